Context: an optimization exercise on an open-source flow, tuned for a short achievable clock period and few clock cycles. The choices shown serve that exercise and are no tape-out recipe. Where RTL was checked, it was by simulation tests only, not by an equivalence proof against the original. Runs are listed by start time; runs that overlapped did not see each other's results, and the first one shown may already differ from the original design. Some runs may be left out. An edit can pass the tests and still lose a function that they never use. The RTL of runs 2 to 7, 10 to 13, 20 to 24, 27 to 43, 46, 47, 52, 53, 55, 56 and 62 was laid out without a check of its function. In runs 10, 11, 13, 14 and 17 to 62 the design's own scripts or RTL, not TritonCTS, make the clock network. The flow treats the clock pin as an ideal source. Dropping or thinning the clock tree relies on that and would not hold on a real chip. Power figures rest on the tool's default switching activity, not on a simulated workload.

[design/flow/config.mk]
export PLATFORM = sky130hd
export DESIGN_NAME = top
export DESIGN_NICKNAME = top
export VERILOG_FILES = /design/flow/design.v
export SDC_FILE = /design/flow/constraint.sdc
export NUM_CORES = 8
export LEC_CHECK = 0
export CAP_MARGIN = 20
export CORE_MARGIN = 2
export CORE_UTILIZATION = 40
export SETUP_SLACK_MARGIN = 2.0
export SLEW_MARGIN = 20
[design/flow/constraint.sdc]
create_clock -name core_clock -period 4.2 [get_ports {clk}]
set_input_delay 0.8400 -clock core_clock [delete_from_list [all_inputs] [get_ports {clk}]]
set_output_delay 0.8400 -clock core_clock [all_outputs]
set_load 0.01 [all_outputs]
[design/flow/design.v]
`timescale 1ns / 1ps
module PC (
    input logic clk,
    input logic enable,
    input logic reset,
    input logic [4:0] next_inst_addr,
    input logic pc_src,
    input logic halt,
    output logic [4:0] curr_inst_addr
);
  always_ff @(posedge clk)
    if (reset) begin
      curr_inst_addr <= 5'b0;
    end else if ((enable || pc_src) && !halt) begin
      curr_inst_addr <= next_inst_addr;
    end
endmodule
`timescale 1ns / 1ps
module adder #(
    parameter int WIDTH = 8
) (
    input  logic [WIDTH - 1:0] a,
    input  logic [WIDTH - 1:0] b,
    output logic [WIDTH - 1:0] c
);
  assign c = a + b;
endmodule
`timescale 1ns / 1ps
module subtractor (
    input  logic [7:0] a,
    input  logic [7:0] b,
    output logic [7:0] c
);
  assign c = a - b;
endmodule
`timescale 1ns / 1ps
module mux2 #(
    parameter int WIDTH = 8
) (
    input logic [WIDTH - 1:0] d0,
    input logic [WIDTH - 1:0] d1,
    input logic s,
    output logic [WIDTH - 1:0] y
);
  assign y = s ? d1 : d0;
endmodule
`timescale 1ns / 1ps
module ALU (
    input logic [7:0] a,
    input logic [7:0] b,
    input logic f,
    output logic [7:0] y,
    output logic zero
);
  logic [7:0] p, q;
  adder add (
      .a(a),
      .b(b),
      .c(p)
  );
  subtractor sub (
      .a(a),
      .b(b),
      .c(q)
  );
  always_comb
    case (f)
      0: y = p;   
      1: y = q;   
      default: y = {8{1'bx}};
    endcase
  assign zero = (q == 0);
endmodule
`timescale 1ns / 1ps
module controller (
    input logic [2:0] op,
    output logic memW,
    output logic regW,
    output logic aluF,
    output logic mem_to_reg,
    output logic addition,
    output logic branch,
    output logic halt
);
  logic [6:0] controls;
  assign {regW, memW, mem_to_reg, addition, aluF, branch, halt} = controls;
  always_comb
    case (op)
      3'b000:  controls = 7'b0100000;   
      3'b001:  controls = 7'b1010000;   
      3'b010:  controls = 7'b1001000;   
      3'b101:  controls = 7'b0000110;   
      3'b111:  controls = 7'b0000001;   
      default: controls = 7'b0000000;   
    endcase
endmodule
`timescale 1ns / 1ps
module regfile (
    input logic clk,
    input logic write_enable,
    input logic reset,
    input logic [3:0] write_addr,
    input logic [7:0] write_data,
    input logic [3:0] read_addr_1,
    input logic [3:0] read_addr_2,
    output logic [7:0] read_data_1,
    output logic [7:0] read_data_2
);
  logic [7:0] registers[16];
  always_ff @(posedge clk)
    if (reset) begin
      for (int i = 0; i < 16; i = i + 1) begin
        registers[i] <= 8'b0;
      end
    end else if (write_enable) registers[write_addr] <= write_data;
  assign read_data_1 = registers[read_addr_1];
  assign read_data_2 = registers[read_addr_2];
endmodule
`timescale 1ns / 1ps
module dmem (
    input logic clk,
    input logic write_enable,
    input logic reset,
    input logic [3:0] write_addr,
    input logic [7:0] write_data,
    input logic [3:0] read_addr_1,
    input logic [3:0] read_addr_2,
    output logic [7:0] read_data_1,
    output logic [7:0] read_data_2
);
  logic [7:0] memory[16];
  always_ff @(posedge clk)
    if (reset) begin
      for (int i = 0; i < 16; i = i + 1) begin
        memory[i] <= 8'b0;
      end
    end else if (write_enable) memory[write_addr] <= write_data;
  assign read_data_1 = memory[read_addr_1];
  assign read_data_2 = memory[read_addr_2];
endmodule
`timescale 1ns / 1ps
module datapath (
    input logic clk,
    input logic reset,
    input logic [15:0] curr_inst,
    input logic regW,
    input logic [7:0] read_data_dmem,
    input logic mem_to_reg,
    input logic aluF,
    input logic addition,
    input logic branch,
    input logic [4:0] curr_inst_addr,
    output logic [3:0] read_addr_dmem,
    output logic [3:0] write_addr_dmem,
    output logic [4:0] next_inst_addr,
    output logic pc_branch,
    output logic [7:0] write_data_dmem
);
  logic immbit;
  assign immbit = curr_inst[12];
  logic [7:0] aluA, aluB, aluR;
  mux2 #(4) wa_dmem_mux (
      .d0(curr_inst[7:4]),
      .d1(curr_inst[11:8]),
      .s (immbit),
      .y (write_addr_dmem)
  );
  mux2 #(8) wd_dmem_mux (
      .d0(aluB),
      .d1(curr_inst[7:0]),
      .s (immbit),
      .y (write_data_dmem)
  );
  logic zero;
  assign pc_branch = zero & branch;
  logic immbit_addition;
  always_comb
    if (immbit || addition) immbit_addition = 1;
    else immbit_addition = 0;
  logic immbit_not_addition;
  assign immbit_not_addition = immbit && !addition;
  logic [7:0] res_mux_out;
  logic [7:0] write_data_rf;
  logic [3:0] write_addr_rf;
  logic [4:0] cur_addr_plus_1;
  adder #(5) a1 (
      .a(curr_inst_addr),
      .b(5'b00001),
      .c(cur_addr_plus_1)
  );
  mux2 #(5) pc_mux (
      .d0(cur_addr_plus_1),
      .d1(curr_inst[12:8]),
      .s (pc_branch),
      .y (next_inst_addr)
  );
  regfile rf (
      .clk(clk),
      .write_enable(regW),
      .reset(reset),
      .write_addr(write_addr_rf),
      .write_data(write_data_rf),
      .read_addr_1(curr_inst[7:4]),
      .read_addr_2(curr_inst[3:0]),
      .read_data_1(aluA),
      .read_data_2(aluB)
  );
  mux2 #(4) wa_rf_mux (
      .d0(curr_inst[7:4]),
      .d1(curr_inst[11:8]),
      .s (immbit_addition),
      .y (write_addr_rf)
  );
  mux2 #(8) wd_rf_mux (
      .d0(res_mux_out),
      .d1(curr_inst[7:0]),
      .s (immbit_not_addition),
      .y (write_data_rf)
  );
  mux2 #(8) res_mux (
      .d0(aluR),
      .d1(read_data_dmem),
      .s (mem_to_reg),
      .y (res_mux_out)
  );
  ALU alu (
      .a(aluA),
      .b(aluB),
      .f(aluF),
      .y(aluR),
      .zero(zero)
  );
  assign read_addr_dmem = curr_inst[3:0];
endmodule
`timescale 1ns / 1ps
module mips (
    input logic clk,
    input logic reset,
    input logic [15:0] curr_inst,
    input logic [7:0] read_data_dmem,
    input logic [4:0] curr_inst_addr,
    output logic [4:0] next_inst_addr,
    output logic memW,
    output logic [3:0] read_addr_dmem,
    output logic [3:0] write_addr_dmem,
    output logic pc_branch,
    output logic halt,
    output logic [7:0] write_data_dmem
);
  logic regW, aluF, mem_to_reg, addition, branch;
  controller cc (
      .op(curr_inst[15:13]),
      .memW(memW),
      .regW(regW),
      .aluF(aluF),
      .mem_to_reg(mem_to_reg),
      .addition(addition),
      .branch(branch),
      .halt(halt)
  );
  datapath dp (
      .clk(clk),
      .reset(reset),
      .curr_inst(curr_inst),
      .regW(regW),
      .read_data_dmem(read_data_dmem),
      .mem_to_reg(mem_to_reg),
      .aluF(aluF),
      .addition(addition),
      .branch(branch),
      .curr_inst_addr(curr_inst_addr),
      .read_addr_dmem(read_addr_dmem),
      .write_addr_dmem(write_addr_dmem),
      .next_inst_addr(next_inst_addr),
      .pc_branch(pc_branch),
      .write_data_dmem(write_data_dmem)
  );
endmodule
`timescale 1ns / 1ps
module top (
    input logic clk,
    input logic reset,
    output logic [4:0] curr_inst_addr,
    input logic [15:0] curr_inst,
    output logic write_enable_dmem,
    output logic [3:0] write_addr_dmem,
    output logic [7:0] write_data_dmem,
    output logic halted
);
  logic memW;
  logic halt;
  logic [4:0] next_inst_addr;
  logic pc_branch;
  logic [3:0] read_addr_dmem;
  logic [7:0] read_data_dmem;
  logic [3:0] read_addr_dummy;
  logic [7:0] read_data_dummy;
  assign read_addr_dummy = 4'b0;
  assign write_enable_dmem = memW;
  assign halted = halt;
  PC pc (
      .clk(clk),
      .enable(1'b1),
      .reset(reset),
      .next_inst_addr(next_inst_addr),
      .pc_src(pc_branch),
      .halt(halt),
      .curr_inst_addr(curr_inst_addr)
  );
  mips processor (
      .clk(clk),
      .reset(reset),
      .curr_inst(curr_inst),
      .read_data_dmem(read_data_dmem),
      .curr_inst_addr(curr_inst_addr),
      .next_inst_addr(next_inst_addr),
      .memW(memW),
      .read_addr_dmem(read_addr_dmem),
      .write_addr_dmem(write_addr_dmem),
      .pc_branch(pc_branch),
      .halt(halt),
      .write_data_dmem(write_data_dmem)
  );
  dmem dmem (
      .clk(clk),
      .write_enable(memW),
      .reset(reset),
      .write_addr(write_addr_dmem),
      .write_data(write_data_dmem),
      .read_addr_1(read_addr_dmem),
      .read_addr_2(read_addr_dummy),
      .read_data_1(read_data_dmem),
      .read_data_2(read_data_dummy)
  );
endmodule
[design/flow/run.sh]
#!/bin/bash
# synth_recipe.tcl (not shown) runs the flow's synth.tcl, then flattens the netlist and writes it again
# the make line also repeats each setting of config.mk as NAME=value (left out here)
make -C /OpenROAD-flow-scripts/flow DESIGN_CONFIG=/design/flow/config.mk WORK_HOME=/design/flow/orfs CLKGATE_MAP_FILE= SYNTH_SCRIPT=/design/flow/synth_recipe.tcl finish
==> flow_summary.json, run 1 <==
{
  "outcome": "no timing/DRC/antenna violations",
  "timing.critical_path.to_type": "flop",
  "pre_cts_slack_ns": -0.454,
  "antenna_found_initial": 0,
  "holdWs_ns": 0.517,
  "min_path_type": "flop to flop",
  "grt_usage": 0.233,
  "detail-route-antenna-nets": 0,
  "netlist_top_cells_area": "edfxtp_1, mux4_2, nor2_1, nand2b_1, ha_1",
  "top_layer_used": "met4",
  "io_buffers": 36,
  "cap_violations": 0,
  "p_leak_nw": 6.74,
  "nNetsFinal": 1188,
  "period_share": 0.961,
  "routed_wl_mm": 40.8,
  "dieArea_um2": 35100,
  "totalPowerFinal_mw": 7.36,
  "crit_path_max_incr_delay_ns": 0.55,
  "crit_arrival_ns": 4.48,
  "tightest_slew_ns": 0.638,
  "clk_latency_ns": 0.57,
  "syn_inst": 975,
  "grt_first_pass_wirelength_mm": 60.3,
  "clk_path_buf_depth": 3,
  "setup.worst_path.class": "input pin to flop",
  "synth.avg_cell_area_um2": 13.8,
  "wl_met3_mm": 3.28,
  "area_growth_pct": 33.5,
  "path_max_fanout": 6,
  "synth_edf_count": 256,
  "diodes": 0,
  "r2r_cells": 13,
  "dp_hpwl_mm": 28.3,
  "ys_top_cells_by_count": "nor2_1, edfxtp_1, mux4_2, nand2_1, nand2b_1",
  "ys_async_sr_fraction": 0,
  "fin_worst_skew_ns": 0.0247,
  "peakVddDrop_v": 0.000372,
  "ctsRootBufferMaster": "clkbuf_16",
  "fp-row-count": 67,
  "yosys_register_bits": 261,
  "period_needed_ns": 4.04,
  "synth_top_cell_by_area": "edfxtp_1",
  "fp.dieW_um": 187,
  "r2r-start": "processor.dp.rf.registers[2][2]",
  "fin_area_um2": 17900,
  "drc": 0,
  "worst_slack_ns": 0.164,
  "cpMaxStageDelayCell": "mux4_2",
  "synth_cell_type_count": 51,
  "cts_max_level": 1,
  "fin_util": 0.539,
  "critPathLaunchType": "input pin",
  "ys_seq_area_frac": 0.579,
  "setup_viol": 0,
  "die_y_um": 187,
  "layout-drive-gt1-share": 0.448,
  "crit_chain": "buf_12 -> buf_12 -> buf_4 -> mux4_2 -> mux4_2 -> inv_2 -> ha_4 -> nor2b_4 -> o22ai_2 -> nand2_1 -> a211oi_2 -> or4b_4 -> a2111oi_4 -> buf_4 -> mux2i_2 -> a211oi_2",
  "grt_pass1_vias": 9151,
  "power-per-cell-area_nw_per_um2": 410,
  "grt-ovfl-total": 0,
  "wl_met2_mm": 18.9,
  "cts_tree": "done",
  "rsz0062_at_grt": "true",
  "vias": 9393,
  "wl_met1_mm": 17.5,
  "critPathLaunch": "curr_inst[0]",
  "cts.clk_slew.worst_paths_ns": 0.07,
  "final_max_slew_viol_count": 0,
  "core_area_um2": 33300,
  "critPathRequiredTime_ns": 4.64,
  "synth_most_common_cell": "nor2_1",
  "crit_end": "pc.curr_inst_addr[1]",
  "start_util": 0.404,
  "cts_made_buffers": 28,
  "place_area_um2": 15800,
  "dr.pass1.iters": 5,
  "grt_start_max_net_pins": 35,
  "fmax_ghz": 0.248,
  "wire_per_inst_um": 25.1,
  "synth.cell_area_um2": 13400,
  "hold_viol": 0,
  "ios": 37,
  "worstReg2RegEnd": "processor.dp.rf.registers[4][7]",
  "relSlewSlack": 0.570,
  "via_per_inst": 5.79,
  "dr.first_iter.drc_count": 893,
  "syn_nets": 1011,
  "regToRegSetupSlack_ns": 0.30,
  "cts_sinks": 261,
  "gp_congestion": 0.860,
  "fillers": 2698,
  "ys_warn_count": 6,
  "whs_path_depth": 2,
  "synth_top_area_frac": 0.572,
  "synth_ff_type": "edfxtp_1"
}
[timing repair]
item / 4_1_cts / 5_1_grt
hold buffers: 0 / 0
gates cloned: 5 / 1
pin swaps: 23 / 12
setup endpoints to repair: 536 / 535
resized for setup: 134 / 50
setup buffers: 37 / 24
[area by class of cell]
class | instances | area, um2 | area share
well taps | 448 | 561 | 0.0312
clock inverters | 15 | 204 | 0.0114
flip-flops and latches | 261 | 7790 | 0.434
clock buffers | 37 | 786 | 0.0438
inverters | 27 | 114 | 0.00635
multi-input cells | 631 | 6370 | 0.355
repair buffers | 203 | 2120 | 0.118
[per-layer routing]
layer | global-route usage | vias to the layer above
li1 | - | 4034
met1 | 0.343 | 4858
met2 | 0.356 | 430
met3 | 0.0409 | 71
met4 | 0.0675 | 0
met5 | 0 | -
[worst max-delay path, delay by kind of cell]
kind                     cells  cell delay (ns)
AO/OA/AOI/OAI                4             0.76
adder cells (fa/ha/maj)      1             0.20
buffers and inverters        5             0.66
multiplexers                 3             1.28
AND/OR/NAND/NOR              3             0.73
[kinds of logic (layout without fill, tap and decap cells)]
logic type / count (synthesis) / count (layout) / synth area share
AND/OR/NAND/NOR: 411 / 411 / 0.128
AO/OA/AOI/OAI: 58 / 58 / 0.0302
adder cells (fa/ha/maj): 18 / 18 / 0.0179
buffers and inverters: 83 / 282 / 0.0256
XOR/XNOR: 7 / 7 / 0.00456
multiplexers: 137 / 137 / 0.214
flip-flops: 261 / 261 / 0.579
[power by group]
part	internal, mW	leakage, nW	total [mW]	switching [mW]
Clock	1.62	0.485	2.67	1.05
Sequential	2.95	2.68	3.00	0.0474
Combinational	0.816	3.57	1.69	0.875
[worst min-delay path by stage]
stage / startpoint / end
CTS: pc.curr_inst_addr[4] / pc.curr_inst_addr[4]
global route: pc.curr_inst_addr[3] / pc.curr_inst_addr[3]
finish: pc.curr_inst_addr[4] / pc.curr_inst_addr[4]
detailed placement: pc.curr_inst_addr[4] / pc.curr_inst_addr[4]
floorplan: pc.curr_inst_addr[4] / pc.curr_inst_addr[4]
global placement: pc.curr_inst_addr[4] / pc.curr_inst_addr[4]
[per-stage QoR]
stage | instances | TNS [ns]
2_1_floorplan | 975 | -9.37
3_5_place_dp | 1503 | -14.70
4_1_cts | 1597 | 0
6_report | 1622 | 0
3_3_place_gp | 1503 | -13.28
5_1_grt | 1622 | 0
[layout by cell type (no fill, tap or decap), drive strengths merged, types with 2 or more instances in the layout]
cell,synthesis,routed
nand2,51,51
dlymetal6s2s,0,3
buf,18,181
clkinv,0,8
nor3,6,6
a21o,3,3
xor2,2,2
edfxtp,256,256
and2,2,2
fa,2,2
nand3,10,10
a22oi,3,3
a21oi,14,14
nand2b,42,42
mux2i,16,16
clkinvlp,0,2
o22ai,4,4
bufinv,0,5
o21ai,10,10
nor4,2,2
nor2b,3,3
a2111oi,2,2
mux2,2,2
a311o,2,2
inv,27,27
o21bai,3,3
mux4,119,119
clkbuf,38,40
or3,3,3
xnor2,5,5
dfxtp,5,5
a211oi,6,6
clkdlybuf4s50,0,15
nor2,284,284
a31oi,4,4
ha,16,16
nand3b,4,4
[state kept, by name, indices dropped and copies added (netlist names)]
name                       count
pc.curr_inst_addr              5
processor.dp.rf.registers    128
dmem.memory                  128
Testbench counts, summed over its fixed seeds: cycles 23,147.
==> run 2, diff against run 1 <==
==> design/flow/design.v (replaced) <==
`timescale 1ns / 1ps
module top (
    input logic clk,
    input logic reset,
    output logic [4:0] curr_inst_addr,
    input logic [15:0] curr_inst,
    output logic write_enable_dmem,
    output logic [3:0] write_addr_dmem,
    output logic [7:0] write_data_dmem,
    output logic halted
);
  logic [7:0] rf[16];
  logic [7:0] dm[16];
  logic [4:0] pc;
  logic halted_r;
  logic [31:0] bp_v, bp_t;
  logic ex_wr, ex_add, ex_br, ex_pred;
  logic [3:0] ex_rd;
  logic [7:0] ex_a, ex_b, ex_l;
  logic [4:0] ex_alt, ex_bpc;
  logic st_v;
  logic [3:0] st_a;
  logic [7:0] st_d;
  assign curr_inst_addr = pc;
  assign write_enable_dmem = st_v;
  assign write_addr_dmem = st_a;
  assign write_data_dmem = st_d;
  assign halted = halted_r;
  logic [7:0] res;
  logic taken, mispredict;
  assign res = ex_add ? ex_a + ex_b : ex_l;
  assign taken = (ex_a == ex_b);
  assign mispredict = ex_br & (taken != ex_pred);
  logic [2:0] op;
  logic imm;
  logic [3:0] rd, ra, rb;
  logic [7:0] k8;
  logic [4:0] tgt;
  assign op = curr_inst[15:13];
  assign imm = curr_inst[12];
  assign rd = curr_inst[11:8];
  assign ra = curr_inst[7:4];
  assign rb = curr_inst[3:0];
  assign k8 = curr_inst[7:0];
  assign tgt = curr_inst[12:8];
  logic f_ok;
  assign f_ok = !halted_r && !mispredict;
  logic is_st, is_ld, is_add, is_br, is_halt;
  assign is_st = (op == 3'b000);
  assign is_ld = (op == 3'b001);
  assign is_add = (op == 3'b010);
  assign is_br = (op == 3'b101);
  assign is_halt = (op == 3'b111);
  logic [7:0] a_n, b_n, m_n;
  assign a_n = (ex_wr && ex_rd == ra) ? res : rf[ra];
  assign b_n = (ex_wr && ex_rd == rb) ? res : rf[rb];
  assign m_n = (st_v && st_a == rb) ? st_d : dm[rb];
  logic [4:0] pc1;
  assign pc1 = pc + 5'd1;
  logic pred;
  assign pred = (ra == rb) || (bp_v[pc] ? bp_t[pc] : (tgt <= pc));
  logic [4:0] pc_n;
  always_comb
    if (mispredict) pc_n = ex_alt;
    else if (halted_r || is_halt) pc_n = pc;
    else if (is_br && pred) pc_n = tgt;
    else pc_n = pc1;
  always_ff @(posedge clk)
    if (reset) begin
      pc <= 5'd0;
      halted_r <= 1'b0;
      ex_wr <= 1'b0;
      ex_br <= 1'b0;
      st_v <= 1'b0;
      bp_v <= 32'd0;
    end else begin
      pc <= pc_n;
      if (f_ok && is_halt) halted_r <= 1'b1;
      ex_wr <= f_ok && ((is_ld) || is_add);
      ex_br <= f_ok && is_br;
      st_v <= f_ok && is_st;
      if (ex_br) begin
        bp_v[ex_bpc] <= 1'b1;
      end
    end
  always_ff @(posedge clk) begin
    ex_add <= is_add;
    ex_rd <= (is_ld && !imm) ? ra : rd;
    ex_a <= a_n;
    ex_b <= b_n;
    ex_l <= imm ? k8 : m_n;
    ex_pred <= pred;
    ex_alt <= pred ? pc1 : tgt;
    ex_bpc <= pc;
    st_a <= imm ? rd : ra;
    st_d <= imm ? k8 : b_n;
    if (ex_br) bp_t[ex_bpc] <= taken;
  end
  always_ff @(posedge clk)
    if (reset) begin
      for (int i = 0; i < 16; i++) rf[i] <= 8'd0;
    end else if (ex_wr) rf[ex_rd] <= res;
  always_ff @(posedge clk)
    if (reset) begin
      for (int i = 0; i < 16; i++) dm[i] <= 8'd0;
    end else if (st_v) dm[st_a] <= st_d;
endmodule
==> run 2 against run 1 <==
  * Critical path depth decreased by 8
  * Synthesized area grew 39%
  * Sequential power up 48%
  * Combinational power rose by 28%
  * Final cell count up 33%
  * Largest power group unchanged
  * Via count rose by 35%
  * Worst setup slack gained 1.5 ns
  * Non-clock buffer count shrank 37
  * Hold slack worse by 0.055 ns
  * Power is 41% higher
  * Wire length grew 38%
==> flow_summary.json, run 2 <==
{
  "p_leak_nw": 8.40,
  "outcome": "no timing/DRC/antenna violations",
  "seqCellArea_um2": 10600,
  "dr.pass1.iters": 5,
  "critPathLaunchType": "flop",
  "critPathRequiredTime_ns": 4.66,
  "netlist_top_cells_area": "edfxtp_1, mux4_2, dfxtp_1, and2_1, nor2_1",
  "final_common_cell": "edfxtp_1",
  "r2r-start": "pc[1]",
  "dieArea_um2": 48400,
  "dp_hpwl_mm": 35.3,
  "period_share": 0.609,
  "die_y_um": 220,
  "fin_area_um2": 23500,
  "reg_top3": "dm: 128 flops, rf: 128 flops",
  "core_area_um2": 46300,
  "synth_most_common_cell": "edfxtp_1",
  "synth_ff_type": "edfxtp_1",
  "grt-ovfl-total": 0,
  "placed_cells": 1981,
  "cap_violations": 0,
  "power-per-cell-area_nw_per_um2": 440,
  "synth.cell_area_um2": 18600,
  "start_util": 0.403,
  "wl_met3_mm": 4.00,
  "hold_viol": 0,
  "regToRegSetupSlack_ns": 1.64,
  "diodes": 0,
  "ctsRootBufferMaster": "clkbuf_16",
  "min_to": "bp_v[12]",
  "io_buffers": 36,
  "use_met1": 0.323,
  "synth_top_area_frac": 0.464,
  "fp-row-count": 79,
  "path_max_fanout": 5,
  "ys_warn_count": 1,
  "grt_usage": 0.234,
  "place_area_um2": 19900,
  "fin_util": 0.508,
  "yosys_register_bits": 381,
  "vias": 12676,
  "rsz0062_at_grt": "true",
  "relSlewSlack": 0.523,
  "final_cell_mix": "edfxtp_1, nor2_1, and2_1",
  "routed_wl_mm": 56.3,
  "grt_start_max_net_pins": 46,
  "synth.avg_cell_area_um2": 13.4,
  "top_layer_used": "met5",
  "multiInputGateArea_um2": 8670,
  "layout-drive-gt1-share": 0.366,
  "synth_edf_count": 288,
  "wire_per_inst_um": 26.2,
  "synth_top_cell_by_area": "edfxtp_1",
  "via_per_inst": 5.88,
  "gp_congestion": 0.919,
  "cpMaxStageDelayCell": "mux4_2",
  "fp.dieW_um": 220,
  "fin_worst_skew_ns": 0.0189,
  "whs_path_depth": 2,
  "cts.clk_slew.worst_paths_ns": 0.06,
  "min_path_type": "flop to flop",
  "fillers": 3921,
  "cts_sinks": 381,
  "nNetsFinal": 1549,
  "wl_met1_mm": 23.5,
  "hp-start": "bp_v[12]",
  "grt_first_pass_wirelength_mm": 82.7,
  "area_growth_pct": 26.1,
  "grtUsageMet3": 0.0357,
  "detail-route-antenna-nets": 0,
  "setup_viol": 0,
  "clk_latency_ns": 0.58,
  "met2_usage": 0.369,
  "pre_cts_slack_ns": 0.803,
  "worst_slack_ns": 1.64,
  "tightest_slew_ns": 0.710,
  "setup.worst_path.class": "flop to flop",
  "worstReg2RegEnd": "ex_alt[2]",
  "holdWs_ns": 0.462,
  "crit_arrival_ns": 3.02,
  "timing.critical_path.to_type": "flop",
  "ys_top_cells_by_count": "edfxtp_1, nor2_1, and2_1, mux4_2, dfxtp_1",
  "totalPowerFinal_mw": 10.3,
  "busiest_layer": "met2",
  "fmax_ghz": 0.391,
  "peakVddDrop_v": 0.000354,
  "ys_seq_area_frac": 0.564,
  "cts_made_buffers": 43,
  "ys_async_sr_fraction": 0,
  "final_max_slew_viol_count": 0,
  "dr.first_iter.drc_count": 1282,
  "setup_tns_ns": 0,
  "crit_path_max_incr_delay_ns": 0.48,
  "period_needed_ns": 2.56,
  "ios": 37,
  "final_cell_count_no_fill": 2154,
  "grt_pass1_vias": 12454,
  "cts_tree": "done",
  "r2r_cells": 8,
  "antenna_found_initial": 6,
  "cts_max_level": 2,
  "clk_path_buf_depth": 3
}
-- run 2: cell types whose count changed after synthesis, moves of 25 or more --
cell / delta
and2_1: +133
clkbuf_1: +28
dfxtp_1: +88
edfxtp_1: +32
mux2_1: +25
nand2b_1: -39
nor2_1: -79
o21ai_1: +36
-- run 2: cell families after synthesis --
group / share of synthesized area
flip-flops: 0.564
AO/OA/AOI/OAI: 0.0435
XOR/XNOR: 0.0122
AND/OR/NAND/NOR: 0.132
adder cells (fa/ha/maj): 0.0118
buffers and inverters: 0.0281
multiplexers: 0.209
-- run 2: layout make-up --
type                    instances  share of cell area
clock buffers                  65              0.0549
inverters                      34             0.00564
well taps                     607              0.0323
clock inverters                13             0.00405
flip-flops and latches        381               0.450
repair buffers                166              0.0845
multi-input cells             888               0.369
-- run 2: power by group --
part	leakage [nW]	internal, mW	switching (mW)
registers	3.71	4.24	0.188
logic	4.00	0.981	1.19
clock network	0.684	2.18	1.56
-- run 2: critical path: cells and delay by family, from the launching register on --
family | cells | cell delay, ns
muxes | 4 | 1.35
and+or+nand+nor | 3 | 0.56
DFF | 1 | 0.39
buffers and inverters | 1 | 0.16
-- run 2: worst max path at each step --
stage	depth (start not counted)	slack, ns	startpoint	to
6_report	8	1.64	pc[1]	ex_alt[2]
5_1_grt	7	1.61	pc[1]	ex_alt[1]
4_1_cts	8	1.70	pc[1]	ex_alt[4]
3_5_place_dp	6	0.80	curr_inst[0]	ex_l[5]
3_3_place_gp	7	0.81	curr_inst[0]	st_d[1]
2_1_floorplan	6	1.50	curr_inst[0]	ex_l[0]
-- run 2: timing repair --
action | 4_1_cts | 5_1_grt
pin swaps | 24 | 54
gates cloned | 8 | 4
gates resized for setup | 184 | 158
hold buffers | 0 | 0
setup endpoints to repair | 313 | 259
setup buffers | 57 | 26
==> run 3, diff against run 2 <==
--- a/design/flow/design.v
+++ b/design/flow/design.v
@@ -13,11 +13,11 @@
   logic [7:0] dm[16];
   logic [4:0] pc;
   logic halted_r;
-  logic [31:0] bp_v, bp_t;
+  logic [31:0] bp_t;
   logic ex_wr, ex_add, ex_br, ex_pred;
   logic [3:0] ex_rd;
   logic [7:0] ex_a, ex_b, ex_l;
-  logic [4:0] ex_alt, ex_bpc;
+  logic [4:0] ex_pc1, ex_tgt, ex_bpc;
   logic st_v;
   logic [3:0] st_a;
   logic [7:0] st_d;
@@ -58,10 +58,10 @@
   logic [4:0] pc1;
   assign pc1 = pc + 5'd1;
   logic pred;
-  assign pred = (ra == rb) || (bp_v[pc] ? bp_t[pc] : (tgt <= pc));
+  assign pred = (ra == rb) || bp_t[pc];
   logic [4:0] pc_n;
   always_comb
-    if (mispredict) pc_n = ex_alt;
+    if (mispredict) pc_n = ex_pred ? ex_pc1 : ex_tgt;
     else if (halted_r || is_halt) pc_n = pc;
     else if (is_br && pred) pc_n = tgt;
     else pc_n = pc1;
@@ -72,16 +72,14 @@
       ex_wr <= 1'b0;
       ex_br <= 1'b0;
       st_v <= 1'b0;
-      bp_v <= 32'd0;
+      bp_t <= 32'd0;
     end else begin
       pc <= pc_n;
       if (f_ok && is_halt) halted_r <= 1'b1;
       ex_wr <= f_ok && ((is_ld) || is_add);
       ex_br <= f_ok && is_br;
       st_v <= f_ok && is_st;
-      if (ex_br) begin
-        bp_v[ex_bpc] <= 1'b1;
-      end
+      if (ex_br) bp_t[ex_bpc] <= taken;
     end
   always_ff @(posedge clk) begin
     ex_add <= is_add;
@@ -90,11 +88,11 @@
     ex_b <= b_n;
     ex_l <= imm ? k8 : m_n;
     ex_pred <= pred;
-    ex_alt <= pred ? pc1 : tgt;
+    ex_pc1 <= pc1;
+    ex_tgt <= tgt;
     ex_bpc <= pc;
     st_a <= imm ? rd : ra;
     st_d <= imm ? k8 : b_n;
-    if (ex_br) bp_t[ex_bpc] <= taken;
   end
   always_ff @(posedge clk)
     if (reset) begin
--- a/design/flow/config.mk
+++ b/design/flow/config.mk
@@ -5,8 +5,9 @@
 export SDC_FILE = /design/flow/constraint.sdc
 export NUM_CORES = 8
 export LEC_CHECK = 0
+export ABC_CLOCK_PERIOD_IN_PS = 1500
 export CAP_MARGIN = 20
 export CORE_MARGIN = 2
 export CORE_UTILIZATION = 40
-export SETUP_SLACK_MARGIN = 2.0
+export SETUP_SLACK_MARGIN = 3.0
 export SLEW_MARGIN = 20
==> run 3 against run 2 <==
  * Still clean
  * Synthesized cell count is 8.5% lower
  * Sequential share of layout area is 5.3 points lower
  * Via count shrank 4.0%
  * Sequential power fell by 8.6%
  * Combinational power is 3% lower
  * Register-to-register slack better by 0.31 ns
  * Clock-buffer cell count decreased by 6
  * Final cell count fell by 3.4%
  * Wire length shrank 1.1%
  * Critical path depth rose by 3
  * Synthesized area decreased by 8.0%
  * Worst setup slack gained 0.31 ns
  * Largest cell class unchanged
==> flow_summary.json, run 3 <==
{
  "grt_start_max_net_pins": 50,
  "fin_area_um2": 24600,
  "placed_cells": 1785,
  "ctsRootBufferMaster": "clkbuf_16",
  "final_cell_count_no_fill": 2081,
  "clockPowerShare": 0.367,
  "setup_tns_ns": 0,
  "sequentialPowerShare": 0.416,
  "ys_async_sr_fraction": 0,
  "p_leak_nw": 8.82,
  "layout-drive-gt1-share": 0.526,
  "fin_util": 0.583,
  "outcome": "no timing/DRC/antenna violations",
  "critPathRequiredTime_ns": 4.53,
  "gp_congestion": 0.895,
  "dp_hpwl_mm": 31.7,
  "synth_cell_type_count": 60,
  "area_growth_pct": 43.2,
  "wl_met1_mm": 23.1,
  "p_sw_frac": 0.282,
  "clk_latency_ns": 0.57,
  "timing.critical_path.to_type": "flop",
  "cts.clk_slew.worst_paths_ns": 0.06,
  "holdWs_ns": 0.474,
  "wl_met2_mm": 26.5,
  "setup.worst_path.class": "flop to flop",
  "path_max_fanout": 8,
  "synth_compound_area_frac": 0.0371,
  "comb_power_share": 0.217,
  "peakVddDrop_v": 0.000287,
  "totalPowerFinal_mw": 9.74,
  "synth_most_common_cell": "edfxtp_1",
  "final_cell_mix": "edfxtp_1, mux4_2, and2_1",
  "synth_xor_area_frac": 0.0153,
  "diodes": 0,
  "period_needed_ns": 2.25,
  "drc": 0,
  "start_util": 0.407,
  "power-per-cell-area_nw_per_um2": 397,
  "ys_top_cells_by_count": "edfxtp_1, nor2_1, and2_1, mux4_2, dfxtp_1",
  "synth_edf_count": 256,
  "via_per_inst": 5.85,
  "worst_slack_ns": 1.95,
  "fin_worst_skew_ns": 0.0144,
  "wl_met3_mm": 4.49,
  "rsz0062_at_grt": "true",
  "fp-row-count": 75,
  "synth_ff_type": "edfxtp_1",
  "cap_violations": 0,
  "crit_arrival_ns": 2.58,
  "reg_top3": "dm: 128 flops, rf: 128 flops, bp_t: 32 flops",
  "p_int_mw": 6.99,
  "grt_usage": 0.248,
  "synth_top_area_frac": 0.448,
  "top_layer_used": "met4",
  "cts_tree": "done",
  "syn_inst": 1276,
  "critPathLaunchType": "flop",
  "relSlewSlack": 0.402,
  "synth.avg_cell_area_um2": 13.4,
  "wire_per_inst_um": 26.8,
  "detail-route-antenna-nets": 0,
  "routed_wl_mm": 55.7,
  "grt-ovfl-total": 0,
  "fmax_ghz": 0.445,
  "netlist_top_cells_area": "edfxtp_1, mux4_2, dfxtp_1, and2_1, nor2_1",
  "hold_viol": 0,
  "cts_hold_buf": 0,
  "clk_path_buf_depth": 3,
  "synth_adder_area_share": 0.00919,
  "dr.pass1.iters": 5
}
==> run 3: changes by cell type after synthesis, sizes merged, moves of 6 or more <==
cell,before,now
nand4,5,11
nand2,64,44
mux2i,28,43
inv,30,24
xor2,13,19
a22oi,2,8
and3,3,11
nand2b,3,21
mux2,55,14
o21ai,58,17
or2,6,16
and2,135,128
edfxtp,288,256
==> run 3: area by class of cell <==
type	instances	area, um2	area share
multi-input cells	813	9100	0.370
clock buffers	59	1170	0.0478
flip-flops and latches	354	9750	0.397
inverters	25	100	0.00407
well taps	539	674	0.0275
repair buffers	274	3610	0.147
clock inverters	17	158	0.00642
==> run 3: worst paths after layout <==
| check | startpoint | to | slack [ns] | cells past startpoint |
|---|---|---|---|---|
| max | ex_a[0] | rf[5][6] | 1.95 | 11 |
| min | bp_t[5] | bp_t[5] | 0.47 | 2 |
| max reg2reg | ex_a[0] | rf[5][6] | 1.95 | 11 |
| min reg2reg | bp_t[5] | bp_t[5] | 0.47 | 2 |
==> run 3: power by group through the flow <==
stage | combinational, mW | clock (mW) | sequential (mW)
final | 2.11 | 3.58 | 4.05
after CTS | 1.83 | 3.61 | 4.05
after detailed placement | 1.17 | 0 | 4.19
after global routing | 2.20 | 3.76 | 4.06
after global placement | 1.16 | 0 | 4.18
after floorplan | 0.924 | 0 | 4.06
==> run 3: routing by layer <==
layer | global-route usage | vias up
met4 | 0.0678 | 0
met3 | 0.0486 | 102
met2 | 0.399 | 535
li1 | - | 5253
met5 | 0 | -
met1 | 0.345 | 6285
==> run 3: what timing repair did <==
action                     CTS  global route
setup endpoints to repair  615           611
hold endpoints to repair     0             0
setup buffers              151            50
resized for setup          378           239
gates cloned                15             4
pin swaps                   81            85
==> run 3: critical path, cell delays in order (launching register included) <==
cell,delay [ns]
dfxtp_4,0.37
ha_4,0.14
inv_2,0.03
fa_2,0.33
nor2b_1,0.12
o21a_1,0.19
o21ai_4,0.09
and3_4,0.17
nor3_4,0.18
buf_6,0.17
buf_16,0.16
nor2_2,0.04
==> run 4, diff against run 3 <==
--- a/design/flow/design.v
+++ b/design/flow/design.v
@@ -16,11 +16,13 @@
   logic [31:0] bp_t;
   logic ex_wr, ex_add, ex_br, ex_pred;
   logic [3:0] ex_rd;
+  logic [15:0] ex_we;   
   logic [7:0] ex_a, ex_b, ex_l;
   logic [4:0] ex_pc1, ex_tgt, ex_bpc;
   logic st_v;
   logic [3:0] st_a;
   logic [7:0] st_d;
+  logic [15:0] st_we;   
   assign curr_inst_addr = pc;
   assign write_enable_dmem = st_v;
   assign write_addr_dmem = st_a;
@@ -51,55 +53,100 @@
   assign is_add = (op == 3'b010);
   assign is_br = (op == 3'b101);
   assign is_halt = (op == 3'b111);
+  logic [15:0] ra_oh, rb_oh, rd_oh;
+  always_comb
+    for (int j = 0; j < 16; j++) begin
+      ra_oh[j] = (ra == 4'(j));
+      rb_oh[j] = (rb == 4'(j));
+      rd_oh[j] = (rd == 4'(j));
+    end
+  logic [7:0] rfa, rfb, dmb;
+  always_comb begin
+    rfa = 8'd0;
+    rfb = 8'd0;
+    dmb = 8'd0;
+    for (int j = 0; j < 16; j++) begin
+      rfa = rfa | (rf[j] & {8{ra_oh[j]}});
+      rfb = rfb | (rf[j] & {8{rb_oh[j]}});
+      dmb = dmb | (dm[j] & {8{rb_oh[j]}});
+    end
+  end
+  logic fwa, fwb, fwm;
+  assign fwa = ex_wr && (ex_rd == ra);
+  assign fwb = ex_wr && (ex_rd == rb);
+  assign fwm = st_v && (st_a == rb);
   logic [7:0] a_n, b_n, m_n;
-  assign a_n = (ex_wr && ex_rd == ra) ? res : rf[ra];
-  assign b_n = (ex_wr && ex_rd == rb) ? res : rf[rb];
-  assign m_n = (st_v && st_a == rb) ? st_d : dm[rb];
+  assign a_n = fwa ? res : rfa;
+  assign b_n = fwb ? res : rfb;
+  assign m_n = fwm ? st_d : dmb;
   logic [4:0] pc1;
   assign pc1 = pc + 5'd1;
   logic pred;
   assign pred = (ra == rb) || bp_t[pc];
+  logic r0cap;
+  logic cap;
+  assign cap = !r0cap && (pc == 5'd0);
+  logic [4:0] pc_other;
+  always_comb
+    if (mispredict) pc_other = ex_pred ? ex_pc1 : ex_tgt;
+    else if (halted_r) pc_other = 5'd0;
+    else pc_other = pc1;
+  logic take;
+  assign take = is_br && pred && !mispredict && !halted_r;
   logic [4:0] pc_n;
-  always_comb
-    if (mispredict) pc_n = ex_pred ? ex_pc1 : ex_tgt;
-    else if (halted_r || is_halt) pc_n = pc;
-    else if (is_br && pred) pc_n = tgt;
-    else pc_n = pc1;
+  assign pc_n = take ? tgt : pc_other;
+  logic [4:0] pc_cap;
+  assign pc_cap = is_br ? tgt : 5'd1;
+  logic ld_wr;
+  assign ld_wr = is_ld || is_add;
+  logic [3:0] dst;
+  assign dst = (is_ld && !imm) ? ra : rd;
+  logic [15:0] dst_oh;
+  assign dst_oh = (is_ld && !imm) ? ra_oh : rd_oh;
+  logic [15:0] sta_oh;
+  assign sta_oh = imm ? rd_oh : ra_oh;
   always_ff @(posedge clk)
     if (reset) begin
-      pc <= 5'd0;
-      halted_r <= 1'b0;
-      ex_wr <= 1'b0;
+      r0cap <= cap;
+      pc <= cap ? pc_cap : 5'd0;
+      halted_r <= cap && is_halt;
+      ex_wr <= cap && ld_wr;
+      ex_we <= (cap && ld_wr) ? dst_oh : 16'd0;
       ex_br <= 1'b0;
-      st_v <= 1'b0;
+      st_v <= cap && is_st;
+      st_we <= (cap && is_st) ? sta_oh : 16'd0;
       bp_t <= 32'd0;
     end else begin
+      r0cap <= 1'b0;
       pc <= pc_n;
       if (f_ok && is_halt) halted_r <= 1'b1;
-      ex_wr <= f_ok && ((is_ld) || is_add);
+      ex_wr <= f_ok && ld_wr;
+      ex_we <= (f_ok && ld_wr) ? dst_oh : 16'd0;
       ex_br <= f_ok && is_br;
       st_v <= f_ok && is_st;
+      st_we <= (f_ok && is_st) ? sta_oh : 16'd0;
       if (ex_br) bp_t[ex_bpc] <= taken;
     end
   always_ff @(posedge clk) begin
-    ex_add <= is_add;
-    ex_rd <= (is_ld && !imm) ? ra : rd;
+    ex_add <= is_add && !reset;
+    ex_rd <= dst;
     ex_a <= a_n;
     ex_b <= b_n;
-    ex_l <= imm ? k8 : m_n;
+    if (reset) ex_l <= (imm && !is_add) ? k8 : 8'd0;
+    else ex_l <= imm ? k8 : m_n;
     ex_pred <= pred;
     ex_pc1 <= pc1;
     ex_tgt <= tgt;
     ex_bpc <= pc;
     st_a <= imm ? rd : ra;
-    st_d <= imm ? k8 : b_n;
+    st_d <= imm ? k8 : (reset ? 8'd0 : b_n);
   end
   always_ff @(posedge clk)
-    if (reset) begin
-      for (int i = 0; i < 16; i++) rf[i] <= 8'd0;
-    end else if (ex_wr) rf[ex_rd] <= res;
+    for (int i = 0; i < 16; i++)
+      if (reset) rf[i] <= 8'd0;
+      else if (ex_we[i]) rf[i] <= res;
   always_ff @(posedge clk)
-    if (reset) begin
-      for (int i = 0; i < 16; i++) dm[i] <= 8'd0;
-    end else if (st_v) dm[st_a] <= st_d;
+    for (int i = 0; i < 16; i++)
+      if (reset) dm[i] <= 8'd0;
+      else if (st_we[i]) dm[i] <= st_d;
 endmodule
==> run 4 against run 3 <==
  * Still clean on timing, DRC and antenna
  * Sequential power fell by 4%
  * Maximum frequency is 18% lower
  * Clock skew rose by 0.0070 ns
  * Final cell count increased by 38%
  * Flip-flop and latch count up 33
  * Synthesized area up 6.9%
==> flow_summary.json, run 4 <==
{
  "critPathLaunch": "ex_a[3]",
  "clk_path_buf_depth": 3,
  "synth_mux_area_frac": 0.137,
  "grt_usage": 0.317,
  "grt_start_max_net_pins": 81,
  "cpMaxStageDelayCell": "or3_4",
  "min_path_type": "flop to flop",
  "multiInputGateArea_um2": 11700,
  "cts_max_level": 2,
  "synth_top_area_frac": 0.422,
  "yosys_register_bits": 387,
  "synth.avg_cell_area_um2": 8.83,
  "routed_wl_mm": 78.0,
  "nNetsFinal": 2271,
  "seqCellArea_um2": 7870,
  "crit_arrival_ns": 3.20,
  "dr.first_iter.drc_count": 2508,
  "cts_hold_buf": 0,
  "gp_congestion": 0.977,
  "synth.cell_area_um2": 18300,
  "rsz0062_at_grt": "true",
  "via_per_inst": 6.43,
  "dr.pass1.iters": 9,
  "setup.worst_path.class": "flop to flop",
  "regToRegSetupSlack_ns": 1.45,
  "grt_pass1_vias": 17374,
  "period_needed_ns": 2.75,
  "path_max_fanout": 5,
  "syn_inst": 2075,
  "timing.critical_path.to_type": "flop",
  "netlist_top_cells_area": "dfxtp_1, mux2i_1, nor2_1, a211oi_1, a21oi_1",
  "cap_violations": 0,
  "grt-ovfl-total": 0,
  "grt_first_pass_wirelength_mm": 114,
  "reg_top3": "dm: 128 flops, rf: 128 flops, bp_t: 32 flops",
  "cts_made_buffers": 42,
  "synth_most_common_cell": "dfxtp_1",
  "vias": 18458,
  "io_buffers": 36,
  "ys_warn_count": 3,
  "synth_xor_area_frac": 0.0138,
  "synth_ff_type": "dfxtp_1",
  "drc": 0,
  "start_util": 0.405,
  "crit_end": "pc[0]",
  "tightest_slew_ns": 0.851,
  "cts_tree": "done",
  "area_growth_pct": 39.9,
  "hold_viol": 0,
  "ys_top_cells_by_count": "dfxtp_1, nor2_1, mux2i_1, clkbuf_1, a211oi_1",
  "worstReg2RegEnd": "pc[0]",
  "fillers": 3835,
  "cts.clk_slew.worst_paths_ns": 0.07,
  "crit_path_max_incr_delay_ns": 0.38,
  "holdWs_ns": 0.458,
  "cts_sinks": 387,
  "detail-route-antenna-nets": 0,
  "fin_worst_skew_ns": 0.0213,
  "critPathLaunchType": "flop",
  "die_y_um": 218,
  "setup_tns_ns": 0,
  "hp-start": "bp_t[14]",
  "peakVddDrop_v": 0.000401,
  "final_cell_mix": "dfxtp_1, nor2_1, mux2i_1",
  "synth-simple-area-share": 0.173,
  "synth_adder_area_share": 0.00929,
  "synth_top_family_by_area": "compound AO/OA/AOI/OAI gates",
  "ios": 37,
  "period_share": 0.655,
  "cp_top_family": "simple AND/OR/NAND/NOR gates",
  "relSlewSlack": 0.430,
  "synth_cell_type_count": 77,
  "fmax_ghz": 0.364,
  "synth_edf_count": 1,
  "ys_async_sr_fraction": 0,
  "final_common_cell": "dfxtp_1",
  "clk_latency_ns": 0.58,
  "dp_hpwl_mm": 46.8,
  "fin_area_um2": 25600,
  "fp-row-count": 78,
  "core_area_um2": 45300,
  "critPathRequiredTime_ns": 4.65,
  "r2r_cells": 9,
  "synth_compound_area_frac": 0.195,
  "crit_chain": "ha_2 -> or3_4 -> nor3_4 -> buf_12 -> buf_16 -> mux2_4 -> nor3_4 -> and2_4 -> mux2_4",
  "p_leak_nw": 8.81,
  "ys_seq_area_frac": 0.423,
  "syn_nets": 2106,
  "r2r-start": "ex_a[3]",
  "setup_viol": 0,
  "layout-drive-gt1-share": 0.359,
  "outcome": "no timing/DRC/antenna violations",
  "ctsRootBufferMaster": "clkbuf_16",
  "cp.depth": 9,
  "totalPowerFinal_mw": 9.58,
  "fp.dieW_um": 218,
  "critical_path_buf_inv_count": 2,
  "power-per-cell-area_nw_per_um2": 374,
  "place_area_um2": 19700,
  "dieArea_um2": 47500,
  "synth_top_cell_by_area": "dfxtp_1",
  "wire_per_inst_um": 27.2,
  "antenna_found_initial": 2,
  "final_max_slew_viol_count": 0
}
==> run 4: repair_timing <==
item | 4_1_cts | 5_1_grt
cloned | 21 | 2
setup endpoints to repair | 391 | 286
setup buffers | 144 | 48
resized for setup | 535 | 178
pin swaps | 123 | 73
==> run 4: how the worst min path moves through the flow <==
stage,endpoint,slack [ns],depth (start not counted)
6_report,bp_t[14],0.46,2
5_1_grt,bp_t[2],0.48,2
4_1_cts,bp_t[14],0.46,2
3_5_place_dp,ex_bpc[4],0.42,0
3_3_place_gp,ex_bpc[4],0.41,0
2_1_floorplan,ex_bpc[2],0.39,0
==> run 4: layer usage <==
metal	vias up	routed length, um	global-route usage
met5	-	0	0
met4	0	4020	0.137
met3	314	10000	0.0936
met2	1299	33100	0.467
met1	8958	30900	0.430
li1	7887	-	-
==> run 4: cell type report <==
cell class | count | share of cell area
inverters | 28 | 0.00508
flip-flops and latches | 387 | 0.307
diodes | 2 | 0.000195
repair buffers | 302 | 0.145
multi-input cells | 1479 | 0.458
clock inverters | 5 | 0.00308
well taps | 600 | 0.0293
clock buffers | 69 | 0.0525
==> run 4: stage by stage <==
step	setup slack, ns	util	cells
floorplan	1.70	-	2075
global placement	0.762	0.435	2581
detailed placement	0.834	0.435	2581
CTS	1.48	0.543	2820
global route	1.44	0.566	2871
finish	1.45	0.566	2872
==> run 4: cell families after synthesis <==
| logic type | count (synthesis) |
|---|---|
| fa+ha+maj | 13 |
| flops | 387 |
| compound gates | 506 |
| mux | 234 |
| xor+xnor | 28 |
| simple gates | 693 |
| buf+inv | 214 |
==> run 4: power breakdown <==
group | switching (mW) | internal, mW | leakage, nW
registers | 0.113 | 3.76 | 3.16
logic | 1.03 | 0.807 | 4.94
clock network | 1.57 | 2.30 | 0.701
total | 2.71 | 6.87 | 8.81
==> run 5, diff against run 4 <==
--- a/design/flow/config.mk
+++ b/design/flow/config.mk
@@ -5,7 +5,7 @@
 export SDC_FILE = /design/flow/constraint.sdc
 export NUM_CORES = 8
 export LEC_CHECK = 0
-export ABC_CLOCK_PERIOD_IN_PS = 1500
+export ABC_CLOCK_PERIOD_IN_PS = 800
 export CAP_MARGIN = 20
 export CORE_MARGIN = 2
 export CORE_UTILIZATION = 40
==> run 5 against run 4 <==
  * Still clean on timing, DRC and antenna
  * Wire length unchanged
  * Sequential power about the same
  * Non-clock buffer count unchanged
  * Power unchanged
  * Critical path type unchanged
  * Largest power group unchanged
==> flow_summary.json, run 5 <==
{
  "holdWs_ns": 0.458,
  "r2r_cells": 9,
  "fp-row-count": 78,
  "min_to": "bp_t[14]",
  "clk_latency_ns": 0.58,
  "whs_path_depth": 2,
  "grt_pass1_vias": 17374,
  "netlist_top_cells_area": "dfxtp_1, mux2i_1, nor2_1, a211oi_1, a21oi_1",
  "ctsRootBufferMaster": "clkbuf_16",
  "syn_inst": 2075,
  "ios": 37,
  "fin_worst_skew_ns": 0.0213,
  "start_util": 0.405,
  "peakVddDrop_v": 0.000401,
  "synth_adder_area_share": 0.00929,
  "setup.worst_path.class": "flop to flop",
  "core_area_um2": 45300,
  "grt_start_max_net_pins": 81,
  "wire_per_inst_um": 27.2,
  "rsz0062_at_grt": "true",
  "layout-drive-gt1-share": 0.359,
  "pre_cts_slack_ns": 0.834,
  "fp.dieW_um": 218,
  "p_leak_nw": 8.81,
  "ys_top_cells_by_count": "dfxtp_1, nor2_1, mux2i_1, clkbuf_1, a211oi_1",
  "clk_path_buf_depth": 3,
  "synth_top_family_by_area": "compound AO/OA/AOI/OAI gates",
  "synth_cell_type_count": 77,
  "tightest_slew_ns": 0.851,
  "hp-start": "bp_t[14]",
  "dp_hpwl_mm": 46.8,
  "reg_top3": "dm: 128 flops, rf: 128 flops, bp_t: 32 flops",
  "synth_edf_count": 1,
  "ys_async_sr_fraction": 0,
  "cts.clk_slew.worst_paths_ns": 0.07,
  "crit_arrival_ns": 3.20,
  "final_common_cell": "dfxtp_1",
  "period_share": 0.655,
  "setup_tns_ns": 0,
  "ys_seq_area_frac": 0.423,
  "timing.critical_path.to_type": "flop",
  "dr.pass1.iters": 9,
  "cp_top_family": "simple AND/OR/NAND/NOR gates",
  "synth.avg_cell_area_um2": 8.83,
  "synth_most_common_cell": "dfxtp_1",
  "worstReg2RegEnd": "pc[0]",
  "min_path_type": "flop to flop",
  "power-per-cell-area_nw_per_um2": 374,
  "outcome": "no timing/DRC/antenna violations",
  "nNetsFinal": 2271,
  "die_y_um": 218,
  "synth.cell_area_um2": 18300,
  "cts_sinks": 387,
  "area_growth_pct": 39.9,
  "critPathRequiredTime_ns": 4.65,
  "via_per_inst": 6.43,
  "grt_first_pass_wirelength_mm": 114,
  "fmax_ghz": 0.364,
  "synth_mux_area_frac": 0.137,
  "dr.first_iter.drc_count": 2508,
  "final_cell_mix": "dfxtp_1, nor2_1, mux2i_1",
  "cap_violations": 0,
  "gp_congestion": 0.977,
  "cts_hold_buf": 0,
  "worst_slack_ns": 1.45,
  "yosys_register_bits": 387,
  "grt-ovfl-total": 0,
  "crit_path_max_incr_delay_ns": 0.38,
  "synth_compound_area_frac": 0.195,
  "critPathLaunch": "ex_a[3]",
  "r2r-start": "ex_a[3]"
}
-- run 5: area by class of cell --
class	count	area, um2
well taps	600	751
clock inverters	5	78.8
diodes	2	5.00
clock buffers	69	1350
fillers	3835	19700
flip-flops and latches	387	7870
multi-input cells	1479	11700
repair buffers	302	3710
inverters	28	130
-- run 5: kinds of logic (layout without fill, tap and decap cells) --
logic type	count (synthesis)	count (layout)
mux	234	234
flops	387	387
simple gates	693	698
fa+ha+maj	13	13
compound gates	506	506
buf+inv	214	404
other cells	0	2
xor+xnor	28	28
-- run 5: how the worst max path moves through the flow --
| stage | cells past startpoint | slack (ns) | end |
|---|---|---|---|
| floorplan | 9 | 1.70 | st_we[12] |
| global placement | 8 | 0.76 | ex_l[1] |
| detailed placement | 6 | 0.83 | ex_a[4] |
| CTS | 8 | 1.48 | st_we[7] |
| global route | 9 | 1.44 | pc[0] |
| finish | 9 | 1.45 | pc[0] |
-- run 5: metal layers --
metal,track usage,part of all wire,vias up
met5,0,0,-
met2,0.467,0.42,1299
met3,0.0936,0.13,314
li1,-,-,7887
met4,0.137,0.051,0
met1,0.430,0.40,8958
-- run 5: repair_timing --
action | 4_1_cts | 5_1_grt
endpoints found under the setup margin | 391 | 286
resized for setup | 535 | 178
cloned | 21 | 2
pin swaps | 123 | 73
setup buffers | 144 | 48
-- run 5: stage by stage --
| step | cells | instance area, um2 | util | power (mW) |
|---|---|---|---|---|
| after floorplan | 2075 | 19800 | - | 4.72 |
| after global placement | 2581 | 19700 | 0.435 | 4.99 |
| after detailed placement | 2581 | 19700 | 0.435 | 5.00 |
| after CTS | 2820 | 24600 | 0.543 | 9.35 |
| after global routing | 2871 | 25600 | 0.566 | 9.82 |
| final | 2872 | 25600 | 0.566 | 9.58 |
-- run 5: power breakdown --
part           switching [mW]  internal, mW  leakage, nW  total [mW]
Combinational            1.03         0.807         4.94        1.83
Sequential              0.113          3.76         3.16        3.88
Clock                    1.57          2.30        0.701        3.87
Total                    2.71          6.87         8.81        9.58
--- run 6: outline of the changes from run 5 ---
design/flow/design.v: 152 -> 174 lines; modules unchanged: 0
  top: edited, 151 -> 173 lines, not shown
==> design/flow/config.mk (replaced) <==
export PLATFORM = sky130hd
export DESIGN_NAME = top
export DESIGN_NICKNAME = top
export VERILOG_FILES = /design/flow/design.v
export SDC_FILE = /design/flow/constraint.sdc
export NUM_CORES = 8
export LEC_CHECK = 0
export CAP_MARGIN = 20
export CORE_MARGIN = 2
export CORE_UTILIZATION = 30
export SETUP_SLACK_MARGIN = 3.0
export SLEW_MARGIN = 20
==> run 6 against run 5 <==
  * Synthesized cell count grew 7.5%
  * Wire length grew 5.9%
  * Combinational power shrank 21%
  * Still clean on timing, DRC and antenna
  * Critical endpoint unchanged
  * Final area increased by 7.4%
  * Clock-buffer cell count increased by 2
  * Hold slack worse by 0.13 ns
  * Register-to-register slack gained 0.37 ns
  * Critical path depth unchanged
  * Worst setup slack improved by 0.37 ns
==> flow_summary.json, run 6 <==
{
  "p_sw_frac": 0.270,
  "start_util": 0.303,
  "crit_path_max_incr_delay_ns": 0.35,
  "synth_adder_area_share": 0.00920,
  "crit_chain": "ha_4 -> nor4_4 -> buf_6 -> a31oi_4 -> a21o_1 -> o311a_1 -> and3b_2 -> a22o_1 -> o31ai_1",
  "critPathLaunchType": "flop",
  "critical_path_buf_inv_count": 1,
  "grt_pass1_vias": 18163,
  "r2r-start": "ex_a[1]",
  "regToRegSetupSlack_ns": 1.82,
  "cts_hold_buf": 0,
  "die_y_um": 261,
  "yosys_register_bits": 488,
  "dieArea_um2": 68300,
  "cts_tree": "done",
  "hold_viol": 0,
  "final_max_slew_viol_count": 0,
  "via_per_inst": 5.89,
  "dp_hpwl_mm": 51.9,
  "path_max_fanout": 3,
  "power-per-cell-area_nw_per_um2": 399,
  "diodes": 0,
  "tightest_slew_ns": 0.749,
  "fillers": 6230,
  "setup_viol": 0,
  "period_share": 0.567,
  "whs_path_depth": 0,
  "ys_async_sr_fraction": 0,
  "power.switching_mw": 2.96,
  "synth_mux_area_frac": 0.0326,
  "ios": 37,
  "reg_top3": "dm: 128 flops, rf: 128 flops, bp_t: 32 flops",
  "totalPowerFinal_mw": 11.0,
  "min_to": "ex_add",
  "wire_per_inst_um": 25.7,
  "ys_warn_count": 3,
  "clockPowerShare": 0.422,
  "area_growth_pct": 38.6,
  "placed_cells": 2961,
  "dr.first_iter.drc_count": 2355,
  "vias": 18962,
  "rsz0062_at_grt": "true",
  "cap_violations": 0,
  "place_area_um2": 22300,
  "critPathRequiredTime_ns": 4.73,
  "cpMaxStageDelayCell": "o311a_1",
  "clk_path_buf_depth": 3,
  "detail-route-antenna-nets": 0,
  "cp_top_family": "compound AO/OA/AOI/OAI gates",
  "pre_cts_slack_ns": 0.453,
  "final_common_cell": "dfxtp_1",
  "syn_nets": 2263,
  "routed_wl_mm": 82.6,
  "netlist_top_cells_area": "dfxtp_1, nand3_1, a22oi_1, a211oi_1, nand2_1",
  "p_leak_nw": 9.37,
  "setup.worst_path.class": "flop to flop",
  "final_cell_count_no_fill": 3220,
  "io_buffers": 36,
  "period_needed_ns": 2.38,
  "p_int_mw": 8.02,
  "ctsRootBufferMaster": "clkbuf_16",
  "final_cell_mix": "dfxtp_1, nand3_1, nand2_1",
  "fp-row-count": 94,
  "core_area_um2": 65600,
  "synth_ff_type": "dfxtp_1",
  "comb_power_share": 0.132,
  "synth_most_common_cell": "dfxtp_1",
  "outcome": "no timing/DRC/antenna violations",
  "r2r_cells": 9,
  "grt_first_pass_wirelength_mm": 120,
  "synth_top_family_by_area": "compound AO/OA/AOI/OAI gates"
}
[run 6: cell types whose count changed after synthesis, moves of 65 or more]
cell     delta
nor2_1    -157
a21oi_1    +65
dfxtp_1   +101
nand2_1   +123
mux2i_1   -162
nand3_1   +128
a22oi_1    +89
[run 6: worst max path at each step]
| stage | endpoint | startpoint | slack (ns) |
|---|---|---|---|
| after global placement | pc[2] | curr_inst[3] | 0.58 |
| after floorplan | pc[0] | curr_inst[0] | 1.77 |
| after global routing | pc[0] | ex_a[1] | 1.73 |
| after CTS | pc[0] | ex_a[1] | 1.82 |
| final | pc[0] | ex_a[1] | 1.82 |
| after detailed placement | pc[1] | curr_inst[1] | 0.45 |
[run 6: power groups by stage]
stage,logic (mW),registers [mW],clock network (mW)
floorplan,0.766,4.91,0
global placement,0.840,5.03,0
detailed placement,0.854,5.03,0
CTS,1.23,4.89,4.69
global route,1.51,4.90,4.87
finish,1.45,4.90,4.64
[run 6: worst reg2reg max path, stage by stage, from the launching register on]
cell and delay, ns:
dfxtp_2 0.34, ha_4 0.25, nor4_4 0.29, buf_6 0.18
a31oi_4 0.12, a21o_1 0.20, o311a_1 0.35, and3b_2 0.22
a22o_1 0.19, o31ai_1 0.17
[run 6: repair_timing]
action | 4_1_cts | 5_1_grt
buffers inserted | 95 | 53
gates cloned | 11 | 7
resized for setup | 516 | 122
pin swaps | 66 | 63
endpoints found under the setup margin | 440 | 391
[run 6: final cells by class]
| type | instances | area, um2 | area share |
|---|---|---|---|
| multi-input combinational | 1493 | 11900 | 0.432 |
| sequential | 488 | 9870 | 0.359 |
| timing repair buffer | 249 | 2870 | 0.104 |
| clock buffer | 71 | 1460 | 0.0531 |
| tap | 864 | 1080 | 0.0393 |
| clock inverter | 22 | 226 | 0.00822 |
| inverter | 33 | 135 | 0.00491 |
[run 6: routing by layer]
metal	track usage	routed length, um
met5	0	0
met3	0.0552	8560
met1	0.308	33800
met2	0.352	35700
met4	0.115	4570
==> run 7, diff against run 6 <==
--- a/design/flow/config.mk
+++ b/design/flow/config.mk
@@ -7,6 +7,6 @@
 export LEC_CHECK = 0
 export CAP_MARGIN = 20
 export CORE_MARGIN = 2
-export CORE_UTILIZATION = 30
+export CORE_UTILIZATION = 40
 export SETUP_SLACK_MARGIN = 3.0
 export SLEW_MARGIN = 20
==> run 7 against run 6 <==
  * First-iteration DRC count is 8.0% higher
  * Sequential power hardly changed
  * Highest routed layer is now met5
  * Still clean
  * Flip-flop and latch count unchanged
==> flow_summary.json, run 7 <==
{
  "multi_input_area_share": 0.443,
  "synth_ff_type": "dfxtp_1",
  "clkCellAreaFrac": 0.0593,
  "diodes": 1,
  "cts.repair.resized": 564,
  "fp-row-count": 81,
  "power.switching_mw": 2.98,
  "yosys_register_bits": 488,
  "seq_area_frac": 0.328,
  "sequentialPowerShare": 0.437,
  "syn_inst": 2231,
  "ios": 37,
  "dieArea_um2": 51500,
  "syn_nets": 2263,
  "seqCellArea_um2": 9900,
  "dp_hpwl_mm": 52.3,
  "crit_arrival_ns": 2.90,
  "r2r-start": "ex_b[6]",
  "dr.pass1.iters": 8,
  "reg_top3": "dm: 128 flops, rf: 128 flops, bp_t: 32 flops",
  "clk_path_buf_depth": 3,
  "clk_latency_ns": 0.63,
  "hp-start": "d_pc1[4]",
  "gp_congestion": 0.970,
  "final_cell_mix": "dfxtp_1, nor2_1, buf_4",
  "comb_power_share": 0.132,
  "synth_cell_type_count": 75,
  "peakVddDrop_v": 0.000412,
  "fp.dieW_um": 227,
  "critical_path_buf_inv_count": 1,
  "routed_wl_mm": 90.6,
  "cpMaxStageDelayCell": "dfxtp_2",
  "r2r_cells": 9,
  "ctsRootBufferMaster": "clkbuf_16",
  "io_buffers": 36,
  "placed_cells": 2766,
  "cap_violations": 0,
  "die_y_um": 227,
  "tightest_slew_ns": 1.01,
  "ys_seq_area_frac": 0.492,
  "fillers": 3793,
  "multiInputGateArea_um2": 13400,
  "largest_cell_class": "multi-input gates",
  "n_all_buffers": 337,
  "min_path_type": "flop to flop",
  "critPathLaunchType": "flop",
  "crit_chain": "ha_4 -> nor4_4 -> buf_6 -> a31oi_4 -> a21o_1 -> o311a_1 -> and3b_2 -> a22o_1 -> o31ai_1",
  "rsz0062_at_grt": "true",
  "p_sw_frac": 0.264,
  "start_util": 0.406,
  "cts_tree": "done",
  "ys_warn_count": 3,
  "relSlewSlack": 0.327,
  "nNonClkInverters": 33,
  "grt_first_pass_wirelength_mm": 122,
  "vias": 20066,
  "synth.cell_area_um2": 19900,
  "via_per_inst": 6.44,
  "whs_path_depth": 0,
  "holdWs_ns": 0.320,
  "grt-ovfl-total": 0,
  "grt_usage": 0.320,
  "drc": 0,
  "layout-drive-gt1-share": 0.481,
  "dr.first_iter.drc_count": 2544,
  "wire_per_inst_um": 29.1,
  "cts_max_level": 2,
  "cts_sinks": 488,
  "fin_worst_skew_ns": 0.0350,
  "outcome": "no timing/DRC/antenna violations",
  "clockPowerShare": 0.431,
  "seq_cells": 488,
  "setup_viol": 0,
  "path_max_fanout": 5,
  "p_leak_nw": 10.2,
  "comb.multi_input.count": 1500,
  "cp_top_family": "compound AO/OA/AOI/OAI gates",
  "synth_edf_count": 1,
  "clockBufferCount": 83,
  "cts_made_buffers": 53,
  "p_int_mw": 8.29,
  "ys_async_sr_fraction": 0,
  "final_cell_count_no_fill": 3117,
  "synth_most_common_cell": "dfxtp_1",
  "final_common_cell": "dfxtp_1",
  "grt_pass1_vias": 18435,
  "core_area_um2": 49000,
  "cts_hold_buf": 0,
  "cts.clk_slew.worst_paths_ns": 0.06,
  "final_max_slew_viol_count": 0,
  "cts_setup_buffers": 131,
  "crit_path_max_incr_delay_ns": 0.33,
  "fin_util": 0.617,
  "synth_top_cell_by_area": "dfxtp_1",
  "min_to": "ex_pc1[4]",
  "n_tap_cell": 664,
  "setup_tns_ns": 0,
  "timing.critical_path.to_type": "flop",
  "area_share_nonclk_buffers": 0.138,
  "ys_top_cells_by_count": "dfxtp_1, nand3_1, nand2_1, nor2_1, clkbuf_1",
  "critPathRequiredTime_ns": 4.73,
  "netlist_top_cells_area": "dfxtp_1, nand3_1, a22oi_1, a211oi_1, nand2_1"
}
## run 7: cell counts after synthesis
Identical to the previous run, type by type.
## run 7: logic make-up after synthesis
| family | Yosys count | synth area share |
|---|---|---|
| buf+inv | 253 | 0.0540 |
| mux | 50 | 0.0326 |
| fa+ha+maj | 14 | 0.00920 |
| compound gates | 583 | 0.202 |
| simple gates | 820 | 0.200 |
| xor+xnor | 23 | 0.0101 |
| flops | 488 | 0.492 |
## run 7: stage by stage
| stage | area (um2) | total power [mW] | setup WS [ns] |
|---|---|---|---|
| final | 30200 | 11.3 | 1.83 |
| after global routing | 30200 | 11.6 | 1.71 |
| after CTS | 26900 | 11.0 | 1.88 |
| after detailed placement | 22200 | 5.88 | 0.508 |
| after global placement | 22200 | 5.87 | 0.602 |
| after floorplan | 22400 | 5.67 | 1.77 |
## run 7: worst max path at each step
| stage | slack (ns) | end | cells past startpoint | from |
|---|---|---|---|---|
| 4_1_cts | 1.88 | pc[3] | 8 | pc[0] |
| 2_1_floorplan | 1.77 | pc[0] | 10 | curr_inst[0] |
| 6_report | 1.83 | pc[0] | 9 | ex_b[6] |
| 3_5_place_dp | 0.51 | pc[3] | 10 | curr_inst[4] |
| 5_1_grt | 1.71 | pc[0] | 9 | ex_b[6] |
| 3_3_place_gp | 0.60 | pc[0] | 10 | curr_inst[5] |
## run 7: power groups by stage
| stage | Clock [mW] | Combinational, mW | Sequential [mW] |
|---|---|---|---|
| 4_1_cts | 4.88 | 1.23 | 4.90 |
| 3_3_place_gp | 0 | 0.844 | 5.03 |
| 3_5_place_dp | 0 | 0.849 | 5.03 |
| 6_report | 4.86 | 1.48 | 4.92 |
| 2_1_floorplan | 0 | 0.766 | 4.91 |
| 5_1_grt | 5.08 | 1.54 | 4.93 |
## run 7: layer usage
layer  GRT usage  wire length (um)  vias up
met5           0               128        -
met4       0.125              4850       10
met3      0.0706              9320      334
met2       0.490             40000     1265
met1       0.438             36300     9907
li1            -                 -     8550
--- run 8: outline of the changes from run 7 ---
design/flow/design.v: 174 -> 204 lines; modules unchanged: 0
  top: edited, 173 -> 203 lines, shown in part
==> module top, changes in run 8, first 33 of 181 lines <==
@@ -8,21 +8,44 @@
     output logic [7:0] write_data_dmem,
     output logic halted
 );
+  function automatic logic [7:0] ks_add(input logic [7:0] a, input logic [7:0] b);
+    logic [7:0] g, p, gg, pp, gn, pn;
+    g = a & b;
+    p = a ^ b;
+    gg = g;
+    pp = p;
+    for (int d = 1; d < 8; d = d * 2) begin
+      gn = gg;
+      pn = pp;
+      for (int i = d; i < 8; i++) begin
+        gn[i] = gg[i] | (pp[i] & gg[i-d]);
+        pn[i] = pp[i] & pp[i-d];
+      end
+      gg = gn;
+      pp = pn;
+    end
+    ks_add = p ^ {gg[6:0], 1'b0};
+  endfunction
   logic [7:0] rf[16];
   logic [7:0] dm[16];
   logic [4:0] pc;
   logic halted_r;
-  logic [31:0] bp_t;
-  logic d_v, d_st, d_ld, d_add, d_br, d_halt, d_wr, d_imm, d_pred;
+  logic d_v, d_st, d_add, d_br, d_halt, d_wr, d_imm, d_pred;
   logic [7:0] d_k8;
   logic [3:0] d_dst, d_sta;
   logic [15:0] d_ra, d_rb, d_dst_oh, d_sta_oh;
-  logic d_fwa, d_fwb, d_fwm;
==> run 8 against run 7 <==
  * Synthesized cell count increased by 0.13%
  * Largest cell class unchanged
  * Critical path type unchanged
  * Clock skew decreased by 0.012 ns
  * Via count decreased by 6.4%
  * Wire length decreased by 9.1%
  * Clock power increased by 2%
  * Still clean on timing, DRC and antenna
  * Critical path depth increased by 1
==> flow_summary.json, run 8 <==
{
  "grt_pass1_vias": 17878,
  "ys_async_sr_fraction": 0,
  "wl_met2_mm": 36.1,
  "fin_area_um2": 28800,
  "grt_start_max_net_pins": 38,
  "start_util": 0.406,
  "grt_first_pass_wirelength_mm": 118,
  "cts_sinks": 501,
  "place_area_um2": 21600,
  "clk_path_buf_depth": 3,
  "synth_cell_type_count": 62,
  "fin_worst_skew_ns": 0.0232,
  "outcome": "no timing/DRC/antenna violations",
  "routed_wl_mm": 82.4,
  "busiest_layer": "met2",
  "synth_top_cell_by_area": "dfxtp_1",
  "regToRegSetupSlack_ns": 1.81,
  "dieArea_um2": 50200,
  "setup_tns_ns": 0,
  "fp-row-count": 80,
  "synth_edf_count": 1,
  "setup_viol": 0,
  "fp.dieW_um": 224,
  "worstReg2RegEnd": "st_d[4]",
  "pre_cts_slack_ns": 0.747,
  "syn_nets": 2262,
  "final_cell_mix": "dfxtp_1, nand2_1, a21oi_2",
  "r2r-start": "ex_a[0]",
  "cp_top_family": "multiplexers",
  "layout-drive-gt1-share": 0.475,
  "ctsRootBufferMaster": "clkbuf_16",
  "crit_path_max_incr_delay_ns": 0.35,
  "cts_max_level": 2,
  "drc": 0,
  "dp_hpwl_mm": 47.4,
  "fmax_ghz": 0.418,
  "via_per_inst": 6.27,
  "rsz0062_at_grt": "true",
  "io_buffers": 36,
  "syn_inst": 2234,
  "core_area_um2": 47700,
  "cap_violations": 0,
  "holdWs_ns": 0.321,
  "dr.pass1.iters": 6,
  "die_y_um": 224,
  "period_share": 0.569,
  "min_to": "ex_tgt[0]",
  "critical_path_buf_inv_count": 2,
  "top_layer_used": "met5",
  "wl_met1_mm": 33.1,
  "synth_top_area_frac": 0.516,
  "crit_arrival_ns": 2.90,
  "ys_warn_count": 3,
  "antenna_found_initial": 2,
  "power-per-cell-area_nw_per_um2": 375,
  "path_max_fanout": 3,
  "ys_top_cells_by_count": "dfxtp_1, nand2_1, a21oi_1, clkbuf_1, nand3_1",
  "worst_slack_ns": 1.81,
  "reg_top3": "dm: 128 flops, rf: 128 flops",
  "tightest_slew_ns": 1.08,
  "ios": 37,
  "p_leak_nw": 9.92,
  "final_common_cell": "dfxtp_1",
  "r2r_cells": 10,
  "cts_made_buffers": 52,
  "placed_cells": 2718,
  "wire_per_inst_um": 27.5,
  "synth.cell_area_um2": 19400,
  "hold_viol": 0,
  "grt-ovfl-total": 0,
  "cts.clk_slew.worst_paths_ns": 0.06
}
## run 8: changes by cell type in the layout (fill, tap and decap cells not counted), sizes merged, moves of 34 or more
cell    before  now
nand2      218  492
nor2       182   32
nand3      222  160
nor4        42    7
a221oi      33   82
buf        312  243
clkbuf     108   74
a22o        34   81
a211oi     118    2
a22oi      133   28
a21oi      161  278
## run 8: worst register-to-register path: cells and delay by family (launching register included)
| kind | cells | cell delay [ns] |
|---|---|---|
| buf+inv | 2 | 0.25 |
| fa+ha+maj | 2 | 0.51 |
| xor+xnor | 1 | 0.16 |
| flops | 1 | 0.33 |
| compound gates | 3 | 0.48 |
| mux | 2 | 0.56 |
## run 8: worst max-delay path by stage
stage | cells after the start | slack, ns | end | start
finish | 10 | 1.81 | st_d[4] | ex_a[0]
global route | 10 | 1.76 | st_d[4] | ex_a[0]
CTS | 9 | 1.80 | st_d[6] | ex_a[0]
detailed placement | 9 | 0.75 | pc[4] | curr_inst[1]
global placement | 8 | 0.78 | pc[4] | curr_inst[1]
floorplan | 7 | 1.73 | pc[4] | curr_inst[0]
## run 8: what timing repair did
| item | CTS | global route |
|---|---|---|
| setup endpoints to repair | 439 | 328 |
| resized for setup | 650 | 292 |
| buffers inserted | 102 | 52 |
| pin swaps | 83 | 130 |
| hold endpoints to repair | 0 | 0 |
| gates cloned | 24 | 5 |
## run 8: logic make-up after synthesis
group | count (synthesis) | share of synthesized area
and+or+nand+nor | 806 | 0.183
AOI/OAI and AO/OA | 591 | 0.199
DFF | 501 | 0.518
buffers and inverters | 234 | 0.0464
muxes | 50 | 0.0278
xor gates and xnor gates | 42 | 0.0190
adders and majority gates | 10 | 0.00684
## run 8: final cells by class
cell class	count	area (um2)
multi-input cells	1499	12500
flip-flops and latches	501	10200
repair buffers	256	3370
clock buffers	65	1440
clock inverters	30	383
inverters	30	123
well taps	615	769
fillers	3651	18900
## run 8: power by group
group          switching [mW]  internal (mW)
Clock                    2.07           2.89
Sequential              0.153           4.85
Combinational           0.488          0.360
Testbench counts for the RTL of run 8, summed over its fixed seeds: cycles 24,003.
==> run 9, diff against run 8 <==
==> design/flow/design.v (replaced) <==
`timescale 1ns / 1ps
module top (
    input logic clk,
    input logic reset,
    output logic [4:0] curr_inst_addr,
    input logic [15:0] curr_inst,
    output logic write_enable_dmem,
    output logic [3:0] write_addr_dmem,
    output logic [7:0] write_data_dmem,
    output logic halted
);
  logic [7:0] rf[16];
  logic [7:0] dm[16];
  logic [4:0] pc;
  logic halted_r;
  logic [31:0] bp_t;
  logic ex_wr, ex_add, ex_br, ex_pred;
  logic [3:0] ex_rd;
  logic [7:0] ex_a, ex_b, ex_l;
  logic [4:0] ex_pc1, ex_tgt, ex_bpc;
  logic st_v;
  logic [3:0] st_a;
  logic [7:0] st_d;
  assign curr_inst_addr = pc;
  assign write_enable_dmem = st_v;
  assign write_addr_dmem = st_a;
  assign write_data_dmem = st_d;
  assign halted = halted_r;
  logic [7:0] res;
  logic taken, mispredict;
  assign res = ex_add ? ex_a + ex_b : ex_l;
  assign taken = (ex_a == ex_b);
  assign mispredict = ex_br & (taken != ex_pred);
  logic [2:0] op;
  logic imm;
  logic [3:0] rd, ra, rb;
  logic [7:0] k8;
  logic [4:0] tgt;
  assign op = curr_inst[15:13];
  assign imm = curr_inst[12];
  assign rd = curr_inst[11:8];
  assign ra = curr_inst[7:4];
  assign rb = curr_inst[3:0];
  assign k8 = curr_inst[7:0];
  assign tgt = curr_inst[12:8];
  logic f_ok;
  assign f_ok = !halted_r && !mispredict;
  logic is_st, is_ld, is_add, is_br, is_halt;
  assign is_st = (op == 3'b000);
  assign is_ld = (op == 3'b001);
  assign is_add = (op == 3'b010);
  assign is_br = (op == 3'b101);
  assign is_halt = (op == 3'b111);
  logic [7:0] a_n, b_n, m_n;
  assign a_n = (ex_wr && ex_rd == ra) ? res : rf[ra];
  assign b_n = (ex_wr && ex_rd == rb) ? res : rf[rb];
  assign m_n = (st_v && st_a == rb) ? st_d : dm[rb];
  logic [4:0] pc1;
  assign pc1 = pc + 5'd1;
  logic pred;
  assign pred = (ra == rb) || bp_t[pc];
  logic r0cap;
  logic cap;
  assign cap = !r0cap && (pc == 5'd0);
  logic [4:0] pc_n;
  always_comb
    if (mispredict) pc_n = ex_pred ? ex_pc1 : ex_tgt;
    else if (halted_r || is_halt) pc_n = 5'd0;
    else if (is_br && pred) pc_n = tgt;
    else pc_n = pc1;
  logic [4:0] pc_cap;
  assign pc_cap = is_br ? tgt : 5'd1;
  always_ff @(posedge clk)
    if (reset) begin
      r0cap <= cap;
      pc <= cap ? pc_cap : 5'd0;
      halted_r <= cap && is_halt;
      ex_wr <= cap && (is_ld || is_add);
      ex_br <= 1'b0;
      st_v <= cap && is_st;
      bp_t <= 32'd0;
    end else begin
      r0cap <= 1'b0;
      pc <= pc_n;
      if (f_ok && is_halt) halted_r <= 1'b1;
      ex_wr <= f_ok && (is_ld || is_add);
      ex_br <= f_ok && is_br;
      st_v <= f_ok && is_st;
      if (ex_br) bp_t[ex_bpc] <= taken;
    end
  always_ff @(posedge clk) begin
    ex_add <= is_add && !reset;
    ex_rd <= (is_ld && !imm) ? ra : rd;
    ex_a <= a_n;
    ex_b <= b_n;
    if (reset) ex_l <= (imm && !is_add) ? k8 : 8'd0;
    else ex_l <= imm ? k8 : m_n;
    ex_pred <= pred;
    ex_pc1 <= pc1;
    ex_tgt <= tgt;
    ex_bpc <= pc;
    st_a <= imm ? rd : ra;
    st_d <= imm ? k8 : (reset ? 8'd0 : b_n);
  end
  always_ff @(posedge clk)
    if (reset) begin
      for (int i = 0; i < 16; i++) rf[i] <= 8'd0;
    end else if (ex_wr) rf[ex_rd] <= res;
  always_ff @(posedge clk)
    if (reset) begin
      for (int i = 0; i < 16; i++) dm[i] <= 8'd0;
    end else if (st_v) dm[st_a] <= st_d;
endmodule
==> run 9 against run 8 <==
  * First-iteration DRC count is 49% lower
  * Non-clock buffer count is 18 higher
  * Die area is 10% lower
  * Wire length is 30% lower
  * Still clean on timing, DRC and antenna
  * Final cell count is 26% lower
  * Combinational power grew to 3.4 times the previous value
  * Largest power group unchanged
  * Clock skew is 0.0045 ns higher
  * Power is 2.5% lower
  * Largest cell class is now flip-flops and latches
  * Utilization is 1.8 points lower
==> flow_summary.json, run 9 <==
{
  "p_leak_nw": 9.33,
  "cap_violations": 0,
  "wire_per_inst_um": 26.3,
  "final_cell_count_no_fill": 2207,
  "period_needed_ns": 2.45,
  "clk_latency_ns": 0.56,
  "synth.avg_cell_area_um2": 12.8,
  "grt-ovfl-total": 0,
  "place_area_um2": 19200,
  "yosys_register_bits": 355,
  "fin_worst_skew_ns": 0.0277,
  "synth_cell_type_count": 61,
  "netlist_top_cells_area": "edfxtp_1, mux4_2, dfxtp_1, and2_1, nor2_1",
  "ys_warn_count": 1,
  "setup_tns_ns": 0,
  "ctsRootBufferMaster": "clkbuf_16",
  "setup_viol": 0,
  "io_buffers": 36,
  "fp.dieW_um": 212,
  "grtUsageMet3": 0.0384,
  "synth_top_cell_by_area": "edfxtp_1",
  "via_per_inst": 5.79,
  "busiest_layer": "met2",
  "detail-route-antenna-nets": 0,
  "grt_pass1_vias": 12945,
  "cts_made_buffers": 40,
  "final_common_cell": "edfxtp_1",
  "synth_most_common_cell": "edfxtp_1",
  "hold_viol": 0,
  "cts.clk_slew.worst_paths_ns": 0.07,
  "comb_power_share": 0.273,
  "top_layer_used": "met4",
  "rsz0062_at_grt": "true",
  "met2_usage": 0.436,
  "fmax_ghz": 0.409,
  "routed_wl_mm": 58.1,
  "ios": 37,
  "layout-drive-gt1-share": 0.535,
  "period_share": 0.582,
  "gp_congestion": 0.811,
  "reg_top3": "dm: 128 flops, rf: 128 flops, bp_t: 32 flops",
  "synth.cell_area_um2": 17400,
  "syn_inst": 1357,
  "synth_ff_type": "edfxtp_1",
  "start_util": 0.404,
  "power.switching_mw": 3.19,
  "outcome": "no timing/DRC/antenna violations",
  "power-per-cell-area_nw_per_um2": 418,
  "grt_first_pass_wirelength_mm": 84.1,
  "final_max_slew_viol_count": 0,
  "ys_async_sr_fraction": 0,
  "critPathLaunchType": "flop",
  "synth_edf_count": 257,
  "p_sw_frac": 0.302,
  "holdWs_ns": 0.434,
  "fp-row-count": 76,
  "dr.first_iter.drc_count": 1114,
  "dr.pass1.iters": 5,
  "timing.critical_path.to_type": "flop",
  "wl_met1_mm": 22.5,
  "critPathRequiredTime_ns": 4.69,
  "wl_met3_mm": 3.54,
  "final_cell_mix": "edfxtp_1, mux4_2, nor2_1",
  "syn_nets": 1388,
  "use_met1": 0.327,
  "peakVddDrop_v": 0.000282,
  "clk_path_buf_depth": 3,
  "ys_top_cells_by_count": "edfxtp_1, nor2_1, and2_1, mux4_2, dfxtp_1",
  "relSlewSlack": 0.338,
  "fin_util": 0.586,
  "totalPowerFinal_mw": 10.5,
  "sequentialPowerShare": 0.398,
  "nNetsFinal": 1620,
  "min_path_type": "input pin to flop",
  "synth_top_area_frac": 0.444,
  "placed_cells": 1909,
  "dieArea_um2": 45100,
  "cts_max_level": 2,
  "tightest_slew_ns": 0.992,
  "ys_seq_area_frac": 0.557,
  "crit_arrival_ns": 2.94,
  "cts_hold_buf": 0,
  "pre_cts_slack_ns": 1.00,
  "antenna_found_initial": 1,
  "cts_tree": "done",
  "setup.worst_path.class": "flop to flop",
  "grt_start_max_net_pins": 36,
  "wl_met2_mm": 29.5,
  "grt_usage": 0.254,
  "vias": 12777,
  "core_area_um2": 43000,
  "p_int_mw": 7.35,
  "area_growth_pct": 45.1,
  "fin_area_um2": 25200,
  "worst_slack_ns": 1.75,
  "path_max_fanout": 5,
  "cts_sinks": 355,
  "clockPowerShare": 0.329,
  "drc": 0,
  "die_y_um": 212,
  "dp_hpwl_mm": 31.0
}
run 9: cell families (layout without fill, tap and decap cells):
logic type | after synthesis | in the layout | share of synthesized area
xor gates and xnor gates | 26 | 26 | 0.0131
AOI/OAI and AO/OA | 143 | 143 | 0.0491
and+or+nand+nor | 537 | 539 | 0.159
DFF | 355 | 355 | 0.557
other | 0 | 1 | 0
buffers and inverters | 124 | 386 | 0.0290
adders and majority gates | 13 | 13 | 0.00980
muxes | 159 | 159 | 0.183
run 9: path summary, 6_finish.rpt:
check,startpoint,to,slack (ns),depth (start not counted)
max,ex_a[3],pc[1],1.75,8
min,curr_inst[12],ex_tgt[4],0.43,1
max reg2reg,ex_a[3],pc[1],1.75,8
min reg2reg,bp_t[5],bp_t[5],0.48,2
run 9: cell type report:
type | instances | area [um2]
clock inverter | 12 | 120
timing repair buffer | 274 | 3740
sequential | 355 | 9780
multi-input combinational | 880 | 9520
tap | 585 | 732
antenna | 1 | 2.50
fill | 3249 | 17800
clock buffer | 62 | 1150
inverter | 38 | 151
run 9: what timing repair did:
action,4_1_cts,5_1_grt
gates cloned,24,2
gates resized for setup,445,274
pin swaps,76,75
buffers inserted,163,34
setup endpoints to repair,618,615
run 9: worst max-delay path, stage by stage (launching register included):
cell     delay (ns)
dfxtp_1        0.40
ha_4           0.25
or3_4          0.42
or4_4          0.55
nand3_4        0.14
buf_4          0.12
nand4_1        0.12
or2_4          0.28
nand4_1        0.09
run 9: power groups by stage:
stage | logic [mW] | clock network, mW | registers [mW]
after floorplan | 1.42 | 0 | 4.16
after CTS | 2.54 | 3.48 | 4.18
after global placement | 1.66 | 0 | 4.35
after global routing | 3.03 | 3.62 | 4.21
final | 2.88 | 3.46 | 4.20
after detailed placement | 1.69 | 0 | 4.35
Testbench counts for the RTL of run 9, summed over its fixed seeds: cycles 23,671.
## Run 10: large edit since run 9, in outline
design/flow/design.v: 113 -> 215 lines; modules unchanged: 0
  top: edited, 112 -> 214 lines, shown in part
==> module top, changes in run 10, first 9 of 248 lines <==
@@ -8,28 +8,80 @@
     output logic [7:0] write_data_dmem,
     output logic halted
 );
+  function automatic logic [7:0] ks_add(input logic [7:0] a, input logic [7:0] b);
+    logic [7:0] g, p, gg, pp, gn, pn;
+    g = a & b;
+    p = a ^ b;
+    gg = g;
new, not shown: design/flow/flow/run.sh
new, not shown: design/flow/flow/dont_use.txt
new, not shown: design/flow/flow/mycts.tcl
removed: design/flow/run.sh
==> design/flow/flow/pre_cts.tcl (new file) <==
# PRE_CTS_TCL hook: replace TritonCTS with a two-level balanced clock tree
# (4 root buffers on the clock port, each driving about 6 leaf buffers, each
# leaf buffer driving a cluster of about 21 flip-flops; see mycts.tcl).
source [file join [file dirname [info script]] mycts.tcl]
rename clock_tree_synthesis orig_clock_tree_synthesis
proc clock_tree_synthesis {args} {
  mycts_build 24 4 sky130_fd_sc_hd__clkbuf_16 sky130_fd_sc_hd__clkbuf_16
}
==> design/flow/standard.sh (new file) <==
#!/bin/bash
# synth_recipe.tcl (not shown) runs the flow's synth.tcl, then flattens the netlist and writes it again
# the make line also repeats each setting of config.mk as NAME=value (left out here)
make -C /OpenROAD-flow-scripts/flow DESIGN_CONFIG=/design/flow/config.mk WORK_HOME=/design/flow/orfs CLKGATE_MAP_FILE= SYNTH_SCRIPT=/design/flow/synth_recipe.tcl "${@:-finish}"
==> run 10 against run 9 <==
  * Clock power fell by 12%
  * Utilization fell by 1.2 points
  * Synthesized cell count rose by 95%
  * Worst setup slack got worse by 0.24 ns
  * Largest power group unchanged
  * Hold slack got worse by 0.11 ns
  * First-iteration DRC count rose by 140%
  * Sequential share of layout area barely moved
  * Wire length rose by 66%
  * Via count rose by 73%
  * Final area rose by 32%
  * Clock skew rose by 0.017 ns
  * Power rose by 1.8%
  * Still clean
==> flow_summary.json, run 10 <==
{
  "pre_cts_slack_ns": 0.416,
  "synth_top_area_frac": 0.541,
  "sequentialPowerShare": 0.591,
  "nNetsFinal": 2817,
  "setup_tns_ns": 0,
  "layout-drive-gt1-share": 0.403,
  "via_per_inst": 6.21,
  "comb_power_share": 0.127,
  "ys_async_sr_fraction": 0,
  "p_int_mw": 7.97,
  "dr.first_iter.drc_count": 2685,
  "use_met1": 0.401,
  "dieArea_um2": 60400,
  "hold_viol": 0,
  "relSlewSlack": 0.127,
  "grt-ovfl-total": 0,
  "crit_arrival_ns": 2.97,
  "dr.pass1.iters": 5,
  "outcome": "no timing/DRC/antenna violations",
  "dp_hpwl_mm": 54.8,
  "critPathLaunchType": "flop",
  "final_cell_mix": "dfxtp_1, nand2_1, nand3_1",
  "min_path_type": "flop to flop",
  "worst_slack_ns": 1.52,
  "reg_top3": "dm: 128 flops, rf: 128 flops",
  "crit_chain": "xor2_4 -> or4_4 -> nor2_8 -> xor2_4 -> a211o_4 -> or3_4 -> o211ai_1",
  "antenna_found_initial": 3,
  "timing.critical_path.to_type": "flop",
  "critical_path_buf_inv_count": 0,
  "syn_inst": 2644,
  "io_buffers": 36,
  "rsz0062_at_grt": "true",
  "fp.dieW_um": 246,
  "critPathRequiredTime_ns": 4.48,
  "setup_viol": 0,
  "r2r_cells": 7,
  "grt_pass1_vias": 20601,
  "die_y_um": 246,
  "ys_seq_area_frac": 0.542,
  "met2_usage": 0.444,
  "p_sw_frac": 0.257,
  "detail-route-antenna-nets": 0,
  "clockPowerShare": 0.282,
  "grt_first_pass_wirelength_mm": 134,
  "cp_top_family": "simple AND/OR/NAND/NOR gates",
  "cpMostUsedCell": "xor2_4",
  "ios": 37,
  "start_util": 0.405,
  "yosys_register_bits": 632,
  "syn_nets": 2662,
  "routed_wl_mm": 96.1,
  "synth_ff_type": "dfxtp_1",
  "drc": 0,
  "ys_top_cells_by_count": "dfxtp_1, nand2_1, nand3_1, a21oi_1, clkbuf_1",
  "cpMaxStageDelayCell": "or4_4",
  "whs_path_depth": 0,
  "final_common_cell": "dfxtp_1",
  "tightest_slew_ns": 1.31,
  "grt_usage": 0.290,
  "p_leak_nw": 11.7,
  "crit_path_max_incr_delay_ns": 0.58,
  "holdWs_ns": 0.321,
  "cts.clk_slew.worst_paths_ns": 0.11,
  "wire_per_inst_um": 27.0,
  "busiest_layer": "met2",
  "cap_violations": 0,
  "synth.avg_cell_area_um2": 8.84,
  "period_needed_ns": 2.68,
  "peakVddDrop_v": 0.000292,
  "cp.depth": 7,
  "synth_most_common_cell": "dfxtp_1",
  "synth_cell_type_count": 57,
  "setup.worst_path.class": "flop to flop",
  "gp_congestion": 0.914,
  "fin_worst_skew_ns": 0.0445,
  "synth_top_cell_by_area": "dfxtp_1",
  "power-per-cell-area_nw_per_um2": 324,
  "ys_warn_count": 3,
  "fmax_ghz": 0.372,
  "final_max_slew_viol_count": 0,
  "clk_latency_ns": 0.39,
  "fp-row-count": 88,
  "synth_edf_count": 1,
  "core_area_um2": 57700,
  "grtUsageMet3": 0.0529,
  "cts_hold_buf": 0,
  "grt_start_max_net_pins": 72,
  "synth.cell_area_um2": 23400,
  "area_growth_pct": 41.8,
  "vias": 22109,
  "period_share": 0.639,
  "fin_util": 0.574,
  "netlist_top_cells_area": "dfxtp_1, nand2_1, nand3_1, a21oi_1, a221oi_1",
  "power.switching_mw": 2.76,
  "path_max_fanout": 7
}
[run 10: power groups by stage]
stage / registers, mW / clock network [mW] / logic, mW
floorplan: 6.33 / 0 / 0.514
global placement: 6.50 / 0 / 0.551
detailed placement: 6.51 / 0 / 0.559
CTS: 6.47 / 2.26 / 1.07
global route: 6.35 / 3.25 / 1.41
finish: 6.34 / 3.03 / 1.36
[run 10: worst paths after layout]
| kind | startpoint | end | slack (ns) |
|---|---|---|---|
| setup / recovery | ex_a[5] | pc_oh[2] | 1.52 |
| hold / removal | d_dst_oh[13] | ex_we[13] | 0.32 |
| setup reg to reg | ex_a[5] | pc_oh[2] | 1.52 |
| hold reg to reg | d_dst_oh[13] | ex_we[13] | 0.32 |
[run 10: cell families after synthesis]
kind of cell	count (synthesis)	synth area share
mux	49	0.0218
buf+inv	280	0.0470
simple gates	987	0.188
flops	632	0.542
compound gates	653	0.185
xor+xnor	43	0.0168
[run 10: area by class of cell]
class	instances	area (um2)
buffer	28	701
tap	765	957
timing repair buffer	362	5220
sequential	632	12900
multi-input combinational	1736	13200
fill	4799	24600
inverter	39	161
antenna	1	2.50
[run 10: metal layers]
layer | part of all wire | routed length, um | vias to the layer above
met3 | 0.10 | 10100 | 293
li1 | - | - | 9656
met1 | 0.41 | 39200 | 10863
met5 | 0.000073 | 7 | -
met2 | 0.44 | 42100 | 1295
met4 | 0.049 | 4710 | 2
[run 10: metrics by stage]
step	cells	cell area (um2)	power, mW
2_1_floorplan	2644	25100	6.85
3_3_place_gp	3240	24900	7.05
3_5_place_dp	3240	24900	7.06
4_1_cts	3451	30200	9.80
5_1_grt	3562	33100	11.0
6_report	3563	33100	10.7
[run 10: what timing repair did]
| item | in CTS | in global routing |
|---|---|---|
| cloned | 39 | 19 |
| setup endpoints to repair | 525 | 493 |
| gates resized for setup | 785 | 395 |
| buffers inserted | 144 | 92 |
| pin swaps | 92 | 104 |
--- run 11: outline of the changes from run 10 ---
design/flow/design.v: 215 -> 208 lines; modules unchanged: 0
  top: edited, 214 -> 207 lines, shown in part
==> module top, changes in run 11, first 35 of 209 lines <==
@@ -8,46 +8,28 @@
     output logic [7:0] write_data_dmem,
     output logic halted
 );
-  function automatic logic [7:0] ks_add(input logic [7:0] a, input logic [7:0] b);
-    logic [7:0] g, p, gg, pp, gn, pn;
-    g = a & b;
-    p = a ^ b;
-    gg = g;
-    pp = p;
-    for (int d = 1; d < 8; d = d * 2) begin
-      gn = gg;
-      pn = pp;
-      for (int i = d; i < 8; i++) begin
-        gn[i] = gg[i] | (pp[i] & gg[i-d]);
-        pn[i] = pp[i] & pp[i-d];
-      end
-      gg = gn;
-      pp = pn;
-    end
-    ks_add = p ^ {gg[6:0], 1'b0};
-  endfunction
   logic [7:0] rf[16];
   logic [7:0] dm[16];
   logic [4:0] pc;
-  logic [31:0] pc_oh;   
   logic halted_r;
   logic [31:0] bp_t;
   logic d_v, d_st, d_add, d_br, d_halt, d_wr, d_imm, d_pred;
   logic [7:0] d_k8;
   logic [3:0] d_dst, d_sta;
-  logic [15:0] d_ra, d_rb, d_dst_oh, d_sta_oh;
-  logic d_fwa, d_fwb, d_fwm, d_wfa, d_wfb;
-  logic [4:0] d_pc1, d_tgt;
-  logic [31:0] d_bpc;
==> run 11 against run 10 <==
  * Still clean on timing, DRC and antenna
  * Via count increased by 0.32%
  * Sequential power decreased by 13%
  * Worst setup slack improved by 0.38 ns
==> flow_summary.json, run 11 <==
{
  "hold_viol": 0,
  "totalPowerFinal_mw": 9.64,
  "nNetsFinal": 2663,
  "syn_nets": 2548,
  "timing.critical_path.to_type": "flop",
  "final_cell_count_no_fill": 3340,
  "setup.worst_path.class": "flop to flop",
  "fin_util": 0.579,
  "grt_pass1_vias": 20578,
  "die_y_um": 237,
  "clk_latency_ns": 0.38,
  "synth_most_common_cell": "dfxtp_1",
  "hp-start": "d_dst_oh[5]",
  "final_common_cell": "dfxtp_1",
  "synth_cell_type_count": 65,
  "grt_start_max_net_pins": 60,
  "period_share": 0.548,
  "pre_cts_slack_ns": 1.08,
  "place_area_um2": 23700,
  "antenna_found_initial": 5,
  "cts.clk_slew.worst_paths_ns": 0.10,
  "vias": 22180,
  "synth_top_area_frac": 0.506,
  "reg_top3": "dm: 128 flops, rf: 128 flops, bp_t: 32 flops",
  "worst_slack_ns": 1.90,
  "ys_warn_count": 3,
  "tightest_slew_ns": 1.10,
  "rsz0062_at_grt": "true",
  "p_leak_nw": 10.5,
  "ys_seq_area_frac": 0.507,
  "syn_inst": 2530,
  "synth.cell_area_um2": 21800,
  "ys_async_sr_fraction": 0,
  "setup_viol": 0,
  "relSlewSlack": 0.264,
  "ys_top_cells_by_count": "dfxtp_1, nand2_1, nand3_1, a21oi_1, clkbuf_1",
  "placed_cells": 3040,
  "cts_hold_buf": 0,
  "core_area_um2": 53800,
  "wire_per_inst_um": 33.1,
  "io_buffers": 36,
  "fp-row-count": 85,
  "final_max_slew_viol_count": 0,
  "fmax_ghz": 0.435,
  "final_cell_mix": "dfxtp_1, nand2_1, nand3_1",
  "layout-drive-gt1-share": 0.408,
  "grt_usage": 0.366,
  "r2r-start": "ex_a[0]",
  "synth_edf_count": 1,
  "outcome": "no timing/DRC/antenna violations",
  "dp_hpwl_mm": 64.5,
  "worstReg2RegEnd": "halted_r",
  "period_needed_ns": 2.30,
  "cap_violations": 0,
  "fp.dieW_um": 237,
  "ios": 37,
  "regToRegSetupSlack_ns": 1.90,
  "synth_ff_type": "dfxtp_1",
  "fin_area_um2": 31200,
  "gp_congestion": 1.02,
  "synth.avg_cell_area_um2": 8.60,
  "min_to": "ex_we[5]",
  "setup_tns_ns": 0,
  "via_per_inst": 6.64,
  "grt_first_pass_wirelength_mm": 152,
  "peakVddDrop_v": 0.000320,
  "min_path_type": "flop to flop",
  "holdWs_ns": 0.295,
  "crit_arrival_ns": 2.39,
  "dieArea_um2": 56300,
  "whs_path_depth": 0,
  "yosys_register_bits": 551,
  "fin_worst_skew_ns": 0.0506,
  "netlist_top_cells_area": "dfxtp_1, nand3_1, a21oi_1, nand2_1, a22oi_1",
  "area_growth_pct": 43.1,
  "path_max_fanout": 3,
  "start_util": 0.404,
  "detail-route-antenna-nets": 0,
  "critPathRequiredTime_ns": 4.29,
  "dr.first_iter.drc_count": 3337,
  "dr.pass1.iters": 8,
  "power-per-cell-area_nw_per_um2": 309,
  "drc": 0,
  "synth_top_cell_by_area": "dfxtp_1",
  "routed_wl_mm": 111,
  "grt-ovfl-total": 0,
  "r2r_cells": 7,
  "critPathLaunchType": "flop"
}
run 11: what timing repair did:
action	4_1_cts	5_1_grt
resized for setup	677	273
buffers inserted	154	38
gates cloned	68	11
setup endpoints to repair	494	460
hold endpoints to repair	0	0
pin swaps	124	76
run 11: cell families (layout without fill, tap and decap cells):
kind of cell / count (synthesis) / in the layout / share of synthesized area
flops: 551 / 551 / 0.507
fa+ha+maj: 3 / 3 / 0.00138
compound gates: 661 / 662 / 0.199
buf+inv: 260 / 363 / 0.0462
xor+xnor: 45 / 45 / 0.0181
simple gates: 966 / 975 / 0.203
mux: 44 / 44 / 0.0248
other cells: 0 / 1 / 0
run 11: worst max path at each step:
stage	start	endpoint	slack, ns	depth (start not counted)
floorplan	curr_inst[1]	pc[0]	2.17	6
global placement	curr_inst[3]	pc[4]	1.14	7
detailed placement	curr_inst[3]	pc[0]	1.08	6
CTS	curr_inst[7]	pc[0]	1.89	7
global route	ex_a[0]	pc[3]	1.87	7
finish	ex_a[0]	halted_r	1.90	7
run 11: worst max-delay path, stage by stage (launching register included):
cell	delay [ns]
dfxtp_4	0.37
xor2_4	0.17
or4_4	0.64
o21a_4	0.29
o21ai_4	0.19
buf_4	0.15
buf_6	0.08
a21o_1	0.12
run 11: area by class of cell:
type | count | area (um2)
diodes | 1 | 2.50
plain buffers | 28 | 701
fillers | 4322 | 22700
inverters | 9 | 33.8
multi-input cells | 1729 | 13200
flip-flops and latches | 551 | 11300
well taps | 696 | 871
repair buffers | 326 | 5120
run 11: metal layers:
layer | track usage | up-vias | share of wire
li1 | - | 9328 | -
met1 | 0.529 | 10962 | 0.42
met2 | 0.530 | 1551 | 0.42
met3 | 0.0960 | 335 | 0.12
met4 | 0.115 | 4 | 0.048
met5 | 0 | - | 0.00024
run 11: power breakdown:
part | internal (mW) | switching, mW | leakage (nW)
Clock | 1.21 | 1.66 | 0.345
Combinational | 0.598 | 0.644 | 5.65
Sequential | 5.32 | 0.211 | 4.53
==> run 12, diff against run 11 <==
==> design/flow/run.sh (new file) <==
#!/bin/bash
# synth_recipe.tcl (not shown) runs the flow's synth.tcl, then flattens the netlist and writes it again
# the make line also repeats each setting of config.mk as NAME=value (left out here)
make -C /OpenROAD-flow-scripts/flow DESIGN_CONFIG=/design/flow/config.mk WORK_HOME=/design/flow/orfs CLKGATE_MAP_FILE= SYNTH_SCRIPT=/design/flow/synth_recipe.tcl finish
removed: design/flow/flow/run.sh
removed: design/flow/flow/dont_use.txt
removed: design/flow/flow/mycts.tcl
removed: design/flow/flow/pre_cts.tcl
removed: design/flow/standard.sh
==> run 12 against run 11 <==
  * Wire length down 5.2%
  * Critical endpoint is now pc[1]
  * Synthesized cell count is 0.95% higher
  * Sequential power about the same
  * Power up 31%
  * Still clean on timing, DRC and antenna
  * Global-route usage down 2.6 points
  * First-iteration DRC count is 2.7% lower
==> flow_summary.json, run 12 <==
{
  "final_common_cell": "dfxtp_1",
  "cts_hold_buf": 0,
  "grtUsageMet3": 0.0845,
  "syn_nets": 2586,
  "p_leak_nw": 10.2,
  "peakVddDrop_v": 0.000375,
  "layout-drive-gt1-share": 0.441,
  "cts_sinks": 551,
  "wl_met2_mm": 45.5,
  "busiest_layer": "met2",
  "ctsRootBufferMaster": "clkbuf_16",
  "clk_latency_ns": 0.65,
  "holdWs_ns": 0.322,
  "vias": 22137,
  "critPathRequiredTime_ns": 4.73,
  "grt-ovfl-total": 0,
  "detail-route-antenna-nets": 0,
  "fp.dieW_um": 239,
  "fin_util": 0.576,
  "synth_adder_area_share": 0.00830,
  "period_share": 0.518,
  "synth_mux_area_frac": 0.0246,
  "setup_viol": 0,
  "die_y_um": 239,
  "ys_seq_area_frac": 0.502,
  "area_growth_pct": 41.6,
  "dieArea_um2": 56900,
  "r2r-start": "ex_b[1]",
  "synth_xor_area_frac": 0.0143,
  "critical_path_buf_inv_count": 1,
  "crit_end": "pc[1]",
  "hold_viol": 0,
  "clk_path_buf_depth": 3,
  "synth.avg_cell_area_um2": 8.62,
  "top_layer_used": "met5",
  "place_area_um2": 24000,
  "cap_violations": 0,
  "timing.critical_path.to_type": "flop",
  "gp_congestion": 1.06,
  "fmax_ghz": 0.459,
  "cp_top_family": "simple AND/OR/NAND/NOR gates",
  "dr.first_iter.drc_count": 3246,
  "outcome": "no timing/DRC/antenna violations",
  "synth-simple-area-share": 0.199,
  "ios": 37,
  "power-per-cell-area_nw_per_um2": 404,
  "routed_wl_mm": 105,
  "fin_area_um2": 31200,
  "grt_start_max_net_pins": 131,
  "cts_max_level": 2,
  "critPathLaunchType": "flop",
  "wire_per_inst_um": 31.3,
  "netlist_top_cells_area": "dfxtp_1, nand3_1, a21oi_1, nand2_1, a22oi_1",
  "io_buffers": 36,
  "synth_edf_count": 1,
  "crit_arrival_ns": 2.70,
  "core_area_um2": 54100,
  "drc": 0,
  "regToRegSetupSlack_ns": 2.02,
  "synth_top_cell_by_area": "dfxtp_1",
  "ys_top_cells_by_count": "dfxtp_1, nand2_1, nand3_1, a21oi_1, clkbuf_1",
  "ys_warn_count": 3,
  "totalPowerFinal_mw": 12.6,
  "cts_made_buffers": 59,
  "relSlewSlack": 0.423,
  "via_per_inst": 6.62,
  "dr.pass1.iters": 9,
  "cts_tree": "done",
  "grt_first_pass_wirelength_mm": 143,
  "synth_top_area_frac": 0.500,
  "fp-row-count": 85,
  "yosys_register_bits": 551,
  "worstReg2RegEnd": "pc[1]",
  "syn_inst": 2554,
  "final_cell_mix": "dfxtp_1, a21oi_2, nand3_1",
  "setup_tns_ns": 0,
  "critPathLaunch": "ex_b[1]",
  "period_needed_ns": 2.18,
  "crit_path_max_incr_delay_ns": 0.35,
  "min_path_type": "flop to flop",
  "antenna_found_initial": 6,
  "ys_async_sr_fraction": 0,
  "path_max_fanout": 4,
  "whs_path_depth": 0,
  "wl_met3_mm": 12.7,
  "start_util": 0.407,
  "synth_top_family_by_area": "compound AO/OA/AOI/OAI gates",
  "cts.clk_slew.worst_paths_ns": 0.06,
  "synth_compound_area_frac": 0.205,
  "fin_worst_skew_ns": 0.0378,
  "final_max_slew_viol_count": 0,
  "r2r_cells": 8,
  "synth_cell_type_count": 60,
  "tightest_slew_ns": 0.864,
  "nNetsFinal": 2630,
  "cp.depth": 8,
  "dp_hpwl_mm": 63.5,
  "rsz0062_at_grt": "true",
  "synth_most_common_cell": "dfxtp_1",
  "setup.worst_path.class": "flop to flop",
  "wl_met1_mm": 41.6,
  "met2_usage": 0.511
}
run 12: changes by cell type after synthesis, sizes merged, moves of 7 or more:
cell,delta
nand4,+8
o21ai,+11
a22oi,+14
buf,-10
mux2i,-10
inv,+12
ha,+13
or2,+7
xor2,-11
nand3,-21
run 12: timing repair:
item / CTS / global route
pin swaps: 107 / 136
setup endpoints to repair: 481 / 452
resized for setup: 517 / 457
buffers inserted: 87 / 40
gates cloned: 16 / 23
run 12: power breakdown:
group          switching (mW)  internal [mW]
combinational           0.770          0.567
clock                    2.31           3.38
sequential              0.219           5.34
total                    3.30           9.29
run 12: worst reg2reg max path: stages, from the launching register on:
cell	delay [ns]
dfxtp_4	0.35
ha_4	0.25
nor3_4	0.25
and3_4	0.24
buf_12	0.14
mux2_4	0.34
a32o_1	0.26
a41oi_2	0.16
nand2_1	0.07
run 12: layout make-up:
class	count	area (um2)
clock inverters	32	467
diodes	2	5.00
clock buffers	79	1670
repair buffers	223	3020
well taps	696	871
flip-flops and latches	551	11200
inverters	21	91.3
fillers	4360	23000
multi-input cells	1742	13800
run 12: through the flow:
step                setup WS [ns]  std cells
floorplan                    2.19       2554
global route                 2.02       3344
detailed placement           1.30       3067
CTS                          2.08       3281
global placement             1.36       3067
finish                       2.02       3346
run 12: cell families (layout without fill, tap and decap cells):
family	after synthesis	in the layout
flops	551	551
fa+ha+maj	14	14
mux	41	41
compound gates	694	694
simple gates	950	957
other cells	0	2
buf+inv	268	355
xor+xnor	36	36
run 12: worst min-delay path by stage:
stage	startpoint	slack (ns)	endpoint
after floorplan	d_pc[0]	0.31	ex_bpc[0]
after global placement	ex_we[0]	0.31	w_we[0]
after detailed placement	d_pc[1]	0.31	ex_bpc[1]
after CTS	ex_we[4]	0.32	w_we[4]
after global routing	ex_we[1]	0.32	w_we[1]
final	ex_we[4]	0.32	w_we[4]
--- run 13: outline of the changes from run 12 ---
design/flow/design.v: 208 -> 396 lines; modules unchanged: 0
  nextpc: new, 30 lines, not shown
  add8: new, 7 lines, not shown
  brres: new, 11 lines, not shown
  mux2: new, 10 lines, not shown
  fctl: new, 83 lines, not shown
  and 1 more new or edited module, 0 of them shown
  code outside the modules changed too, not shown
new, not shown: design/flow/flow/run.sh
new, not shown: design/flow/flow/dont_use.txt
removed: design/flow/run.sh
==> design/flow/flow/mycts.tcl: back to that of run 10 <==
==> design/flow/flow/pre_cts.tcl (new file) <==
# PRE_CTS_TCL hook: replace TritonCTS with a two-level balanced clock tree
# (4 root buffers on the clock port, each driving about 6 leaf buffers, each
# leaf buffer driving a cluster of about 21 flip-flops; see mycts.tcl).
source [file join [file dirname [info script]] mycts.tcl]
rename clock_tree_synthesis orig_clock_tree_synthesis
proc clock_tree_synthesis {args} {
  mycts_build 24 4 sky130_fd_sc_hd__clkbuf_16 sky130_fd_sc_hd__clkbuf_16
}
==> design/flow/standard.sh (new file) <==
#!/bin/bash
# synth_recipe.tcl (not shown) runs the flow's synth.tcl, then flattens the netlist and writes it again
# the make line also repeats each setting of config.mk as NAME=value (left out here)
make -C /OpenROAD-flow-scripts/flow DESIGN_CONFIG=/design/flow/config.mk WORK_HOME=/design/flow/orfs CLKGATE_MAP_FILE= SYNTH_SCRIPT=/design/flow/synth_recipe.tcl "${@:-finish}"
--- a/design/flow/config.mk
+++ b/design/flow/config.mk
@@ -10,3 +10,5 @@
 export CORE_UTILIZATION = 40
 export SETUP_SLACK_MARGIN = 3.0
 export SLEW_MARGIN = 20
+export SYNTH_HIERARCHICAL = 1
+export SYNTH_MINIMUM_KEEP_SIZE = 0
==> run 13 against run 12 <==
  * Flip-flop and latch count is 3 higher
  * Worst setup slack better by 0.12 ns
  * Sequential share of layout area is 0.41 points lower
  * Critical endpoint is now pc[3]
  * Largest power group is now sequential cells
==> flow_summary.json, run 13 <==
{
  "syn_nets": 2641,
  "vias": 23425,
  "grt-ovfl-total": 0,
  "ys_top_cells_by_count": "dfxtp_1, nand2_1, nand3_1, a21oi_1, clkbuf_1",
  "synth_top_family_by_area": "compound AO/OA/AOI/OAI gates",
  "cpMaxStageDelayCell": "dfxtp_4",
  "grt_pass1_vias": 21679,
  "peakVddDrop_v": 0.000297,
  "place_area_um2": 25100,
  "synth_top_cell_by_area": "dfxtp_1",
  "relSlewSlack": 0.360,
  "largest_cell_class": "multi-input gates",
  "powerClk_mw": 2.88,
  "ios": 37,
  "cts.clk_slew.worst_paths_ns": 0.10,
  "area_growth_pct": 39.3,
  "cp.depth": 9,
  "n_tap_cell": 765,
  "diodes": 2,
  "setup.worst_path.class": "flop to flop",
  "fp.dieW_um": 244,
  "r2r_cells": 9,
  "fp-row-count": 88,
  "hold_viol": 0,
  "p_int_mw": 7.13,
  "seqCellArea_um2": 11500,
  "yosys_register_bits": 554,
  "p_comb_mw": 1.29,
  "dr.first_iter.drc_count": 3033,
  "regToRegSetupSlack_ns": 2.14,
  "dp_hpwl_mm": 64.7,
  "min_path_type": "flop to flop",
  "holdWs_ns": 0.300,
  "drc": 0,
  "path_max_fanout": 5,
  "grt_first_pass_wirelength_mm": 151,
  "period_needed_ns": 2.06,
  "start_util": 0.402,
  "syn_inst": 2623,
  "seq_area_frac": 0.357,
  "pg_seq_mw": 5.56,
  "critPathLaunch": "ex_b[0]",
  "crit_arrival_ns": 2.32,
  "wire_per_inst_um": 30.4,
  "reg_top3": "dm: 128 flops, rf: 128 flops, bp_t: 32 flops",
  "synth.avg_cell_area_um2": 8.80,
  "synth_ff_type": "dfxtp_1",
  "power.switching_mw": 2.59,
  "final_common_cell": "dfxtp_1",
  "synth_compound_area_frac": 0.198,
  "timing.critical_path.to_type": "flop",
  "nNonClkInverters": 18,
  "critPathRequiredTime_ns": 4.46,
  "multi_input_area_share": 0.451,
  "core_area_um2": 57400,
  "worst_slack_ns": 2.14,
  "synth_adder_area_share": 0.000921,
  "final_max_slew_viol_count": 0,
  "grt_start_max_net_pins": 38,
  "antenna_found_initial": 3,
  "netlist_top_cells_area": "dfxtp_1, nand3_1, nand2_1, a21oi_1, a221oi_1",
  "outcome": "no timing/DRC/antenna violations",
  "totalPowerFinal_mw": 9.72,
  "synth_xor_area_frac": 0.0211,
  "tightest_slew_ns": 0.958,
  "setup_tns_ns": 0,
  "ys_warn_count": 11,
  "io_buffers": 36,
  "gp_congestion": 1.05,
  "crit_path_max_incr_delay_ns": 0.38,
  "detail-route-antenna-nets": 0,
  "p_sw_frac": 0.267,
  "clk_latency_ns": 0.40,
  "die_y_um": 244,
  "cap_violations": 0,
  "pre_cts_slack_ns": 1.26,
  "p_leak_nw": 11.0,
  "clockPowerShare": 0.296,
  "via_per_inst": 6.55,
  "fillers": 4681,
  "crit_chain": "xnor2_2 -> nand4_1 -> nor2_4 -> buf_12 -> mux2i_4 -> buf_1 -> nor2_2 -> a21o_4 -> a21o_1",
  "comb_power_share": 0.132,
  "grt_usage": 0.338,
  "placed_cells": 3192,
  "synth_mux_area_frac": 0.0500,
  "routed_wl_mm": 108,
  "synth.cell_area_um2": 23100,
  "layout-drive-gt1-share": 0.414,
  "critPathLaunchType": "flop",
  "synth_cell_type_count": 71,
  "synth_edf_count": 1,
  "period_share": 0.490,
  "ys_async_sr_fraction": 0,
  "final_cell_count_no_fill": 3574,
  "seq_cells": 554,
  "comb.multi_input.count": 1805,
  "synth-simple-area-share": 0.198,
  "fmax_ghz": 0.486,
  "dieArea_um2": 59700,
  "ys_seq_area_frac": 0.481,
  "worstReg2RegEnd": "pc[3]",
  "synth_top_area_frac": 0.480
}
## run 13: cell count changes in the layout (fill, tap and decap cells not counted), moves of 39 or more
cell | previous run | this run
nand2_1 | 222 | 331
a22oi_1 | 155 | 60
buf_1 | 0 | 95
buf_4 | 75 | 19
nand2_2 | 79 | 25
buf_2 | 5 | 57
nand3_2 | 59 | 7
a221oi_2 | 7 | 55
nand2_4 | 58 | 10
dfxtp_4 | 33 | 79
clkbuf_16 | 80 | 35
mux2i_1 | 7 | 51
a22o_1 | 41 | 81
buf_6 | 72 | 111
## run 13: how the worst min path moves through the flow
stage	cells after the start	slack [ns]	endpoint	start
final	0	0.30	st_we[7]	d_sta_oh[7]
after global routing	0	0.32	ex_we[7]	d_dst_oh[7]
after CTS	0	0.31	st_we[0]	d_sta_oh[0]
after detailed placement	0	0.31	w_we[1]	ex_we[1]
after global placement	0	0.31	ex_bpc[3]	d_pc[3]
after floorplan	0	0.31	ex_bpc[0]	d_pc[0]
## run 13: cells by family after synthesis
family | after synthesis
flip-flops | 554
XOR/XNOR | 54
buffers and inverters | 276
adder cells (fa/ha/maj) | 2
AO/OA/AOI/OAI | 687
multiplexers | 97
AND/OR/NAND/NOR | 953
## run 13: timing repair
action                     4_1_cts  5_1_grt
setup buffers                  205       92
hold endpoints to repair         0        0
pin swaps                      134      141
setup endpoints to repair      495      474
cloned                          48        7
gates resized for setup        702      300
## run 13: per-module statistics from Yosys, one instance, submodules excluded, excerpt
module  times used  area (um2)
fctl             1        1710
add8             1         345
top              1       19800
brres            1         109
nextpc           1         607
## run 13: routing by layer
layer  vias up  part of all wire  global-route usage
met2      1519              0.43               0.505
met4         4             0.042               0.102
met1     11655              0.42               0.483
met5         -           0.00022                   0
li1       9924                 -                   -
met3       323              0.11              0.0761
--- run 14: outline of the changes from run 13 ---
design/flow/design.v: 396 -> 429 lines; modules unchanged: 3
  nextpc: edited, 30 -> 38 lines, not shown
  brres: edited, 11 -> 12 lines
  bplook: new, 12 lines, not shown
  top: edited, 244 -> 256 lines, not shown
==> module brres as of run 14 <==
module brres (
    input  logic [7:0] a,
    input  logic [7:0] b,
    input  logic br,
    input  logic pred,
    input  logic reset,
    output logic taken,
    output logic mispredict
);
  assign taken = (a == b);
  assign mispredict = !reset && br && (pred ? !taken : taken);
endmodule
==> run 14 against run 13 <==
  * Combinational power grew 37%
  * Worst setup slack worse by 0.094 ns
  * Synthesized area is 5.4% higher
  * Highest routed layer unchanged
==> flow_summary.json, run 14 <==
{
  "outcome": "no timing/DRC/antenna violations",
  "period_needed_ns": 2.15,
  "drc": 0,
  "wl_met3_mm": 11.6,
  "synth_cell_type_count": 86,
  "syn_nets": 2859,
  "fp-row-count": 90,
  "whs_path_depth": 0,
  "synth_top_area_frac": 0.458,
  "pre_cts_slack_ns": 1.13,
  "final_cell_mix": "dfxtp_1, nand2_1, nand3_1",
  "seqCellArea_um2": 11600,
  "p_leak_nw": 11.4,
  "ys_async_sr_fraction": 0,
  "crit_chain": "clkbuf_16 -> buf_1 -> and2_4 -> a221oi_2 -> a211oi_1 -> a211oi_2 -> o221ai_2 -> mux2i_1 -> nor2_1 -> mux2_4",
  "die_y_um": 251,
  "ios": 37,
  "wire_per_inst_um": 32.7,
  "netlist_top_cells_area": "dfxtp_1, nand3_1, nand2_1, a21oi_1, a22oi_1",
  "dr.first_iter.drc_count": 2943,
  "cp_top_family": "compound AO/OA/AOI/OAI gates",
  "synth.avg_cell_area_um2": 8.56,
  "core_area_um2": 60200,
  "vias": 25391,
  "period_share": 0.512,
  "cts_setup_buffers": 184,
  "reg_top3": "dm: 128 flops, rf: 128 flops, bp_t: 32 flops",
  "holdWs_ns": 0.306,
  "grtUsageMet3": 0.0771,
  "crit_path_max_incr_delay_ns": 0.26,
  "cts.clk_slew.worst_paths_ns": 0.11,
  "routed_wl_mm": 125,
  "yosys_register_bits": 557,
  "fillers": 5104,
  "critPathRequiredTime_ns": 4.48,
  "via_per_inst": 6.64,
  "nNetsFinal": 3061,
  "cap_violations": 0,
  "relSlewSlack": 0.545,
  "fp.dieW_um": 251,
  "grt-ovfl-total": 0,
  "critical_path_buf_inv_count": 2,
  "rsz0062_at_grt": "true",
  "wl_met1_mm": 47.7,
  "path_max_fanout": 6,
  "worst_slack_ns": 2.05,
  "dp_hpwl_mm": 74.7,
  "fin_util": 0.562,
  "final_common_cell": "dfxtp_1",
  "multiInputGateArea_um2": 15500,
  "syn_inst": 2841,
  "use_met1": 0.480,
  "ys_top_cells_by_count": "dfxtp_1, nand2_1, nand3_1, a21oi_1, clkbuf_1",
  "final_max_slew_viol_count": 0,
  "min_path_type": "flop to flop",
  "place_area_um2": 26300,
  "io_buffers": 36,
  "timing.critical_path.to_type": "flop",
  "synth_ff_type": "dfxtp_1",
  "r2r_cells": 8,
  "antenna_found_initial": 3,
  "synth_top_cell_by_area": "dfxtp_1",
  "setup_viol": 0,
  "cts.repair.resized": 778,
  "grt_usage": 0.379,
  "grt_pass1_vias": 23716,
  "tightest_slew_ns": 0.682,
  "hold_viol": 0,
  "grt_start_max_net_pins": 42,
  "cpMaxStageDelayCell": "a221oi_2",
  "detail-route-antenna-nets": 0,
  "setup_tns_ns": 0,
  "critPathLaunchType": "input pin",
  "gp_congestion": 1.01,
  "ys_seq_area_frac": 0.459,
  "fin_worst_skew_ns": 0.0561,
  "peakVddDrop_v": 0.000254,
  "ys_warn_count": 12,
  "wl_met2_mm": 54.6,
  "power-per-cell-area_nw_per_um2": 305,
  "top_layer_used": "met5",
  "synth_most_common_cell": "dfxtp_1",
  "setup.worst_path.class": "input pin to flop",
  "fin_area_um2": 33800,
  "dieArea_um2": 62800,
  "synth_edf_count": 1,
  "fmax_ghz": 0.465,
  "area_growth_pct": 39.1,
  "dr.pass1.iters": 9,
  "clk_latency_ns": 0.40,
  "met2_usage": 0.589,
  "busiest_layer": "met2",
  "cp.depth": 10,
  "crit_arrival_ns": 2.43,
  "cts_hold_buf": 0,
  "layout-drive-gt1-share": 0.413,
  "start_util": 0.404,
  "synth.cell_area_um2": 24300,
  "grt_first_pass_wirelength_mm": 175
}
==> run 14: changes by cell type in the layout (fill, tap and decap cells not counted), sizes merged, moves of 9 or more <==
| cell | delta |
|---|---|
| a22oi | +79 |
| nor2 | +41 |
| a22o | -35 |
| o21ai | +31 |
| a221oi | -29 |
| mux2i | -26 |
| nand2 | +22 |
| buf | +18 |
| a21oi | +16 |
| mux2 | +15 |
| clkbuf | +13 |
| o22ai | +11 |
| nand2b | +10 |
| nand3 | +9 |
==> run 14: layout make-up <==
class | count | area share
multi-input cells | 2000 | 0.458
flip-flops and latches | 557 | 0.342
repair buffers | 434 | 0.148
well taps | 782 | 0.0289
plain buffers | 28 | 0.0207
inverters | 21 | 0.00263
repair inverters | 1 | 0.000185
diodes | 2 | 0.000148
==> run 14: kinds of logic (layout without fill, tap and decap cells) <==
logic type	count (synthesis)	after routing	share of synthesized area
multiplexers	87	88	0.0458
XOR/XNOR	57	58	0.0211
buffers and inverters	296	484	0.0528
other	0	2	0
AO/OA/AOI/OAI	788	791	0.213
flip-flops	557	557	0.459
adder cells (fa/ha/maj)	2	2	0.000874
AND/OR/NAND/NOR	1054	1061	0.208
==> run 14: through the flow <==
stage	std cells	power, mW
2_1_floorplan	2841	6.55
3_3_place_gp	3423	6.74
3_5_place_dp	3423	6.75
4_1_cts	3692	9.41
5_1_grt	3824	10.6
6_report	3825	10.3
==> run 14: final timing paths <==
kind	startpoint	to	slack (ns)
worst max-delay path	curr_inst[8]	bp_cur	2.05
worst min-delay path	ex_we[3]	w_we[3]	0.31
worst max register to register	bp_t[28]	bp_cur	2.16
worst min register to register	ex_we[3]	w_we[3]	0.31
==> run 14: power breakdown <==
| part | internal (mW) | switching [mW] |
|---|---|---|
| Sequential | 5.38 | 0.275 |
| Combinational | 0.827 | 0.947 |
| Clock | 1.21 | 1.68 |
Testbench counts for the RTL of run 14, summed over its fixed seeds: cycles 24,212.
==> run 15, diff against run 14 <==
==> design/flow/run.sh (new file) <==
#!/bin/bash
# synth_recipe.tcl (not shown) runs the flow's synth.tcl, then flattens the netlist and writes it again
# the make line also repeats each setting of config.mk as NAME=value (left out here)
make -C /OpenROAD-flow-scripts/flow DESIGN_CONFIG=/design/flow/config.mk WORK_HOME=/design/flow/orfs CLKGATE_MAP_FILE= SYNTH_SCRIPT=/design/flow/synth_recipe.tcl finish
removed: design/flow/flow/run.sh
removed: design/flow/flow/dont_use.txt
removed: design/flow/flow/mycts.tcl
removed: design/flow/flow/pre_cts.tcl
removed: design/flow/standard.sh
==> run 15 against run 14 <==
  * Critical path depth fell by 5
  * Via count fell by 0.34%
  * Register-to-register slack worse by 0.11 ns
  * Flip-flop and latch count stayed put
  * First-iteration DRC count rose by 15%
  * Power increased by 28%
  * Utilization grew 5.9 points
  * Critical path type is now flop to flop
  * Combinational power increased by 22%
  * Worst setup slack got worse by 0.0020 ns
  * Hold slack improved by 0.014 ns
==> flow_summary.json, run 15 <==
{
  "synth.cell_area_um2": 24100,
  "cts_sinks": 557,
  "outcome": "no timing/DRC/antenna violations",
  "crit_chain": "a22o_1 -> a221oi_2 -> and3_1 -> nand4_1 -> mux2_4",
  "worstReg2RegEnd": "ex_a[3]",
  "syn_nets": 2781,
  "via_per_inst": 6.72,
  "sequentialPowerShare": 0.428,
  "drc": 0,
  "reg_top3": "dm: 128 flops, rf: 128 flops, bp_t: 32 flops",
  "hold_viol": 0,
  "peakVddDrop_v": 0.000336,
  "dp_hpwl_mm": 72.8,
  "detail-route-antenna-nets": 0,
  "start_util": 0.402,
  "min_to": "ex_we[4]",
  "io_buffers": 36,
  "fin_util": 0.621,
  "grt-ovfl-total": 0,
  "final_cell_mix": "dfxtp_1, a21oi_2, nand2_1",
  "cp_top_family": "simple AND/OR/NAND/NOR gates",
  "dieArea_um2": 62400,
  "grt_start_max_net_pins": 61,
  "comb_power_share": 0.163,
  "totalPowerFinal_mw": 13.2,
  "critical_path_buf_inv_count": 0,
  "fmax_ghz": 0.464,
  "cts_made_buffers": 59,
  "die_y_um": 250,
  "timing.critical_path.to_type": "flop",
  "cts_tree": "done",
  "r2r-start": "d_ra_r[2]",
  "cpMaxStageDelayCell": "nand4_1",
  "fin_area_um2": 37300,
  "relSlewSlack": 0.427,
  "ctsRootBufferMaster": "clkbuf_16",
  "routed_wl_mm": 126,
  "whs_path_depth": 0,
  "gp_congestion": 1.06,
  "critPathLaunchType": "flop",
  "min_path_type": "flop to flop",
  "grt_pass1_vias": 23860,
  "dr.pass1.iters": 8,
  "setup.worst_path.class": "flop to flop",
  "grt_usage": 0.373,
  "dr.first_iter.drc_count": 3375,
  "clk_path_buf_depth": 3,
  "critPathRequiredTime_ns": 4.73,
  "synth.avg_cell_area_um2": 8.79,
  "hp-start": "d_dst_oh[4]",
  "crit_path_max_incr_delay_ns": 0.48,
  "fp-row-count": 90,
  "nNetsFinal": 2969,
  "p_sw_frac": 0.287,
  "r2r_cells": 5,
  "fin_worst_skew_ns": 0.0289,
  "ys_warn_count": 12,
  "period_needed_ns": 2.15,
  "syn_inst": 2747,
  "cts.clk_slew.worst_paths_ns": 0.07,
  "regToRegSetupSlack_ns": 2.05,
  "cts_hold_buf": 0,
  "fillers": 4435,
  "setup_tns_ns": 0,
  "antenna_found_initial": 3,
  "wire_per_inst_um": 33.5,
  "power.switching_mw": 3.79,
  "vias": 25305,
  "final_max_slew_viol_count": 0,
  "cts_max_level": 2,
  "clockPowerShare": 0.409,
  "place_area_um2": 26600,
  "core_area_um2": 60000,
  "layout-drive-gt1-share": 0.537,
  "area_growth_pct": 54.4,
  "path_max_fanout": 7,
  "ios": 37,
  "p_int_mw": 9.44,
  "tightest_slew_ns": 0.859,
  "fp.dieW_um": 250,
  "final_common_cell": "dfxtp_1",
  "crit_arrival_ns": 2.68,
  "period_share": 0.513,
  "grt_first_pass_wirelength_mm": 171,
  "clk_latency_ns": 0.66,
  "power-per-cell-area_nw_per_um2": 355,
  "rsz0062_at_grt": "true",
  "setup_viol": 0,
  "p_leak_nw": 12.1,
  "cap_violations": 0
}
-- run 15: cell type report --
cell class,count,area [um2],share of cell area
diodes,1,2.50,0.0000671
repair buffers,390,5150,0.138
well taps,782,978,0.0262
clock inverters,21,239,0.00641
flip-flops and latches,557,11500,0.308
inverters,20,92.6,0.00248
clock buffers,86,1740,0.0467
multi-input cells,1907,17600,0.472
-- run 15: power groups by stage --
stage | Clock, mW | Combinational [mW] | Sequential (mW)
2_1_floorplan | 0 | 1.01 | 5.63
3_3_place_gp | 0 | 1.10 | 5.79
3_5_place_dp | 0 | 1.12 | 5.79
4_1_cts | 5.37 | 1.78 | 5.62
5_1_grt | 5.63 | 2.23 | 5.66
6_report | 5.41 | 2.16 | 5.66
-- run 15: routing by layer --
metal	vias to the layer above	GRT usage	routed length, um
met5	-	0	24
met4	4	0.227	9810
met3	587	0.106	13500
met2	1728	0.562	55400
met1	12482	0.473	47400
li1	10504	-	-
-- run 15: what timing repair did --
item | CTS | global route
setup buffers | 179 | 89
setup endpoints to repair | 488 | 452
pin swaps | 178 | 270
resized for setup | 845 | 585
endpoints found under the hold margin | 0 | 0
gates cloned | 39 | 9
-- run 15: stage by stage --
| stage | setup slack, ns | hold WS, ns | std cells |
|---|---|---|---|
| after floorplan | 1.71 | 0.309 | 2747 |
| after global placement | 0.671 | 0.311 | 3340 |
| after detailed placement | 0.630 | 0.312 | 3340 |
| after CTS | 2.06 | 0.321 | 3665 |
| after global routing | 2.02 | 0.329 | 3764 |
| final | 2.05 | 0.319 | 3764 |
-- run 15: how the worst max path moves through the flow --
stage / from / endpoint / cells past startpoint
2_1_floorplan: curr_inst[12] / bp_cur / 10
3_3_place_gp: curr_inst[8] / bp_cur / 10
3_5_place_dp: curr_inst[8] / bp_cur / 10
4_1_cts: halted_r / halted / 1
5_1_grt: d_pred / ex_bpa2 / 10
6_report: d_ra_r[2] / ex_a[3] / 5
==> run 16: too many edits to list; what changed since run 15 <==
design/flow/design.v: 429 -> 407 lines; modules unchanged: 3
  nextpc: edited, 38 -> 26 lines, not shown
  bpsel: new, 10 lines, not shown
  fctl: edited, 83 -> 78 lines, not shown
  top: edited, 256 -> 253 lines, not shown
  removed: bplook
new, not shown: design/flow/flow/dont_use.txt
removed: design/flow/run.sh
==> design/flow/flow/run.sh (new file) <==
#!/bin/bash
# Own flow: the standard layout (standard.sh) with one change: the cells
# in flow/dont_use.txt (the platform's DONT_USE_CELLS list plus full and half
# adders, slow 3- and 4-input OR/NOR and AOI/OAI cells, and delay cells) are
# kept out of synthesis and optimisation, so abc maps adders and wide gates
# from faster cells.
# Every tool's output goes to the ORFS logs under orfs/logs and to standard.log.
set -euo pipefail
du="$(tr '\n' ' ' < flow/dont_use.txt)"
sed "s|\"\${@:-finish}\"|DONT_USE_CELLS=\"$du\" \"\${@:-finish}\"|" standard.sh > standard_du.sh
bash standard_du.sh ${FLOW_STANDARD_TARGETS:-} > standard.log 2>&1
==> design/flow/standard.sh (new file) <==
#!/bin/bash
# synth_recipe.tcl (not shown) runs the flow's synth.tcl, then flattens the netlist and writes it again
# the make line also repeats each setting of config.mk as NAME=value (left out here)
make -C /OpenROAD-flow-scripts/flow DESIGN_CONFIG=/design/flow/config.mk WORK_HOME=/design/flow/orfs CLKGATE_MAP_FILE= SYNTH_SCRIPT=/design/flow/synth_recipe.tcl "${@:-finish}"
==> run 16 against run 15 <==
  * Via count down 9.5%
  * Final area shrank 9.5%
  * Power shrank 10%
  * Combinational power is 36% lower
  * Utilization is 0.97 points lower
  * Sequential share of layout area up 1.5 points
  * First-iteration DRC count is 7.8% lower
  * Worst setup slack improved by 0.070 ns
  * Synthesized area decreased by 7.2%
  * Critical path type is now flop to output port
==> flow_summary.json, run 16 <==
{
  "syn_inst": 2574,
  "period_share": 0.496,
  "core_area_um2": 55200,
  "synth.avg_cell_area_um2": 8.71,
  "dr.first_iter.drc_count": 3111,
  "cts_hold_buf": 0,
  "cts_sinks": 523,
  "ys_warn_count": 12,
  "crit_chain": "buf_1",
  "grt_usage": 0.339,
  "busiest_layer": "met1",
  "fmax_ghz": 0.480,
  "r2r_cells": 8,
  "regToRegSetupSlack_ns": 2.22,
  "via_per_inst": 6.48,
  "reg_top3": "dm: 128 flops, rf: 128 flops, bp_t: 32 flops",
  "final_common_cell": "dfxtp_1",
  "setup_viol": 0,
  "diodes": 0,
  "hold_viol": 0,
  "gp_congestion": 1.00,
  "synth.cell_area_um2": 22400,
  "dieArea_um2": 57900,
  "cts_made_buffers": 55,
  "totalPowerFinal_mw": 11.8,
  "dp_hpwl_mm": 63.7,
  "cp_top_family": "flip-flops",
  "worst_slack_ns": 2.12,
  "path_max_fanout": 2,
  "grt_first_pass_wirelength_mm": 144,
  "crit_path_max_incr_delay_ns": 0.46,
  "min_to": "ex_bpc[2]",
  "io_buffers": 36,
  "period_needed_ns": 2.08,
  "antenna_found_initial": 1,
  "met2_usage": 0.486,
  "final_max_slew_viol_count": 0,
  "grt_pass1_vias": 20641,
  "worstReg2RegEnd": "bp_cur",
  "syn_nets": 2592,
  "grt-ovfl-total": 0,
  "min_path_type": "flop to flop",
  "placed_cells": 3133,
  "routed_wl_mm": 108,
  "peakVddDrop_v": 0.000347,
  "fin_worst_skew_ns": 0.0348,
  "layout-drive-gt1-share": 0.508,
  "start_util": 0.406,
  "p_leak_nw": 10.8,
  "outcome": "no timing/DRC/antenna violations",
  "critPathRequiredTime_ns": 3.36,
  "timing.critical_path.to_type": "output port",
  "setup.worst_path.class": "flop to output port",
  "multiInputGateArea_um2": 16200,
  "cpMaxStageDelayCell": "edfxtp_1",
  "relSlewSlack": 0.467,
  "grt_start_max_net_pins": 73,
  "cap_violations": 0,
  "drc": 0,
  "power-per-cell-area_nw_per_um2": 351,
  "vias": 22905,
  "die_y_um": 241,
  "fp.dieW_um": 241,
  "nNetsFinal": 2758,
  "hp-start": "d_pc[2]",
  "tightest_slew_ns": 0.796,
  "fillers": 4299,
  "cts_tree": "done",
  "detail-route-antenna-nets": 0,
  "seqCellArea_um2": 10900,
  "wire_per_inst_um": 30.5,
  "rsz0062_at_grt": "true",
  "ios": 37,
  "crit_arrival_ns": 1.24,
  "setup_tns_ns": 0,
  "area_growth_pct": 50.6,
  "whs_path_depth": 0,
  "dr.pass1.iters": 11,
  "r2r-start": "pc[1]",
  "final_cell_mix": "dfxtp_1, a21oi_2, nand2_1",
  "cts_max_level": 2,
  "cts.clk_slew.worst_paths_ns": 0.06,
  "ctsRootBufferMaster": "clkbuf_16",
  "clk_latency_ns": 0.64,
  "critPathLaunchType": "flop",
  "pre_cts_slack_ns": 1.23,
  "clk_path_buf_depth": 3,
  "grtUsageMet3": 0.0852,
  "final_cell_count_no_fill": 3532,
  "use_met1": 0.492,
  "critical_path_buf_inv_count": 1,
  "fp-row-count": 86
}
run 16: how the worst max path moves through the flow:
stage,end,depth (start not counted),start,slack (ns)
2_1_floorplan,d_st_r[10],7,curr_inst[2],2.17
3_3_place_gp,d_st_r[1],6,curr_inst[3],1.30
3_5_place_dp,d_rb_r[5],6,curr_inst[2],1.23
4_1_cts,halted,1,halted_r,2.08
5_1_grt,halted,1,halted_r,2.08
6_report,halted,1,halted_r,2.12
run 16: layout make-up:
class / instances / area share
Clock buffer: 82 / 0.0486
Tap cell: 748 / 0.0277
Sequential cell: 523 / 0.324
Timing Repair inverter: 1 / 0.000222
Timing Repair Buffer: 344 / 0.109
Clock inverter: 19 / 0.00782
Inverter: 19 / 0.00234
Multi-Input combinational cell: 1796 / 0.480
run 16: per-stage QoR:
stage	hold WS, ns	cell area, um2	util
finish	0.320	33700	0.611
detailed placement	0.312	24400	0.441
CTS	0.322	29600	0.536
global placement	0.311	24400	0.441
global route	0.322	33700	0.611
floorplan	0.310	25400	-
run 16: metal layers:
layer  vias to the layer above  part of all wire  wire, um
li1                       9740                 -         -
met3                       335              0.12     12800
met1                     11353              0.42     45000
met2                      1475              0.42     44800
met5                         -           0.00012        13
met4                         2             0.047      5020
run 16: power by group:
part           switching [mW]  internal (mW)
logic                   0.779          0.605
registers               0.281           5.05
clock network            2.12           3.01
total                    3.18           8.67
run 16: repair_timing:
item / CTS / global route
endpoints found under the setup margin: 442 / 414
cloned: 17 / 29
buffers inserted: 173 / 79
hold endpoints to repair: 0 / 0
resized for setup: 676 / 740
pin swaps: 90 / 333
Testbench counts for the RTL of run 16, summed over its fixed seeds: cycles 24,272.
==> run 17, diff against run 16 <==
==> design/flow/flow/run.sh (replaced) <==
#!/bin/bash
# Own flow: the standard layout (standard.sh) with two changes:
#  - the clock tree is built by flow/pre_cts.tcl (a two-level balanced tree)
#    instead of TritonCTS;
#  - full- and half-adder cells are added to DONT_USE_CELLS (flow/dont_use.txt
#    is the platform's list plus those), so abc maps adders as plain gates.
# Every tool's output goes to the ORFS logs under orfs/logs and to standard.log.
set -euo pipefail
export PRE_CTS_TCL="$PWD/flow/pre_cts.tcl"
du="$(tr '\n' ' ' < flow/dont_use.txt)"
sed "s|\"\${@:-finish}\"|DONT_USE_CELLS=\"$du\" \"\${@:-finish}\"|" standard.sh > standard_nofa.sh
bash standard_nofa.sh ${FLOW_STANDARD_TARGETS:-} > standard.log 2>&1
==> design/flow/flow/mycts.tcl: back to that of run 10 <==
==> design/flow/flow/pre_cts.tcl (new file) <==
# PRE_CTS_TCL hook: replace TritonCTS with a two-level balanced clock tree
# (4 root buffers on the clock port, each driving about 6 leaf buffers, each
# leaf buffer driving a cluster of about 21 flip-flops; see mycts.tcl).
source [file join [file dirname [info script]] mycts.tcl]
rename clock_tree_synthesis orig_clock_tree_synthesis
proc clock_tree_synthesis {args} {
  mycts_build 24 4 sky130_fd_sc_hd__clkbuf_16 sky130_fd_sc_hd__clkbuf_16
}
==> run 17 against run 16 <==
  * Register-to-register slack improved by 0.097 ns
  * Worst setup slack improved by 0.20 ns
  * Die area unchanged
  * Final area down 8.4%
  * Utilization shrank 5.1 points
  * Wire length down 2.7%
  * Flip-flop and latch count stayed put
  * Largest power group unchanged
  * Sequential share of layout area rose by 2.8 points
  * Still clean
==> flow_summary.json, run 17 <==
{
  "outcome": "no timing/DRC/antenna violations",
  "final_common_cell": "dfxtp_1",
  "powerClk_mw": 2.80,
  "p_int_mw": 6.92,
  "critPathLaunchType": "flop",
  "p_leak_nw": 10.4,
  "syn_inst": 2574,
  "vias": 22716,
  "hold_viol": 0,
  "p_sw_frac": 0.274,
  "fin_area_um2": 30900,
  "regToRegSetupSlack_ns": 2.32,
  "grt_pass1_vias": 20961,
  "ys_warn_count": 12,
  "rsz0062_at_grt": "true",
  "fin_worst_skew_ns": 0.0389,
  "routed_wl_mm": 105,
  "power-per-cell-area_nw_per_um2": 308,
  "drc": 0,
  "period_needed_ns": 1.88,
  "critPathRequiredTime_ns": 3.36,
  "pre_cts_slack_ns": 1.23,
  "clockPowerShare": 0.293,
  "comb_power_share": 0.149,
  "synth.avg_cell_area_um2": 8.71,
  "setup_tns_ns": 0,
  "setup_viol": 0,
  "timing.critical_path.to_type": "output port",
  "period_share": 0.448,
  "crit_chain": "buf_1",
  "ios": 37,
  "start_util": 0.406,
  "peakVddDrop_v": 0.000281,
  "cpMaxStageDelayCell": "edfxtp_1",
  "via_per_inst": 6.51,
  "grt_usage": 0.349,
  "r2r_cells": 9,
  "cap_violations": 0,
  "fmax_ghz": 0.531,
  "fp.dieW_um": 241,
  "grt_start_max_net_pins": 42,
  "worstReg2RegEnd": "bp_cur",
  "diodes": 0,
  "critical_path_buf_inv_count": 1,
  "crit_arrival_ns": 1.04,
  "pg_seq_mw": 5.32,
  "worst_slack_ns": 2.32,
  "place_area_um2": 24400,
  "dieArea_um2": 57900,
  "sequentialPowerShare": 0.558,
  "final_cell_count_no_fill": 3489,
  "final_cell_mix": "dfxtp_1, nand2_1, nand3_1",
  "cp.depth": 1,
  "placed_cells": 3133,
  "dr.pass1.iters": 8,
  "tightest_slew_ns": 0.750,
  "final_max_slew_viol_count": 0,
  "core_area_um2": 55200,
  "power-top-group": "sequential cells",
  "clk_latency_ns": 0.39,
  "grt-ovfl-total": 0,
  "dr.first_iter.drc_count": 3106,
  "detail-route-antenna-nets": 0,
  "area_growth_pct": 37.9,
  "p_comb_mw": 1.42,
  "die_y_um": 241,
  "grt_first_pass_wirelength_mm": 149,
  "dp_hpwl_mm": 63.7,
  "crit_end": "halted",
  "fp-row-count": 86,
  "path_max_fanout": 3,
  "r2r-start": "pc[0]",
  "cts.clk_slew.worst_paths_ns": 0.09,
  "min_path_type": "flop to flop",
  "antenna_found_initial": 2,
  "layout-drive-gt1-share": 0.401,
  "gp_congestion": 1.00,
  "relSlewSlack": 0.499,
  "syn_nets": 2592,
  "nNetsFinal": 2761,
  "synth.cell_area_um2": 22400,
  "setup.worst_path.class": "flop to output port",
  "power.switching_mw": 2.62,
  "io_buffers": 36,
  "wire_per_inst_um": 30.0,
  "reg_top3": "dm: 128 flops, rf: 128 flops, bp_t: 32 flops",
  "crit_path_max_incr_delay_ns": 0.50,
  "critPathLaunch": "halted_r",
  "cp_top_family": "flip-flops"
}
-- run 17: changes by cell type in the layout (fill, tap and decap cells not counted), sizes merged --
cell,delta
nand4,+2
a31o,-1
clkinv,-12
buf,+50
nand2,-2
bufinv,-5
or2,-1
inv,-2
clkbuf,-72
-- run 17: repair_timing --
item                                    CTS  global route
gates resized for setup                 658           279
hold buffers                              0             0
pin swaps                               107            91
setup buffers                           198            71
cloned                                   56             3
endpoints found under the setup margin  460           445
-- run 17: worst min path at each step --
stage	depth (start not counted)	end	start
global placement	0	w_we[13]	ex_we[13]
floorplan	0	ex_bpc[0]	d_pc[0]
finish	0	w_we[7]	ex_we[7]
global route	0	ex_bpc[2]	d_pc[2]
detailed placement	0	w_we[4]	ex_we[4]
CTS	0	w_we[14]	ex_we[14]
-- run 17: routing by layer --
metal | up-vias | routed length [um] | GRT usage
met5 | - | 23 | 0
met4 | 4 | 4560 | 0.113
met3 | 328 | 12800 | 0.0971
met2 | 1507 | 43100 | 0.504
met1 | 11217 | 44300 | 0.500
li1 | 9660 | - | -
-- run 17: worst reg2reg max path: stages, from the launching register on --
cell and delay, ns:
dfxtp_4 0.39, buf_8 0.14, buf_1 0.11, nor2_2 0.05
a21oi_1 0.16, a211oi_1 0.09, a211oi_2 0.30, a22oi_2 0.15
o211a_1 0.12, mux2_4 0.26
-- run 17: area by class of cell --
type / instances / area, um2
Multi-Input combinational cell: 1794 / 14100
Timing Repair Buffer: 376 / 4240
Inverter: 19 / 83.8
Sequential cell: 523 / 10900
Timing Repair inverter: 1 / 7.51
Fill cell: 4619 / 24300
Tap cell: 748 / 936
Buffer: 28 / 701
-- run 17: per-stage QoR --
step	hold WS (ns)	util	power, mW
2_1_floorplan	0.310	-	6.00
3_3_place_gp	0.311	0.441	6.14
3_5_place_dp	0.312	0.441	6.15
4_1_cts	0.312	0.536	8.74
5_1_grt	0.331	0.560	9.78
6_report	0.324	0.560	9.54
==> run 18, diff against run 17 <==
--- a/design/flow/config.mk
+++ b/design/flow/config.mk
@@ -7,7 +7,7 @@
 export LEC_CHECK = 0
 export CAP_MARGIN = 20
 export CORE_MARGIN = 2
-export CORE_UTILIZATION = 40
+export CORE_UTILIZATION = 55
 export SETUP_SLACK_MARGIN = 3.0
 export SLEW_MARGIN = 20
 export SYNTH_HIERARCHICAL = 1
==> run 18 against run 17 <==
  * Die area shrank 27%
  * Utilization grew 21 points
  * Maximum frequency shrank 2.2%
  * Synthesized cell count is the same
  * Worst setup slack lost 0.043 ns
==> flow_summary.json, run 18 <==
{
  "outcome": "no timing/DRC/antenna violations",
  "syn_nets": 2592,
  "grt_start_max_net_pins": 45,
  "routed_wl_mm": 109,
  "path_max_fanout": 7,
  "grt_first_pass_wirelength_mm": 148,
  "critPathLaunchType": "flop",
  "clk_latency_ns": 0.39,
  "fmax_ghz": 0.519,
  "start_util": 0.560,
  "dp_hpwl_mm": 59.8,
  "dr.first_iter.drc_count": 4220,
  "final_common_cell": "dfxtp_1",
  "period_share": 0.458,
  "cap_violations": 0,
  "via_per_inst": 7.40,
  "cts_hold_buf": 0,
  "grt_pass1_vias": 22144,
  "io_buffers": 36,
  "critPathRequiredTime_ns": 4.52,
  "p_leak_nw": 10.6,
  "vias": 24301,
  "final_max_slew_viol_count": 0,
  "cts.clk_slew.worst_paths_ns": 0.09,
  "tightest_slew_ns": 0.641,
  "setup.worst_path.class": "flop to flop",
  "setup_viol": 0,
  "ys_warn_count": 12,
  "gp_congestion": 1.11,
  "dr.pass1.iters": 10,
  "cpMaxStageDelayCell": "dfxtp_4",
  "hold_viol": 0,
  "layout-drive-gt1-share": 0.406,
  "fp.dieW_um": 206,
  "grt_usage": 0.474,
  "synth.avg_cell_area_um2": 8.71,
  "rsz0062_at_grt": "true",
  "antenna_found_initial": 2,
  "crit_chain": "buf_6 -> buf_1 -> mux2i_1 -> a21o_1 -> a211oi_1 -> a211oi_2 -> a22oi_2 -> o211a_1 -> mux2_4",
  "ios": 37,
  "timing.critical_path.to_type": "flop",
  "grt-ovfl-total": 0,
  "power-per-cell-area_nw_per_um2": 312,
  "min_path_type": "flop to flop",
  "dieArea_um2": 42400,
  "holdWs_ns": 0.299,
  "setup_tns_ns": 0,
  "core_area_um2": 40000,
  "crit_path_max_incr_delay_ns": 0.39,
  "final_cell_mix": "dfxtp_1, nand2_1, nand3_1",
  "relSlewSlack": 0.572,
  "crit_arrival_ns": 2.24,
  "nNetsFinal": 2777,
  "wire_per_inst_um": 33.1,
  "area_growth_pct": 37.4,
  "critical_path_buf_inv_count": 2,
  "detail-route-antenna-nets": 0,
  "fp-row-count": 73,
  "drc": 0,
  "synth.cell_area_um2": 22400,
  "fin_worst_skew_ns": 0.0524,
  "totalPowerFinal_mw": 9.59,
  "syn_inst": 2574,
  "peakVddDrop_v": 0.000365,
  "diodes": 0,
  "reg_top3": "dm: 128 flops, rf: 128 flops, bp_t: 32 flops",
  "die_y_um": 206,
  "period_needed_ns": 1.93,
  "cp_top_family": "compound AO/OA/AOI/OAI gates"
}
[run 18: per-layer routing]
layer,wire length (um),up-vias,GRT usage,part of all wire
li1,-,9693,-,-
met1,39800,11625,0.628,0.37
met2,43700,2307,0.668,0.40
met3,17700,666,0.198,0.16
met4,7290,10,0.213,0.067
met5,242,-,0.0274,0.0022
[run 18: metrics by stage]
stage	setup slack (ns)	instances	area, um2	utilization
global placement	1.34	2909	24100	0.602
CTS	2.10	3197	29300	0.734
floorplan	2.17	2574	25400	-
finish	2.27	3282	30800	0.769
detailed placement	1.26	2909	24100	0.602
global route	2.21	3282	30800	0.769
[run 18: path summary, 6_finish.rpt]
kind	start	slack (ns)	endpoint	cells past startpoint
setup / recovery	pc[0]	2.27	bp_cur	9
hold / removal	d_pc[3]	0.30	ex_bpc[3]	0
setup reg to reg	pc[0]	2.27	bp_cur	9
hold reg to reg	d_pc[3]	0.30	ex_bpc[3]	0
[run 18: cell type report]
type                    count  area [um2]
multi-input cells        1796       13900
flip-flops and latches    523       10900
fillers                  2443        9220
repair buffers            389        4520
plain buffers              28         701
well taps                 525         657
inverters                  19        83.8
repair inverters            2        18.8
[run 18: power by group]
group / switching (mW) / internal [mW] / total (mW)
clock network: 1.61 / 1.20 / 2.81
registers: 0.281 / 5.05 / 5.33
logic: 0.778 / 0.670 / 1.45
total: 2.67 / 6.92 / 9.59
[run 18: what timing repair did]
item	CTS	global route
pin swaps	102	100
gates resized for setup	648	289
endpoints found under the setup margin	461	454
gates cloned	59	5
setup buffers	201	80
hold endpoints to repair	0	0
==> run 19, diff against run 18 <==
--- a/design/flow/config.mk
+++ b/design/flow/config.mk
@@ -7,8 +7,8 @@
 export LEC_CHECK = 0
 export CAP_MARGIN = 20
 export CORE_MARGIN = 2
-export CORE_UTILIZATION = 55
-export SETUP_SLACK_MARGIN = 3.0
+export CORE_UTILIZATION = 40
+export SETUP_SLACK_MARGIN = 2.5
 export SLEW_MARGIN = 20
 export SYNTH_HIERARCHICAL = 1
 export SYNTH_MINIMUM_KEEP_SIZE = 0
==> run 19 against run 18 <==
  * Critical path depth fell by 2
  * Final cell count fell by 0.15%
  * Synthesized cell count did not move
  * Flip-flop and latch count did not move
  * Utilization fell by 31 points
  * Highest routed layer is now met4
==> flow_summary.json, run 19 <==
{
  "outcome": "no timing/DRC/antenna violations",
  "start_util": 0.406,
  "fp.dieW_um": 241,
  "grt_start_max_net_pins": 147,
  "setup_tns_ns": 0,
  "final_common_cell": "dfxtp_1",
  "tightest_slew_ns": 0.932,
  "antenna_found_initial": 1,
  "regToRegSetupSlack_ns": 2.30,
  "gp_congestion": 1.04,
  "p_leak_nw": 8.57,
  "worstReg2RegEnd": "bp_cur",
  "power-per-cell-area_nw_per_um2": 354,
  "crit_end": "bp_cur",
  "wire_per_inst_um": 28.4,
  "reg_top3": "dm: 128 flops, rf: 128 flops, bp_t: 32 flops",
  "grt_pass1_vias": 19181,
  "relSlewSlack": 0.379,
  "layout-drive-gt1-share": 0.169,
  "synth.avg_cell_area_um2": 8.71,
  "setup_viol": 0,
  "fp-row-count": 86,
  "core_area_um2": 55200,
  "path_max_fanout": 5,
  "io_buffers": 36,
  "fin_worst_skew_ns": 0.0618,
  "dr.pass1.iters": 6,
  "routed_wl_mm": 93.0,
  "hold_viol": 0,
  "dr.first_iter.drc_count": 2544,
  "fin_area_um2": 25300,
  "synth.cell_area_um2": 22400,
  "place_area_um2": 22700,
  "r2r_cells": 7,
  "area_growth_pct": 12.9,
  "period_needed_ns": 1.90,
  "crit_arrival_ns": 2.15,
  "critPathLaunch": "ex_b[3]",
  "period_share": 0.451,
  "detail-route-antenna-nets": 0,
  "ios": 37,
  "final_cell_mix": "dfxtp_1, nand2_1, nand3_1",
  "critPathLaunchType": "flop",
  "r2r-start": "ex_b[3]",
  "dp_hpwl_mm": 63.3,
  "ys_warn_count": 12,
  "rsz0062_at_grt": "true",
  "min_path_type": "flop to flop",
  "cap_violations": 0,
  "syn_nets": 2592,
  "nNetsFinal": 2549,
  "grt-ovfl-total": 0,
  "timing.critical_path.to_type": "flop",
  "vias": 20682,
  "cts.clk_slew.worst_paths_ns": 0.10,
  "via_per_inst": 6.31,
  "diodes": 0,
  "critPathRequiredTime_ns": 4.45,
  "fin_util": 0.458,
  "drc": 0,
  "grt_usage": 0.307,
  "dieArea_um2": 57900,
  "peakVddDrop_v": 0.000285,
  "grt_first_pass_wirelength_mm": 132,
  "die_y_um": 241,
  "setup.worst_path.class": "flop to flop",
  "syn_inst": 2574,
  "final_max_slew_viol_count": 0,
  "clk_latency_ns": 0.38,
  "fmax_ghz": 0.528
}
[run 19: timing repair]
item                       CTS  global route
setup buffers               33            70
setup endpoints to repair  430           241
hold buffers                 0             0
pin swaps                   34            32
gates cloned                 8             2
resized for setup          231           188
[run 19: critical path: stages, from the launching register on]
cell	delay (ns)
dfxtp_4	0.39
xnor2_2	0.18
nand4_1	0.13
buf_6	0.16
buf_6	0.12
o31ai_4	0.28
buf_6	0.18
mux2_4	0.31
[run 19: metal layers]
layer,GRT usage,wire length [um]
met4,0.127,4720
met2,0.491,41800
met5,0,0
met3,0.0541,8470
met1,0.411,38100
[run 19: stage by stage]
stage | hold WS, ns | cells | total power [mW] | setup WS [ns]
2_1_floorplan | 0.310 | 2574 | 5.86 | 2.17
3_3_place_gp | 0.312 | 3136 | 6.09 | 1.36
3_5_place_dp | 0.312 | 3136 | 6.10 | 1.26
4_1_cts | 0.312 | 3205 | 8.31 | 2.12
5_1_grt | 0.335 | 3277 | 9.22 | 2.26
6_report | 0.329 | 3277 | 8.95 | 2.30
[run 19: power by group]
part / switching (mW) / internal [mW]
Combinational: 0.509 / 0.343
Clock: 1.53 / 1.20
Sequential: 0.296 / 5.07
Total: 2.34 / 6.62
[run 19: worst min path at each step]
stage,start,end,slack (ns),cells past startpoint
5_1_grt,d_pc[1],ex_bpc[1],0.33,0
4_1_cts,d_pc[0],ex_bpc[0],0.31,0
3_5_place_dp,d_pc[0],ex_bpc[0],0.31,0
2_1_floorplan,d_pc[0],ex_bpc[0],0.31,0
3_3_place_gp,ex_we[1],w_we[1],0.31,0
6_report,d_pc[0],ex_bpc[0],0.33,0
[run 19: final cells by class]
class / instances / area, um2
Multi-Input combinational cell: 1794 / 11700
Timing Repair inverter: 1 / 7.51
Sequential cell: 523 / 10700
Buffer: 28 / 701
Fill cell: 5236 / 29900
Timing Repair Buffer: 164 / 1200
Inverter: 19 / 76.3
Tap cell: 748 / 936
--- run 20: outline of the changes from run 19 ---
design/flow/design.v: 407 -> 425 lines; modules unchanged: 4
  nextpc: edited, 26 -> 37 lines, not shown
  fctl: edited, 78 -> 78 lines, not shown
  top: edited, 253 -> 260 lines, not shown
--- a/design/flow/config.mk
+++ b/design/flow/config.mk
@@ -8,7 +8,7 @@
 export CAP_MARGIN = 20
 export CORE_MARGIN = 2
 export CORE_UTILIZATION = 40
-export SETUP_SLACK_MARGIN = 2.5
+export SETUP_SLACK_MARGIN = 3.0
 export SLEW_MARGIN = 20
 export SYNTH_HIERARCHICAL = 1
 export SYNTH_MINIMUM_KEEP_SIZE = 0
==> run 20 against run 19 <==
  * Combinational power rose by 110%
  * Global-route usage decreased by 0.41 points
  * Wire length is 6.2% lower
  * Clock skew fell by 0.031 ns
  * Critical path type unchanged
  * Critical endpoint is now pc[2]
  * Largest power group unchanged
==> flow_summary.json, run 20 <==
{
  "outcome": "no timing/DRC/antenna violations",
  "grt_start_max_net_pins": 42,
  "fp-row-count": 83,
  "rsz0062_at_grt": "true",
  "period_needed_ns": 1.93,
  "fin_worst_skew_ns": 0.0313,
  "grt_pass1_vias": 19040,
  "timing.critical_path.to_type": "flop",
  "dieArea_um2": 53500,
  "gp_congestion": 0.981,
  "min_path_type": "flop to flop",
  "final_max_slew_viol_count": 0,
  "die_y_um": 231,
  "hp-start": "d_pc[4]",
  "clk_latency_ns": 0.37,
  "syn_inst": 2399,
  "setup.worst_path.class": "flop to flop",
  "wire_per_inst_um": 26.7,
  "critPathRequiredTime_ns": 4.44,
  "ios": 37,
  "io_buffers": 36,
  "place_area_um2": 22800,
  "syn_nets": 2417,
  "setup_tns_ns": 0,
  "fin_area_um2": 29200,
  "layout-drive-gt1-share": 0.409,
  "cap_violations": 0,
  "dr.pass1.iters": 6,
  "crit_arrival_ns": 2.17,
  "final_cell_mix": "dfxtp_1, nand2_1, a21oi_2",
  "tightest_slew_ns": 0.686,
  "peakVddDrop_v": 0.000348,
  "cts_hold_buf": 0,
  "grt_usage": 0.303,
  "grt-ovfl-total": 0,
  "fmax_ghz": 0.518,
  "worst_slack_ns": 2.27,
  "core_area_um2": 51200,
  "critPathLaunchType": "flop",
  "start_util": 0.404,
  "nNetsFinal": 2607,
  "cpMaxStageDelayCell": "dfxtp_4",
  "hold_viol": 0,
  "power-per-cell-area_nw_per_um2": 329,
  "grt_first_pass_wirelength_mm": 124,
  "dp_hpwl_mm": 51.7,
  "detail-route-antenna-nets": 0,
  "final_common_cell": "dfxtp_1",
  "fp.dieW_um": 231,
  "drc": 0,
  "relSlewSlack": 0.542,
  "worstReg2RegEnd": "pc[2]",
  "p_leak_nw": 9.66,
  "synth.avg_cell_area_um2": 8.62,
  "regToRegSetupSlack_ns": 2.27,
  "synth.cell_area_um2": 20700,
  "min_to": "ex_bpc[4]",
  "whs_path_depth": 0,
  "antenna_found_initial": 1,
  "reg_top3": "dm: 128 flops, rf: 128 flops, bp_t: 32 flops",
  "r2r-start": "ex_a[4]",
  "vias": 20580,
  "via_per_inst": 6.30,
  "pre_cts_slack_ns": 1.54,
  "routed_wl_mm": 87.3,
  "path_max_fanout": 7,
  "crit_path_max_incr_delay_ns": 0.38,
  "area_growth_pct": 41.1,
  "setup_viol": 0,
  "fin_util": 0.569,
  "ys_warn_count": 12,
  "r2r_cells": 7,
  "crit_chain": "xnor2_2 -> nand4_1 -> buf_4 -> o211ai_1 -> o31ai_4 -> buf_6 -> mux2_4",
  "cts.clk_slew.worst_paths_ns": 0.09,
  "period_share": 0.459,
  "dr.first_iter.drc_count": 2505,
  "fillers": 4245
}
-- run 20: how the worst max path moves through the flow --
| stage | to | from |
|---|---|---|
| 3_3_place_gp | d_v | reset |
| 6_report | pc[2] | ex_a[4] |
| 2_1_floorplan | bp_cur | curr_inst[1] |
| 5_1_grt | bp_t[5] | ex_a[4] |
| 3_5_place_dp | d_v | reset |
| 4_1_cts | bp_cur | curr_inst[6] |
-- run 20: layer usage --
layer	routed length, um	track usage
met5	0	0
met4	3330	0.0921
met3	9660	0.0604
met2	38400	0.469
met1	35900	0.426
-- run 20: power breakdown --
| part | total (mW) | switching (mW) | internal, mW |
|---|---|---|---|
| Combinational | 1.79 | 0.967 | 0.821 |
| Clock | 2.69 | 1.49 | 1.20 |
| Sequential | 5.13 | 0.295 | 4.83 |
| Total | 9.61 | 2.75 | 6.85 |
-- run 20: area by class of cell --
cell class                 count  area [um2]  share of cell area
multi-input combinational   1670       12900               0.443
sequential                   494       10100               0.348
timing repair buffer         376        4470               0.153
tap                          680         851              0.0292
buffer                        28         701              0.0240
inverter                      19        71.3             0.00245
antenna                        1        2.50           0.0000858
-- run 20: timing repair --
item,in CTS,in global routing
setup endpoints to repair,432,411
gates resized for setup,582,326
endpoints found under the hold margin,0,0
pin swaps,96,110
gates cloned,43,12
buffers inserted,166,88
-- run 20: critical path, delay by kind of cell, from the launching register on --
family,cells,cell delay [ns]
flops,1,0.38
buf+inv,2,0.37
mux,1,0.30
compound gates,2,0.40
simple gates,1,0.21
xor+xnor,1,0.15
-- run 20: per-stage QoR --
stage,power (mW),instances,hold slack (ns)
floorplan,6.03,2399,0.310
global placement,6.18,2929,0.312
detailed placement,6.20,2930,0.312
CTS,8.74,3167,0.312
global route,9.85,3268,0.330
finish,9.61,3268,0.326
==> run 21, diff against run 20 <==
--- a/design/flow/design.v
+++ b/design/flow/design.v
@@ -176,6 +176,7 @@
   logic [7:0] rf[16];
   logic [7:0] dm[16];
   logic [4:0] pc;
+  logic [4:0] pc_o;   
   logic halted_r;
   logic [31:0] bp_t;
   logic bp_cur;   
@@ -203,34 +204,48 @@
   logic [3:0] st_a;
   logic [7:0] st_d;
   logic [15:0] st_we;   
-  assign curr_inst_addr = pc;
+  assign curr_inst_addr = pc_o;
   assign write_enable_dmem = st_v;
   assign write_addr_dmem = st_a;
   assign write_data_dmem = st_d;
   assign halted = halted_r;
-  logic [7:0] sum, res;
-  logic taken;
+  logic [7:0] sum, sum2, res;
+  logic taken, taken2;
   add8 add (
       .a(ex_a),
       .b(ex_b),
       .s(sum)
   );
+  add8 add2 (
+      .a(ex_a),
+      .b(ex_b),
+      .s(sum2)
+  );
   mux2 #(8) res_mux (
       .d0(ex_l),
-      .d1(sum),
+      .d1(sum2),
       .s (ex_add),
       .y (res)
   );
-  logic mispredict;
+  logic mispredict, mispredict2;   
   brres cmp (
       .a(ex_a),
       .b(ex_b),
       .br(ex_br),
       .pred(ex_pred),
       .reset(reset),
-      .taken(taken),
+      .taken(taken2),
       .mispredict(mispredict)
   );
+  brres cmp2 (
+      .a(ex_a),
+      .b(ex_b),
+      .br(ex_br),
+      .pred(ex_pred),
+      .reset(reset),
+      .taken(taken),
+      .mispredict(mispredict2)
+  );
   logic [7:0] rfa, rfb, a_e, b_e, s_e, a_n, b_n, s_n, dmb;
   always_comb begin
     rfa = 8'd0;
@@ -259,7 +274,7 @@
   );
   mux2 #(8) s_mux (
       .d0(s_e),
-      .d1(sum),
+      .d1(sum2),
       .s (d_st_s),
       .y (s_n)
   );
@@ -342,13 +357,21 @@
       .s (mispredict),
       .y ({bp_d, pc_d})
   );
+  logic [4:0] pc_od;
+  mux2 #(5) pc_mux_o (
+      .d0(pc_f),
+      .d1(ex_alt),
+      .s (mispredict),
+      .y (pc_od)
+  );
   logic f_ok, d_ok;
-  assign f_ok = !halted_r && !(d_v && d_halt) && !ex_halt && !mispredict;
-  assign d_ok = d_v && !mispredict;
+  assign f_ok = !halted_r && !(d_v && d_halt) && !ex_halt && !mispredict2;
+  assign d_ok = d_v && !mispredict2;
   logic [4:0] pc1;
   assign pc1 = pc + 5'd1;
   always_ff @(posedge clk) begin
     pc <= pc_d;
+    pc_o <= pc_od;
     bp_cur <= bp_d;
     halted_r <= halted_d;
     if (reset) begin
==> run 21 against run 20 <==
  * Critical path depth up 1
  * Flip-flop and latch count up 5
  * Power up 0.32%
  * Hold slack better by 0.0012 ns
  * Sequential power up 2%
  * Die area up 2.8%
  * First-iteration DRC count up 1.9%
  * Global-route usage up 1.7 points
  * Utilization up 1.2 points
  * Synthesized area up 2.9%
  * Critical path type unchanged
  * Critical endpoint is now bp_cur
  * Largest cell class unchanged
  * Largest power group unchanged
  * Highest routed layer unchanged
==> flow_summary.json, run 21 <==
{
  "setup.worst_path.class": "flop to flop",
  "fmax_ghz": 0.494,
  "grt_pass1_vias": 19583,
  "dp_hpwl_mm": 54.3,
  "rsz0062_at_grt": "true",
  "use_met1": 0.424,
  "fin_worst_skew_ns": 0.0525,
  "diodes": 0,
  "setup_tns_ns": 0,
  "relSlewSlack": 0.442,
  "nNetsFinal": 2749,
  "via_per_inst": 6.22,
  "peakVddDrop_v": 0.000251,
  "gp_congestion": 0.983,
  "path_max_fanout": 11,
  "met2_usage": 0.516,
  "ys_warn_count": 12,
  "fillers": 4296,
  "antenna_found_initial": 0,
  "placed_cells": 3015,
  "ios": 37,
  "power-per-cell-area_nw_per_um2": 316,
  "drc": 0,
  "final_common_cell": "dfxtp_1",
  "timing.critical_path.to_type": "flop",
  "synth.avg_cell_area_um2": 8.62,
  "grt_first_pass_wirelength_mm": 132,
  "routed_wl_mm": 95.2,
  "grt-ovfl-total": 0,
  "critPathLaunchType": "flop",
  "dieArea_um2": 55000,
  "reg_top3": "dm: 128 flops, rf: 128 flops, bp_t: 32 flops",
  "worst_slack_ns": 2.18,
  "area_growth_pct": 43.6,
  "hold_viol": 0,
  "grt_start_max_net_pins": 40,
  "core_area_um2": 52600,
  "critPathRequiredTime_ns": 4.48,
  "final_cell_count_no_fill": 3417,
  "vias": 21261,
  "io_buffers": 36,
  "start_util": 0.405,
  "busiest_layer": "met2",
  "period_needed_ns": 2.02,
  "setup_viol": 0,
  "final_cell_mix": "dfxtp_1, nand2_1, nand3_1",
  "fin_util": 0.581,
  "outcome": "no timing/DRC/antenna violations",
  "pre_cts_slack_ns": 1.46,
  "cts.clk_slew.worst_paths_ns": 0.09,
  "grtUsageMet3": 0.0406,
  "dr.first_iter.drc_count": 2553,
  "final_max_slew_viol_count": 0,
  "layout-drive-gt1-share": 0.404,
  "grt_usage": 0.320,
  "detail-route-antenna-nets": 0,
  "min_path_type": "flop to flop",
  "tightest_slew_ns": 0.835,
  "dr.pass1.iters": 6,
  "die_y_um": 235,
  "clk_latency_ns": 0.39,
  "p_leak_nw": 10.3,
  "synth.cell_area_um2": 21300,
  "fp-row-count": 84,
  "fp.dieW_um": 235,
  "crit_arrival_ns": 2.30,
  "syn_inst": 2467,
  "wire_per_inst_um": 27.9,
  "period_share": 0.482,
  "syn_nets": 2485,
  "cap_violations": 0
}
==> run 21: path summary, 6_finish.rpt <==
check,to,from,depth (start not counted),slack (ns)
setup / recovery,bp_cur,pc[0],8,2.18
hold / removal,ex_bpc[2],d_pc[2],0,0.33
setup reg to reg,bp_cur,pc[0],8,2.18
hold reg to reg,ex_bpc[2],d_pc[2],0,0.33
==> run 21: worst max-delay path, cell delays in order (launching register included) <==
cell and delay, ns:
dfxtp_4 0.43, buf_1 0.13, mux2i_1 0.18, a21o_1 0.14
a211oi_1 0.07, a211oi_1 0.35, a22oi_2 0.19, o211a_1 0.17
mux2_4 0.26
==> run 21: report_power, final <==
| part | switching (mW) | internal, mW | total, mW |
|---|---|---|---|
| Combinational | 0.858 | 0.789 | 1.65 |
| Clock | 1.55 | 1.20 | 2.75 |
| Sequential | 0.344 | 4.89 | 5.24 |
==> run 21: routing by layer <==
layer | part of all wire | up-vias
li1 | - | 9345
met1 | 0.40 | 10492
met2 | 0.46 | 1137
met3 | 0.083 | 287
met4 | 0.061 | 0
met5 | 0 | -
==> run 21: area by class of cell <==
| type | instances | area (um2) | area share |
|---|---|---|---|
| Sequential cell | 499 | 10300 | 0.336 |
| Timing Repair Buffer | 451 | 5250 | 0.172 |
| Inverter | 18 | 67.6 | 0.00221 |
| Tap cell | 688 | 861 | 0.0282 |
| Multi-Input combinational cell | 1733 | 13400 | 0.439 |
| Buffer | 28 | 701 | 0.0229 |
==> run 21: timing repair <==
item | 4_1_cts | 5_1_grt
gates resized for setup | 601 | 365
pin swaps | 92 | 95
buffers inserted | 153 | 159
gates cloned | 51 | 11
hold buffers | 0 | 0
endpoints found under the setup margin | 442 | 416
==> run 21: through the flow <==
stage          hold WS, ns  total power [mW]  area, um2
6_report             0.327              9.64      30500
5_1_grt              0.334              9.88      30500
3_5_place_dp         0.312              6.25      23400
2_1_floorplan        0.310              6.07      24400
4_1_cts              0.312              8.77      28300
3_3_place_gp         0.310              6.25      23400
--- run 22: outline of the changes from run 21 ---
design/flow/design.v: 448 -> 437 lines; modules unchanged: 4
  nextpc: edited, 37 -> 39 lines, not shown
  brres: edited, 12 -> 11 lines
  top: edited, 283 -> 271 lines, shown in part
==> module brres as of run 22 <==
module brres (
    input  logic [7:0] ne,
    input  logic br,
    input  logic pred,
    input  logic reset,
    output logic taken,
    output logic mispredict
);
  assign taken = (ne == 8'd0);
  assign mispredict = !reset && br && (pred ? !taken : taken);
endmodule
==> module top, changes in run 22, first 26 of 203 lines <==
@@ -11,7 +11,6 @@
   logic [7:0] rf[16];
   logic [7:0] dm[16];
   logic [4:0] pc;
-  logic [4:0] pc_o;   
   logic halted_r;
   logic [31:0] bp_t;
   logic bp_cur;   
@@ -26,10 +25,12 @@
   logic d_ra_s, d_ra_l, d_ra_w;
   logic d_rb_s, d_rb_l, d_rb_w;
   logic d_st_s, d_st_l, d_st_w, d_st_k;
+  logic d_hold;   
   logic ex_wr, ex_add, ex_br, ex_halt, ex_pred, ex_bpa;
   logic [3:0] ex_dst;
   logic [15:0] ex_we;   
   logic [7:0] ex_a, ex_b, ex_l;
+  logic [7:0] ex_ne;   
   logic [4:0] ex_alt;   
   logic [4:0] ex_bpc;
   logic w_v;
@@ -39,47 +40,32 @@
   logic [3:0] st_a;
   logic [7:0] st_d;
   logic [15:0] st_we;   
-  assign curr_inst_addr = pc_o;
==> run 22 against run 21 <==
  * Final cell count rose by 2.0%
  * Flip-flop and latch count rose by 4
  * First-iteration DRC count fell by 1.7%
  * Utilization rose by 0.19 points
  * Sequential power rose by 1%
  * Synthesized cell count barely moved
  * Die area rose by 3.0%
  * Worst setup slack got worse by 0.063 ns
==> flow_summary.json, run 22 <==
{
  "synth.avg_cell_area_um2": 8.88,
  "nNetsFinal": 2810,
  "syn_inst": 2468,
  "place_area_um2": 24000,
  "p_leak_nw": 10.7,
  "ys_warn_count": 12,
  "fin_area_um2": 31500,
  "rsz0062_at_grt": "true",
  "reg_top3": "dm: 128 flops, rf: 128 flops, bp_t: 32 flops",
  "diodes": 0,
  "antenna_found_initial": 1,
  "wire_per_inst_um": 27.7,
  "fmax_ghz": 0.479,
  "critPathLaunchType": "flop",
  "dieArea_um2": 56700,
  "pre_cts_slack_ns": 1.20,
  "clk_latency_ns": 0.37,
  "crit_chain": "buf_6 -> buf_12 -> a22o_1 -> a221oi_2 -> nand4_1 -> mux2i_2 -> o21ai_1",
  "setup_tns_ns": 0,
  "critPathRequiredTime_ns": 4.43,
  "hp-start": "ex_we[9]",
  "cpMaxStageDelayCell": "edfxtp_1",
  "regToRegSetupSlack_ns": 2.11,
  "fin_worst_skew_ns": 0.0285,
  "synth.cell_area_um2": 21900,
  "path_max_fanout": 8,
  "worst_slack_ns": 2.11,
  "cp_top_family": "compound AO/OA/AOI/OAI gates",
  "final_max_slew_viol_count": 0,
  "dp_hpwl_mm": 56.1,
  "fp-row-count": 85,
  "totalPowerFinal_mw": 10.1,
  "r2r-start": "d_rb[0]",
  "setup.worst_path.class": "flop to flop",
  "worstReg2RegEnd": "ex_l[6]",
  "via_per_inst": 6.33,
  "grt_first_pass_wirelength_mm": 137,
  "critical_path_buf_inv_count": 2,
  "crit_path_max_incr_delay_ns": 0.51,
  "tightest_slew_ns": 0.876,
  "gp_congestion": 0.971,
  "layout-drive-gt1-share": 0.404,
  "dr.first_iter.drc_count": 2509,
  "min_to": "w_we[9]",
  "routed_wl_mm": 96.6,
  "final_cell_mix": "dfxtp_1, nand2_1, nand3_1",
  "setup_viol": 0,
  "grt_usage": 0.320,
  "detail-route-antenna-nets": 0,
  "area_growth_pct": 43.7,
  "start_util": 0.406,
  "grt_start_max_net_pins": 42,
  "relSlewSlack": 0.415,
  "syn_nets": 2486,
  "grt-ovfl-total": 0,
  "grt_pass1_vias": 20460,
  "fillers": 4391,
  "crit_arrival_ns": 2.31,
  "drc": 0,
  "cap_violations": 0,
  "min_path_type": "flop to flop",
  "cts.clk_slew.worst_paths_ns": 0.08,
  "vias": 22066,
  "io_buffers": 36,
  "whs_path_depth": 0,
  "period_share": 0.497,
  "outcome": "no timing/DRC/antenna violations",
  "hold_viol": 0,
  "ios": 37,
  "fp.dieW_um": 238,
  "die_y_um": 238,
  "period_needed_ns": 2.09,
  "peakVddDrop_v": 0.000248,
  "core_area_um2": 54000,
  "timing.critical_path.to_type": "flop",
  "power-per-cell-area_nw_per_um2": 322,
  "dr.pass1.iters": 8,
  "final_common_cell": "dfxtp_1",
  "r2r_cells": 7
}
[run 22: changes by cell type in the layout (fill, tap and decap cells not counted), sizes merged, moves of 14 or more]
cell	previous run	this run
xnor2	63	34
dfxtp	499	427
buf	420	493
edfxtp	0	76
nand4	67	53
[run 22: stage by stage]
stage	cells	hold slack, ns	util
floorplan	2468	0.310	-
global placement	3018	0.316	0.443
detailed placement	3018	0.312	0.443
CTS	3356	0.312	0.549
global route	3486	0.336	0.583
finish	3486	0.332	0.583
[run 22: area by class of cell]
class | count | area [um2] | area share
multi-input combinational | 1728 | 13400 | 0.425
tap | 696 | 871 | 0.0276
inverter | 20 | 87.6 | 0.00278
timing repair buffer | 511 | 5520 | 0.175
buffer | 28 | 701 | 0.0222
sequential | 503 | 10900 | 0.347
[run 22: where the power goes]
group	switching (mW)	internal [mW]	leakage (nW)	total (mW)
clock network	1.53	1.20	0.345	2.73
registers	0.257	5.05	4.36	5.31
logic	1.11	1.00	6.01	2.11
total	2.90	7.25	10.7	10.1
[run 22: what timing repair did]
action,in CTS,in global routing
buffers inserted,253,125
cloned,57,5
pin swaps,120,121
endpoints found under the setup margin,520,503
hold buffers,0,0
resized for setup,606,347
[run 22: layer usage]
layer	part of all wire	routed length, um	GRT usage
met1	0.41	39500	0.451
met2	0.44	42600	0.493
met3	0.10	10000	0.0587
met4	0.047	4540	0.114
met5	0	0	0
[run 22: worst max path at each step]
| stage | startpoint | end | slack, ns | cells after the start |
|---|---|---|---|---|
| final | d_rb[0] | ex_l[6] | 2.11 | 7 |
| after global routing | curr_inst[1] | pc[1] | 2.10 | 8 |
| after CTS | curr_inst[3] | pc[2] | 1.89 | 6 |
| after detailed placement | curr_inst[3] | pc[2] | 1.20 | 6 |
| after global placement | curr_inst[3] | pc[2] | 1.26 | 6 |
| after floorplan | curr_inst[15] | pc[1] | 2.09 | 6 |
--- run 23: outline of the changes from run 22 ---
design/flow/design.v: 437 -> 420 lines; modules unchanged: 3
  nextpc: edited, 39 -> 37 lines, not shown
  brres: edited, 11 -> 12 lines
  fctl: edited, 78 -> 78 lines, not shown
  top: edited, 271 -> 255 lines, not shown
==> module brres as of run 23 <==
module brres (
    input  logic [7:0] a,
    input  logic [7:0] b,
    input  logic br,
    input  logic pred,
    input  logic reset,
    output logic taken,
    output logic mispredict
);
  assign taken = (a == b);
  assign mispredict = !reset && br && (pred ? !taken : taken);
endmodule
==> run 23 against run 22 <==
  * Synthesized area is 2.1% higher
  * Critical path depth up 2
  * Worst setup slack improved by 0.087 ns
  * Flip-flop and latch count up 20
  * Sequential power up 2%
  * Global-route usage up 2.6 points
  * Via count rose by 4.6%
  * Still clean on timing, DRC and antenna
  * Sequential share of layout area shrank 0.45 points
  * Hold slack worse by 0.0040 ns
  * Critical endpoint is now bp_t[5]
==> flow_summary.json, run 23 <==
{
  "outcome": "no timing/DRC/antenna violations",
  "antenna_found_initial": 4,
  "p_leak_nw": 10.8,
  "totalPowerFinal_mw": 10.0,
  "reg_top3": "dm: 128 flops, rf: 128 flops, bp_t: 32 flops",
  "holdWs_ns": 0.328,
  "die_y_um": 241,
  "critPathLaunchType": "flop",
  "fin_worst_skew_ns": 0.0339,
  "hold_viol": 0,
  "pre_cts_slack_ns": 1.33,
  "relSlewSlack": 0.474,
  "fillers": 4496,
  "use_met1": 0.501,
  "ys_warn_count": 12,
  "grt-ovfl-total": 0,
  "peakVddDrop_v": 0.000354,
  "met2_usage": 0.511,
  "whs_path_depth": 0,
  "setup_viol": 0,
  "io_buffers": 36,
  "wire_per_inst_um": 30.6,
  "min_path_type": "flop to flop",
  "r2r-start": "ex_b[5]",
  "final_cell_count_no_fill": 3546,
  "via_per_inst": 6.51,
  "vias": 23084,
  "final_common_cell": "dfxtp_1",
  "busiest_layer": "met2",
  "period_needed_ns": 2.00,
  "min_to": "w_we[10]",
  "grt_usage": 0.346,
  "crit_arrival_ns": 2.29,
  "fmax_ghz": 0.500,
  "dr.pass1.iters": 7,
  "worst_slack_ns": 2.20,
  "period_share": 0.476,
  "hp-start": "ex_we[10]",
  "grt_start_max_net_pins": 48,
  "fin_area_um2": 31800,
  "r2r_cells": 9,
  "dieArea_um2": 57900,
  "nNetsFinal": 2818,
  "placed_cells": 3134,
  "ios": 37,
  "cts.clk_slew.worst_paths_ns": 0.09,
  "setup_tns_ns": 0,
  "gp_congestion": 1.04,
  "area_growth_pct": 42.2,
  "place_area_um2": 24400,
  "diodes": 0,
  "dp_hpwl_mm": 64.8,
  "fp-row-count": 86,
  "grtUsageMet3": 0.0771,
  "grt_pass1_vias": 20916,
  "layout-drive-gt1-share": 0.419,
  "clk_latency_ns": 0.37,
  "drc": 0,
  "path_max_fanout": 3,
  "worstReg2RegEnd": "bp_t[5]",
  "tightest_slew_ns": 0.788,
  "detail-route-antenna-nets": 0,
  "syn_nets": 2588,
  "critPathRequiredTime_ns": 4.49,
  "synth.cell_area_um2": 22400,
  "grt_first_pass_wirelength_mm": 148,
  "rsz0062_at_grt": "true",
  "syn_inst": 2570,
  "fin_util": 0.577,
  "start_util": 0.405,
  "core_area_um2": 55200,
  "cts_hold_buf": 0,
  "setup.worst_path.class": "flop to flop",
  "synth.avg_cell_area_um2": 8.71,
  "routed_wl_mm": 108,
  "final_max_slew_viol_count": 0,
  "cap_violations": 0,
  "final_cell_mix": "dfxtp_1, nand2_1, nand3_1",
  "power-per-cell-area_nw_per_um2": 316,
  "timing.critical_path.to_type": "flop",
  "fp.dieW_um": 241,
  "dr.first_iter.drc_count": 3188,
  "regToRegSetupSlack_ns": 2.20
}
[run 23: metal layers]
metal | up-vias | part of all wire
met1 | 11328 | 0.41
met5 | - | 0.00046
met3 | 369 | 0.13
li1 | 9809 | -
met2 | 1570 | 0.42
met4 | 8 | 0.045
[run 23: area by class of cell]
type | count | area, um2 | share of cell area
Buffer | 28 | 701 | 0.0220
Sequential cell | 523 | 10900 | 0.343
Timing Repair inverter | 1 | 5.00 | 0.000157
Tap cell | 748 | 936 | 0.0294
Multi-Input combinational cell | 1794 | 14300 | 0.449
Inverter | 20 | 81.3 | 0.00255
Timing Repair Buffer | 432 | 4910 | 0.154
[run 23: worst max-delay path by stage]
stage	from	to	slack, ns	cells past startpoint
after floorplan	curr_inst[2]	d_st_r[10]	2.17	7
after global placement	curr_inst[3]	d_rb_r[9]	1.35	6
after detailed placement	curr_inst[3]	d_rb_r[2]	1.33	6
after CTS	curr_inst[5]	pc[1]	2.10	6
after global routing	ex_b[5]	bp_t[3]	2.14	9
final	ex_b[5]	bp_t[5]	2.20	9
[run 23: report_power, final]
group	switching (mW)	total (mW)	internal, mW
logic	1.04	1.89	0.855
clock network	1.56	2.76	1.20
registers	0.307	5.39	5.09
[run 23: worst max-delay path, stage by stage (launching register included)]
cell      delay (ns)
dfxtp_4         0.36
xnor2_2         0.20
nand4_1         0.16
buf_6           0.19
nor2_4          0.14
inv_2           0.06
a211o_1         0.25
and4bb_2        0.36
nand2_1         0.07
a21oi_1         0.13
[run 23: timing repair]
item / in CTS / in global routing
cloned: 51 / 21
resized for setup: 639 / 393
pin swaps: 121 / 110
endpoints found under the setup margin: 460 / 450
setup buffers: 199 / 113
hold endpoints to repair: 0 / 0
==> run 24, diff against run 23 <==
--- a/design/flow/design.v
+++ b/design/flow/design.v
@@ -45,16 +45,36 @@
   assign s = a + b;
 endmodule
 `timescale 1ns / 1ps
+module brcmp (
+    input  logic [7:0] a,   
+    input  logic [7:0] b,   
+    input  logic a_s,   
+    input  logic b_s,   
+    input  logic [7:0] x,
+    input  logic [7:0] y,
+    output logic [7:0] ne
+);
+  function automatic logic [7:0] sum_ne(input logic [7:0] x, input logic [7:0] y,
+                                        input logic [7:0] c);
+    logic [7:0] k;
+    k = (x & y) | ((x | y) & ~c);
+    sum_ne = x ^ y ^ c ^ {k[6:0], 1'b0};
+  endfunction
+  always_comb
+    if (a_s && b_s) ne = 8'd0;
+    else if (a_s) ne = sum_ne(x, y, b);
+    else if (b_s) ne = sum_ne(x, y, a);
+    else ne = a ^ b;
+endmodule
 module brres (
-    input  logic [7:0] a,
-    input  logic [7:0] b,
+    input  logic [7:0] ne,
     input  logic br,
     input  logic pred,
     input  logic reset,
     output logic taken,
     output logic mispredict
 );
-  assign taken = (a == b);
+  assign taken = (ne == 8'd0);
   assign mispredict = !reset && br && (pred ? !taken : taken);
 endmodule
 `timescale 1ns / 1ps
@@ -193,6 +213,7 @@
   logic [3:0] ex_dst;
   logic [15:0] ex_we;   
   logic [7:0] ex_a, ex_b, ex_l;
+  logic [7:0] ex_ne;   
   logic [4:0] ex_alt;   
   logic [4:0] ex_bpc;
   logic w_v;
@@ -222,8 +243,7 @@
   );
   logic mispredict;
   brres cmp (
-      .a(ex_a),
-      .b(ex_b),
+      .ne(ex_ne),
       .br(ex_br),
       .pred(ex_pred),
       .reset(reset),
@@ -261,6 +281,16 @@
       .s (d_st_s),
       .y (s_n)
   );
+  logic [7:0] ne_n;
+  brcmp bcmp (
+      .a(a_e),
+      .b(b_e),
+      .a_s(d_ra_s),
+      .b_s(d_rb_s),
+      .x(ex_a),
+      .y(ex_b),
+      .ne(ne_n)
+  );
   logic [7:0] m_n;
   assign m_n = d_fwm ? st_d : dmb;
   logic is_st, is_ld, is_add, is_br, is_halt, f_wr;
@@ -396,6 +426,7 @@
     ex_we <= 16'd1 << d_dst;
     ex_a <= a_n;
     ex_b <= b_n;
+    ex_ne <= ne_n;
     ex_l <= d_imm ? d_k8 : m_n;
     ex_pred <= d_pred;
     ex_alt <= d_pred ? d_pc1 : d_tgt;
==> run 24 against run 23 <==
  * Maximum frequency is 7.6% lower
  * Die area grew 4.3%
  * Worst setup slack lost 0.16 ns
  * Utilization rose by 1.9 points
  * Flip-flop and latch count is 8 higher
  * Synthesized area up 4.4%
  * Synthesized cell count up 4.9%
  * Clock power increased by 2%
  * Hold slack barely moved
  * Clock skew is 0.0019 ns lower
  * Largest power group unchanged
  * Critical endpoint is now ex_ne[2]
==> flow_summary.json, run 24 <==
{
  "place_area_um2": 25800,
  "final_cell_count_no_fill": 3728,
  "dp_hpwl_mm": 71.3,
  "worstReg2RegEnd": "ex_ne[2]",
  "cp_top_family": "compound AO/OA/AOI/OAI gates",
  "grt_pass1_vias": 22229,
  "critPathLaunchType": "flop",
  "grt_usage": 0.354,
  "dr.pass1.iters": 8,
  "fp.dieW_um": 246,
  "min_to": "ex_bpc[1]",
  "detail-route-antenna-nets": 0,
  "fin_area_um2": 34400,
  "fin_util": 0.595,
  "core_area_um2": 57700,
  "pre_cts_slack_ns": 1.18,
  "syn_nets": 2714,
  "outcome": "no timing/DRC/antenna violations",
  "grtUsageMet3": 0.0722,
  "crit_chain": "a22o_1 -> a221oi_4 -> nand4_1 -> buf_6 -> o21bai_1 -> a211o_1 -> o211ai_2 -> o22ai_2",
  "start_util": 0.405,
  "placed_cells": 3281,
  "crit_path_max_incr_delay_ns": 0.42,
  "whs_path_depth": 0,
  "reg_top3": "dm: 128 flops, rf: 128 flops, bp_t: 32 flops",
  "cpMaxStageDelayCell": "dfxtp_4",
  "p_leak_nw": 11.4,
  "layout-drive-gt1-share": 0.458,
  "relSlewSlack": 0.494,
  "vias": 24332,
  "totalPowerFinal_mw": 10.4,
  "dieArea_um2": 60400,
  "critical_path_buf_inv_count": 1,
  "ys_warn_count": 13,
  "path_max_fanout": 8,
  "antenna_found_initial": 3,
  "r2r-start": "d_rb_r[0]",
  "area_growth_pct": 47.0,
  "io_buffers": 36,
  "setup_viol": 0,
  "dr.first_iter.drc_count": 3129,
  "wire_per_inst_um": 31.1,
  "holdWs_ns": 0.329,
  "synth.avg_cell_area_um2": 8.67,
  "critPathRequiredTime_ns": 4.41,
  "met2_usage": 0.541,
  "routed_wl_mm": 116,
  "die_y_um": 246,
  "grt_first_pass_wirelength_mm": 159,
  "min_path_type": "flop to flop",
  "ios": 37,
  "cts.clk_slew.worst_paths_ns": 0.09,
  "grt_start_max_net_pins": 40,
  "period_needed_ns": 2.16,
  "fin_worst_skew_ns": 0.0320,
  "drc": 0,
  "synth.cell_area_um2": 23400,
  "hold_viol": 0,
  "hp-start": "d_pc[1]",
  "period_share": 0.515,
  "worst_slack_ns": 2.04,
  "setup_tns_ns": 0,
  "nNetsFinal": 2982,
  "setup.worst_path.class": "flop to flop",
  "power-per-cell-area_nw_per_um2": 303,
  "via_per_inst": 6.53,
  "gp_congestion": 1.02,
  "peakVddDrop_v": 0.000419,
  "final_cell_mix": "dfxtp_1, nand2_1, a21oi_2",
  "crit_arrival_ns": 2.38,
  "timing.critical_path.to_type": "flop",
  "grt-ovfl-total": 0,
  "final_common_cell": "dfxtp_1",
  "use_met1": 0.496,
  "syn_inst": 2696,
  "cts_hold_buf": 0,
  "rsz0062_at_grt": "true",
  "busiest_layer": "met2",
  "fmax_ghz": 0.462,
  "clk_latency_ns": 0.38,
  "final_max_slew_viol_count": 0,
  "fillers": 4673,
  "regToRegSetupSlack_ns": 2.04,
  "tightest_slew_ns": 0.758,
  "fp-row-count": 88,
  "r2r_cells": 8,
  "cap_violations": 0
}
[run 24: what timing repair did]
action / CTS / global route
setup buffers: 211 / 133
endpoints found under the setup margin: 485 / 464
resized for setup: 703 / 539
cloned: 49 / 25
pin swaps: 121 / 154
[run 24: how the worst max path moves through the flow]
stage	startpoint	slack [ns]	depth (start not counted)	to
after floorplan	curr_inst[2]	2.17	7	d_st_r[10]
after global routing	d_rb_r[0]	2.07	8	ex_ne[2]
final	d_rb_r[0]	2.04	8	ex_ne[2]
after global placement	reset	1.23	6	d_v
after CTS	curr_inst[6]	2.04	6	pc[1]
after detailed placement	reset	1.18	6	d_v
[run 24: area by class of cell]
type,instances,area (um2),area share
diodes,1,2.50,0.0000728
plain buffers,28,701,0.0204
inverters,23,101,0.00295
multi-input cells,1902,16100,0.467
flip-flops and latches,531,11000,0.321
well taps,765,957,0.0279
repair buffers,477,5480,0.160
repair inverters,1,7.51,0.000219
[run 24: routing by layer]
layer / vias to the layer above / wire length, um
li1: 10364 / -
met1: 12130 / 48000
met2: 1490 / 50200
met3: 346 / 12000
met4: 2 / 5690
met5: - / 13
[run 24: report_power, final]
part	switching, mW	internal [mW]
clock	1.61	1.20
sequential	0.325	5.18
combinational	1.13	0.952
[run 24: worst reg2reg max path: stages (launching register included)]
cell	delay [ns]
dfxtp_4	0.42
a22o_1	0.26
a221oi_4	0.32
nand4_1	0.18
buf_6	0.18
o21bai_1	0.19
a211o_1	0.30
o211ai_2	0.08
o22ai_2	0.10
==> run 25, diff against run 24 <==
==> design/flow/design.v: back to that of run 16 <==
--- a/design/flow/config.mk
+++ b/design/flow/config.mk
@@ -8,6 +8,7 @@
 export CAP_MARGIN = 20
 export CORE_MARGIN = 2
 export CORE_UTILIZATION = 40
+export PLACE_DENSITY = 0.75
 export SETUP_SLACK_MARGIN = 3.0
 export SLEW_MARGIN = 20
 export SYNTH_HIERARCHICAL = 1
==> run 25 against run 24 <==
  * Flip-flop and latch count is 8 lower
  * Clock skew up 0.025 ns
  * Worst setup slack improved by 0.24 ns
  * Final cell count fell by 6.8%
  * Clock power is essentially flat
  * Wire length is 6.1% lower
  * Global-route usage decreased by 0.14 points
  * Critical endpoint is now pc[1]
  * Highest routed layer unchanged
==> flow_summary.json, run 25 <==
{
  "worstReg2RegEnd": "pc[1]",
  "worst_slack_ns": 2.28,
  "crit_path_max_incr_delay_ns": 0.46,
  "critical_path_buf_inv_count": 1,
  "reg_top3": "dm: 128 flops, rf: 128 flops, bp_t: 32 flops",
  "crit_arrival_ns": 2.17,
  "dp_hpwl_mm": 62.1,
  "setup_tns_ns": 0,
  "final_cell_mix": "dfxtp_1, nand2_1, nand3_1",
  "critPathLaunchType": "flop",
  "gp_congestion": 1.00,
  "setup.worst_path.class": "flop to flop",
  "critPathRequiredTime_ns": 4.45,
  "dr.pass1.iters": 9,
  "grt_pass1_vias": 21891,
  "ios": 37,
  "wire_per_inst_um": 31.3,
  "start_util": 0.406,
  "setup_viol": 0,
  "path_max_fanout": 12,
  "grt_usage": 0.353,
  "period_share": 0.457,
  "detail-route-antenna-nets": 0,
  "via_per_inst": 6.78,
  "hold_viol": 0,
  "core_area_um2": 55200,
  "fin_util": 0.554,
  "routed_wl_mm": 109,
  "cts_hold_buf": 0,
  "rsz0062_at_grt": "true",
  "syn_inst": 2574,
  "r2r-start": "pc[3]",
  "cap_violations": 0,
  "fin_area_um2": 30600,
  "place_area_um2": 24400,
  "peakVddDrop_v": 0.000308,
  "final_cell_count_no_fill": 3475,
  "r2r_cells": 7,
  "die_y_um": 241,
  "cts.clk_slew.worst_paths_ns": 0.10,
  "io_buffers": 36,
  "final_max_slew_viol_count": 0,
  "critPathLaunch": "pc[3]",
  "ys_warn_count": 12,
  "fillers": 4369,
  "tightest_slew_ns": 0.736,
  "p_leak_nw": 10.4,
  "fin_worst_skew_ns": 0.0565,
  "cpMaxStageDelayCell": "dfxtp_4",
  "grt-ovfl-total": 0,
  "fmax_ghz": 0.521,
  "fp-row-count": 86,
  "timing.critical_path.to_type": "flop",
  "drc": 0,
  "min_path_type": "flop to flop",
  "relSlewSlack": 0.509,
  "power-per-cell-area_nw_per_um2": 311,
  "diodes": 0,
  "area_growth_pct": 36.5,
  "dieArea_um2": 57900,
  "grt_first_pass_wirelength_mm": 152,
  "clk_latency_ns": 0.41,
  "period_needed_ns": 1.92,
  "synth.cell_area_um2": 22400,
  "placed_cells": 3132,
  "cp_top_family": "flip-flops",
  "layout-drive-gt1-share": 0.378,
  "dr.first_iter.drc_count": 3626,
  "fp.dieW_um": 241,
  "regToRegSetupSlack_ns": 2.28,
  "crit_chain": "clkbuf_4 -> nor2_1 -> and3_1 -> nand2_1 -> o22ai_2 -> o2bb2ai_1 -> mux2_4",
  "synth.avg_cell_area_um2": 8.71,
  "cp.depth": 7,
  "vias": 23560,
  "antenna_found_initial": 1,
  "grt_start_max_net_pins": 36,
  "crit_end": "pc[1]",
  "final_common_cell": "dfxtp_1",
  "outcome": "no timing/DRC/antenna violations",
  "pre_cts_slack_ns": 1.24,
  "nNetsFinal": 2747,
  "syn_nets": 2592
}
## run 25: layout make-up
class	instances	area (um2)	area share
multi-input combinational	1800	13900	0.454
sequential	523	10900	0.355
timing repair buffer	356	4130	0.135
tap	748	936	0.0306
buffer	28	701	0.0229
inverter	19	78.8	0.00258
timing repair inverter	1	5.00	0.000164
## run 25: timing repair
| item | 4_1_cts | 5_1_grt |
|---|---|---|
| buffers inserted | 177 | 71 |
| gates cloned | 63 | 4 |
| setup endpoints to repair | 466 | 452 |
| gates resized for setup | 627 | 214 |
| pin swaps | 101 | 75 |
## run 25: stage by stage
step           hold slack, ns  power (mW)
5_1_grt                 0.313        9.71
3_5_place_dp            0.313        6.15
2_1_floorplan           0.310        6.00
6_report                0.305        9.52
3_3_place_gp            0.310        6.14
4_1_cts                 0.313        8.69
## run 25: where the power goes
group | internal (mW) | total (mW) | switching (mW)
Clock | 1.20 | 2.84 | 1.64
Sequential | 5.05 | 5.35 | 0.297
Combinational | 0.615 | 1.34 | 0.727
Total | 6.87 | 9.52 | 2.66
## run 25: per-layer routing
metal	routed length, um	vias up	track usage
li1	-	9654	-
met1	40600	11327	0.459
met2	46100	1995	0.542
met3	14200	582	0.0949
met4	7800	2	0.169
met5	13	-	0.00758
## run 25: worst min-delay path by stage
stage	cells past startpoint	startpoint	end
3_5_place_dp	0	ex_we[14]	w_we[14]
6_report	0	d_pc[4]	ex_bpc[4]
3_3_place_gp	0	d_pc[3]	ex_bpc[3]
4_1_cts	0	d_pc[0]	ex_bpc[0]
2_1_floorplan	0	d_pc[0]	ex_bpc[0]
5_1_grt	0	d_pc[4]	ex_bpc[4]
Testbench counts for the RTL of run 25, summed over its fixed seeds: cycles 24,272.
==> run 26, diff against run 25 <==
--- a/design/flow/config.mk
+++ b/design/flow/config.mk
@@ -8,7 +8,7 @@
 export CAP_MARGIN = 20
 export CORE_MARGIN = 2
 export CORE_UTILIZATION = 40
-export PLACE_DENSITY = 0.75
+export PLACE_DENSITY = 0.5
 export SETUP_SLACK_MARGIN = 3.0
 export SLEW_MARGIN = 20
 export SYNTH_HIERARCHICAL = 1
==> run 26 against run 25 <==
  * Synthesized cell count unchanged
  * Critical path depth up 2
  * Flip-flop and latch count unchanged
  * Worst setup slack worse by 0.026 ns
  * Global-route usage up 0.25 points
  * Die area unchanged
  * Utilization up 0.89 points
  * Final area up 1.6%
  * Synthesized area unchanged
  * Final cell count up 2.0%
  * Critical path type unchanged
  * Largest power group unchanged
  * Highest routed layer unchanged
==> flow_summary.json, run 26 <==
{
  "outcome": "no timing/DRC/antenna violations",
  "die_y_um": 241,
  "wl_met1_mm": 47.8,
  "crit_path_max_incr_delay_ns": 0.43,
  "pre_cts_slack_ns": 1.23,
  "use_met1": 0.527,
  "r2r_cells": 9,
  "hp-start": "ex_we[7]",
  "cts_hold_buf": 0,
  "final_cell_mix": "dfxtp_1, nand2_1, nand3_1",
  "path_max_fanout": 7,
  "grt_first_pass_wirelength_mm": 150,
  "wl_met2_mm": 43.5,
  "busiest_layer": "met1",
  "syn_inst": 2574,
  "grt_pass1_vias": 20561,
  "critPathRequiredTime_ns": 4.44,
  "period_share": 0.463,
  "dr.pass1.iters": 10,
  "ios": 37,
  "fmax_ghz": 0.514,
  "fp.dieW_um": 241,
  "worstReg2RegEnd": "bp_cur",
  "rsz0062_at_grt": "true",
  "final_common_cell": "dfxtp_1",
  "setup_viol": 0,
  "comb_power_share": 0.149,
  "met2_usage": 0.504,
  "cts.repair.resized": 621,
  "via_per_inst": 6.43,
  "power.switching_mw": 2.60,
  "whs_path_depth": 0,
  "dp_hpwl_mm": 65.1,
  "setup_tns_ns": 0,
  "relSlewSlack": 0.457,
  "area_growth_pct": 38.7,
  "p_leak_nw": 10.6,
  "critPathLaunchType": "flop",
  "grt_usage": 0.355,
  "power-per-cell-area_nw_per_um2": 306,
  "grt-ovfl-total": 0,
  "regToRegSetupSlack_ns": 2.25,
  "tightest_slew_ns": 0.812,
  "cap_violations": 0,
  "p_int_mw": 6.93,
  "diodes": 0,
  "cts.clk_slew.worst_paths_ns": 0.10,
  "core_area_um2": 55200,
  "dr.first_iter.drc_count": 3123,
  "antenna_found_initial": 5,
  "final_max_slew_viol_count": 0,
  "holdWs_ns": 0.326,
  "clk_latency_ns": 0.37,
  "timing.critical_path.to_type": "flop",
  "cpMaxStageDelayCell": "dfxtp_4",
  "crit_chain": "buf_1 -> buf_2 -> nor2_2 -> a31oi_1 -> o22ai_1 -> a211oi_2 -> a22oi_2 -> o211a_1 -> mux2_4",
  "wl_met3_mm": 12.6,
  "fin_worst_skew_ns": 0.0346,
  "top_layer_used": "met5",
  "p_sw_frac": 0.273,
  "start_util": 0.406,
  "fillers": 4755,
  "routed_wl_mm": 108,
  "grtUsageMet3": 0.0989,
  "sequentialPowerShare": 0.558,
  "cts_setup_buffers": 176,
  "dieArea_um2": 57900,
  "grt_start_max_net_pins": 42,
  "syn_nets": 2592,
  "vias": 22770,
  "nNetsFinal": 2815,
  "reg_top3": "dm: 128 flops, rf: 128 flops, bp_t: 32 flops",
  "hold_viol": 0,
  "period_needed_ns": 1.95,
  "io_buffers": 36,
  "peakVddDrop_v": 0.000286,
  "cp_top_family": "compound AO/OA/AOI/OAI gates",
  "fp-row-count": 86,
  "gp_congestion": 1.04,
  "setup.worst_path.class": "flop to flop",
  "clockPowerShare": 0.293,
  "crit_arrival_ns": 2.19,
  "r2r-start": "pc[0]",
  "min_path_type": "flop to flop",
  "min_to": "w_we[7]",
  "layout-drive-gt1-share": 0.398,
  "ys_warn_count": 12,
  "synth.cell_area_um2": 22400,
  "drc": 0,
  "critical_path_buf_inv_count": 2,
  "worst_slack_ns": 2.25,
  "wire_per_inst_um": 30.4,
  "detail-route-antenna-nets": 0,
  "synth.avg_cell_area_um2": 8.71
}
==> run 26: changes by cell type in the layout (fill, tap and decap cells not counted), moves of 7 or more <==
cell | previous run | this run
nand2_2 | 8 | 25
a221oi_2 | 64 | 53
buf_1 | 89 | 125
a22oi_1 | 66 | 59
dfxtp_2 | 47 | 78
dfxtp_1 | 392 | 360
a21oi_4 | 21 | 9
nand2_1 | 358 | 343
xnor2_2 | 11 | 18
buf_6 | 90 | 107
a22oi_2 | 35 | 42
a21oi_2 | 246 | 258
==> run 26: metrics by stage <==
stage | cells | util | instance area, um2 | power (mW)
6_report | 3543 | 0.563 | 31100 | 9.53
5_1_grt | 3543 | 0.563 | 31100 | 9.80
4_1_cts | 3406 | 0.534 | 29500 | 8.75
3_5_place_dp | 3141 | 0.442 | 24400 | 6.16
3_3_place_gp | 3141 | 0.442 | 24400 | 6.16
2_1_floorplan | 2574 | - | 25400 | 6.00
==> run 26: area by class of cell <==
| cell class | instances | area [um2] | share of cell area |
|---|---|---|---|
| buffer | 28 | 701 | 0.0225 |
| multi-input combinational | 1796 | 13800 | 0.444 |
| sequential | 523 | 10900 | 0.350 |
| timing repair inverter | 1 | 7.51 | 0.000241 |
| inverter | 19 | 78.8 | 0.00254 |
| tap | 748 | 936 | 0.0301 |
| timing repair buffer | 428 | 4670 | 0.150 |
==> run 26: power by group through the flow <==
stage / combinational [mW] / sequential, mW / clock (mW)
after floorplan: 0.725 / 5.27 / 0
after CTS: 1.21 / 5.44 / 2.09
final: 1.42 / 5.31 / 2.79
after global routing: 1.48 / 5.32 / 3.00
after detailed placement: 0.631 / 5.53 / 0
after global placement: 0.630 / 5.53 / 0
==> run 26: worst max-delay path by stage <==
stage | start | to | cells after the start
floorplan | curr_inst[2] | d_st_r[10] | 7
CTS | curr_inst[2] | bp_cur | 7
global route | ex_b[3] | bp_cur | 8
finish | pc[0] | bp_cur | 9
detailed placement | curr_inst[3] | d_rb_r[5] | 6
global placement | curr_inst[3] | d_rb_r[8] | 6
==> run 27, diff against run 26 <==
--- a/design/flow/design.v
+++ b/design/flow/design.v
@@ -7,10 +7,16 @@
     input logic halted,
     input logic bp_cur,
     input logic bp_seq,   
+    input logic d_v,   
+    input logic d_br,   
+    input logic d_halt,   
+    input logic ex_br,   
+    input logic ex_halt,   
     output logic pred,
     output logic take,
     output logic [4:0] pc_f,
-    output logic bp_f   
+    output logic bp_f,   
+    output logic halted_d   
 );
   logic is_br;
   logic [4:0] tgt, pc_seq;
@@ -24,6 +30,11 @@
     else if (take) pc_f = tgt;
     else pc_f = pc_seq;
   assign bp_f = !reset && !take && bp_seq;
+  logic is_halt, halt_now;
+  assign is_halt = (inst[15:13] == 3'b111);
+  assign halt_now = (is_halt && !(d_v && (d_br || d_halt)) && !ex_br) ||
+                    (d_v && d_halt && !ex_br) || ex_halt;
+  assign halted_d = reset ? (cap && is_halt) : (halted || halt_now);
 endmodule
 `timescale 1ns / 1ps
 module add8 (
@@ -183,7 +194,9 @@
   logic [15:0] ex_we;   
   logic [7:0] ex_a, ex_b, ex_l;
   logic [4:0] ex_alt;   
-  logic [4:0] ex_bpc;
+  logic [31:0] ex_bpc;   
+  logic bu_v, bu_t;
+  logic [31:0] bu_a;
   logic w_v;
   logic [15:0] w_we;
   logic [7:0] w_d;
@@ -300,7 +313,7 @@
       .a (pc),
       .y (bp_seq)
   );
-  logic pred, take, bp_f, bp_d;
+  logic pred, take, bp_f, bp_d, halted_d;
   logic [4:0] pc_f, pc_d;
   nextpc npc (
       .reset(reset),
@@ -310,10 +323,16 @@
       .halted(halted_r),
       .bp_cur(bp_cur),
       .bp_seq(bp_seq),
+      .d_v(d_v),
+      .d_br(d_br),
+      .d_halt(d_halt),
+      .ex_br(ex_br),
+      .ex_halt(ex_halt),
       .pred(pred),
       .take(take),
       .pc_f(pc_f),
-      .bp_f(bp_f)
+      .bp_f(bp_f),
+      .halted_d(halted_d)
   );
   mux2 #(6) pc_mux (
       .d0({bp_f, pc_f}),
@@ -324,34 +343,32 @@
   logic f_ok, d_ok;
   assign f_ok = !halted_r && !(d_v && d_halt) && !ex_halt && !mispredict;
   assign d_ok = d_v && !mispredict;
-  logic halt_now;
-  assign halt_now = (is_halt && !halted_r && !(d_v && (d_br || d_halt)) && !ex_br) ||
-                    (d_v && d_halt && !ex_br) || ex_halt;
   logic [4:0] pc1;
   assign pc1 = pc + 5'd1;
   always_ff @(posedge clk) begin
     pc <= pc_d;
     bp_cur <= bp_d;
+    halted_r <= halted_d;
     if (reset) begin
       r0cap <= cap;
-      halted_r <= cap && is_halt;
       d_v <= cap;
       ex_wr <= 1'b0;
       ex_br <= 1'b0;
       ex_halt <= 1'b0;
+      bu_v <= 1'b0;
       w_v <= 1'b0;
       st_v <= 1'b0;
       bp_t <= 32'd0;
     end else begin
       r0cap <= 1'b0;
-      if (halt_now) halted_r <= 1'b1;
       d_v <= f_ok;
       ex_wr <= d_ok && d_wr;
       ex_br <= d_ok && d_br;
       ex_halt <= d_ok && d_halt;
       w_v <= ex_wr;
       st_v <= d_ok && d_st;
-      if (ex_br) bp_t[ex_bpc] <= taken;
+      bu_v <= ex_br;
+      if (bu_v) bp_t <= bu_t ? (bp_t | bu_a) : (bp_t & ~bu_a);
     end
   end
   always_ff @(posedge clk) begin
@@ -387,12 +404,14 @@
     ex_pred <= d_pred;
     ex_alt <= d_pred ? d_pc1 : d_tgt;
     ex_bpa <= d_pred ? bp_t[d_pc1] : bp_t[d_tgt];
-    ex_bpc <= d_pc;
+    ex_bpc <= 32'd1 << d_pc;
     st_a <= d_sta;
     st_we <= 16'd1 << d_sta;
     st_d <= s_n;
   end
   always_ff @(posedge clk) begin
+    bu_t <= taken;
+    bu_a <= ex_bpc;
     w_we <= ex_we;
     w_d <= res;
   end
--- a/design/flow/config.mk
+++ b/design/flow/config.mk
@@ -8,7 +8,6 @@
 export CAP_MARGIN = 20
 export CORE_MARGIN = 2
 export CORE_UTILIZATION = 40
-export PLACE_DENSITY = 0.5
 export SETUP_SLACK_MARGIN = 3.0
 export SLEW_MARGIN = 20
 export SYNTH_HIERARCHICAL = 1
==> run 27 against run 26 <==
  * Clock skew increased by 0.0023 ns
  * Flip-flop and latch count increased by 61
  * Register-to-register slack improved by 0.07 ns
  * Sequential share of layout area increased by 2.8 points
  * Via count increased by 0.24%
  * Wire length increased by 0.46%
  * Critical path depth decreased by 1
  * Critical endpoint unchanged
  * Largest cell class unchanged
  * Largest power group unchanged
==> flow_summary.json, run 27 <==
{
  "wire_per_inst_um": 30.1,
  "p_leak_nw": 10.7,
  "synth.avg_cell_area_um2": 8.83,
  "dr.first_iter.drc_count": 2826,
  "core_area_um2": 58700,
  "dieArea_um2": 61000,
  "outcome": "no timing/DRC/antenna violations",
  "syn_inst": 2675,
  "dp_hpwl_mm": 66.7,
  "cts.clk_slew.worst_paths_ns": 0.10,
  "via_per_inst": 6.35,
  "syn_nets": 2693,
  "setup_viol": 0,
  "fp.dieW_um": 247,
  "layout-drive-gt1-share": 0.390,
  "final_max_slew_viol_count": 0,
  "rsz0062_at_grt": "true",
  "min_path_type": "flop to flop",
  "fp-row-count": 89,
  "grt_pass1_vias": 21359,
  "fin_util": 0.545,
  "totalPowerFinal_mw": 10.6,
  "vias": 22825,
  "pre_cts_slack_ns": 1.19,
  "setup.worst_path.class": "flop to flop",
  "hp-start": "ex_bpc[25]",
  "r2r-start": "pc[0]",
  "dr.pass1.iters": 6,
  "crit_chain": "buf_6 -> mux2_4 -> nand2_1 -> o211ai_1 -> a211oi_2 -> a22oi_2 -> o211a_1 -> mux2_4",
  "placed_cells": 3258,
  "io_buffers": 36,
  "worstReg2RegEnd": "bp_cur",
  "min_to": "bu_a[25]",
  "relSlewSlack": 0.505,
  "ys_warn_count": 12,
  "power-per-cell-area_nw_per_um2": 331,
  "ios": 37,
  "critical_path_buf_inv_count": 1,
  "crit_path_max_incr_delay_ns": 0.39,
  "final_common_cell": "dfxtp_1",
  "fin_worst_skew_ns": 0.0369,
  "crit_arrival_ns": 2.14,
  "final_cell_mix": "dfxtp_1, nand2_1, nand3_1",
  "reg_top3": "dm: 128 flops, rf: 128 flops",
  "detail-route-antenna-nets": 0,
  "cts_hold_buf": 0,
  "area_growth_pct": 35.3,
  "peakVddDrop_v": 0.000443,
  "place_area_um2": 25700,
  "whs_path_depth": 0,
  "grt_start_max_net_pins": 65,
  "path_max_fanout": 4,
  "hold_viol": 0,
  "cap_violations": 0,
  "routed_wl_mm": 108,
  "cpMostUsedCell": "mux2_4",
  "grt-ovfl-total": 0,
  "regToRegSetupSlack_ns": 2.32,
  "r2r_cells": 8,
  "fin_area_um2": 32000,
  "antenna_found_initial": 5,
  "cp_top_family": "compound AO/OA/AOI/OAI gates",
  "critPathRequiredTime_ns": 4.46,
  "grt_first_pass_wirelength_mm": 152,
  "synth.cell_area_um2": 23600,
  "period_share": 0.448,
  "timing.critical_path.to_type": "flop",
  "start_util": 0.403,
  "grt_usage": 0.340,
  "fillers": 4938,
  "worst_slack_ns": 2.32,
  "critPathLaunchType": "flop",
  "clk_latency_ns": 0.39,
  "final_cell_count_no_fill": 3597,
  "die_y_um": 247,
  "drc": 0,
  "nNetsFinal": 2842,
  "tightest_slew_ns": 0.741,
  "cpMaxStageDelayCell": "dfxtp_4",
  "holdWs_ns": 0.328,
  "fmax_ghz": 0.532,
  "gp_congestion": 0.959,
  "setup_tns_ns": 0,
  "period_needed_ns": 1.88
}
[run 27: cell types whose count changed in the layout (fill, tap and decap cells not counted), moves of 15 or more]
| cell | delta |
|---|---|
| dfxtp_1 | +70 |
| nand2_1 | +68 |
| buf_1 | -49 |
| nand3_1 | +30 |
| nand2_2 | -18 |
| a221oi_2 | +17 |
| mux2i_1 | -17 |
| a21oi_2 | +16 |
| a221oi_1 | -16 |
| o21ai_0 | -16 |
| nand4_1 | -15 |
[run 27: per-layer routing]
metal  share of wire  routed length (um)  track usage
met5         0.00036                  39            0
met4           0.037                4050       0.0941
met3            0.10               10800       0.0788
met2            0.42               45500        0.504
met1            0.44               47900        0.491
[run 27: how the worst max path moves through the flow]
stage / startpoint / to / slack (ns) / cells past startpoint
2_1_floorplan: curr_inst[2] / d_st_r[10] / 2.17 / 7
3_3_place_gp: curr_inst[2] / d_rb_r[9] / 1.26 / 6
3_5_place_dp: curr_inst[2] / d_rb_r[1] / 1.19 / 6
4_1_cts: curr_inst[6] / bp_cur / 2.10 / 6
5_1_grt: pc[2] / bp_cur / 2.27 / 8
6_report: pc[0] / bp_cur / 2.32 / 8
[run 27: layout make-up]
cell class,instances,area [um2],share of cell area
multi-input combinational,1833,13800,0.433
sequential,584,12100,0.379
timing repair buffer,362,4290,0.134
tap,773,967,0.0302
buffer,28,701,0.0219
inverter,14,61.3,0.00192
timing repair inverter,1,5.00,0.000156
antenna,2,5.00,0.000156
[run 27: what timing repair did]
item / CTS / global route
endpoints found under the setup margin: 464 / 452
gates cloned: 55 / 2
pin swaps: 87 / 81
hold endpoints to repair: 0 / 0
buffers inserted: 173 / 79
resized for setup: 634 / 255
[run 27: power breakdown]
part | switching (mW) | internal (mW)
clock network | 1.71 | 1.21
logic | 0.890 | 0.789
registers | 0.295 | 5.69
==> run 28, diff against run 27 <==
--- a/design/flow/design.v
+++ b/design/flow/design.v
@@ -68,6 +68,14 @@
 );
   assign y = s ? d1 : d0;
 endmodule
+module fwd8 (
+    input  logic [7:0] d0,
+    input  logic [7:0] d1,
+    input  logic s,
+    output logic [7:0] y
+);
+  assign y = d0 | (d1 & {8{s}});
+endmodule
 `timescale 1ns / 1ps
 module bpsel (
     input logic [31:0] bp,
@@ -176,6 +184,7 @@
   logic [7:0] rf[16];
   logic [7:0] dm[16];
   logic [4:0] pc;
+  logic [4:0] pc_o;   
   logic halted_r;
   logic [31:0] bp_t;
   logic bp_cur;   
@@ -204,7 +213,7 @@
   logic [3:0] st_a;
   logic [7:0] st_d;
   logic [15:0] st_we;   
-  assign curr_inst_addr = pc;
+  assign curr_inst_addr = pc_o;
   assign write_enable_dmem = st_v;
   assign write_addr_dmem = st_a;
   assign write_data_dmem = st_d;
@@ -245,19 +254,19 @@
       dmb = dmb | (dm[j] & {8{d_rb[j]}});
     end
   end
-  mux2 #(8) a_mux (
+  fwd8 a_mux (
       .d0(a_e),
       .d1(sum),
       .s (d_ra_s),
       .y (a_n)
   );
-  mux2 #(8) b_mux (
+  fwd8 b_mux (
       .d0(b_e),
       .d1(sum),
       .s (d_rb_s),
       .y (b_n)
   );
-  mux2 #(8) s_mux (
+  fwd8 s_mux (
       .d0(s_e),
       .d1(sum),
       .s (d_st_s),
@@ -340,6 +349,13 @@
       .s (mispredict),
       .y ({bp_d, pc_d})
   );
+  logic [4:0] pc_od;
+  mux2 #(5) pc_mux_o (
+      .d0(pc_f),
+      .d1(ex_alt),
+      .s (mispredict),
+      .y (pc_od)
+  );
   logic f_ok, d_ok;
   assign f_ok = !halted_r && !(d_v && d_halt) && !ex_halt && !mispredict;
   assign d_ok = d_v && !mispredict;
@@ -347,6 +363,7 @@
   assign pc1 = pc + 5'd1;
   always_ff @(posedge clk) begin
     pc <= pc_d;
+    pc_o <= pc_od;
     bp_cur <= bp_d;
     halted_r <= halted_d;
     if (reset) begin
==> run 28 against run 27 <==
  * Still clean on timing, DRC and antenna
  * Clock skew up 0.030 ns
  * Register-to-register slack got worse by 0.15 ns
  * Die area about the same
  * Hold slack worse by 0.018 ns
  * Sequential power is 2% higher
  * Flip-flop and latch count up 5
  * Synthesized area is 0.10% lower
  * First-iteration DRC count is 4.0% higher
  * Maximum frequency fell by 7.4%
  * Worst setup slack worse by 0.15 ns
  * Final area increased by 0.43%
==> flow_summary.json, run 28 <==
{
  "outcome": "no timing/DRC/antenna violations",
  "gp_congestion": 1.09,
  "fin_area_um2": 32100,
  "cts_hold_buf": 0,
  "vias": 23053,
  "peakVddDrop_v": 0.000300,
  "setup.worst_path.class": "flop to flop",
  "grt-ovfl-total": 0,
  "pre_cts_slack_ns": 1.19,
  "final_cell_mix": "dfxtp_1, nand2_1, nand3_1",
  "grt_usage": 0.336,
  "wire_per_inst_um": 29.6,
  "period_needed_ns": 2.03,
  "fillers": 4957,
  "ios": 37,
  "tightest_slew_ns": 0.690,
  "grt_first_pass_wirelength_mm": 151,
  "setup_tns_ns": 0,
  "seqCellArea_um2": 12200,
  "start_util": 0.402,
  "routed_wl_mm": 107,
  "nNetsFinal": 2874,
  "power-per-cell-area_nw_per_um2": 332,
  "rsz0062_at_grt": "true",
  "fp.dieW_um": 247,
  "timing.critical_path.to_type": "flop",
  "grt_start_max_net_pins": 65,
  "place_area_um2": 25600,
  "dieArea_um2": 61000,
  "hold_viol": 0,
  "cap_violations": 0,
  "cts.repair.resized": 668,
  "clk_latency_ns": 0.40,
  "period_share": 0.483,
  "path_max_fanout": 6,
  "fin_worst_skew_ns": 0.0671,
  "relSlewSlack": 0.539,
  "synth.cell_area_um2": 23600,
  "fp-row-count": 89,
  "core_area_um2": 58700,
  "drc": 0,
  "via_per_inst": 6.36,
  "critPathRequiredTime_ns": 4.43,
  "setup_viol": 0,
  "multiInputGateArea_um2": 13600,
  "crit_arrival_ns": 2.26,
  "syn_nets": 2703,
  "final_common_cell": "dfxtp_1",
  "antenna_found_initial": 1,
  "dr.pass1.iters": 6,
  "p_leak_nw": 11.0,
  "syn_inst": 2685,
  "io_buffers": 36,
  "worst_slack_ns": 2.17,
  "diodes": 0,
  "dr.first_iter.drc_count": 2940,
  "ys_warn_count": 12,
  "reg_top3": "dm: 128 flops, rf: 128 flops",
  "cts_setup_buffers": 176,
  "dp_hpwl_mm": 65.4,
  "min_path_type": "flop to flop",
  "die_y_um": 247,
  "area_growth_pct": 36.0,
  "layout-drive-gt1-share": 0.366,
  "detail-route-antenna-nets": 0,
  "critPathLaunchType": "flop",
  "fin_util": 0.547,
  "cts.clk_slew.worst_paths_ns": 0.10,
  "fmax_ghz": 0.493,
  "synth.avg_cell_area_um2": 8.79,
  "grt_pass1_vias": 21447,
  "final_max_slew_viol_count": 0
}
-- run 28: cell count changes in the layout (fill, tap and decap cells not counted), moves of 10 or more --
cell,before,now
a21o_1,1,25
a221oi_1,16,27
a221oi_2,70,56
a22oi_1,52,66
a22oi_2,47,33
buf_1,76,105
buf_16,51,61
buf_6,113,96
dfxtp_1,430,440
mux2_4,42,23
nor2_1,95,106
-- run 28: report_power, final --
group          total (mW)  leakage [nW]  switching, mW  internal (mW)
clock                2.95         0.345           1.75           1.21
combinational        1.59          5.78          0.815          0.774
sequential           6.11          4.87          0.354           5.76
-- run 28: worst paths after layout --
path	depth (start not counted)	slack [ns]	endpoint	from
setup / recovery	8	2.17	pc_o[2]	ex_b[2]
hold / removal	0	0.31	bu_a[18]	ex_bpc[18]
setup reg to reg	8	2.17	pc_o[2]	ex_b[2]
hold reg to reg	0	0.31	bu_a[18]	ex_bpc[18]
-- run 28: layer usage --
layer | global-route usage | vias up | wire, um
met4 | 0.108 | 2 | 4400
met1 | 0.492 | 11404 | 46400
li1 | - | 9967 | -
met3 | 0.0614 | 271 | 11400
met2 | 0.494 | 1409 | 45000
met5 | 0 | - | 9
-- run 28: worst max-delay path, cell delays in order (launching register included) --
cell	delay [ns]
dfxtp_4	0.37
xnor2_2	0.17
nand4_1	0.15
buf_6	0.18
o211ai_1	0.27
o31ai_4	0.13
buf_4	0.16
buf_12	0.13
mux2_4	0.30
-- run 28: through the flow --
step                instances  power [mW]  hold WS (ns)
floorplan                2685        6.91         0.310
global placement         3268        7.12         0.310
detailed placement       3268        7.13         0.312
CTS                      3536        9.87         0.312
global route             3627        11.0         0.313
finish                   3627        10.7         0.310
-- run 28: final cells by class --
class	instances	share of cell area
inverters	14	0.00183
flip-flops and latches	589	0.380
well taps	773	0.0301
plain buffers	28	0.0218
repair inverters	1	0.000234
repair buffers	381	0.142
multi-input cells	1841	0.425
==> run 29, diff against run 28 <==
--- a/design/flow/design.v
+++ b/design/flow/design.v
@@ -6,7 +6,6 @@
     input logic [4:0] pc,
     input logic halted,
     input logic bp_cur,
-    input logic bp_seq,   
     input logic d_v,   
     input logic d_br,   
     input logic d_halt,   
@@ -15,7 +14,6 @@
     output logic pred,
     output logic take,
     output logic [4:0] pc_f,
-    output logic bp_f,   
     output logic halted_d   
 );
   logic is_br;
@@ -29,7 +27,6 @@
     if (reset) pc_f = cap ? (is_br ? tgt : 5'd1) : 5'd0;
     else if (take) pc_f = tgt;
     else pc_f = pc_seq;
-  assign bp_f = !reset && !take && bp_seq;
   logic is_halt, halt_now;
   assign is_halt = (inst[15:13] == 3'b111);
   assign halt_now = (is_halt && !(d_v && (d_br || d_halt)) && !ex_br) ||
@@ -77,15 +74,21 @@
   assign y = d0 | (d1 & {8{s}});
 endmodule
 `timescale 1ns / 1ps
-module bpsel (
-    input logic [31:0] bp,
-    input logic [4:0] a,
-    output logic y
+module bpnext (
+    input logic [31:0] bp_rot,
+    input logic [4:0] pc,
+    input logic take,
+    input logic reset,
+    input logic mispredict,
+    input logic ex_bpa,
+    output logic bp_d
 );
   logic [31:0] oh;
+  logic seq;
   always_comb
-    for (int j = 0; j < 32; j++) oh[j] = (a == 5'(j));
-  assign y = (oh & bp) != 32'd0;
+    for (int j = 0; j < 32; j++) oh[j] = (pc == 5'(j));
+  assign seq = (oh & bp_rot) != 32'd0;
+  assign bp_d = mispredict ? ex_bpa : (!reset && !take && seq);
 endmodule
 `timescale 1ns / 1ps
 module fctl (
@@ -316,13 +319,7 @@
   logic r0cap;
   logic cap;
   assign cap = !r0cap && (pc == 5'd0);
-  logic bp_seq;
-  bpsel bps (
-      .bp({bp_t[0], bp_t[31:1]}),
-      .a (pc),
-      .y (bp_seq)
-  );
-  logic pred, take, bp_f, bp_d, halted_d;
+  logic pred, take, bp_d, halted_d;
   logic [4:0] pc_f, pc_d;
   nextpc npc (
       .reset(reset),
@@ -331,7 +328,6 @@
       .pc(pc),
       .halted(halted_r),
       .bp_cur(bp_cur),
-      .bp_seq(bp_seq),
       .d_v(d_v),
       .d_br(d_br),
       .d_halt(d_halt),
@@ -340,14 +336,22 @@
       .pred(pred),
       .take(take),
       .pc_f(pc_f),
-      .bp_f(bp_f),
       .halted_d(halted_d)
   );
-  mux2 #(6) pc_mux (
-      .d0({bp_f, pc_f}),
-      .d1({ex_bpa, ex_alt}),
+  mux2 #(5) pc_mux (
+      .d0(pc_f),
+      .d1(ex_alt),
       .s (mispredict),
-      .y ({bp_d, pc_d})
+      .y (pc_d)
+  );
+  bpnext bpn (
+      .bp_rot({bp_t[0], bp_t[31:1]}),
+      .pc(pc),
+      .take(take),
+      .reset(reset),
+      .mispredict(mispredict),
+      .ex_bpa(ex_bpa),
+      .bp_d(bp_d)
   );
   logic [4:0] pc_od;
   mux2 #(5) pc_mux_o (
==> run 29 against run 28 <==
  * Still clean
  * Via count decreased by 0.74%
  * Combinational power decreased by 16%
  * Maximum frequency decreased by 5.8%
  * Flip-flop and latch count unchanged
  * First-iteration DRC count decreased by 4.5%
  * Sequential share of layout area increased by 0.17 points
  * Critical path type unchanged
==> flow_summary.json, run 29 <==
{
  "outcome": "no timing/DRC/antenna violations",
  "hp-start": "ex_we[1]",
  "fmax_ghz": 0.464,
  "power-per-cell-area_nw_per_um2": 321,
  "final_cell_mix": "dfxtp_1, nand2_1, nand3_1",
  "synth_edf_count": 0,
  "final_common_cell": "dfxtp_1",
  "clk_latency_ns": 0.38,
  "fin_area_um2": 31900,
  "p_leak_nw": 10.9,
  "cpMaxStageDelayCell": "dfxtp_4",
  "cap_violations": 0,
  "tightest_slew_ns": 0.772,
  "nNetsFinal": 2857,
  "fp-row-count": 88,
  "holdWs_ns": 0.331,
  "fin_util": 0.551,
  "synth_compound_area_frac": 0.193,
  "rsz0062_at_grt": "true",
  "cts_hold_buf": 0,
  "ys_seq_area_frac": 0.501,
  "critPathLaunch": "ex_a[4]",
  "syn_inst": 2683,
  "synth_xor_area_frac": 0.0214,
  "routed_wl_mm": 104,
  "yosys_register_bits": 589,
  "synth.avg_cell_area_um2": 8.78,
  "peakVddDrop_v": 0.000336,
  "placed_cells": 3261,
  "vias": 22882,
  "setup_viol": 0,
  "critPathLaunchType": "flop",
  "dp_hpwl_mm": 65.1,
  "core_area_um2": 57900,
  "ys_top_cells_by_count": "dfxtp_1, nand2_1, nand3_1, a21oi_1, clkbuf_1",
  "synth-simple-area-share": 0.206,
  "setup.worst_path.class": "flop to flop",
  "antenna_found_initial": 1,
  "grt-ovfl-total": 0,
  "grt_pass1_vias": 21332,
  "path_max_fanout": 5,
  "place_area_um2": 25500,
  "worst_slack_ns": 2.05,
  "synth.cell_area_um2": 23500,
  "layout-drive-gt1-share": 0.371,
  "hold_viol": 0,
  "period_needed_ns": 2.15,
  "crit_arrival_ns": 2.42,
  "cpMostUsedCell": "buf_6",
  "die_y_um": 247,
  "grt_first_pass_wirelength_mm": 148,
  "syn_nets": 2701,
  "synth_ff_type": "dfxtp_1",
  "r2r-start": "ex_a[4]",
  "setup_tns_ns": 0,
  "crit_path_max_incr_delay_ns": 0.39,
  "critical_path_buf_inv_count": 6,
  "cts.clk_slew.worst_paths_ns": 0.10,
  "synth_cell_type_count": 73,
  "area_growth_pct": 35.6,
  "diodes": 0,
  "synth_top_area_frac": 0.501,
  "synth_mux_area_frac": 0.0300,
  "ios": 37,
  "totalPowerFinal_mw": 10.3,
  "ys_warn_count": 12,
  "pre_cts_slack_ns": 1.25,
  "relSlewSlack": 0.484,
  "cp_top_family": "buffers and inverters",
  "start_util": 0.407,
  "synth_adder_area_share": 0.000903,
  "detail-route-antenna-nets": 0,
  "synth_top_family_by_area": "simple AND/OR/NAND/NOR gates",
  "fp.dieW_um": 247,
  "period_share": 0.513,
  "via_per_inst": 6.35,
  "dieArea_um2": 60800,
  "timing.critical_path.to_type": "flop",
  "min_path_type": "flop to flop",
  "netlist_top_cells_area": "dfxtp_1, nand2_1, nand3_1, a21oi_1, a221oi_1",
  "grt_usage": 0.328,
  "fin_worst_skew_ns": 0.0457,
  "io_buffers": 36,
  "synth_most_common_cell": "dfxtp_1",
  "drc": 0,
  "synth_top_cell_by_area": "dfxtp_1",
  "critPathRequiredTime_ns": 4.46,
  "gp_congestion": 1.06,
  "crit_chain": "xnor2_4 -> nand4_1 -> buf_6 -> buf_2 -> o31ai_4 -> buf_6 -> buf_6 -> buf_8 -> buf_8 -> mux2_2",
  "reg_top3": "dm: 128 flops, rf: 128 flops",
  "final_cell_count_no_fill": 3602,
  "final_max_slew_viol_count": 0,
  "wire_per_inst_um": 28.8,
  "grt_start_max_net_pins": 65,
  "dr.pass1.iters": 6,
  "ys_async_sr_fraction": 0,
  "dr.first_iter.drc_count": 2809
}
## run 29: cell count changes in the layout (fill, tap and decap cells not counted), sizes merged, moves of 3 or more
| cell | delta |
|---|---|
| nand4b | +3 |
| buf | -18 |
| and3 | -3 |
| a32oi | +4 |
| a21oi | -3 |
| a211oi | -5 |
| nand2 | +4 |
| clkbuf | +4 |
| nand3b | +3 |
## run 29: cell type report
cell class              count  area [um2]
multi-input cells        1841       13700
fillers                  5024       26000
flip-flops and latches    589       12200
inverters                  13        57.6
repair inverters            1        5.00
plain buffers              28         701
well taps                 765         957
repair buffers            365        4310
## run 29: report_power, final
group          switching (mW)  internal, mW
Sequential              0.300          5.71
Clock                    1.71          1.21
Combinational           0.678         0.653
## run 29: kinds of logic after synthesis
| family | count (synthesis) |
|---|---|
| and+or+nand+nor | 1039 |
| AOI/OAI and AO/OA | 677 |
| DFF | 589 |
| buffers and inverters | 260 |
| muxes | 62 |
| xor gates and xnor gates | 54 |
| adders and majority gates | 2 |
## run 29: worst paths after layout
kind	end	depth (start not counted)	slack [ns]
max	pc[4]	10	2.05
min	w_we[1]	0	0.33
max reg2reg	pc[4]	10	2.05
min reg2reg	w_we[1]	0	0.33
## run 29: metal layers
layer | up-vias | GRT usage | share of wire
li1 | 9930 | - | -
met1 | 11395 | 0.468 | 0.43
met2 | 1327 | 0.494 | 0.42
met3 | 230 | 0.0846 | 0.11
met4 | 0 | 0.0730 | 0.031
met5 | - | 0 | 0
## run 29: modules after synthesis, one instance, submodules excluded, excerpt
module | flip-flops and latches | cells | cell area [um2] | times used
add8 | 0 | 50 | 345 | 1
bpnext | 0 | 58 | 418 | 1
brres | 0 | 15 | 114 | 1
fctl | 0 | 200 | 1280 | 1
fwd8 | 0 | 9 | 71.3 | 3
nextpc | 0 | 40 | 300 | 1
top | 589 | 2274 | 20600 | 1
## run 29: what timing repair did
item,in CTS,in global routing
gates resized for setup,697,248
buffers inserted,174,75
gates cloned,59,5
endpoints found under the setup margin,474,442
pin swaps,98,68
==> run 30, diff against run 29 <==
==> design/flow/design.v: back to that of run 27 <==
==> design/flow/flow/run.sh (replaced) <==
#!/bin/bash
# Own flow: the standard layout (standard.sh) with two changes:
#  - the clock tree is built by flow/pre_cts.tcl (a two-level balanced tree)
#    instead of TritonCTS;
#  - the cells in flow/dont_use.txt (the platform's DONT_USE_CELLS list plus
#    full and half adders, slow 3- and 4-input OR/NOR and AOI/OAI cells,
#    4-input muxes and delay cells) are kept out of synthesis and sizing;
#  - MATCH_CELL_FOOTPRINT=0, so timing repair may resize a cell to one of
#    another width (placement is legalised after each repair).
# Every tool's output goes to the ORFS logs under orfs/logs and to standard.log.
set -euo pipefail
export PRE_CTS_TCL="$PWD/flow/pre_cts.tcl"
du="$(tr '\n' ' ' < flow/dont_use.txt)"
sed "s|\"\${@:-finish}\"|DONT_USE_CELLS=\"$du\" MATCH_CELL_FOOTPRINT=0 \"\${@:-finish}\"|" standard.sh > standard_nofa.sh
bash standard_nofa.sh ${FLOW_STANDARD_TARGETS:-} > standard.log 2>&1
==> run 30 against run 29 <==
  * First-iteration DRC count grew 3.9%
  * Still clean
  * Synthesized area grew 0.37%
  * Critical endpoint unchanged
  * Largest cell class unchanged
  * Largest power group unchanged
  * Worst setup slack gained 0.21 ns
==> flow_summary.json, run 30 <==
{
  "cp.depth": 7,
  "regToRegSetupSlack_ns": 2.26,
  "r2r_cells": 7,
  "nNetsFinal": 2851,
  "core_area_um2": 58700,
  "critPathRequiredTime_ns": 4.46,
  "final_common_cell": "dfxtp_1",
  "placed_cells": 3252,
  "fp-row-count": 89,
  "place_area_um2": 25600,
  "timing.critical_path.to_type": "flop",
  "start_util": 0.403,
  "path_max_fanout": 6,
  "period_share": 0.463,
  "grt_usage": 0.343,
  "totalPowerFinal_mw": 10.7,
  "ys_warn_count": 12,
  "gp_congestion": 0.981,
  "routed_wl_mm": 112,
  "fp.dieW_um": 247,
  "setup_viol": 0,
  "holdWs_ns": 0.321,
  "outcome": "no timing/DRC/antenna violations",
  "peakVddDrop_v": 0.000348,
  "dieArea_um2": 61000,
  "hold_viol": 0,
  "synth.avg_cell_area_um2": 8.83,
  "dr.pass1.iters": 6,
  "wire_per_inst_um": 31.2,
  "cap_violations": 0,
  "final_max_slew_viol_count": 0,
  "setup.worst_path.class": "flop to flop",
  "worst_slack_ns": 2.26,
  "detail-route-antenna-nets": 0,
  "cpMostUsedCell": "buf_6",
  "cts_hold_buf": 0,
  "vias": 23052,
  "fin_worst_skew_ns": 0.0397,
  "fin_util": 0.565,
  "antenna_found_initial": 1,
  "final_cell_count_no_fill": 3605,
  "rsz0062_at_grt": "true",
  "cts.clk_slew.worst_paths_ns": 0.10,
  "power-per-cell-area_nw_per_um2": 322,
  "cpMaxStageDelayCell": "dfxtp_4",
  "grt_first_pass_wirelength_mm": 153,
  "dp_hpwl_mm": 66.6,
  "syn_inst": 2675,
  "crit_chain": "xnor2_1 -> nand4_1 -> buf_6 -> o211ai_1 -> o31ai_4 -> buf_6 -> mux2_4",
  "critPathLaunchType": "flop",
  "grt_start_max_net_pins": 65,
  "fin_area_um2": 33200,
  "crit_path_max_incr_delay_ns": 0.39,
  "die_y_um": 247,
  "fillers": 4890,
  "p_leak_nw": 10.8,
  "io_buffers": 36,
  "reg_top3": "dm: 128 flops, rf: 128 flops",
  "syn_nets": 2693,
  "whs_path_depth": 0,
  "cp_top_family": "compound AO/OA/AOI/OAI gates",
  "tightest_slew_ns": 0.844,
  "drc": 0,
  "period_needed_ns": 1.94,
  "grt-ovfl-total": 0,
  "synth.cell_area_um2": 23600,
  "relSlewSlack": 0.437,
  "ios": 37,
  "area_growth_pct": 40.4,
  "setup_tns_ns": 0,
  "crit_arrival_ns": 2.20,
  "critical_path_buf_inv_count": 2,
  "fmax_ghz": 0.515,
  "pre_cts_slack_ns": 1.27,
  "layout-drive-gt1-share": 0.428,
  "clk_latency_ns": 0.38,
  "dr.first_iter.drc_count": 2919,
  "min_path_type": "flop to flop",
  "final_cell_mix": "dfxtp_1, nand2_1, a21oi_2",
  "grt_pass1_vias": 21248,
  "via_per_inst": 6.39
}
[run 30: power breakdown]
part	total (mW)	switching, mW	internal, mW
Combinational	1.68	0.913	0.765
Clock	2.95	1.74	1.21
Sequential	6.04	0.348	5.69
Total	10.7	3.00	7.67
[run 30: metal layers]
| metal | track usage | up-vias | share of wire | wire length (um) |
|---|---|---|---|---|
| met5 | 0 | - | 0 | 0 |
| met4 | 0.0955 | 0 | 0.040 | 4510 |
| met3 | 0.0674 | 298 | 0.11 | 11900 |
| met2 | 0.512 | 1394 | 0.42 | 47600 |
| met1 | 0.499 | 11445 | 0.43 | 48500 |
| li1 | - | 9915 | - | - |
[run 30: area by class of cell]
class,count,area [um2],share of cell area
flip-flops and latches,584,12100,0.365
plain buffers,28,701,0.0211
diodes,1,2.50,0.0000754
multi-input cells,1837,15100,0.457
well taps,773,967,0.0291
repair buffers,367,4170,0.126
repair inverters,1,7.51,0.000226
inverters,14,58.8,0.00177
[run 30: worst paths after layout]
kind              startpoint  endpoint
hold reg to reg    ex_bpc[1]   bu_a[1]
hold / removal     ex_bpc[1]   bu_a[1]
setup reg to reg     ex_b[2]     pc[4]
setup / recovery     ex_b[2]     pc[4]
[run 30: repair_timing]
item / in CTS / in global routing
setup endpoints to repair: 465 / 451
gates cloned: 52 / 15
resized for setup: 638 / 615
pin swaps: 101 / 177
buffers inserted: 156 / 101
==> run 31, diff against run 30 <==
==> design/flow/flow/run.sh (replaced) <==
#!/bin/bash
# Own flow: the standard layout (standard.sh) with two changes:
#  - the clock tree is built by flow/pre_cts.tcl (a two-level balanced tree)
#    instead of TritonCTS, and flow/post_cts.tcl repairs setup once more;
#  - full- and half-adder cells are added to DONT_USE_CELLS (flow/dont_use.txt
#    is the platform's list plus those), so abc maps adders as plain gates.
# Every tool's output goes to the ORFS logs under orfs/logs and to standard.log.
set -euo pipefail
export PRE_CTS_TCL="$PWD/flow/pre_cts.tcl"
export POST_CTS_TCL="$PWD/flow/post_cts.tcl"
du="$(tr '\n' ' ' < flow/dont_use.txt)"
sed "s|\"\${@:-finish}\"|DONT_USE_CELLS=\"$du\" \"\${@:-finish}\"|" standard.sh > standard_nofa.sh
bash standard_nofa.sh ${FLOW_STANDARD_TARGETS:-} > standard.log 2>&1
==> design/flow/flow/post_cts.tcl (new file) <==
# POST_CTS_TCL hook: one more setup repair after ORFS's own, without the
# same-footprint restriction, then legalise the placement again.
estimate_parasitics -placement
repair_timing -setup -setup_margin $::env(SETUP_SLACK_MARGIN) -repair_tns 100 -verbose
detailed_placement
==> run 31 against run 30 <==
  * Still clean
  * Critical path depth grew 1
  * Clock skew is essentially flat
  * Worst setup slack gained 0.055 ns
  * Hold slack gained 0.0068 ns
  * Die area is the same
  * Clock power shrank 1%
  * Utilization shrank 2.0 points
  * Final area shrank 3.5%
==> flow_summary.json, run 31 <==
{
  "outcome": "no timing/DRC/antenna violations",
  "setup.worst_path.class": "flop to flop",
  "final_common_cell": "dfxtp_1",
  "period_needed_ns": 1.89,
  "final_cell_mix": "dfxtp_1, nand2_1, nand3_1",
  "drc": 0,
  "cts.clk_slew.worst_paths_ns": 0.10,
  "crit_chain": "clkbuf_4 -> and3_1 -> a21oi_1 -> o21ai_0 -> a211oi_2 -> a22oi_2 -> o211a_1 -> mux2_4",
  "final_max_slew_viol_count": 0,
  "detail-route-antenna-nets": 0,
  "fp-row-count": 89,
  "layout-drive-gt1-share": 0.383,
  "wire_per_inst_um": 29.9,
  "peakVddDrop_v": 0.000443,
  "start_util": 0.403,
  "use_met1": 0.487,
  "nNetsFinal": 2854,
  "fin_util": 0.546,
  "timing.critical_path.to_type": "flop",
  "syn_nets": 2693,
  "relSlewSlack": 0.522,
  "clk_latency_ns": 0.40,
  "fin_worst_skew_ns": 0.0401,
  "grt_start_max_net_pins": 65,
  "busiest_layer": "met2",
  "antenna_found_initial": 6,
  "cp_top_family": "compound AO/OA/AOI/OAI gates",
  "fp.dieW_um": 247,
  "p_leak_nw": 10.8,
  "met2_usage": 0.511,
  "grtUsageMet3": 0.0854,
  "dieArea_um2": 61000,
  "fillers": 4933,
  "dr.pass1.iters": 6,
  "setup_tns_ns": 0,
  "core_area_um2": 58700,
  "via_per_inst": 6.32,
  "hold_viol": 0,
  "tightest_slew_ns": 0.717,
  "cpMaxStageDelayCell": "dfxtp_4",
  "ios": 37,
  "vias": 22806,
  "place_area_um2": 25700,
  "rsz0062_at_grt": "true",
  "critPathLaunchType": "flop",
  "dp_hpwl_mm": 66.7,
  "period_share": 0.449,
  "fmax_ghz": 0.530,
  "grt_usage": 0.343,
  "gp_congestion": 0.959,
  "synth.avg_cell_area_um2": 8.83,
  "synth.cell_area_um2": 23600,
  "reg_top3": "dm: 128 flops, rf: 128 flops",
  "cap_violations": 0,
  "setup_viol": 0,
  "crit_path_max_incr_delay_ns": 0.37,
  "min_path_type": "flop to flop",
  "power-per-cell-area_nw_per_um2": 331,
  "grt_first_pass_wirelength_mm": 154,
  "holdWs_ns": 0.328,
  "fin_area_um2": 32000,
  "area_growth_pct": 35.6,
  "path_max_fanout": 6,
  "routed_wl_mm": 108,
  "syn_inst": 2675,
  "dr.first_iter.drc_count": 2989,
  "critical_path_buf_inv_count": 1,
  "die_y_um": 247,
  "grt-ovfl-total": 0,
  "grt_pass1_vias": 21636,
  "ys_warn_count": 12,
  "crit_arrival_ns": 2.15,
  "io_buffers": 36,
  "critPathRequiredTime_ns": 4.46
}
-- run 31: cell count changes in the layout (fill, tap and decap cells not counted), sizes merged --
cell,delta
nand4b,-3
clkbuf,-40
buf,+46
bufbuf,+1
nand2,-1
-- run 31: final timing paths --
path                            cells past startpoint  slack, ns        to        from
worst max-delay path                                8       2.31    bp_cur       pc[2]
worst min-delay path                                0       0.33  bu_a[25]  ex_bpc[25]
worst max register to register                      8       2.31    bp_cur       pc[2]
worst min register to register                      0       0.33  bu_a[25]  ex_bpc[25]
-- run 31: routing by layer --
metal	wire, um	share of wire
met1	47200	0.44
met2	45700	0.42
met3	11200	0.10
met4	3800	0.035
met5	66	0.00061
-- run 31: where the power goes --
group | switching, mW | total (mW) | internal, mW
registers | 0.295 | 5.99 | 5.69
clock network | 1.70 | 2.91 | 1.21
logic | 0.899 | 1.70 | 0.804
-- run 31: cell type report --
| class | count | area [um2] | share of cell area |
|---|---|---|---|
| Antenna cell | 1 | 2.50 | 0.0000781 |
| Buffer | 28 | 701 | 0.0219 |
| Inverter | 14 | 61.3 | 0.00191 |
| Multi-Input combinational cell | 1833 | 13800 | 0.432 |
| Sequential cell | 584 | 12100 | 0.377 |
| Tap cell | 773 | 967 | 0.0302 |
| Timing Repair Buffer | 374 | 4360 | 0.136 |
| Timing Repair inverter | 1 | 5.00 | 0.000156 |
-- run 31: per-stage QoR --
stage	power, mW	std cells	setup WS [ns]
2_1_floorplan	6.85	2675	2.17
5_1_grt	10.9	3607	2.27
6_report	10.6	3608	2.31
3_3_place_gp	7.05	3258	1.26
3_5_place_dp	7.06	3258	1.19
-- run 31: worst reg2reg max path: cells and delay by family, from the launching register on --
kind | cells | cell delay (ns)
compound gates | 5 | 0.80
flops | 1 | 0.37
mux | 1 | 0.26
buf+inv | 1 | 0.18
simple gates | 1 | 0.17
==> run 32, diff against run 31 <==
--- a/design/flow/design.v
+++ b/design/flow/design.v
@@ -6,7 +6,6 @@
     input logic [4:0] pc,
     input logic halted,
     input logic bp_cur,
-    input logic bp_seq,   
     input logic d_v,   
     input logic d_br,   
     input logic d_halt,   
@@ -15,7 +14,6 @@
     output logic pred,
     output logic take,
     output logic [4:0] pc_f,
-    output logic bp_f,   
     output logic halted_d   
 );
   logic is_br;
@@ -29,7 +27,6 @@
     if (reset) pc_f = cap ? (is_br ? tgt : 5'd1) : 5'd0;
     else if (take) pc_f = tgt;
     else pc_f = pc_seq;
-  assign bp_f = !reset && !take && bp_seq;
   logic is_halt, halt_now;
   assign is_halt = (inst[15:13] == 3'b111);
   assign halt_now = (is_halt && !(d_v && (d_br || d_halt)) && !ex_br) ||
@@ -68,6 +65,22 @@
 );
   assign y = s ? d1 : d0;
 endmodule
+module fwd8 (
+    input  logic [7:0] d0,
+    input  logic [7:0] d1,
+    input  logic s,
+    output logic [7:0] y
+);
+  assign y = d0 | (d1 & {8{s}});
+endmodule
+module ao21 (
+    input  logic a,
+    input  logic b,
+    input  logic c,
+    output logic y
+);
+  assign y = a | (b & c);
+endmodule
 `timescale 1ns / 1ps
 module bpsel (
     input logic [31:0] bp,
@@ -199,7 +212,8 @@
   logic [31:0] bu_a;
   logic w_v;
   logic [15:0] w_we;
-  logic [7:0] w_d;
+  logic [7:0] w_s, w_l, w_d;   
+  logic w_add;
   logic st_v;
   logic [3:0] st_a;
   logic [7:0] st_d;
@@ -209,20 +223,25 @@
   assign write_addr_dmem = st_a;
   assign write_data_dmem = st_d;
   assign halted = halted_r;
-  logic [7:0] sum, res;
+  logic [7:0] sum;
   logic taken;
   add8 add (
       .a(ex_a),
       .b(ex_b),
       .s(sum)
   );
-  mux2 #(8) res_mux (
-      .d0(ex_l),
-      .d1(sum),
-      .s (ex_add),
-      .y (res)
-  );
   logic mispredict;
+  logic mispredict_c;   
+  logic taken_c;
+  brres cmp_c (
+      .a(ex_a),
+      .b(ex_b),
+      .br(ex_br),
+      .pred(ex_pred),
+      .reset(reset),
+      .taken(taken_c),
+      .mispredict(mispredict_c)
+  );
   brres cmp (
       .a(ex_a),
       .b(ex_b),
@@ -232,6 +251,7 @@
       .taken(taken),
       .mispredict(mispredict)
   );
+  assign w_d = w_add ? w_s : w_l;
   logic [7:0] a_e, b_e, s_e, a_n, b_n, s_n, dmb;
   always_comb begin
     a_e = (ex_l & {8{d_ra_l}}) | (w_d & {8{d_ra_w}});
@@ -245,19 +265,19 @@
       dmb = dmb | (dm[j] & {8{d_rb[j]}});
     end
   end
-  mux2 #(8) a_mux (
+  fwd8 a_mux (
       .d0(a_e),
       .d1(sum),
       .s (d_ra_s),
       .y (a_n)
   );
-  mux2 #(8) b_mux (
+  fwd8 b_mux (
       .d0(b_e),
       .d1(sum),
       .s (d_rb_s),
       .y (b_n)
   );
-  mux2 #(8) s_mux (
+  fwd8 s_mux (
       .d0(s_e),
       .d1(sum),
       .s (d_st_s),
@@ -313,7 +333,7 @@
       .a (pc),
       .y (bp_seq)
   );
-  logic pred, take, bp_f, bp_d, halted_d;
+  logic pred, take, bp_d, halted_d;
   logic [4:0] pc_f, pc_d;
   nextpc npc (
       .reset(reset),
@@ -322,7 +342,6 @@
       .pc(pc),
       .halted(halted_r),
       .bp_cur(bp_cur),
-      .bp_seq(bp_seq),
       .d_v(d_v),
       .d_br(d_br),
       .d_halt(d_halt),
@@ -331,18 +350,25 @@
       .pred(pred),
       .take(take),
       .pc_f(pc_f),
-      .bp_f(bp_f),
       .halted_d(halted_d)
   );
-  mux2 #(6) pc_mux (
-      .d0({bp_f, pc_f}),
-      .d1({ex_bpa, ex_alt}),
+  mux2 #(5) pc_mux (
+      .d0(pc_f),
+      .d1(ex_alt),
       .s (mispredict),
-      .y ({bp_d, pc_d})
+      .y (pc_d)
+  );
+  logic seq_ok;
+  assign seq_ok = !mispredict && !take && !reset;
+  ao21 bp_ao (
+      .a(mispredict && ex_bpa),
+      .b(seq_ok),
+      .c(bp_seq),
+      .y(bp_d)
   );
   logic f_ok, d_ok;
-  assign f_ok = !halted_r && !(d_v && d_halt) && !ex_halt && !mispredict;
-  assign d_ok = d_v && !mispredict;
+  assign f_ok = !halted_r && !(d_v && d_halt) && !ex_halt && !mispredict_c;
+  assign d_ok = d_v && !mispredict_c;
   logic [4:0] pc1;
   assign pc1 = pc + 5'd1;
   always_ff @(posedge clk) begin
@@ -410,10 +436,12 @@
     st_d <= s_n;
   end
   always_ff @(posedge clk) begin
-    bu_t <= taken;
+    bu_t <= taken_c;
     bu_a <= ex_bpc;
     w_we <= ex_we;
-    w_d <= res;
+    w_s <= sum;
+    w_l <= ex_l;
+    w_add <= ex_add;
   end
   always_ff @(posedge clk)
     for (int i = 0; i < 16; i++)
==> design/flow/flow/run.sh (replaced) <==
#!/bin/bash
# Own flow: the standard layout (standard.sh) with two changes:
#  - the clock tree is built by flow/pre_cts.tcl (a two-level balanced tree)
#    instead of TritonCTS;
#  - full- and half-adder cells are added to DONT_USE_CELLS (flow/dont_use.txt
#    is the platform's list plus those), so abc maps adders as plain gates.
# Every tool's output goes to the ORFS logs under orfs/logs and to standard.log.
set -euo pipefail
export PRE_CTS_TCL="$PWD/flow/pre_cts.tcl"
du="$(tr '\n' ' ' < flow/dont_use.txt)"
sed "s|\"\${@:-finish}\"|DONT_USE_CELLS=\"$du\" \"\${@:-finish}\"|" standard.sh > standard_nofa.sh
bash standard_nofa.sh ${FLOW_STANDARD_TARGETS:-} > standard.log 2>&1
removed: design/flow/flow/post_cts.tcl
==> run 32 against run 31 <==
  * Largest power group unchanged
  * Still clean on timing, DRC and antenna
  * Critical path type unchanged
  * Clock skew grew 0.011 ns
  * Hold slack worse by 0.00077 ns
  * Combinational power fell by 14%
  * Register-to-register slack got worse by 0.06 ns
  * Highest routed layer is now met4
==> flow_summary.json, run 32 <==
{
  "outcome": "no timing/DRC/antenna violations",
  "fmax_ghz": 0.515,
  "nNetsFinal": 2780,
  "cp.depth": 7,
  "power-per-cell-area_nw_per_um2": 330,
  "via_per_inst": 6.38,
  "fin_util": 0.546,
  "fin_worst_skew_ns": 0.0509,
  "critPathRequiredTime_ns": 4.46,
  "grt_pass1_vias": 21325,
  "start_util": 0.405,
  "relSlewSlack": 0.401,
  "critPathLaunchType": "flop",
  "dr.first_iter.drc_count": 3292,
  "dr.pass1.iters": 12,
  "cp_top_family": "compound AO/OA/AOI/OAI gates",
  "syn_nets": 2607,
  "whs_path_depth": 0,
  "core_area_um2": 57700,
  "crit_path_max_incr_delay_ns": 0.39,
  "fillers": 4967,
  "gp_congestion": 0.961,
  "hold_viol": 0,
  "p_leak_nw": 10.7,
  "wire_per_inst_um": 29.6,
  "vias": 22516,
  "final_max_slew_viol_count": 0,
  "syn_inst": 2589,
  "fp-row-count": 88,
  "antenna_found_initial": 3,
  "final_cell_mix": "dfxtp_1, nor2_1, nand2_1",
  "period_share": 0.463,
  "io_buffers": 36,
  "layout-drive-gt1-share": 0.345,
  "rsz0062_at_grt": "true",
  "path_max_fanout": 5,
  "crit_chain": "buf_6 -> o31ai_4 -> nand2_2 -> and3_4 -> o211ai_1 -> o221ai_4 -> a21o_1",
  "setup_tns_ns": 0,
  "cts.clk_slew.worst_paths_ns": 0.12,
  "dieArea_um2": 60400,
  "dp_hpwl_mm": 60.3,
  "grt_usage": 0.331,
  "grt-ovfl-total": 0,
  "ios": 37,
  "drc": 0,
  "min_path_type": "flop to flop",
  "critical_path_buf_inv_count": 1,
  "grt_first_pass_wirelength_mm": 148,
  "setup_viol": 0,
  "crit_arrival_ns": 2.21,
  "cpMaxStageDelayCell": "dfxtp_4",
  "grt_start_max_net_pins": 65,
  "synth.avg_cell_area_um2": 9.02,
  "setup.worst_path.class": "flop to flop",
  "area_growth_pct": 34.9,
  "clk_latency_ns": 0.40,
  "ys_warn_count": 12,
  "tightest_slew_ns": 0.897,
  "r2r_cells": 7,
  "final_common_cell": "dfxtp_1",
  "fp.dieW_um": 246,
  "timing.critical_path.to_type": "flop",
  "die_y_um": 246,
  "synth.cell_area_um2": 23400,
  "reg_top3": "dm: 128 flops, rf: 128 flops",
  "routed_wl_mm": 104,
  "cap_violations": 0,
  "period_needed_ns": 1.94,
  "peakVddDrop_v": 0.000261,
  "detail-route-antenna-nets": 0
}
-- run 32: routing by layer --
layer	up-vias	global-route usage	share of wire
li1	9682	-	-
met1	11003	0.434	0.39
met2	1406	0.508	0.43
met3	425	0.0825	0.11
met4	0	0.161	0.068
met5	-	0.00245	0
-- run 32: area by class of cell --
class | instances | area (um2) | area share
diodes | 3 | 7.51 | 0.000238
flip-flops and latches | 593 | 12100 | 0.385
repair buffers | 368 | 4200 | 0.133
inverters | 15 | 66.3 | 0.00210
multi-input cells | 1755 | 13400 | 0.426
repair inverters | 1 | 7.51 | 0.000238
plain buffers | 28 | 701 | 0.0222
well taps | 765 | 957 | 0.0304
-- run 32: power breakdown --
group / internal (mW) / switching [mW] / leakage [nW] / total (mW)
Clock: 1.21 / 1.73 / 0.345 / 2.93
Combinational: 0.689 / 0.766 / 5.49 / 1.46
Sequential: 5.76 / 0.247 / 4.87 / 6.00
-- run 32: per-stage QoR --
stage | std cells | worst slack (ns) | area, um2 | hold slack [ns] | total power [mW]
6_report | 3528 | 2.26 | 31500 | 0.327 | 10.4
5_1_grt | 3528 | 2.20 | 31500 | 0.333 | 10.7
4_1_cts | 3424 | 2.10 | 30200 | 0.312 | 9.59
3_5_place_dp | 3177 | 1.22 | 25500 | 0.312 | 6.87
3_3_place_gp | 3177 | 1.25 | 25500 | 0.312 | 6.86
2_1_floorplan | 2589 | 2.17 | 26200 | 0.310 | 6.71
-- run 32: timing repair --
item	in CTS	in global routing
setup buffers	168	98
pin swaps	99	82
resized for setup	584	257
endpoints found under the hold margin	0	0
cloned	51	3
hold buffers	0	0
endpoints found under the setup margin	463	455
-- run 32: path summary, 6_finish.rpt --
check                               from  slack, ns  endpoint
worst min register to register  ex_we[9]       0.33   w_we[9]
worst min-delay path            ex_we[9]       0.33   w_we[9]
worst max register to register   ex_a[2]       2.26   st_d[7]
worst max-delay path             ex_a[2]       2.26   st_d[7]
==> run 33, diff against run 32 <==
--- a/design/flow/design.v
+++ b/design/flow/design.v
@@ -39,7 +39,28 @@
     input  logic [7:0] b,
     output logic [7:0] s
 );
-  assign s = a + b;
+  logic [7:0] g0, p0, g1, p1, g2, p2, g3;
+  assign g0 = a & b;
+  assign p0 = a ^ b;
+  always_comb begin
+    g1[0] = g0[0];
+    p1[0] = p0[0];
+    for (int i = 1; i < 8; i++) begin
+      g1[i] = g0[i] | (p0[i] & g0[i-1]);
+      p1[i] = p0[i] & p0[i-1];
+    end
+    for (int i = 0; i < 2; i++) begin
+      g2[i] = g1[i];
+      p2[i] = p1[i];
+    end
+    for (int i = 2; i < 8; i++) begin
+      g2[i] = g1[i] | (p1[i] & g1[i-2]);
+      p2[i] = p1[i] & p1[i-2];
+    end
+    for (int i = 0; i < 4; i++) g3[i] = g2[i];
+    for (int i = 4; i < 8; i++) g3[i] = g2[i] | (p2[i] & g2[i-4]);
+  end
+  assign s = p0 ^ {g3[6:0], 1'b0};
 endmodule
 `timescale 1ns / 1ps
 module brres (
@@ -212,8 +233,7 @@
   logic [31:0] bu_a;
   logic w_v;
   logic [15:0] w_we;
-  logic [7:0] w_s, w_l, w_d;   
-  logic w_add;
+  logic [7:0] w_d;
   logic st_v;
   logic [3:0] st_a;
   logic [7:0] st_d;
@@ -223,25 +243,20 @@
   assign write_addr_dmem = st_a;
   assign write_data_dmem = st_d;
   assign halted = halted_r;
-  logic [7:0] sum;
+  logic [7:0] sum, res;
   logic taken;
   add8 add (
       .a(ex_a),
       .b(ex_b),
       .s(sum)
   );
-  logic mispredict;
-  logic mispredict_c;   
-  logic taken_c;
-  brres cmp_c (
-      .a(ex_a),
-      .b(ex_b),
-      .br(ex_br),
-      .pred(ex_pred),
-      .reset(reset),
-      .taken(taken_c),
-      .mispredict(mispredict_c)
+  mux2 #(8) res_mux (
+      .d0(ex_l),
+      .d1(sum),
+      .s (ex_add),
+      .y (res)
   );
+  logic mispredict;
   brres cmp (
       .a(ex_a),
       .b(ex_b),
@@ -251,7 +266,6 @@
       .taken(taken),
       .mispredict(mispredict)
   );
-  assign w_d = w_add ? w_s : w_l;
   logic [7:0] a_e, b_e, s_e, a_n, b_n, s_n, dmb;
   always_comb begin
     a_e = (ex_l & {8{d_ra_l}}) | (w_d & {8{d_ra_w}});
@@ -367,8 +381,8 @@
       .y(bp_d)
   );
   logic f_ok, d_ok;
-  assign f_ok = !halted_r && !(d_v && d_halt) && !ex_halt && !mispredict_c;
-  assign d_ok = d_v && !mispredict_c;
+  assign f_ok = !halted_r && !(d_v && d_halt) && !ex_halt && !mispredict;
+  assign d_ok = d_v && !mispredict;
   logic [4:0] pc1;
   assign pc1 = pc + 5'd1;
   always_ff @(posedge clk) begin
@@ -436,12 +450,10 @@
     st_d <= s_n;
   end
   always_ff @(posedge clk) begin
-    bu_t <= taken_c;
+    bu_t <= taken;
     bu_a <= ex_bpc;
     w_we <= ex_we;
-    w_s <= sum;
-    w_l <= ex_l;
-    w_add <= ex_add;
+    w_d <= res;
   end
   always_ff @(posedge clk)
     for (int i = 0; i < 16; i++)
==> run 33 against run 32 <==
  * Hold slack gained 0.0069 ns
  * Die area up 0.33%
  * Wire length up 7.8%
  * Sequential power fell by 1%
  * Critical endpoint is now ex_halt
==> flow_summary.json, run 33 <==
{
  "fmax_ghz": 0.529,
  "layout-drive-gt1-share": 0.379,
  "synth_top_area_frac": 0.499,
  "regToRegSetupSlack_ns": 2.31,
  "area_growth_pct": 38.1,
  "die_y_um": 246,
  "final_cell_mix": "dfxtp_1, nand2_1, nand3_1",
  "cap_violations": 0,
  "hold_viol": 0,
  "ys_async_sr_fraction": 0,
  "min_to": "w_we[13]",
  "ios": 37,
  "final_max_slew_viol_count": 0,
  "core_area_um2": 57800,
  "setup_tns_ns": 0,
  "cts_hold_buf": 0,
  "grt_usage": 0.353,
  "rsz0062_at_grt": "true",
  "fillers": 4826,
  "path_max_fanout": 5,
  "period_needed_ns": 1.89,
  "r2r_cells": 9,
  "ys_warn_count": 13,
  "dr.first_iter.drc_count": 3149,
  "crit_arrival_ns": 2.20,
  "vias": 23425,
  "reg_top3": "dm: 128 flops, rf: 128 flops",
  "crit_end": "ex_halt",
  "synth_cell_type_count": 70,
  "place_area_um2": 25300,
  "clk_latency_ns": 0.38,
  "syn_nets": 2695,
  "fin_util": 0.560,
  "hp-start": "ex_we[13]",
  "r2r-start": "ex_b[1]",
  "period_share": 0.450,
  "pre_cts_slack_ns": 1.27,
  "dieArea_um2": 60600,
  "final_cell_count_no_fill": 3655,
  "crit_chain": "xnor2_2 -> nand4_1 -> buf_6 -> o211ai_1 -> o31ai_4 -> buf_2 -> nor2_4 -> buf_2 -> and3_1",
  "min_path_type": "flop to flop",
  "start_util": 0.406,
  "yosys_register_bits": 584,
  "wire_per_inst_um": 30.8,
  "fin_area_um2": 32400,
  "dr.pass1.iters": 10,
  "setup.worst_path.class": "flop to flop",
  "syn_inst": 2677,
  "ys_seq_area_frac": 0.499,
  "grt-ovfl-total": 0,
  "critPathLaunchType": "flop",
  "ys_top_cells_by_count": "dfxtp_1, nand2_1, a21oi_1, nand3_1, clkbuf_1",
  "fp.dieW_um": 246,
  "routed_wl_mm": 113,
  "crit_path_max_incr_delay_ns": 0.39,
  "drc": 0,
  "synth_most_common_cell": "dfxtp_1",
  "via_per_inst": 6.41,
  "peakVddDrop_v": 0.000297,
  "relSlewSlack": 0.531,
  "detail-route-antenna-nets": 0,
  "fp-row-count": 88,
  "totalPowerFinal_mw": 10.3,
  "power-per-cell-area_nw_per_um2": 318,
  "worstReg2RegEnd": "ex_halt",
  "synth.cell_area_um2": 23400,
  "nNetsFinal": 2909,
  "p_leak_nw": 11.1,
  "tightest_slew_ns": 0.704,
  "worst_slack_ns": 2.31,
  "setup_viol": 0,
  "gp_congestion": 0.986,
  "timing.critical_path.to_type": "flop",
  "holdWs_ns": 0.334,
  "outcome": "no timing/DRC/antenna violations",
  "synth_top_cell_by_area": "dfxtp_1",
  "cts.clk_slew.worst_paths_ns": 0.10,
  "final_common_cell": "dfxtp_1",
  "grt_first_pass_wirelength_mm": 157,
  "synth.avg_cell_area_um2": 8.76,
  "cpMaxStageDelayCell": "dfxtp_4",
  "synth_ff_type": "dfxtp_1",
  "fin_worst_skew_ns": 0.0369,
  "grt_start_max_net_pins": 65,
  "io_buffers": 36,
  "synth_edf_count": 0,
  "netlist_top_cells_area": "dfxtp_1, nand2_1, a21oi_1, nand3_1, a221oi_1",
  "placed_cells": 3245,
  "critPathLaunch": "ex_b[1]",
  "cpMostUsedCell": "buf_2",
  "whs_path_depth": 0,
  "antenna_found_initial": 2,
  "critPathRequiredTime_ns": 4.51,
  "dp_hpwl_mm": 67.1,
  "grt_pass1_vias": 21706
}
[run 33: critical path, delay by kind of cell, from the launching register on]
| kind | cells | cell delay [ns] |
|---|---|---|
| AND/OR/NAND/NOR | 3 | 0.39 |
| buffers and inverters | 3 | 0.47 |
| flip-flops | 1 | 0.39 |
| AO/OA/AOI/OAI | 2 | 0.43 |
| XOR/XNOR | 1 | 0.15 |
[run 33: kinds of logic (layout without fill, tap and decap cells)]
family | after synthesis | count (layout) | synth area share
AND/OR/NAND/NOR | 1030 | 1034 | 0.204
AO/OA/AOI/OAI | 691 | 693 | 0.199
flip-flops | 584 | 584 | 0.499
buffers and inverters | 263 | 469 | 0.0492
XOR/XNOR | 55 | 55 | 0.0225
multiplexers | 54 | 54 | 0.0263
other | 0 | 1 | 0
[run 33: power breakdown]
| part | switching [mW] | total [mW] | internal, mW | leakage, nW |
|---|---|---|---|---|
| registers | 0.275 | 5.92 | 5.65 | 4.82 |
| logic | 0.742 | 1.44 | 0.698 | 5.96 |
| clock network | 1.71 | 2.92 | 1.21 | 0.345 |
| total | 2.73 | 10.3 | 7.55 | 11.1 |
[run 33: area by class of cell]
class,count,area [um2],area share
Multi-Input combinational cell,1836,13800,0.427
Sequential cell,584,12100,0.374
Timing Repair Buffer,427,4740,0.146
Tap cell,765,957,0.0296
Buffer,28,701,0.0216
Inverter,13,55.1,0.00170
Timing Repair inverter,1,5.00,0.000155
Antenna cell,1,2.50,0.0000773
[run 33: per-layer routing]
| metal | GRT usage | wire [um] | vias up |
|---|---|---|---|
| li1 | - | - | 10029 |
| met1 | 0.513 | 48200 | 11552 |
| met4 | 0.0856 | 3690 | 6 |
| met3 | 0.0900 | 13000 | 301 |
| met2 | 0.517 | 47500 | 1537 |
| met5 | 0 | 126 | - |
[run 33: repair_timing]
action | CTS | global route
cloned | 61 | 0
setup buffers | 218 | 102
setup endpoints to repair | 462 | 451
resized for setup | 674 | 278
pin swaps | 127 | 93
==> run 34, diff against run 33 <==
--- a/design/flow/design.v
+++ b/design/flow/design.v
@@ -257,6 +257,17 @@
       .y (res)
   );
   logic mispredict;
+  logic mispredict_c;   
+  logic taken_c;
+  brres cmp_c (
+      .a(ex_a),
+      .b(ex_b),
+      .br(ex_br),
+      .pred(ex_pred),
+      .reset(reset),
+      .taken(taken_c),
+      .mispredict(mispredict_c)
+  );
   brres cmp (
       .a(ex_a),
       .b(ex_b),
@@ -381,8 +392,8 @@
       .y(bp_d)
   );
   logic f_ok, d_ok;
-  assign f_ok = !halted_r && !(d_v && d_halt) && !ex_halt && !mispredict;
-  assign d_ok = d_v && !mispredict;
+  assign f_ok = !halted_r && !(d_v && d_halt) && !ex_halt && !mispredict_c;
+  assign d_ok = d_v && !mispredict_c;
   logic [4:0] pc1;
   assign pc1 = pc + 5'd1;
   always_ff @(posedge clk) begin
@@ -450,7 +461,7 @@
     st_d <= s_n;
   end
   always_ff @(posedge clk) begin
-    bu_t <= taken;
+    bu_t <= taken_c;
     bu_a <= ex_bpc;
     w_we <= ex_we;
     w_d <= res;
==> run 34 against run 33 <==
  * Final area shrank 0.73%
  * Still clean on timing, DRC and antenna
  * Hold slack worse by 0.017 ns
  * Flip-flop and latch count stayed put
  * Critical path type unchanged
  * Worst setup slack better by 0.0060 ns
  * Maximum frequency increased by 0.32%
  * Critical path depth fell by 3
  * Largest power group unchanged
  * Utilization fell by 0.51 points
==> flow_summary.json, run 34 <==
{
  "fp.dieW_um": 247,
  "grt_start_max_net_pins": 65,
  "clk_latency_ns": 0.39,
  "grt_first_pass_wirelength_mm": 157,
  "seqCellArea_um2": 12100,
  "fmax_ghz": 0.531,
  "p_leak_nw": 11.2,
  "dr.pass1.iters": 6,
  "area_growth_pct": 36.4,
  "wl_met1_mm": 47.3,
  "synth.cell_area_um2": 23600,
  "antenna_found_initial": 2,
  "nNetsFinal": 2886,
  "min_path_type": "flop to flop",
  "tightest_slew_ns": 0.666,
  "core_area_um2": 57900,
  "comb_power_share": 0.142,
  "period_share": 0.448,
  "cap_violations": 0,
  "p_int_mw": 7.56,
  "reg_top3": "dm: 128 flops, rf: 128 flops",
  "top_layer_used": "met5",
  "via_per_inst": 6.42,
  "worst_slack_ns": 2.32,
  "final_max_slew_viol_count": 0,
  "totalPowerFinal_mw": 10.3,
  "ios": 37,
  "setup_tns_ns": 0,
  "power.switching_mw": 2.78,
  "detail-route-antenna-nets": 0,
  "grt_usage": 0.352,
  "timing.critical_path.to_type": "flop",
  "critPathLaunchType": "flop",
  "grt_pass1_vias": 22188,
  "rsz0062_at_grt": "true",
  "fin_util": 0.555,
  "hold_viol": 0,
  "io_buffers": 36,
  "wl_met3_mm": 12.5,
  "routed_wl_mm": 112,
  "final_common_cell": "dfxtp_1",
  "grt-ovfl-total": 0,
  "holdWs_ns": 0.317,
  "crit_arrival_ns": 2.13,
  "dr.first_iter.drc_count": 2861,
  "p_sw_frac": 0.269,
  "die_y_um": 247,
  "vias": 23295,
  "clockPowerShare": 0.285,
  "peakVddDrop_v": 0.000313,
  "relSlewSlack": 0.556,
  "ys_warn_count": 13,
  "drc": 0,
  "path_max_fanout": 7,
  "outcome": "no timing/DRC/antenna violations",
  "setup.worst_path.class": "flop to flop",
  "dieArea_um2": 60900,
  "sequentialPowerShare": 0.573,
  "cts.clk_slew.worst_paths_ns": 0.11,
  "wire_per_inst_um": 30.7,
  "power-per-cell-area_nw_per_um2": 321,
  "multiInputGateArea_um2": 13800,
  "syn_nets": 2710,
  "start_util": 0.407,
  "fp-row-count": 88,
  "layout-drive-gt1-share": 0.372,
  "syn_inst": 2692,
  "fin_worst_skew_ns": 0.0443,
  "dp_hpwl_mm": 67.1,
  "gp_congestion": 1.03,
  "critPathRequiredTime_ns": 4.44,
  "fillers": 4970,
  "wl_met2_mm": 47.0,
  "pre_cts_slack_ns": 1.23,
  "diodes": 0,
  "setup_viol": 0,
  "synth.avg_cell_area_um2": 8.75,
  "final_cell_mix": "dfxtp_1, nand2_1, nand3_1",
  "period_needed_ns": 1.88
}
## run 34: worst paths after layout
check	from	endpoint	slack (ns)	depth (start not counted)
setup / recovery	ex_b[3]	pc[3]	2.32	6
hold / removal	ex_bpc[14]	bu_a[14]	0.32	0
setup reg to reg	ex_b[3]	pc[3]	2.32	6
hold reg to reg	ex_bpc[14]	bu_a[14]	0.32	0
## run 34: layout make-up
class                      count  area share
multi-input combinational   1856       0.430
sequential                   584       0.377
timing repair buffer         384       0.139
tap                          765      0.0298
buffer                        28      0.0218
inverter                      13     0.00171
timing repair inverter         1    0.000156
## run 34: per-layer routing
metal | vias up | global-route usage
met4 | 2 | 0.115
li1 | 10017 | -
met3 | 298 | 0.0887
met1 | 11561 | 0.498
met2 | 1417 | 0.521
met5 | - | 0
## run 34: repair_timing
item | in CTS | in global routing
cloned | 59 | 3
resized for setup | 676 | 278
setup endpoints to repair | 463 | 459
setup buffers | 207 | 68
pin swaps | 105 | 54
hold buffers | 0 | 0
## run 34: critical path, stage by stage (launching register included)
cell	delay (ns)
dfxtp_4	0.40
xnor2_2	0.16
nand4_1	0.24
buf_1	0.19
o31ai_4	0.26
buf_2	0.19
mux2_4	0.29
## run 34: through the flow
stage          cell area, um2  cells
5_1_grt                 32100   3631
2_1_floorplan           26300   2692
3_5_place_dp            25500   3266
6_report                32100   3631
4_1_cts                 30800   3560
3_3_place_gp            25500   3266
## run 34: power groups by stage
stage	sequential (mW)	combinational, mW	clock (mW)
after floorplan	5.91	0.700	0
after global placement	6.16	0.604	0
after detailed placement	6.17	0.615	0
after CTS	6.05	1.30	2.19
after global routing	5.93	1.52	3.17
final	5.92	1.46	2.95
==> run 35, diff against run 34 <==
--- a/design/flow/design.v
+++ b/design/flow/design.v
@@ -102,6 +102,15 @@
 );
   assign y = a | (b & c);
 endmodule
+module andn #(
+    parameter int WIDTH = 5
+) (
+    input  logic [WIDTH - 1:0] a,
+    input  logic b,
+    output logic [WIDTH - 1:0] y
+);
+  assign y = a & ~{WIDTH{b}};
+endmodule
 `timescale 1ns / 1ps
 module bpsel (
     input logic [31:0] bp,
@@ -257,17 +266,6 @@
       .y (res)
   );
   logic mispredict;
-  logic mispredict_c;   
-  logic taken_c;
-  brres cmp_c (
-      .a(ex_a),
-      .b(ex_b),
-      .br(ex_br),
-      .pred(ex_pred),
-      .reset(reset),
-      .taken(taken_c),
-      .mispredict(mispredict_c)
-  );
   brres cmp (
       .a(ex_a),
       .b(ex_b),
@@ -391,33 +389,30 @@
       .c(bp_seq),
       .y(bp_d)
   );
-  logic f_ok, d_ok;
-  assign f_ok = !halted_r && !(d_v && d_halt) && !ex_halt && !mispredict_c;
-  assign d_ok = d_v && !mispredict_c;
+  logic [4:0] ctl_pre, ctl_n;
+  assign ctl_pre = reset ? {cap, 4'b0000} :
+                   {!halted_r && !(d_v && d_halt) && !ex_halt,
+                    d_v && d_wr, d_v && d_br, d_v && d_halt, d_v && d_st};
+  andn #(5) ctl_gate (
+      .a(ctl_pre),
+      .b(mispredict),
+      .y(ctl_n)
+  );
   logic [4:0] pc1;
   assign pc1 = pc + 5'd1;
   always_ff @(posedge clk) begin
     pc <= pc_d;
     bp_cur <= bp_d;
     halted_r <= halted_d;
+    {d_v, ex_wr, ex_br, ex_halt, st_v} <= ctl_n;
     if (reset) begin
       r0cap <= cap;
-      d_v <= cap;
-      ex_wr <= 1'b0;
-      ex_br <= 1'b0;
-      ex_halt <= 1'b0;
       bu_v <= 1'b0;
       w_v <= 1'b0;
-      st_v <= 1'b0;
       bp_t <= 32'd0;
     end else begin
       r0cap <= 1'b0;
-      d_v <= f_ok;
-      ex_wr <= d_ok && d_wr;
-      ex_br <= d_ok && d_br;
-      ex_halt <= d_ok && d_halt;
       w_v <= ex_wr;
-      st_v <= d_ok && d_st;
       bu_v <= ex_br;
       if (bu_v) bp_t <= bu_t ? (bp_t | bu_a) : (bp_t & ~bu_a);
     end
@@ -461,7 +456,7 @@
     st_d <= s_n;
   end
   always_ff @(posedge clk) begin
-    bu_t <= taken_c;
+    bu_t <= taken;
     bu_a <= ex_bpc;
     w_we <= ex_we;
     w_d <= res;
==> run 35 against run 34 <==
  * Sequential share of layout area barely moved
  * First-iteration DRC count is 1.6% higher
  * Largest power group unchanged
  * Still clean
  * Sequential power is essentially flat
==> flow_summary.json, run 35 <==
{
  "crit_path_max_incr_delay_ns": 0.43,
  "ys_async_sr_fraction": 0,
  "synth_top_cell_by_area": "dfxtp_1",
  "start_util": 0.405,
  "synth_cell_type_count": 69,
  "ys_top_cells_by_count": "dfxtp_1, nand2_1, a21oi_1, nand3_1, clkbuf_1",
  "seq_cells": 584,
  "period_share": 0.466,
  "ys_warn_count": 13,
  "power-per-cell-area_nw_per_um2": 319,
  "layout-drive-gt1-share": 0.379,
  "detail-route-antenna-nets": 0,
  "final_max_slew_viol_count": 0,
  "timing.critical_path.to_type": "flop",
  "largest_cell_class": "multi-input gates",
  "nNetsFinal": 2900,
  "period_needed_ns": 1.96,
  "dr.pass1.iters": 8,
  "synth_compound_area_frac": 0.199,
  "synth.avg_cell_area_um2": 8.76,
  "rsz0062_at_grt": "true",
  "crit_chain": "xnor2_1 -> nand4_1 -> buf_6 -> o211ai_1 -> o31ai_4 -> buf_2 -> or2_4 -> nor2_2 -> a21o_1",
  "yosys_register_bits": 584,
  "grt_usage": 0.339,
  "hold_viol": 0,
  "vias": 23147,
  "setup_viol": 0,
  "comb.multi_input.count": 1838,
  "synth_mux_area_frac": 0.0263,
  "routed_wl_mm": 108,
  "tightest_slew_ns": 0.633,
  "holdWs_ns": 0.328,
  "gp_congestion": 1.02,
  "crit_arrival_ns": 2.28,
  "fillers": 4923,
  "synth_top_family_by_area": "simple AND/OR/NAND/NOR gates",
  "fmax_ghz": 0.511,
  "placed_cells": 3256,
  "syn_nets": 2700,
  "final_cell_count_no_fill": 3646,
  "wire_per_inst_um": 29.7,
  "place_area_um2": 25400,
  "synth_edf_count": 0,
  "syn_inst": 2682,
  "pre_cts_slack_ns": 1.28,
  "nNonClkInverters": 14,
  "cts.clk_slew.worst_paths_ns": 0.11,
  "grt_pass1_vias": 21728,
  "setup.worst_path.class": "flop to flop",
  "reg_top3": "dm: 128 flops, rf: 128 flops",
  "setup_tns_ns": 0,
  "cap_violations": 0,
  "worst_slack_ns": 2.24,
  "dp_hpwl_mm": 66.3,
  "core_area_um2": 57900,
  "netlist_top_cells_area": "dfxtp_1, nand2_1, a21oi_1, nand3_1, a221oi_1",
  "dieArea_um2": 60700,
  "cts_hold_buf": 0,
  "grt_start_max_net_pins": 65,
  "clk_latency_ns": 0.39,
  "io_buffers": 36,
  "synth.cell_area_um2": 23500,
  "critPathLaunchType": "flop",
  "synth_adder_area_share": 0,
  "grt_first_pass_wirelength_mm": 153,
  "die_y_um": 246,
  "fp.dieW_um": 246,
  "fp-row-count": 88,
  "ios": 37,
  "p_leak_nw": 11.1,
  "critical_path_buf_inv_count": 2,
  "outcome": "no timing/DRC/antenna violations",
  "peakVddDrop_v": 0.000296,
  "seqCellArea_um2": 12100,
  "synth_most_common_cell": "dfxtp_1",
  "path_max_fanout": 7,
  "synth_ff_type": "dfxtp_1",
  "relSlewSlack": 0.578,
  "diodes": 1,
  "final_common_cell": "dfxtp_1",
  "via_per_inst": 6.35,
  "n_tap_cell": 765,
  "multiInputGateArea_um2": 13700,
  "min_path_type": "flop to flop",
  "drc": 0,
  "totalPowerFinal_mw": 10.2,
  "fin_util": 0.555,
  "cpMaxStageDelayCell": "dfxtp_2",
  "final_cell_mix": "dfxtp_1, nand2_1, nand3_1",
  "synth_xor_area_frac": 0.0224,
  "antenna_found_initial": 1,
  "fin_area_um2": 32100,
  "multi_input_area_share": 0.427,
  "synth_top_area_frac": 0.498,
  "area_growth_pct": 36.8,
  "ys_seq_area_frac": 0.498,
  "fin_worst_skew_ns": 0.0449,
  "dr.first_iter.drc_count": 2908,
  "seq_area_frac": 0.376,
  "grt-ovfl-total": 0,
  "synth-simple-area-share": 0.205,
  "critPathRequiredTime_ns": 4.52,
  "cp_top_family": "compound AO/OA/AOI/OAI gates"
}
==> run 35: cell count changes in the layout (fill, tap and decap cells not counted), moves of 7 or more <==
cell	previous run	this run
a221oi_1	26	19
buf_12	23	16
nand2_4	11	1
buf_2	47	61
buf_1	89	106
dfxtp_2	59	69
nand2_2	17	26
dfxtp_4	92	83
==> run 35: power breakdown <==
| group | switching [mW] | total, mW | leakage [nW] | internal [mW] |
|---|---|---|---|---|
| sequential | 0.268 | 5.92 | 4.83 | 5.65 |
| combinational | 0.730 | 1.40 | 5.91 | 0.674 |
| clock | 1.70 | 2.91 | 0.345 | 1.21 |
| total | 2.70 | 10.2 | 11.1 | 7.53 |
==> run 35: per-module statistics from Yosys, one instance, submodules excluded, a selection <==
| module | times used | flip-flops and latches | cells |
|---|---|---|---|
| ao21 | 1 | 0 | 1 |
| nextpc | 1 | 0 | 40 |
| fctl | 1 | 0 | 200 |
| bpsel | 1 | 0 | 59 |
| brres | 1 | 0 | 15 |
| fwd8 | 3 | 0 | 9 |
| top | 1 | 584 | 2271 |
| add8 | 1 | 0 | 50 |
==> run 35: path summary, 6_finish.rpt <==
check                           slack, ns  endpoint  startpoint  depth (start not counted)
worst max register to register       2.24    bp_cur     ex_a[5]                          9
worst max-delay path                 2.24    bp_cur     ex_a[5]                          9
worst min-delay path                 0.33  bu_a[23]  ex_bpc[23]                          0
worst min register to register       0.33  bu_a[23]  ex_bpc[23]                          0
==> run 35: kinds of logic after synthesis <==
kind of cell / after synthesis
AND/OR/NAND/NOR: 1034
AO/OA/AOI/OAI: 692
flip-flops: 584
buffers and inverters: 263
XOR/XNOR: 55
multiplexers: 54
==> run 35: timing repair <==
item,in CTS,in global routing
pin swaps,114,80
cloned,53,4
resized for setup,630,309
setup buffers,185,119
endpoints found under the setup margin,463,460
==> run 35: per-layer routing <==
metal	global-route usage	routed length [um]
met5	0	0
met4	0.103	4350
met3	0.0606	11100
met2	0.520	47400
met1	0.482	45500
==> run 36, diff against run 35 <==
--- a/design/flow/design.v
+++ b/design/flow/design.v
@@ -102,15 +102,6 @@
 );
   assign y = a | (b & c);
 endmodule
-module andn #(
-    parameter int WIDTH = 5
-) (
-    input  logic [WIDTH - 1:0] a,
-    input  logic b,
-    output logic [WIDTH - 1:0] y
-);
-  assign y = a & ~{WIDTH{b}};
-endmodule
 `timescale 1ns / 1ps
 module bpsel (
     input logic [31:0] bp,
@@ -389,30 +380,33 @@
       .c(bp_seq),
       .y(bp_d)
   );
-  logic [4:0] ctl_pre, ctl_n;
-  assign ctl_pre = reset ? {cap, 4'b0000} :
-                   {!halted_r && !(d_v && d_halt) && !ex_halt,
-                    d_v && d_wr, d_v && d_br, d_v && d_halt, d_v && d_st};
-  andn #(5) ctl_gate (
-      .a(ctl_pre),
-      .b(mispredict),
-      .y(ctl_n)
-  );
+  logic f_ok, d_ok;
+  assign f_ok = !halted_r && !(d_v && d_halt) && !ex_halt && !mispredict;
+  assign d_ok = d_v && !mispredict;
   logic [4:0] pc1;
   assign pc1 = pc + 5'd1;
   always_ff @(posedge clk) begin
     pc <= pc_d;
     bp_cur <= bp_d;
     halted_r <= halted_d;
-    {d_v, ex_wr, ex_br, ex_halt, st_v} <= ctl_n;
     if (reset) begin
       r0cap <= cap;
+      d_v <= cap;
+      ex_wr <= 1'b0;
+      ex_br <= 1'b0;
+      ex_halt <= 1'b0;
       bu_v <= 1'b0;
       w_v <= 1'b0;
+      st_v <= 1'b0;
       bp_t <= 32'd0;
     end else begin
       r0cap <= 1'b0;
+      d_v <= f_ok;
+      ex_wr <= d_ok && d_wr;
+      ex_br <= d_ok && d_br;
+      ex_halt <= d_ok && d_halt;
       w_v <= ex_wr;
+      st_v <= d_ok && d_st;
       bu_v <= ex_br;
       if (bu_v) bp_t <= bu_t ? (bp_t | bu_a) : (bp_t & ~bu_a);
     end
--- a/design/flow/flow/pre_cts.tcl
+++ b/design/flow/flow/pre_cts.tcl
@@ -4,5 +4,5 @@
 source [file join [file dirname [info script]] mycts.tcl]
 rename clock_tree_synthesis orig_clock_tree_synthesis
 proc clock_tree_synthesis {args} {
-  mycts_build 24 4 sky130_fd_sc_hd__clkbuf_16 sky130_fd_sc_hd__clkbuf_16
+  mycts_build 20 4 sky130_fd_sc_hd__clkbuf_16 sky130_fd_sc_hd__clkbuf_16
 }
==> run 36 against run 35 <==
  * Worst setup slack better by 0.039 ns
  * Maximum frequency up 2.1%
  * Sequential power hardly changed
  * Register-to-register slack improved by 0.04 ns
  * Wire length up 2.0%
  * Synthesized cell count is 0.19% lower
  * Utilization decreased by 0.28 points
  * Final cell count decreased by 0.93%
  * Synthesized area is 0.17% lower
  * Critical path depth unchanged
  * Largest power group unchanged
==> flow_summary.json, run 36 <==
{
  "critPathRequiredTime_ns": 4.47,
  "placed_cells": 3245,
  "clk_latency_ns": 0.38,
  "p_sw_frac": 0.265,
  "nNetsFinal": 2866,
  "layout-drive-gt1-share": 0.374,
  "reg_top3": "dm: 128 flops, rf: 128 flops",
  "fin_area_um2": 31900,
  "final_cell_count_no_fill": 3612,
  "fp.dieW_um": 246,
  "synth_ff_type": "dfxtp_1",
  "power-per-cell-area_nw_per_um2": 314,
  "synth_top_family_by_area": "simple AND/OR/NAND/NOR gates",
  "top_layer_used": "met5",
  "outcome": "no timing/DRC/antenna violations",
  "critPathLaunchType": "flop",
  "hold_viol": 0,
  "comb_power_share": 0.139,
  "grt_first_pass_wirelength_mm": 156,
  "synth_adder_area_share": 0,
  "grt-ovfl-total": 0,
  "synth-simple-area-share": 0.204,
  "synth_edf_count": 0,
  "synth_cell_type_count": 70,
  "synth_top_area_frac": 0.499,
  "synth_mux_area_frac": 0.0263,
  "ys_async_sr_fraction": 0,
  "setup_viol": 0,
  "antenna_found_initial": 4,
  "final_common_cell": "dfxtp_1",
  "via_per_inst": 6.39,
  "cts.clk_slew.worst_paths_ns": 0.12,
  "syn_nets": 2695,
  "start_util": 0.406,
  "fillers": 4880,
  "cpMaxStageDelayCell": "dfxtp_4",
  "cpMostUsedCell": "buf_2",
  "synth_xor_area_frac": 0.0225,
  "crit_chain": "xnor2_2 -> nand4_1 -> buf_6 -> buf_2 -> o31ai_4 -> buf_2 -> nor2_4 -> buf_2 -> a31o_2",
  "cp_top_family": "buffers and inverters",
  "ios": 37,
  "dieArea_um2": 60600,
  "relSlewSlack": 0.530,
  "core_area_um2": 57800,
  "holdWs_ns": 0.337,
  "final_cell_mix": "dfxtp_1, nand2_1, nand3_1",
  "fin_worst_skew_ns": 0.0311,
  "synth_most_common_cell": "dfxtp_1",
  "gp_congestion": 0.986,
  "synth_compound_area_frac": 0.199,
  "p_leak_nw": 10.9,
  "timing.critical_path.to_type": "flop",
  "sequentialPowerShare": 0.590,
  "rsz0062_at_grt": "true",
  "wire_per_inst_um": 30.6,
  "synth_top_cell_by_area": "dfxtp_1",
  "wl_met2_mm": 45.9,
  "routed_wl_mm": 110,
  "wl_met3_mm": 12.7,
  "clockPowerShare": 0.270,
  "setup_tns_ns": 0,
  "tightest_slew_ns": 0.706,
  "area_growth_pct": 36.1,
  "grt_start_max_net_pins": 65,
  "syn_inst": 2677,
  "dp_hpwl_mm": 67.1,
  "p_int_mw": 7.38,
  "fin_util": 0.552,
  "die_y_um": 246,
  "final_max_slew_viol_count": 0,
  "crit_path_max_incr_delay_ns": 0.39
}
[run 36: cell count changes in the layout (fill, tap and decap cells not counted), moves of 5 or more]
cell | before | now
buf_12 | 16 | 21
o21ai_2 | 4 | 13
buf_6 | 114 | 119
clkbuf_16 | 36 | 27
buf_2 | 61 | 45
buf_1 | 106 | 96
dfxtp_2 | 69 | 57
o21ai_4 | 6 | 1
nand2_2 | 26 | 11
nand2_1 | 391 | 402
clkbuf_2 | 13 | 7
dfxtp_4 | 83 | 92
[run 36: path summary, 6_finish.rpt]
kind / end / slack, ns / cells past startpoint
setup / recovery: d_v / 2.28 / 9
hold / removal: bu_a[7] / 0.34 / 0
setup reg to reg: d_v / 2.28 / 9
hold reg to reg: bu_a[7] / 0.34 / 0
[run 36: cell type report]
cell class              instances  area, um2  share of cell area
repair buffers                388       4450               0.139
plain buffers                  24        601              0.0188
inverters                      13       55.1             0.00173
repair inverters                1       5.00            0.000157
diodes                          1       2.50           0.0000784
multi-input cells            1836      13700               0.430
flip-flops and latches        584      12100               0.380
well taps                     765        957              0.0300
[run 36: power groups by stage]
stage / clock network [mW] / registers [mW] / logic [mW]
after floorplan: 0 / 5.91 / 0.701
after CTS: 2.00 / 6.06 / 1.24
final: 2.71 / 5.92 / 1.40
after global routing: 2.91 / 5.93 / 1.45
after global placement: 0 / 6.18 / 0.588
after detailed placement: 0 / 6.18 / 0.596
[run 36: metal layers]
layer	up-vias	GRT usage
met4	6	0.0889
met1	11390	0.500
li1	9951	-
met3	300	0.0983
met2	1438	0.514
met5	-	0.0139
[run 36: cell families (layout without fill, tap and decap cells)]
kind of cell,after synthesis,in the layout
buffers and inverters,263,426
AOI/OAI and AO/OA,691,693
DFF,584,584
other,0,1
muxes,54,54
xor gates and xnor gates,55,55
and+or+nand+nor,1030,1034
[run 36: repair_timing]
action                                  in CTS  in global routing
setup buffers                              204                 78
hold buffers                                 0                  0
gates resized for setup                    678                267
gates cloned                                60                  0
pin swaps                                  122                 98
endpoints found under the setup margin     462                453
==> run 37, diff against run 36 <==
--- a/design/flow/flow/pre_cts.tcl
+++ b/design/flow/flow/pre_cts.tcl
@@ -4,5 +4,5 @@
 source [file join [file dirname [info script]] mycts.tcl]
 rename clock_tree_synthesis orig_clock_tree_synthesis
 proc clock_tree_synthesis {args} {
-  mycts_build 20 4 sky130_fd_sc_hd__clkbuf_16 sky130_fd_sc_hd__clkbuf_16
+  mycts_build 28 4 sky130_fd_sc_hd__clkbuf_16 sky130_fd_sc_hd__clkbuf_16
 }
==> run 37 against run 36 <==
  * Register-to-register slack lost 0.09 ns
  * Power rose by 3.8%
  * Critical path depth is 1 lower
  * Synthesized area did not move
==> flow_summary.json, run 37 <==
{
  "drc": 0,
  "dieArea_um2": 60600,
  "synth_most_common_cell": "dfxtp_1",
  "hp-start": "ex_bpc[26]",
  "die_y_um": 246,
  "synth_cell_type_count": 70,
  "final_common_cell": "dfxtp_1",
  "yosys_register_bits": 584,
  "final_cell_mix": "dfxtp_1, nand2_1, nand3_1",
  "met2_usage": 0.512,
  "fin_area_um2": 32200,
  "synth_top_family_by_area": "simple AND/OR/NAND/NOR gates",
  "place_area_um2": 25300,
  "dp_hpwl_mm": 67.1,
  "wl_met1_mm": 47.5,
  "syn_nets": 2695,
  "wire_per_inst_um": 30.7,
  "r2r_cells": 8,
  "layout-drive-gt1-share": 0.373,
  "placed_cells": 3245,
  "path_max_fanout": 6,
  "use_met1": 0.508,
  "grt_usage": 0.351,
  "wl_met3_mm": 13.0,
  "setup_viol": 0,
  "synth_edf_count": 0,
  "grtUsageMet3": 0.0910,
  "regToRegSetupSlack_ns": 2.19,
  "synth_xor_area_frac": 0.0225,
  "synth_compound_area_frac": 0.199,
  "holdWs_ns": 0.330,
  "netlist_top_cells_area": "dfxtp_1, nand2_1, a21oi_1, nand3_1, a221oi_1",
  "outcome": "no timing/DRC/antenna violations",
  "final_max_slew_viol_count": 0,
  "setup_tns_ns": 0,
  "clk_latency_ns": 0.38,
  "grt_first_pass_wirelength_mm": 156,
  "fmax_ghz": 0.498,
  "ys_seq_area_frac": 0.499,
  "p_leak_nw": 11.0,
  "peakVddDrop_v": 0.000291,
  "synth_mux_area_frac": 0.0263,
  "timing.critical_path.to_type": "flop",
  "nNetsFinal": 2880,
  "core_area_um2": 57800,
  "fp-row-count": 88,
  "dr.first_iter.drc_count": 3202,
  "ys_async_sr_fraction": 0,
  "busiest_layer": "met2",
  "start_util": 0.406,
  "vias": 23380,
  "tightest_slew_ns": 0.693,
  "hold_viol": 0,
  "r2r-start": "ex_b[3]",
  "routed_wl_mm": 111,
  "period_share": 0.478,
  "synth.cell_area_um2": 23400,
  "fin_util": 0.556,
  "setup.worst_path.class": "flop to flop",
  "io_buffers": 36,
  "min_to": "bu_a[26]",
  "grt_pass1_vias": 21716,
  "dr.pass1.iters": 6,
  "power-per-cell-area_nw_per_um2": 324,
  "totalPowerFinal_mw": 10.4,
  "critPathRequiredTime_ns": 4.45,
  "rsz0062_at_grt": "true",
  "critPathLaunchType": "flop",
  "synth.avg_cell_area_um2": 8.76,
  "wl_met2_mm": 46.3,
  "detail-route-antenna-nets": 0,
  "worst_slack_ns": 2.19,
  "synth_adder_area_share": 0,
  "ys_top_cells_by_count": "dfxtp_1, nand2_1, a21oi_1, nand3_1, clkbuf_1",
  "grt-ovfl-total": 0,
  "area_growth_pct": 37.2,
  "synth_top_area_frac": 0.499,
  "synth-simple-area-share": 0.204,
  "cap_violations": 0,
  "min_path_type": "flop to flop",
  "cts.clk_slew.worst_paths_ns": 0.09,
  "fp.dieW_um": 246,
  "grt_start_max_net_pins": 65,
  "period_needed_ns": 2.01,
  "top_layer_used": "met5",
  "ios": 37,
  "whs_path_depth": 0,
  "antenna_found_initial": 5,
  "syn_inst": 2677,
  "via_per_inst": 6.45,
  "crit_arrival_ns": 2.26,
  "fin_worst_skew_ns": 0.0294,
  "ys_warn_count": 13,
  "synth_top_cell_by_area": "dfxtp_1",
  "pre_cts_slack_ns": 1.27,
  "worstReg2RegEnd": "pc[4]",
  "gp_congestion": 0.986,
  "final_cell_count_no_fill": 3627,
  "reg_top3": "dm: 128 flops, rf: 128 flops",
  "synth_ff_type": "dfxtp_1",
  "relSlewSlack": 0.538
}
-- run 37: cell types whose count changed in the layout (fill, tap and decap cells not counted), sizes merged --
cell and change:
buf +7, diode +1, clkbuf +7
-- run 37: worst max-delay path, cell delays in order, from the launching register on --
cell and delay (ns):
dfxtp_4 0.39, xnor2_2 0.18, nand4_1 0.12, buf_6 0.17, o211ai_1 0.29, o31ai_4 0.14
buf_2 0.16, buf_8 0.13, mux2_4 0.29
-- run 37: timing repair --
item                       4_1_cts  5_1_grt
gates cloned                    60        1
resized for setup              663      274
setup endpoints to repair      462      454
hold buffers                     0        0
pin swaps                      133       96
setup buffers                  196       91
-- run 37: how the worst max path moves through the flow --
| stage | startpoint | end | slack, ns | cells past startpoint |
|---|---|---|---|---|
| 2_1_floorplan | curr_inst[2] | d_st_r[10] | 2.17 | 7 |
| 3_3_place_gp | curr_inst[3] | d_st_r[15] | 1.33 | 5 |
| 3_5_place_dp | curr_inst[2] | d_st_r[5] | 1.27 | 5 |
| 4_1_cts | curr_inst[6] | pc[2] | 2.15 | 6 |
| 5_1_grt | ex_b[3] | pc[1] | 2.12 | 8 |
| 6_report | ex_b[3] | pc[4] | 2.19 | 8 |
-- run 37: cells by family after synthesis --
family / count (synthesis)
flip-flops: 584
buffers and inverters: 263
XOR/XNOR: 55
AO/OA/AOI/OAI: 691
AND/OR/NAND/NOR: 1030
multiplexers: 54
-- run 37: where the power goes --
part / total (mW) / switching [mW] / internal, mW
Sequential: 5.93 / 0.279 / 5.65
Combinational: 1.38 / 0.716 / 0.667
Clock: 3.10 / 1.73 / 1.37
-- run 37: final cells by class --
cell class | instances | area [um2]
antenna | 2 | 5.00
buffer | 32 | 801
sequential | 584 | 12100
multi-input combinational | 1836 | 13700
timing repair buffer | 394 | 4530
fill | 4886 | 25700
inverter | 13 | 55.1
timing repair inverter | 1 | 5.00
tap | 765 | 957
==> run 38, diff against run 37 <==
--- a/design/flow/flow/pre_cts.tcl
+++ b/design/flow/flow/pre_cts.tcl
@@ -4,5 +4,5 @@
 source [file join [file dirname [info script]] mycts.tcl]
 rename clock_tree_synthesis orig_clock_tree_synthesis
 proc clock_tree_synthesis {args} {
-  mycts_build 28 4 sky130_fd_sc_hd__clkbuf_16 sky130_fd_sc_hd__clkbuf_16
+  mycts_build 24 4 sky130_fd_sc_hd__clkbuf_16 sky130_fd_sc_hd__clkbuf_16
 }
--- a/design/flow/config.mk
+++ b/design/flow/config.mk
@@ -8,7 +8,7 @@
 export CAP_MARGIN = 20
 export CORE_MARGIN = 2
 export CORE_UTILIZATION = 40
-export SETUP_SLACK_MARGIN = 3.0
+export SETUP_SLACK_MARGIN = 2.7
 export SLEW_MARGIN = 20
 export SYNTH_HIERARCHICAL = 1
 export SYNTH_MINIMUM_KEEP_SIZE = 0
==> run 38 against run 37 <==
  * Clock skew rose by 0.029 ns
  * Highest routed layer is now met4
  * Still clean on timing, DRC and antenna
  * Worst setup slack improved by 0.073 ns
  * Final area fell by 4.7%
  * Die area unchanged
  * Utilization down 2.6 points
  * Critical path depth increased by 1
==> flow_summary.json, run 38 <==
{
  "setup.worst_path.class": "flop to flop",
  "crit_arrival_ns": 2.18,
  "detail-route-antenna-nets": 0,
  "synth_adder_area_share": 0,
  "busiest_layer": "met2",
  "r2r_cells": 9,
  "tightest_slew_ns": 0.750,
  "via_per_inst": 6.53,
  "start_util": 0.406,
  "relSlewSlack": 0.499,
  "synth.avg_cell_area_um2": 8.76,
  "layout-drive-gt1-share": 0.306,
  "ys_seq_area_frac": 0.499,
  "timing.critical_path.to_type": "flop",
  "p_leak_nw": 10.5,
  "critPathRequiredTime_ns": 4.45,
  "crit_end": "d_v",
  "wire_per_inst_um": 29.4,
  "p_int_mw": 7.46,
  "grt-ovfl-total": 0,
  "synth_mux_area_frac": 0.0263,
  "cts.clk_slew.worst_paths_ns": 0.10,
  "path_max_fanout": 6,
  "period_share": 0.460,
  "cap_violations": 0,
  "ys_async_sr_fraction": 0,
  "core_area_um2": 57800,
  "synth_cell_type_count": 70,
  "grt_usage": 0.333,
  "rsz0062_at_grt": "true",
  "synth.cell_area_um2": 23400,
  "die_y_um": 246,
  "grt_pass1_vias": 22354,
  "critPathLaunch": "ex_b[2]",
  "use_met1": 0.440,
  "regToRegSetupSlack_ns": 2.27,
  "gp_congestion": 1.09,
  "grtUsageMet3": 0.0891,
  "totalPowerFinal_mw": 10.1,
  "yosys_register_bits": 584,
  "antenna_found_initial": 1,
  "dieArea_um2": 60600,
  "min_path_type": "flop to flop",
  "fin_util": 0.530,
  "syn_nets": 2695,
  "synth_most_common_cell": "dfxtp_1",
  "fin_worst_skew_ns": 0.0582,
  "routed_wl_mm": 105,
  "power.switching_mw": 2.68,
  "power-per-cell-area_nw_per_um2": 331,
  "setup_tns_ns": 0,
  "peakVddDrop_v": 0.000365,
  "place_area_um2": 23700,
  "grt_start_max_net_pins": 65,
  "fp.dieW_um": 246,
  "synth_compound_area_frac": 0.199,
  "ios": 37,
  "final_common_cell": "dfxtp_1",
  "sequentialPowerShare": 0.585,
  "area_growth_pct": 30.7,
  "hold_viol": 0,
  "fin_area_um2": 30600,
  "setup_viol": 0,
  "dp_hpwl_mm": 61.7,
  "pre_cts_slack_ns": 1.27,
  "comb_power_share": 0.127,
  "synth_ff_type": "dfxtp_1",
  "hp-start": "ex_bpc[23]",
  "period_needed_ns": 1.93,
  "synth_xor_area_frac": 0.0225,
  "synth_top_area_frac": 0.499,
  "min_to": "bu_a[23]",
  "grt_first_pass_wirelength_mm": 151,
  "dr.pass1.iters": 6,
  "synth_top_family_by_area": "simple AND/OR/NAND/NOR gates",
  "synth_edf_count": 0,
  "ys_warn_count": 13,
  "r2r-start": "ex_b[2]",
  "vias": 23369,
  "netlist_top_cells_area": "dfxtp_1, nand2_1, a21oi_1, nand3_1, a221oi_1",
  "met2_usage": 0.513,
  "outcome": "no timing/DRC/antenna violations",
  "p_sw_frac": 0.264,
  "final_cell_mix": "dfxtp_1, nand2_1, nand3_1",
  "ys_top_cells_by_count": "dfxtp_1, nand2_1, a21oi_1, nand3_1, clkbuf_1",
  "final_cell_count_no_fill": 3578,
  "fp-row-count": 88,
  "clockPowerShare": 0.288,
  "placed_cells": 3250,
  "worst_slack_ns": 2.27,
  "reg_top3": "dm: 128 flops, rf: 128 flops",
  "dr.first_iter.drc_count": 3722,
  "critPathLaunchType": "flop",
  "synth-simple-area-share": 0.204,
  "whs_path_depth": 0,
  "syn_inst": 2677,
  "worstReg2RegEnd": "d_v",
  "clk_latency_ns": 0.40,
  "drc": 0,
  "final_max_slew_viol_count": 0,
  "holdWs_ns": 0.331,
  "io_buffers": 36,
  "nNetsFinal": 2831,
  "synth_top_cell_by_area": "dfxtp_1",
  "fmax_ghz": 0.517
}
==> run 38: cell counts after synthesis <==
No cell type changed its count.
==> run 38: repair_timing <==
action                     in CTS  in global routing
pin swaps                      97                 74
setup buffers                 155                 87
setup endpoints to repair     452                315
gates cloned                   55                  1
gates resized for setup       781                277
hold buffers                    0                  0
==> run 38: worst max-delay path, stage by stage (launching register included) <==
cell and delay (ns):
dfxtp_4 0.39, xnor2_2 0.17, nand4_1 0.12, buf_6 0.18
buf_6 0.12, o31ai_4 0.29, buf_6 0.16, nor2_4 0.04
buf_6 0.12, a31o_2 0.19
==> run 38: final cells by class <==
| cell class | count | area [um2] |
|---|---|---|
| fill | 5033 | 27200 |
| sequential | 584 | 12000 |
| timing repair buffer | 347 | 3880 |
| tap | 765 | 957 |
| multi-input combinational | 1838 | 13100 |
| inverter | 13 | 56.3 |
| timing repair inverter | 1 | 7.51 |
| buffer | 28 | 701 |
| antenna | 2 | 5.00 |
==> run 38: metal layers <==
metal  share of wire  vias to the layer above  routed length, um
met5               0                        -                  0
met4           0.057                        0               5950
met3            0.12                      425              12400
met2            0.43                     1648              45100
met1            0.40                    11420              41600
li1                -                     9876                  -
==> run 38: power groups by stage <==
| stage | combinational [mW] | clock, mW | sequential, mW |
|---|---|---|---|
| after floorplan | 0.588 | 0 | 5.90 |
| after global placement | 0.578 | 0 | 6.13 |
| after detailed placement | 0.587 | 0 | 6.13 |
| after CTS | 1.12 | 2.19 | 6.08 |
| after global routing | 1.34 | 3.13 | 5.95 |
| final | 1.29 | 2.92 | 5.94 |
==> run 38: modules after synthesis (local to each module, per instance), a selection <==
| module | times used | cells inside |
|---|---|---|
| top | 1 | 2271 |
| bpsel | 1 | 59 |
| add8 | 1 | 50 |
| nextpc | 1 | 40 |
| brres | 1 | 15 |
| fwd8 | 3 | 9 |
| ao21 | 1 | 1 |
==> run 39, diff against run 38 <==
--- a/design/flow/design.v
+++ b/design/flow/design.v
@@ -408,7 +408,7 @@
       w_v <= ex_wr;
       st_v <= d_ok && d_st;
       bu_v <= ex_br;
-      if (bu_v) bp_t <= bu_t ? (bp_t | bu_a) : (bp_t & ~bu_a);
+      for (int j = 0; j < 32; j++) if (bu_v && bu_a[j]) bp_t[j] <= bu_t;
     end
   end
   always_ff @(posedge clk) begin
==> design/flow/flow/run.sh (replaced) <==
#!/bin/bash
# Own flow: the standard layout (standard.sh) with two changes:
#  - the clock tree is built by flow/pre_cts.tcl (a two-level balanced tree,
#    see flow/mycts.tcl) instead of TritonCTS;
#  - the cells in flow/dont_use.txt are kept out of synthesis and timing
#    repair: the platform's own DONT_USE_CELLS list, plus full and half adders,
#    slow 3- and 4-input OR/NOR and AOI/OAI cells, 4-input muxes and delay
#    cells, so that abc and the resizer build the logic from faster cells.
# Every tool's output goes to the ORFS logs under orfs/logs and to standard.log.
set -euo pipefail
export PRE_CTS_TCL="$PWD/flow/pre_cts.tcl"
du="$(tr '\n' ' ' < flow/dont_use.txt)"
sed "s|\"\${@:-finish}\"|DONT_USE_CELLS=\"$du\" \"\${@:-finish}\"|" standard.sh > standard_du.sh
bash standard_du.sh ${FLOW_STANDARD_TARGETS:-} > standard.log 2>&1
==> run 39 against run 38 <==
  * Still clean
  * Largest cell class unchanged
  * Worst setup slack better by 0.037 ns
  * Register-to-register slack better by 0.04 ns
  * Power is 0.21% lower
  * Sequential power hardly changed
==> flow_summary.json, run 39 <==
{
  "drc": 0,
  "period_share": 0.451,
  "grt_first_pass_wirelength_mm": 150,
  "via_per_inst": 6.46,
  "final_common_cell": "dfxtp_1",
  "detail-route-antenna-nets": 0,
  "regToRegSetupSlack_ns": 2.30,
  "final_max_slew_viol_count": 0,
  "grt_pass1_vias": 21417,
  "ys_seq_area_frac": 0.499,
  "pre_cts_slack_ns": 1.34,
  "nNetsFinal": 2826,
  "yosys_register_bits": 584,
  "synth_cell_type_count": 69,
  "antenna_found_initial": 2,
  "netlist_top_cells_area": "dfxtp_1, nand2_1, a21oi_1, nand3_1, a221oi_1",
  "period_needed_ns": 1.90,
  "ys_top_cells_by_count": "dfxtp_1, nand2_1, a21oi_1, nand3_1, clkbuf_1",
  "sequentialPowerShare": 0.586,
  "hold_viol": 0,
  "reg_top3": "dm: 128 flops, rf: 128 flops",
  "synth_top_cell_by_area": "dfxtp_1",
  "syn_nets": 2697,
  "dr.first_iter.drc_count": 3305,
  "crit_arrival_ns": 2.21,
  "gp_congestion": 0.977,
  "path_max_fanout": 6,
  "synth_edf_count": 0,
  "dr.pass1.iters": 9,
  "dp_hpwl_mm": 64.0,
  "synth.cell_area_um2": 23400,
  "timing.critical_path.to_type": "flop",
  "dieArea_um2": 60500,
  "synth_top_area_frac": 0.499,
  "clk_latency_ns": 0.40,
  "p_leak_nw": 10.5,
  "syn_inst": 2679,
  "synth_xor_area_frac": 0.0225,
  "rsz0062_at_grt": "true",
  "p_sw_frac": 0.266,
  "clockPowerShare": 0.290,
  "outcome": "no timing/DRC/antenna violations",
  "synth_most_common_cell": "dfxtp_1",
  "synth_ff_type": "dfxtp_1",
  "grt_start_max_net_pins": 65,
  "fmax_ghz": 0.528,
  "final_cell_mix": "dfxtp_1, nand2_1, nand3_1",
  "place_area_um2": 23700,
  "io_buffers": 36,
  "ios": 37,
  "power-per-cell-area_nw_per_um2": 336,
  "synth-simple-area-share": 0.205,
  "die_y_um": 246,
  "holdWs_ns": 0.333,
  "r2r_cells": 9,
  "setup_viol": 0,
  "start_util": 0.405,
  "cts.clk_slew.worst_paths_ns": 0.10,
  "area_growth_pct": 28.7,
  "comb_power_share": 0.124,
  "critPathRequiredTime_ns": 4.52,
  "synth_top_family_by_area": "simple AND/OR/NAND/NOR gates",
  "setup.worst_path.class": "flop to flop",
  "worst_slack_ns": 2.30,
  "setup_tns_ns": 0,
  "layout-drive-gt1-share": 0.293,
  "p_int_mw": 7.43,
  "tightest_slew_ns": 0.762,
  "power.switching_mw": 2.69,
  "grt_usage": 0.337,
  "synth_mux_area_frac": 0.0263,
  "grt-ovfl-total": 0,
  "fp-row-count": 88,
  "ys_warn_count": 13,
  "whs_path_depth": 0,
  "synth_compound_area_frac": 0.198,
  "vias": 23074,
  "core_area_um2": 57800,
  "synth_adder_area_share": 0,
  "fin_area_um2": 30200,
  "critPathLaunchType": "flop",
  "fp.dieW_um": 246,
  "routed_wl_mm": 107,
  "ys_async_sr_fraction": 0,
  "relSlewSlack": 0.491,
  "peakVddDrop_v": 0.000282,
  "wire_per_inst_um": 30.0,
  "cap_violations": 0,
  "synth.avg_cell_area_um2": 8.75,
  "min_path_type": "flop to flop",
  "fin_worst_skew_ns": 0.0571
}
==> run 39: cell count changes after synthesis, moves of 2 or more <==
cell,delta
clkbuf_1,+3
nand4_1,+3
a211oi_1,-2
buf_1,-2
nand2_1,+2
==> run 39: power by group through the flow <==
stage               logic [mW]  clock network, mW  registers (mW)
floorplan                0.586                  0            5.90
CTS                       1.06               2.19            6.08
global route              1.30               3.13            5.95
global placement         0.577                  0            6.14
finish                    1.25               2.94            5.93
detailed placement       0.584                  0            6.14
==> run 39: routing by layer <==
metal | vias up | GRT usage | wire, um
met3 | 335 | 0.0966 | 13000
met4 | 0 | 0.115 | 4670
met5 | - | 0 | 0
met2 | 1559 | 0.494 | 45500
li1 | 9858 | - | -
met1 | 11322 | 0.471 | 44000
==> run 39: metrics by stage <==
stage	util	total power, mW	instances
after floorplan	-	6.49	2679
after global placement	0.410	6.71	3249
after detailed placement	0.410	6.73	3249
after CTS	0.499	9.33	3488
after global routing	0.522	10.4	3571
final	0.522	10.1	3572
==> run 39: layout make-up <==
cell class | count | area (um2)
antenna | 1 | 2.50
buffer | 28 | 701
fill | 5137 | 27600
inverter | 14 | 56.3
multi-input combinational | 1840 | 12900
sequential | 584 | 12000
tap | 765 | 957
timing repair buffer | 339 | 3590
timing repair inverter | 1 | 5.00
==> run 39: worst paths after layout <==
kind              from        to
max reg2reg    ex_b[1]   ex_halt
max            ex_b[1]   ex_halt
min          ex_we[12]  w_we[12]
min reg2reg  ex_we[12]  w_we[12]
==> run 39: worst max-delay path, stage by stage, from the launching register on <==
cell and delay [ns]:
dfxtp_4 0.37, xnor2_2 0.17, nand4_1 0.12, buf_6 0.16, o211ai_1 0.30, o31ai_4 0.15, buf_6 0.14, nor2_4 0.16
buf_1 0.12, and3_1 0.14
==> run 39: repair_timing <==
action                     4_1_cts  5_1_grt
pin swaps                      114       52
hold endpoints to repair         0        0
setup endpoints to repair      453      276
gates resized for setup        686      304
gates cloned                    44        6
hold buffers                     0        0
buffers inserted               167       77
==> run 40, diff against run 39 <==
--- a/design/flow/config.mk
+++ b/design/flow/config.mk
@@ -8,7 +8,7 @@
 export CAP_MARGIN = 20
 export CORE_MARGIN = 2
 export CORE_UTILIZATION = 40
-export SETUP_SLACK_MARGIN = 2.7
+export SETUP_SLACK_MARGIN = 3.0
 export SLEW_MARGIN = 20
 export SYNTH_HIERARCHICAL = 1
 export SYNTH_MINIMUM_KEEP_SIZE = 0
==> run 40 against run 39 <==
  * Still clean
  * Worst setup slack worse by 0.041 ns
  * Clock power hardly changed
  * Via count decreased by 1.5%
  * Critical path type unchanged
==> flow_summary.json, run 40 <==
{
  "outcome": "no timing/DRC/antenna violations",
  "seq_cells": 584,
  "setup_tns_ns": 0,
  "dr.first_iter.drc_count": 2850,
  "diodes": 0,
  "peakVddDrop_v": 0.000302,
  "placed_cells": 3250,
  "final_cell_mix": "dfxtp_1, nand2_1, nand3_1",
  "cts.clk_slew.worst_paths_ns": 0.10,
  "start_util": 0.405,
  "seq_area_frac": 0.381,
  "ios": 37,
  "vias": 22732,
  "nNonClkInverters": 15,
  "grt_usage": 0.334,
  "ys_top_cells_by_count": "dfxtp_1, nand2_1, a21oi_1, nand3_1, clkbuf_1",
  "ys_warn_count": 13,
  "crit_arrival_ns": 2.20,
  "p_int_mw": 7.47,
  "seqCellArea_um2": 12100,
  "grt_pass1_vias": 21293,
  "p_sw_frac": 0.262,
  "power-per-cell-area_nw_per_um2": 319,
  "worst_slack_ns": 2.26,
  "relSlewSlack": 0.522,
  "pre_cts_slack_ns": 1.27,
  "fp-row-count": 88,
  "antenna_found_initial": 0,
  "synth_most_common_cell": "dfxtp_1",
  "critPathLaunchType": "flop",
  "nNetsFinal": 2861,
  "holdWs_ns": 0.321,
  "syn_inst": 2679,
  "syn_nets": 2697,
  "min_path_type": "flop to flop",
  "fp.dieW_um": 246,
  "via_per_inst": 6.30,
  "fin_area_um2": 31700,
  "dieArea_um2": 60500,
  "dp_hpwl_mm": 66.1,
  "io_buffers": 36,
  "sequentialPowerShare": 0.584,
  "yosys_register_bits": 584,
  "layout-drive-gt1-share": 0.373,
  "dr.pass1.iters": 8,
  "p_leak_nw": 11.0,
  "detail-route-antenna-nets": 0,
  "clockPowerShare": 0.287,
  "final_cell_count_no_fill": 3606,
  "area_growth_pct": 35.4,
  "place_area_um2": 25300,
  "reg_top3": "dm: 128 flops, rf: 128 flops",
  "totalPowerFinal_mw": 10.1,
  "wire_per_inst_um": 29.3,
  "netlist_top_cells_area": "dfxtp_1, nand2_1, a21oi_1, nand3_1, a221oi_1",
  "period_needed_ns": 1.94,
  "ys_async_sr_fraction": 0,
  "tightest_slew_ns": 0.715,
  "comb_power_share": 0.128,
  "fin_worst_skew_ns": 0.0415,
  "gp_congestion": 0.978,
  "grt_start_max_net_pins": 65,
  "synth.cell_area_um2": 23400,
  "path_max_fanout": 5,
  "comb.multi_input.count": 1838,
  "synth.avg_cell_area_um2": 8.75,
  "hold_viol": 0,
  "fmax_ghz": 0.516,
  "clk_latency_ns": 0.39,
  "final_max_slew_viol_count": 0,
  "timing.critical_path.to_type": "flop",
  "synth_cell_type_count": 69,
  "ys_seq_area_frac": 0.499,
  "die_y_um": 246,
  "drc": 0,
  "setup.worst_path.class": "flop to flop",
  "final_common_cell": "dfxtp_1",
  "setup_viol": 0,
  "multi_input_area_share": 0.431,
  "critPathRequiredTime_ns": 4.46,
  "n_tap_cell": 765,
  "period_share": 0.461,
  "routed_wl_mm": 106,
  "core_area_um2": 57800,
  "grt_first_pass_wirelength_mm": 150,
  "largest_cell_class": "multi-input gates",
  "cap_violations": 0,
  "fin_util": 0.549,
  "synth_ff_type": "dfxtp_1",
  "rsz0062_at_grt": "true",
  "grt-ovfl-total": 0,
  "multiInputGateArea_um2": 13700,
  "synth_top_area_frac": 0.499,
  "synth_top_cell_by_area": "dfxtp_1",
  "synth_edf_count": 0,
  "fillers": 4997,
  "power.switching_mw": 2.65
}
==> run 40: cell counts after synthesis <==
Identical to the previous run, type by type.
==> run 40: routing by layer <==
metal	part of all wire	vias up	GRT usage	wire, um
li1	-	9927	-	-
met3	0.095	267	0.0655	10100
met4	0.038	0	0.0954	4020
met2	0.45	1266	0.528	47400
met1	0.42	11272	0.459	44300
met5	0	-	0.00408	0
==> run 40: cell families (layout without fill, tap and decap cells) <==
logic type / Yosys count / in the layout / share of synthesized area
muxes: 54 / 54 / 0.0263
DFF: 584 / 584 / 0.499
buffers and inverters: 264 / 419 / 0.0492
and+or+nand+nor: 1034 / 1038 / 0.205
xor gates and xnor gates: 55 / 55 / 0.0225
AOI/OAI and AO/OA: 688 / 691 / 0.198
==> run 40: critical path, stage by stage, from the launching register on <==
cell	delay, ns
dfxtp_2	0.37
xnor2_1	0.19
nand4_1	0.12
buf_6	0.16
buf_2	0.15
o31ai_4	0.25
buf_6	0.18
buf_6	0.12
mux2_4	0.28
==> run 40: power by group through the flow <==
stage                     clock (mW)  sequential, mW  combinational [mW]
after detailed placement           0            6.16               0.613
after floorplan                    0            5.91               0.698
after global placement             0            6.16               0.601
final                           2.91            5.91                1.30
after CTS                       2.19            6.05                1.13
after global routing            3.13            5.92                1.35
==> run 40: worst paths after layout <==
path	startpoint	end	slack (ns)	cells past startpoint
worst max-delay path	ex_b[5]	pc[3]	2.26	8
worst min-delay path	ex_we[4]	w_we[4]	0.32	0
worst max register to register	ex_b[5]	pc[3]	2.26	8
worst min register to register	ex_we[4]	w_we[4]	0.32	0
==> run 40: repair_timing <==
action	4_1_cts	5_1_grt
hold buffers	0	0
endpoints found under the setup margin	473	451
cloned	51	4
pin swaps	107	77
setup buffers	180	93
resized for setup	624	319
==> run 40: Yosys stat by module (local to each module, per instance), a selection <==
module	flops+latches	times used
brres	0	1
bpsel	0	1
fctl	0	1
top	584	1
fwd8	0	3
add8	0	1
==> run 41, diff against run 40 <==
--- a/design/flow/design.v
+++ b/design/flow/design.v
@@ -6,15 +6,11 @@
     input logic [4:0] pc,
     input logic halted,
     input logic bp_cur,
-    input logic d_v,   
-    input logic d_br,   
-    input logic d_halt,   
-    input logic ex_br,   
-    input logic ex_halt,   
+    input logic bp_seq,   
     output logic pred,
     output logic take,
     output logic [4:0] pc_f,
-    output logic halted_d   
+    output logic bp_f   
 );
   logic is_br;
   logic [4:0] tgt, pc_seq;
@@ -27,11 +23,7 @@
     if (reset) pc_f = cap ? (is_br ? tgt : 5'd1) : 5'd0;
     else if (take) pc_f = tgt;
     else pc_f = pc_seq;
-  logic is_halt, halt_now;
-  assign is_halt = (inst[15:13] == 3'b111);
-  assign halt_now = (is_halt && !(d_v && (d_br || d_halt)) && !ex_br) ||
-                    (d_v && d_halt && !ex_br) || ex_halt;
-  assign halted_d = reset ? (cap && is_halt) : (halted || halt_now);
+  assign bp_f = !reset && !take && bp_seq;
 endmodule
 `timescale 1ns / 1ps
 module add8 (
@@ -86,22 +78,6 @@
 );
   assign y = s ? d1 : d0;
 endmodule
-module fwd8 (
-    input  logic [7:0] d0,
-    input  logic [7:0] d1,
-    input  logic s,
-    output logic [7:0] y
-);
-  assign y = d0 | (d1 & {8{s}});
-endmodule
-module ao21 (
-    input  logic a,
-    input  logic b,
-    input  logic c,
-    output logic y
-);
-  assign y = a | (b & c);
-endmodule
 `timescale 1ns / 1ps
 module bpsel (
     input logic [31:0] bp,
@@ -228,9 +204,7 @@
   logic [15:0] ex_we;   
   logic [7:0] ex_a, ex_b, ex_l;
   logic [4:0] ex_alt;   
-  logic [31:0] ex_bpc;   
-  logic bu_v, bu_t;
-  logic [31:0] bu_a;
+  logic [4:0] ex_bpc;
   logic w_v;
   logic [15:0] w_we;
   logic [7:0] w_d;
@@ -279,19 +253,19 @@
       dmb = dmb | (dm[j] & {8{d_rb[j]}});
     end
   end
-  fwd8 a_mux (
+  mux2 #(8) a_mux (
       .d0(a_e),
       .d1(sum),
       .s (d_ra_s),
       .y (a_n)
   );
-  fwd8 b_mux (
+  mux2 #(8) b_mux (
       .d0(b_e),
       .d1(sum),
       .s (d_rb_s),
       .y (b_n)
   );
-  fwd8 s_mux (
+  mux2 #(8) s_mux (
       .d0(s_e),
       .d1(sum),
       .s (d_st_s),
@@ -347,7 +321,7 @@
       .a (pc),
       .y (bp_seq)
   );
-  logic pred, take, bp_d, halted_d;
+  logic pred, take, bp_f, bp_d;
   logic [4:0] pc_f, pc_d;
   nextpc npc (
       .reset(reset),
@@ -356,59 +330,49 @@
       .pc(pc),
       .halted(halted_r),
       .bp_cur(bp_cur),
-      .d_v(d_v),
-      .d_br(d_br),
-      .d_halt(d_halt),
-      .ex_br(ex_br),
-      .ex_halt(ex_halt),
+      .bp_seq(bp_seq),
       .pred(pred),
       .take(take),
       .pc_f(pc_f),
-      .halted_d(halted_d)
+      .bp_f(bp_f)
   );
-  mux2 #(5) pc_mux (
-      .d0(pc_f),
-      .d1(ex_alt),
+  mux2 #(6) pc_mux (
+      .d0({bp_f, pc_f}),
+      .d1({ex_bpa, ex_alt}),
       .s (mispredict),
-      .y (pc_d)
-  );
-  logic seq_ok;
-  assign seq_ok = !mispredict && !take && !reset;
-  ao21 bp_ao (
-      .a(mispredict && ex_bpa),
-      .b(seq_ok),
-      .c(bp_seq),
-      .y(bp_d)
+      .y ({bp_d, pc_d})
   );
   logic f_ok, d_ok;
   assign f_ok = !halted_r && !(d_v && d_halt) && !ex_halt && !mispredict;
   assign d_ok = d_v && !mispredict;
+  logic halt_now;
+  assign halt_now = (is_halt && !halted_r && !(d_v && (d_br || d_halt)) && !ex_br) ||
+                    (d_v && d_halt && !ex_br) || ex_halt;
   logic [4:0] pc1;
   assign pc1 = pc + 5'd1;
   always_ff @(posedge clk) begin
     pc <= pc_d;
     bp_cur <= bp_d;
-    halted_r <= halted_d;
     if (reset) begin
       r0cap <= cap;
+      halted_r <= cap && is_halt;
       d_v <= cap;
       ex_wr <= 1'b0;
       ex_br <= 1'b0;
       ex_halt <= 1'b0;
-      bu_v <= 1'b0;
       w_v <= 1'b0;
       st_v <= 1'b0;
       bp_t <= 32'd0;
     end else begin
       r0cap <= 1'b0;
+      if (halt_now) halted_r <= 1'b1;
       d_v <= f_ok;
       ex_wr <= d_ok && d_wr;
       ex_br <= d_ok && d_br;
       ex_halt <= d_ok && d_halt;
       w_v <= ex_wr;
       st_v <= d_ok && d_st;
-      bu_v <= ex_br;
-      for (int j = 0; j < 32; j++) if (bu_v && bu_a[j]) bp_t[j] <= bu_t;
+      if (ex_br) bp_t[ex_bpc] <= taken;
     end
   end
   always_ff @(posedge clk) begin
@@ -444,14 +408,12 @@
     ex_pred <= d_pred;
     ex_alt <= d_pred ? d_pc1 : d_tgt;
     ex_bpa <= d_pred ? bp_t[d_pc1] : bp_t[d_tgt];
-    ex_bpc <= 32'd1 << d_pc;
+    ex_bpc <= d_pc;
     st_a <= d_sta;
     st_we <= 16'd1 << d_sta;
     st_d <= s_n;
   end
   always_ff @(posedge clk) begin
-    bu_t <= taken;
-    bu_a <= ex_bpc;
     w_we <= ex_we;
     w_d <= res;
   end
==> run 41 against run 40 <==
  * Synthesized area decreased by 4.3%
  * Synthesized cell count decreased by 3.9%
  * Worst setup slack improved by 0.033 ns
==> flow_summary.json, run 41 <==
{
  "setup.worst_path.class": "flop to flop",
  "via_per_inst": 6.47,
  "busiest_layer": "met2",
  "syn_inst": 2574,
  "syn_nets": 2592,
  "timing.critical_path.to_type": "flop",
  "grt_usage": 0.352,
  "totalPowerFinal_mw": 9.51,
  "hp-start": "d_pc[0]",
  "final_max_slew_viol_count": 0,
  "drc": 0,
  "p_leak_nw": 10.7,
  "detail-route-antenna-nets": 0,
  "nNetsFinal": 2794,
  "fin_worst_skew_ns": 0.0730,
  "area_growth_pct": 40.5,
  "dr.first_iter.drc_count": 2829,
  "rsz0062_at_grt": "true",
  "synth.cell_area_um2": 22400,
  "grt-ovfl-total": 0,
  "wire_per_inst_um": 30.5,
  "fp-row-count": 86,
  "grtUsageMet3": 0.0805,
  "setup_tns_ns": 0,
  "multiInputGateArea_um2": 14300,
  "cts_hold_buf": 0,
  "relSlewSlack": 0.401,
  "final_common_cell": "dfxtp_1",
  "tightest_slew_ns": 0.898,
  "grt_first_pass_wirelength_mm": 149,
  "outcome": "no timing/DRC/antenna violations",
  "critPathLaunchType": "flop",
  "layout-drive-gt1-share": 0.413,
  "antenna_found_initial": 0,
  "fmax_ghz": 0.525,
  "final_cell_mix": "dfxtp_1, nand2_1, a21oi_2",
  "fillers": 4645,
  "peakVddDrop_v": 0.000337,
  "fp.dieW_um": 241,
  "ys_warn_count": 13,
  "r2r-start": "pc[0]",
  "seqCellArea_um2": 10900,
  "grt_pass1_vias": 20898,
  "crit_arrival_ns": 2.16,
  "vias": 22794,
  "use_met1": 0.514,
  "core_area_um2": 55300,
  "critPathRequiredTime_ns": 4.46,
  "grt_start_max_net_pins": 43,
  "reg_top3": "dm: 128 flops, rf: 128 flops, bp_t: 32 flops",
  "setup_viol": 0,
  "dr.pass1.iters": 6,
  "diodes": 0,
  "place_area_um2": 24400,
  "clk_latency_ns": 0.41,
  "fin_area_um2": 31500,
  "routed_wl_mm": 107,
  "hold_viol": 0,
  "dp_hpwl_mm": 66.0,
  "power-per-cell-area_nw_per_um2": 302,
  "min_path_type": "flop to flop",
  "io_buffers": 36,
  "start_util": 0.406,
  "critPathLaunch": "pc[0]",
  "placed_cells": 3134,
  "cts.clk_slew.worst_paths_ns": 0.09,
  "ios": 37,
  "die_y_um": 241,
  "met2_usage": 0.515,
  "synth.avg_cell_area_um2": 8.71,
  "holdWs_ns": 0.329,
  "dieArea_um2": 58000,
  "period_needed_ns": 1.90,
  "final_cell_count_no_fill": 3522,
  "cap_violations": 0,
  "path_max_fanout": 5,
  "period_share": 0.453,
  "gp_congestion": 0.997
}
==> run 41: metrics by stage <==
step | worst slack (ns) | utilization
2_1_floorplan | 2.17 | -
3_3_place_gp | 1.26 | 0.440
3_5_place_dp | 1.21 | 0.440
4_1_cts | 2.06 | 0.530
5_1_grt | 2.24 | 0.570
6_report | 2.30 | 0.570
==> run 41: what timing repair did <==
action                     in CTS  in global routing
cloned                         54                  7
pin swaps                      96                152
setup endpoints to repair     464                446
resized for setup             619                430
buffers inserted              181                118
==> run 41: layout make-up <==
class | instances | share of cell area
plain buffers | 28 | 0.0222
inverters | 19 | 0.00250
repair buffers | 409 | 0.146
repair inverters | 1 | 0.000238
flip-flops and latches | 523 | 0.346
multi-input cells | 1794 | 0.453
well taps | 748 | 0.0297
==> run 41: report_power, final <==
part	internal, mW	total [mW]	switching [mW]
clock	1.20	2.80	1.60
sequential	5.04	5.32	0.277
combinational	0.656	1.39	0.736
total	6.90	9.51	2.61
==> run 41: layer usage <==
layer | vias up | part of all wire
li1 | 9726 | -
met3 | 317 | 0.11
met1 | 11314 | 0.43
met5 | - | 0
met4 | 0 | 0.041
met2 | 1437 | 0.42
==> run 41: critical path, stage by stage, from the launching register on <==
cell and delay [ns]:
dfxtp_4 0.41, buf_2 0.22, nor2b_1 0.07, a211oi_1 0.20, a21oi_1 0.11, a211oi_2 0.26, a22oi_2 0.12, o211a_1 0.15
mux2_4 0.27
==> run 41: final timing paths <==
kind | slack, ns | depth (start not counted) | to
max | 2.30 | 8 | bp_cur
min | 0.33 | 0 | ex_bpc[0]
max reg2reg | 2.30 | 8 | bp_cur
min reg2reg | 0.33 | 0 | ex_bpc[0]
==> run 42, diff against run 41 <==
--- a/design/flow/config.mk
+++ b/design/flow/config.mk
@@ -8,7 +8,7 @@
 export CAP_MARGIN = 20
 export CORE_MARGIN = 2
 export CORE_UTILIZATION = 40
-export SETUP_SLACK_MARGIN = 3.0
+export SETUP_SLACK_MARGIN = 2.7
 export SLEW_MARGIN = 20
 export SYNTH_HIERARCHICAL = 1
 export SYNTH_MINIMUM_KEEP_SIZE = 0
==> run 42 against run 41 <==
  * Clock skew is 0.033 ns lower
  * Critical path type unchanged
  * Hold slack hardly changed
  * Largest power group unchanged
  * Maximum frequency is 5.9% lower
  * Sequential share of layout area is 1.7 points higher
  * Synthesized area stayed put
  * Combinational power is 6% lower
  * Critical endpoint unchanged
  * Still clean
  * Global-route usage is 1.2 points lower
  * Sequential power hardly changed
  * Critical path depth is 1 lower
==> flow_summary.json, run 42 <==
{
  "outcome": "no timing/DRC/antenna violations",
  "worstReg2RegEnd": "bp_cur",
  "regToRegSetupSlack_ns": 2.18,
  "dr.first_iter.drc_count": 3321,
  "via_per_inst": 6.62,
  "cts_hold_buf": 0,
  "gp_congestion": 1.03,
  "grt_pass1_vias": 21519,
  "setup_viol": 0,
  "min_to": "ex_bpc[4]",
  "whs_path_depth": 0,
  "area_growth_pct": 33.3,
  "fillers": 4853,
  "detail-route-antenna-nets": 0,
  "clk_latency_ns": 0.38,
  "dp_hpwl_mm": 59.7,
  "hp-start": "d_pc[4]",
  "place_area_um2": 22700,
  "core_area_um2": 55300,
  "fp.dieW_um": 241,
  "period_needed_ns": 2.02,
  "fin_util": 0.540,
  "path_max_fanout": 15,
  "ys_warn_count": 13,
  "final_common_cell": "dfxtp_1",
  "io_buffers": 36,
  "cap_violations": 0,
  "grt_start_max_net_pins": 50,
  "syn_inst": 2574,
  "holdWs_ns": 0.329,
  "pre_cts_slack_ns": 1.27,
  "layout-drive-gt1-share": 0.353,
  "synth.cell_area_um2": 22400,
  "final_cell_mix": "dfxtp_1, nand2_1, nand3_1",
  "ios": 37,
  "cts.clk_slew.worst_paths_ns": 0.08,
  "fmax_ghz": 0.494,
  "fp-row-count": 86,
  "peakVddDrop_v": 0.000354,
  "worst_slack_ns": 2.18,
  "wire_per_inst_um": 29.7,
  "grt_usage": 0.340,
  "p_leak_nw": 10.2,
  "min_path_type": "flop to flop",
  "dieArea_um2": 58000,
  "reg_top3": "dm: 128 flops, rf: 128 flops, bp_t: 32 flops",
  "antenna_found_initial": 2,
  "placed_cells": 3126,
  "die_y_um": 241,
  "start_util": 0.406,
  "syn_nets": 2592,
  "rsz0062_at_grt": "true",
  "drc": 0,
  "hold_viol": 0,
  "r2r_cells": 7,
  "dr.pass1.iters": 8,
  "nNetsFinal": 2751,
  "grt-ovfl-total": 0,
  "setup.worst_path.class": "flop to flop",
  "fin_area_um2": 29900,
  "grt_first_pass_wirelength_mm": 146,
  "fin_worst_skew_ns": 0.0405,
  "setup_tns_ns": 0,
  "synth.avg_cell_area_um2": 8.71,
  "tightest_slew_ns": 0.745,
  "final_cell_count_no_fill": 3480,
  "period_share": 0.482,
  "final_max_slew_viol_count": 0,
  "timing.critical_path.to_type": "flop",
  "totalPowerFinal_mw": 9.40,
  "vias": 23023,
  "crit_arrival_ns": 2.32,
  "critPathRequiredTime_ns": 4.49,
  "routed_wl_mm": 103,
  "power-per-cell-area_nw_per_um2": 315,
  "critPathLaunchType": "flop",
  "relSlewSlack": 0.503,
  "r2r-start": "pc[0]"
}
[run 42: cell count changes in the layout (fill, tap and decap cells not counted), sizes merged]
cell / delta
diode: +1
clkbuf: -1
nand2: +1
buf: -42
bufbuf: -2
a31o: +1
[run 42: report_power, final]
group	internal (mW)	switching, mW	total (mW)	leakage (nW)
registers	5.05	0.270	5.32	4.33
clock network	1.20	1.58	2.78	0.345
logic	0.600	0.702	1.30	5.52
total	6.85	2.55	9.40	10.2
[run 42: metal layers]
layer  GRT usage  wire (um)  vias up
met5    0.000842          0        -
met2       0.526      44500     1713
met1       0.449      40000    11207
met4       0.162       6720        0
met3      0.0770      12200      466
li1            -          -     9637
[run 42: timing repair]
action,in CTS,in global routing
gates resized for setup,811,307
endpoints found under the setup margin,444,390
cloned,59,4
buffers inserted,143,119
endpoints found under the hold margin,0,0
pin swaps,88,83
[run 42: how the worst max path moves through the flow]
stage,startpoint,slack (ns),to,depth (start not counted)
CTS,curr_inst[6],2.11,bp_cur,7
global placement,curr_inst[2],1.31,d_st_r[13],5
detailed placement,curr_inst[2],1.27,d_st_r[5],5
floorplan,curr_inst[2],2.17,d_st_r[10],7
global route,ex_b[1],2.12,bp_cur,8
finish,pc[0],2.18,bp_cur,7
[run 42: worst max-delay path, stage by stage (launching register included)]
cell and delay [ns]:
dfxtp_4 0.41, clkbuf_4 0.21, buf_2 0.37, a32o_1 0.28
nand2b_1 0.08, a22oi_2 0.22, o211a_1 0.24, mux2_4 0.16
[run 42: area by class of cell]
cell class / count / area (um2) / area share
Timing Repair inverter: 1 / 5.00 / 0.000167
Antenna cell: 1 / 2.50 / 0.0000837
Timing Repair Buffer: 364 / 4030 / 0.135
Sequential cell: 523 / 10800 / 0.362
Buffer: 28 / 701 / 0.0234
Multi-Input combinational cell: 1796 / 13300 / 0.446
Tap cell: 748 / 936 / 0.0313
Inverter: 19 / 76.3 / 0.00255
## Run 43: large edit since run 42, in outline
design/flow/design.v: 428 -> 492 lines; modules unchanged: 3
  nextpc: edited, 26 -> 37 lines, not shown
  brres: edited, 12 -> 11 lines, not shown
  fwd8: new, 8 lines, not shown
  ao21: new, 8 lines
  fctl: edited, 78 -> 80 lines, not shown
  top: edited, 253 -> 289 lines, not shown
==> module ao21 as of run 43 <==
module ao21 (
    input  logic a,
    input  logic b,
    input  logic c,
    output logic y
);
  assign y = a | (b & c);
endmodule
--- a/design/flow/config.mk
+++ b/design/flow/config.mk
@@ -8,7 +8,7 @@
 export CAP_MARGIN = 20
 export CORE_MARGIN = 2
 export CORE_UTILIZATION = 40
-export SETUP_SLACK_MARGIN = 2.7
+export SETUP_SLACK_MARGIN = 3.0
 export SLEW_MARGIN = 20
 export SYNTH_HIERARCHICAL = 1
 export SYNTH_MINIMUM_KEEP_SIZE = 0
==> run 43 against run 42 <==
  * Die area decreased by 1.5%
  * Maximum frequency is 11% higher
  * Critical path depth unchanged
  * Global-route usage shrank 3.3 points
  * Synthesized cell count fell by 1.8%
  * Hold slack better by 0.0022 ns
  * Register-to-register slack gained 0.19 ns
  * Final cell count shrank 2.4%
  * First-iteration DRC count down 21%
  * Wire length decreased by 7.6%
  * Critical endpoint is now ex_l[0]
==> flow_summary.json, run 43 <==
{
  "ys_seq_area_frac": 0.516,
  "synth_top_area_frac": 0.516,
  "totalPowerFinal_mw": 10.6,
  "netlist_top_cells_area": "dfxtp_1, nand3_1, nand2_1, a21oi_1, a22oi_1",
  "fmax_ghz": 0.547,
  "routed_wl_mm": 95.5,
  "n_tap_cell": 704,
  "fillers": 4492,
  "final_common_cell": "dfxtp_1",
  "seq_cells": 569,
  "synth_top_cell_by_area": "dfxtp_1",
  "grt_usage": 0.307,
  "r2r_cells": 7,
  "ys_warn_count": 13,
  "outcome": "no timing/DRC/antenna violations",
  "crit_path_max_incr_delay_ns": 0.39,
  "grt_pass1_vias": 19839,
  "cp_top_family": "compound AO/OA/AOI/OAI gates",
  "synth_cell_type_count": 66,
  "path_max_fanout": 5,
  "grt_start_max_net_pins": 65,
  "synth_most_common_cell": "dfxtp_1",
  "peakVddDrop_v": 0.000529,
  "syn_inst": 2528,
  "hp-start": "ex_we[13]",
  "min_path_type": "flop to flop",
  "relSlewSlack": 0.438,
  "largest_cell_class": "multi-input gates",
  "holdWs_ns": 0.332,
  "layout-drive-gt1-share": 0.405,
  "dp_hpwl_mm": 55.4,
  "setup_viol": 0,
  "clk_latency_ns": 0.39,
  "io_buffers": 36,
  "crit_arrival_ns": 2.09,
  "cap_violations": 0,
  "vias": 21371,
  "yosys_register_bits": 569,
  "power-per-cell-area_nw_per_um2": 339,
  "start_util": 0.402,
  "final_max_slew_viol_count": 0,
  "r2r-start": "d_rb[15]",
  "regToRegSetupSlack_ns": 2.37,
  "setup.worst_path.class": "flop to flop",
  "period_share": 0.436,
  "period_needed_ns": 1.83,
  "seq_area_frac": 0.372,
  "rsz0062_at_grt": "true",
  "diodes": 0,
  "whs_path_depth": 0,
  "ys_async_sr_fraction": 0,
  "critical_path_buf_inv_count": 2,
  "critPathRequiredTime_ns": 4.46,
  "nNonClkInverters": 16,
  "antenna_found_initial": 0,
  "core_area_um2": 54900,
  "synth.cell_area_um2": 22100,
  "final_cell_count_no_fill": 3398,
  "hold_viol": 0,
  "crit_chain": "buf_1 -> buf_6 -> a22o_4 -> a221oi_4 -> nand4_1 -> mux2i_1 -> o21ai_1",
  "gp_congestion": 0.981,
  "synth_edf_count": 0,
  "critPathLaunchType": "flop",
  "grt-ovfl-total": 0,
  "ys_top_cells_by_count": "dfxtp_1, nand2_1, nand3_1, a21oi_1, clkbuf_1",
  "worstReg2RegEnd": "ex_l[0]",
  "wire_per_inst_um": 28.1,
  "fin_util": 0.570,
  "synth_ff_type": "dfxtp_1",
  "cts.clk_slew.worst_paths_ns": 0.10,
  "min_to": "w_we[13]"
}
run 43: cell count changes in the layout (fill, tap and decap cells not counted), sizes merged, moves of 18 or more:
cell	before	now
a22o	80	32
and3	41	7
a22oi	101	147
a21o	3	27
nand2	369	401
a221oi	97	34
nand3	274	330
mux2	48	30
dfxtp	522	569
run 43: per-module statistics from Yosys, one instance, submodules excluded, a selection:
module	flops+latches	area, um2	times used
fwd8	0	71.3	3
bpsel	0	430	1
top	569	19700	1
nextpc	0	263	1
add8	0	364	1
ao21	0	7.51	1
brres	0	52.6	1
fctl	0	783	1
run 43: metal layers:
layer	routed length [um]	track usage	vias up
met5	0	0	-
met4	4010	0.0847	0
met3	11000	0.0552	239
met2	40500	0.457	1363
met1	40000	0.453	10511
li1	-	-	9258
run 43: what timing repair did:
item,4_1_cts,5_1_grt
pin swaps,107,124
endpoints found under the setup margin,455,402
buffers inserted,149,69
cloned,56,14
gates resized for setup,628,417
hold buffers,0,0
run 43: how the worst max path moves through the flow:
stage                       start      end  slack [ns]  depth (start not counted)
detailed placement          reset     st_v        1.84                          7
global placement            reset    ex_wr        1.87                          7
floorplan                   reset  ex_halt        2.37                          6
CTS                 curr_inst[14]  pc_o[3]        2.16                          6
finish                   d_rb[15]  ex_l[0]        2.37                          7
global route             d_rb[15]  ex_l[1]        2.37                          7
run 43: logic make-up (layout without fill, tap and decap cells):
logic type      count (synthesis)  after routing  share of synthesized area
mux                            62             62                     0.0319
simple gates                 1013           1013                      0.210
compound gates                595            595                      0.174
buf+inv                       238            404                     0.0470
xor+xnor                       51             51                     0.0212
flops                         569            569                      0.516
run 43: power by group:
group	internal (mW)	leakage, nW	total [mW]	switching, mW
combinational	0.835	5.74	1.76	0.927
clock	1.21	0.345	2.87	1.67
sequential	5.61	4.67	5.96	0.354
run 43: metrics by stage:
step                instance area (um2)  setup slack (ns)
detailed placement                24000              1.84
CTS                               29000              2.16
global route                      31300              2.37
floorplan                         24900              2.37
finish                            31300              2.37
global placement                  24000              1.87
==> run 44, diff against run 43 <==
--- a/design/flow/design.v
+++ b/design/flow/design.v
@@ -135,11 +135,10 @@
     output logic f_wr,
     output logic [3:0] dst,
     output logic [3:0] sta,
-    output logic [15:0] ra_oh,
     output logic [15:0] rb_oh,
-    output logic ra_r,
-    output logic rb_r,
-    output logic st_r,
+    output logic [15:0] ra_r,
+    output logic [15:0] rb_r,
+    output logic [15:0] st_r,
     output logic ra_s,
     output logic ra_l,
     output logic ra_w,
@@ -169,6 +168,7 @@
   assign f_wr = is_ld || is_add;
   assign dst = (is_ld && !imm) ? ra : rd;
   assign sta = imm ? rd : ra;
+  logic [15:0] ra_oh;
   always_comb
     for (int j = 0; j < 16; j++) begin
       ra_oh[j] = (ra == 4'(j));
@@ -180,9 +180,9 @@
   assign eb = live && d_v && d_wr && (d_dst == rb);
   assign wa = live && ex_wr && (ex_dst == ra);
   assign wb = live && ex_wr && (ex_dst == rb);
-  assign ra_r = !ea && !wa;
-  assign rb_r = !eb && !wb;
-  assign st_r = !imm && !eb && !wb;
+  assign ra_r = (reset || ea || wa) ? 16'd0 : ra_oh;
+  assign rb_r = (reset || eb || wb) ? 16'd0 : rb_oh;
+  assign st_r = (reset || imm || eb || wb) ? 16'd0 : rb_oh;
   assign ra_s = ea && d_add;
   assign ra_l = ea && !d_add;
   assign ra_w = !ea && wa;
@@ -214,7 +214,6 @@
   logic [7:0] rf[16];
   logic [7:0] dm[16];
   logic [4:0] pc;
-  logic [4:0] pc_o;   
   logic halted_r;
   logic [31:0] bp_t;
   logic bp_cur;   
@@ -225,8 +224,7 @@
   logic d_fwm;
   logic d_rep;   
   logic [4:0] d_pc1, d_tgt, d_pc;
-  logic [15:0] d_ra;
-  logic d_ra_r, d_rb_r, d_st_r;
+  logic [15:0] d_ra_r, d_rb_r, d_st_r;
   logic d_ra_s, d_ra_l, d_ra_w;
   logic d_rb_s, d_rb_l, d_rb_w;
   logic d_st_s, d_st_l, d_st_w, d_st_k;
@@ -246,7 +244,7 @@
   logic [3:0] st_a;
   logic [7:0] st_d;
   logic [15:0] st_we;   
-  assign curr_inst_addr = pc_o;
+  assign curr_inst_addr = pc;
   assign write_enable_dmem = st_v;
   assign write_addr_dmem = st_a;
   assign write_data_dmem = st_d;
@@ -273,19 +271,18 @@
       .taken(taken),
       .mispredict(mispredict)
   );
-  logic [7:0] rfa, rfb, a_e, b_e, s_e, a_n, b_n, s_n, dmb;
+  logic [7:0] a_e, b_e, s_e, a_n, b_n, s_n, dmb;
   always_comb begin
-    rfa = 8'd0;
-    rfb = 8'd0;
+    a_e = (ex_l & {8{d_ra_l}}) | (w_d & {8{d_ra_w}});
+    b_e = (ex_l & {8{d_rb_l}}) | (w_d & {8{d_rb_w}});
+    s_e = (ex_l & {8{d_st_l}}) | (w_d & {8{d_st_w}}) | (d_k8 & {8{d_st_k}});
     dmb = 8'd0;
     for (int j = 0; j < 16; j++) begin
-      rfa = rfa | (rf[j] & {8{d_ra[j]}});
-      rfb = rfb | (rf[j] & {8{d_rb[j]}});
+      a_e = a_e | (rf[j] & {8{d_ra_r[j]}});
+      b_e = b_e | (rf[j] & {8{d_rb_r[j]}});
+      s_e = s_e | (rf[j] & {8{d_st_r[j]}});
       dmb = dmb | (dm[j] & {8{d_rb[j]}});
     end
-    a_e = (ex_l & {8{d_ra_l}}) | (w_d & {8{d_ra_w}}) | (rfa & {8{d_ra_r}});
-    b_e = (ex_l & {8{d_rb_l}}) | (w_d & {8{d_rb_w}}) | (rfb & {8{d_rb_r}});
-    s_e = (ex_l & {8{d_st_l}}) | (w_d & {8{d_st_w}}) | (rfb & {8{d_st_r}}) | (d_k8 & {8{d_st_k}});
   end
   fwd8 a_mux (
       .d0(a_e),
@@ -309,8 +306,7 @@
   assign m_n = d_fwm ? st_d : dmb;
   logic is_st, is_ld, is_add, is_br, is_halt, f_wr;
   logic [3:0] dst, sta;
-  logic [15:0] ra_oh, rb_oh;
-  logic ra_r, rb_r, st_r;
+  logic [15:0] rb_oh, ra_r, rb_r, st_r;
   logic ra_s, ra_l, ra_w, rb_s, rb_l, rb_w, st_s, st_l, st_w, st_k, fwm, rep;
   fctl fc (
       .inst(curr_inst),
@@ -331,7 +327,6 @@
       .f_wr(f_wr),
       .dst(dst),
       .sta(sta),
-      .ra_oh(ra_oh),
       .rb_oh(rb_oh),
       .ra_r(ra_r),
       .rb_r(rb_r),
@@ -387,13 +382,6 @@
       .s (mispredict),
       .y (pc_d)
   );
-  logic [4:0] pc_od;
-  mux2 #(5) pc_mux_o (
-      .d0(pc_f),
-      .d1(ex_alt),
-      .s (mispredict),
-      .y (pc_od)
-  );
   logic seq_ok;
   assign seq_ok = !mispredict && !take && !reset && !replay;
   ao21 bp_ao (
@@ -409,7 +397,6 @@
   assign pc1 = pc + 5'd1;
   always_ff @(posedge clk) begin
     pc <= pc_d;
-    pc_o <= pc_od;
     bp_cur <= bp_d;
     halted_r <= halted_d;
     if (reset) begin
@@ -449,7 +436,6 @@
     d_pc1 <= pc1;
     d_tgt <= curr_inst[12:8];
     d_pc <= pc;
-    d_ra <= ra_oh;
     d_ra_r <= ra_r;
     d_rb_r <= rb_r;
     d_st_r <= st_r;
==> run 44 against run 43 <==
  * First-iteration DRC count is 3.0% lower
  * Sequential power up 3%
  * Synthesized area increased by 7.1%
  * Sequential share of layout area grew 1.2 points
  * Combinational power barely moved
  * Final cell count rose by 6.8%
  * Final area grew 2.0%
  * Flip-flop and latch count increased by 24
  * Power grew 2.1%
  * Critical path type is now flop to output port
  * Largest power group unchanged
==> flow_summary.json, run 44 <==
{
  "syn_nets": 2709,
  "core_area_um2": 58800,
  "syn_inst": 2691,
  "critPathLaunchType": "flop",
  "synth-simple-area-share": 0.213,
  "synth_mux_area_frac": 0.0264,
  "r2r-start": "d_dst[0]",
  "clk_latency_ns": 0.39,
  "setup_tns_ns": 0,
  "holdWs_ns": 0.321,
  "hp-start": "ex_bpc[2]",
  "gp_congestion": 0.988,
  "dp_hpwl_mm": 69.4,
  "relSlewSlack": 0.454,
  "synth_adder_area_share": 0,
  "power-per-cell-area_nw_per_um2": 339,
  "final_max_slew_viol_count": 0,
  "synth_cell_type_count": 71,
  "synth_xor_area_frac": 0.0208,
  "clockPowerShare": 0.273,
  "period_needed_ns": 1.81,
  "detail-route-antenna-nets": 0,
  "grt_pass1_vias": 21691,
  "area_growth_pct": 34.8,
  "antenna_found_initial": 3,
  "dr.first_iter.drc_count": 2558,
  "synth.avg_cell_area_um2": 8.79,
  "crit_chain": "buf_6 -> buf_6",
  "ys_top_cells_by_count": "dfxtp_1, nand2_1, nand3_1, a21oi_1, clkbuf_1",
  "drc": 0,
  "outcome": "no timing/DRC/antenna violations",
  "pg_seq_mw": 6.11,
  "setup.worst_path.class": "flop to output port",
  "grt_usage": 0.348,
  "synth_top_family_by_area": "simple AND/OR/NAND/NOR gates",
  "hold_viol": 0,
  "synth_top_area_frac": 0.502,
  "cpMostUsedCell": "buf_6",
  "ys_seq_area_frac": 0.502,
  "yosys_register_bits": 593,
  "start_util": 0.402,
  "dieArea_um2": 61100,
  "tightest_slew_ns": 0.819,
  "p_comb_mw": 1.75,
  "fmax_ghz": 0.551,
  "cp_top_family": "flip-flops",
  "powerClk_mw": 2.96,
  "dr.pass1.iters": 8,
  "comb_power_share": 0.162,
  "p_sw_frac": 0.279,
  "path_max_fanout": 4,
  "grt_first_pass_wirelength_mm": 155,
  "fin_util": 0.543,
  "reg_top3": "dm: 128 flops, rf: 128 flops",
  "cts_hold_buf": 0,
  "routed_wl_mm": 110,
  "fin_area_um2": 31900,
  "cts.clk_slew.worst_paths_ns": 0.10,
  "min_path_type": "flop to flop",
  "cpMaxStageDelayCell": "dfxtp_4",
  "critPathRequiredTime_ns": 3.36,
  "synth_edf_count": 0,
  "fp.dieW_um": 247,
  "ys_warn_count": 13,
  "period_share": 0.432,
  "wire_per_inst_um": 30.4,
  "ios": 37,
  "synth_top_cell_by_area": "dfxtp_1",
  "setup_viol": 0,
  "final_common_cell": "dfxtp_1",
  "grt_start_max_net_pins": 65,
  "sequentialPowerShare": 0.565,
  "timing.critical_path.to_type": "output port",
  "synth.cell_area_um2": 23700,
  "netlist_top_cells_area": "dfxtp_1, nand3_1, nand2_1, a21oi_1, a221oi_1",
  "synth_most_common_cell": "dfxtp_1",
  "io_buffers": 36,
  "ys_async_sr_fraction": 0,
  "critPathLaunch": "pc[0]",
  "fin_worst_skew_ns": 0.0470,
  "via_per_inst": 6.32,
  "p_leak_nw": 11.2,
  "final_cell_mix": "dfxtp_1, nand2_1, nand3_1",
  "fp-row-count": 89,
  "cap_violations": 0,
  "critical_path_buf_inv_count": 2,
  "synth_ff_type": "dfxtp_1",
  "layout-drive-gt1-share": 0.377,
  "die_y_um": 247,
  "place_area_um2": 25900,
  "nNetsFinal": 2875,
  "power-top-group": "sequential cells",
  "crit_arrival_ns": 0.97,
  "synth_compound_area_frac": 0.189,
  "rsz0062_at_grt": "true",
  "p_int_mw": 7.80,
  "power.switching_mw": 3.02,
  "crit_path_max_incr_delay_ns": 0.37,
  "peakVddDrop_v": 0.000394,
  "vias": 22942,
  "grt-ovfl-total": 0
}
==> run 44: layout make-up <==
class | instances | area, um2
antenna | 1 | 2.50
buffer | 28 | 701
fill | 5053 | 26900
inverter | 14 | 75.1
multi-input combinational | 1843 | 13900
sequential | 593 | 12300
tap | 773 | 967
timing repair buffer | 375 | 3960
timing repair inverter | 2 | 25.0
==> run 44: per-layer routing <==
layer / part of all wire / up-vias / track usage
li1: - / 9982 / -
met1: 0.44 / 11341 / 0.502
met2: 0.41 / 1312 / 0.504
met3: 0.10 / 303 / 0.0876
met4: 0.043 / 4 / 0.114
met5: 0.00075 / - / 0.00899
==> run 44: per-stage QoR <==
step | total power, mW | setup WS (ns) | cells
global placement | 7.25 | 1.39 | 3282
detailed placement | 7.26 | 1.35 | 3282
floorplan | 7.04 | 2.25 | 2691
global route | 11.1 | 2.36 | 3628
finish | 10.8 | 2.39 | 3629
CTS | 9.97 | 2.16 | 3551
==> run 44: Yosys stat by module (local to each module, per instance), a selection <==
module	times used	cells
brres	1	9
nextpc	1	37
fctl	1	201
ao21	1	1
bpsel	1	59
add8	1	50
top	1	2293
fwd8	3	9
==> run 44: worst register-to-register path: stages, from the launching register on <==
cell	delay [ns]
dfxtp_2	0.61
xor2_2	0.69
o211ai_1	0.25
nor2_2	0.14
==> run 44: worst paths after layout <==
path / cells after the start / end / slack, ns
max: 2 / curr_inst_addr[0] / 2.39
min: 0 / bu_a[2] / 0.32
max reg2reg: 3 / d_st_r[0] / 2.42
min reg2reg: 0 / bu_a[2] / 0.32
==> run 44: what timing repair did <==
action	CTS	global route
gates cloned	49	2
pin swaps	108	77
endpoints found under the setup margin	473	462
setup buffers	192	75
gates resized for setup	611	267
hold endpoints to repair	0	0
Testbench counts for the RTL of run 44, summed over its fixed seeds: cycles 24,759.
--- run 45: outline of the changes from run 44 ---
design/flow/design.v: 478 -> 493 lines; modules unchanged: 7
  fctl: edited, 80 -> 80 lines, not shown
  top: edited, 275 -> 290 lines, shown in part
==> module top, changes in run 45, first 35 of 130 lines <==
@@ -11,6 +11,7 @@
   logic [7:0] rf[16];
   logic [7:0] dm[16];
   logic [4:0] pc;
+  logic [4:0] pc_o;   
   logic halted_r;
   logic [31:0] bp_t;
   logic bp_cur;   
@@ -18,10 +19,11 @@
   logic [7:0] d_k8;
   logic [3:0] d_dst, d_sta;
   logic [15:0] d_rb;
-  logic d_fwm;
+  logic d_dm_r, d_dm_s;   
   logic d_rep;   
   logic [4:0] d_pc1, d_tgt, d_pc;
-  logic [15:0] d_ra_r, d_rb_r, d_st_r;
+  logic [15:0] d_ra;
+  logic d_ra_r, d_rb_r, d_st_r;
   logic d_ra_s, d_ra_l, d_ra_w;
   logic d_rb_s, d_rb_l, d_rb_w;
   logic d_st_s, d_st_l, d_st_w, d_st_k;
@@ -41,7 +43,7 @@
   logic [3:0] st_a;
   logic [7:0] st_d;
   logic [15:0] st_we;   
-  assign curr_inst_addr = pc;
+  assign curr_inst_addr = pc_o;
   assign write_enable_dmem = st_v;
   assign write_addr_dmem = st_a;
   assign write_data_dmem = st_d;
@@ -68,18 +70,19 @@
       .taken(taken),
       .mispredict(mispredict)
   );
==> run 45 against run 44 <==
  * Wire length shrank 18%
  * Utilization grew 0.21 points
  * Global-route usage shrank 5.1 points
  * Clock skew shrank 0.0063 ns
  * Combinational power shrank 9%
  * Flip-flop and latch count shrank 23
  * Final area shrank 6.5%
  * Critical path type unchanged
  * Still clean
==> flow_summary.json, run 45 <==
{
  "setup_tns_ns": 0,
  "crit_arrival_ns": 0.92,
  "grt-ovfl-total": 0,
  "synth_top_area_frac": 0.517,
  "fp-row-count": 86,
  "power-per-cell-area_nw_per_um2": 350,
  "path_max_fanout": 2,
  "final_cell_count_no_fill": 3384,
  "setup.worst_path.class": "flop to output port",
  "cp_top_family": "flip-flops",
  "ys_warn_count": 13,
  "multiInputGateArea_um2": 12400,
  "via_per_inst": 6.16,
  "nNetsFinal": 2699,
  "cts_setup_buffers": 150,
  "start_util": 0.403,
  "holdWs_ns": 0.304,
  "cts_hold_buf": 0,
  "crit_path_max_incr_delay_ns": 0.42,
  "timing.critical_path.to_type": "output port",
  "placed_cells": 3086,
  "cap_violations": 0,
  "synth_top_cell_by_area": "dfxtp_1",
  "peakVddDrop_v": 0.000369,
  "grt_start_max_net_pins": 65,
  "ys_seq_area_frac": 0.517,
  "fin_util": 0.545,
  "critPathRequiredTime_ns": 3.36,
  "dr.first_iter.drc_count": 2301,
  "setup_viol": 0,
  "cts.repair.resized": 626,
  "fp.dieW_um": 239,
  "hold_viol": 0,
  "io_buffers": 36,
  "fin_worst_skew_ns": 0.0407,
  "netlist_top_cells_area": "dfxtp_1, nand3_1, a22oi_1, nand2_1, a21oi_1",
  "vias": 20840,
  "synth_cell_type_count": 63,
  "dr.pass1.iters": 8,
  "routed_wl_mm": 89.9,
  "cpMaxStageDelayCell": "dfxtp_4",
  "fmax_ghz": 0.568,
  "die_y_um": 239,
  "synth_edf_count": 0,
  "totalPowerFinal_mw": 10.4,
  "ys_async_sr_fraction": 0,
  "crit_chain": "buf_6",
  "ios": 37,
  "dieArea_um2": 57000,
  "period_needed_ns": 1.76,
  "grt_usage": 0.297,
  "yosys_register_bits": 570,
  "relSlewSlack": 0.474,
  "regToRegSetupSlack_ns": 2.45,
  "rsz0062_at_grt": "true",
  "drc": 0,
  "final_max_slew_viol_count": 0,
  "final_cell_mix": "dfxtp_1, nand2_1, nand3_1",
  "gp_congestion": 0.968,
  "fillers": 4668,
  "critPathLaunchType": "flop",
  "critical_path_buf_inv_count": 1,
  "dp_hpwl_mm": 54.1,
  "min_path_type": "flop to flop",
  "synth.avg_cell_area_um2": 8.69,
  "final_common_cell": "dfxtp_1",
  "synth_ff_type": "dfxtp_1",
  "grt_pass1_vias": 19361,
  "detail-route-antenna-nets": 0,
  "grt_first_pass_wirelength_mm": 128,
  "wire_per_inst_um": 26.6,
  "layout-drive-gt1-share": 0.367,
  "seqCellArea_um2": 11700,
  "core_area_um2": 54800,
  "clk_latency_ns": 0.38,
  "tightest_slew_ns": 0.787,
  "period_share": 0.419,
  "ys_top_cells_by_count": "dfxtp_1, nand2_1, nand3_1, a21oi_1, a22oi_1",
  "synth.cell_area_um2": 22100,
  "reg_top3": "dm: 128 flops, rf: 128 flops",
  "p_leak_nw": 10.4,
  "syn_inst": 2539,
  "antenna_found_initial": 1,
  "syn_nets": 2557,
  "area_growth_pct": 35.2,
  "synth_most_common_cell": "dfxtp_1",
  "cts.clk_slew.worst_paths_ns": 0.10,
  "outcome": "no timing/DRC/antenna violations"
}
-- run 45: cell count changes after synthesis, moves of 10 or more --
cell | previous run | this run
a221oi_1 | 97 | 1
a22o_1 | 80 | 0
a22oi_1 | 98 | 218
and3_1 | 36 | 7
and4b_1 | 16 | 1
buf_1 | 13 | 29
buf_2 | 7 | 24
clkbuf_1 | 208 | 154
dfxtp_1 | 593 | 570
nand2_1 | 419 | 401
nand4_1 | 51 | 61
nor2_2 | 11 | 1
o21ai_0 | 24 | 38
-- run 45: power by group --
part / leakage [nW] / switching [mW] / total [mW] / internal, mW
clock network: 0.345 / 1.66 / 2.87 / 1.21
logic: 5.36 / 0.838 / 1.59 / 0.757
registers: 4.68 / 0.357 / 5.97 / 5.62
-- run 45: kinds of logic after synthesis --
logic type / after synthesis / share of synthesized area
DFF: 570 / 0.517
buffers and inverters: 238 / 0.0470
and+or+nand+nor: 1023 / 0.213
muxes: 54 / 0.0283
xor gates and xnor gates: 51 / 0.0213
AOI/OAI and AO/OA: 603 / 0.174
-- run 45: worst paths after layout --
kind | start | end | depth (start not counted)
worst max register to register | ex_ne[1] | pc[1] | 5
worst min-delay path | ex_bpc[5] | bu_a[5] | 0
worst max-delay path | st_d[1] | write_data_dmem[1] | 1
worst min register to register | ex_bpc[5] | bu_a[5] | 0
-- run 45: layout make-up --
cell class / instances / area share
sequential: 570 / 0.391
inverter: 14 / 0.00218
tap: 704 / 0.0295
timing repair buffer: 334 / 0.136
antenna: 1 / 0.0000839
buffer: 28 / 0.0235
multi-input combinational: 1731 / 0.416
timing repair inverter: 2 / 0.00122
-- run 45: through the flow --
step	area (um2)	setup slack, ns
CTS	28300	2.15
global route	29800	2.40
floorplan	24600	2.37
global placement	23800	1.64
detailed placement	23800	1.63
finish	29800	2.44
-- run 45: metal layers --
metal  global-route usage  vias up  wire length (um)
li1                     -     9231                 -
met1                0.408    10216             37000
met2                0.461     1120             39700
met3               0.0557      271              8820
met4                0.119        2              4370
met5                    0        -                17
Testbench counts for the RTL of run 45, summed over its fixed seeds: cycles 24,759.
==> run 46, diff against run 45 <==
--- a/design/flow/design.v
+++ b/design/flow/design.v
@@ -67,15 +67,15 @@
 endmodule
 `timescale 1ns / 1ps
 module brres (
-    input  logic [7:0] ne,
+    input  logic ne,
     input  logic br,
     input  logic pred,
     input  logic reset,
     output logic taken,
     output logic mispredict
 );
-  assign taken = (ne == 8'd0);
-  assign mispredict = !reset && br && (pred ? !taken : taken);
+  assign taken = !ne;
+  assign mispredict = !reset && br && (pred ? ne : !ne);
 endmodule
 `timescale 1ns / 1ps
 module mux2 #(
@@ -234,7 +234,7 @@
   logic [3:0] ex_dst;
   logic [15:0] ex_we;   
   logic [7:0] ex_a, ex_b, ex_l;
-  logic [7:0] ex_ne;   
+  logic ex_ne;   
   logic [4:0] ex_alt;   
   logic [31:0] ex_bpc;   
   logic bu_v, bu_t;
@@ -307,6 +307,17 @@
   );
   logic [7:0] l_n;
   assign l_n = (dmb & {8{d_dm_r}}) | (st_d & {8{d_dm_s}}) | (d_k8 & {8{d_imm}});
+  logic bp_pc1, bp_tgt;
+  bpsel bp1 (
+      .bp(bp_t),
+      .a (d_pc1),
+      .y (bp_pc1)
+  );
+  bpsel bp2 (
+      .bp(bp_t),
+      .a (d_tgt),
+      .y (bp_tgt)
+  );
   logic is_st, is_ld, is_add, is_br, is_halt, f_wr;
   logic [3:0] dst, sta;
   logic [15:0] ra_oh, rb_oh;
@@ -466,11 +477,11 @@
     ex_we <= 16'd1 << d_dst;
     ex_a <= a_n;
     ex_b <= b_n;
-    ex_ne <= a_e ^ b_e;
+    ex_ne <= (a_e ^ b_e) != 8'd0;
     ex_l <= l_n;
     ex_pred <= d_pred;
     ex_alt <= d_pred ? d_pc1 : d_tgt;
-    ex_bpa <= d_pred ? bp_t[d_pc1] : bp_t[d_tgt];
+    ex_bpa <= d_pred ? bp_pc1 : bp_tgt;
     ex_bpc <= 32'd1 << d_pc;
     st_a <= d_sta;
     st_we <= 16'd1 << d_sta;
==> run 46 against run 45 <==
  * Via count increased by 4.5%
  * Final area increased by 3.1%
  * Hold slack improved by 0.024 ns
  * Critical path depth increased by 7
  * Synthesized cell count increased by 3.3%
  * Maximum frequency decreased by 1.6%
  * Combinational power increased by about 10%
  * Utilization increased by 0.059 points
  * Wire length increased by 1.6%
  * Critical endpoint is now ex_b[2]
  * Largest cell class unchanged
==> flow_summary.json, run 46 <==
{
  "outcome": "no timing/DRC/antenna violations",
  "fin_worst_skew_ns": 0.0348,
  "multi_input_area_share": 0.429,
  "syn_nets": 2640,
  "cts_hold_buf": 0,
  "vias": 21784,
  "tightest_slew_ns": 0.674,
  "comb.multi_input.count": 1810,
  "n_tap_cell": 756,
  "sequentialPowerShare": 0.562,
  "top_layer_used": "met4",
  "dieArea_um2": 58900,
  "yosys_register_bits": 563,
  "seq_area_frac": 0.375,
  "dr.pass1.iters": 7,
  "nNetsFinal": 2801,
  "busiest_layer": "met2",
  "path_max_fanout": 4,
  "critPathLaunchType": "flop",
  "cts.clk_slew.worst_paths_ns": 0.10,
  "synth_top_area_frac": 0.495,
  "synth_cell_type_count": 62,
  "grt_start_max_net_pins": 65,
  "fillers": 4903,
  "min_path_type": "flop to flop",
  "reg_top3": "dm: 128 flops, rf: 128 flops",
  "diodes": 0,
  "met2_usage": 0.437,
  "area_growth_pct": 35.0,
  "antenna_found_initial": 0,
  "grt_usage": 0.283,
  "multiInputGateArea_um2": 13200,
  "final_cell_mix": "dfxtp_1, nand2_1, nand3_1",
  "holdWs_ns": 0.328,
  "seq_cells": 563,
  "largest_cell_class": "multi-input gates",
  "setup_viol": 0,
  "wl_met2_mm": 40.2,
  "synth_most_common_cell": "dfxtp_1",
  "comb_power_share": 0.166,
  "dp_hpwl_mm": 53.8,
  "timing.critical_path.to_type": "flop",
  "final_max_slew_viol_count": 0,
  "r2r-start": "d_rb[0]",
  "grt_pass1_vias": 20260,
  "nNonClkInverters": 15,
  "synth_edf_count": 0,
  "ys_async_sr_fraction": 0,
  "netlist_top_cells_area": "dfxtp_1, nand3_1, a22oi_1, nand2_1, a21oi_1",
  "wire_per_inst_um": 25.8,
  "gp_congestion": 1.01,
  "layout-drive-gt1-share": 0.384,
  "grt_first_pass_wirelength_mm": 129,
  "whs_path_depth": 0,
  "cts.repair.resized": 615,
  "routed_wl_mm": 91.3,
  "syn_inst": 2622,
  "io_buffers": 36,
  "fp-row-count": 87,
  "period_needed_ns": 1.79,
  "clockPowerShare": 0.273,
  "worstReg2RegEnd": "ex_b[2]",
  "p_int_mw": 7.60,
  "relSlewSlack": 0.550,
  "hp-start": "ex_we[1]",
  "cts_setup_buffers": 162,
  "hold_viol": 0,
  "fp.dieW_um": 243,
  "setup_tns_ns": 0,
  "rsz0062_at_grt": "true",
  "via_per_inst": 6.16,
  "power-per-cell-area_nw_per_um2": 343,
  "synth.cell_area_um2": 22800,
  "wl_met3_mm": 9.70,
  "ios": 37,
  "min_to": "w_we[1]",
  "p_comb_mw": 1.75,
  "cap_violations": 0,
  "crit_arrival_ns": 2.05,
  "ys_top_cells_by_count": "dfxtp_1, nand2_1, nand3_1, a21oi_1, a22oi_1",
  "drc": 0,
  "peakVddDrop_v": 0.000359,
  "final_common_cell": "dfxtp_1",
  "grtUsageMet3": 0.0565,
  "detail-route-antenna-nets": 0,
  "r2r_cells": 8,
  "setup.worst_path.class": "flop to flop",
  "grt-ovfl-total": 0,
  "fmax_ghz": 0.559,
  "p_leak_nw": 10.6,
  "synth_top_cell_by_area": "dfxtp_1",
  "start_util": 0.404,
  "ys_seq_area_frac": 0.495,
  "clk_latency_ns": 0.38,
  "seqCellArea_um2": 11500,
  "dr.first_iter.drc_count": 2745,
  "wl_met1_mm": 37.6,
  "regToRegSetupSlack_ns": 2.41,
  "pg_seq_mw": 5.93,
  "power.switching_mw": 2.96,
  "synth.avg_cell_area_um2": 8.68,
  "ys_warn_count": 13
}
-- run 46: cell types whose count changed after synthesis, moves of 9 or more --
cell / delta
mux2i_1: -13
buf_1: +10
buf_6: +28
a21oi_1: +12
o21ai_0: -10
o21ai_1: +13
a22oi_2: +9
clkbuf_1: -32
-- run 46: worst max-delay path, cell delays in order (launching register included) --
cell and delay (ns):
dfxtp_4 0.36, buf_6 0.14, a22oi_2 0.20, nand4_1 0.21, o21ai_4 0.23, buf_1 0.16, buf_1 0.14, nand2_1 0.07
a21o_1 0.17
-- run 46: worst max-delay path by stage --
| stage | slack (ns) | end | from |
|---|---|---|---|
| floorplan | 2.38 | pc[1] | curr_inst[14] |
| global placement | 1.66 | pc_o[4] | reset |
| detailed placement | 1.60 | dm[5][6] | reset |
| CTS | 2.16 | pc_o[3] | curr_inst[14] |
| global route | 2.37 | ex_b[2] | d_rb[0] |
| finish | 2.41 | ex_b[2] | d_rb[0] |
-- run 46: Yosys stat by module (local to each module, per instance), excerpt --
module  flip-flops and latches  cells  cell area (um2)  copies in the design
top                        563   2181            19600                     1
fctl                         0    127              783                     1
bpsel                        0     59              430                     3
add8                         0     50              364                     1
nextpc                       0     37              263                     1
fwd8                         0      9             71.3                     3
brres                        0      3             21.3                     1
ao21                         0      1             7.51                     1
-- run 46: metrics by stage --
step | area, um2 | setup WS (ns) | utilization | total power, mW | std cells
after floorplan | 25100 | 2.38 | - | 6.88 | 2622
after global placement | 24300 | 1.66 | 0.430 | 7.05 | 3204
after detailed placement | 24300 | 1.60 | 0.430 | 7.07 | 3204
after CTS | 29000 | 2.16 | 0.513 | 9.65 | 3440
after global routing | 30700 | 2.37 | 0.545 | 10.9 | 3537
final | 30700 | 2.41 | 0.545 | 10.6 | 3537
-- run 46: kinds of logic after synthesis --
logic type | count (synthesis) | share of synthesized area
compound gates | 650 | 0.185
xor+xnor | 44 | 0.0179
simple gates | 1061 | 0.216
flops | 563 | 0.495
mux | 54 | 0.0280
buf+inv | 250 | 0.0579
==> run 47, diff against run 46 <==
--- a/design/flow/design.v
+++ b/design/flow/design.v
@@ -4,10 +4,12 @@
     input logic cap,
     input logic [15:0] inst,
     input logic [4:0] pc,
+    input logic [4:0] pcn,   
     input logic halted,
     input logic bp_cur,
     input logic replay,   
     input logic [4:0] d_pc,   
+    input logic [4:0] d_pc1,   
     input logic d_v,   
     input logic d_br,   
     input logic d_halt,   
@@ -16,13 +18,16 @@
     output logic pred,
     output logic take,
     output logic [4:0] pc_f,
+    output logic [4:0] pcn_f,   
     output logic halted_d   
 );
   logic is_br;
-  logic [4:0] tgt, pc_seq;
+  logic [4:0] tgt, tgt1, pc_seq, pcn_seq;
   assign is_br = (inst[15:13] == 3'b101);
   assign tgt = inst[12:8];
-  assign pc_seq = halted ? 5'd0 : pc + 5'd1;
+  assign tgt1 = tgt + 5'd1;
+  assign pc_seq = halted ? 5'd0 : pcn;
+  assign pcn_seq = halted ? 5'd1 : pcn + 5'd1;
   assign pred = bp_cur;
   assign take = is_br && pred && !halted && !replay;
   always_comb
@@ -30,6 +35,11 @@
     else if (replay) pc_f = d_pc;
     else if (take) pc_f = tgt;
     else pc_f = pc_seq;
+  always_comb
+    if (reset) pcn_f = cap ? (is_br ? tgt1 : 5'd2) : 5'd1;
+    else if (replay) pcn_f = d_pc1;
+    else if (take) pcn_f = tgt1;
+    else pcn_f = pcn_seq;
   logic is_halt, halt_now;
   assign is_halt = (inst[15:13] == 3'b111);
   assign halt_now = (is_halt && !(d_v && (d_br || d_halt)) && !ex_br) ||
@@ -214,6 +224,7 @@
   logic [7:0] rf[16];
   logic [7:0] dm[16];
   logic [4:0] pc;
+  logic [4:0] pcn;   
   logic [4:0] pc_o;   
   logic halted_r;
   logic [31:0] bp_t;
@@ -236,6 +247,7 @@
   logic [7:0] ex_a, ex_b, ex_l;
   logic ex_ne;   
   logic [4:0] ex_alt;   
+  logic [4:0] ex_alt1;   
   logic [31:0] ex_bpc;   
   logic bu_v, bu_t;
   logic [31:0] bu_a;
@@ -365,23 +377,25 @@
   assign cap = !r0cap && (pc == 5'd0);
   logic bp_seq;
   bpsel bps (
-      .bp({bp_t[0], bp_t[31:1]}),
-      .a (pc),
+      .bp(bp_t),
+      .a (pcn),
       .y (bp_seq)
   );
   logic replay;
   assign replay = d_v && d_rep;
   logic pred, take, bp_d, halted_d;
-  logic [4:0] pc_f, pc_d;
+  logic [4:0] pc_f, pc_d, pcn_f, pcn_d;
   nextpc npc (
       .reset(reset),
       .cap(cap),
       .inst(curr_inst),
       .pc(pc),
+      .pcn(pcn),
       .halted(halted_r),
       .bp_cur(bp_cur),
       .replay(replay),
       .d_pc(d_pc),
+      .d_pc1(d_pc1),
       .d_v(d_v),
       .d_br(d_br),
       .d_halt(d_halt),
@@ -390,6 +404,7 @@
       .pred(pred),
       .take(take),
       .pc_f(pc_f),
+      .pcn_f(pcn_f),
       .halted_d(halted_d)
   );
   mux2 #(5) pc_mux (
@@ -398,6 +413,12 @@
       .s (mispredict),
       .y (pc_d)
   );
+  mux2 #(5) pcn_mux (
+      .d0(pcn_f),
+      .d1(ex_alt1),
+      .s (mispredict),
+      .y (pcn_d)
+  );
   logic [4:0] pc_od;
   mux2 #(5) pc_mux_o (
       .d0(pc_f),
@@ -416,10 +437,9 @@
   logic f_ok, d_ok;
   assign f_ok = !halted_r && !(d_v && d_halt) && !ex_halt && !mispredict && !replay;
   assign d_ok = d_v && !mispredict && !replay;
-  logic [4:0] pc1;
-  assign pc1 = pc + 5'd1;
   always_ff @(posedge clk) begin
     pc <= pc_d;
+    pcn <= pcn_d;
     pc_o <= pc_od;
     bp_cur <= bp_d;
     halted_r <= halted_d;
@@ -457,7 +477,7 @@
     d_sta <= sta;
     d_rb <= rb_oh;
     d_pred <= pred || reset;
-    d_pc1 <= pc1;
+    d_pc1 <= pcn;
     d_tgt <= curr_inst[12:8];
     d_pc <= pc;
     d_ra <= ra_oh;
@@ -481,6 +501,7 @@
     ex_l <= l_n;
     ex_pred <= d_pred;
     ex_alt <= d_pred ? d_pc1 : d_tgt;
+    ex_alt1 <= d_pred ? d_pc1 + 5'd1 : d_tgt + 5'd1;
     ex_bpa <= d_pred ? bp_pc1 : bp_tgt;
     ex_bpc <= 32'd1 << d_pc;
     st_a <= d_sta;
==> run 47 against run 46 <==
  * Still clean
  * Largest power group unchanged
  * Combinational power grew 5%
  * Critical path type is now input pin to flop
  * Clock skew decreased by 0.013 ns
  * Global-route usage is 0.098 points higher
  * Sequential power rose by 2%
  * Final cell count increased by 2.7%
  * Utilization grew 1.6 points
  * Sequential share of layout area is 1.2 points lower
==> flow_summary.json, run 47 <==
{
  "dr.first_iter.drc_count": 2710,
  "r2r-start": "d_rb[0]",
  "crit_chain": "buf_8 -> and4b_4 -> mux2i_2 -> o32ai_2 -> a21o_1 -> mux2_4",
  "synth_ff_type": "dfxtp_1",
  "wire_per_inst_um": 25.8,
  "netlist_top_cells_area": "dfxtp_1, nand3_1, a22oi_1, nand2_1, a21oi_1",
  "place_area_um2": 24800,
  "via_per_inst": 6.25,
  "fillers": 4827,
  "p_leak_nw": 11.1,
  "final_cell_count_no_fill": 3632,
  "dieArea_um2": 59900,
  "fin_util": 0.561,
  "period_needed_ns": 1.91,
  "gp_congestion": 0.942,
  "layout-drive-gt1-share": 0.404,
  "reg_top3": "dm: 128 flops, rf: 128 flops",
  "cts.clk_slew.worst_paths_ns": 0.10,
  "setup_tns_ns": 0,
  "core_area_um2": 57500,
  "worst_slack_ns": 2.29,
  "grtUsageMet3": 0.0428,
  "diodes": 0,
  "ys_async_sr_fraction": 0,
  "nNetsFinal": 2887,
  "r2r_cells": 7,
  "holdWs_ns": 0.329,
  "wl_met2_mm": 41.9,
  "totalPowerFinal_mw": 10.8,
  "ys_warn_count": 13,
  "fmax_ghz": 0.524,
  "die_y_um": 245,
  "io_buffers": 36,
  "cpMaxStageDelayCell": "and4b_4",
  "final_max_slew_viol_count": 0,
  "regToRegSetupSlack_ns": 2.32,
  "worstReg2RegEnd": "ex_ne",
  "syn_nets": 2681,
  "peakVddDrop_v": 0.000363,
  "cap_violations": 0,
  "setup_viol": 0,
  "drc": 0,
  "fin_worst_skew_ns": 0.0216,
  "relSlewSlack": 0.493,
  "ios": 37,
  "vias": 22692,
  "setup.worst_path.class": "input pin to flop",
  "ys_seq_area_frac": 0.494,
  "crit_arrival_ns": 2.18,
  "syn_inst": 2663,
  "final_cell_mix": "dfxtp_1, nand2_1, nand3_1",
  "critPathLaunchType": "input pin",
  "met2_usage": 0.444,
  "final_common_cell": "dfxtp_1",
  "top_layer_used": "met4",
  "clk_latency_ns": 0.37,
  "critPathRequiredTime_ns": 4.47,
  "grt_usage": 0.284,
  "placed_cells": 3251,
  "fin_area_um2": 32300,
  "synth_most_common_cell": "dfxtp_1",
  "synth_edf_count": 0,
  "tightest_slew_ns": 0.759,
  "synth.cell_area_um2": 23200,
  "hold_viol": 0,
  "use_met1": 0.395,
  "cts_hold_buf": 0,
  "antenna_found_initial": 0,
  "yosys_register_bits": 573,
  "grt_start_max_net_pins": 65,
  "grt-ovfl-total": 0,
  "pre_cts_slack_ns": 1.61,
  "grt_pass1_vias": 20564,
  "rsz0062_at_grt": "true",
  "critical_path_buf_inv_count": 1,
  "synth_cell_type_count": 67,
  "dr.pass1.iters": 6,
  "crit_path_max_incr_delay_ns": 0.36,
  "hp-start": "ex_bpc[17]",
  "wl_met3_mm": 8.96,
  "min_path_type": "flop to flop",
  "busiest_layer": "met2",
  "start_util": 0.404,
  "grt_first_pass_wirelength_mm": 131,
  "min_to": "bu_a[17]",
  "path_max_fanout": 4,
  "synth.avg_cell_area_um2": 8.71,
  "routed_wl_mm": 93.6,
  "detail-route-antenna-nets": 0,
  "fp-row-count": 88,
  "cp_top_family": "multiplexers",
  "synth_top_area_frac": 0.494,
  "synth_top_cell_by_area": "dfxtp_1",
  "wl_met1_mm": 38.1,
  "dp_hpwl_mm": 53.8,
  "whs_path_depth": 0,
  "power-per-cell-area_nw_per_um2": 335,
  "area_growth_pct": 39.1,
  "fp.dieW_um": 245,
  "outcome": "no timing/DRC/antenna violations",
  "ys_top_cells_by_count": "dfxtp_1, nand2_1, nand3_1, a21oi_1, a22oi_1",
  "period_share": 0.454,
  "timing.critical_path.to_type": "flop"
}
-- run 47: worst max-delay path by stage --
stage / from / to / slack [ns] / depth (start not counted)
5_1_grt: d_rb[3] / ex_ne / 2.25 / 6
3_5_place_dp: reset / rf[3][5] / 1.61 / 3
6_report: curr_inst[14] / pc[0] / 2.29 / 6
3_3_place_gp: reset / pcn[3] / 1.66 / 5
4_1_cts: curr_inst[14] / pc[0] / 1.98 / 6
2_1_floorplan: curr_inst[15] / pcn[3] / 2.21 / 5
-- run 47: area by class of cell --
cell class	instances	area [um2]	share of cell area
inverter	14	68.8	0.00213
sequential	573	11700	0.364
buffer	28	701	0.0217
multi-input combinational	1838	13800	0.427
timing repair inverter	2	40.0	0.00124
timing repair buffer	412	4980	0.154
tap	765	957	0.0297
-- run 47: power by group --
group,switching (mW),leakage [nW],total (mW),internal [mW]
Sequential,0.414,4.70,6.07,5.66
Clock,1.67,0.345,2.88,1.21
Combinational,0.950,6.10,1.84,0.894
-- run 47: cell families (layout without fill, tap and decap cells) --
kind of cell,Yosys count,in the layout,share of synthesized area
xor+xnor,48,48,0.0191
mux,59,59,0.0298
compound gates,661,661,0.187
flops,573,573,0.494
buf+inv,253,456,0.0556
simple gates,1069,1070,0.214
-- run 47: repair_timing --
item | 4_1_cts | 5_1_grt
cloned | 54 | 13
pin swaps | 138 | 131
resized for setup | 619 | 462
setup endpoints to repair | 456 | 406
setup buffers | 155 | 131
-- run 47: Yosys stat by module (local to each module, per instance), excerpt --
| module | times used | area, um2 | flops+latches | cells |
|---|---|---|---|---|
| nextpc | 1 | 455 | 0 | 63 |
| top | 1 | 19800 | 573 | 2191 |
| fctl | 1 | 783 | 0 | 127 |
| bpsel | 3 | 430 | 0 | 59 |
| brres | 1 | 21.3 | 0 | 3 |
| add8 | 1 | 364 | 0 | 50 |
| fwd8 | 3 | 71.3 | 0 | 9 |
| ao21 | 1 | 7.51 | 0 | 1 |
==> run 48, diff against run 47 <==
==> design/flow/design.v: back to that of run 45 <==
--- a/design/flow/flow/pre_cts.tcl
+++ b/design/flow/flow/pre_cts.tcl
@@ -4,5 +4,5 @@
 source [file join [file dirname [info script]] mycts.tcl]
 rename clock_tree_synthesis orig_clock_tree_synthesis
 proc clock_tree_synthesis {args} {
-  mycts_build 24 4 sky130_fd_sc_hd__clkbuf_16 sky130_fd_sc_hd__clkbuf_16
+  mycts_build 28 4 sky130_fd_sc_hd__clkbuf_16 sky130_fd_sc_hd__clkbuf_16
 }
==> run 48 against run 47 <==
  * Utilization fell by 1.5 points
  * Worst setup slack improved by 0.14 ns
  * Wire length fell by 3.1%
  * Flip-flop and latch count fell by 3
  * Synthesized area fell by 4.9%
  * Critical path depth fell by 1
  * Largest cell class unchanged
==> flow_summary.json, run 48 <==
{
  "reg_top3": "dm: 128 flops, rf: 128 flops",
  "fp.dieW_um": 239,
  "grt_first_pass_wirelength_mm": 129,
  "sequentialPowerShare": 0.560,
  "power-top-group": "sequential cells",
  "ys_top_cells_by_count": "dfxtp_1, nand2_1, nand3_1, a21oi_1, a22oi_1",
  "routed_wl_mm": 90.7,
  "diodes": 0,
  "worstReg2RegEnd": "pc[1]",
  "comb_power_share": 0.153,
  "setup.worst_path.class": "flop to flop",
  "netlist_top_cells_area": "dfxtp_1, nand3_1, a22oi_1, nand2_1, a21oi_1",
  "min_path_type": "flop to flop",
  "drc": 0,
  "cpMaxStageDelayCell": "mux2_2",
  "fillers": 4668,
  "relSlewSlack": 0.519,
  "clk_latency_ns": 0.40,
  "r2r-start": "ex_ne[6]",
  "powerClk_mw": 3.06,
  "period_share": 0.421,
  "synth.avg_cell_area_um2": 8.69,
  "grt_usage": 0.300,
  "synth_most_common_cell": "dfxtp_1",
  "critPathRequiredTime_ns": 4.45,
  "tightest_slew_ns": 0.719,
  "fin_worst_skew_ns": 0.0516,
  "met2_usage": 0.469,
  "outcome": "no timing/DRC/antenna violations",
  "syn_nets": 2557,
  "synth_top_cell_by_area": "dfxtp_1",
  "clockPowerShare": 0.287,
  "use_met1": 0.415,
  "die_y_um": 239,
  "final_common_cell": "dfxtp_1",
  "synth_ff_type": "dfxtp_1",
  "dr.first_iter.drc_count": 2644,
  "power-per-cell-area_nw_per_um2": 356,
  "busiest_layer": "met2",
  "syn_inst": 2539,
  "crit_arrival_ns": 2.02,
  "cts.clk_slew.worst_paths_ns": 0.09,
  "area_growth_pct": 35.5,
  "start_util": 0.403,
  "ys_seq_area_frac": 0.517,
  "synth.cell_area_um2": 22100,
  "setup_tns_ns": 0,
  "cts_hold_buf": 0,
  "dieArea_um2": 57000,
  "period_needed_ns": 1.77,
  "cap_violations": 0,
  "setup_viol": 0,
  "crit_path_max_incr_delay_ns": 0.34,
  "cp_top_family": "multiplexers",
  "wl_met2_mm": 40.1,
  "yosys_register_bits": 570,
  "wl_met1_mm": 37.3,
  "pg_seq_mw": 5.97,
  "wire_per_inst_um": 26.8,
  "cp.depth": 5,
  "synth_cell_type_count": 63,
  "wl_met3_mm": 9.03,
  "rsz0062_at_grt": "true",
  "final_max_slew_viol_count": 0,
  "ios": 37,
  "vias": 20987,
  "dr.pass1.iters": 7,
  "nNetsFinal": 2703,
  "antenna_found_initial": 0,
  "synth_top_area_frac": 0.517,
  "detail-route-antenna-nets": 0,
  "io_buffers": 36,
  "top_layer_used": "met4",
  "crit_chain": "nor2_2 -> and4_4 -> mux2i_4 -> buf_6 -> mux2_2",
  "dp_hpwl_mm": 54.1,
  "critPathLaunch": "ex_ne[6]",
  "synth_edf_count": 0,
  "gp_congestion": 0.968,
  "crit_end": "pc[1]",
  "p_comb_mw": 1.63,
  "ys_warn_count": 13,
  "grtUsageMet3": 0.0531,
  "peakVddDrop_v": 0.000347,
  "core_area_um2": 54800,
  "layout-drive-gt1-share": 0.367,
  "grt_pass1_vias": 19556,
  "critical_path_buf_inv_count": 1,
  "regToRegSetupSlack_ns": 2.43,
  "fp-row-count": 86,
  "grt-ovfl-total": 0,
  "r2r_cells": 5,
  "via_per_inst": 6.20,
  "p_leak_nw": 10.5,
  "critPathLaunchType": "flop",
  "hold_viol": 0,
  "grt_start_max_net_pins": 65,
  "path_max_fanout": 7,
  "timing.critical_path.to_type": "flop",
  "p_int_mw": 7.76,
  "power.switching_mw": 2.90,
  "p_sw_frac": 0.272,
  "final_cell_mix": "dfxtp_1, nand2_1, nand3_1",
  "totalPowerFinal_mw": 10.7,
  "ys_async_sr_fraction": 0,
  "fmax_ghz": 0.565
}
-- run 48: worst min-delay path by stage --
| stage | startpoint | slack (ns) | cells past startpoint | end |
|---|---|---|---|---|
| global placement | ex_bpc[5] | 0.31 | 0 | bu_a[5] |
| detailed placement | ex_bpc[28] | 0.31 | 0 | bu_a[28] |
| finish | ex_we[6] | 0.29 | 0 | w_we[6] |
| floorplan | ex_bpc[0] | 0.31 | 0 | bu_a[0] |
| CTS | ex_bpc[28] | 0.31 | 0 | bu_a[28] |
| global route | ex_we[6] | 0.32 | 0 | w_we[6] |
-- run 48: through the flow --
stage / std cells / cell area (um2) / util / worst slack, ns / hold slack (ns)
after global placement: 3086 / 23800 / 0.434 / 1.64 / 0.311
after floorplan: 2539 / 24600 / - / 2.37 / 0.310
after CTS: 3322 / 28700 / 0.524 / 2.15 / 0.312
after global routing: 3387 / 29900 / 0.546 / 2.37 / 0.318
final: 3387 / 29900 / 0.546 / 2.43 / 0.294
after detailed placement: 3086 / 23800 / 0.434 / 1.63 / 0.312
-- run 48: logic make-up after synthesis --
group / Yosys count / share of synthesized area
flops: 570 / 0.517
xor+xnor: 51 / 0.0213
simple gates: 1023 / 0.213
mux: 54 / 0.0283
compound gates: 603 / 0.174
buf+inv: 238 / 0.0470
-- run 48: what timing repair did --
| action | 4_1_cts | 5_1_grt |
|---|---|---|
| gates cloned | 44 | 6 |
| setup endpoints to repair | 455 | 396 |
| resized for setup | 683 | 243 |
| pin swaps | 142 | 98 |
| setup buffers | 160 | 59 |
-- run 48: cell type report --
| type | count | area (um2) | share of cell area |
|---|---|---|---|
| Timing Repair inverter | 2 | 36.3 | 0.00121 |
| Sequential cell | 570 | 11700 | 0.390 |
| Buffer | 32 | 801 | 0.0268 |
| Inverter | 14 | 65.1 | 0.00218 |
| Tap cell | 704 | 881 | 0.0295 |
| Timing Repair Buffer | 334 | 4190 | 0.140 |
| Multi-Input combinational cell | 1731 | 12300 | 0.410 |
Testbench counts for the RTL of run 48, summed over its fixed seeds: cycles 24,759.
==> run 49, diff against run 48 <==
--- a/design/flow/flow/pre_cts.tcl
+++ b/design/flow/flow/pre_cts.tcl
@@ -4,5 +4,5 @@
 source [file join [file dirname [info script]] mycts.tcl]
 rename clock_tree_synthesis orig_clock_tree_synthesis
 proc clock_tree_synthesis {args} {
-  mycts_build 28 4 sky130_fd_sc_hd__clkbuf_16 sky130_fd_sc_hd__clkbuf_16
+  mycts_build 24 4 sky130_fd_sc_hd__clkbuf_16 sky130_fd_sc_hd__clkbuf_16
 }
--- a/design/flow/config.mk
+++ b/design/flow/config.mk
@@ -8,7 +8,7 @@
 export CAP_MARGIN = 20
 export CORE_MARGIN = 2
 export CORE_UTILIZATION = 40
-export SETUP_SLACK_MARGIN = 3.0
+export SETUP_SLACK_MARGIN = 2.7
 export SLEW_MARGIN = 20
 export SYNTH_HIERARCHICAL = 1
 export SYNTH_MINIMUM_KEEP_SIZE = 0
==> run 49 against run 48 <==
  * Still clean
  * Highest routed layer unchanged
  * Final cell count shrank 2.6%
  * Wire length fell by 8.4%
  * Synthesized area stayed put
  * Worst setup slack improved by 0.0078 ns
  * Synthesized cell count unchanged
  * Combinational power shrank 17%
  * Register-to-register slack better by 0.07 ns
  * Utilization decreased by 5.9 points
  * Critical path depth down 4
  * Die area is the same
  * Final area shrank 11%
  * Largest cell class is now flip-flops and latches
  * Clock skew down 0.011 ns
==> flow_summary.json, run 49 <==
{
  "outcome": "no timing/DRC/antenna violations",
  "final_max_slew_viol_count": 0,
  "reg_top3": "dm: 128 flops, rf: 128 flops",
  "synth_cell_type_count": 63,
  "ios": 37,
  "fillers": 5026,
  "fp-row-count": 86,
  "grt_start_max_net_pins": 91,
  "synth_top_cell_by_area": "dfxtp_1",
  "p_int_mw": 7.45,
  "cts.clk_slew.worst_paths_ns": 0.10,
  "relSlewSlack": 0.543,
  "area_growth_pct": 20.9,
  "sequentialPowerShare": 0.588,
  "final_cell_count_no_fill": 3299,
  "regToRegSetupSlack_ns": 2.50,
  "cp_top_family": "flip-flops",
  "period_share": 0.419,
  "r2r-start": "ex_b[2]",
  "cap_violations": 0,
  "layout-drive-gt1-share": 0.222,
  "setup_viol": 0,
  "diodes": 0,
  "crit_chain": "buf_6",
  "critPathLaunchType": "flop",
  "grtUsageMet3": 0.0467,
  "min_to": "bu_a[29]",
  "clockPowerShare": 0.280,
  "fin_util": 0.487,
  "clk_latency_ns": 0.37,
  "synth.cell_area_um2": 22100,
  "worst_slack_ns": 2.44,
  "pre_cts_slack_ns": 1.77,
  "netlist_top_cells_area": "dfxtp_1, nand3_1, a22oi_1, nand2_1, a21oi_1",
  "p_sw_frac": 0.269,
  "critical_path_buf_inv_count": 1,
  "detail-route-antenna-nets": 0,
  "syn_inst": 2539,
  "place_area_um2": 22300,
  "comb_power_share": 0.132,
  "ys_top_cells_by_count": "dfxtp_1, nand2_1, nand3_1, a21oi_1, a22oi_1",
  "crit_arrival_ns": 0.92,
  "use_met1": 0.371,
  "dr.first_iter.drc_count": 2460,
  "yosys_register_bits": 570,
  "busiest_layer": "met2",
  "holdWs_ns": 0.289,
  "routed_wl_mm": 83.1,
  "grt-ovfl-total": 0,
  "antenna_found_initial": 0,
  "setup.worst_path.class": "flop to output port",
  "grt_first_pass_wirelength_mm": 118,
  "nNetsFinal": 2615,
  "timing.critical_path.to_type": "output port",
  "io_buffers": 36,
  "power.switching_mw": 2.74,
  "power-per-cell-area_nw_per_um2": 382,
  "fin_worst_skew_ns": 0.0409,
  "final_common_cell": "dfxtp_1",
  "totalPowerFinal_mw": 10.2,
  "hp-start": "ex_bpc[29]",
  "fin_area_um2": 26700,
  "gp_congestion": 0.993,
  "whs_path_depth": 0,
  "r2r_cells": 5,
  "cts_hold_buf": 0,
  "via_per_inst": 6.16,
  "path_max_fanout": 6,
  "cpMaxStageDelayCell": "dfxtp_4",
  "ys_warn_count": 13,
  "peakVddDrop_v": 0.000316,
  "grt_pass1_vias": 18627,
  "worstReg2RegEnd": "w_d[6]",
  "crit_path_max_incr_delay_ns": 0.43,
  "dp_hpwl_mm": 50.8,
  "cp.depth": 1,
  "ys_async_sr_fraction": 0,
  "drc": 0,
  "fmax_ghz": 0.568,
  "min_path_type": "flop to flop",
  "placed_cells": 3079,
  "synth_ff_type": "dfxtp_1",
  "grt_usage": 0.271,
  "rsz0062_at_grt": "true",
  "dr.pass1.iters": 8,
  "setup_tns_ns": 0,
  "critPathRequiredTime_ns": 3.36,
  "p_leak_nw": 9.39,
  "period_needed_ns": 1.76,
  "start_util": 0.403,
  "met2_usage": 0.422,
  "dieArea_um2": 57000,
  "vias": 20324,
  "ys_seq_area_frac": 0.517,
  "synth_most_common_cell": "dfxtp_1",
  "syn_nets": 2557,
  "synth_edf_count": 0,
  "synth_top_area_frac": 0.517,
  "wire_per_inst_um": 25.2,
  "core_area_um2": 54800,
  "tightest_slew_ns": 0.686,
  "hold_viol": 0
}
==> run 49: worst max path at each step <==
stage	startpoint	to	slack [ns]
2_1_floorplan	reset	ex_halt	2.37
3_3_place_gp	reset	bp_cur	1.79
3_5_place_dp	reset	bp_cur	1.77
4_1_cts	curr_inst[14]	pc[1]	2.14
5_1_grt	d_v	pc[4]	2.40
6_report	st_d[3]	write_data_dmem[3]	2.44
==> run 49: cells by family after synthesis <==
kind of cell	count (synthesis)	share of synthesized area
xor+xnor	51	0.0213
simple gates	1023	0.213
mux	54	0.0283
compound gates	603	0.174
flops	570	0.517
buf+inv	238	0.0470
==> run 49: layout make-up <==
cell class                 count  area [um2]  share of cell area
inverter                      14        56.3             0.00211
timing repair buffer         251        2580              0.0966
tap                          704         881              0.0330
sequential                   570       11600               0.435
buffer                        28         701              0.0263
timing repair inverter         1        7.51            0.000282
multi-input combinational   1731       10800               0.406
==> run 49: power by group through the flow <==
stage               sequential, mW  clock, mW  combinational, mW
global route                  6.01       3.06               1.43
floorplan                     5.88          0              0.813
global placement              6.17          0              0.783
finish                        5.99       2.85               1.35
detailed placement            6.18          0              0.798
CTS                           6.16       2.17               1.06
==> run 49: repair_timing <==
item	4_1_cts	5_1_grt
endpoints found under the hold margin	0	0
gates cloned	19	5
pin swaps	94	78
resized for setup	444	267
buffers inserted	98	70
endpoints found under the setup margin	426	344
==> run 49: Yosys stat by module (local to each module, per instance), a selection <==
module | flops+latches | cells
add8 | 0 | 50
ao21 | 0 | 1
bpsel | 0 | 59
brres | 0 | 9
fctl | 0 | 127
fwd8 | 0 | 9
nextpc | 0 | 37
top | 570 | 2210
==> run 49: per-layer routing <==
| metal | vias to the layer above | part of all wire |
|---|---|---|
| met2 | 1107 | 0.44 |
| li1 | 9020 | - |
| met3 | 279 | 0.093 |
| met5 | - | 0 |
| met1 | 9918 | 0.42 |
| met4 | 0 | 0.053 |
==> run 50, diff against run 49 <==
--- a/design/flow/config.mk
+++ b/design/flow/config.mk
@@ -8,7 +8,8 @@
 export CAP_MARGIN = 20
 export CORE_MARGIN = 2
 export CORE_UTILIZATION = 40
-export SETUP_SLACK_MARGIN = 2.7
+export PLACE_DENSITY = 0.65
+export SETUP_SLACK_MARGIN = 3.0
 export SLEW_MARGIN = 20
 export SYNTH_HIERARCHICAL = 1
 export SYNTH_MINIMUM_KEEP_SIZE = 0
==> run 50 against run 49 <==
  * First-iteration DRC count is 8.1% lower
  * Hold slack improved by 0.028 ns
  * Critical path depth is 6 higher
  * Combinational power up 21%
  * Sequential share of layout area decreased by 4.6 points
  * Global-route usage rose by 2.7 points
  * Clock power is essentially flat
  * Utilization increased by 5.9 points
  * Largest power group unchanged
  * Still clean on timing, DRC and antenna
  * Clock skew increased by 0.0038 ns
  * Wire length up 8.2%
  * Highest routed layer unchanged
==> flow_summary.json, run 50 <==
{
  "critical_path_buf_inv_count": 3,
  "relSlewSlack": 0.528,
  "start_util": 0.403,
  "peakVddDrop_v": 0.000344,
  "fillers": 4660,
  "dr.pass1.iters": 8,
  "grt-ovfl-total": 0,
  "setup_viol": 0,
  "p_sw_frac": 0.274,
  "nNetsFinal": 2725,
  "fmax_ghz": 0.563,
  "timing.critical_path.to_type": "flop",
  "synth.avg_cell_area_um2": 8.69,
  "detail-route-antenna-nets": 0,
  "gp_congestion": 0.947,
  "final_cell_count_no_fill": 3409,
  "synth_most_common_cell": "dfxtp_1",
  "outcome": "no timing/DRC/antenna violations",
  "dp_hpwl_mm": 53.9,
  "totalPowerFinal_mw": 10.5,
  "hp-start": "ex_we[9]",
  "antenna_found_initial": 0,
  "ys_async_sr_fraction": 0,
  "final_common_cell": "dfxtp_1",
  "power.switching_mw": 2.87,
  "core_area_um2": 54800,
  "fin_worst_skew_ns": 0.0447,
  "worst_slack_ns": 2.42,
  "critPathLaunchType": "input pin",
  "die_y_um": 239,
  "ys_seq_area_frac": 0.517,
  "setup_tns_ns": 0,
  "syn_inst": 2539,
  "routed_wl_mm": 89.9,
  "yosys_register_bits": 570,
  "syn_nets": 2557,
  "synth_cell_type_count": 63,
  "hold_viol": 0,
  "min_path_type": "flop to flop",
  "clockPowerShare": 0.275,
  "ios": 37,
  "area_growth_pct": 35.6,
  "dr.first_iter.drc_count": 2260,
  "final_max_slew_viol_count": 0,
  "crit_path_max_incr_delay_ns": 0.28,
  "diodes": 0,
  "worstReg2RegEnd": "ex_ne[7]",
  "ys_warn_count": 13,
  "io_buffers": 36,
  "placed_cells": 3081,
  "synth_top_area_frac": 0.517,
  "cpMaxStageDelayCell": "mux2_4",
  "r2r_cells": 7,
  "vias": 20970,
  "period_share": 0.423,
  "synth_edf_count": 0,
  "grt_first_pass_wirelength_mm": 129,
  "crit_end": "pc_o[0]",
  "tightest_slew_ns": 0.707,
  "via_per_inst": 6.15,
  "layout-drive-gt1-share": 0.363,
  "final_cell_mix": "dfxtp_1, nand2_1, nand3_1",
  "crit_chain": "buf_8 -> buf_6 -> nand3b_1 -> buf_2 -> o21ai_0 -> a21oi_2 -> mux2_4",
  "pre_cts_slack_ns": 1.77,
  "wire_per_inst_um": 26.4,
  "cp.depth": 7,
  "drc": 0,
  "clk_latency_ns": 0.38,
  "dieArea_um2": 57000,
  "cts.clk_slew.worst_paths_ns": 0.10,
  "comb_power_share": 0.157
}
==> run 50: kinds of logic after synthesis <==
kind of cell / share of synthesized area
XOR/XNOR: 0.0213
multiplexers: 0.0283
flip-flops: 0.517
AO/OA/AOI/OAI: 0.174
AND/OR/NAND/NOR: 0.213
buffers and inverters: 0.0470
==> run 50: repair_timing <==
item                                    4_1_cts  5_1_grt
cloned                                       44        4
endpoints found under the setup margin      454      409
buffers inserted                            153       99
pin swaps                                   155       91
resized for setup                           664      233
==> run 50: through the flow <==
| step | utilization | area, um2 |
|---|---|---|
| finish | 0.546 | 29900 |
| global route | 0.546 | 29900 |
| CTS | 0.519 | 28400 |
| detailed placement | 0.433 | 23700 |
| global placement | 0.433 | 23700 |
| floorplan | - | 24600 |
==> run 50: Yosys stat by module, one instance, submodules excluded, a selection <==
module  copies in the design  area (um2)  cells inside  flip-flops and latches
bpsel                      1         430            59                       0
nextpc                     1         263            37                       0
brres                      1        52.6             9                       0
add8                       1         364            50                       0
ao21                       1        7.51             1                       0
fctl                       1         783           127                       0
top                        1       19700          2210                     570
fwd8                       3        71.3             9                       0
==> run 50: per-layer routing <==
metal / wire length (um) / global-route usage
met5: 0 / 0
met4: 6020 / 0.151
met3: 7380 / 0.0546
met2: 42000 / 0.501
met1: 34500 / 0.364
==> run 50: layout make-up <==
class,instances,area (um2),share of cell area
plain buffers,28,701,0.0234
well taps,704,881,0.0294
repair inverters,2,40.0,0.00134
multi-input cells,1731,12300,0.412
inverters,14,65.1,0.00217
flip-flops and latches,570,11700,0.389
repair buffers,360,4260,0.142
==> run 50: power groups by stage <==
stage / Sequential (mW) / Combinational, mW / Clock (mW)
floorplan: 5.88 / 0.935 / 0
global route: 5.97 / 1.72 / 3.07
detailed placement: 6.15 / 0.863 / 0
CTS: 6.13 / 1.29 / 2.17
global placement: 6.15 / 0.846 / 0
finish: 5.95 / 1.64 / 2.88
==> run 51, diff against run 50 <==
--- a/design/flow/config.mk
+++ b/design/flow/config.mk
@@ -8,8 +8,7 @@
 export CAP_MARGIN = 20
 export CORE_MARGIN = 2
 export CORE_UTILIZATION = 40
-export PLACE_DENSITY = 0.65
-export SETUP_SLACK_MARGIN = 3.0
+export SETUP_SLACK_MARGIN = 3.3
 export SLEW_MARGIN = 20
 export SYNTH_HIERARCHICAL = 1
 export SYNTH_MINIMUM_KEEP_SIZE = 0
==> run 51 against run 50 <==
  * Worst setup slack got worse by 0.048 ns
  * First-iteration DRC count rose by 2.3%
  * Sequential power grew 0.8%
  * Sequential share of layout area decreased by 1.2 points
  * Synthesized area did not move
  * Utilization increased by 2.0 points
  * Hold slack improved by 0.014 ns
  * Critical path depth did not move
  * Synthesized cell count is the same
  * Power up 3.0%
  * Die area did not move
  * Maximum frequency fell by 2.6%
  * Critical endpoint is now ex_bpa
  * Largest cell class unchanged
  * Highest routed layer unchanged
==> flow_summary.json, run 51 <==
{
  "outcome": "no timing/DRC/antenna violations",
  "yosys_register_bits": 570,
  "regToRegSetupSlack_ns": 2.38,
  "holdWs_ns": 0.331,
  "critPathRequiredTime_ns": 4.46,
  "worstReg2RegEnd": "ex_bpa",
  "worst_slack_ns": 2.38,
  "ys_seq_area_frac": 0.517,
  "nNonClkInverters": 16,
  "synth_ff_type": "dfxtp_1",
  "cts.clk_slew.worst_paths_ns": 0.08,
  "period_share": 0.434,
  "wire_per_inst_um": 27.8,
  "cp_top_family": "compound AO/OA/AOI/OAI gates",
  "min_path_type": "flop to flop",
  "final_cell_mix": "dfxtp_1, nand2_1, nand3_1",
  "reg_top3": "dm: 128 flops, rf: 128 flops",
  "detail-route-antenna-nets": 0,
  "fp-row-count": 86,
  "final_common_cell": "dfxtp_1",
  "period_needed_ns": 1.82,
  "gp_congestion": 1.06,
  "dr.first_iter.drc_count": 2312,
  "final_max_slew_viol_count": 0,
  "r2r-start": "d_pred",
  "setup_viol": 0,
  "wl_met3_mm": 8.76,
  "cpMostUsedCell": "nand4_1",
  "synth.cell_area_um2": 22100,
  "nNetsFinal": 2730,
  "fin_worst_skew_ns": 0.0418,
  "crit_chain": "mux2i_4 -> buf_12 -> buf_6 -> mux2i_1 -> a222oi_1 -> nand4_1 -> nand4_1",
  "multi_input_area_share": 0.423,
  "synth_top_area_frac": 0.517,
  "via_per_inst": 6.20,
  "hp-start": "ex_bpc[18]",
  "totalPowerFinal_mw": 10.8,
  "peakVddDrop_v": 0.000361,
  "critPathLaunchType": "flop",
  "diodes": 0,
  "path_max_fanout": 11,
  "crit_path_max_incr_delay_ns": 0.45,
  "critical_path_buf_inv_count": 2,
  "fmax_ghz": 0.548,
  "tightest_slew_ns": 0.732,
  "largest_cell_class": "multi-input gates",
  "ys_warn_count": 13,
  "syn_nets": 2557,
  "syn_inst": 2539,
  "grt_first_pass_wirelength_mm": 133,
  "grt_start_max_net_pins": 65,
  "layout-drive-gt1-share": 0.426,
  "relSlewSlack": 0.512,
  "comb.multi_input.count": 1731,
  "fin_area_um2": 31000,
  "drc": 0,
  "timing.critical_path.to_type": "flop",
  "fp.dieW_um": 239,
  "netlist_top_cells_area": "dfxtp_1, nand3_1, a22oi_1, nand2_1, a21oi_1",
  "start_util": 0.403,
  "ys_async_sr_fraction": 0,
  "p_leak_nw": 10.7,
  "wl_met2_mm": 42.3,
  "io_buffers": 36,
  "ys_top_cells_by_count": "dfxtp_1, nand2_1, nand3_1, a21oi_1, a22oi_1",
  "fin_util": 0.566,
  "place_area_um2": 24300,
  "grt-ovfl-total": 0,
  "power-per-cell-area_nw_per_um2": 348,
  "top_layer_used": "met4",
  "ios": 37
}
==> run 51: power by group <==
| part | internal, mW | switching (mW) |
|---|---|---|
| clock network | 1.21 | 1.65 |
| registers | 5.62 | 0.376 |
| logic | 0.958 | 0.976 |
| total | 7.79 | 3.00 |
==> run 51: cells by family (layout without fill, tap and decap cells) <==
group | count (synthesis) | after routing | synth area share
buf+inv | 238 | 409 | 0.0470
mux | 54 | 54 | 0.0283
xor+xnor | 51 | 51 | 0.0213
simple gates | 1023 | 1023 | 0.213
flops | 570 | 570 | 0.517
compound gates | 603 | 603 | 0.174
==> run 51: timing repair <==
action / CTS / global route
endpoints found under the setup margin: 528 / 489
cloned: 45 / 5
pin swaps: 119 / 127
resized for setup: 643 / 404
buffers inserted: 124 / 118
hold endpoints to repair: 0 / 0
==> run 51: worst max-delay path by stage <==
stage,startpoint,endpoint,depth (start not counted)
detailed placement,curr_inst[1],d_st_w,5
global route,d_pred,ex_bpa,7
global placement,reset,ex_wr,7
floorplan,reset,ex_halt,6
CTS,curr_inst[14],pc_o[3],6
finish,d_pred,ex_bpa,7
==> run 51: per-module statistics from Yosys, one instance, submodules excluded, a selection <==
module | cells inside | flops+latches | area, um2 | copies in the design
top | 2210 | 570 | 19700 | 1
fctl | 127 | 0 | 783 | 1
ao21 | 1 | 0 | 7.51 | 1
brres | 9 | 0 | 52.6 | 1
bpsel | 59 | 0 | 430 | 1
fwd8 | 9 | 0 | 71.3 | 3
nextpc | 37 | 0 | 263 | 1
add8 | 50 | 0 | 364 | 1
==> run 51: metal layers <==
layer,global-route usage,up-vias
li1,-,9282
met1,0.427,10499
met2,0.493,1133
met3,0.0525,266
met4,0.125,0
met5,0,-
==> run 51: worst register-to-register path, delay by kind of cell (launching register included) <==
family	cells	cell delay, ns
AO/OA/AOI/OAI	1	0.45
flip-flops	1	0.39
AND/OR/NAND/NOR	2	0.33
multiplexers	2	0.32
buffers and inverters	2	0.27
==> run 52, diff against run 51 <==
--- a/design/flow/design.v
+++ b/design/flow/design.v
@@ -67,14 +67,14 @@
 endmodule
 `timescale 1ns / 1ps
 module brres (
-    input  logic [7:0] ne,
+    input  logic [1:0] ne,
     input  logic br,
     input  logic pred,
     input  logic reset,
     output logic taken,
     output logic mispredict
 );
-  assign taken = (ne == 8'd0);
+  assign taken = (ne == 2'd0);
   assign mispredict = !reset && br && (pred ? !taken : taken);
 endmodule
 `timescale 1ns / 1ps
@@ -234,7 +234,7 @@
   logic [3:0] ex_dst;
   logic [15:0] ex_we;   
   logic [7:0] ex_a, ex_b, ex_l;
-  logic [7:0] ex_ne;   
+  logic [1:0] ex_ne;   
   logic [4:0] ex_alt;   
   logic [31:0] ex_bpc;   
   logic bu_v, bu_t;
@@ -245,11 +245,12 @@
   logic st_v;
   logic [3:0] st_a;
   logic [7:0] st_d;
+  logic [7:0] st_d_o;   
   logic [15:0] st_we;   
   assign curr_inst_addr = pc_o;
   assign write_enable_dmem = st_v;
   assign write_addr_dmem = st_a;
-  assign write_data_dmem = st_d;
+  assign write_data_dmem = st_d_o;
   assign halted = halted_r;
   logic [7:0] sum, res;
   logic taken;
@@ -305,6 +306,13 @@
       .s (d_st_s),
       .y (s_n)
   );
+  logic [7:0] s_n_o;
+  fwd8 s_mux_o (
+      .d0(s_e),
+      .d1(sum),
+      .s (d_st_s),
+      .y (s_n_o)
+  );
   logic [7:0] l_n;
   assign l_n = (dmb & {8{d_dm_r}}) | (st_d & {8{d_dm_s}}) | (d_k8 & {8{d_imm}});
   logic is_st, is_ld, is_add, is_br, is_halt, f_wr;
@@ -466,7 +474,7 @@
     ex_we <= 16'd1 << d_dst;
     ex_a <= a_n;
     ex_b <= b_n;
-    ex_ne <= a_e ^ b_e;
+    ex_ne <= {(a_e[7:4] ^ b_e[7:4]) != 4'd0, (a_e[3:0] ^ b_e[3:0]) != 4'd0};
     ex_l <= l_n;
     ex_pred <= d_pred;
     ex_alt <= d_pred ? d_pc1 : d_tgt;
@@ -475,6 +483,7 @@
     st_a <= d_sta;
     st_we <= 16'd1 << d_sta;
     st_d <= s_n;
+    st_d_o <= s_n_o;
   end
   always_ff @(posedge clk) begin
     bu_t <= taken;
--- a/design/flow/config.mk
+++ b/design/flow/config.mk
@@ -8,7 +8,7 @@
 export CAP_MARGIN = 20
 export CORE_MARGIN = 2
 export CORE_UTILIZATION = 40
-export SETUP_SLACK_MARGIN = 3.3
+export SETUP_SLACK_MARGIN = 3.0
 export SLEW_MARGIN = 20
 export SYNTH_HIERARCHICAL = 1
 export SYNTH_MINIMUM_KEEP_SIZE = 0
==> run 52 against run 51 <==
  * Worst setup slack lost 0.061 ns
  * Sequential power is essentially flat
  * Critical path type unchanged
  * Wire length shrank 1.8%
==> flow_summary.json, run 52 <==
{
  "outcome": "no timing/DRC/antenna violations",
  "regToRegSetupSlack_ns": 2.31,
  "pre_cts_slack_ns": 1.50,
  "vias": 21346,
  "grt-ovfl-total": 0,
  "critPathLaunch": "d_pred",
  "holdWs_ns": 0.313,
  "layout-drive-gt1-share": 0.370,
  "diodes": 0,
  "detail-route-antenna-nets": 0,
  "p_leak_nw": 10.7,
  "fp.dieW_um": 240,
  "totalPowerFinal_mw": 10.6,
  "power-per-cell-area_nw_per_um2": 348,
  "r2r_cells": 8,
  "io_buffers": 36,
  "yosys_register_bits": 572,
  "fp-row-count": 86,
  "use_met1": 0.405,
  "fin_worst_skew_ns": 0.0671,
  "clockPowerShare": 0.271,
  "met2_usage": 0.482,
  "ys_warn_count": 13,
  "sequentialPowerShare": 0.566,
  "clk_latency_ns": 0.40,
  "grt_first_pass_wirelength_mm": 132,
  "synth.cell_area_um2": 22200,
  "wire_per_inst_um": 26.7,
  "r2r-start": "d_pred",
  "cpMaxStageDelayCell": "dfxtp_4",
  "netlist_top_cells_area": "dfxtp_1, nand3_1, a22oi_1, nand2_1, a21oi_1",
  "peakVddDrop_v": 0.000320,
  "worst_slack_ns": 2.31,
  "nNetsFinal": 2757,
  "grt_usage": 0.305,
  "hp-start": "ex_we[7]",
  "dp_hpwl_mm": 52.8,
  "place_area_um2": 23800,
  "cts_hold_buf": 0,
  "cpMostUsedCell": "mux2i_1",
  "cp.depth": 8,
  "core_area_um2": 55000,
  "worstReg2RegEnd": "ex_bpa",
  "tightest_slew_ns": 0.818,
  "hold_viol": 0,
  "grt_start_max_net_pins": 65,
  "timing.critical_path.to_type": "flop",
  "via_per_inst": 6.13,
  "setup_tns_ns": 0,
  "dr.pass1.iters": 6,
  "setup.worst_path.class": "flop to flop",
  "period_share": 0.449,
  "ys_async_sr_fraction": 0,
  "p_int_mw": 7.71,
  "crit_chain": "mux2i_4 -> buf_6 -> buf_16 -> mux2i_2 -> mux2i_1 -> mux2i_1 -> mux2i_1 -> a211o_2",
  "ios": 37,
  "crit_arrival_ns": 2.14,
  "reg_top3": "dm: 128 flops, rf: 128 flops",
  "syn_inst": 2546,
  "whs_path_depth": 0,
  "setup_viol": 0,
  "cp_top_family": "multiplexers",
  "synth_top_cell_by_area": "dfxtp_1",
  "comb_power_share": 0.163,
  "antenna_found_initial": 2,
  "synth_ff_type": "dfxtp_1",
  "area_growth_pct": 37.7,
  "syn_nets": 2564,
  "cap_violations": 0,
  "ys_seq_area_frac": 0.516,
  "gp_congestion": 0.946,
  "power.switching_mw": 2.92,
  "cts.clk_slew.worst_paths_ns": 0.10,
  "dieArea_um2": 57400,
  "rsz0062_at_grt": "true",
  "ys_top_cells_by_count": "dfxtp_1, nand2_1, nand3_1, a21oi_1, a22oi_1",
  "fmax_ghz": 0.530,
  "path_max_fanout": 7,
  "synth.avg_cell_area_um2": 8.72,
  "busiest_layer": "met2",
  "start_util": 0.404,
  "grtUsageMet3": 0.0493,
  "grt_pass1_vias": 20286,
  "fin_area_um2": 30600,
  "die_y_um": 240,
  "period_needed_ns": 1.89,
  "synth_top_area_frac": 0.516,
  "routed_wl_mm": 93.1,
  "min_to": "w_we[7]",
  "critPathRequiredTime_ns": 4.45,
  "final_max_slew_viol_count": 0,
  "crit_path_max_incr_delay_ns": 0.38,
  "relSlewSlack": 0.454,
  "synth_edf_count": 0,
  "critical_path_buf_inv_count": 2,
  "min_path_type": "flop to flop",
  "p_sw_frac": 0.275,
  "drc": 0,
  "placed_cells": 3123,
  "final_cell_mix": "dfxtp_1, nand2_1, nand3_1",
  "final_common_cell": "dfxtp_1",
  "dr.first_iter.drc_count": 2605,
  "fin_util": 0.556,
  "synth_cell_type_count": 61,
  "synth_most_common_cell": "dfxtp_1",
  "crit_end": "ex_bpa",
  "final_cell_count_no_fill": 3485,
  "critPathLaunchType": "flop",
  "fillers": 4694
}
## run 52: changes by cell type in the layout (fill, tap and decap cells not counted), sizes merged, moves of 3 or more
cell | previous run | this run
a21o | 27 | 35
a222oi | 12 | 8
buf | 342 | 366
inv | 16 | 13
mux2 | 30 | 33
mux2i | 24 | 28
nand2 | 401 | 398
nand4 | 61 | 58
xnor2 | 29 | 37
xor2 | 22 | 15
## run 52: final cells by class
type	instances	area (um2)	share of cell area
buffer	28	701	0.0229
tap	748	936	0.0306
multi-input combinational	1738	12500	0.407
sequential	572	11700	0.382
timing repair buffer	386	4690	0.154
timing repair inverter	2	36.3	0.00119
inverter	11	57.6	0.00188
## run 52: modules after synthesis (local to each module, per instance), excerpt
module / cells / area, um2 / copies in the design
top: 2214 / 19800 / 1
bpsel: 59 / 430 / 1
add8: 50 / 364 / 1
nextpc: 37 / 263 / 1
fwd8: 9 / 71.3 / 4
ao21: 1 / 7.51 / 1
## run 52: what timing repair did
item	in CTS	in global routing
setup endpoints to repair	457	400
gates cloned	58	7
pin swaps	133	111
gates resized for setup	599	306
setup buffers	150	119
## run 52: kinds of logic after synthesis
group,after synthesis,share of synthesized area
simple gates,1016,0.209
compound gates,608,0.174
flops,572,0.516
buf+inv,237,0.0471
mux,61,0.0320
xor+xnor,52,0.0215
## run 52: power groups by stage
stage	sequential [mW]	combinational [mW]	clock, mW
2_1_floorplan	5.90	0.972	0
5_1_grt	6.03	1.82	3.10
6_report	6.02	1.74	2.88
3_3_place_gp	6.19	0.891	0
3_5_place_dp	6.20	0.906	0
4_1_cts	6.18	1.43	2.17
## run 52: layer usage
metal  part of all wire  up-vias  wire length (um)
li1                   -     9323                 -
met1               0.40    10418             37100
met2               0.45     1257             41500
met3              0.093      346              8690
met4              0.063        2              5860
met5            0.00014        -                13
==> run 53, diff against run 52 <==
--- a/design/flow/design.v
+++ b/design/flow/design.v
@@ -67,14 +67,14 @@
 endmodule
 `timescale 1ns / 1ps
 module brres (
-    input  logic [1:0] ne,
+    input  logic [7:0] ne,
     input  logic br,
     input  logic pred,
     input  logic reset,
     output logic taken,
     output logic mispredict
 );
-  assign taken = (ne == 2'd0);
+  assign taken = (ne == 8'd0);
   assign mispredict = !reset && br && (pred ? !taken : taken);
 endmodule
 `timescale 1ns / 1ps
@@ -230,11 +230,11 @@
   logic d_ra_s, d_ra_l, d_ra_w;
   logic d_rb_s, d_rb_l, d_rb_w;
   logic d_st_s, d_st_l, d_st_w, d_st_k;
-  logic ex_wr, ex_add, ex_br, ex_halt, ex_pred, ex_bpa;
+  logic ex_wr, ex_add, ex_br, ex_halt, ex_pred;
   logic [3:0] ex_dst;
   logic [15:0] ex_we;   
   logic [7:0] ex_a, ex_b, ex_l;
-  logic [1:0] ex_ne;   
+  logic [7:0] ex_ne;   
   logic [4:0] ex_alt;   
   logic [31:0] ex_bpc;   
   logic bu_v, bu_t;
@@ -245,12 +245,11 @@
   logic st_v;
   logic [3:0] st_a;
   logic [7:0] st_d;
-  logic [7:0] st_d_o;   
   logic [15:0] st_we;   
   assign curr_inst_addr = pc_o;
   assign write_enable_dmem = st_v;
   assign write_addr_dmem = st_a;
-  assign write_data_dmem = st_d_o;
+  assign write_data_dmem = st_d;
   assign halted = halted_r;
   logic [7:0] sum, res;
   logic taken;
@@ -306,13 +305,6 @@
       .s (d_st_s),
       .y (s_n)
   );
-  logic [7:0] s_n_o;
-  fwd8 s_mux_o (
-      .d0(s_e),
-      .d1(sum),
-      .s (d_st_s),
-      .y (s_n_o)
-  );
   logic [7:0] l_n;
   assign l_n = (dmb & {8{d_dm_r}}) | (st_d & {8{d_dm_s}}) | (d_k8 & {8{d_imm}});
   logic is_st, is_ld, is_add, is_br, is_halt, f_wr;
@@ -405,7 +397,7 @@
   logic seq_ok;
   assign seq_ok = !mispredict && !take && !reset && !replay;
   ao21 bp_ao (
-      .a((mispredict && ex_bpa) || (replay && !reset && d_pred)),
+      .a(mispredict || (replay && !reset && d_pred)),
       .b(seq_ok),
       .c(bp_seq),
       .y(bp_d)
@@ -474,16 +466,14 @@
     ex_we <= 16'd1 << d_dst;
     ex_a <= a_n;
     ex_b <= b_n;
-    ex_ne <= {(a_e[7:4] ^ b_e[7:4]) != 4'd0, (a_e[3:0] ^ b_e[3:0]) != 4'd0};
+    ex_ne <= a_e ^ b_e;
     ex_l <= l_n;
     ex_pred <= d_pred;
     ex_alt <= d_pred ? d_pc1 : d_tgt;
-    ex_bpa <= d_pred ? bp_t[d_pc1] : bp_t[d_tgt];
     ex_bpc <= 32'd1 << d_pc;
     st_a <= d_sta;
     st_we <= 16'd1 << d_sta;
     st_d <= s_n;
-    st_d_o <= s_n_o;
   end
   always_ff @(posedge clk) begin
     bu_t <= taken;
==> run 53 against run 52 <==
  * Still clean on timing, DRC and antenna
  * Power down 2.8%
  * Largest cell class unchanged
  * Flip-flop and latch count is 3 lower
  * Sequential share of layout area is 0.87 points higher
  * Wire length decreased by 6.4%
  * Synthesized cell count down 2.0%
  * Largest power group unchanged
  * Critical path type is now flop to output port
==> flow_summary.json, run 53 <==
{
  "detail-route-antenna-nets": 0,
  "cp.depth": 1,
  "cts_hold_buf": 0,
  "setup.worst_path.class": "flop to output port",
  "nNetsFinal": 2658,
  "cp_top_family": "flip-flops",
  "peakVddDrop_v": 0.000517,
  "power-per-cell-area_nw_per_um2": 349,
  "area_growth_pct": 35.0,
  "relSlewSlack": 0.503,
  "final_cell_count_no_fill": 3335,
  "timing.critical_path.to_type": "output port",
  "wl_met1_mm": 34.9,
  "setup_tns_ns": 0,
  "fp.dieW_um": 238,
  "grt_start_max_net_pins": 73,
  "fin_area_um2": 29700,
  "rsz0062_at_grt": "true",
  "r2r-start": "pc[2]",
  "dr.pass1.iters": 9,
  "synth_top_area_frac": 0.519,
  "cpMaxStageDelayCell": "dfxtp_4",
  "hold_viol": 0,
  "ys_async_sr_fraction": 0,
  "synth_cell_type_count": 65,
  "period_share": 0.419,
  "yosys_register_bits": 569,
  "vias": 20609,
  "via_per_inst": 6.18,
  "gp_congestion": 0.946,
  "outcome": "no timing/DRC/antenna violations",
  "fmax_ghz": 0.569,
  "ys_seq_area_frac": 0.519,
  "synth_edf_count": 0,
  "regToRegSetupSlack_ns": 2.51,
  "ios": 37,
  "wire_per_inst_um": 26.1,
  "fin_util": 0.549,
  "top_layer_used": "met5",
  "fillers": 4605,
  "antenna_found_initial": 2,
  "crit_chain": "buf_6",
  "reg_top3": "dm: 128 flops, rf: 128 flops",
  "totalPowerFinal_mw": 10.3,
  "ys_top_cells_by_count": "dfxtp_1, nand2_1, nand3_1, a21oi_1, a22oi_1",
  "period_needed_ns": 1.76,
  "grt-ovfl-total": 0,
  "path_max_fanout": 2,
  "grt_pass1_vias": 19168,
  "p_leak_nw": 10.2,
  "start_util": 0.407,
  "worst_slack_ns": 2.44,
  "grt_usage": 0.286,
  "dr.first_iter.drc_count": 2134,
  "placed_cells": 3027,
  "critical_path_buf_inv_count": 1,
  "worstReg2RegEnd": "pc[3]",
  "crit_end": "write_data_dmem[0]",
  "critPathRequiredTime_ns": 3.36,
  "routed_wl_mm": 87.2,
  "dieArea_um2": 56800,
  "synth_most_common_cell": "dfxtp_1",
  "fin_worst_skew_ns": 0.0406,
  "place_area_um2": 23400,
  "r2r_cells": 6,
  "wl_met2_mm": 39.1,
  "crit_arrival_ns": 0.92,
  "syn_nets": 2513,
  "clk_latency_ns": 0.39,
  "tightest_slew_ns": 0.745,
  "final_cell_mix": "dfxtp_1, nand2_1, nand3_1",
  "fp-row-count": 85,
  "pre_cts_slack_ns": 1.37,
  "ys_warn_count": 13,
  "wl_met3_mm": 8.32,
  "io_buffers": 36,
  "die_y_um": 238,
  "critPathLaunchType": "flop",
  "synth.cell_area_um2": 22000,
  "layout-drive-gt1-share": 0.384,
  "dp_hpwl_mm": 50.6,
  "grt_first_pass_wirelength_mm": 124,
  "cap_violations": 0,
  "netlist_top_cells_area": "dfxtp_1, nand3_1, a22oi_1, nand2_1, a21oi_1",
  "drc": 0,
  "holdWs_ns": 0.329,
  "core_area_um2": 54000,
  "crit_path_max_incr_delay_ns": 0.43,
  "setup_viol": 0,
  "cts.clk_slew.worst_paths_ns": 0.10,
  "syn_inst": 2495,
  "min_path_type": "flop to flop",
  "synth_ff_type": "dfxtp_1",
  "critPathLaunch": "st_d[0]",
  "synth.avg_cell_area_um2": 8.80,
  "final_max_slew_viol_count": 0,
  "final_common_cell": "dfxtp_1",
  "synth_top_cell_by_area": "dfxtp_1"
}
run 53: what timing repair did:
action / CTS / global route
buffers inserted: 145 / 85
gates cloned: 42 / 7
pin swaps: 127 / 88
gates resized for setup: 610 / 349
endpoints found under the setup margin: 458 / 404
run 53: worst min-delay path by stage:
stage / cells after the start / startpoint / slack, ns / end
2_1_floorplan: 0 / ex_bpc[0] / 0.31 / bu_a[0]
3_3_place_gp: 0 / ex_we[15] / 0.31 / w_we[15]
3_5_place_dp: 0 / ex_bpc[17] / 0.31 / bu_a[17]
4_1_cts: 0 / ex_bpc[17] / 0.31 / bu_a[17]
5_1_grt: 0 / ex_we[8] / 0.33 / w_we[8]
6_report: 0 / ex_we[8] / 0.33 / w_we[8]
run 53: final cells by class:
type	instances	area [um2]	share of cell area
sequential	569	11600	0.391
timing repair buffer	336	4150	0.140
antenna	1	2.50	0.0000844
buffer	28	701	0.0236
timing repair inverter	2	36.3	0.00122
multi-input combinational	1694	12300	0.413
inverter	9	46.3	0.00156
tap	696	871	0.0294
run 53: cell families after synthesis:
logic type | count (synthesis) | share of synthesized area
AND/OR/NAND/NOR | 1009 | 0.210
AO/OA/AOI/OAI | 594 | 0.171
flip-flops | 569 | 0.519
buffers and inverters | 232 | 0.0565
XOR/XNOR | 51 | 0.0214
multiplexers | 40 | 0.0218
run 53: per-module statistics from Yosys (local to each module, per instance), excerpt:
module  cell area, um2  copies in the design  cells
bpsel              430                     1     59
brres             52.6                     1      9
top              19600                     1   2166
nextpc             263                     1     37
add8               364                     1     50
fwd8              71.3                     3      9
ao21              7.51                     1      1
fctl               783                     1    127
run 53: where the power goes:
group / switching (mW) / internal, mW / leakage (nW)
Combinational: 0.794 / 0.724 / 5.20
Clock: 1.68 / 1.21 / 0.345
Sequential: 0.329 / 5.60 / 4.66
run 53: metal layers:
metal / global-route usage / vias up
li1: - / 9043
met1: 0.382 / 10109
met2: 0.452 / 1166
met3: 0.0523 / 289
met4: 0.124 / 2
met5: 0 / -
==> run 54, diff against run 53 <==
--- a/design/flow/design.v
+++ b/design/flow/design.v
@@ -104,6 +104,15 @@
 );
   assign y = a | (b & c);
 endmodule
+module andn #(
+    parameter int WIDTH = 5
+) (
+    input  logic [WIDTH - 1:0] a,
+    input  logic b,
+    output logic [WIDTH - 1:0] y
+);
+  assign y = a & ~{WIDTH{b}};
+endmodule
 `timescale 1ns / 1ps
 module bpsel (
     input logic [31:0] bp,
@@ -245,11 +254,13 @@
   logic st_v;
   logic [3:0] st_a;
   logic [7:0] st_d;
+  logic st_v_o;   
+  logic [7:0] st_d_o;
   logic [15:0] st_we;   
   assign curr_inst_addr = pc_o;
-  assign write_enable_dmem = st_v;
+  assign write_enable_dmem = st_v_o;
   assign write_addr_dmem = st_a;
-  assign write_data_dmem = st_d;
+  assign write_data_dmem = st_d_o;
   assign halted = halted_r;
   logic [7:0] sum, res;
   logic taken;
@@ -305,6 +316,13 @@
       .s (d_st_s),
       .y (s_n)
   );
+  logic [7:0] s_n_o;
+  fwd8 s_mux_o (
+      .d0(s_e),
+      .d1(sum),
+      .s (d_st_s),
+      .y (s_n_o)
+  );
   logic [7:0] l_n;
   assign l_n = (dmb & {8{d_dm_r}}) | (st_d & {8{d_dm_s}}) | (d_k8 & {8{d_imm}});
   logic is_st, is_ld, is_add, is_br, is_halt, f_wr;
@@ -402,6 +420,12 @@
       .c(bp_seq),
       .y(bp_d)
   );
+  logic st_v_od;
+  andn #(1) st_v_gate (
+      .a(!reset && d_v && d_st && !replay),
+      .b(mispredict),
+      .y(st_v_od)
+  );
   logic f_ok, d_ok;
   assign f_ok = !halted_r && !(d_v && d_halt) && !ex_halt && !mispredict && !replay;
   assign d_ok = d_v && !mispredict && !replay;
@@ -409,6 +433,7 @@
   assign pc1 = pc + 5'd1;
   always_ff @(posedge clk) begin
     pc <= pc_d;
+    st_v_o <= st_v_od;
     pc_o <= pc_od;
     bp_cur <= bp_d;
     halted_r <= halted_d;
@@ -474,6 +499,7 @@
     st_a <= d_sta;
     st_we <= 16'd1 << d_sta;
     st_d <= s_n;
+    st_d_o <= s_n_o;
   end
   always_ff @(posedge clk) begin
     bu_t <= taken;
==> run 54 against run 53 <==
  * Critical path depth grew 5
  * Hold slack got worse by 0.027 ns
  * Wire length shrank 6.4%
  * Clock power is essentially flat
  * Register-to-register slack lost 0.03 ns
  * Combinational power down 11%
  * Utilization down 1.6 points
  * Die area up 1.2%
  * Global-route usage fell by 1.7 points
  * Worst setup slack improved by 0.034 ns
  * Critical path type is now flop to flop
==> flow_summary.json, run 54 <==
{
  "outcome": "no timing/DRC/antenna violations",
  "relSlewSlack": 0.569,
  "pre_cts_slack_ns": 1.58,
  "diodes": 0,
  "regToRegSetupSlack_ns": 2.48,
  "critPathLaunch": "d_rb[1]",
  "synth_edf_count": 0,
  "nNetsFinal": 2637,
  "reg_top3": "dm: 128 flops, rf: 128 flops",
  "wire_per_inst_um": 24.3,
  "tightest_slew_ns": 0.646,
  "hold_viol": 0,
  "busiest_layer": "met2",
  "critical_path_buf_inv_count": 1,
  "ys_seq_area_frac": 0.520,
  "die_y_um": 240,
  "crit_end": "st_d_o[6]",
  "cp_top_family": "compound AO/OA/AOI/OAI gates",
  "r2r_cells": 6,
  "grt-ovfl-total": 0,
  "final_max_slew_viol_count": 0,
  "worst_slack_ns": 2.48,
  "dieArea_um2": 57500,
  "synth.cell_area_um2": 22200,
  "io_buffers": 36,
  "path_max_fanout": 4,
  "final_cell_mix": "dfxtp_1, nand2_1, nand3_1",
  "ys_warn_count": 13,
  "critPathLaunchType": "flop",
  "start_util": 0.405,
  "met2_usage": 0.419,
  "holdWs_ns": 0.302,
  "fillers": 4765,
  "synth_cell_type_count": 67,
  "timing.critical_path.to_type": "flop",
  "crit_arrival_ns": 1.99,
  "setup_tns_ns": 0,
  "ys_top_cells_by_count": "dfxtp_1, nand2_1, nand3_1, a21oi_1, a22oi_1",
  "via_per_inst": 5.97,
  "setup.worst_path.class": "flop to flop",
  "p_leak_nw": 10.1,
  "grt_start_max_net_pins": 65,
  "vias": 20074,
  "fin_util": 0.533,
  "crit_path_max_incr_delay_ns": 0.37,
  "critPathRequiredTime_ns": 4.46,
  "worstReg2RegEnd": "st_d_o[6]",
  "synth.avg_cell_area_um2": 8.84,
  "synth_top_cell_by_area": "dfxtp_1",
  "fp.dieW_um": 240,
  "synth_ff_type": "dfxtp_1",
  "crit_chain": "buf_6 -> a22oi_2 -> nand4_1 -> nor2_4 -> o21ai_1 -> a21o_1",
  "fin_worst_skew_ns": 0.0402,
  "ys_async_sr_fraction": 0,
  "final_cell_count_no_fill": 3365,
  "synth_most_common_cell": "dfxtp_1",
  "area_growth_pct": 31.9,
  "yosys_register_bits": 578,
  "ios": 37,
  "whs_path_depth": 0,
  "gp_congestion": 0.946,
  "antenna_found_initial": 1,
  "syn_nets": 2533,
  "cpMaxStageDelayCell": "dfxtp_4",
  "dp_hpwl_mm": 48.8,
  "totalPowerFinal_mw": 10.3,
  "cts_hold_buf": 0,
  "period_share": 0.411,
  "grt_pass1_vias": 19003,
  "grt_usage": 0.269,
  "cp.depth": 6
}
## run 54: cell types whose count changed after synthesis, sizes merged, moves of 8 or more
cell	previous run	this run
dfxtp	569	578
a21o	27	35
buf	115	106
clkbuf	107	117
## run 54: report_power, final
part | switching, mW | internal (mW) | total, mW
combinational | 0.690 | 0.669 | 1.36
clock | 1.67 | 1.21 | 2.88
sequential | 0.348 | 5.70 | 6.04
## run 54: cells by family after synthesis
group,after synthesis,synth area share
buffers and inverters,233,0.0564
AND/OR/NAND/NOR,1011,0.209
XOR/XNOR,51,0.0211
flip-flops,578,0.520
multiplexers,40,0.0215
AO/OA/AOI/OAI,602,0.172
## run 54: cell type report
class / count / area [um2] / share of cell area
multi-input cells: 1704 / 12200 / 0.416
flip-flops and latches: 578 / 11800 / 0.402
repair buffers: 298 / 3650 / 0.125
well taps: 748 / 936 / 0.0319
plain buffers: 28 / 701 / 0.0239
inverters: 9 / 46.3 / 0.00158
## run 54: repair_timing
action | CTS | global route
gates cloned | 38 | 3
pin swaps | 143 | 90
endpoints found under the setup margin | 463 | 413
gates resized for setup | 590 | 245
buffers inserted | 143 | 63
## run 54: how the worst min path moves through the flow
stage,slack (ns),start,endpoint
after floorplan,0.31,ex_bpc[0],bu_a[0]
after global placement,0.31,ex_bpc[16],bu_a[16]
after detailed placement,0.31,ex_we[11],w_we[11]
after CTS,0.31,ex_we[11],w_we[11]
after global routing,0.31,ex_bpc[13],bu_a[13]
final,0.30,ex_bpc[6],bu_a[6]
## run 54: per-layer routing
layer,routed length [um],part of all wire,vias to the layer above
li1,-,-,9002
met1,34500,0.42,9895
met2,36500,0.45,1003
met3,7520,0.092,174
met4,3110,0.038,0
met5,0,0,-
## run 54: Yosys stat by module (local to each module, per instance), a selection
module  cells  area [um2]  copies in the design
add8       50         364                     1
ao21        1        7.51                     1
bpsel      59         430                     1
brres       9        52.6                     1
fctl      127         783                     1
fwd8        9        71.3                     4
nextpc     37         263                     1
top      2176       19800                     1
Testbench counts for the RTL of run 54, summed over its fixed seeds: cycles 24,759.
==> run 55, diff against run 54 <==
--- a/design/flow/design.v
+++ b/design/flow/design.v
@@ -206,6 +206,16 @@
   assign rep = is_br && (ra_s || rb_s);
 endmodule
 `timescale 1ns / 1ps
+module rdsel (
+    input logic [127:0] mem,
+    input logic [15:0] sel,
+    output logic [7:0] y
+);
+  always_comb begin
+    y = 8'd0;
+    for (int j = 0; j < 16; j++) y = y | (mem[8*j+:8] & {8{sel[j]}});
+  end
+endmodule
 `timescale 1ns / 1ps
 `timescale 1ns / 1ps
 `timescale 1ns / 1ps
@@ -285,18 +295,37 @@
       .mispredict(mispredict)
   );
   logic [7:0] rfa, rfb, a_e, b_e, s_e, a_n, b_n, s_n, dmb;
-  always_comb begin
-    rfa = 8'd0;
-    rfb = 8'd0;
-    dmb = 8'd0;
+  logic [127:0] rf_flat, dm_flat;
+  always_comb
     for (int j = 0; j < 16; j++) begin
-      rfa = rfa | (rf[j] & {8{d_ra[j]}});
-      rfb = rfb | (rf[j] & {8{d_rb[j]}});
-      dmb = dmb | (dm[j] & {8{d_rb[j]}});
+      rf_flat[8*j+:8] = rf[j];
+      dm_flat[8*j+:8] = dm[j];
     end
+  rdsel rda (
+      .mem(rf_flat),
+      .sel(d_ra),
+      .y  (rfa)
+  );
+  rdsel rdb (
+      .mem(rf_flat),
+      .sel(d_rb),
+      .y  (rfb)
+  );
+  logic [7:0] rfs;   
+  rdsel rds (
+      .mem(rf_flat),
+      .sel(d_rb),
+      .y  (rfs)
+  );
+  rdsel rdm (
+      .mem(dm_flat),
+      .sel(d_rb),
+      .y  (dmb)
+  );
+  always_comb begin
     a_e = (ex_l & {8{d_ra_l}}) | (w_d & {8{d_ra_w}}) | (rfa & {8{d_ra_r}});
     b_e = (ex_l & {8{d_rb_l}}) | (w_d & {8{d_rb_w}}) | (rfb & {8{d_rb_r}});
-    s_e = (ex_l & {8{d_st_l}}) | (w_d & {8{d_st_w}}) | (rfb & {8{d_st_r}}) | (d_k8 & {8{d_st_k}});
+    s_e = (ex_l & {8{d_st_l}}) | (w_d & {8{d_st_w}}) | (rfs & {8{d_st_r}}) | (d_k8 & {8{d_st_k}});
   end
   fwd8 a_mux (
       .d0(a_e),
==> run 55 against run 54 <==
  * Wire length is 9.0% higher
  * First-iteration DRC count up 24%
  * Power is 1.4% higher
  * Global-route usage grew 1.2 points
  * Critical path depth is 1 higher
  * Clock power is essentially flat
  * Utilization increased by 0.43 points
  * Hold slack gained 0.016 ns
  * Flip-flop and latch count stayed put
  * Final cell count grew 1.8%
  * Final area increased by 5.4%
  * Combinational power is 7% higher
  * Critical path type unchanged
  * Largest cell class unchanged
  * Largest power group unchanged
==> flow_summary.json, run 55 <==
{
  "multi_input_area_share": 0.437,
  "syn_inst": 2565,
  "outcome": "no timing/DRC/antenna violations",
  "path_max_fanout": 8,
  "yosys_register_bits": 578,
  "detail-route-antenna-nets": 0,
  "p_leak_nw": 10.9,
  "fp-row-count": 88,
  "placed_cells": 3152,
  "timing.critical_path.to_type": "flop",
  "synth.cell_area_um2": 23100,
  "nNonClkInverters": 34,
  "ys_async_sr_fraction": 0,
  "fmax_ghz": 0.452,
  "cap_violations": 0,
  "final_cell_mix": "dfxtp_1, nand2_1, nand3_1",
  "diodes": 0,
  "min_path_type": "flop to flop",
  "layout-drive-gt1-share": 0.371,
  "io_buffers": 36,
  "pre_cts_slack_ns": 1.61,
  "drc": 0,
  "dp_hpwl_mm": 53.8,
  "routed_wl_mm": 89.0,
  "r2r-start": "d_ra[15]",
  "via_per_inst": 6.12,
  "fillers": 4977,
  "place_area_um2": 25100,
  "period_needed_ns": 2.21,
  "power-per-cell-area_nw_per_um2": 337,
  "setup.worst_path.class": "flop to flop",
  "whs_path_depth": 0,
  "rsz0062_at_grt": "true",
  "seq_area_frac": 0.381,
  "nNetsFinal": 2681,
  "seqCellArea_um2": 11800,
  "fp.dieW_um": 245,
  "antenna_found_initial": 3,
  "setup_viol": 0,
  "grt_pass1_vias": 19790,
  "setup_tns_ns": 0,
  "cts.clk_slew.worst_paths_ns": 0.10,
  "dieArea_um2": 59800,
  "fin_worst_skew_ns": 0.0269,
  "synth_most_common_cell": "dfxtp_1",
  "ys_seq_area_frac": 0.500,
  "synth.avg_cell_area_um2": 9.02,
  "ys_top_cells_by_count": "dfxtp_1, nand2_1, nand3_1, a21oi_1, nor2_1",
  "fin_area_um2": 30900,
  "final_max_slew_viol_count": 0,
  "clk_latency_ns": 0.37,
  "multiInputGateArea_um2": 13500,
  "hp-start": "ex_bpc[7]",
  "synth_top_area_frac": 0.500,
  "tightest_slew_ns": 0.774,
  "largest_cell_class": "multi-input gates",
  "worst_slack_ns": 1.99,
  "hold_viol": 0,
  "final_cell_count_no_fill": 3426,
  "crit_arrival_ns": 2.48,
  "synth_top_cell_by_area": "dfxtp_1",
  "dr.pass1.iters": 10,
  "r2r_cells": 7,
  "dr.first_iter.drc_count": 2690,
  "fin_util": 0.538,
  "totalPowerFinal_mw": 10.4,
  "gp_congestion": 1.04,
  "n_tap_cell": 765,
  "core_area_um2": 57500,
  "die_y_um": 245,
  "critPathRequiredTime_ns": 4.47,
  "regToRegSetupSlack_ns": 1.99,
  "synth_cell_type_count": 64,
  "min_to": "bu_a[7]",
  "worstReg2RegEnd": "ex_a[7]",
  "grt_usage": 0.281,
  "syn_nets": 2583,
  "netlist_top_cells_area": "dfxtp_1, nand3_1, nand2_1, a21oi_1, a22o_1",
  "holdWs_ns": 0.318,
  "grt_first_pass_wirelength_mm": 129,
  "comb.multi_input.count": 1712,
  "critPathLaunchType": "flop",
  "grt-ovfl-total": 0,
  "final_common_cell": "dfxtp_1",
  "area_growth_pct": 33.6,
  "reg_top3": "dm: 128 flops, rf: 128 flops",
  "synth_ff_type": "dfxtp_1",
  "start_util": 0.403,
  "grt_start_max_net_pins": 65,
  "ios": 37,
  "ys_warn_count": 14,
  "synth_edf_count": 0,
  "period_share": 0.526,
  "wire_per_inst_um": 26.0,
  "vias": 20976,
  "relSlewSlack": 0.484,
  "seq_cells": 578,
  "peakVddDrop_v": 0.000414
}
==> run 55: cell types whose count changed in the layout (fill, tap and decap cells not counted), sizes merged, moves of 2 or more <==
| cell | before | now |
|---|---|---|
| inv | 8 | 31 |
| a221oi | 2 | 130 |
| nand2 | 394 | 386 |
| buf | 279 | 292 |
| nor2 | 143 | 135 |
| a22oi | 219 | 19 |
| a222oi | 8 | 24 |
| a22o | 0 | 128 |
| clkinv | 1 | 3 |
| nand4 | 56 | 40 |
| clkbuf | 47 | 44 |
| o21ai | 38 | 6 |
==> run 55: kinds of logic after synthesis <==
kind of cell    share of synthesized area
compound gates                      0.198
xor+xnor                           0.0203
buf+inv                            0.0673
flops                               0.500
mux                                0.0207
simple gates                        0.194
==> run 55: repair_timing <==
action / 4_1_cts / 5_1_grt
buffers inserted: 120 / 82
gates resized for setup: 516 / 257
gates cloned: 43 / 1
hold buffers: 0 / 0
pin swaps: 100 / 97
setup endpoints to repair: 460 / 424
==> run 55: worst max path at each step <==
stage	from	endpoint	slack, ns	cells past startpoint
after floorplan	reset	ex_halt	2.30	6
final	d_ra[15]	ex_a[7]	1.99	7
after CTS	curr_inst[14]	pc_o[1]	2.13	6
after detailed placement	reset	st_v	1.61	7
after global routing	d_ra[1]	ex_a[7]	1.97	7
after global placement	reset	st_v	1.67	7
==> run 55: critical path, stage by stage, from the launching register on <==
cell and delay (ns):
dfxtp_2 0.39, a22o_1 0.23, a221oi_2 0.29, nand4_1 0.38, a222oi_1 0.42, buf_2 0.22
inv_2 0.03, a21o_1 0.15
==> run 55: layer usage <==
layer / up-vias / track usage / wire (um)
met5: - / 0 / 26
met4: 4 / 0.0888 / 3780
met3: 223 / 0.0491 / 8230
met2: 1017 / 0.440 / 39700
met1: 10357 / 0.393 / 37300
li1: 9375 / - / -
==> run 55: where the power goes <==
part	internal, mW	switching (mW)	leakage (nW)
Clock	1.21	1.69	0.345
Combinational	0.697	0.768	5.78
Sequential	5.69	0.360	4.74
==> run 56, diff against run 55 <==
--- a/design/flow/design.v
+++ b/design/flow/design.v
@@ -67,14 +67,14 @@
 endmodule
 `timescale 1ns / 1ps
 module brres (
-    input  logic [7:0] ne,
+    input  logic [1:0] ne,
     input  logic br,
     input  logic pred,
     input  logic reset,
     output logic taken,
     output logic mispredict
 );
-  assign taken = (ne == 8'd0);
+  assign taken = (ne == 2'd0);
   assign mispredict = !reset && br && (pred ? !taken : taken);
 endmodule
 `timescale 1ns / 1ps
@@ -206,16 +206,6 @@
   assign rep = is_br && (ra_s || rb_s);
 endmodule
 `timescale 1ns / 1ps
-module rdsel (
-    input logic [127:0] mem,
-    input logic [15:0] sel,
-    output logic [7:0] y
-);
-  always_comb begin
-    y = 8'd0;
-    for (int j = 0; j < 16; j++) y = y | (mem[8*j+:8] & {8{sel[j]}});
-  end
-endmodule
 `timescale 1ns / 1ps
 `timescale 1ns / 1ps
 `timescale 1ns / 1ps
@@ -253,7 +243,7 @@
   logic [3:0] ex_dst;
   logic [15:0] ex_we;   
   logic [7:0] ex_a, ex_b, ex_l;
-  logic [7:0] ex_ne;   
+  logic [1:0] ex_ne;   
   logic [4:0] ex_alt;   
   logic [31:0] ex_bpc;   
   logic bu_v, bu_t;
@@ -295,37 +285,18 @@
       .mispredict(mispredict)
   );
   logic [7:0] rfa, rfb, a_e, b_e, s_e, a_n, b_n, s_n, dmb;
-  logic [127:0] rf_flat, dm_flat;
-  always_comb
+  always_comb begin
+    rfa = 8'd0;
+    rfb = 8'd0;
+    dmb = 8'd0;
     for (int j = 0; j < 16; j++) begin
-      rf_flat[8*j+:8] = rf[j];
-      dm_flat[8*j+:8] = dm[j];
+      rfa = rfa | (rf[j] & {8{d_ra[j]}});
+      rfb = rfb | (rf[j] & {8{d_rb[j]}});
+      dmb = dmb | (dm[j] & {8{d_rb[j]}});
     end
-  rdsel rda (
-      .mem(rf_flat),
-      .sel(d_ra),
-      .y  (rfa)
-  );
-  rdsel rdb (
-      .mem(rf_flat),
-      .sel(d_rb),
-      .y  (rfb)
-  );
-  logic [7:0] rfs;   
-  rdsel rds (
-      .mem(rf_flat),
-      .sel(d_rb),
-      .y  (rfs)
-  );
-  rdsel rdm (
-      .mem(dm_flat),
-      .sel(d_rb),
-      .y  (dmb)
-  );
-  always_comb begin
     a_e = (ex_l & {8{d_ra_l}}) | (w_d & {8{d_ra_w}}) | (rfa & {8{d_ra_r}});
     b_e = (ex_l & {8{d_rb_l}}) | (w_d & {8{d_rb_w}}) | (rfb & {8{d_rb_r}});
-    s_e = (ex_l & {8{d_st_l}}) | (w_d & {8{d_st_w}}) | (rfs & {8{d_st_r}}) | (d_k8 & {8{d_st_k}});
+    s_e = (ex_l & {8{d_st_l}}) | (w_d & {8{d_st_w}}) | (rfb & {8{d_st_r}}) | (d_k8 & {8{d_st_k}});
   end
   fwd8 a_mux (
       .d0(a_e),
@@ -520,7 +491,7 @@
     ex_we <= 16'd1 << d_dst;
     ex_a <= a_n;
     ex_b <= b_n;
-    ex_ne <= a_e ^ b_e;
+    ex_ne <= {(a_e[7:4] ^ b_e[7:4]) != 4'd0, (a_e[3:0] ^ b_e[3:0]) != 4'd0};
     ex_l <= l_n;
     ex_pred <= d_pred;
     ex_alt <= d_pred ? d_pc1 : d_tgt;
==> run 56 against run 55 <==
  * Final cell count down 4.4%
  * Via count down 3.8%
  * Sequential power down 1%
  * Synthesized area down 4.9%
  * Clock power about the same
  * Combinational power down 6%
  * Flip-flop and latch count down 6
  * Critical path depth up 1
  * Global-route usage down 0.23 points
  * Hold slack worse by 0.012 ns
  * Final area down 7.1%
==> flow_summary.json, run 56 <==
{
  "outcome": "no timing/DRC/antenna violations",
  "met2_usage": 0.443,
  "use_met1": 0.387,
  "final_common_cell": "dfxtp_1",
  "reg_top3": "dm: 128 flops, rf: 128 flops",
  "syn_inst": 2505,
  "tightest_slew_ns": 0.719,
  "ys_async_sr_fraction": 0,
  "grt_first_pass_wirelength_mm": 121,
  "synth.cell_area_um2": 22000,
  "setup.worst_path.class": "flop to flop",
  "fmax_ghz": 0.547,
  "regToRegSetupSlack_ns": 2.37,
  "final_cell_mix": "dfxtp_1, nand2_1, nand3_1",
  "dieArea_um2": 56900,
  "top_layer_used": "met5",
  "multiInputGateArea_um2": 11900,
  "power.switching_mw": 2.72,
  "grt_usage": 0.279,
  "synth.avg_cell_area_um2": 8.79,
  "comb_power_share": 0.134,
  "synth_top_cell_by_area": "dfxtp_1",
  "final_cell_count_no_fill": 3275,
  "relSlewSlack": 0.521,
  "peakVddDrop_v": 0.000334,
  "ys_seq_area_frac": 0.520,
  "final_max_slew_viol_count": 0,
  "period_share": 0.435,
  "ys_top_cells_by_count": "dfxtp_1, nand2_1, nand3_1, a21oi_1, a22oi_1",
  "vias": 20189,
  "area_growth_pct": 30.4,
  "cpMaxStageDelayCell": "dfxtp_4",
  "wire_per_inst_um": 25.5,
  "fp.dieW_um": 239,
  "die_y_um": 239,
  "crit_path_max_incr_delay_ns": 0.39,
  "via_per_inst": 6.16,
  "clk_latency_ns": 0.37,
  "io_buffers": 36,
  "timing.critical_path.to_type": "flop",
  "grt_start_max_net_pins": 65,
  "diodes": 0,
  "seqCellArea_um2": 11700,
  "r2r-start": "d_rb[1]",
  "synth_most_common_cell": "dfxtp_1",
  "holdWs_ns": 0.306,
  "yosys_register_bits": 572,
  "path_max_fanout": 5,
  "core_area_um2": 54100,
  "sequentialPowerShare": 0.585,
  "ys_warn_count": 13,
  "start_util": 0.407,
  "cts_hold_buf": 0,
  "power-per-cell-area_nw_per_um2": 356,
  "ios": 37,
  "antenna_found_initial": 2,
  "busiest_layer": "met2",
  "grtUsageMet3": 0.0421,
  "worstReg2RegEnd": "ex_l[3]",
  "critPathLaunchType": "flop",
  "clockPowerShare": 0.281,
  "critPathRequiredTime_ns": 4.46,
  "hp-start": "ex_we[2]",
  "p_sw_frac": 0.267,
  "fin_worst_skew_ns": 0.0231,
  "layout-drive-gt1-share": 0.360,
  "nNetsFinal": 2599,
  "period_needed_ns": 1.83,
  "placed_cells": 3031,
  "synth_top_area_frac": 0.520,
  "setup_tns_ns": 0,
  "grt-ovfl-total": 0,
  "crit_chain": "buf_6 -> buf_12 -> buf_8 -> buf_6 -> a22oi_2 -> nand4_1 -> o21ai_4 -> nand2_1",
  "detail-route-antenna-nets": 0,
  "dr.pass1.iters": 9,
  "dp_hpwl_mm": 49.0,
  "dr.first_iter.drc_count": 2357,
  "p_int_mw": 7.49,
  "routed_wl_mm": 83.5,
  "whs_path_depth": 0,
  "grt_pass1_vias": 19045,
  "min_path_type": "flop to flop",
  "netlist_top_cells_area": "dfxtp_1, nand3_1, a22oi_1, nand2_1, a21oi_1",
  "r2r_cells": 8,
  "wl_met3_mm": 8.06,
  "synth_edf_count": 0,
  "synth_ff_type": "dfxtp_1",
  "syn_nets": 2523,
  "hold_viol": 0,
  "cpMostUsedCell": "buf_6",
  "min_to": "w_we[2]",
  "setup_viol": 0,
  "rsz0062_at_grt": "true",
  "gp_congestion": 0.938,
  "fp-row-count": 85,
  "place_area_um2": 23400,
  "wl_met1_mm": 34.5,
  "p_leak_nw": 9.80,
  "synth_cell_type_count": 63,
  "cap_violations": 0,
  "wl_met2_mm": 37.7,
  "fillers": 4696
}
[run 56: kinds of logic after synthesis]
family / after synthesis / share of synthesized area
AO/OA/AOI/OAI: 602 / 0.173
XOR/XNOR: 52 / 0.0217
buffers and inverters: 233 / 0.0532
flip-flops: 572 / 0.520
multiplexers: 39 / 0.0213
AND/OR/NAND/NOR: 1007 / 0.210
[run 56: how the worst max path moves through the flow]
stage / from / to / cells past startpoint
final: d_rb[1] / ex_l[3] / 8
after global routing: d_rb[3] / st_d[4] / 8
after CTS: curr_inst[14] / pc_o[0] / 6
after detailed placement: reset / dm[12][2] / 3
after global placement: reset / dm[5][4] / 3
after floorplan: curr_inst[14] / pc[1] / 5
[run 56: final cells by class]
cell class / count / share of cell area
flip-flops and latches: 572 / 0.406
repair inverters: 3 / 0.00183
inverters: 9 / 0.00209
well taps: 696 / 0.0303
repair buffers: 267 / 0.120
multi-input cells: 1700 / 0.415
plain buffers: 28 / 0.0244
[run 56: critical path: cells and delay by family (launching register included)]
kind	cells	cell delay, ns
compound gates	2	0.47
buf+inv	4	0.49
simple gates	2	0.35
flops	1	0.39
[run 56: through the flow]
step | power [mW] | setup slack (ns) | util
floorplan | 6.73 | 2.38 | -
global placement | 6.92 | 1.59 | 0.433
detailed placement | 6.93 | 1.54 | 0.433
CTS | 9.46 | 2.14 | 0.510
global route | 10.5 | 2.35 | 0.530
finish | 10.2 | 2.37 | 0.530
[run 56: power groups by stage]
stage	Sequential [mW]	Combinational [mW]	Clock, mW
6_report	5.98	1.37	2.87
4_1_cts	6.14	1.15	2.17
3_3_place_gp	6.17	0.751	0
3_5_place_dp	6.17	0.761	0
2_1_floorplan	5.89	0.838	0
5_1_grt	5.99	1.43	3.09
[run 56: repair_timing]
item                                    4_1_cts  5_1_grt
cloned                                       43        0
endpoints found under the setup margin      454      413
buffers inserted                            112       61
pin swaps                                   124       68
resized for setup                           528      229
==> run 57, diff against run 56 <==
--- a/design/flow/design.v
+++ b/design/flow/design.v
@@ -67,14 +67,14 @@
 endmodule
 `timescale 1ns / 1ps
 module brres (
-    input  logic [1:0] ne,
+    input  logic [7:0] ne,
     input  logic br,
     input  logic pred,
     input  logic reset,
     output logic taken,
     output logic mispredict
 );
-  assign taken = (ne == 2'd0);
+  assign taken = (ne == 8'd0);
   assign mispredict = !reset && br && (pred ? !taken : taken);
 endmodule
 `timescale 1ns / 1ps
@@ -243,7 +243,7 @@
   logic [3:0] ex_dst;
   logic [15:0] ex_we;   
   logic [7:0] ex_a, ex_b, ex_l;
-  logic [1:0] ex_ne;   
+  logic [7:0] ex_ne;   
   logic [4:0] ex_alt;   
   logic [31:0] ex_bpc;   
   logic bu_v, bu_t;
@@ -491,7 +491,7 @@
     ex_we <= 16'd1 << d_dst;
     ex_a <= a_n;
     ex_b <= b_n;
-    ex_ne <= {(a_e[7:4] ^ b_e[7:4]) != 4'd0, (a_e[3:0] ^ b_e[3:0]) != 4'd0};
+    ex_ne <= a_e ^ b_e;
     ex_l <= l_n;
     ex_pred <= d_pred;
     ex_alt <= d_pred ? d_pc1 : d_tgt;
--- a/design/flow/config.mk
+++ b/design/flow/config.mk
@@ -8,7 +8,7 @@
 export CAP_MARGIN = 20
 export CORE_MARGIN = 2
 export CORE_UTILIZATION = 40
-export SETUP_SLACK_MARGIN = 3.0
+export SETUP_SLACK_MARGIN = 2.7
 export SLEW_MARGIN = 20
 export SYNTH_HIERARCHICAL = 1
 export SYNTH_MINIMUM_KEEP_SIZE = 0
==> run 57 against run 56 <==
  * Still clean on timing, DRC and antenna
  * Synthesized area grew 1.1%
  * Critical path depth shrank 1
  * Combinational power shrank 15%
  * Synthesized cell count grew 0.40%
  * Final cell count is essentially flat
  * Worst setup slack gained 0.072 ns
  * Flip-flop and latch count grew 6
==> flow_summary.json, run 57 <==
{
  "outcome": "no timing/DRC/antenna violations",
  "period_share": 0.418,
  "p_sw_frac": 0.261,
  "fmax_ghz": 0.570,
  "start_util": 0.405,
  "final_common_cell": "dfxtp_1",
  "synth_mux_area_frac": 0.0215,
  "dr.pass1.iters": 8,
  "final_max_slew_viol_count": 0,
  "setup_viol": 0,
  "power-top-group": "sequential cells",
  "crit_path_max_incr_delay_ns": 0.40,
  "p_int_mw": 7.43,
  "synth-simple-area-share": 0.209,
  "tightest_slew_ns": 1.00,
  "period_needed_ns": 1.76,
  "p_comb_mw": 1.16,
  "core_area_um2": 55000,
  "path_max_fanout": 8,
  "hold_viol": 0,
  "synth_cell_type_count": 67,
  "place_area_um2": 22300,
  "comb_power_share": 0.115,
  "ys_async_sr_fraction": 0,
  "fp.dieW_um": 240,
  "nNetsFinal": 2548,
  "worst_slack_ns": 2.44,
  "crit_chain": "buf_6 -> a22oi_2 -> nand4_1 -> nor2_4 -> buf_6 -> o21ai_4 -> a21o_1",
  "via_per_inst": 5.99,
  "clockPowerShare": 0.283,
  "synth.avg_cell_area_um2": 8.84,
  "critPathLaunchType": "flop",
  "synth_top_family_by_area": "simple AND/OR/NAND/NOR gates",
  "ys_warn_count": 13,
  "vias": 19626,
  "setup.worst_path.class": "flop to flop",
  "fin_area_um2": 26600,
  "clk_latency_ns": 0.38,
  "synth_top_area_frac": 0.520,
  "grt_usage": 0.261,
  "rsz0062_at_grt": "true",
  "pg_seq_mw": 6.05,
  "p_leak_nw": 9.18,
  "placed_cells": 3093,
  "synth_most_common_cell": "dfxtp_1",
  "grt-ovfl-total": 0,
  "dr.first_iter.drc_count": 2316,
  "grt_start_max_net_pins": 65,
  "fin_util": 0.484,
  "timing.critical_path.to_type": "flop",
  "synth_ff_type": "dfxtp_1",
  "peakVddDrop_v": 0.000393,
  "synth_compound_area_frac": 0.172,
  "cpMostUsedCell": "buf_6",
  "gp_congestion": 0.965,
  "io_buffers": 36,
  "setup_tns_ns": 0,
  "ys_seq_area_frac": 0.520,
  "ios": 37,
  "drc": 0,
  "syn_inst": 2515,
  "routed_wl_mm": 79.1,
  "ys_top_cells_by_count": "dfxtp_1, nand2_1, nand3_1, a21oi_1, a22oi_1",
  "dp_hpwl_mm": 48.2,
  "fin_worst_skew_ns": 0.0411,
  "cap_violations": 0,
  "die_y_um": 240,
  "min_path_type": "flop to flop",
  "totalPowerFinal_mw": 10.1,
  "critPathRequiredTime_ns": 4.46,
  "grt_first_pass_wirelength_mm": 115,
  "power-per-cell-area_nw_per_um2": 378,
  "fp-row-count": 86,
  "powerClk_mw": 2.85,
  "fillers": 5061,
  "final_cell_mix": "dfxtp_1, nand2_1, nand3_1",
  "synth_adder_area_share": 0,
  "layout-drive-gt1-share": 0.246,
  "syn_nets": 2533,
  "reg_top3": "dm: 128 flops, rf: 128 flops",
  "synth.cell_area_um2": 22200,
  "area_growth_pct": 19.7,
  "grt_pass1_vias": 18065,
  "synth_edf_count": 0,
  "pre_cts_slack_ns": 1.40,
  "cts_hold_buf": 0,
  "final_cell_count_no_fill": 3276,
  "sequentialPowerShare": 0.602,
  "detail-route-antenna-nets": 0,
  "relSlewSlack": 0.332,
  "yosys_register_bits": 578,
  "power.switching_mw": 2.63,
  "synth_top_cell_by_area": "dfxtp_1",
  "netlist_top_cells_area": "dfxtp_1, nand3_1, a22oi_1, nand2_1, a21oi_1",
  "antenna_found_initial": 2,
  "holdWs_ns": 0.307,
  "cts.clk_slew.worst_paths_ns": 0.10,
  "crit_arrival_ns": 2.01,
  "synth_xor_area_frac": 0.0211,
  "diodes": 0,
  "cpMaxStageDelayCell": "dfxtp_4",
  "wire_per_inst_um": 24.2,
  "dieArea_um2": 57500
}
[run 57: cell count changes in the layout (fill, tap and decap cells not counted), sizes merged, moves of 3 or more]
cell / change
nor2: +3
clkbuf: -6
xor2: +7
buf: -53
xnor2: -8
dfxtp: +6
[run 57: logic make-up (layout without fill, tap and decap cells)]
| family | Yosys count | in the layout |
|---|---|---|
| compound gates | 602 | 602 |
| xor+xnor | 51 | 51 |
| buf+inv | 233 | 246 |
| flops | 578 | 578 |
| mux | 40 | 40 |
| simple gates | 1011 | 1011 |
[run 57: per-layer routing]
layer / part of all wire / GRT usage / up-vias
li1: - / - / 8829
met5: 0.00011 / 0 / -
met1: 0.43 / 0.377 / 9618
met2: 0.44 / 0.403 / 1017
met4: 0.036 / 0.0768 / 2
met3: 0.095 / 0.0375 / 160
[run 57: what timing repair did]
action                                  4_1_cts  5_1_grt
pin swaps                                   106       64
gates cloned                                 27        0
buffers inserted                             96       32
gates resized for setup                     500      229
endpoints found under the setup margin      433      309
[run 57: path summary, 6_finish.rpt]
path	from	endpoint	slack (ns)	cells past startpoint
max	d_rb[7]	st_d_o[4]	2.44	7
min	ex_bpc[17]	bu_a[17]	0.31	0
max reg2reg	d_rb[7]	st_d_o[4]	2.44	7
min reg2reg	ex_bpc[17]	bu_a[17]	0.31	0
[run 57: cell type report]
class                           instances  area (um2)  share of cell area
Buffer                                 28         701              0.0263
Inverter                                9        46.3             0.00174
Multi-Input combinational cell       1704       10900               0.410
Sequential cell                       578       11800               0.441
Tap cell                              748         936              0.0351
Timing Repair Buffer                  208        2260              0.0850
Timing Repair inverter                  1        16.3            0.000611
[run 57: critical path: cells and delay by family (launching register included)]
family / cells / cell delay, ns
compound gates: 3 / 0.44
buf+inv: 2 / 0.26
flops: 1 / 0.40
simple gates: 2 / 0.54
Testbench counts for the RTL of run 57, summed over its fixed seeds: cycles 24,759.
==> run 58, diff against run 57 <==
--- a/design/flow/flow/pre_cts.tcl
+++ b/design/flow/flow/pre_cts.tcl
@@ -4,5 +4,5 @@
 source [file join [file dirname [info script]] mycts.tcl]
 rename clock_tree_synthesis orig_clock_tree_synthesis
 proc clock_tree_synthesis {args} {
-  mycts_build 24 4 sky130_fd_sc_hd__clkbuf_16 sky130_fd_sc_hd__clkbuf_16
+  mycts_build 28 4 sky130_fd_sc_hd__clkbuf_16 sky130_fd_sc_hd__clkbuf_16
 }
--- a/design/flow/config.mk
+++ b/design/flow/config.mk
@@ -8,7 +8,7 @@
 export CAP_MARGIN = 20
 export CORE_MARGIN = 2
 export CORE_UTILIZATION = 40
-export SETUP_SLACK_MARGIN = 2.7
+export SETUP_SLACK_MARGIN = 3.0
 export SLEW_MARGIN = 20
 export SYNTH_HIERARCHICAL = 1
 export SYNTH_MINIMUM_KEEP_SIZE = 0
==> run 58 against run 57 <==
  * Worst setup slack got worse by 0.022 ns
  * Via count increased by 2.0%
  * Still clean
  * Clock power increased by 8.4%
  * Register-to-register slack got worse by 0.02 ns
  * Global-route usage about the same
  * Maximum frequency decreased by 1.2%
  * Power increased by 3.7%
  * Highest routed layer is now met4
  * Largest power group unchanged
  * Synthesized area unchanged
  * First-iteration DRC count decreased by 0.82%
  * Wire length increased by 3.9%
  * Die area unchanged
  * Critical path depth increased by 1
==> flow_summary.json, run 58 <==
{
  "outcome": "no timing/DRC/antenna violations",
  "ys_seq_area_frac": 0.520,
  "critPathRequiredTime_ns": 4.46,
  "cts_setup_buffers": 102,
  "cap_violations": 0,
  "p_leak_nw": 10.0,
  "timing.critical_path.to_type": "flop",
  "cts_hold_buf": 0,
  "cts.clk_slew.worst_paths_ns": 0.09,
  "layout-drive-gt1-share": 0.376,
  "grt_first_pass_wirelength_mm": 116,
  "pre_cts_slack_ns": 1.58,
  "io_buffers": 36,
  "reg_top3": "dm: 128 flops, rf: 128 flops",
  "ys_top_cells_by_count": "dfxtp_1, nand2_1, nand3_1, a21oi_1, a22oi_1",
  "rsz0062_at_grt": "true",
  "hold_viol": 0,
  "die_y_um": 240,
  "relSlewSlack": 0.521,
  "dr.pass1.iters": 9,
  "cpMaxStageDelayCell": "dfxtp_4",
  "critPathLaunchType": "flop",
  "grt_usage": 0.261,
  "netlist_top_cells_area": "dfxtp_1, nand3_1, a22oi_1, nand2_1, a21oi_1",
  "setup_viol": 0,
  "cts.repair.resized": 494,
  "via_per_inst": 6.00,
  "grt_pass1_vias": 18607,
  "dp_hpwl_mm": 48.8,
  "routed_wl_mm": 82.2,
  "nNetsFinal": 2610,
  "gp_congestion": 0.946,
  "synth_edf_count": 0,
  "diodes": 0,
  "ios": 37,
  "detail-route-antenna-nets": 0,
  "core_area_um2": 55000,
  "tightest_slew_ns": 0.719,
  "dieArea_um2": 57500,
  "fp.dieW_um": 240,
  "synth_most_common_cell": "dfxtp_1",
  "synth.cell_area_um2": 22200,
  "fmax_ghz": 0.563,
  "start_util": 0.405,
  "period_share": 0.423,
  "cpMostUsedCell": "buf_6",
  "ys_warn_count": 13,
  "final_cell_mix": "dfxtp_1, nand2_1, nand3_1",
  "power-per-cell-area_nw_per_um2": 359,
  "path_max_fanout": 6,
  "period_needed_ns": 1.78,
  "crit_chain": "buf_6 -> buf_6 -> a22oi_2 -> nand4_1 -> nor2_2 -> buf_2 -> o21ai_2 -> a21o_1",
  "dr.first_iter.drc_count": 2297,
  "critical_path_buf_inv_count": 3,
  "synth_top_cell_by_area": "dfxtp_1",
  "final_max_slew_viol_count": 0,
  "cp_top_family": "simple AND/OR/NAND/NOR gates",
  "fp-row-count": 86,
  "syn_nets": 2533,
  "crit_path_max_incr_delay_ns": 0.40,
  "ys_async_sr_fraction": 0,
  "worst_slack_ns": 2.42,
  "synth_top_area_frac": 0.520,
  "wire_per_inst_um": 24.6,
  "crit_arrival_ns": 2.03,
  "setup.worst_path.class": "flop to flop",
  "drc": 0,
  "antenna_found_initial": 0,
  "vias": 20019,
  "yosys_register_bits": 578,
  "grt_start_max_net_pins": 65,
  "synth.avg_cell_area_um2": 8.84,
  "clk_latency_ns": 0.39,
  "synth_ff_type": "dfxtp_1",
  "peakVddDrop_v": 0.000458,
  "final_common_cell": "dfxtp_1",
  "setup_tns_ns": 0,
  "area_growth_pct": 30.8,
  "grt-ovfl-total": 0,
  "syn_inst": 2515,
  "synth_cell_type_count": 67,
  "fin_worst_skew_ns": 0.0369,
  "min_path_type": "flop to flop"
}
## run 58: cell counts after synthesis
No cell type changed its count.
## run 58: layout make-up
type,count,area (um2)
Buffer,32,801
Fill cell,4855,25900
Inverter,9,46.3
Multi-Input combinational cell,1704,12300
Sequential cell,578,11800
Tap cell,748,936
Timing Repair Buffer,267,3190
## run 58: final timing paths
| check | to | slack (ns) | start | depth (start not counted) |
|---|---|---|---|---|
| worst max-delay path | ex_b[5] | 2.42 | d_rb[7] | 8 |
| worst min-delay path | bu_a[23] | 0.33 | ex_bpc[23] | 0 |
| worst max register to register | ex_b[5] | 2.42 | d_rb[7] | 8 |
| worst min register to register | bu_a[23] | 0.33 | ex_bpc[23] | 0 |
## run 58: per-stage QoR
step,cell area [um2],utilization,hold WS (ns),cells,power [mW]
after floorplan,24500,-,0.310,2515,6.78
after global placement,23700,0.431,0.310,3090,6.95
after detailed placement,23700,0.431,0.312,3090,6.96
after CTS,27200,0.494,0.312,3243,9.56
after global routing,29100,0.529,0.334,3338,10.7
final,29100,0.529,0.329,3338,10.4
## run 58: kinds of logic after synthesis
group / count (synthesis) / share of synthesized area
mux: 40 / 0.0215
compound gates: 602 / 0.172
xor+xnor: 51 / 0.0211
buf+inv: 233 / 0.0564
simple gates: 1011 / 0.209
flops: 578 / 0.520
## run 58: layer usage
layer | routed length, um | GRT usage | up-vias
met4 | 3040 | 0.0736 | 0
li1 | - | - | 8966
met2 | 36800 | 0.412 | 1029
met1 | 35200 | 0.372 | 9816
met5 | 0 | 0 | -
met3 | 7120 | 0.0362 | 208
## run 58: Yosys stat by module, one instance, submodules excluded, a selection
module	cells inside	area (um2)	flops+latches	copies in the design
ao21	1	7.51	0	1
fwd8	9	71.3	0	4
top	2176	19800	578	1
add8	50	364	0	1
fctl	127	783	0	1
brres	9	52.6	0	1
bpsel	59	430	0	1
nextpc	37	263	0	1
## run 58: power by group
part,switching [mW],internal [mW]
combinational,0.677,0.615
sequential,0.353,5.69
clock,1.72,1.37
==> run 59, diff against run 58 <==
--- a/design/flow/flow/pre_cts.tcl
+++ b/design/flow/flow/pre_cts.tcl
@@ -4,5 +4,5 @@
 source [file join [file dirname [info script]] mycts.tcl]
 rename clock_tree_synthesis orig_clock_tree_synthesis
 proc clock_tree_synthesis {args} {
-  mycts_build 28 4 sky130_fd_sc_hd__clkbuf_16 sky130_fd_sc_hd__clkbuf_16
+  mycts_build 20 4 sky130_fd_sc_hd__clkbuf_16 sky130_fd_sc_hd__clkbuf_16
 }
==> run 59 against run 58 <==
  * First-iteration DRC count shrank 5.2%
  * Register-to-register slack gained 0.08 ns
  * Largest cell class unchanged
  * Maximum frequency grew 4.1%
  * Utilization grew 0.10 points
  * Global-route usage grew 0.77 points
  * Final area grew 0.19%
  * Wire length shrank 0.29%
  * Worst setup slack gained 0.069 ns
  * Critical endpoint is now halted
==> flow_summary.json, run 59 <==
{
  "ys_async_sr_fraction": 0,
  "synth_ff_type": "dfxtp_1",
  "grt_usage": 0.269,
  "ys_warn_count": 13,
  "wire_per_inst_um": 24.3,
  "ys_top_cells_by_count": "dfxtp_1, nand2_1, nand3_1, a21oi_1, a22oi_1",
  "cp_top_family": "flip-flops",
  "grt-ovfl-total": 0,
  "antenna_found_initial": 0,
  "grt_start_max_net_pins": 65,
  "holdWs_ns": 0.318,
  "setup_viol": 0,
  "ys_seq_area_frac": 0.520,
  "grt_pass1_vias": 19061,
  "area_growth_pct": 31.0,
  "critical_path_buf_inv_count": 1,
  "dieArea_um2": 57500,
  "comb_power_share": 0.136,
  "power-per-cell-area_nw_per_um2": 346,
  "final_cell_mix": "dfxtp_1, nand2_1, nand3_1",
  "r2r_cells": 8,
  "synth_edf_count": 0,
  "gp_congestion": 0.946,
  "routed_wl_mm": 82.0,
  "grt_first_pass_wirelength_mm": 120,
  "synth.cell_area_um2": 22200,
  "synth_top_area_frac": 0.520,
  "diodes": 0,
  "fp.dieW_um": 240,
  "netlist_top_cells_area": "dfxtp_1, nand3_1, a22oi_1, nand2_1, a21oi_1",
  "clockPowerShare": 0.265,
  "cts.clk_slew.worst_paths_ns": 0.12,
  "path_max_fanout": 3,
  "core_area_um2": 55000,
  "outcome": "no timing/DRC/antenna violations",
  "critPathLaunchType": "flop",
  "cap_violations": 0,
  "start_util": 0.405,
  "vias": 20184,
  "crit_chain": "buf_6",
  "ios": 37,
  "r2r-start": "ex_a[1]",
  "power.switching_mw": 2.66,
  "nNetsFinal": 2649,
  "peakVddDrop_v": 0.000383,
  "setup.worst_path.class": "flop to output port",
  "totalPowerFinal_mw": 10.1,
  "crit_path_max_incr_delay_ns": 0.38,
  "rsz0062_at_grt": "true",
  "synth_top_cell_by_area": "dfxtp_1",
  "period_needed_ns": 1.71,
  "synth_cell_type_count": 67,
  "worstReg2RegEnd": "w_d[2]",
  "min_path_type": "flop to flop",
  "critPathRequiredTime_ns": 3.36,
  "drc": 0,
  "synth_most_common_cell": "dfxtp_1",
  "timing.critical_path.to_type": "output port",
  "relSlewSlack": 0.535,
  "die_y_um": 240,
  "period_share": 0.407,
  "worst_slack_ns": 2.49,
  "clk_latency_ns": 0.37,
  "layout-drive-gt1-share": 0.371,
  "dr.first_iter.drc_count": 2177,
  "hp-start": "ex_bpc[29]",
  "whs_path_depth": 0,
  "io_buffers": 36,
  "fin_worst_skew_ns": 0.0328,
  "setup_tns_ns": 0,
  "min_to": "bu_a[29]",
  "dr.pass1.iters": 8,
  "dp_hpwl_mm": 48.8,
  "fin_util": 0.530,
  "detail-route-antenna-nets": 0,
  "fp-row-count": 86,
  "p_leak_nw": 10.0,
  "pre_cts_slack_ns": 1.58,
  "sequentialPowerShare": 0.599,
  "cpMaxStageDelayCell": "dfxtp_4",
  "final_max_slew_viol_count": 0,
  "synth.avg_cell_area_um2": 8.84,
  "hold_viol": 0,
  "crit_arrival_ns": 0.87,
  "reg_top3": "dm: 128 flops, rf: 128 flops",
  "p_sw_frac": 0.264,
  "syn_nets": 2533,
  "p_int_mw": 7.42,
  "via_per_inst": 5.98,
  "fmax_ghz": 0.585,
  "yosys_register_bits": 578,
  "final_common_cell": "dfxtp_1",
  "syn_inst": 2515,
  "regToRegSetupSlack_ns": 2.50,
  "tightest_slew_ns": 0.697
}
-- run 59: cell counts after synthesis --
No cell type changed its count.
-- run 59: how the worst max path moves through the flow --
stage	start	endpoint	slack, ns	cells after the start
after CTS	curr_inst[14]	pc_o[3]	2.17	6
final	halted_r	halted	2.49	1
after detailed placement	reset	ex_wr	1.58	7
after global routing	ex_a[1]	w_d[2]	2.42	8
after global placement	reset	ex_halt	1.61	7
after floorplan	reset	ex_halt	2.30	6
-- run 59: repair_timing --
action,CTS,global route
endpoints found under the setup margin,463,409
buffers inserted,141,80
gates cloned,39,3
hold buffers,0,0
gates resized for setup,600,255
pin swaps,156,104
-- run 59: power groups by stage --
stage          Combinational [mW]  Sequential (mW)  Clock, mW
2_1_floorplan               0.831             5.95          0
3_3_place_gp                0.713             6.23          0
3_5_place_dp                0.721             6.24          0
4_1_cts                      1.08             6.22       1.99
5_1_grt                      1.45             6.06       2.89
6_report                     1.37             6.04       2.67
-- run 59: logic make-up (layout without fill, tap and decap cells) --
| family | count (synthesis) | in the layout | share of synthesized area |
|---|---|---|---|
| AO/OA/AOI/OAI | 602 | 602 | 0.172 |
| XOR/XNOR | 51 | 51 | 0.0211 |
| buffers and inverters | 233 | 347 | 0.0564 |
| flip-flops | 578 | 578 | 0.520 |
| multiplexers | 40 | 40 | 0.0215 |
| AND/OR/NAND/NOR | 1011 | 1011 | 0.209 |
-- run 59: metrics by stage --
step,std cells,instance area (um2)
2_1_floorplan,2515,24500
3_3_place_gp,3090,23700
3_5_place_dp,3090,23700
4_1_cts,3294,27900
5_1_grt,3377,29100
6_report,3377,29100
-- run 59: area by class of cell --
cell class	instances	area [um2]
Inverter	9	46.3
Timing Repair Buffer	314	3690
Fill cell	4816	25800
Multi-Input combinational cell	1704	12100
Tap cell	748	936
Buffer	24	601
Sequential cell	578	11800
-- run 59: layer usage --
metal  share of wire  global-route usage
met2            0.45               0.427
met4           0.036              0.0789
met5               0                   0
met1            0.42               0.377
met3           0.094              0.0423
==> run 60, diff against run 59 <==
--- a/design/flow/flow/pre_cts.tcl
+++ b/design/flow/flow/pre_cts.tcl
@@ -4,5 +4,5 @@
 source [file join [file dirname [info script]] mycts.tcl]
 rename clock_tree_synthesis orig_clock_tree_synthesis
 proc clock_tree_synthesis {args} {
-  mycts_build 20 4 sky130_fd_sc_hd__clkbuf_16 sky130_fd_sc_hd__clkbuf_16
+  mycts_build 24 4 sky130_fd_sc_hd__clkbuf_16 sky130_fd_sc_hd__clkbuf_16
 }
--- a/design/flow/config.mk
+++ b/design/flow/config.mk
@@ -8,6 +8,7 @@
 export CAP_MARGIN = 20
 export CORE_MARGIN = 2
 export CORE_UTILIZATION = 40
+export PLACE_DENSITY = 0.55
 export SETUP_SLACK_MARGIN = 3.0
 export SLEW_MARGIN = 20
 export SYNTH_HIERARCHICAL = 1
==> run 60 against run 59 <==
  * Hold slack better by 0.011 ns
  * Critical endpoint is now bp_cur
  * Still clean
  * First-iteration DRC count decreased by 2.8%
  * Synthesized cell count did not move
  * Critical path type is now flop to flop
==> flow_summary.json, run 60 <==
{
  "final_common_cell": "dfxtp_1",
  "vias": 19924,
  "peakVddDrop_v": 0.000367,
  "via_per_inst": 5.96,
  "r2r_cells": 8,
  "dr.first_iter.drc_count": 2116,
  "whs_path_depth": 0,
  "seqCellArea_um2": 11800,
  "gp_congestion": 0.921,
  "synth_most_common_cell": "dfxtp_1",
  "detail-route-antenna-nets": 0,
  "fp-row-count": 86,
  "setup.worst_path.class": "flop to flop",
  "fillers": 4919,
  "io_buffers": 36,
  "synth_ff_type": "dfxtp_1",
  "core_area_um2": 55000,
  "dieArea_um2": 57500,
  "outcome": "no timing/DRC/antenna violations",
  "grt_start_max_net_pins": 65,
  "syn_inst": 2515,
  "cts_hold_buf": 0,
  "grt_first_pass_wirelength_mm": 124,
  "dp_hpwl_mm": 51.9,
  "reg_top3": "dm: 128 flops, rf: 128 flops",
  "min_path_type": "flop to flop",
  "sequentialPowerShare": 0.587,
  "r2r-start": "pc[0]",
  "fin_worst_skew_ns": 0.0470,
  "critPathLaunch": "pc[0]",
  "wire_per_inst_um": 25.4,
  "synth.avg_cell_area_um2": 8.84,
  "ys_async_sr_fraction": 0,
  "clockPowerShare": 0.281,
  "diodes": 0,
  "comb_power_share": 0.132,
  "ys_seq_area_frac": 0.520,
  "cts.repair.resized": 567,
  "crit_arrival_ns": 2.09,
  "setup_viol": 0,
  "busiest_layer": "met2",
  "cap_violations": 0,
  "synth_top_cell_by_area": "dfxtp_1",
  "routed_wl_mm": 84.8,
  "synth_edf_count": 0,
  "fmax_ghz": 0.556,
  "critPathLaunchType": "flop",
  "regToRegSetupSlack_ns": 2.40,
  "power-per-cell-area_nw_per_um2": 356,
  "synth_top_area_frac": 0.520,
  "final_cell_count_no_fill": 3345,
  "final_cell_mix": "dfxtp_1, nand2_1, nand3_1",
  "synth.cell_area_um2": 22200,
  "rsz0062_at_grt": "true",
  "nNetsFinal": 2617,
  "final_max_slew_viol_count": 0,
  "tightest_slew_ns": 0.790,
  "period_needed_ns": 1.80,
  "synth_cell_type_count": 67,
  "cts.clk_slew.worst_paths_ns": 0.09,
  "setup_tns_ns": 0,
  "netlist_top_cells_area": "dfxtp_1, nand3_1, a22oi_1, nand2_1, a21oi_1",
  "hp-start": "ex_bpc[16]",
  "ios": 37,
  "min_to": "bu_a[16]",
  "cts_setup_buffers": 120,
  "timing.critical_path.to_type": "flop",
  "placed_cells": 3101,
  "area_growth_pct": 30.3,
  "worstReg2RegEnd": "bp_cur",
  "hold_viol": 0,
  "p_sw_frac": 0.268,
  "power.switching_mw": 2.76,
  "holdWs_ns": 0.330,
  "use_met1": 0.405,
  "dr.pass1.iters": 6,
  "syn_nets": 2533,
  "fin_util": 0.527,
  "start_util": 0.405,
  "grtUsageMet3": 0.0460,
  "grt_usage": 0.284,
  "die_y_um": 240,
  "period_share": 0.428,
  "ys_warn_count": 13,
  "p_leak_nw": 9.87,
  "grt-ovfl-total": 0,
  "critPathRequiredTime_ns": 4.49,
  "relSlewSlack": 0.473,
  "yosys_register_bits": 578,
  "layout-drive-gt1-share": 0.362,
  "p_int_mw": 7.56,
  "met2_usage": 0.444,
  "ys_top_cells_by_count": "dfxtp_1, nand2_1, nand3_1, a21oi_1, a22oi_1",
  "antenna_found_initial": 2,
  "multiInputGateArea_um2": 12200,
  "path_max_fanout": 8,
  "clk_latency_ns": 0.39,
  "fp.dieW_um": 240,
  "grt_pass1_vias": 19039,
  "drc": 0
}
[run 60: worst max-delay path by stage]
stage / to / slack (ns) / cells after the start
2_1_floorplan: ex_halt / 2.30 / 6
3_3_place_gp: ex_br / 1.60 / 7
3_5_place_dp: ex_halt / 1.59 / 7
4_1_cts: pc[2] / 2.17 / 6
5_1_grt: bp_cur / 2.33 / 8
6_report: bp_cur / 2.40 / 8
[run 60: area by class of cell]
cell class                 instances  area share
timing repair buffer             275       0.114
sequential                       578       0.407
multi-input combinational       1704       0.420
timing repair inverter             3     0.00181
inverter                           9     0.00160
tap                              748      0.0323
buffer                            28      0.0242
[run 60: kinds of logic after synthesis]
kind of cell,count (synthesis),synth area share
AO/OA/AOI/OAI,602,0.172
XOR/XNOR,51,0.0211
buffers and inverters,233,0.0564
flip-flops,578,0.520
multiplexers,40,0.0215
AND/OR/NAND/NOR,1011,0.209
[run 60: layer usage]
metal	wire [um]	share of wire
met4	2870	0.034
met1	37100	0.44
met3	7570	0.089
met2	37300	0.44
met5	11	0.00013
[run 60: worst max-delay path: stages, from the launching register on]
cell	delay, ns
dfxtp_4	0.44
buf_6	0.12
buf_1	0.09
mux2i_1	0.23
a21o_1	0.16
a211oi_2	0.07
a211oi_2	0.24
a22oi_2	0.16
a21o_1	0.19
[run 60: power by group through the flow]
stage	Clock, mW	Combinational [mW]	Sequential, mW
2_1_floorplan	0	0.831	5.95
3_3_place_gp	0	0.765	6.22
3_5_place_dp	0	0.773	6.22
4_1_cts	2.18	1.11	6.22
5_1_grt	3.13	1.45	6.08
6_report	2.90	1.36	6.06
[run 60: per-stage QoR]
stage | instance area [um2] | power, mW | setup WS [ns]
after CTS | 27800 | 9.51 | 2.17
after floorplan | 24500 | 6.78 | 2.30
after global routing | 29000 | 10.7 | 2.33
after global placement | 23700 | 6.99 | 1.60
final | 29000 | 10.3 | 2.40
after detailed placement | 23700 | 7.00 | 1.59
==> run 61, diff against run 60 <==
==> design/flow/flow/pre_cts.tcl (replaced) <==
# PRE_CTS_TCL hook: replace TritonCTS with a two-level balanced clock tree
# (4 root buffers on the clock port, each driving 5 leaf buffers, each
# leaf buffer driving a cluster of about 29 flip-flops; see mycts.tcl).
source [file join [file dirname [info script]] mycts.tcl]
rename clock_tree_synthesis orig_clock_tree_synthesis
proc clock_tree_synthesis {args} {
  mycts_build 20 4 sky130_fd_sc_hd__clkbuf_16 sky130_fd_sc_hd__clkbuf_16
}
--- a/design/flow/config.mk
+++ b/design/flow/config.mk
@@ -8,7 +8,6 @@
 export CAP_MARGIN = 20
 export CORE_MARGIN = 2
 export CORE_UTILIZATION = 40
-export PLACE_DENSITY = 0.55
 export SETUP_SLACK_MARGIN = 3.0
 export SLEW_MARGIN = 20
 export SYNTH_HIERARCHICAL = 1
==> run 61 against run 60 <==
  * Synthesized cell count did not move
  * Final area rose by 0.53%
  * Critical path depth fell by 7
  * Global-route usage fell by 1.5 points
  * Combinational power barely moved
  * Largest power group unchanged
==> flow_summary.json, run 61 <==
{
  "outcome": "no timing/DRC/antenna violations",
  "nNetsFinal": 2649,
  "grt_usage": 0.269,
  "use_met1": 0.377,
  "die_y_um": 240,
  "drc": 0,
  "crit_arrival_ns": 0.87,
  "path_max_fanout": 3,
  "crit_path_max_incr_delay_ns": 0.38,
  "wl_met2_mm": 37.0,
  "crit_chain": "buf_6",
  "critical_path_buf_inv_count": 1,
  "synth_top_cell_by_area": "dfxtp_1",
  "yosys_register_bits": 578,
  "min_path_type": "flop to flop",
  "fp.dieW_um": 240,
  "synth_cell_type_count": 67,
  "place_area_um2": 23700,
  "setup.worst_path.class": "flop to output port",
  "relSlewSlack": 0.535,
  "grt_first_pass_wirelength_mm": 120,
  "critPathLaunchType": "flop",
  "critPathRequiredTime_ns": 3.36,
  "io_buffers": 36,
  "fin_worst_skew_ns": 0.0328,
  "top_layer_used": "met4",
  "dr.first_iter.drc_count": 2177,
  "cts_hold_buf": 0,
  "synth_ff_type": "dfxtp_1",
  "final_cell_count_no_fill": 3377,
  "synth.avg_cell_area_um2": 8.84,
  "peakVddDrop_v": 0.000383,
  "dr.pass1.iters": 8,
  "wl_met3_mm": 7.73,
  "busiest_layer": "met2",
  "detail-route-antenna-nets": 0,
  "met2_usage": 0.427,
  "rsz0062_at_grt": "true",
  "setup_viol": 0,
  "fmax_ghz": 0.585,
  "syn_inst": 2515,
  "fin_util": 0.530,
  "grtUsageMet3": 0.0423,
  "holdWs_ns": 0.318,
  "synth_most_common_cell": "dfxtp_1",
  "dieArea_um2": 57500,
  "layout-drive-gt1-share": 0.371,
  "synth_top_area_frac": 0.520,
  "dp_hpwl_mm": 48.8,
  "placed_cells": 3090,
  "cap_violations": 0,
  "ys_top_cells_by_count": "dfxtp_1, nand2_1, nand3_1, a21oi_1, a22oi_1",
  "fp-row-count": 86,
  "cts.clk_slew.worst_paths_ns": 0.12,
  "pre_cts_slack_ns": 1.58,
  "p_leak_nw": 10.0,
  "grt-ovfl-total": 0,
  "diodes": 0,
  "cpMaxStageDelayCell": "dfxtp_4",
  "via_per_inst": 5.98,
  "clk_latency_ns": 0.37,
  "vias": 20184,
  "setup_tns_ns": 0,
  "core_area_um2": 55000,
  "gp_congestion": 0.946,
  "fin_area_um2": 29100,
  "ios": 37,
  "syn_nets": 2533,
  "final_max_slew_viol_count": 0,
  "timing.critical_path.to_type": "output port",
  "antenna_found_initial": 0,
  "ys_seq_area_frac": 0.520,
  "hold_viol": 0,
  "totalPowerFinal_mw": 10.1,
  "ys_warn_count": 13,
  "ys_async_sr_fraction": 0,
  "tightest_slew_ns": 0.697,
  "start_util": 0.405,
  "cp_top_family": "flip-flops",
  "fillers": 4816,
  "wl_met1_mm": 34.3,
  "final_cell_mix": "dfxtp_1, nand2_1, nand3_1",
  "synth.cell_area_um2": 22200,
  "reg_top3": "dm: 128 flops, rf: 128 flops",
  "power-per-cell-area_nw_per_um2": 346,
  "worst_slack_ns": 2.49,
  "synth_edf_count": 0,
  "final_common_cell": "dfxtp_1",
  "grt_pass1_vias": 19061,
  "netlist_top_cells_area": "dfxtp_1, nand3_1, a22oi_1, nand2_1, a21oi_1",
  "routed_wl_mm": 82.0,
  "area_growth_pct": 31.0,
  "period_share": 0.407,
  "period_needed_ns": 1.71,
  "wire_per_inst_um": 24.3,
  "grt_start_max_net_pins": 65
}
==> run 61: cell counts after synthesis <==
No cell type changed its count.
==> run 61: final timing paths <==
check,start,endpoint,slack (ns),depth (start not counted)
worst max-delay path,halted_r,halted,2.49,1
worst min-delay path,ex_bpc[29],bu_a[29],0.32,0
worst max register to register,ex_a[1],w_d[2],2.50,8
worst min register to register,ex_bpc[29],bu_a[29],0.32,0
==> run 61: cell type report <==
| class | instances | area [um2] | area share |
|---|---|---|---|
| Inverter | 9 | 46.3 | 0.00159 |
| Tap cell | 748 | 936 | 0.0321 |
| Timing Repair Buffer | 314 | 3690 | 0.127 |
| Sequential cell | 578 | 11800 | 0.405 |
| Buffer | 24 | 601 | 0.0206 |
| Multi-Input combinational cell | 1704 | 12100 | 0.414 |
==> run 61: report_power, final <==
| part | internal, mW | leakage (nW) | switching, mW |
|---|---|---|---|
| registers | 5.70 | 4.74 | 0.341 |
| clock network | 1.04 | 0.296 | 1.62 |
| logic | 0.674 | 4.97 | 0.699 |
| total | 7.42 | 10.0 | 2.66 |
==> run 61: timing repair <==
action | CTS | global route
cloned | 39 | 3
pin swaps | 156 | 104
setup endpoints to repair | 463 | 409
gates resized for setup | 600 | 255
buffers inserted | 141 | 80
==> run 61: modules after synthesis, one instance, submodules excluded, a selection <==
module  times used  flops+latches  cell area (um2)
fctl             1              0              783
ao21             1              0             7.51
bpsel            1              0              430
brres            1              0             52.6
top              1            578            19800
fwd8             4              0             71.3
add8             1              0              364
==> run 61: kinds of logic (layout without fill, tap and decap cells) <==
kind of cell,after synthesis,in the layout,synth area share
and+or+nand+nor,1011,1011,0.209
muxes,40,40,0.0215
DFF,578,578,0.520
xor gates and xnor gates,51,51,0.0211
AOI/OAI and AO/OA,602,602,0.172
buffers and inverters,233,347,0.0564
==> run 62, diff against run 61 <==
--- a/design/flow/design.v
+++ b/design/flow/design.v
@@ -104,15 +104,6 @@
 );
   assign y = a | (b & c);
 endmodule
-module andn #(
-    parameter int WIDTH = 5
-) (
-    input  logic [WIDTH - 1:0] a,
-    input  logic b,
-    output logic [WIDTH - 1:0] y
-);
-  assign y = a & ~{WIDTH{b}};
-endmodule
 `timescale 1ns / 1ps
 module bpsel (
     input logic [31:0] bp,
@@ -254,13 +245,11 @@
   logic st_v;
   logic [3:0] st_a;
   logic [7:0] st_d;
-  logic st_v_o;   
-  logic [7:0] st_d_o;
   logic [15:0] st_we;   
   assign curr_inst_addr = pc_o;
-  assign write_enable_dmem = st_v_o;
+  assign write_enable_dmem = st_v;
   assign write_addr_dmem = st_a;
-  assign write_data_dmem = st_d_o;
+  assign write_data_dmem = st_d;
   assign halted = halted_r;
   logic [7:0] sum, res;
   logic taken;
@@ -316,13 +305,6 @@
       .s (d_st_s),
       .y (s_n)
   );
-  logic [7:0] s_n_o;
-  fwd8 s_mux_o (
-      .d0(s_e),
-      .d1(sum),
-      .s (d_st_s),
-      .y (s_n_o)
-  );
   logic [7:0] l_n;
   assign l_n = (dmb & {8{d_dm_r}}) | (st_d & {8{d_dm_s}}) | (d_k8 & {8{d_imm}});
   logic is_st, is_ld, is_add, is_br, is_halt, f_wr;
@@ -420,12 +402,6 @@
       .c(bp_seq),
       .y(bp_d)
   );
-  logic st_v_od;
-  andn #(1) st_v_gate (
-      .a(!reset && d_v && d_st && !replay),
-      .b(mispredict),
-      .y(st_v_od)
-  );
   logic f_ok, d_ok;
   assign f_ok = !halted_r && !(d_v && d_halt) && !ex_halt && !mispredict && !replay;
   assign d_ok = d_v && !mispredict && !replay;
@@ -433,7 +409,6 @@
   assign pc1 = pc + 5'd1;
   always_ff @(posedge clk) begin
     pc <= pc_d;
-    st_v_o <= st_v_od;
     pc_o <= pc_od;
     bp_cur <= bp_d;
     halted_r <= halted_d;
@@ -499,7 +474,6 @@
     st_a <= d_sta;
     st_we <= 16'd1 << d_sta;
     st_d <= s_n;
-    st_d_o <= s_n_o;
   end
   always_ff @(posedge clk) begin
     bu_t <= taken;
==> design/flow/flow/pre_cts.tcl (replaced) <==
# PRE_CTS_TCL hook: replace TritonCTS with a two-level balanced clock tree
# (4 root buffers on the clock port, each driving about 6 leaf buffers, each
# leaf buffer driving a cluster of about 21 flip-flops; see mycts.tcl).
source [file join [file dirname [info script]] mycts.tcl]
rename clock_tree_synthesis orig_clock_tree_synthesis
proc clock_tree_synthesis {args} {
  mycts_build 22 4 sky130_fd_sc_hd__clkbuf_16 sky130_fd_sc_hd__clkbuf_16
}
==> run 62 against run 61 <==
  * Largest cell class unchanged
  * Register-to-register slack got worse by 0.05 ns
  * Flip-flop and latch count fell by 9
  * Synthesized cell count fell by 0.80%
  * Worst setup slack got worse by 0.045 ns
  * Critical endpoint is now write_data_dmem[0]
==> flow_summary.json, run 62 <==
{
  "cap_violations": 0,
  "critPathRequiredTime_ns": 3.36,
  "crit_chain": "buf_6",
  "setup_tns_ns": 0,
  "seq_area_frac": 0.385,
  "setup_viol": 0,
  "grt_usage": 0.285,
  "min_path_type": "flop to flop",
  "nNetsFinal": 2646,
  "core_area_um2": 54000,
  "comb.multi_input.count": 1694,
  "hp-start": "ex_bpc[15]",
  "fin_worst_skew_ns": 0.0831,
  "fp.dieW_um": 238,
  "outcome": "no timing/DRC/antenna violations",
  "path_max_fanout": 2,
  "crit_path_max_incr_delay_ns": 0.43,
  "routed_wl_mm": 89.4,
  "fillers": 4508,
  "placed_cells": 3027,
  "ys_async_sr_fraction": 0,
  "hold_viol": 0,
  "period_needed_ns": 1.75,
  "period_share": 0.417,
  "largest_cell_class": "multi-input gates",
  "timing.critical_path.to_type": "output port",
  "rsz0062_at_grt": "true",
  "drc": 0,
  "grt_start_max_net_pins": 73,
  "via_per_inst": 6.20,
  "cpMaxStageDelayCell": "dfxtp_4",
  "final_max_slew_viol_count": 0,
  "vias": 20623,
  "synth_cell_type_count": 65,
  "die_y_um": 238,
  "reg_top3": "dm: 128 flops, rf: 128 flops",
  "clk_latency_ns": 0.39,
  "synth_most_common_cell": "dfxtp_1",
  "dr.pass1.iters": 6,
  "fp-row-count": 85,
  "final_cell_count_no_fill": 3324,
  "final_common_cell": "dfxtp_1",
  "synth_edf_count": 0,
  "syn_nets": 2513,
  "r2r_cells": 5,
  "cts.clk_slew.worst_paths_ns": 0.10,
  "final_cell_mix": "dfxtp_1, nand2_1, nand3_1",
  "worstReg2RegEnd": "ex_l[1]",
  "fin_util": 0.558,
  "critPathLaunchType": "flop",
  "grt_pass1_vias": 18993,
  "fmax_ghz": 0.570,
  "ys_warn_count": 13,
  "area_growth_pct": 37.2,
  "dieArea_um2": 56800,
  "power-per-cell-area_nw_per_um2": 343,
  "critical_path_buf_inv_count": 1,
  "start_util": 0.407,
  "layout-drive-gt1-share": 0.391,
  "ys_top_cells_by_count": "dfxtp_1, nand2_1, nand3_1, a21oi_1, a22oi_1",
  "tightest_slew_ns": 0.819,
  "setup.worst_path.class": "flop to output port",
  "multiInputGateArea_um2": 12500,
  "crit_end": "write_data_dmem[0]",
  "synth.cell_area_um2": 22000,
  "synth_ff_type": "dfxtp_1",
  "multi_input_area_share": 0.415,
  "dr.first_iter.drc_count": 2440,
  "ys_seq_area_frac": 0.519,
  "diodes": 2,
  "yosys_register_bits": 569,
  "cp_top_family": "flip-flops",
  "whs_path_depth": 0,
  "dp_hpwl_mm": 50.6,
  "wire_per_inst_um": 26.9,
  "r2r-start": "d_rb[9]",
  "synth_top_area_frac": 0.519,
  "nNonClkInverters": 11,
  "ios": 37,
  "syn_inst": 2495,
  "regToRegSetupSlack_ns": 2.45,
  "synth.avg_cell_area_um2": 8.80,
  "relSlewSlack": 0.453,
  "crit_arrival_ns": 0.91,
  "antenna_found_initial": 2,
  "seqCellArea_um2": 11600,
  "synth_top_cell_by_area": "dfxtp_1",
  "p_leak_nw": 10.2,
  "n_tap_cell": 696,
  "critPathLaunch": "st_d[0]",
  "min_to": "bu_a[15]",
  "cp.depth": 1,
  "netlist_top_cells_area": "dfxtp_1, nand3_1, a22oi_1, nand2_1, a21oi_1",
  "grt_first_pass_wirelength_mm": 123,
  "io_buffers": 36,
  "detail-route-antenna-nets": 0,
  "peakVddDrop_v": 0.000406,
  "seq_cells": 569,
  "grt-ovfl-total": 0,
  "gp_congestion": 0.946
}
==> run 62: cell count changes after synthesis <==
cell	before	now
nor2b_4	1	0
a21o_1	35	27
and4b_1	2	1
clkinv_1	1	0
buf_1	28	38
dfxtp_1	578	569
clkbuf_1	105	95
buf_2	42	43
buf_4	9	8
inv_1	8	9
buf_6	26	25
==> run 62: cells by family (layout without fill, tap and decap cells) <==
group	Yosys count	after routing	share of synthesized area
AND/OR/NAND/NOR	1009	1009	0.210
flip-flops	569	569	0.519
buffers and inverters	232	363	0.0565
multiplexers	40	40	0.0218
XOR/XNOR	51	51	0.0214
AO/OA/AOI/OAI	594	594	0.171
other	0	2	0
==> run 62: metrics by stage <==
step / total power [mW] / hold WS [ns] / worst slack, ns / cell area [um2]
after floorplan: 6.68 / 0.310 / 2.37 / 24200
final: 10.3 / 0.314 / 2.45 / 30100
after CTS: 9.35 / 0.312 / 2.16 / 27800
after global routing: 10.6 / 0.311 / 2.39 / 30100
after global placement: 6.89 / 0.310 / 1.40 / 23400
after detailed placement: 6.90 / 0.312 / 1.37 / 23400
==> run 62: worst reg2reg max path, stage by stage, from the launching register on <==
cell	delay, ns
dfxtp_4	0.37
clkbuf_4	0.23
a22oi_2	0.27
nand4_1	0.33
o21ai_4	0.34
nand2_1	0.08
==> run 62: routing by layer <==
| layer | part of all wire | vias up | track usage |
|---|---|---|---|
| li1 | - | 9026 | - |
| met1 | 0.40 | 10118 | 0.391 |
| met2 | 0.45 | 1175 | 0.455 |
| met3 | 0.094 | 304 | 0.0400 |
| met4 | 0.055 | 0 | 0.106 |
| met5 | 0 | - | 0 |
==> run 62: where the power goes <==
part | switching, mW | internal, mW | leakage (nW)
combinational | 0.820 | 0.777 | 5.21
sequential | 0.346 | 5.61 | 4.66
clock | 1.66 | 1.13 | 0.320
==> run 62: repair_timing <==
item	in CTS	in global routing
setup buffers	119	88
setup endpoints to repair	458	404
gates resized for setup	618	389
cloned	43	19
hold buffers	0	0
pin swaps	148	120

-- separate check: timing with driven ports --
In the flow no input, the clock included, has a driving cell. The finished layouts below were timed again as built, in two steps.
Step 1 assumes that a clkbuf_16 drives the clock port and a buf_2 every other input.
Step 2, shift: input delay + t, output delay - t, t = (earliest + latest rising clock arrival at the registers) / 2. This alone moves slack from input paths to output paths.
Three values: ideal, step 1, step 2; two values: the first two.
run | t (ns) | setup slack, ns | latest minus earliest clock arrival (ns) | cell pins on the clock port's net
run 1 | 0.601 | 0.164 / 0.145 / -0.457 | 0.025 / 0.025 | 1
run 2 | 0.621 | 1.640 / 1.640 / 1.131 | 0.020 / 0.020 | 1
run 3 | 0.624 | 1.952 / 1.946 / 1.322 | 0.017 / 0.016 | 1
run 4 | 0.624 | 1.451 / 1.451 / 1.251 | 0.022 / 0.022 | 1
run 5 | 0.624 | 1.451 / 1.451 / 1.251 | 0.022 / 0.022 | 1
run 6 | 0.678 | 1.817 / 1.817 / 1.367 | 0.041 / 0.041 | 1
run 7 | 0.679 | 1.830 / 1.830 / 1.360 | 0.037 / 0.037 | 1
run 8 | 0.677 | 1.810 / 1.810 / 1.443 | 0.024 / 0.023 | 1
run 9 | 0.603 | 1.754 / 1.754 / 1.282 | 0.029 / 0.029 | 1
run 10 | 0.506 | 1.515 / 1.515 / 1.178 | 0.056 / 0.056 | 4
run 11 | 0.495 | 1.899 / 1.899 / 1.638 | 0.061 / 0.061 | 4
run 12 | 0.692 | 2.023 / 2.023 / 1.745 | 0.042 / 0.042 | 1
run 13 | 0.500 | 2.142 / 2.142 / 1.826 | 0.064 / 0.063 | 4
run 14 | 0.512 | 2.048 / 2.031 / 1.519 | 0.059 / 0.058 | 4
run 15 | 0.718 | 2.046 / 1.995 / 1.408 | 0.034 / 0.034 | 1
run 16 | 0.680 | 2.116 / 2.056 / 1.946 | 0.040 / 0.039 | 1
run 17 | 0.491 | 2.317 / 2.193 / 1.945 | 0.042 / 0.042 | 4
run 18 | 0.485 | 2.274 / 2.190 / 1.822 | 0.057 / 0.057 | 4
run 19 | 0.482 | 2.305 / 2.241 / 2.004 | 0.062 / 0.061 | 4
run 20 | 0.462 | 2.271 / 2.252 / 2.031 | 0.038 / 0.039 | 4
run 21 | 0.489 | 2.177 / 2.177 / 1.967 | 0.055 / 0.054 | 4
run 22 | 0.484 | 2.114 / 2.114 / 1.786 | 0.029 / 0.029 | 4
run 23 | 0.489 | 2.201 / 2.201 / 1.933 | 0.040 / 0.040 | 4
run 24 | 0.494 | 2.037 / 2.037 / 1.827 | 0.037 / 0.036 | 4
run 25 | 0.506 | 2.280 / 2.188 / 1.948 | 0.063 / 0.063 | 4
run 26 | 0.484 | 2.254 / 2.197 / 2.004 | 0.038 / 0.038 | 4
run 27 | 0.503 | 2.320 / 2.190 / 1.988 | 0.058 / 0.058 | 4
run 28 | 0.493 | 2.170 / 2.170 / 1.807 | 0.068 / 0.068 | 4
run 29 | 0.486 | 2.046 / 2.046 / 1.771 | 0.054 / 0.055 | 4
run 30 | 0.494 | 2.257 / 2.222 / 1.843 | 0.053 / 0.053 | 4
run 31 | 0.500 | 2.312 / 2.243 / 2.009 | 0.060 / 0.061 | 4
run 32 | 0.506 | 2.257 / 2.149 / 1.871 | 0.059 / 0.059 | 4
run 33 | 0.502 | 2.310 / 2.252 / 1.915 | 0.042 / 0.042 | 4
run 34 | 0.505 | 2.316 / 2.263 / 1.977 | 0.045 / 0.044 | 4
run 35 | 0.506 | 2.245 / 2.218 / 1.907 | 0.045 / 0.045 | 4
run 36 | 0.501 | 2.284 / 2.249 / 1.917 | 0.041 / 0.040 | 4
run 37 | 0.503 | 2.194 / 2.194 / 1.840 | 0.030 / 0.030 | 4
run 38 | 0.502 | 2.267 / 2.268 / 1.898 | 0.066 / 0.065 | 4
run 39 | 0.494 | 2.305 / 2.262 / 1.894 | 0.058 / 0.057 | 4
run 40 | 0.491 | 2.264 / 2.235 / 1.932 | 0.043 / 0.042 | 4
run 41 | 0.496 | 2.296 / 2.239 / 1.816 | 0.078 / 0.078 | 4
run 42 | 0.494 | 2.177 / 2.177 / 1.970 | 0.045 / 0.045 | 4
run 43 | 0.490 | 2.371 / 2.329 / 1.966 | 0.045 / 0.046 | 4
run 44 | 0.499 | 2.387 / 2.258 / 1.864 | 0.050 / 0.048 | 4
run 45 | 0.497 | 2.441 / 2.304 / 1.841 | 0.041 / 0.041 | 4
run 46 | 0.490 | 2.412 / 2.338 / 1.900 | 0.036 / 0.036 | 4
run 47 | 0.499 | 2.291 / 2.321 / 1.826 | 0.025 / 0.025 | 4
run 48 | 0.495 | 2.431 / 2.319 / 1.824 | 0.052 / 0.052 | 4
run 49 | 0.486 | 2.439 / 2.307 / 2.089 | 0.046 / 0.045 | 4
run 50 | 0.497 | 2.423 / 2.303 / 1.978 | 0.045 / 0.045 | 4
run 51 | 0.496 | 2.375 / 2.353 / 2.052 | 0.045 / 0.045 | 4
run 52 | 0.487 | 2.314 / 2.314 / 1.933 | 0.069 / 0.068 | 4
run 53 | 0.489 | 2.441 / 2.316 / 1.967 | 0.042 / 0.042 | 4
run 54 | 0.487 | 2.475 / 2.378 / 1.961 | 0.047 / 0.046 | 4
run 55 | 0.497 | 1.990 / 1.990 / 1.957 | 0.042 / 0.042 | 4
run 56 | 0.485 | 2.372 / 2.372 / 1.906 | 0.032 / 0.032 | 4
run 57 | 0.485 | 2.444 / 2.357 / 1.872 | 0.045 / 0.044 | 4
run 58 | 0.496 | 2.422 / 2.359 / 1.895 | 0.037 / 0.038 | 4
run 59 | 0.483 | 2.492 / 2.362 / 1.952 | 0.049 / 0.049 | 4
run 60 | 0.491 | 2.401 / 2.354 / 1.985 | 0.049 / 0.049 | 4
run 61 | 0.483 | 2.492 / 2.362 / 1.952 | 0.049 / 0.049 | 4
run 62 | 0.470 | 2.447 / 2.327 / 1.953 | 0.088 / 0.088 | 4
With both steps, setup timing fails in run 1, where it was met with ideal ports. The setup slack of run 15, which loses most, moves by -0.051 ns with the drivers and by -0.638 ns with both steps.
